What follows belongs to an exercise in optimizing a design on an open flow for a short achievable clock period and few clock cycles; a production flow would make more cautious choices.
Where RTL was checked, it was by simulation tests only, not by an equivalence proof against the original.
Runs are listed by start time; runs that overlapped did not see each other's results, and the first one shown may already differ from the original design.
Not every run is shown, and edits may drop behaviour that the tests do not exercise.
No functional check of the RTL was part of runs 2, 4, 5, 7, 8, 10, 11 and 15.

==> flow/design.v <==
module mux
       #(parameter integer P_WIDTH = 'd2,
         parameter integer P_DEPTH = 'd1)
       (input wire [P_WIDTH - 1 : 0][P_DEPTH - 1 : 0] I_INPUT,
        input wire [$clog2(P_WIDTH) - 1 : 0] I_SELECT,
        output wire [P_DEPTH - 1 : 0] O_OUTPUT);
assign O_OUTPUT = I_INPUT[I_SELECT];
endmodule
module register #(parameter integer P_WIDTH = 16)
       (input wire I_CLK,
        input wire I_ENABLE,
        input wire I_NRESET,
        input wire [P_WIDTH - 1 : 0] I_DATA,
        output reg [P_WIDTH - 1 : 0] O_DATA);
always @(posedge I_CLK or negedge I_NRESET) begin
    if (!I_NRESET)
        O_DATA <= 0;
    else begin
        if (I_ENABLE)
            O_DATA <= I_DATA;
        else
            O_DATA <= O_DATA;
    end
end
endmodule
module decoder4_16
       (input wire [3:0] I_DATA,
        output reg [15:0] O_DATA);
always @(*) begin
    case (I_DATA)
        4'd0:
            O_DATA = 16'h0001;
        4'd1:
            O_DATA = 16'h0002;
        4'd2:
            O_DATA = 16'h0004;
        4'd3:
            O_DATA = 16'h0008;
        4'd4:
            O_DATA = 16'h0010;
        4'd5:
            O_DATA = 16'h0020;
        4'd6:
            O_DATA = 16'h0040;
        4'd7:
            O_DATA = 16'h0080;
        4'd8:
            O_DATA = 16'h0100;
        4'd9:
            O_DATA = 16'h0200;
        4'd10:
            O_DATA = 16'h0400;
        4'd11:
            O_DATA = 16'h0800;
        4'd12:
            O_DATA = 16'h1000;
        4'd13:
            O_DATA = 16'h2000;
        4'd14:
            O_DATA = 16'h4000;
        4'd15:
            O_DATA = 16'h8000;
        default:
            O_DATA = 16'h0;
    endcase
end
endmodule
module regfile
       #(parameter integer P_REG_WIDTH = 16,
         parameter integer P_FILE_WIDTH = 16)
       (input wire I_CLK,
        input wire I_NRESET,
        input wire [P_REG_WIDTH - 1 : 0] I_REG_BUS,
        input wire [P_FILE_WIDTH - 1 : 0] I_REG_ENABLE,
        output wire [P_FILE_WIDTH - 1 : 0][P_REG_WIDTH - 1 : 0] O_REG_DATA);
genvar reg_idx;
generate
    for (reg_idx = 0; reg_idx < P_FILE_WIDTH; reg_idx++) begin: g_registers
        register #(.P_WIDTH(P_REG_WIDTH))
                 i_register
                 (.I_CLK(I_CLK),
                  .I_ENABLE(I_REG_ENABLE[reg_idx]),
                  .I_NRESET(I_NRESET),
                  .I_DATA(I_REG_BUS),
                  .O_DATA(O_REG_DATA[reg_idx]));
    end
endgenerate
endmodule
module alu #(parameter integer P_WIDTH = 16)
       (input wire [3:0] I_OPCODE,
        input wire [P_WIDTH - 1 : 0] I_A,
        input wire [P_WIDTH - 1 : 0] I_B,
        output reg [P_WIDTH - 1 : 0] O_C,
        output reg [4:0] O_STATUS);
localparam [3:0]
           ADD  = 4'd0,   
           ADDC = 4'd1,   
           MUL  = 4'd2,   
           SUB  = 4'd3,   
           NOT  = 4'd4,   
           AND  = 4'd5,   
           OR   = 4'd6,   
           XOR  = 4'd7,   
           LSH  = 4'd8,   
           RSH  = 4'd9,   
           ALSH = 4'd10,  
           ARSH = 4'd11;  
localparam integer
           STATUS_INDEX_CARRY    = 0,  
           STATUS_INDEX_LOW      = 1,  
           STATUS_INDEX_FLAG     = 2,  
           STATUS_INDEX_ZERO     = 3,  
           STATUS_INDEX_NEGATIVE = 4;  
always @(*) begin
    case (I_OPCODE)
        ADD,
        ADDC: begin
            {O_STATUS[STATUS_INDEX_CARRY], O_C} = I_OPCODE == ADD ? I_B + I_A : I_B + I_A + 1'b1;
            if (I_B > I_A)
                O_STATUS[STATUS_INDEX_LOW] = 1'b1;
            else
                O_STATUS[STATUS_INDEX_LOW] = 1'b0;
            O_STATUS[STATUS_INDEX_FLAG] = (I_A[P_WIDTH - 1] == I_B[P_WIDTH - 1]) &
                                          (I_A[P_WIDTH - 1] != O_C[P_WIDTH - 1]);
            O_STATUS[STATUS_INDEX_ZERO] = O_C == 0;
            O_STATUS[STATUS_INDEX_NEGATIVE] =
                    (I_A[P_WIDTH - 1] != I_B[P_WIDTH - 1] & O_C[P_WIDTH - 1] == 1'b1) |
                    (I_A[P_WIDTH - 1] == 1'b1 & I_B[P_WIDTH - 1] == 1'b1);
        end
        MUL: begin
            O_C = $signed(I_A) * $signed(I_B);
            O_STATUS = 0;
        end
        SUB: begin
            O_C = I_B - I_A;
            if (I_B > I_A) begin
                O_STATUS[STATUS_INDEX_CARRY] = 1'b1;
                O_STATUS[STATUS_INDEX_LOW]   = 1'b1;
            end
            else begin
                O_STATUS[STATUS_INDEX_CARRY] = 1'b0;
                O_STATUS[STATUS_INDEX_LOW]   = 1'b0;
            end
            O_STATUS[STATUS_INDEX_FLAG] = (I_A[P_WIDTH - 1] != I_B[P_WIDTH - 1]) &
                                          (I_A[P_WIDTH - 1] == O_C[P_WIDTH - 1]);
            O_STATUS[STATUS_INDEX_ZERO] = O_C == 0;
            if ($signed(I_B) > $signed(I_A))
                O_STATUS[STATUS_INDEX_NEGATIVE] = 1'b1;
            else
                O_STATUS[STATUS_INDEX_NEGATIVE] = 1'b0;
        end
        NOT: begin
            O_C = ~I_A;
            O_STATUS[STATUS_INDEX_CARRY]    = 1'b0;
            O_STATUS[STATUS_INDEX_LOW]      = 1'b0;
            O_STATUS[STATUS_INDEX_FLAG]     = 1'b0;
            O_STATUS[STATUS_INDEX_ZERO]     = O_C == 0;
            O_STATUS[STATUS_INDEX_NEGATIVE] = 1'b0;
        end
        AND: begin
            O_C = I_A & I_B;
            O_STATUS[STATUS_INDEX_CARRY]    = 1'b0;
            O_STATUS[STATUS_INDEX_LOW]      = 1'b0;
            O_STATUS[STATUS_INDEX_FLAG]     = 1'b0;
            O_STATUS[STATUS_INDEX_ZERO]     = O_C == 0;
            O_STATUS[STATUS_INDEX_NEGATIVE] = 1'b0;
        end
        OR: begin
            O_C = I_A | I_B;
            O_STATUS[STATUS_INDEX_CARRY]    = 1'b0;
            O_STATUS[STATUS_INDEX_LOW]      = 1'b0;
            O_STATUS[STATUS_INDEX_FLAG]     = 1'b0;
            O_STATUS[STATUS_INDEX_ZERO]     = O_C == 0;
            O_STATUS[STATUS_INDEX_NEGATIVE] = 1'b0;
        end
        XOR: begin
            O_C = I_A ^ I_B;
            O_STATUS[STATUS_INDEX_CARRY]    = 1'b0;
            O_STATUS[STATUS_INDEX_LOW]      = 1'b0;
            O_STATUS[STATUS_INDEX_FLAG]     = 1'b0;
            O_STATUS[STATUS_INDEX_ZERO]     = O_C == 0;
            O_STATUS[STATUS_INDEX_NEGATIVE] = 1'b0;
        end
        LSH: begin
            O_C = I_B << I_A[3:0];
            O_STATUS[STATUS_INDEX_CARRY]    = 1'b0;
            O_STATUS[STATUS_INDEX_LOW]      = 1'b0;
            O_STATUS[STATUS_INDEX_FLAG]     = 1'b0;
            O_STATUS[STATUS_INDEX_ZERO]     = O_C == 0;
            O_STATUS[STATUS_INDEX_NEGATIVE] = 1'b0;
        end
        RSH: begin
            O_C = I_B >> I_A[3:0];
            O_STATUS[STATUS_INDEX_CARRY]    = 1'b0;
            O_STATUS[STATUS_INDEX_LOW]      = 1'b0;
            O_STATUS[STATUS_INDEX_FLAG]     = 1'b0;
            O_STATUS[STATUS_INDEX_ZERO]     = O_C == 0;
            O_STATUS[STATUS_INDEX_NEGATIVE] = 1'b0;
        end
        ALSH: begin
            O_C = I_B <<< I_A[3:0];
            O_STATUS[STATUS_INDEX_CARRY]    = 1'b0;
            O_STATUS[STATUS_INDEX_LOW]      = 1'b0;
            O_STATUS[STATUS_INDEX_FLAG]     = 1'b0;
            O_STATUS[STATUS_INDEX_ZERO]     = O_C == 0;
            O_STATUS[STATUS_INDEX_NEGATIVE] = 1'b0;
        end
        ARSH: begin
            O_C = I_B >>> I_A[3:0];
            O_STATUS[STATUS_INDEX_CARRY]    = 1'b0;
            O_STATUS[STATUS_INDEX_LOW]      = 1'b0;
            O_STATUS[STATUS_INDEX_FLAG]     = 1'b0;
            O_STATUS[STATUS_INDEX_ZERO]     = O_C == 0;
            O_STATUS[STATUS_INDEX_NEGATIVE] = 1'b0;
        end
        default: begin
            O_C      = 0;
            O_STATUS = 0;
        end
    endcase
end
endmodule
module datapath
       (input wire I_CLK,
        input wire I_ENABLE,
        input wire I_NRESET,
        input wire [15:0] I_REG_WRITE_ENABLE,
        input wire [3:0] I_REG_A_SELECT,
        input wire [3:0] I_REG_B_SELECT,
        input wire [15:0] I_IMMEDIATE,
        input wire I_IMMEDIATE_SELECT,
        input wire [3:0] I_OPCODE,
        input wire [15:0] I_REGFILE_DATA,
        input wire I_REGFILE_DATA_SELECT,
        output wire [15:0] O_A,
        output wire [15:0] O_B,
        output wire [15:0] O_RESULT_BUS,
        output reg [4:0] O_STATUS_FLAGS);
wire [15:0][15:0] regfile_data;  
wire [15:0] regfile_a;           
wire [15:0] regfile_b;           
wire [15:0] alu_input_a;         
wire [15:0] alu_input_b;         
wire [15:0] alu_output;          
assign O_A = regfile_a;
assign O_B = regfile_b;
assign alu_input_b = regfile_b;  
mux #(.P_WIDTH(16),
      .P_DEPTH(16))
    i_mux_regfile_reg_a_select
    (.I_INPUT(regfile_data),
     .I_SELECT(I_REG_A_SELECT),
     .O_OUTPUT(regfile_a));
mux #(.P_WIDTH(16),
      .P_DEPTH(16))
    i_mux_regfile_reg_b_select
    (.I_INPUT(regfile_data),
     .I_SELECT(I_REG_B_SELECT),
     .O_OUTPUT(regfile_b));
mux #(.P_WIDTH(2),
      .P_DEPTH(16))
    i_mux_immediate_select
    (.I_INPUT({I_IMMEDIATE, regfile_a}),
     .I_SELECT(I_IMMEDIATE_SELECT),
     .O_OUTPUT(alu_input_a));
regfile i_regfile
        (.I_CLK(I_CLK),
         .I_NRESET(I_NRESET),
         .I_REG_BUS(O_RESULT_BUS),
         .I_REG_ENABLE(I_REG_WRITE_ENABLE & {16{I_ENABLE}}),
         .O_REG_DATA(regfile_data));
mux #(.P_WIDTH(2),
      .P_DEPTH(16))
    i_mux_regfile_data_select
    (.I_INPUT({I_REGFILE_DATA, alu_output}),
     .I_SELECT(I_REGFILE_DATA_SELECT),
     .O_OUTPUT(O_RESULT_BUS));
alu #(.P_WIDTH(16))
    i_alu
    (.I_OPCODE(I_OPCODE),
     .I_A(alu_input_a),
     .I_B(alu_input_b),
     .O_C(alu_output),
     .O_STATUS(O_STATUS_FLAGS));
endmodule
module pc #(parameter integer P_ADDRESS_WIDTH = 16)
       (input wire I_CLK,
        input wire I_ENABLE,
        input wire I_NRESET,
        input wire [P_ADDRESS_WIDTH - 1 : 0] I_ADDRESS,
        input wire I_ADDRESS_SELECT,
        input wire I_ADDRESS_SELECT_DISPLACE,
        output reg [P_ADDRESS_WIDTH - 1 : 0] O_ADDRESS);
always @(posedge I_CLK or negedge I_NRESET) begin
    if (!I_NRESET)
        O_ADDRESS <= {P_ADDRESS_WIDTH{1'b0}};
    else if (I_ENABLE)
        if (I_ADDRESS_SELECT)
            if (I_ADDRESS_SELECT_DISPLACE)
                O_ADDRESS <= O_ADDRESS + $signed(I_ADDRESS);
            else
                O_ADDRESS <= I_ADDRESS;
        else
            O_ADDRESS <= O_ADDRESS + 1'b1;
    else
        O_ADDRESS <= O_ADDRESS;
end
endmodule
module cr16
       (input wire I_CLK,
        input wire I_ENABLE,
        input wire I_NRESET,
        input wire [15:0] I_MEM_DATA,
        input wire [15:0] I_EXT_MEM_DATA,
        output reg [15:0] O_MEM_DATA,
        output reg [15:0] O_MEM_ADDRESS,
        output reg O_MEM_WRITE_ENABLE,
        output reg [15:0] O_EXT_MEM_DATA,
        output reg [15:0] O_EXT_MEM_ADDRESS,
        output reg O_EXT_MEM_WRITE_ENABLE,
        output wire [15:0] O_RESULT_BUS,
        output wire [4:0] O_STATUS_FLAGS,
        output wire [15:0] O_PC);
localparam P_STATE_BIT_WIDTH = 5;
localparam [P_STATE_BIT_WIDTH - 1 : 0]
           S_FETCH                 = 0,
           S_DECODE                = 1,
           S_EXECUTE_ALU           = 2,
           S_EXECUTE_MOV           = 3,
           S_EXECUTE_J_COND        = 4,
           S_EXECUTE_CALL          = 5,
           S_EXECUTE_CALLD         = 6,
           S_EXECUTE_RET           = 7,
           S_EXECUTE_RET_SET_PC    = 8,
           S_EXECUTE_SSF           = 9,
           S_EXECUTE_PUSH          = 10,
           S_EXECUTE_POP           = 11,
           S_EXECUTE_POP_REGFILE   = 12,
           S_EXECUTE_LOAD          = 13,
           S_EXECUTE_LOAD_REGFILE  = 14,
           S_EXECUTE_STORE         = 15,
           S_DISABLE_PC_FETCH_WAIT = 16,
           S_FETCH_WAIT            = 17;
localparam [7:0]
           ADD    = 8'b0000_0000,
           ADDC   = 8'b0000_0001,
           MUL    = 8'b0000_0010,
           SUB    = 8'b0000_0011,
           CMP    = 8'b0000_0100,
           NOT    = 8'b0000_0101,
           AND    = 8'b0000_0110,
           OR     = 8'b0000_0111,
           XOR    = 8'b0000_1000,
           LSH    = 8'b0000_1001,
           LSHI   = 8'b0000_1010,
           RSH    = 8'b0000_1011,
           RSHI   = 8'b0000_1100,
           ALSH   = 8'b0000_1101,
           ALSHI  = 8'b0000_1110,
           ARSH   = 8'b0000_1111,
           ARSHI  = 8'b1111_0000,
           MOV    = 8'b1111_0001,
           J_COND = 8'b1111_0010,
           CALL   = 8'b1111_0011,
           RET    = 8'b1111_0100,
           LPC    = 8'b1111_0101,
           LSF    = 8'b1111_0110,
           SSF    = 8'b1111_0111,
           PUSH   = 8'b1111_1000,
           POP    = 8'b1111_1001,
           LOAD   = 8'b1111_1010,
           STORE  = 8'b1111_1011,
           LOADX  = 8'b1111_1100,
           STOREX = 8'b1111_1101;
localparam [3:0]
           ADDI   = 4'b0001,
           ADDCI  = 4'b0010,
           MULI   = 4'b0011,
           SUBI   = 4'b0100,
           CMPI   = 4'b0101,
           NOTI   = 4'b0110,
           ANDI   = 4'b0111,
           ORI    = 4'b1000,
           XORI   = 4'b1001,
           MOVIL  = 4'b1010,
           MOVIU  = 4'b1011,
           B_COND = 4'b1100,
           CALLD  = 4'b1101;
localparam [3:0]
           ALU_ADD   = 4'd0,
           ALU_ADDC  = 4'd1,
           ALU_MUL   = 4'd2,
           ALU_SUB   = 4'd3,
           ALU_NOT   = 4'd4,
           ALU_AND   = 4'd5,
           ALU_OR    = 4'd6,
           ALU_XOR   = 4'd7,
           ALU_LSH   = 4'd8,
           ALU_RSH   = 4'd9,
           ALU_ALSH  = 4'd10,
           ALU_ARSH  = 4'd11,
           ALU_CLEAR = 4'd12;  
localparam integer
           ALU_STATUS_INDEX_CARRY    = 0,  
           ALU_STATUS_INDEX_LOW      = 1,  
           ALU_STATUS_INDEX_FLAG     = 2,  
           ALU_STATUS_INDEX_ZERO     = 3,  
           ALU_STATUS_INDEX_NEGATIVE = 4;  
localparam [3:0]
           COND_EQ = 4'b0000,  
           COND_NE = 4'b0001,  
           COND_CS = 4'b0010,  
           COND_CC = 4'b0011,  
           COND_FS = 4'b0100,  
           COND_FC = 4'b0101,  
           COND_LT = 4'b0110,  
           COND_LE = 4'b0111,  
           COND_LO = 4'b1000,  
           COND_LS = 4'b1001,  
           COND_GT = 4'b1010,  
           COND_GE = 4'b1011,  
           COND_HI = 4'b1100,  
           COND_HS = 4'b1101,  
           COND_UC = 4'b1110;  
localparam [3:0] RSP = 4'd15;
localparam [15:0] REGFILE_WRITE_ENABLE_RSP = {1'b1, 15'b0};
reg pc_enable;
reg [15:0] pc_i_address;
reg pc_address_select;
reg pc_address_select_displace;
wire [15:0] pc_o_address;
assign O_PC = pc_o_address;
reg [15:0] reg_write_enable;
reg [3:0] reg_a_select, reg_b_select;
reg [15:0] immediate;
reg immediate_select;
reg [3:0] alu_opcode;
reg [15:0] regfile_data;
reg regfile_data_select;
wire [15:0] a, b;  
wire [15:0] result_bus;
wire [4:0] alu_status_flags;
assign O_RESULT_BUS = result_bus;
wire [15:0] regfile_instr_dest_reg;
reg [P_STATE_BIT_WIDTH - 1 : 0] state;
reg [15:0] instruction;
wire [3:0] instr_opcode         = instruction[15:12];
wire [3:0] instr_opcode_ext     = instruction[7:4];
wire [7:0] instr_opcode_and_ext = {instr_opcode, instr_opcode_ext};
wire [3:0] instr_rdest          = instruction[11:8];
wire [3:0] instr_rsrc           = instruction[3:0];
wire [3:0] instr_immhi          = instruction[7:4];
wire [3:0] instr_immlo          = instruction[3:0];
wire [7:0] instr_immhi_immlo    = {instr_immhi, instr_immlo};
wire instr_has_opcode_ext = instr_opcode == 4'b0000 || instr_opcode == 4'b1111;
wire instr_has_imm = !instr_has_opcode_ext ||
                     instr_opcode_and_ext == LSHI || instr_opcode_and_ext == RSHI ||
                     instr_opcode_and_ext == ALSHI || instr_opcode_and_ext == ARSHI;
reg [15:0] instr_alu_immediate;
reg instr_alu_immediate_select;
reg [3:0] instr_alu_opcode;
wire [15:0] instr_mov_imm_lower = {a[15:8], instr_immhi_immlo};
wire [15:0] instr_mov_imm_upper = {instr_immhi_immlo, a[7:0]};
wire [3:0] instr_load_raddr  = instr_rsrc;
wire [3:0] instr_store_raddr = instr_rdest;
wire [3:0] instr_store_rsrc  = instr_rsrc;
wire [15:0] instr_load_i_mem_data_port = instr_opcode_and_ext == LOADX
                                         ? I_EXT_MEM_DATA : I_MEM_DATA;
wire [3:0] instr_cond_condition      = instr_rdest;
wire [3:0] instr_jcond_rtarget       = instr_rsrc;
wire [15:0] instr_bcond_displacement = {{8{instr_immhi_immlo[7]}}, instr_immhi_immlo};
reg instr_cond_true;
wire [3:0] instr_call_rtarget = instr_rsrc;
wire [15:0] instr_calld_displacement = {{4{instruction[11]}}, instruction[11:0]};
reg [4:0] status_flags;
assign O_STATUS_FLAGS = status_flags;
pc #(.P_ADDRESS_WIDTH(16))
   i_pc
   (.I_CLK(I_CLK),
    .I_ENABLE(pc_enable),
    .I_NRESET(I_NRESET),
    .I_ADDRESS(pc_i_address),
    .I_ADDRESS_SELECT(pc_address_select),
    .I_ADDRESS_SELECT_DISPLACE(pc_address_select_displace),
    .O_ADDRESS(pc_o_address));
datapath i_datapath
         (.I_CLK(I_CLK),
          .I_ENABLE(I_ENABLE),
          .I_NRESET(I_NRESET),
          .I_REG_WRITE_ENABLE(reg_write_enable),
          .I_REG_A_SELECT(reg_a_select),
          .I_REG_B_SELECT(reg_b_select),
          .I_IMMEDIATE(immediate),
          .I_IMMEDIATE_SELECT(immediate_select),
          .I_OPCODE(alu_opcode),
          .I_REGFILE_DATA(regfile_data),
          .I_REGFILE_DATA_SELECT(regfile_data_select),
          .O_A(a),
          .O_B(b),
          .O_RESULT_BUS(result_bus),
          .O_STATUS_FLAGS(alu_status_flags));
decoder4_16 i_decoder_regfile_instr_dest_reg
            (.I_DATA(instr_rdest),
             .O_DATA(regfile_instr_dest_reg));
always @(posedge I_CLK or negedge I_NRESET) begin
    if (!I_NRESET) begin
        state        <= S_FETCH;
        instruction  <= 16'b0;
        status_flags <= 5'b0;
        pc_enable                  <= 1'b0;
        pc_i_address               <= 16'b0;
        pc_address_select          <= 1'b0;
        pc_address_select_displace <= 1'b0;
        reg_write_enable    <= 16'b0;
        reg_a_select        <= 4'b0;
        reg_b_select        <= 4'b0;
        immediate           <= 16'b0;
        immediate_select    <= 1'b0;
        alu_opcode          <= 4'b0;
        regfile_data        <= 16'b0;
        regfile_data_select <= 1'b0;
    end
    else if (I_ENABLE)
        case (state)
            S_FETCH: begin
                state        <= S_DECODE;
                instruction  <= I_MEM_DATA;
                pc_enable                  <= 1'b1;
                pc_address_select          <= 1'b0;
                pc_address_select_displace <= 1'b0;
                reg_write_enable    <= 16'b0;
                immediate_select    <= 1'b0;
                regfile_data_select <= 1'b0;
            end
            S_DECODE: begin
                if (instr_has_opcode_ext) begin
                    pc_enable <= 1'b0;
                    case (instr_opcode_and_ext)
                        ADD,
                        ADDC,
                        MUL,
                        SUB,
                        CMP,
                        NOT,
                        AND,
                        OR,
                        XOR,
                        LSH,
                        LSHI,
                        RSH,
                        RSHI,
                        ALSH,
                        ALSHI,
                        ARSH,
                        ARSHI: begin
                            state <= S_EXECUTE_ALU;
                            reg_a_select     <= instr_rsrc;
                            reg_b_select     <= instr_rdest;
                            immediate        <= instr_alu_immediate;
                            immediate_select <= instr_alu_immediate_select;
                            alu_opcode       <= instr_alu_opcode;
                        end
                        MOV: begin
                            state        <= S_EXECUTE_MOV;
                            reg_a_select <= instr_rsrc;
                        end
                        J_COND: begin
                            if (instr_cond_true) begin
                                state        <= S_EXECUTE_J_COND;
                                reg_a_select <= instr_jcond_rtarget;
                            end
                            else
                                state <= S_FETCH_WAIT;
                        end
                        CALL: begin
                            state <= S_EXECUTE_CALL;
                            reg_write_enable <= REGFILE_WRITE_ENABLE_RSP;
                            reg_a_select     <= instr_call_rtarget;
                            reg_b_select     <= RSP;
                            immediate        <= 16'd1;
                            immediate_select <= 1'b1;
                            alu_opcode       <= ALU_SUB;
                        end
                        RET: begin
                            state <= S_EXECUTE_RET;
                            reg_write_enable <= REGFILE_WRITE_ENABLE_RSP;
                            reg_b_select     <= RSP;
                            immediate        <= 16'd1;
                            immediate_select <= 1'b1;
                            alu_opcode       <= ALU_ADD;
                        end
                        LPC: begin
                            state <= S_FETCH_WAIT;
                            reg_write_enable    <= regfile_instr_dest_reg;
                            regfile_data        <= pc_o_address;
                            regfile_data_select <= 1'b1;
                        end
                        LSF: begin
                            state <= S_FETCH_WAIT;
                            reg_write_enable    <= regfile_instr_dest_reg;
                            regfile_data        <= {11'b0, status_flags};
                            regfile_data_select <= 1'b1;
                        end
                        SSF: begin
                            state        <= S_EXECUTE_SSF;
                            reg_a_select <= instr_rsrc;
                        end
                        PUSH: begin
                            state <= S_EXECUTE_PUSH;
                            reg_write_enable <= REGFILE_WRITE_ENABLE_RSP;
                            reg_a_select     <= instr_call_rtarget;
                            reg_b_select     <= RSP;
                            immediate        <= 16'd1;
                            immediate_select <= 1'b1;
                            alu_opcode       <= ALU_SUB;
                        end
                        POP: begin
                            state <= S_EXECUTE_POP;
                            reg_write_enable <= REGFILE_WRITE_ENABLE_RSP;
                            reg_b_select     <= RSP;
                            immediate        <= 16'd1;
                            immediate_select <= 1'b1;
                            alu_opcode       <= ALU_ADD;
                        end
                        LOAD,
                        LOADX: begin
                            state        <= S_EXECUTE_LOAD;
                            reg_a_select <= instr_load_raddr;
                        end
                        STORE,
                        STOREX: begin
                            state <= S_EXECUTE_STORE;
                            reg_a_select <= instr_store_rsrc;
                            reg_b_select <= instr_store_raddr;
                        end
                        default:
                            state <= S_FETCH_WAIT;
                    endcase
                end
                else begin
                    case (instr_opcode)
                        ADDI,
                        ADDCI,
                        MULI,
                        SUBI,
                        CMPI,
                        NOTI,
                        ANDI,
                        ORI,
                        XORI: begin
                            state <= S_EXECUTE_ALU;
                            pc_enable <= 1'b0;
                            reg_a_select     <= instr_rsrc;
                            reg_b_select     <= instr_rdest;
                            immediate        <= instr_alu_immediate;
                            immediate_select <= instr_alu_immediate_select;
                            alu_opcode       <= instr_alu_opcode;
                        end
                        MOVIL,
                        MOVIU: begin
                            state        <= S_EXECUTE_MOV;
                            pc_enable    <= 1'b0;
                            reg_a_select <= instr_rdest;
                        end
                        B_COND: begin
                            if (instr_cond_true) begin
                                state <= S_DISABLE_PC_FETCH_WAIT;
                                pc_enable                  <= 1'b1;
                                pc_i_address               <= instr_bcond_displacement;
                                pc_address_select          <= 1'b1;
                                pc_address_select_displace <= 1'b1;
                            end
                            else begin
                                state     <= S_FETCH_WAIT;
                                pc_enable <= 1'b0;
                            end
                        end
                        CALLD: begin
                            state <= S_EXECUTE_CALLD;
                            pc_enable                  <= 1'b1;
                            pc_i_address               <= instr_calld_displacement;
                            pc_address_select          <= 1'b1;
                            pc_address_select_displace <= 1'b1;
                            reg_write_enable <= REGFILE_WRITE_ENABLE_RSP;
                            reg_b_select     <= RSP;
                            immediate        <= 16'd1;
                            immediate_select <= 1'b1;
                            alu_opcode       <= ALU_SUB;
                        end
                        default: begin
                            state     <= S_FETCH_WAIT;
                            pc_enable <= 1'b0;
                        end
                    endcase
                end
            end
            S_EXECUTE_ALU: begin
                state <= S_FETCH;
                status_flags <= alu_status_flags;
                if (instr_opcode_and_ext != CMP && instr_opcode != CMPI)
                    reg_write_enable <= regfile_instr_dest_reg;
            end
            S_EXECUTE_MOV: begin
                state <= S_FETCH;
                reg_write_enable <= regfile_instr_dest_reg;
                if (instr_opcode_and_ext == MOV)
                    regfile_data <= a;
                else if (instr_opcode == MOVIL)
                    regfile_data <= instr_mov_imm_lower;
                else if (instr_opcode == MOVIU)
                    regfile_data <= instr_mov_imm_upper;
                regfile_data_select <= 1'b1;
            end
            S_EXECUTE_J_COND: begin
                state <= S_DISABLE_PC_FETCH_WAIT;
                pc_enable         <= 1'b1;
                pc_i_address      <= a;
                pc_address_select <= 1'b1;
            end
            S_EXECUTE_CALL: begin
                state <= S_DISABLE_PC_FETCH_WAIT;
                pc_enable         <= 1'b1;
                pc_i_address      <= a;
                pc_address_select <= 1'b1;
                reg_write_enable <= 16'b0;
            end
            S_EXECUTE_CALLD: begin
                state            <= S_FETCH_WAIT;
                pc_enable        <= 1'b0;
                reg_write_enable <= 16'b0;
            end
            S_EXECUTE_RET: begin
                state            <= S_EXECUTE_RET_SET_PC;
                reg_write_enable <= 16'b0;
            end
            S_EXECUTE_RET_SET_PC: begin
                state <= S_DISABLE_PC_FETCH_WAIT;
                pc_enable         <= 1'b1;
                pc_i_address      <= I_MEM_DATA;
                pc_address_select <= 1'b1;
            end
            S_EXECUTE_SSF: begin
                state        <= S_FETCH;
                status_flags <= a[4:0];
            end
            S_EXECUTE_PUSH: begin
                state            <= S_FETCH_WAIT;
                reg_write_enable <= 16'b0;
            end
            S_EXECUTE_POP: begin
                state            <= S_EXECUTE_POP_REGFILE;
                reg_write_enable <= 16'b0;
            end
            S_EXECUTE_POP_REGFILE: begin
                state <= S_FETCH;
                reg_write_enable    <= regfile_instr_dest_reg;
                regfile_data        <= I_MEM_DATA;
                regfile_data_select <= 1'b1;
            end
            S_EXECUTE_LOAD: begin
                state <= S_EXECUTE_LOAD_REGFILE;
            end
            S_EXECUTE_LOAD_REGFILE: begin
                state <= S_FETCH;
                reg_write_enable    <= regfile_instr_dest_reg;
                regfile_data        <= instr_load_i_mem_data_port;
                regfile_data_select <= 1'b1;
            end
            S_EXECUTE_STORE: begin
                state <= S_FETCH_WAIT;
            end
            S_DISABLE_PC_FETCH_WAIT: begin
                state     <= S_FETCH_WAIT;
                pc_enable <= 1'b0;
            end
            S_FETCH_WAIT: begin
                state <= S_FETCH;
            end
            default: begin
                state <= S_FETCH;
            end
        endcase
end
always @(instr_opcode, instr_opcode_and_ext, instr_has_opcode_ext, instr_has_imm,
         instr_immhi_immlo, instr_immlo) begin
    if (instr_has_imm)
        if (instr_has_opcode_ext)
            case (instr_opcode_and_ext)
                LSHI,
                RSHI,
                ALSHI,
                ARSHI: begin
                    instr_alu_immediate        = {12'b0, instr_immlo};
                    instr_alu_immediate_select = 1'b1;
                end
                default: begin
                    instr_alu_immediate        = 16'b0;
                    instr_alu_immediate_select = 1'b0;
                end
            endcase
        else
            case (instr_opcode)
                ADDI,
                ADDCI,
                MULI,
                SUBI,
                CMPI: begin
                    instr_alu_immediate        = {{8{instr_immhi_immlo[7]}}, instr_immhi_immlo};
                    instr_alu_immediate_select = 1'b1;
                end
                NOTI,
                ANDI,
                ORI,
                XORI: begin
                    instr_alu_immediate        = {8'b0, instr_immhi_immlo};
                    instr_alu_immediate_select = 1'b1;
                end
                default: begin
                    instr_alu_immediate        = 16'b0;
                    instr_alu_immediate_select = 1'b0;
                end
            endcase
    else begin
        instr_alu_immediate        = 16'b0;
        instr_alu_immediate_select = 1'b0;
    end
end
always @(instr_opcode, instr_opcode_and_ext, instr_has_opcode_ext) begin
    if (instr_has_opcode_ext)
        case (instr_opcode_and_ext)
            ADD:
                instr_alu_opcode = ALU_ADD;
            ADDC:
                instr_alu_opcode = ALU_ADDC;
            MUL:
                instr_alu_opcode = ALU_MUL;
            SUB:
                instr_alu_opcode = ALU_SUB;
            CMP:
                instr_alu_opcode = ALU_SUB;
            NOT:
                instr_alu_opcode = ALU_NOT;
            AND:
                instr_alu_opcode = ALU_AND;
            OR:
                instr_alu_opcode = ALU_OR;
            XOR:
                instr_alu_opcode = ALU_XOR;
            LSH,
            LSHI:
                instr_alu_opcode = ALU_LSH;
            RSH,
            RSHI:
                instr_alu_opcode = ALU_RSH;
            ALSH,
            ALSHI:
                instr_alu_opcode = ALU_ALSH;
            ARSH,
            ARSHI:
                instr_alu_opcode = ALU_ARSH;
            default:
                instr_alu_opcode = ALU_CLEAR;
        endcase
    else
        case (instr_opcode)
            ADDI:
                instr_alu_opcode = ALU_ADD;
            ADDCI:
                instr_alu_opcode = ALU_ADDC;
            MULI:
                instr_alu_opcode = ALU_MUL;
            SUBI:
                instr_alu_opcode = ALU_SUB;
            CMPI:
                instr_alu_opcode = ALU_SUB;
            NOTI:
                instr_alu_opcode = ALU_NOT;
            ANDI:
                instr_alu_opcode = ALU_AND;
            ORI:
                instr_alu_opcode = ALU_OR;
            XORI:
                instr_alu_opcode = ALU_XOR;
            default:
                instr_alu_opcode = ALU_CLEAR;
        endcase
end
always @(instr_cond_condition, status_flags) begin
    case (instr_cond_condition)
        COND_EQ:
            instr_cond_true = status_flags[ALU_STATUS_INDEX_ZERO];
        COND_NE:
            instr_cond_true = ~status_flags[ALU_STATUS_INDEX_ZERO];
        COND_CS:
            instr_cond_true = status_flags[ALU_STATUS_INDEX_CARRY];
        COND_CC:
            instr_cond_true = ~status_flags[ALU_STATUS_INDEX_CARRY];
        COND_FS:
            instr_cond_true = status_flags[ALU_STATUS_INDEX_FLAG];
        COND_FC:
            instr_cond_true = ~status_flags[ALU_STATUS_INDEX_FLAG];
        COND_LT:
            instr_cond_true = ~status_flags[ALU_STATUS_INDEX_NEGATIVE] &
                              ~status_flags[ALU_STATUS_INDEX_ZERO];
        COND_LE:
            instr_cond_true = ~status_flags[ALU_STATUS_INDEX_NEGATIVE];
        COND_LO:
            instr_cond_true = ~status_flags[ALU_STATUS_INDEX_LOW] &
                              ~status_flags[ALU_STATUS_INDEX_ZERO];
        COND_LS:
            instr_cond_true = ~status_flags[ALU_STATUS_INDEX_LOW];
        COND_GT:
            instr_cond_true = status_flags[ALU_STATUS_INDEX_NEGATIVE];
        COND_GE:
            instr_cond_true = status_flags[ALU_STATUS_INDEX_NEGATIVE] |
                              status_flags[ALU_STATUS_INDEX_ZERO];
        COND_HI:
            instr_cond_true = status_flags[ALU_STATUS_INDEX_LOW];
        COND_HS:
            instr_cond_true = status_flags[ALU_STATUS_INDEX_LOW] |
                              status_flags[ALU_STATUS_INDEX_ZERO];
        COND_UC:
            instr_cond_true = 1'b1;
        default:
            instr_cond_true = 1'b0;
    endcase
end
always @(I_NRESET, state, instr_has_opcode_ext, instr_opcode_and_ext, pc_o_address, a, b,
         result_bus) begin
    if (!I_NRESET) begin
        O_MEM_DATA             = 16'b0;
        O_MEM_ADDRESS          = 16'b0;
        O_MEM_WRITE_ENABLE     = 1'b0;
        O_EXT_MEM_DATA         = 16'b0;
        O_EXT_MEM_ADDRESS      = 16'b0;
        O_EXT_MEM_WRITE_ENABLE = 1'b0;
    end
    else
        case (state)
            S_EXECUTE_CALL,
            S_EXECUTE_CALLD: begin
                O_MEM_DATA             = pc_o_address;
                O_MEM_ADDRESS          = b;
                O_MEM_WRITE_ENABLE     = 1'b1;
                O_EXT_MEM_DATA         = 16'b0;
                O_EXT_MEM_ADDRESS      = 16'b0;
                O_EXT_MEM_WRITE_ENABLE = 1'b0;
            end
            S_EXECUTE_PUSH: begin
                O_MEM_DATA             = a;
                O_MEM_ADDRESS          = b;
                O_MEM_WRITE_ENABLE     = 1'b1;
                O_EXT_MEM_DATA         = 16'b0;
                O_EXT_MEM_ADDRESS      = 16'b0;
                O_EXT_MEM_WRITE_ENABLE = 1'b0;
            end
            S_EXECUTE_RET,
            S_EXECUTE_POP: begin
                O_MEM_DATA             = 16'b0;
                O_MEM_ADDRESS          = result_bus;
                O_MEM_WRITE_ENABLE     = 1'b0;
                O_EXT_MEM_DATA         = 16'b0;
                O_EXT_MEM_ADDRESS      = 16'b0;
                O_EXT_MEM_WRITE_ENABLE = 1'b0;
            end
            S_EXECUTE_LOAD: begin
                if (instr_opcode_and_ext == LOAD) begin
                    O_MEM_DATA             = 16'b0;
                    O_MEM_ADDRESS          = a;
                    O_MEM_WRITE_ENABLE     = 1'b0;
                    O_EXT_MEM_DATA         = 16'b0;
                    O_EXT_MEM_ADDRESS      = 16'b0;
                    O_EXT_MEM_WRITE_ENABLE = 1'b0;
                end
                else begin
                    O_MEM_DATA             = 16'b0;
                    O_MEM_ADDRESS          = pc_o_address;
                    O_MEM_WRITE_ENABLE     = 1'b0;
                    O_EXT_MEM_DATA         = 16'b0;
                    O_EXT_MEM_ADDRESS      = a;
                    O_EXT_MEM_WRITE_ENABLE = 1'b0;
                end
            end
            S_EXECUTE_STORE: begin
                if (instr_opcode_and_ext == STORE) begin
                    O_MEM_DATA             = a;
                    O_MEM_ADDRESS          = b;
                    O_MEM_WRITE_ENABLE     = 1'b1;
                    O_EXT_MEM_DATA         = 16'b0;
                    O_EXT_MEM_ADDRESS      = 16'b0;
                    O_EXT_MEM_WRITE_ENABLE = 1'b0;
                end
                else begin
                    O_MEM_DATA             = 16'b0;
                    O_MEM_ADDRESS          = 16'b0;
                    O_MEM_WRITE_ENABLE     = 1'b0;
                    O_EXT_MEM_DATA         = a;
                    O_EXT_MEM_ADDRESS      = b;
                    O_EXT_MEM_WRITE_ENABLE = 1'b1;
                end
            end
            default: begin
                O_MEM_DATA             = 16'b0;
                O_MEM_ADDRESS          = pc_o_address;
                O_MEM_WRITE_ENABLE     = 1'b0;
                O_EXT_MEM_DATA         = 16'b0;
                O_EXT_MEM_ADDRESS      = 16'b0;
                O_EXT_MEM_WRITE_ENABLE = 1'b0;
            end
        endcase
end
endmodule
module cr16_core
       (input wire I_CLK,
        input wire I_NRESET,
        input wire [15:0] I_MEM_DATA,
        input wire [15:0] I_EXT_MEM_DATA,
        output wire [15:0] O_MEM_DATA,
        output wire [15:0] O_MEM_ADDRESS,
        output wire O_MEM_WRITE_ENABLE,
        output wire [15:0] O_EXT_MEM_DATA,
        output wire [15:0] O_EXT_MEM_ADDRESS,
        output wire O_EXT_MEM_WRITE_ENABLE);
cr16 i_cr16
     (.I_CLK(I_CLK),
      .I_ENABLE(1'b1),
      .I_NRESET(I_NRESET),
      .I_MEM_DATA(I_MEM_DATA),
      .I_EXT_MEM_DATA(I_EXT_MEM_DATA),
      .O_MEM_DATA(O_MEM_DATA),
      .O_MEM_ADDRESS(O_MEM_ADDRESS),
      .O_MEM_WRITE_ENABLE(O_MEM_WRITE_ENABLE),
      .O_EXT_MEM_DATA(O_EXT_MEM_DATA),
      .O_EXT_MEM_ADDRESS(O_EXT_MEM_ADDRESS),
      .O_EXT_MEM_WRITE_ENABLE(O_EXT_MEM_WRITE_ENABLE),
      .O_RESULT_BUS(),
      .O_STATUS_FLAGS(),
      .O_PC());
endmodule
==> flow/run.sh <==
#!/bin/bash
# synth_recipe.tcl (not shown) runs the flow's synth.tcl, then flattens the netlist and writes it again
# the make line also repeats each setting of config.mk as NAME=value (left out here)
make -C /OpenROAD-flow-scripts/flow DESIGN_CONFIG=/design/flow/config.mk WORK_HOME=/design/flow/orfs CLKGATE_MAP_FILE= SYNTH_SCRIPT=/design/flow/synth_recipe.tcl finish
==> flow/config.mk <==
export PLATFORM = sky130hd
export DESIGN_NAME = cr16_core
export DESIGN_NICKNAME = cr16_core
export VERILOG_FILES = /design/flow/design.v
export SDC_FILE = /design/flow/constraint.sdc
export NUM_CORES = 4
export LEC_CHECK = 0
export CAP_MARGIN = 20
export CORE_MARGIN = 2
export CORE_UTILIZATION = 40
export SLEW_MARGIN = 20
==> flow/constraint.sdc <==
create_clock -name core_clock -period 15.0 [get_ports {I_CLK}]
set_input_delay 3.0000 -clock core_clock [delete_from_list [all_inputs] [get_ports {I_CLK}]]
set_output_delay 3.0000 -clock core_clock [all_outputs]
set_load 0.01 [all_outputs]
==> results by group, run 1 <==
Outcome
  • Status: timing/DRC/antenna clean

Timing
  • Setup TNS: 0 ns
  • Period utilisation layout: 0.876
  • Fmax: 0.0761 GHz
  • RSZ-0062 raised after global routing: no
  • Measured slew at the worst slew-check pin: 1.12 ns
  • Slew margin rel.: 0.252
  • Fin crit period: 13.14 ns
  • Final setup viols: 0
  • Final Hold Vio Count: 0
  • Final setup skew: 0.0228 ns
  • Final slew viol count: 0

Clock tree
  • # Post-CTS Setup Buffers: 0
  • CTS root buf: clkbuf_16
  • Clock transition at path regs: 0.07 ns
  • Total CTS buffers: 41
  • H-Tree Level Count: 2
  • CTS tree: built
  • Clock tree buffer depth: 3
  • Hold_buf cts: 0
  • Clk sinks: 372
  • Post-CTS Resized: 0
  • Clock latency (worst-skew pair): 0.59 ns

Die
  • Row cnt: 102
  • Core ar.: 0.0773 mm^2
  • # IOs: 100
  • Chip Width: 283 um
  • Height of the die: 283 um
  • Die ar.: 0.0803 mm^2
  • Initial Util: 0.404

Critical path
  • Crit path DAT: 10.14 ns
  • Critical path peak fanout: 34
  • Worst setup SP type: flip-flop
  • CP bufs+invs: 8
  • Worst Path Required: 12.00 ns
  • Setup CP Type: flip-flop to primary output
  • CP Capture Type: primary output
  • CP most frequent cell: inv_1
  • Delay-heaviest family, CP: adder cells
  • CP peak stage delay: 0.86 ns
  • Slowest CP cell: dfrtp_4

GRT
  • Vias in the first global route: 27,200
  • Initial antenna violation count: 0
  • Largest net degree at the start of global routing: 160
  • Total grt overflow: 0
  • Global-route wire length before repair: 179,000 um
  • GRT Overall Usage: 0.293

Logic synthesis
  • Yosys reg bits: 372
  • Sequential share of the synthesized area: 0.298
  • Synth Area per Inst: 9.05 um^2
  • Syn nets: 3,697
  • Synth warnings: 5
  • Post-Syn Instances: 3,450
  • Primary FF master, synth: dfrtp_1
  • Area of the mapped netlist: 0.0312 mm^2
  • Post-synth ARST share: 1.00
  • Synth unique cells: 105
  • Post-synth EDFFs: 0

Route
  • Final WL: 120,000 um
  • Routed len/inst: 26.7 um
  • Detail Route Antenna Nets: 0
  • Routed vias: 28,000
  • First-pass detailed-route iteration total: 7
  • Violation count after the first detailed-route iteration: 3,373
  • # DRC: 0
  • Vias per cell: 6.25

Layout
  • Filler cell count: 7,616
  • Fin nets: 3,663
  • Layout cells sized above 1: 0.130
  • Layout Area Growth over Synthesis: 10.3%

Placed design
  • HPWL after detailed placement: 84,900 um
  • Placer Congestion: 1.05
  • # port buffers: 99

Hold path
  • Worst hold path type: flip-flop to flip-flop

Job
  • Max-cap violations: 0
## cells in the final DEF, fill, tap and decap left out, types with 11 or more instances in the layout
master           count
o211ai_1            21
nand2b_1            19
nand4_1             16
inv_1              217
dfrtp_1            367
o22ai_1             20
o31ai_1             11
a221oi_1            24
nor3_1              42
a21oi_1            377
a211oi_1            25
clkbuf_16           42
buf_4               90
mux4_2             125
xnor2_1             58
a21o_1              18
mux4_1              16
nor2_1             508
o221ai_1            23
mux2i_1            137
and3_1              29
or2_2               13
mux2_2              91
fa_1                82
ha_1               131
a222oi_1            14
nand3_1             36
nand2_1            265
nor2b_1             15
nor4_1              18
clkdlybuf4s50_1     98
o21ai_0            160
a22oi_1             39
xor2_1              20
a31oi_1             30
## cells by family after synthesis
logic type,Yosys count,synth area share
adders and majority gates,213,0.105
DFF,372,0.298
xor gates and xnor gates,84,0.0258
and+or+nand+nor,1016,0.141
muxes,372,0.182
AOI/OAI and AO/OA,899,0.182
buffers and inverters,494,0.0668
## registers in the layout, indices dropped and copies added (netlist names), 5 cells and up
name	count
i_cr16.i_datapath.i_regfile.g_registers.i_register.O_DATA	256
i_cr16.i_pc.O_ADDRESS	16
i_cr16.instruction	16
i_cr16.pc_i_address	16
i_cr16.reg_write_enable	16
i_cr16.regfile_data	16
i_cr16.immediate	9
i_cr16.state	5
i_cr16.status_flags	5
## final cells by class
cell class / instances / area [um^2] / share of cell area
multi-input combinational: 2584 / 19900 / 0.577
clock inverter: 14 / 221 / 0.00643
inverter: 227 / 857 / 0.0249
antenna: 1 / 2.50 / 0.0000727
clock buffer: 56 / 1170 / 0.0341
tap: 1040 / 1300 / 0.0378
sequential: 372 / 9320 / 0.271
timing repair buffer: 190 / 1690 / 0.0491
## synth_stat cells, drive strengths merged, types with 8 or more instances
| cell type | count | share of area |
|---|---|---|
| nand4 | 16 | 0.0032 |
| o21a | 11 | 0.0027 |
| nor4 | 19 | 0.0038 |
| nor2 | 510 | 0.062 |
| a21o | 18 | 0.0043 |
| o21ai | 167 | 0.027 |
| ha | 131 | 0.052 |
| a222oi | 14 | 0.0045 |
| nand2 | 267 | 0.032 |
| nand3 | 36 | 0.0058 |
| or2 | 13 | 0.0026 |
| buf | 92 | 0.018 |
| mux2i | 139 | 0.045 |
| a31o | 8 | 0.0022 |
| o31ai | 11 | 0.0026 |
| inv | 222 | 0.027 |
| fa | 82 | 0.053 |
| a21oi | 379 | 0.061 |
| o22ai | 20 | 0.0040 |
| a31oi | 40 | 0.010 |
| mux2 | 92 | 0.033 |
| a221oi | 25 | 0.0072 |
| nor3 | 44 | 0.0070 |
| xor2 | 21 | 0.0061 |
| o211ai | 22 | 0.0054 |
| xnor2 | 59 | 0.017 |
| mux4 | 141 | 0.10 |
| dfrtp | 372 | 0.30 |
| a22oi | 39 | 0.0094 |
| a211oi | 25 | 0.0060 |
| nor2b | 15 | 0.0030 |
| a21boi | 12 | 0.0034 |
| clkbuf | 175 | 0.021 |
| o221ai | 23 | 0.0064 |
| and3 | 29 | 0.0058 |
| o21bai | 8 | 0.0019 |
| nand2b | 20 | 0.0040 |
## final timing paths
path | start | to | slack, ns | cells past startpoint
min | i_cr16.immediate[3] | i_cr16.immediate[3] | 0.47 | 2
max in group asynchronous | I_NRESET | async pin | 10.23 | 3
min in group asynchronous | I_NRESET | i_cr16.pc_i_address[8] | 2.47 | 1
min reg2reg | i_cr16.immediate[3] | i_cr16.immediate[3] | 0.47 | 2
max | i_cr16.reg_b_select[0] | O_MEM_ADDRESS[15] | 1.86 | 29
max reg2reg | i_cr16.reg_b_select[0] | flip-flop | 5.33 | 24
## metal layers
layer	vias to the layer above	wire length, um	track usage
li1	12300	-	-
met1	13900	49700	0.403
met2	1524	52300	0.442
met3	319	11900	0.0697
met4	0	5950	0.125
met5	-	0	0
## worst register-to-register path: cells and delay by family (launching register included)
family / cells / cell delay (ns)
mux: 3 / 1.12
xor+xnor: 7 / 1.56
flops: 1 / 0.86
compound gates: 3 / 1.06
simple gates: 3 / 0.61
fa+ha+maj: 6 / 2.94
buf+inv: 2 / 1.38
## through the flow
step	utilization	std cells	setup WS (ns)	hold WS (ns)	cell area (um^2)
finish	0.445	4484	1.86	0.474	34400
global route	0.445	4483	1.42	0.499	34400
CTS	0.445	4483	1.87	0.476	34400
detailed placement	0.427	4413	2.51	0.462	33000
global placement	0.427	4413	2.64	0.456	33000
floorplan	-	3450	4.62	0.441	31200
Testbench counts, summed over its fixed seeds: cycles 799,184.
Power of run 1 is not shown: default switching activity piles up to over one toggle a cycle in this logic, so the estimate is an artifact.
==> run 2, diff against run 1 <==
==> flow/design.v (replaced) <==
module cr16_core
       (input wire I_CLK,
        input wire I_NRESET,
        input wire [15:0] I_MEM_DATA,
        input wire [15:0] I_EXT_MEM_DATA,
        output wire [15:0] O_MEM_DATA,
        output wire [15:0] O_MEM_ADDRESS,
        output wire O_MEM_WRITE_ENABLE,
        output wire [15:0] O_EXT_MEM_DATA,
        output wire [15:0] O_EXT_MEM_ADDRESS,
        output wire O_EXT_MEM_WRITE_ENABLE);
reg [15:0][15:0] rf;      
reg [4:0] flags;          
reg [15:0] maddr, mwd;
reg mwe;
reg [15:0] xaddr, xwd;
reg xwe;
assign O_MEM_ADDRESS          = maddr;
assign O_MEM_DATA             = mwd;
assign O_MEM_WRITE_ENABLE     = mwe;
assign O_EXT_MEM_ADDRESS      = xaddr;
assign O_EXT_MEM_DATA         = xwd;
assign O_EXT_MEM_WRITE_ENABLE = xwe;
reg rq_f;                 
reg ar_f;                 
reg [15:0] ar_pc;
reg [15:0] lastf;         
reg pend_v;               
reg [15:0] pend_tgt;
reg ret_q, ret_a;         
reg lq_v, lq_x, la_v, la_x;
reg [3:0] lq_rd, la_rd;
reg [2:0] qv;
reg [2:0][15:0] qi, qpc;
reg mul_ph;
reg [15:0] ma, mb;
wire [15:0] ir   = qi[0];
wire [15:0] irpc = qpc[0];
wire iv          = qv[0];
wire [3:0] op  = ir[15:12];
wire [3:0] ex  = ir[7:4];
wire [3:0] rdf = ir[11:8];
wire [3:0] rsf = ir[3:0];
wire [15:0] ra = rf[rsf];
wire [15:0] rb = rf[rdf];
wire [15:0] sp = rf[15];
wire op0 = op == 4'h0;
wire opf = op == 4'hF;
wire d_aluim  = op >= 4'h1 && op <= 4'h9;
wire d_arshi  = opf && ex == 4'h0;
wire d_alu    = op0 || d_aluim || d_arshi;
wire d_mul    = (op0 && ex == 4'h2) || op == 4'h3;
wire d_cmp    = (op0 && ex == 4'h4) || op == 4'h5;
wire d_mov    = opf && ex == 4'h1;
wire d_jc     = opf && ex == 4'h2;
wire d_call   = opf && ex == 4'h3;
wire d_ret    = opf && ex == 4'h4;
wire d_lpc    = opf && ex == 4'h5;
wire d_lsf    = opf && ex == 4'h6;
wire d_ssf    = opf && ex == 4'h7;
wire d_push   = opf && ex == 4'h8;
wire d_pop    = opf && ex == 4'h9;
wire d_load   = opf && ex == 4'hA;
wire d_store  = opf && ex == 4'hB;
wire d_loadx  = opf && ex == 4'hC;
wire d_storex = opf && ex == 4'hD;
wire d_movil  = op == 4'hA;
wire d_moviu  = op == 4'hB;
wire d_bc     = op == 4'hC;
wire d_calld  = op == 4'hD;
wire imm_shift = op0 && (ex == 4'hA || ex == 4'hC || ex == 4'hE);
wire u_rs = (op0 && !imm_shift) || d_mov || d_jc || d_call || d_ssf || d_push ||
            d_load || d_loadx || d_store || d_storex;
wire u_rd = d_alu || d_movil || d_moviu || d_store || d_storex || d_mov || d_lpc || d_lsf ||
            d_pop || d_load || d_loadx;
wire u_sp = d_push || d_pop || d_call || d_calld || d_ret;
function automatic hz(input v, input [3:0] r, input urs, input urd, input usp,
                      input [3:0] rs_, input [3:0] rd_);
    hz = v && ((urs && rs_ == r) || (urd && rd_ == r) || (usp && r == 4'd15));
endfunction
wire stall_ld = hz(lq_v, lq_rd, u_rs, u_rd, u_sp, rsf, rdf) ||
                hz(la_v, la_rd, u_rs, u_rd, u_sp, rsf, rdf);
wire stall    = stall_ld || (d_mul && !mul_ph);
wire e_go     = iv && !stall;
reg ctrue;
always @(*) begin
    case (rdf)
        4'h0: ctrue = flags[3];
        4'h1: ctrue = !flags[3];
        4'h2: ctrue = flags[0];
        4'h3: ctrue = !flags[0];
        4'h4: ctrue = flags[2];
        4'h5: ctrue = !flags[2];
        4'h6: ctrue = !flags[4] && !flags[3];
        4'h7: ctrue = !flags[4];
        4'h8: ctrue = !flags[1] && !flags[3];
        4'h9: ctrue = !flags[1];
        4'hA: ctrue = flags[4];
        4'hB: ctrue = flags[4] || flags[3];
        4'hC: ctrue = flags[1];
        4'hD: ctrue = flags[1] || flags[3];
        4'hE: ctrue = 1'b1;
        default: ctrue = 1'b0;
    endcase
end
reg [15:0] aa;
always @(*) begin
    if (op0)
        aa = imm_shift ? {12'b0, ir[3:0]} : ra;
    else if (opf)
        aa = {12'b0, ir[3:0]};
    else if (op <= 4'h5)
        aa = {{8{ir[7]}}, ir[7:0]};
    else
        aa = {8'b0, ir[7:0]};
end
wire [15:0] bb = rb;
wire k_add  = (op0 && (ex == 4'h0 || ex == 4'h1)) || op == 4'h1 || op == 4'h2;
wire k_addc = (op0 && ex == 4'h1) || op == 4'h2;
wire k_sub  = (op0 && (ex == 4'h3 || ex == 4'h4)) || op == 4'h4 || op == 4'h5;
wire k_not  = (op0 && ex == 4'h5) || op == 4'h6;
wire k_and  = (op0 && ex == 4'h6) || op == 4'h7;
wire k_or   = (op0 && ex == 4'h7) || op == 4'h8;
wire k_xor  = (op0 && ex == 4'h8) || op == 4'h9;
wire k_lsh  = op0 && (ex == 4'h9 || ex == 4'hA || ex == 4'hD || ex == 4'hE);
wire k_rsh  = (op0 && (ex == 4'hB || ex == 4'hC || ex == 4'hF)) || d_arshi;
wire [15:0] a_x = k_sub ? ~aa : aa;
wire [16:0] sum = {1'b0, bb} + {1'b0, a_x} + {16'b0, k_sub || k_addc};
wire b_gt_a  = bb > aa;
wire b_gt_as = $signed(bb) > $signed(aa);
reg [15:0] alu_r;
always @(*) begin
    alu_r = 16'b0;
    if (k_add || k_sub) alu_r = sum[15:0];
    if (k_not) alu_r = ~aa;
    if (k_and) alu_r = aa & bb;
    if (k_or)  alu_r = aa | bb;
    if (k_xor) alu_r = aa ^ bb;
    if (k_lsh) alu_r = bb << aa[3:0];
    if (k_rsh) alu_r = bb >> aa[3:0];
end
reg [4:0] alu_f;
always @(*) begin
    alu_f = 5'b0;
    alu_f[3] = alu_r == 16'b0;
    if (k_add) begin
        alu_f[0] = sum[16];
        alu_f[1] = b_gt_a;
        alu_f[2] = (aa[15] == bb[15]) && (aa[15] != sum[15]);
        alu_f[4] = (aa[15] != bb[15] && sum[15]) || (aa[15] && bb[15]);
    end
    if (k_sub) begin
        alu_f[0] = b_gt_a;
        alu_f[1] = b_gt_a;
        alu_f[2] = (aa[15] != bb[15]) && (aa[15] == sum[15]);
        alu_f[4] = b_gt_as;
    end
    if (d_mul) alu_f = 5'b0;
end
wire [15:0] mul_r = ma * mb;
reg e_we;
reg [3:0] e_wr;
reg [15:0] e_wd;
always @(*) begin
    e_we = 1'b0;
    e_wr = rdf;
    e_wd = alu_r;
    if (d_mul)
        e_wd = mul_r;
    else if (d_mov)
        e_wd = ra;
    else if (d_movil)
        e_wd = {rb[15:8], ir[7:0]};
    else if (d_moviu)
        e_wd = {ir[7:0], rb[7:0]};
    else if (d_lpc)
        e_wd = irpc;
    else if (d_lsf)
        e_wd = {11'b0, flags};
    if ((d_alu && !d_cmp) || d_mov || d_movil || d_moviu || d_lpc || d_lsf)
        e_we = e_go;
    if (d_push || d_call || d_calld) begin
        e_we = e_go;
        e_wr = 4'd15;
        e_wd = sp - 16'd1;
    end
    if (d_pop || d_ret) begin
        e_we = e_go;
        e_wr = 4'd15;
        e_wd = sp + 16'd1;
    end
end
wire [15:0] pc1 = irpc + 16'd1;
wire [15:0] br_tgt = pc1 + {{8{ir[7]}}, ir[7:0]};
wire [15:0] cd_tgt = pc1 + {{4{ir[11]}}, ir[11:0]};
wire t_br   = e_go && ((d_bc || d_jc) && ctrue);
wire [15:0] t_tgt = d_bc ? br_tgt : ra;
wire t_call = e_go && (d_call || d_calld);
wire t_ret  = e_go && d_ret;
wire kill   = t_br || t_call || t_ret;
wire e_mw = e_go && (d_push || d_call || d_calld || d_store);
wire e_mr = e_go && (d_pop || d_ret || d_load);
reg [15:0] e_ma, e_md;
always @(*) begin
    e_ma = sp;
    e_md = ra;
    if (d_call || d_calld) e_md = pc1;
    if (d_pop || d_ret) e_ma = sp + 16'd1;
    if (d_load) e_ma = ra;
    if (d_store) e_ma = rb;
end
wire [2:0] sv = e_go ? {1'b0, qv[2:1]} : qv;
wire [2:0][15:0] si = e_go ? {qi[2], qi[2:1]} : qi;
wire [2:0][15:0] sp_ = e_go ? {qpc[2], qpc[2:1]} : qpc;
wire [1:0] scnt = {1'b0, sv[0]} + {1'b0, sv[1]} + {1'b0, sv[2]};
wire enq = ar_f && !kill;
wire [2:0] sv_prev = {sv[1:0], 1'b1};
wire [1:0] qcnt_n = kill ? 2'd0 : scnt + {1'b0, enq};
wire ar_f_n = rq_f && !kill;
wire room = ({1'b0, qcnt_n} + {2'b0, ar_f_n}) <= 3'd2;
integer i;
always @(posedge I_CLK or negedge I_NRESET) begin
    if (!I_NRESET) begin
        rf     <= '0;
        flags  <= 5'b0;
        maddr  <= 16'b0;
        mwd    <= 16'b0;
        mwe    <= 1'b0;
        xaddr  <= 16'b0;
        xwd    <= 16'b0;
        xwe    <= 1'b0;
        rq_f   <= 1'b0;
        ar_f   <= 1'b1;
        ar_pc  <= 16'b0;
        lastf  <= 16'b0;
        pend_v <= 1'b0;
        pend_tgt <= 16'b0;
        ret_q  <= 1'b0;
        ret_a  <= 1'b0;
        lq_v   <= 1'b0;
        lq_x   <= 1'b0;
        lq_rd  <= 4'b0;
        la_v   <= 1'b0;
        la_x   <= 1'b0;
        la_rd  <= 4'b0;
        qv     <= 3'b0;
        qi     <= '0;
        qpc    <= '0;
        mul_ph <= 1'b0;
        ma     <= 16'b0;
        mb     <= 16'b0;
    end
    else begin
        for (i = 0; i < 16; i = i + 1) begin
            if (e_we && e_wr == i)
                rf[i] <= e_wd;
            else if (la_v && la_rd == i)
                rf[i] <= la_x ? I_EXT_MEM_DATA : I_MEM_DATA;
        end
        if (e_go && d_alu) flags <= alu_f;
        if (e_go && d_ssf) flags <= ra[4:0];
        if (iv && d_mul && !stall_ld) begin
            mul_ph <= !mul_ph;
            ma <= aa;
            mb <= bb;
        end
        lq_v  <= e_go && (d_pop || d_load || d_loadx);
        lq_x  <= d_loadx;
        lq_rd <= rdf;
        la_v  <= lq_v;
        la_x  <= lq_x;
        la_rd <= lq_rd;
        ret_q <= t_ret;
        ret_a <= ret_q;
        xwe <= e_go && d_storex;
        if (e_go && (d_loadx || d_storex)) begin
            xaddr <= d_storex ? rb : ra;
            xwd   <= ra;
        end
        ar_f  <= ar_f_n;
        ar_pc <= maddr;
        if (t_call) begin
            pend_v   <= 1'b1;
            pend_tgt <= d_calld ? cd_tgt : ra;
        end
        mwe  <= e_mw;
        rq_f <= 1'b0;
        if (e_mw || e_mr) begin
            maddr <= e_ma;
            mwd   <= e_md;
        end
        else if (t_br) begin
            maddr <= t_tgt;
            lastf <= t_tgt;
            rq_f  <= 1'b1;
        end
        else if (pend_v) begin
            pend_v <= 1'b0;
            maddr  <= pend_tgt;
            lastf  <= pend_tgt;
            rq_f   <= 1'b1;
        end
        else if (ret_a) begin
            maddr <= I_MEM_DATA;
            lastf <= I_MEM_DATA;
            rq_f  <= 1'b1;
        end
        else if (!ret_q && room) begin
            maddr <= lastf + 16'd1;
            lastf <= lastf + 16'd1;
            rq_f  <= 1'b1;
        end
        for (i = 0; i < 3; i = i + 1) begin
            if (kill)
                qv[i] <= 1'b0;
            else if (sv[i]) begin
                qv[i]  <= 1'b1;
                qi[i]  <= si[i];
                qpc[i] <= sp_[i];
            end
            else if (enq && sv_prev[i]) begin
                qv[i]  <= 1'b1;
                qi[i]  <= I_MEM_DATA;
                qpc[i] <= ar_pc;
            end
            else
                qv[i] <= 1'b0;
        end
    end
end
endmodule
==> results by group, run 2 <==
Outcome
  • Status: timing/DRC/antenna clean

Critical path
  • CP peak stage delay: 1.07 ns (+0.21 ns)
  • CP Capture Type: flip-flop
  • Setup CP Type: flip-flop to flip-flop
  • Cell depth of the worst flop-to-flop path: 24 (unchanged)
  • Slowest CP cell: o31ai_4
  • CP Depth: 24 (-17%)
  • Crit. Startpoint: qi[13]
  • CP bufs+invs: 5 (-3)
  • Setup crit end: maddr[15]
  • Crit Reg-Reg Startpoint: qi[13]
  • Delay-heaviest family, CP: simple AND/OR/NAND/NOR gates
  • Critical path, cell by cell: nand4_1, o31ai_4, a21oi_1, buf_4, nor3_1, o21ai_0, nand3_1, o21ai_2, buf_4, inv_1, fa_1, ha_1, nor2b_1, ha_1, ha_1, a21oi_1, nor2_1, nor4_2, buf_4, or2_2, inv_2, nand3_1, nor3b_1, a311o_1
  • Worst Path Required: 15.57 ns (+3.57 ns)
  • Setup slack, reg-to-reg: 7.03 ns (+1.70 ns)
  • RR Endpoint: maddr[15]
  • Crit path DAT: 8.54 ns (-1.60 ns)
  • Critical path peak fanout: 24 (-29%)
  • Worst setup SP type: flip-flop

GRT
  • Largest net degree at the start of global routing: 148 (-7.5%)
  • Vias in the first global route: 34,300 (+26%)
  • Initial antenna violation count: 10 (+10)
  • Global-route wire length before repair: 245,000 um (+36%)
  • GRT Overall Usage: 0.333 (+0.0395)
  • Total grt overflow: 0 (unchanged)

Layout
  • Layout cells sized above 1: 0.118 (-0.0111)
  • Top reg by flops: rf
  • Max reg flops: 256 (unchanged)
  • Most common cell after layout, fill and taps aside: nand2_1
  • Register area: 0.0131 mm^2 (+41%)
  • Layout Area Growth over Synthesis: 11.5%
  • Fin nets: 4,512 (+23%)
  • Multi-input gate area: 0.0242 mm^2 (+22%)
  • Top flop regs: rf (256), qi (48), qpc (48)
  • Most frequent cells in the layout: nand2_1 (622), dfrtp_1 (517), o21ai_0 (389)
  • Filler cell count: 9,426 (+24%)
  • Final Util: 0.450 (+0.00502)

Clock tree
  • CTS root buf: clkbuf_16
  • H-Tree Level Count: 2 (unchanged)
  • # Post-CTS Setup Buffers: 0 (unchanged)
  • Post-CTS Resized: 0 (unchanged)
  • Clock latency (worst-skew pair): 0.70 ns (+0.11 ns)
  • Clock tree buffer depth: 3 (unchanged)
  • Hold_buf cts: 0 (unchanged)
  • Clock transition at path regs: 0.07 ns (about the same)
  • Clk sinks: 524 (+41%)
  • CTS tree: built
  • Total CTS buffers: 58 (+41%)

Route
  • Violation count after the first detailed-route iteration: 5,129 (+52%)
  • First-pass detailed-route iteration total: 7 (unchanged)
  • # DRC: 0 (unchanged)
  • Final WL: 168,000 um (+40%)
  • Detail Route Antenna Nets: 0 (unchanged)
  • Vias per cell: 6.55 (+4.8%)
  • Routed len/inst: 30.1 um (+13%)
  • Routed vias: 36,500 (+30%)

Logic synthesis
  • Area of the mapped netlist: 0.0390 mm^2 (+25%)
  • Synth Area per Inst: 9.13 um^2 (+0.83%)
  • Post-synth EDFFs: 0 (unchanged)
  • Count leader, synth: nand2_1
  • Synth Area in Compound Gates: 0.212 (+0.0300)
  • Syn nets: 4,538 (+23%)
  • Sequential share of the synthesized area: 0.336 (+0.0378)
  • Simple-gate share of the synthesized area: 0.150 (+0.00884)
  • Commonest cells post-synth: nand2_1 (624), dfrtp_1 (523), o21ai_0 (389)
  • Top cell type's share of synthesized area: 0.335 (+0.0372)
  • Main combinational cell family by area after synthesis: compound AO/OA/AOI/OAI gates
  • Yosys reg bits: 524 (+41%)
  • Primary FF master, synth: dfrtp_1
  • Top post-synthesis cells by area: dfrtp_1 (34%), mux4_2 (7.8%), nand2_1 (6.0%)
  • Post-Syn Instances: 4,277 (+24%)
  • Post-synthesis xor/xnor area fraction: 0.0336 (+0.00785)
  • Post-synth ARST share: 1.00 (unchanged)
  • Synth warnings: 1 (-4)
  • Synth area leader: dfrtp_1
  • Synth unique cells: 96 (-8.6%)
  • Synth Area in Adders: 0.0889 (-0.0161)
  • Post-synthesis mux area share: 0.128 (-0.0534)

Die
  • Core ar.: 0.0967 mm^2 (+25%)
  • # IOs: 100 (unchanged)
  • Height of the die: 316 um (+12%)
  • Chip Width: 316 um (+12%)
  • Die ar.: 0.100 mm^2 (+25%)
  • Initial Util: 0.404 (about the same)
  • Row cnt: 114 (+12%)

Placed design
  • HPWL after detailed placement: 118,000 um (+40%)
  • # port buffers: 99 (unchanged)
  • Placer Congestion: 1.04 (-1.7%)

Job
  • Max-cap violations: 0 (unchanged)

Timing
  • Final setup viols: 0 (unchanged)
  • Period utilisation layout: 0.531 (-0.345)
  • Fmax: 0.125 GHz (+65%)
  • Measured slew at the worst slew-check pin: 1.24 ns (+0.115 ns)
  • Setup TNS: 0 ns (unchanged)
  • RSZ-0062 raised after global routing: no
  • Final Hold Vio Count: 0 (unchanged)
  • Fin crit period: 7.97 ns (-5.17 ns)
  • Slew margin rel.: 0.172 (-0.0799)
  • Final setup skew: 0.0555 ns (+0.0327 ns)
  • Final slew viol count: 0 (unchanged)

Hold path
  • Worst hold path type: flip-flop to flip-flop
==> run 2: cell types whose count changed in the layout (fill, tap and decap cells not counted), sizes merged, moves of 45 or more <==
cell / delta
nand2: +358
o21ai: +233
nor2: -198
a21oi: -186
dfrtp: +151
o211ai: +134
and2: +68
a221o: +65
nand3: +55
inv: -45
==> run 2: layout make-up <==
type / count / share of cell area
Timing Repair Buffer: 229 / 0.0462
Sequential cell: 524 / 0.301
Tap cell: 1276 / 0.0367
Multi-Input combinational cell: 3261 / 0.555
Clock inverter: 18 / 0.00488
Antenna cell: 3 / 0.000172
Inverter: 177 / 0.0153
Clock buffer: 89 / 0.0404
==> run 2: logic make-up after synthesis <==
kind of cell	Yosys count
simple gates	1327
compound gates	1237
flops	524
buf+inv	492
mux	320
fa+ha+maj	227
xor+xnor	150
==> run 2: worst register-to-register path: stages, from the launching register on <==
cell and delay (ns):
dfrtp_1 0.83, nand4_1 0.78, o31ai_4 1.07, a21oi_1 0.08, buf_4 0.25, nor3_1 0.19, o21ai_0 0.18, nand3_1 0.16
o21ai_2 0.06, buf_4 0.24, inv_1 0.75, fa_1 0.56, ha_1 0.29, nor2b_1 0.13, ha_1 0.23, ha_1 0.27
a21oi_1 0.14, nor2_1 0.07, nor4_2 0.12, buf_4 0.33, or2_2 0.42, inv_2 0.20, nand3_1 0.11, nor3b_1 0.06
a311o_1 0.33
==> run 2: metal layers <==
metal | up-vias | global-route usage | routed length, um | part of all wire
li1 | 15600 | - | - | -
met1 | 18100 | 0.462 | 68200 | 0.41
met5 | - | 0 | 100 | 0.00060
met4 | 16 | 0.154 | 9270 | 0.055
met3 | 523 | 0.0969 | 20300 | 0.12
met2 | 2319 | 0.477 | 70200 | 0.42
==> run 2: worst min-delay path by stage <==
stage                     startpoint   end  slack (ns)  cells past startpoint
final                           lq_x  la_x        0.35                      0
after floorplan                 lq_x  la_x        0.33                      0
after global placement          lq_x  la_x        0.33                      0
after detailed placement        lq_x  la_x        0.34                      0
after global routing            lq_x  la_x        0.36                      0
after CTS                       lq_x  la_x        0.35                      0
==> run 2: per-stage QoR <==
| stage | hold WS [ns] | cells | cell area (um^2) | worst slack [ns] |
|---|---|---|---|---|
| 5_1_grt | 0.355 | 5574 | 43500 | 6.44 |
| 4_1_cts | 0.348 | 5573 | 43500 | 7.21 |
| 2_1_floorplan | 0.331 | 4277 | 39000 | 8.85 |
| 6_report | 0.346 | 5577 | 43600 | 7.03 |
| 3_5_place_dp | 0.337 | 5466 | 41500 | 7.17 |
| 3_3_place_gp | 0.334 | 5464 | 41500 | 7.20 |
Power of run 2 is left out for the same reason.
==> run 3, diff against run 2 <==
==> flow/design.v (replaced) <==
module cr16_core
       (input wire I_CLK,
        input wire I_NRESET,
        input wire [15:0] I_MEM_DATA,
        input wire [15:0] I_EXT_MEM_DATA,
        output wire [15:0] O_MEM_DATA,
        output wire [15:0] O_MEM_ADDRESS,
        output wire O_MEM_WRITE_ENABLE,
        output wire [15:0] O_EXT_MEM_DATA,
        output wire [15:0] O_EXT_MEM_ADDRESS,
        output wire O_EXT_MEM_WRITE_ENABLE);
reg [15:0][15:0] rf;      
reg [4:0] flags;          
reg [15:0] maddr, mwd;
reg mwe;
reg [15:0] xaddr, xwd;
reg xwe;
assign O_MEM_ADDRESS          = maddr;
assign O_MEM_DATA             = mwd;
assign O_MEM_WRITE_ENABLE     = mwe;
assign O_EXT_MEM_ADDRESS      = xaddr;
assign O_EXT_MEM_DATA         = xwd;
assign O_EXT_MEM_WRITE_ENABLE = xwe;
reg rq_f;                 
reg ar_f;                 
reg [15:0] ar_pc;
reg [15:0] lastf;         
reg pend_v;               
reg [15:0] pend_tgt;
reg ret_q, ret_a;         
reg lq_v, lq_x, la_v, la_x;
reg [3:0] lq_rd, la_rd;
wire [15:0] ldata = la_x ? I_EXT_MEM_DATA : I_MEM_DATA;
reg [3:0] qv;
reg [3:0][15:0] qi, qpc;
reg e_v;
reg [15:0] opa, opx, opb, e_sd, e_tgt;
reg [3:0] sh;
reg [3:0] e_rd, e_ldrd, e_cc;
reg e_add, e_addc, e_sub, e_not, e_and, e_or, e_xor, e_lsh, e_rsh;
reg e_alu, e_mul, e_ssf, e_wrd;
reg e_push, e_call, e_store, e_pop, e_ret, e_load, e_loadx, e_storex, e_bc, e_jc;
reg mul_ph;
reg [15:0] ma, mb, mp0, mp1, mp2, mp3;
reg wb_v;
reg [3:0] wb_rd;
reg [15:0] wb_d;
wire e_stall = e_v && e_mul && !mul_ph;
wire e_go    = e_v && !e_stall;
reg ctrue;
always @(*) begin
    case (e_cc)
        4'h0: ctrue = flags[3];
        4'h1: ctrue = !flags[3];
        4'h2: ctrue = flags[0];
        4'h3: ctrue = !flags[0];
        4'h4: ctrue = flags[2];
        4'h5: ctrue = !flags[2];
        4'h6: ctrue = !flags[4] && !flags[3];
        4'h7: ctrue = !flags[4];
        4'h8: ctrue = !flags[1] && !flags[3];
        4'h9: ctrue = !flags[1];
        4'hA: ctrue = flags[4];
        4'hB: ctrue = flags[4] || flags[3];
        4'hC: ctrue = flags[1];
        4'hD: ctrue = flags[1] || flags[3];
        4'hE: ctrue = 1'b1;
        default: ctrue = 1'b0;
    endcase
end
wire cin = e_sub || e_addc;
wire [16:0] sum = {1'b0, opb} + {1'b0, opx} + {16'b0, cin};
wire z_sum = ((opb ^ opx) ^ {opb[14:0] | opx[14:0], cin}) == 16'b0;
wire b_gt_a  = opb > opa;
wire b_gt_as = $signed(opb) > $signed(opa);
reg [15:0] alu_r;
always @(*) begin
    alu_r = 16'b0;
    if (e_add || e_sub) alu_r = sum[15:0];
    if (e_not) alu_r = ~opa;
    if (e_and) alu_r = opa & opb;
    if (e_or)  alu_r = opa | opb;
    if (e_xor) alu_r = opa ^ opb;
    if (e_lsh) alu_r = opb << sh;
    if (e_rsh) alu_r = opb >> sh;
end
reg [4:0] alu_f;
always @(*) begin
    alu_f = 5'b0;
    alu_f[3] = (e_add || e_sub) ? z_sum : alu_r == 16'b0;
    if (e_add) begin
        alu_f[0] = sum[16];
        alu_f[1] = b_gt_a;
        alu_f[2] = (opa[15] == opb[15]) && (opa[15] != sum[15]);
        alu_f[4] = (opa[15] != opb[15] && sum[15]) || (opa[15] && opb[15]);
    end
    if (e_sub) begin
        alu_f[0] = b_gt_a;
        alu_f[1] = b_gt_a;
        alu_f[2] = (opa[15] != opb[15]) && (opa[15] == sum[15]);
        alu_f[4] = b_gt_as;
    end
    if (e_mul) alu_f = 5'b0;
end
wire [4:0] flags_n = (e_go && e_alu) ? alu_f : (e_go && e_ssf) ? opa[4:0] : flags;
wire [15:0] mul_r = mp0 + mp1 + mp2 + mp3;
wire e_we = e_go && e_wrd;
wire [3:0] e_wr = e_rd;
wire [15:0] e_wd = e_mul ? mul_r : alu_r;
wire t_br   = e_go && (e_bc || e_jc) && ctrue;
wire t_call = e_go && e_call;
wire t_ret  = e_go && e_ret;
wire kill   = t_br || t_call || t_ret;
wire e_mw = e_go && (e_push || e_call || e_store);
wire e_mr = e_go && (e_pop || e_ret || e_load);
wire [15:0] e_ma = (e_pop || e_ret) ? sum[15:0] : opb;
wire [15:0] ir   = qi[0];
wire [15:0] irpc = qpc[0];
wire [3:0] op  = ir[15:12];
wire [3:0] ex  = ir[7:4];
wire [3:0] rdf = ir[11:8];
wire [3:0] rsf = ir[3:0];
wire op0 = op == 4'h0;
wire opf = op == 4'hF;
wire d_aluim  = op >= 4'h1 && op <= 4'h9;
wire d_arshi  = opf && ex == 4'h0;
wire d_alu    = op0 || d_aluim || d_arshi;
wire d_mul    = (op0 && ex == 4'h2) || op == 4'h3;
wire d_cmp    = (op0 && ex == 4'h4) || op == 4'h5;
wire d_mov    = opf && ex == 4'h1;
wire d_jc     = opf && ex == 4'h2;
wire d_call   = opf && ex == 4'h3;
wire d_ret    = opf && ex == 4'h4;
wire d_lpc    = opf && ex == 4'h5;
wire d_lsf    = opf && ex == 4'h6;
wire d_ssf    = opf && ex == 4'h7;
wire d_push   = opf && ex == 4'h8;
wire d_pop    = opf && ex == 4'h9;
wire d_load   = opf && ex == 4'hA;
wire d_store  = opf && ex == 4'hB;
wire d_loadx  = opf && ex == 4'hC;
wire d_storex = opf && ex == 4'hD;
wire d_movil  = op == 4'hA;
wire d_moviu  = op == 4'hB;
wire d_bc     = op == 4'hC;
wire d_calld  = op == 4'hD;
wire d_lsh    = op0 && (ex == 4'h9 || ex == 4'hA || ex == 4'hD || ex == 4'hE);
wire d_rsh    = (op0 && (ex == 4'hB || ex == 4'hC || ex == 4'hF)) || d_arshi;
wire imm_shift = (op0 && (ex == 4'hA || ex == 4'hC || ex == 4'hE)) || d_arshi;
wire a_reg = (op0 && !imm_shift) || d_mov || d_ssf;    
wire u_rs = a_reg || d_jc || d_call || d_push || d_load || d_loadx || d_store || d_storex;
wire u_rd = d_alu || d_movil || d_moviu || d_store || d_storex || d_mov || d_lpc || d_lsf ||
            d_pop || d_load || d_loadx;
wire u_sp = d_push || d_pop || d_call || d_calld || d_ret;
wire d_pass = d_mov || d_movil || d_moviu || d_lpc || d_lsf;
wire b_rs   = d_load || d_loadx;                       
wire [3:0] bsel = u_sp ? 4'd15 : b_rs ? rsf : rdf;
wire [15:0] ra_w = (wb_v && wb_rd == rsf) ? wb_d : rf[rsf];
wire [15:0] rb_w = (wb_v && wb_rd == bsel) ? wb_d : rf[bsel];
wire fa = e_we && e_wr == rsf;               
wire fb = e_we && e_wr == bsel;              
wire la_a = la_v && la_rd == rsf && !fa;     
wire la_b = la_v && la_rd == bsel && !fb;    
wire e_isld = e_v && (e_pop || e_load || e_loadx);
function automatic hz(input v, input [3:0] r, input urs, input urd, input usp,
                      input [3:0] rs_, input [3:0] rd_);
    hz = v && ((urs && rs_ == r) || (urd && rd_ == r) || (usp && r == 4'd15));
endfunction
wire r_stall = hz(e_isld, e_ldrd, u_rs, u_rd, u_sp, rsf, rdf) ||
               hz(lq_v, lq_rd, u_rs, u_rd, u_sp, rsf, rdf) ||
               (d_mul && (fa || fb || la_a || la_b)) ||
               (d_lsf && e_v && (e_alu || e_ssf));
wire issue = qv[0] && !r_stall && !e_stall && !kill;
reg [15:0] opa_e;
always @(*) begin
    if (d_movil)
        opa_e = {rb_w[15:8], ir[7:0]};
    else if (d_moviu)
        opa_e = {ir[7:0], rb_w[7:0]};
    else if (d_lpc)
        opa_e = irpc;
    else if (u_sp)
        opa_e = 16'd1;
    else if (imm_shift)
        opa_e = {12'b0, ir[3:0]};
    else if (d_aluim && op <= 4'h5)
        opa_e = {{8{ir[7]}}, ir[7:0]};
    else if (d_aluim)
        opa_e = {8'b0, ir[7:0]};
    else if (d_lsf)
        opa_e = 16'b0;
    else
        opa_e = ra_w;
end
wire a_hi_f = (a_reg && fa) || (d_movil && fb);
wire a_lo_f = (a_reg && fa) || (d_moviu && fb);
wire a_hi_l = (a_reg && la_a) || (d_movil && la_b);
wire a_lo_l = (a_reg && la_a) || (d_moviu && la_b);
wire [15:0] opa_d;
assign opa_d[15:8] = a_hi_f ? e_wd[15:8] : a_hi_l ? ldata[15:8] : opa_e[15:8];
assign opa_d[7:0]  = a_lo_f ? e_wd[7:0] : a_lo_l ? ldata[7:0] :
                     d_lsf ? {3'b0, flags} : opa_e[7:0];
wire [15:0] opb_d = d_pass ? 16'b0 : fb ? e_wd : la_b ? ldata : rb_w;
wire [15:0] r_pc1 = irpc + 16'd1;
wire sd_call = d_call || d_calld;
wire [15:0] sd_d = sd_call ? r_pc1 : fa ? e_wd : la_a ? ldata : ra_w;
wire [15:0] r_disp = d_bc ? {{8{ir[7]}}, ir[7:0]} : {{4{ir[11]}}, ir[11:0]};
wire t_imm = d_bc || d_calld;
wire r_sub = (op0 && (ex == 4'h3 || ex == 4'h4)) || op == 4'h4 || op == 4'h5 ||
             d_push || d_call || d_calld;
wire [15:0] tgt_d = t_imm ? r_pc1 + r_disp : fa ? e_wd : la_a ? ldata : ra_w;
wire [3:0] sv = issue ? {1'b0, qv[3:1]} : qv;
wire [3:0][15:0] si = issue ? {qi[3], qi[3:1]} : qi;
wire [3:0][15:0] sp_ = issue ? {qpc[3], qpc[3:1]} : qpc;
wire enq = ar_f && !kill;
wire [3:0] sv_prev = {sv[2:0], 1'b1};
wire ar_f_n = rq_f && !kill;
wire room = !qv[3] && !(qv[2] && (ar_f || rq_f)) && !(qv[1] && ar_f && rq_f);
integer i;
always @(posedge I_CLK or negedge I_NRESET) begin
    if (!I_NRESET) begin
        rf       <= '0;
        flags    <= 5'b0;
        maddr    <= 16'b0;
        mwd      <= 16'b0;
        mwe      <= 1'b0;
        xaddr    <= 16'b0;
        xwd      <= 16'b0;
        xwe      <= 1'b0;
        rq_f     <= 1'b0;
        ar_f     <= 1'b1;
        ar_pc    <= 16'b0;
        lastf    <= 16'b0;
        pend_v   <= 1'b0;
        pend_tgt <= 16'b0;
        ret_q    <= 1'b0;
        ret_a    <= 1'b0;
        lq_v     <= 1'b0;
        lq_x     <= 1'b0;
        lq_rd    <= 4'b0;
        la_v     <= 1'b0;
        la_x     <= 1'b0;
        la_rd    <= 4'b0;
        qv       <= 4'b0;
        qi       <= '0;
        qpc      <= '0;
        e_v      <= 1'b0;
        opa      <= 16'b0;
        opx      <= 16'b0;
        opb      <= 16'b0;
        e_sd     <= 16'b0;
        e_tgt    <= 16'b0;
        sh       <= 4'b0;
        e_rd     <= 4'b0;
        e_ldrd   <= 4'b0;
        e_cc     <= 4'b0;
        {e_add, e_addc, e_sub, e_not, e_and, e_or, e_xor, e_lsh, e_rsh} <= 9'b0;
        {e_alu, e_mul, e_ssf, e_wrd} <= 4'b0;
        {e_push, e_call, e_store, e_pop, e_ret, e_load, e_loadx, e_storex, e_bc, e_jc} <= 10'b0;
        mul_ph   <= 1'b0;
        ma       <= 16'b0;
        mb       <= 16'b0;
        mp0      <= 16'b0;
        mp1      <= 16'b0;
        mp2      <= 16'b0;
        mp3      <= 16'b0;
        wb_v     <= 1'b0;
        wb_rd    <= 4'b0;
        wb_d     <= 16'b0;
    end
    else begin
        for (i = 0; i < 16; i = i + 1) begin
            if (wb_v && wb_rd == i)
                rf[i] <= wb_d;
            else if (la_v && la_rd == i)
                rf[i] <= ldata;
        end
        wb_v  <= e_we;
        wb_rd <= e_wr;
        wb_d  <= e_wd;
        flags <= flags_n;
        if (e_v && e_mul) begin
            mul_ph <= !mul_ph;
            mp0 <= ma * mb[3:0];
            mp1 <= (ma * mb[7:4]) << 4;
            mp2 <= (ma * mb[11:8]) << 8;
            mp3 <= (ma * mb[15:12]) << 12;
        end
        lq_v  <= e_go && (e_pop || e_load || e_loadx);
        lq_x  <= e_loadx;
        lq_rd <= e_ldrd;
        la_v  <= lq_v;
        la_x  <= lq_x;
        la_rd <= lq_rd;
        ret_q <= t_ret;
        ret_a <= ret_q;
        xwe <= e_go && e_storex;
        if (e_go && (e_loadx || e_storex)) begin
            xaddr <= opb;
            xwd   <= e_sd;
        end
        ar_f  <= ar_f_n;
        ar_pc <= maddr;
        if (t_call) begin
            pend_v   <= 1'b1;
            pend_tgt <= e_tgt;
        end
        mwe  <= e_mw;
        rq_f <= 1'b0;
        if (e_mw || e_mr) begin
            maddr <= e_ma;
            mwd   <= e_sd;
        end
        else if (t_br) begin
            maddr <= e_tgt;
            lastf <= e_tgt;
            rq_f  <= 1'b1;
        end
        else if (pend_v) begin
            pend_v <= 1'b0;
            maddr  <= pend_tgt;
            lastf  <= pend_tgt;
            rq_f   <= 1'b1;
        end
        else if (ret_a) begin
            maddr <= I_MEM_DATA;
            lastf <= I_MEM_DATA;
            rq_f  <= 1'b1;
        end
        else if (!ret_q && room) begin
            maddr <= lastf + 16'd1;
            lastf <= lastf + 16'd1;
            rq_f  <= 1'b1;
        end
        for (i = 0; i < 4; i = i + 1) begin
            if (kill)
                qv[i] <= 1'b0;
            else if (sv[i]) begin
                qv[i]  <= 1'b1;
                qi[i]  <= si[i];
                qpc[i] <= sp_[i];
            end
            else if (enq && sv_prev[i]) begin
                qv[i]  <= 1'b1;
                qi[i]  <= I_MEM_DATA;
                qpc[i] <= ar_pc;
            end
            else
                qv[i] <= 1'b0;
        end
        if (issue && d_mul) begin
            ma <= opa_e;
            mb <= rb_w;
        end
        if (issue && (d_lsh || d_rsh))
            sh <= opa_d[3:0];
        if (kill)
            e_v <= 1'b0;
        else if (!e_stall) begin
            e_v <= issue;
            if (issue) begin
                opa    <= opa_d;
                opx    <= r_sub ? ~opa_d : opa_d;
                opb    <= opb_d;
                e_sd   <= sd_d;
                e_tgt  <= tgt_d;
                e_rd   <= u_sp ? 4'd15 : rdf;
                e_ldrd <= rdf;
                e_cc   <= rdf;
                e_add  <= (op0 && (ex == 4'h0 || ex == 4'h1)) || op == 4'h1 || op == 4'h2 ||
                          d_pop || d_ret;
                e_addc <= (op0 && ex == 4'h1) || op == 4'h2;
                e_sub  <= r_sub;
                e_not  <= (op0 && ex == 4'h5) || op == 4'h6;
                e_and  <= (op0 && ex == 4'h6) || op == 4'h7;
                e_or   <= (op0 && ex == 4'h7) || op == 4'h8 || d_pass;
                e_xor  <= (op0 && ex == 4'h8) || op == 4'h9;
                e_lsh  <= d_lsh;
                e_rsh  <= d_rsh;
                e_alu  <= d_alu;
                e_mul  <= d_mul;
                e_ssf  <= d_ssf;
                e_wrd  <= (d_alu && !d_cmp) || d_pass || u_sp;
                e_push   <= d_push;
                e_call   <= d_call || d_calld;
                e_store  <= d_store;
                e_pop    <= d_pop;
                e_ret    <= d_ret;
                e_load   <= d_load;
                e_loadx  <= d_loadx;
                e_storex <= d_storex;
                e_bc     <= d_bc;
                e_jc     <= d_jc;
            end
        end
    end
end
endmodule
==> results by group, run 3 <==
Timing
  • Final Hold Vio Count: 0 (unchanged)
  • Final slew viol count: 0 (unchanged)
  • Final setup skew: 0.0542 ns (-0.00130 ns)
  • Period utilisation layout: 0.442 (-0.0890)
  • Setup TNS: 0 ns (unchanged)
  • Fin crit period: 6.64 ns (-1.34 ns)
  • RSZ-0062 raised after global routing: no
  • Final setup viols: 0 (unchanged)
  • Fmax: 0.151 GHz (+20%)
  • Measured slew at the worst slew-check pin: 1.12 ns (-0.119 ns)
  • Slew margin rel.: 0.246 (+0.0744)

GRT
  • Vias in the first global route: 41,400 (+21%)
  • GRT Overall Usage: 0.300 (-0.0332)
  • Total grt overflow: 0 (unchanged)
  • Global-route wire length before repair: 283,000 um (+15%)
  • Initial antenna violation count: 13 (+3)
  • Largest net degree at the start of global routing: 145 (-2.0%)

Logic synthesis
  • Synth area leader: dfrtp_1
  • Post-synth ARST share: 1.00 (unchanged)
  • Top cell type's share of synthesized area: 0.375 (+0.0398)
  • Post-synth EDFFs: 0 (unchanged)
  • Post-Syn Instances: 5,546 (+30%)
  • Synth unique cells: 97 (+1.0%)
  • Top post-synthesis cells by area: dfrtp_1 (37%), nand2_1 (7.8%), o21ai_0 (7.6%)
  • Area of the mapped netlist: 0.0489 mm^2 (+25%)
  • Count leader, synth: nand2_1
  • Sequential share of the synthesized area: 0.376 (+0.0397)
  • Syn nets: 5,800 (+28%)
  • Commonest cells post-synth: nand2_1 (1,022), o21ai_0 (738), dfrtp_1 (733)
  • Synth warnings: 1 (unchanged)
  • Synth Area per Inst: 8.82 um^2 (-3.4%)
  • Yosys reg bits: 734 (+40%)
  • Primary FF master, synth: dfrtp_1

Placed design
  • # port buffers: 99 (unchanged)
  • Placement Cell Area: 0.0515 mm^2 (+24%)
  • Placer Congestion: 0.995 (-3.9%)
  • Dpl cells: 6,952 (+27%)
  • HPWL after detailed placement: 133,000 um (+12%)

Route
  • Detail Route Antenna Nets: 0 (unchanged)
  • Final WL: 190,000 um (+13%)
  • First-pass detailed-route iteration total: 7 (unchanged)
  • Routed vias: 43,600 (+19%)
  • Violation count after the first detailed-route iteration: 5,022 (-2.1%)
  • Vias per cell: 6.14 (-6.3%)
  • # DRC: 0 (unchanged)
  • Routed len/inst: 26.8 um (-11%)

Critical path
  • CP Capture Type: flip-flop
  • Slowest CP cell: o211ai_1
  • Critical path peak fanout: 25 (+4.2%)
  • Worst Path Required: 15.54 ns (-0.03 ns)
  • Crit Reg-Reg Startpoint: qi[13]
  • RR Endpoint: opx[7]
  • CP peak stage delay: 0.97 ns (-0.10 ns)
  • CP bufs+invs: 0 (-5)
  • Crit path DAT: 7.17 ns (-1.37 ns)
  • CP most frequent cell: o221ai_1
  • Setup CP Type: flip-flop to flip-flop
  • Worst setup SP type: flip-flop
  • CP Depth: 10 (-58%)
  • Cell depth of the worst flop-to-flop path: 10 (-58%)
  • Critical path, cell by cell: nand4_2, nor3_4, mux2i_1, nand2_1, o211ai_1, and2_1, o31ai_1, o2bb2ai_1, o221ai_1, o221ai_1
  • Setup slack, reg-to-reg: 8.36 ns (+1.34 ns)
  • Delay-heaviest family, CP: simple AND/OR/NAND/NOR gates

Die
  • Core ar.: 0.122 mm^2 (+26%)
  • Die ar.: 0.125 mm^2 (+25%)
  • Height of the die: 354 um (+12%)
  • Initial Util: 0.402 (-0.00134)
  • # IOs: 100 (unchanged)
  • Chip Width: 354 um (+12%)
  • Row cnt: 128 (+12%)

Layout
  • Filler cell count: 11,700 (+24%)
  • Multi-input gate area: 0.0284 mm^2 (+18%)
  • Layout Cells excl Fill: 7,109 (+27%)
  • Design Area, Final: 0.0544 mm^2 (+25%)
  • Layout Area Growth over Synthesis: 11.2%
  • Layout cells sized above 1: 0.134 (+0.0159)
  • Top reg by flops: rf
  • Fin nets: 5,668 (+26%)
  • Final Util: 0.448 (-0.00279)
  • Top flop regs: rf (256), qi (64), qpc (64)
  • Register area: 0.0184 mm^2 (+40%)
  • Most frequent cells in the layout: nand2_1 (1,020), o21ai_0 (736), dfrtp_1 (727)
  • Max reg flops: 256 (unchanged)
  • Most common cell after layout, fill and taps aside: nand2_1

Clock tree
  • Post-CTS Resized: 0 (unchanged)
  • # Post-CTS Setup Buffers: 0 (unchanged)
  • Clock latency (worst-skew pair): 0.72 ns (+0.02 ns)
  • Hold_buf cts: 0 (unchanged)
  • Clock transition at path regs: 0.06 ns (about the same)
  • CTS root buf: clkbuf_16
  • CTS tree: built
  • Clock tree buffer depth: 3 (unchanged)
  • Total CTS buffers: 84 (+45%)
  • H-Tree Level Count: 3 (+1)
  • Clk sinks: 734 (+40%)

Outcome
  • Status: timing/DRC/antenna clean

Hold path
  • Hold_sp: lq_x
  • Worst hold path type: flip-flop to flip-flop
  • Hold Path Sink: la_x
  • Worst hold stages: 0 (unchanged)

Job
  • Max-cap violations: 0 (unchanged)
[run 3: changes by cell type after synthesis, moves of 28 or more]
cell      change
o21ai_0     +349
a31oi_1      +28
o211ai_1    -107
mux2_2      +176
a21oi_1      +88
o221ai_1     -30
mux4_2       -31
clkbuf_1    +117
a221o_1      -60
nor2_1       +34
dfrtp_1     +210
nand2_1     +398
a22oi_1      -36
[run 3: metrics by stage]
stage	setup slack (ns)	hold slack (ns)
floorplan	10.78	0.331
finish	8.36	0.358
detailed placement	8.46	0.336
global placement	8.71	0.334
global route	7.99	0.379
CTS	8.47	0.362
[run 3: cell type report]
cell class / instances / share of cell area
diodes: 3 / 0.000138
clock buffers: 124 / 0.0464
clock inverters: 29 / 0.00674
inverters: 174 / 0.0120
multi-input cells: 4187 / 0.522
flip-flops and latches: 734 / 0.338
well taps: 1625 / 0.0374
repair buffers: 233 / 0.0373
[run 3: worst reg2reg max path: cells and delay by family, from the launching register on]
family,cells,cell delay [ns]
compound gates,5,2.28
simple gates,4,2.77
mux,1,0.58
flops,1,0.84
[run 3: how the worst max path moves through the flow]
stage          startpoint  endpoint  slack (ns)
2_1_floorplan       e_sub   opx[14]       10.78
3_3_place_gp       qi[13]    qi[32]        8.71
3_5_place_dp       qi[13]    opx[7]        8.46
4_1_cts            qi[13]    opx[7]        8.47
5_1_grt            qi[13]    opx[7]        7.99
6_report           qi[13]    opx[7]        8.36
[run 3: kinds of logic (layout without fill, tap and decap cells)]
logic type | after synthesis | after routing | share of synthesized area
AND/OR/NAND/NOR | 1777 | 1777 | 0.156
adder cells (fa/ha/maj) | 220 | 220 | 0.0662
AO/OA/AOI/OAI | 1580 | 1580 | 0.196
other | 0 | 3 | 0
buffers and inverters | 625 | 560 | 0.0504
flip-flops | 734 | 734 | 0.376
multiplexers | 453 | 453 | 0.126
XOR/XNOR | 157 | 157 | 0.0289
[run 3: layer usage]
metal  up-vias  global-route usage  part of all wire
met3       485              0.0599             0.095
li1      19300                   -                 -
met1     21500               0.420              0.42
met4         6               0.137             0.051
met2      2317               0.446              0.43
met5         -                   0           0.00024
Testbench counts for the RTL of run 3, summed over its fixed seeds: cycles 363,852.
Power of run 3 is not shown: the default activity estimate is doubtful for this run.
==> run 4, diff against run 3 <==
--- a/flow/design.v
+++ b/flow/design.v
@@ -25,15 +25,47 @@
 reg ar_f;                 
 reg [15:0] ar_pc;
-reg [15:0] lastf;         
+reg [15:0] fpc;           
+reg [15:0] nextf;         
+reg ar_pt;                
+reg [15:0] ar_ptgt;
+reg [31:0] btb_v;
+reg [31:0][10:0] btb_tag;
+reg [31:0][15:0] btb_tgt;
+reg [31:0] fidx;          
+reg bt_v;
+reg [10:0] bt_tag;
+reg [15:0] bt_tgt;
+integer j;
+always @(*) begin
+    bt_v   = 1'b0;
+    bt_tag = 11'b0;
+    bt_tgt = 16'b0;
+    for (j = 0; j < 32; j = j + 1) begin
+        bt_v   = bt_v | (fidx[j] & btb_v[j]);
+        bt_tag = bt_tag | ({11{fidx[j]}} & btb_tag[j]);
+        bt_tgt = bt_tgt | ({16{fidx[j]}} & btb_tgt[j]);
+    end
+end
+wire bt_hit = bt_v && bt_tag == fpc[15:5];
+wire [15:0] succ = rq_f ? (bt_hit ? bt_tgt : fpc + 16'd1) : nextf;
 reg pend_v;               
 reg [15:0] pend_tgt;
 reg ret_q, ret_a;         
-reg lq_v, lq_x, la_v, la_x;
+reg lq_v, lq_x, la_v, la_x, lq_c, la_c;
 reg [3:0] lq_rd, la_rd;
-wire [15:0] ldata = la_x ? I_EXT_MEM_DATA : I_MEM_DATA;
-reg [3:0] qv;
-reg [3:0][15:0] qi, qpc;
+reg [15:0] lq_cd, la_cd;
+wire [15:0] ldata = la_c ? la_cd : la_x ? I_EXT_MEM_DATA : I_MEM_DATA;
+reg [15:0] wc_v;
+reg [15:0] sp1;           
+reg sp1_ok;
+reg [15:0][15:0] wc_a, wc_d;
+reg [3:0][15:0] qi, qpc, qptgt;
+reg [3:0] qpt;
+reg [3:0] qh, qt;
+reg [2:0] qn;
 reg e_v;
-reg [15:0] opa, opx, opb, e_sd, e_tgt;
+reg [15:0] opa, opx, opb, e_sd, e_tgt, e_pc, e_pc1, e_ptgt;
+reg e_pt, e_chit;
+reg [15:0] e_cdata;
 reg [3:0] sh;
 reg [3:0] e_rd, e_ldrd, e_cc;
@@ -108,13 +140,32 @@
 wire [3:0] e_wr = e_rd;
 wire [15:0] e_wd = e_mul ? mul_r : alu_r;
-wire t_br   = e_go && (e_bc || e_jc) && ctrue;
+wire e_retm = e_ret && !e_chit;             
+wire e_ctl  = e_bc || e_jc || e_call || e_ret;
+wire taken  = ((e_bc || e_jc) && ctrue) || e_call || e_ret;
+wire tgt_ok = e_tgt == e_ptgt;
+wire mispr  = e_go && !e_retm && (taken ? !(e_pt && tgt_ok) : e_pt);
+wire [15:0] fix_tgt = taken ? e_tgt : e_pc1;
 wire t_call = e_go && e_call;
-wire t_ret  = e_go && e_ret;
-wire kill   = t_br || t_call || t_ret;
+wire t_ret  = e_go && e_retm;
+wire kill   = mispr || t_ret;
 wire e_mw = e_go && (e_push || e_call || e_store);
-wire e_mr = e_go && (e_pop || e_ret || e_load);
+wire e_mr = e_go && (((e_pop || e_load) && !e_chit) || e_retm);
 wire [15:0] e_ma = (e_pop || e_ret) ? sum[15:0] : opb;
-wire [15:0] ir   = qi[0];
-wire [15:0] irpc = qpc[0];
+reg [15:0] ir, irpc, irptgt;
+reg irpt;
+integer k;
+always @(*) begin
+    ir = 16'b0;
+    irpc = 16'b0;
+    irptgt = 16'b0;
+    irpt = 1'b0;
+    for (k = 0; k < 4; k = k + 1) begin
+        ir     = ir | ({16{qh[k]}} & qi[k]);
+        irpc   = irpc | ({16{qh[k]}} & qpc[k]);
+        irptgt = irptgt | ({16{qh[k]}} & qptgt[k]);
+        irpt   = irpt | (qh[k] & qpt[k]);
+    end
+end
+wire iv = qn != 3'd0;
 wire [3:0] op  = ir[15:12];
 wire [3:0] ex  = ir[7:4];
@@ -154,4 +205,6 @@
 wire u_sp = d_push || d_pop || d_call || d_calld || d_ret;
 wire d_pass = d_mov || d_movil || d_moviu || d_lpc || d_lsf;
+wire r_sub = (op0 && (ex == 4'h3 || ex == 4'h4)) || op == 4'h4 || op == 4'h5 ||
+             d_push || d_call || d_calld;
 wire b_rs   = d_load || d_loadx;                       
 wire [3:0] bsel = u_sp ? 4'd15 : b_rs ? rsf : rdf;
@@ -170,6 +223,15 @@
                hz(lq_v, lq_rd, u_rs, u_rd, u_sp, rsf, rdf) ||
                (d_mul && (fa || fb || la_a || la_b)) ||
-               (d_lsf && e_v && (e_alu || e_ssf));
-wire issue = qv[0] && !r_stall && !e_stall && !kill;
+               (d_lsf && e_v && (e_alu || e_ssf)) ||
+               (d_ret && (fb || la_b || (wb_v && wb_rd == 4'd15)));
+wire issue = iv && !r_stall && !e_stall && !kill;
+wire lk_sp = d_pop || d_ret;
+wire sp_cur = !fb && !la_b && !(wb_v && wb_rd == 4'd15) && sp1_ok;    
+wire [15:0] lk_a = lk_sp ? sp1 : ra_w;
+wire lk_fwd = lk_sp ? !sp_cur : (fa || la_a);
+wire e_wr_hit = e_mw && opb == lk_a;
+wire c_hit = wc_v[lk_a[3:0]] && wc_a[lk_a[3:0]] == lk_a;
+wire r_hit = (lk_sp || d_load) && !lk_fwd && (e_wr_hit || c_hit);
+wire [15:0] r_cd = e_wr_hit ? e_sd : wc_d[lk_a[3:0]];
 reg [15:0] opa_e;
 always @(*) begin
@@ -197,24 +259,24 @@
 wire a_hi_l = (a_reg && la_a) || (d_movil && la_b);
 wire a_lo_l = (a_reg && la_a) || (d_moviu && la_b);
-wire [15:0] opa_d;
-assign opa_d[15:8] = a_hi_f ? e_wd[15:8] : a_hi_l ? ldata[15:8] : opa_e[15:8];
-assign opa_d[7:0]  = a_lo_f ? e_wd[7:0] : a_lo_l ? ldata[7:0] :
-                     d_lsf ? {3'b0, flags} : opa_e[7:0];
-wire [15:0] opb_d = d_pass ? 16'b0 : fb ? e_wd : la_b ? ldata : rb_w;
+wire [15:0] opa_d, opa_n, opx_d;
+assign opa_n[15:8] = a_hi_l ? ldata[15:8] : opa_e[15:8];
+assign opa_n[7:0]  = a_lo_l ? ldata[7:0] : d_lsf ? {3'b0, flags} : opa_e[7:0];
+assign opa_d[15:8] = a_hi_f ? e_wd[15:8] : opa_n[15:8];
+assign opa_d[7:0]  = a_lo_f ? e_wd[7:0] : opa_n[7:0];
+wire [15:0] subm = {16{r_sub}};
+assign opx_d[15:8] = a_hi_f ? e_wd[15:8] ^ subm[15:8] : opa_n[15:8] ^ subm[15:8];
+assign opx_d[7:0]  = a_lo_f ? e_wd[7:0] ^ subm[7:0] : opa_n[7:0] ^ subm[7:0];
+wire [15:0] opb_d = (fb && !d_pass) ? e_wd : d_pass ? 16'b0 : la_b ? ldata : rb_w;
 wire [15:0] r_pc1 = irpc + 16'd1;
 wire sd_call = d_call || d_calld;
-wire [15:0] sd_d = sd_call ? r_pc1 : fa ? e_wd : la_a ? ldata : ra_w;
+wire [15:0] sd_d = (fa && !sd_call) ? e_wd : sd_call ? r_pc1 : la_a ? ldata : ra_w;
 wire [15:0] r_disp = d_bc ? {{8{ir[7]}}, ir[7:0]} : {{4{ir[11]}}, ir[11:0]};
 wire t_imm = d_bc || d_calld;
-wire r_sub = (op0 && (ex == 4'h3 || ex == 4'h4)) || op == 4'h4 || op == 4'h5 ||
-             d_push || d_call || d_calld;
-wire [15:0] tgt_d = t_imm ? r_pc1 + r_disp : fa ? e_wd : la_a ? ldata : ra_w;
-wire [3:0] sv = issue ? {1'b0, qv[3:1]} : qv;
-wire [3:0][15:0] si = issue ? {qi[3], qi[3:1]} : qi;
-wire [3:0][15:0] sp_ = issue ? {qpc[3], qpc[3:1]} : qpc;
+wire [15:0] r_tgt = r_pc1 + r_disp;
+wire [15:0] tgt_d = (fa && !t_imm && !d_ret) ? e_wd : t_imm ? r_tgt : d_ret ? r_cd :
+                   la_a ? ldata : ra_w;
 wire enq = ar_f && !kill;
-wire [3:0] sv_prev = {sv[2:0], 1'b1};
 wire ar_f_n = rq_f && !kill;
-wire room = !qv[3] && !(qv[2] && (ar_f || rq_f)) && !(qv[1] && ar_f && rq_f);
+wire room = qn[2] ? 1'b0 : (qn == 3'd3) ? !(ar_f || rq_f) : (qn == 3'd2) ? !(ar_f && rq_f) : 1'b1;
 integer i;
 always @(posedge I_CLK or negedge I_NRESET) begin
@@ -231,5 +293,29 @@
         ar_f     <= 1'b1;
         ar_pc    <= 16'b0;
-        lastf    <= 16'b0;
+        fpc      <= 16'b0;
+        fidx     <= 32'b1;
+        nextf    <= 16'd1;
+        ar_pt    <= 1'b0;
+        ar_ptgt  <= 16'b0;
+        btb_v    <= 32'b0;
+        btb_tag  <= '0;
+        btb_tgt  <= '0;
+        qpt      <= 4'b0;
+        qptgt    <= '0;
+        e_pc     <= 16'b0;
+        e_pc1    <= 16'b0;
+        e_ptgt   <= 16'b0;
+        e_pt     <= 1'b0;
+        e_chit   <= 1'b0;
+        e_cdata  <= 16'b0;
+        lq_c     <= 1'b0;
+        la_c     <= 1'b0;
+        lq_cd    <= 16'b0;
+        la_cd    <= 16'b0;
+        wc_v     <= 16'b0;
+        sp1      <= 16'd1;
+        sp1_ok   <= 1'b1;
+        wc_a     <= '0;
+        wc_d     <= '0;
         pend_v   <= 1'b0;
         pend_tgt <= 16'b0;
@@ -242,5 +328,7 @@
         la_x     <= 1'b0;
         la_rd    <= 4'b0;
-        qv       <= 4'b0;
+        qh       <= 4'b1;
+        qt       <= 4'b1;
+        qn       <= 3'b0;
         qi       <= '0;
         qpc      <= '0;
@@ -276,4 +364,10 @@
                 rf[i] <= ldata;
         end
+        if (wb_v && wb_rd == 4'd15) begin
+            sp1    <= wb_d + 16'd1;
+            sp1_ok <= 1'b1;
+        end
+        else if (la_v && la_rd == 4'd15)
+            sp1_ok <= 1'b0;
         wb_v  <= e_we;
         wb_rd <= e_wr;
@@ -288,4 +382,13 @@
         end
         lq_v  <= e_go && (e_pop || e_load || e_loadx);
+        lq_c  <= e_chit && !e_loadx;
+        lq_cd <= e_cdata;
+        la_c  <= lq_c;
+        la_cd <= lq_cd;
+        if (e_mw) begin
+            wc_v[opb[3:0]] <= 1'b1;
+            wc_a[opb[3:0]] <= opb;
+            wc_d[opb[3:0]] <= e_sd;
+        end
         lq_x  <= e_loadx;
         lq_rd <= e_ldrd;
@@ -300,19 +403,23 @@
             xwd   <= e_sd;
         end
-        ar_f  <= ar_f_n;
-        ar_pc <= maddr;
-        if (t_call) begin
+        ar_f    <= ar_f_n;
+        ar_pc   <= fpc;
+        ar_pt   <= bt_hit;
+        ar_ptgt <= bt_tgt;
+        if (t_call && mispr) begin
             pend_v   <= 1'b1;
             pend_tgt <= e_tgt;
         end
-        mwe  <= e_mw;
-        rq_f <= 1'b0;
+        mwe   <= e_mw;
+        rq_f  <= 1'b0;
+        nextf <= succ;
         if (e_mw || e_mr) begin
             maddr <= e_ma;
             mwd   <= e_sd;
         end
-        else if (t_br) begin
-            maddr <= e_tgt;
-            lastf <= e_tgt;
+        else if (mispr) begin
+            maddr <= fix_tgt;
+            fpc   <= fix_tgt;
+            fidx   <= 32'b1 << fix_tgt[4:0];
             rq_f  <= 1'b1;
         end
@@ -320,38 +427,52 @@
             pend_v <= 1'b0;
             maddr  <= pend_tgt;
-            lastf  <= pend_tgt;
+            fpc    <= pend_tgt;
+            fidx    <= 32'b1 << pend_tgt[4:0];
             rq_f   <= 1'b1;
         end
         else if (ret_a) begin
             maddr <= I_MEM_DATA;
-            lastf <= I_MEM_DATA;
+            fpc   <= I_MEM_DATA;
+            fidx   <= 32'b1 << I_MEM_DATA[4:0];
             rq_f  <= 1'b1;
         end
         else if (!ret_q && room) begin
-            maddr <= lastf + 16'd1;
-            lastf <= lastf + 16'd1;
+            maddr <= succ;
+            fpc   <= succ;
+            fidx   <= 32'b1 << succ[4:0];
             rq_f  <= 1'b1;
         end
-        for (i = 0; i < 4; i = i + 1) begin
-            if (kill)
-                qv[i] <= 1'b0;
-            else if (sv[i]) begin
-                qv[i]  <= 1'b1;
-                qi[i]  <= si[i];
-                qpc[i] <= sp_[i];
+        if (e_go && e_ctl) begin
+            if (taken) begin
+                btb_v[e_pc[4:0]]   <= 1'b1;
+                btb_tag[e_pc[4:0]] <= e_pc[15:5];
+                btb_tgt[e_pc[4:0]] <= e_tgt;
             end
-            else if (enq && sv_prev[i]) begin
-                qv[i]  <= 1'b1;
-                qi[i]  <= I_MEM_DATA;
-                qpc[i] <= ar_pc;
+            else if (e_pt)
+                btb_v[e_pc[4:0]] <= 1'b0;
+        end
+        for (i = 0; i < 4; i = i + 1) begin
+            if (enq && qt[i]) begin
+                qi[i]    <= I_MEM_DATA;
+                qpc[i]   <= ar_pc;
+                qpt[i]   <= ar_pt;
+                qptgt[i] <= ar_ptgt;
             end
-            else
-                qv[i] <= 1'b0;
         end
-        if (issue && d_mul) begin
+        if (kill) begin
+            qh <= 4'b1;
+            qt <= 4'b1;
+            qn <= 3'b0;
+        end
+        else begin
+            if (enq) qt <= {qt[2:0], qt[3]};
+            if (issue) qh <= {qh[2:0], qh[3]};
+            qn <= issue ? (enq ? qn : qn - 3'd1) : (enq ? qn + 3'd1 : qn);
+        end
+        if (!e_stall && d_mul) begin
             ma <= opa_e;
             mb <= rb_w;
         end
-        if (issue && (d_lsh || d_rsh))
+        if (!e_stall && (d_lsh || d_rsh))
             sh <= opa_d[3:0];
         if (kill)
@@ -359,10 +480,16 @@
         else if (!e_stall) begin
             e_v <= issue;
-            if (issue) begin
+            begin
                 opa    <= opa_d;
-                opx    <= r_sub ? ~opa_d : opa_d;
+                opx    <= opx_d;
                 opb    <= opb_d;
                 e_sd   <= sd_d;
                 e_tgt  <= tgt_d;
+                e_pc   <= irpc;
+                e_pc1  <= r_pc1;
+                e_pt   <= irpt;
+                e_ptgt <= irptgt;
+                e_chit <= r_hit;
+                e_cdata <= r_cd;
                 e_rd   <= u_sp ? 4'd15 : rdf;
                 e_ldrd <= rdf;
--- a/flow/config.mk
+++ b/flow/config.mk
@@ -6,6 +6,6 @@
 export NUM_CORES = 4
 export LEC_CHECK = 0
-export CAP_MARGIN = 20
+export CAP_MARGIN = 80
 export CORE_MARGIN = 2
 export CORE_UTILIZATION = 40
-export SLEW_MARGIN = 20
+export SLEW_MARGIN = 80
==> results by group, run 4 <==
Outcome
  • Status: timing/DRC/antenna clean

Logic synthesis
  • Primary FF master, synth: dfrtp_1
  • Yosys reg bits: 2,415 (+230%)
  • Top cell type's share of synthesized area: 0.495 (+0.120)
  • Count leader, synth: dfrtp_1
  • Commonest cells post-synth: dfrtp_1 (2,408), nand2_1 (1,989), mux2_2 (1,073)
  • Post-synth EDFFs: 0 (unchanged)
  • Synth Area per Inst: 10.2 um^2 (+16%)
  • Synth warnings: 1 (unchanged)
  • Synth unique cells: 104 (+7.2%)
  • Synth area leader: dfrtp_1
  • Top post-synthesis cells by area: dfrtp_1 (50%), mux2_2 (9.9%), nand2_1 (6.1%)
  • Syn nets: 12,200 (+110%)
  • Post-Syn Instances: 11,900 (+110%)
  • Area of the mapped netlist: 0.122 mm^2 (+150%)
  • Sequential share of the synthesized area: 0.497 (+0.121)
  • Post-synth ARST share: 1.00 (unchanged)

Critical path
  • Critical path peak fanout: 23 (-8.0%)
  • Setup CP Type: flip-flop to flip-flop
  • Crit Reg-Reg Startpoint: qh[0]
  • Setup slack, reg-to-reg: 7.98 ns (-0.38 ns)
  • Slowest CP cell: dfstp_4
  • Crit. Startpoint: qh[0]
  • CP peak stage delay: 0.80 ns (-0.17 ns)
  • CP bufs+invs: 14 (+14)
  • Cell depth of the worst flop-to-flop path: 28 (+18)
  • CP Capture Type: flip-flop
  • Worst Path Required: 15.83 ns (+0.29 ns)
  • Delay-heaviest family, CP: buffers and inverters
  • Crit path DAT: 7.85 ns (+0.68 ns)
  • CP most frequent cell: buf_8
  • Worst setup SP type: flip-flop
  • RR Endpoint: e_chit

Timing
  • Final setup skew: 0.0738 ns (+0.0196 ns)
  • Final setup viols: 0 (unchanged)
  • Setup TNS: 0 ns (unchanged)
  • Worst setup margin: 7.98 ns (-0.380 ns)
  • Period utilisation layout: 0.468 (+0.0253)
  • Final slew viol count: 0 (unchanged)
  • Measured slew at the worst slew-check pin: 0.345 ns (-0.773 ns)
  • Fin crit period: 7.02 ns (+0.380 ns)
  • Fmax: 0.143 GHz (-5.4%)
  • Final Hold Vio Count: 0 (unchanged)
  • RSZ-0062 raised after global routing: no
  • Slew margin rel.: 0.770 (+0.524)

Placed design
  • Placer Congestion: 1.01 (+1.8%)
  • # port buffers: 99 (unchanged)
  • Dpl cells: 16,000 (+130%)
  • Placement Cell Area: 0.142 mm^2 (+180%)
  • HPWL after detailed placement: 361,000 um (+170%)
  • Setup WS pre-CTS: 8.64 ns (+0.181 ns)

GRT
  • Initial antenna violation count: 36 (+23)
  • Total grt overflow: 0 (unchanged)
  • Largest net degree at the start of global routing: 43 (-70%)
  • Vias in the first global route: 104,000 (+150%)
  • GRT Overall Usage: 0.324 (+0.0248)
  • Global-route wire length before repair: 739,000 um (+160%)

Die
  • Chip Width: 555 um (+57%)
  • Die ar.: 0.309 mm^2 (+150%)
  • Core ar.: 0.303 mm^2 (+150%)
  • Initial Util: 0.402 (-0.000710)
  • Height of the die: 555 um (+57%)
  • # IOs: 100 (unchanged)
  • Row cnt: 202 (+58%)

Clock tree
  • Clock transition at path regs: 0.06 ns (about the same)
  • H-Tree Level Count: 5 (+2)
  • CTS tree: built
  • Hold_buf cts: 0 (unchanged)
  • CTS root buf: clkbuf_16
  • # Post-CTS Setup Buffers: 0 (unchanged)
  • Clock tree buffer depth: 4 (+1)
  • Total CTS buffers: 278 (+230%)
  • Clock latency (worst-skew pair): 0.93 ns (+0.21 ns)
  • Clk sinks: 2,415 (+230%)
  • Post-CTS Resized: 0 (unchanged)

Layout
  • Fin nets: 12,600 (+120%)
  • Max reg flops: 512 (+100%)
  • Most common cell after layout, fill and taps aside: dfrtp_1
  • Layout Cells excl Fill: 16,600 (+130%)
  • Most frequent cells in the layout: dfrtp_1 (2,289), nand2_1 (1,878), mux2_2 (1,070)
  • Layout Area Growth over Synthesis: 26.1%
  • Design Area, Final: 0.153 mm^2 (+180%)
  • Top reg by flops: btb_tgt
  • Layout cells sized above 1: 0.287 (+0.153)
  • Top flop regs: btb_tgt (512), btb_tag (352)
  • Filler cell count: 26,200 (+120%)

Route
  • Detail Route Antenna Nets: 0 (unchanged)
  • Routed len/inst: 30.8 um (+15%)
  • Routed vias: 105,000 (+140%)
  • Final WL: 511,000 um (+170%)
  • First-pass detailed-route iteration total: 6 (-1)
  • Violation count after the first detailed-route iteration: 13,900 (+180%)
  • # DRC: 0 (unchanged)
  • Vias per cell: 6.35 (+3.5%)

Hold path
  • Worst hold stages: 0 (unchanged)
  • Hold Path Sink: la_cd[10]
  • Worst hold path type: flip-flop to flip-flop
  • Hold_sp: lq_cd[10]

Job
  • Max-cap violations: 0 (unchanged)
run 4: cell types whose count changed after synthesis, sizes merged, moves of 232 or more:
cell    before   now
a22o        11   288
mux2i      100   354
mux2       249  1077
dfrtp      733  2408
nand2     1023  1994
a22oi       17   392
nand3       85   431
clkbuf     371   731
nor2       347   579
run 4: cells by family (layout without fill, tap and decap cells):
family / after synthesis / count (layout) / synth area share
flops: 2415 / 2415 / 0.497
buf+inv: 1196 / 1890 / 0.0405
other cells: 0 / 13 / 0
mux: 1456 / 1456 / 0.134
compound gates: 2787 / 2787 / 0.157
xor+xnor: 265 / 265 / 0.0191
fa+ha+maj: 232 / 232 / 0.0279
simple gates: 3544 / 3544 / 0.125
run 4: area by class of cell:
class | instances | area (um^2) | share of cell area
timing repair buffer | 1207 | 14700 | 0.0955
antenna | 13 | 32.5 | 0.000212
sequential | 2415 | 60800 | 0.396
multi-input combinational | 8284 | 62800 | 0.409
clock inverter | 100 | 1270 | 0.00826
clock buffer | 399 | 8140 | 0.0531
tap | 3978 | 4980 | 0.0325
inverter | 184 | 756 | 0.00493
run 4: routing by layer:
layer  GRT usage  share of wire  vias to the layer above
met3      0.0876           0.11                     1612
li1            -              -                    43600
met1       0.438           0.40                    53600
met5           0        0.00033                        -
met4       0.184          0.067                       28
met2       0.469           0.42                     6558
run 4: worst register-to-register path: cells and delay by family, from the launching register on:
kind | cells | cell delay [ns]
DFF | 1 | 0.80
AOI/OAI and AO/OA | 6 | 1.35
muxes | 1 | 0.37
and+or+nand+nor | 7 | 0.99
buffers and inverters | 14 | 3.40
run 4: worst max-delay path by stage:
stage,end,slack (ns),cells after the start
floorplan,e_tgt[13],10.34,23
global route,e_chit,7.82,28
finish,e_chit,7.98,28
detailed placement,e_chit,8.64,27
global placement,e_chit,7.96,19
CTS,e_chit,8.55,27
run 4: through the flow:
stage / hold slack, ns / utilization
after CTS: 0.344 / 0.500
after detailed placement: 0.336 / 0.469
final: 0.343 / 0.507
after global routing: 0.355 / 0.506
after floorplan: 0.331 / -
after global placement: 0.334 / 0.418
Power of run 4 is not shown: the default activity estimate is doubtful for this run.
==> run 5, diff against run 4 <==
--- a/flow/config.mk
+++ b/flow/config.mk
@@ -6,6 +6,6 @@
 export NUM_CORES = 4
 export LEC_CHECK = 0
-export CAP_MARGIN = 80
+export CAP_MARGIN = 90
 export CORE_MARGIN = 2
-export CORE_UTILIZATION = 40
-export SLEW_MARGIN = 80
+export CORE_UTILIZATION = 55
+export SLEW_MARGIN = 90
==> results by group, run 5 <==
Logic synthesis
  • Post-synthesis xor/xnor area fraction: 0.0191 (unchanged)
  • Post-synthesis mux area share: 0.134 (unchanged)
  • Area of the mapped netlist: 0.122 mm^2 (unchanged)
  • Primary FF master, synth: dfrtp_1
  • Commonest cells post-synth: dfrtp_1 (2,408), nand2_1 (1,989), mux2_2 (1,073)
  • Post-synth EDFFs: 0 (unchanged)
  • Yosys reg bits: 2,415 (unchanged)
  • Syn nets: 12,200 (unchanged)
  • Sequential share of the synthesized area: 0.497 (unchanged)
  • Top post-synthesis cells by area: dfrtp_1 (50%), mux2_2 (9.9%), nand2_1 (6.1%)
  • Count leader, synth: dfrtp_1
  • Simple-gate share of the synthesized area: 0.125 (unchanged)
  • Top cell type's share of synthesized area: 0.495 (unchanged)
  • Synth Area per Inst: 10.2 um^2 (unchanged)
  • Synth area leader: dfrtp_1
  • Synth warnings: 1 (unchanged)
  • Synth Area in Adders: 0.0279 (unchanged)
  • Main combinational cell family by area after synthesis: compound AO/OA/AOI/OAI gates
  • Synth Area in Compound Gates: 0.157 (unchanged)
  • Post-synth ARST share: 1.00 (unchanged)
  • Synth unique cells: 104 (unchanged)
  • Post-Syn Instances: 11,900 (unchanged)

Outcome
  • Err: [ERROR DPL-0033] detailed placement checks failed during check placement.
  • Status: did not finish
  • Last stage reached: clock tree synthesis

Die
  • # IOs: 100 (unchanged)
  • Height of the die: 474 um (-15%)
  • Row cnt: 172 (-15%)
  • Chip Width: 474 um (-15%)
  • Initial Util: 0.554 (+0.152)

Clock tree
  • # Post-CTS Setup Buffers: 39 (+39)
  • Total CTS buffers: 280 (+0.72%)
  • Clock tree buffer depth: 4 (unchanged)
  • Hold_buf cts: 0 (unchanged)
  • CTS root buf: clkbuf_16
  • Clk sinks: 2,415 (unchanged)
  • Post-CTS Resized: 185 (+185)
  • H-Tree Level Count: 5 (unchanged)

Placed design
  • Setup WS pre-CTS: -10.36 ns (-19.00 ns)
  • Placer Congestion: 1.03 (+1.7%)
  • Dpl cells: 19,400 (+21%)
  • # port buffers: 99 (unchanged)
  • HPWL after detailed placement: 566,000 um (+57%)
-- run 5: cell counts after synthesis --
No cell type changed its count.
-- run 5: worst max path at each step --
stage,from,endpoint,slack (ns),cells past startpoint
after detailed placement,qh[1],e_tgt[9],-10.36,68
after floorplan,qh[0],e_tgt[13],10.34,23
after global placement,qh[2],e_tgt[15],8.24,17
-- run 5: cell families after synthesis --
kind of cell / count (synthesis)
AOI/OAI and AO/OA: 2787
xor gates and xnor gates: 265
adders and majority gates: 232
buffers and inverters: 1196
DFF: 2415
muxes: 1456
and+or+nand+nor: 3544
-- run 5: through the flow --
stage          hold WS, ns  cell area, um^2  TNS (ns)
3_5_place_dp         0.340           207000   -543.61
3_3_place_gp         0.333           125000         0
2_1_floorplan        0.331           122000         0
==> run 6, diff against run 5 <==
==> flow/design.v: back to that of run 3 <==
--- a/flow/config.mk
+++ b/flow/config.mk
@@ -6,6 +6,6 @@
 export NUM_CORES = 4
 export LEC_CHECK = 0
-export CAP_MARGIN = 90
+export CAP_MARGIN = 80
 export CORE_MARGIN = 2
-export CORE_UTILIZATION = 55
-export SLEW_MARGIN = 90
+export CORE_UTILIZATION = 40
+export SLEW_MARGIN = 80
==> results by group, run 6 <==
Route
  • Routed len/inst: 26.5 um
  • Violation count after the first detailed-route iteration: 5,260
  • Detail Route Antenna Nets: 0
  • Routed vias: 45,300
  • Vias per cell: 6.12
  • Final WL: 196,000 um
  • # DRC: 0
  • First-pass detailed-route iteration total: 7

Critical path
  • CP Capture Type: flip-flop
  • Worst setup SP type: flip-flop
  • Crit path DAT: 6.04 ns
  • Slowest CP cell: o41ai_4
  • Critical path peak fanout: 31
  • Worst Path Required: 15.59 ns
  • Critical path, cell by cell: buf_8, nand4_4, buf_4, nor3_4, buf_2, buf_2, mux2i_4, buf_2, xnor2_1, a32o_1, and2_4, o41ai_4, buf_1, buf_1, buf_2, nand2_8, buf_12, a21boi_4, buf_8, buf_12, mux2_2, mux2_2
  • CP most frequent cell: buf_2
  • CP peak stage delay: 0.38 ns
  • Setup CP Type: flip-flop to flip-flop

Logic synthesis
  • Synth area leader: dfrtp_1
  • Post-synthesis mux area share: 0.126 (-0.00733)
  • Synth Area in Compound Gates: 0.196 (+0.0399)
  • Post-synthesis xor/xnor area fraction: 0.0289 (+0.00980)
  • Top post-synthesis cells by area: dfrtp_1 (37%), nand2_1 (7.8%), o21ai_0 (7.6%)
  • Synth Area in Adders: 0.0662 (+0.0383)
  • Count leader, synth: nand2_1
  • Synth warnings: 1 (unchanged)
  • Synth unique cells: 97 (-6.7%)
  • Commonest cells post-synth: nand2_1 (1,022), o21ai_0 (738), dfrtp_1 (733)
  • Simple-gate share of the synthesized area: 0.156 (+0.0308)
  • Sequential share of the synthesized area: 0.376 (-0.121)
  • Synth Area per Inst: 8.82 um^2 (-14%)
  • Primary FF master, synth: dfrtp_1
  • Post-synth ARST share: 1.00 (unchanged)
  • Yosys reg bits: 734 (-70%)
  • Syn nets: 5,800 (-52%)
  • Post-synth EDFFs: 0 (unchanged)
  • Area of the mapped netlist: 0.0489 mm^2 (-60%)
  • Main combinational cell family by area after synthesis: compound AO/OA/AOI/OAI gates
  • Post-Syn Instances: 5,546 (-53%)
  • Top cell type's share of synthesized area: 0.375 (-0.120)

Layout
  • N_diodes: 0
  • Most common cell after layout, fill and taps aside: nand2_1
  • Filler cell count: 10,900
  • Top flop regs: rf (256), qi (64), qpc (64)
  • Fin nets: 5,958
  • Most frequent cells in the layout: nand2_1 (1,006), o21ai_0 (663), dfrtp_1 (624)
  • Top reg by flops: rf
  • Layout Area Growth over Synthesis: 26.4%
  • Max reg flops: 256
  • Layout cells sized above 1: 0.258

Die
  • Row cnt: 128 (-26%)
  • # IOs: 100 (unchanged)
  • Chip Width: 354 um (-25%)
  • Core ar.: 0.122 mm^2
  • Height of the die: 354 um (-25%)
  • Die ar.: 0.125 mm^2
  • Initial Util: 0.402 (-0.151)

Placed design
  • HPWL after detailed placement: 144,000 um (-75%)
  • Placer Congestion: 0.995 (-3.4%)
  • # port buffers: 99 (unchanged)

Timing
  • Slew margin rel.: 0.747
  • Final Hold Vio Count: 0
  • Fin crit period: 5.45 ns
  • Setup TNS: 0 ns
  • RSZ-0062 raised after global routing: no
  • Measured slew at the worst slew-check pin: 0.379 ns
  • Final setup viols: 0
  • Fmax: 0.183 GHz
  • Final slew viol count: 0
  • Period utilisation layout: 0.364
  • Final setup skew: 0.0276 ns

Clock tree
  • Clock latency (worst-skew pair): 0.71 ns
  • # Post-CTS Setup Buffers: 0 (-100%)
  • Clock tree buffer depth: 3 (-1)
  • Total CTS buffers: 87 (-69%)
  • Post-CTS Resized: 0 (-100%)
  • H-Tree Level Count: 3 (-2)
  • Hold_buf cts: 0 (unchanged)
  • CTS tree: built
  • Clock transition at path regs: 0.06 ns
  • CTS root buf: clkbuf_16
  • Clk sinks: 734 (-70%)

GRT
  • Vias in the first global route: 43,700
  • GRT Overall Usage: 0.308
  • Largest net degree at the start of global routing: 49
  • GR met1 Demand/Resource: 0.423
  • Initial antenna violation count: 18
  • Global-route wire length before repair: 292,000 um
  • GR Util met3: 0.0641
  • Gr busiest metal: met2
  • GRT met2 Usage: 0.461
  • Total grt overflow: 0

Job
  • Max-cap violations: 0

Outcome
  • Status: timing/DRC/antenna clean

Hold path
  • Worst hold path type: flip-flop to flip-flop
## run 6: cell count changes after synthesis, moves of 82 or more
cell      previous run  this run
nand3_1            431        85
mux2_2            1073       236
nand2_1           1989      1022
a22oi_1            386        17
clkbuf_1           727       371
nor2_1             571       345
a22o_1             288        11
mux2i_1            353       100
a311oi_1            95        13
dfrtp_1           2408       733
a32o_1             145         4
a21oi_1            471       280
buf_2              120        31
## run 6: cell type report
type                            instances  area (um^2)  area share
Sequential cell                       734        18600       0.302
Clock inverter                         38          539     0.00872
Timing Repair Buffer                  520         5660      0.0916
Inverter                              174          666      0.0108
Clock buffer                          123         2560      0.0414
Multi-Input combinational cell       4187        31700       0.513
Tap cell                             1625         2030      0.0329
## run 6: cell families after synthesis
kind of cell,after synthesis
xor gates and xnor gates,157
AOI/OAI and AO/OA,1580
muxes,453
and+or+nand+nor,1777
buffers and inverters,625
DFF,734
adders and majority gates,220
## run 6: worst paths after layout
| check | from | end | slack (ns) | cells past startpoint |
|---|---|---|---|---|
| setup / recovery | qi[12] | qi[16] | 9.55 | 22 |
| hold / removal | lq_x | la_x | 0.35 | 0 |
| setup reg to reg | qi[12] | qi[16] | 9.55 | 22 |
| hold reg to reg | lq_x | la_x | 0.35 | 0 |
| max in group asynchronous | I_NRESET | rf[85] | 10.69 | 12 |
| min in group asynchronous | I_NRESET | xwd[3] | 2.19 | 2 |
## run 6: worst max-delay path, delay by kind of cell, from the launching register on
family | cells | cell delay [ns]
buffers and inverters | 11 | 2.30
multiplexers | 3 | 0.89
AO/OA/AOI/OAI | 3 | 0.82
AND/OR/NAND/NOR | 4 | 0.81
flip-flops | 1 | 0.35
XOR/XNOR | 1 | 0.08
## run 6: routing by layer
| metal | vias up | share of wire |
|---|---|---|
| met1 | 22500 | 0.42 |
| met5 | - | 0.00034 |
| met2 | 2324 | 0.44 |
| met4 | 10 | 0.057 |
| met3 | 565 | 0.090 |
| li1 | 19900 | - |
## run 6: through the flow
step | worst slack [ns] | hold slack, ns | instance area, um^2 | utilization | instances
6_report | 9.55 | 0.347 | 61800 | 0.508 | 7401
5_1_grt | 9.36 | 0.366 | 61800 | 0.508 | 7401
4_1_cts | 9.41 | 0.349 | 60700 | 0.499 | 7361
3_5_place_dp | 9.42 | 0.336 | 57600 | 0.474 | 7200
3_3_place_gp | 8.71 | 0.334 | 51500 | 0.423 | 6952
2_1_floorplan | 10.78 | 0.331 | 48900 | - | 5546
Testbench counts for the RTL of run 6, summed over its fixed seeds: cycles 363,852.
Power of run 6 is not shown: the default activity estimate is doubtful for this run.
==> run 7, diff against run 6 <==
--- a/flow/design.v
+++ b/flow/design.v
@@ -10,4 +10,25 @@
         output wire [15:0] O_EXT_MEM_ADDRESS,
         output wire O_EXT_MEM_WRITE_ENABLE);
+function automatic [16:0] add16(input [15:0] a, input [15:0] b, input cin);
+    reg [15:0] g, p, gn, pn, c;
+    integer d, n;
+    begin
+        g = a & b;
+        p = a ^ b;
+        g[0] = g[0] | (p[0] & cin);
+        for (d = 1; d < 16; d = d * 2) begin
+            gn = g;
+            pn = p;
+            for (n = d; n < 16; n = n + 1) begin
+                gn[n] = g[n] | (p[n] & g[n - d]);
+                pn[n] = p[n] & p[n - d];
+            end
+            g = gn;
+            p = pn;
+        end
+        c = {g[14:0], cin};
+        add16 = {g[15], (a ^ b) ^ c};
+    end
+endfunction
 reg [15:0][15:0] rf;      
 reg [4:0] flags;          
@@ -24,16 +45,55 @@
 reg rq_f;                 
 reg ar_f;                 
-reg [15:0] ar_pc;
-reg [15:0] lastf;         
+reg [15:0] ar_pc, ar_pc1;    
+reg [15:0] fpc;           
+reg [15:0] nextf;         
+reg ar_pt;                
+reg [15:0] ar_ptgt;
+reg [31:0] btb_v;
+reg [31:0][10:0] btb_tag;
+reg [31:0][15:0] btb_tgt;
+reg [31:0] btb_r;         
+reg [3:0][15:0] ras;
+reg [31:0] fidx;          
+reg bt_v, bt_r;
+reg [10:0] bt_tag;
+reg [15:0] bt_tgt0;
+integer j;
+always @(*) begin
+    bt_v   = 1'b0;
+    bt_r   = 1'b0;
+    bt_tag = 11'b0;
+    bt_tgt0 = 16'b0;
+    for (j = 0; j < 32; j = j + 1) begin
+        bt_v   = bt_v | (fidx[j] & btb_v[j]);
+        bt_tag = bt_tag | ({11{fidx[j]}} & btb_tag[j]);
+        bt_r   = bt_r | (fidx[j] & btb_r[j]);
+        bt_tgt0 = bt_tgt0 | ({16{fidx[j]}} & btb_tgt[j]);
+    end
+end
+wire bt_hit = bt_v && bt_tag == fpc[15:5];
+wire [15:0] bt_tgt = bt_r ? ras[0] : bt_tgt0;
+wire [15:0] succ = rq_f ? (bt_hit ? bt_tgt : fpc + 16'd1) : nextf;
 reg pend_v;               
 reg [15:0] pend_tgt;
 reg ret_q, ret_a;         
-reg lq_v, lq_x, la_v, la_x;
+reg lq_v, lq_x, la_v, la_x, lq_c, la_c;
 reg [3:0] lq_rd, la_rd;
-wire [15:0] ldata = la_x ? I_EXT_MEM_DATA : I_MEM_DATA;
-reg [3:0] qv;
-reg [3:0][15:0] qi, qpc;
+reg [15:0] lq_cd, la_cd;
+wire [15:0] ldata = la_c ? la_cd : la_x ? I_EXT_MEM_DATA : I_MEM_DATA;
+reg [15:0] wc_v;
+reg [15:0] sp1;           
+reg sp1_ok;
+reg [15:0][15:0] wc_a, wc_d;
+reg [2:0][15:0] qi, qpc, qpc1, qptgt;
+reg [2:0] qpt;
+reg [2:0] qh, qt;
+reg [1:0] qn;
+reg ir_v, irpt;
+reg [15:0] ir, irpc, r_pc1, irptgt;
 reg e_v;
-reg [15:0] opa, opx, opb, e_sd, e_tgt;
+reg [15:0] opa, opx, opb, e_sd, e_tgt, e_pc, e_pc1, e_ptgt;
+reg e_pt, e_chit, e_topa;
+reg [15:0] e_cdata;
 reg [3:0] sh;
 reg [3:0] e_rd, e_ldrd, e_cc;
@@ -70,5 +130,5 @@
 end
 wire cin = e_sub || e_addc;
-wire [16:0] sum = {1'b0, opb} + {1'b0, opx} + {16'b0, cin};
+wire [16:0] sum = add16(opb, opx, cin);
 wire z_sum = ((opb ^ opx) ^ {opb[14:0] | opx[14:0], cin}) == 16'b0;
 wire b_gt_a  = opb > opa;
@@ -108,13 +168,36 @@
 wire [3:0] e_wr = e_rd;
 wire [15:0] e_wd = e_mul ? mul_r : alu_r;
-wire t_br   = e_go && (e_bc || e_jc) && ctrue;
+wire e_retm = e_ret && !e_chit;             
+wire e_ctl  = e_bc || e_jc || e_call || e_ret;
+wire taken  = ((e_bc || e_jc) && ctrue) || e_call || e_ret;
+wire [15:0] e_rt = e_topa ? opa : e_tgt;     
+wire tgt_ok = e_rt == e_ptgt;
+wire mispr  = e_go && !e_retm && (taken ? !(e_pt && tgt_ok) : e_pt);
+wire [15:0] fix_tgt = taken ? e_rt : e_pc1;
+wire [15:0] e_wdat = e_call ? e_sd : opa;
 wire t_call = e_go && e_call;
-wire t_ret  = e_go && e_ret;
-wire kill   = t_br || t_call || t_ret;
+wire t_ret  = e_go && e_retm;
+wire kill   = mispr || t_ret;
 wire e_mw = e_go && (e_push || e_call || e_store);
-wire e_mr = e_go && (e_pop || e_ret || e_load);
+wire e_mr = e_go && (((e_pop || e_load) && !e_chit) || e_retm);
 wire [15:0] e_ma = (e_pop || e_ret) ? sum[15:0] : opb;
-wire [15:0] ir   = qi[0];
-wire [15:0] irpc = qpc[0];
+wire iv = ir_v;
+reg [15:0] qh_i, qh_pc, qh_pc1, qh_ptgt;
+reg qh_pt;
+integer k;
+always @(*) begin
+    qh_i = 16'b0;
+    qh_pc = 16'b0;
+    qh_pc1 = 16'b0;
+    qh_ptgt = 16'b0;
+    qh_pt = 1'b0;
+    for (k = 0; k < 3; k = k + 1) begin
+        qh_i    = qh_i | ({16{qh[k]}} & qi[k]);
+        qh_pc   = qh_pc | ({16{qh[k]}} & qpc[k]);
+        qh_pc1  = qh_pc1 | ({16{qh[k]}} & qpc1[k]);
+        qh_ptgt = qh_ptgt | ({16{qh[k]}} & qptgt[k]);
+        qh_pt   = qh_pt | (qh[k] & qpt[k]);
+    end
+end
 wire [3:0] op  = ir[15:12];
 wire [3:0] ex  = ir[7:4];
@@ -148,5 +231,6 @@
 wire d_rsh    = (op0 && (ex == 4'hB || ex == 4'hC || ex == 4'hF)) || d_arshi;
 wire imm_shift = (op0 && (ex == 4'hA || ex == 4'hC || ex == 4'hE)) || d_arshi;
-wire a_reg = (op0 && !imm_shift) || d_mov || d_ssf;    
+wire a_reg = (op0 && !imm_shift) || d_mov || d_ssf ||   
+             d_jc || d_call || d_push || d_store || d_storex;
 wire u_rs = a_reg || d_jc || d_call || d_push || d_load || d_loadx || d_store || d_storex;
 wire u_rd = d_alu || d_movil || d_moviu || d_store || d_storex || d_mov || d_lpc || d_lsf ||
@@ -154,4 +238,6 @@
 wire u_sp = d_push || d_pop || d_call || d_calld || d_ret;
 wire d_pass = d_mov || d_movil || d_moviu || d_lpc || d_lsf;
+wire r_sub = (op0 && (ex == 4'h3 || ex == 4'h4)) || op == 4'h4 || op == 4'h5 ||
+             d_push || d_call || d_calld;
 wire b_rs   = d_load || d_loadx;                       
 wire [3:0] bsel = u_sp ? 4'd15 : b_rs ? rsf : rdf;
@@ -170,6 +256,15 @@
                hz(lq_v, lq_rd, u_rs, u_rd, u_sp, rsf, rdf) ||
                (d_mul && (fa || fb || la_a || la_b)) ||
-               (d_lsf && e_v && (e_alu || e_ssf));
-wire issue = qv[0] && !r_stall && !e_stall && !kill;
+               (d_lsf && e_v && (e_alu || e_ssf)) ||
+               (d_ret && (fb || la_b || (wb_v && wb_rd == 4'd15)));
+wire issue = iv && !r_stall && !e_stall && !kill;
+wire lk_sp = d_pop || d_ret;
+wire sp_cur = !fb && !la_b && !(wb_v && wb_rd == 4'd15) && sp1_ok;    
+wire [15:0] lk_a = lk_sp ? sp1 : ra_w;
+wire lk_fwd = lk_sp ? !sp_cur : (fa || la_a);
+wire e_wr_hit = e_mw && opb == lk_a;
+wire c_hit = wc_v[lk_a[3:0]] && wc_a[lk_a[3:0]] == lk_a;
+wire r_hit = (lk_sp || d_load) && !lk_fwd && (e_wr_hit || c_hit);
+wire [15:0] r_cd = e_wr_hit ? e_wdat : wc_d[lk_a[3:0]];
 reg [15:0] opa_e;
 always @(*) begin
@@ -180,6 +275,4 @@
     else if (d_lpc)
         opa_e = irpc;
-    else if (u_sp)
-        opa_e = 16'd1;
     else if (imm_shift)
         opa_e = {12'b0, ir[3:0]};
@@ -197,24 +290,30 @@
 wire a_hi_l = (a_reg && la_a) || (d_movil && la_b);
 wire a_lo_l = (a_reg && la_a) || (d_moviu && la_b);
-wire [15:0] opa_d;
-assign opa_d[15:8] = a_hi_f ? e_wd[15:8] : a_hi_l ? ldata[15:8] : opa_e[15:8];
-assign opa_d[7:0]  = a_lo_f ? e_wd[7:0] : a_lo_l ? ldata[7:0] :
-                     d_lsf ? {3'b0, flags} : opa_e[7:0];
-wire [15:0] opb_d = d_pass ? 16'b0 : fb ? e_wd : la_b ? ldata : rb_w;
-wire [15:0] r_pc1 = irpc + 16'd1;
+wire [15:0] opa_d, opa_n, opx_d;
+assign opa_n[15:8] = a_hi_l ? ldata[15:8] : opa_e[15:8];
+assign opa_n[7:0]  = a_lo_l ? ldata[7:0] : d_lsf ? {3'b0, flags} : opa_e[7:0];
+assign opa_d[15:8] = a_hi_f ? e_wd[15:8] : opa_n[15:8];
+assign opa_d[7:0]  = a_lo_f ? e_wd[7:0] : opa_n[7:0];
+wire [15:0] subm = {16{r_sub}};
+wire [15:0] opx_sp = r_sub ? 16'hFFFE : 16'h0001;
+assign opx_d[15:8] = (a_hi_f && !u_sp) ? e_wd[15:8] ^ subm[15:8] :
+                     u_sp ? opx_sp[15:8] : opa_n[15:8] ^ subm[15:8];
+assign opx_d[7:0]  = (a_lo_f && !u_sp) ? e_wd[7:0] ^ subm[7:0] :
+                     u_sp ? opx_sp[7:0] : opa_n[7:0] ^ subm[7:0];
+wire [15:0] opb_d = (fb && !d_pass) ? e_wd : d_pass ? 16'b0 : la_b ? ldata : rb_w;
 wire sd_call = d_call || d_calld;
-wire [15:0] sd_d = sd_call ? r_pc1 : fa ? e_wd : la_a ? ldata : ra_w;
+wire [15:0] sd_d = r_pc1;
 wire [15:0] r_disp = d_bc ? {{8{ir[7]}}, ir[7:0]} : {{4{ir[11]}}, ir[11:0]};
 wire t_imm = d_bc || d_calld;
-wire r_sub = (op0 && (ex == 4'h3 || ex == 4'h4)) || op == 4'h4 || op == 4'h5 ||
-             d_push || d_call || d_calld;
-wire [15:0] tgt_d = t_imm ? r_pc1 + r_disp : fa ? e_wd : la_a ? ldata : ra_w;
-wire [3:0] sv = issue ? {1'b0, qv[3:1]} : qv;
-wire [3:0][15:0] si = issue ? {qi[3], qi[3:1]} : qi;
-wire [3:0][15:0] sp_ = issue ? {qpc[3], qpc[3:1]} : qpc;
+wire [16:0] r_tgt17 = add16(r_pc1, r_disp, 1'b0);
+wire [15:0] r_tgt = r_tgt17[15:0];
+wire [15:0] tgt_d = d_ret ? r_cd : r_tgt;
 wire enq = ar_f && !kill;
-wire [3:0] sv_prev = {sv[2:0], 1'b1};
 wire ar_f_n = rq_f && !kill;
-wire room = !qv[3] && !(qv[2] && (ar_f || rq_f)) && !(qv[1] && ar_f && rq_f);
+wire [2:0] held = {1'b0, qn} + {2'b0, ir_v};
+wire room = (held <= 3'd1) || (held == 3'd2 && !(ar_f && rq_f)) || (held == 3'd3 && !(ar_f || rq_f));
+wire ir_take = issue || !ir_v;          
+wire q_deq = ir_take && qn != 2'd0;    
+wire q_enq = enq && !(ir_take && qn == 2'd0);
 integer i;
 always @(posedge I_CLK or negedge I_NRESET) begin
@@ -231,5 +330,39 @@
         ar_f     <= 1'b1;
         ar_pc    <= 16'b0;
-        lastf    <= 16'b0;
+        ar_pc1   <= 16'd1;
+        fpc      <= 16'b0;
+        fidx     <= 32'b1;
+        nextf    <= 16'd1;
+        ar_pt    <= 1'b0;
+        ar_ptgt  <= 16'b0;
+        btb_v    <= 32'b0;
+        btb_tag  <= '0;
+        btb_tgt  <= '0;
+        btb_r    <= 32'b0;
+        ras      <= '0;
+        qpt      <= 3'b0;
+        ir_v     <= 1'b0;
+        irpt     <= 1'b0;
+        ir       <= 16'b0;
+        irpc     <= 16'b0;
+        r_pc1    <= 16'b0;
+        irptgt   <= 16'b0;
+        qptgt    <= '0;
+        e_pc     <= 16'b0;
+        e_pc1    <= 16'b0;
+        e_ptgt   <= 16'b0;
+        e_pt     <= 1'b0;
+        e_chit   <= 1'b0;
+        e_topa   <= 1'b0;
+        e_cdata  <= 16'b0;
+        lq_c     <= 1'b0;
+        la_c     <= 1'b0;
+        lq_cd    <= 16'b0;
+        la_cd    <= 16'b0;
+        wc_v     <= 16'b0;
+        sp1      <= 16'd1;
+        sp1_ok   <= 1'b1;
+        wc_a     <= '0;
+        wc_d     <= '0;
         pend_v   <= 1'b0;
         pend_tgt <= 16'b0;
@@ -242,7 +375,10 @@
         la_x     <= 1'b0;
         la_rd    <= 4'b0;
-        qv       <= 4'b0;
+        qh       <= 3'b1;
+        qt       <= 3'b1;
+        qn       <= 2'b0;
         qi       <= '0;
         qpc      <= '0;
+        qpc1     <= '0;
         e_v      <= 1'b0;
         opa      <= 16'b0;
@@ -276,4 +412,10 @@
                 rf[i] <= ldata;
         end
+        if (wb_v && wb_rd == 4'd15) begin
+            sp1    <= wb_d + 16'd1;
+            sp1_ok <= 1'b1;
+        end
+        else if (la_v && la_rd == 4'd15)
+            sp1_ok <= 1'b0;
         wb_v  <= e_we;
         wb_rd <= e_wr;
@@ -288,4 +430,13 @@
         end
         lq_v  <= e_go && (e_pop || e_load || e_loadx);
+        lq_c  <= e_chit && !e_loadx;
+        lq_cd <= e_cdata;
+        la_c  <= lq_c;
+        la_cd <= lq_cd;
+        if (e_mw) begin
+            wc_v[opb[3:0]] <= 1'b1;
+            wc_a[opb[3:0]] <= opb;
+            wc_d[opb[3:0]] <= e_wdat;
+        end
         lq_x  <= e_loadx;
         lq_rd <= e_ldrd;
@@ -298,21 +449,26 @@
         if (e_go && (e_loadx || e_storex)) begin
             xaddr <= opb;
-            xwd   <= e_sd;
+            xwd   <= opa;
         end
-        ar_f  <= ar_f_n;
-        ar_pc <= maddr;
-        if (t_call) begin
+        ar_f    <= ar_f_n;
+        ar_pc   <= fpc;
+        ar_pc1  <= fpc + 16'd1;
+        ar_pt   <= bt_hit;
+        ar_ptgt <= bt_tgt;
+        if (t_call && mispr) begin
             pend_v   <= 1'b1;
-            pend_tgt <= e_tgt;
+            pend_tgt <= e_rt;
         end
-        mwe  <= e_mw;
-        rq_f <= 1'b0;
+        mwe   <= e_mw;
+        rq_f  <= 1'b0;
+        nextf <= succ;
         if (e_mw || e_mr) begin
             maddr <= e_ma;
-            mwd   <= e_sd;
+            mwd   <= e_wdat;
         end
-        else if (t_br) begin
-            maddr <= e_tgt;
-            lastf <= e_tgt;
+        else if (mispr) begin
+            maddr <= fix_tgt;
+            fpc   <= fix_tgt;
+            fidx   <= 32'b1 << fix_tgt[4:0];
             rq_f  <= 1'b1;
         end
@@ -320,38 +476,76 @@
             pend_v <= 1'b0;
             maddr  <= pend_tgt;
-            lastf  <= pend_tgt;
+            fpc    <= pend_tgt;
+            fidx    <= 32'b1 << pend_tgt[4:0];
             rq_f   <= 1'b1;
         end
         else if (ret_a) begin
             maddr <= I_MEM_DATA;
-            lastf <= I_MEM_DATA;
+            fpc   <= I_MEM_DATA;
+            fidx   <= 32'b1 << I_MEM_DATA[4:0];
             rq_f  <= 1'b1;
         end
         else if (!ret_q && room) begin
-            maddr <= lastf + 16'd1;
-            lastf <= lastf + 16'd1;
+            maddr <= succ;
+            fpc   <= succ;
+            fidx   <= 32'b1 << succ[4:0];
             rq_f  <= 1'b1;
         end
-        for (i = 0; i < 4; i = i + 1) begin
-            if (kill)
-                qv[i] <= 1'b0;
-            else if (sv[i]) begin
-                qv[i]  <= 1'b1;
-                qi[i]  <= si[i];
-                qpc[i] <= sp_[i];
+        if (e_go && e_call)
+            ras <= {ras[2:0], e_pc1};
+        else if (e_go && e_ret)
+            ras <= {ras[3], ras[3:1]};
+        if (e_go && e_ctl) begin
+            if (taken) begin
+                btb_v[e_pc[4:0]]   <= 1'b1;
+                btb_tag[e_pc[4:0]] <= e_pc[15:5];
+                btb_tgt[e_pc[4:0]] <= e_rt;
+                btb_r[e_pc[4:0]]   <= e_ret;
+            end
+            else if (e_pt)
+                btb_v[e_pc[4:0]] <= 1'b0;
+        end
+        for (i = 0; i < 3; i = i + 1) begin
+            if (q_enq && qt[i]) begin
+                qi[i]    <= I_MEM_DATA;
+                qpc[i]   <= ar_pc;
+                qpc1[i]  <= ar_pc1;
+                qpt[i]   <= ar_pt;
+                qptgt[i] <= ar_ptgt;
             end
-            else if (enq && sv_prev[i]) begin
-                qv[i]  <= 1'b1;
-                qi[i]  <= I_MEM_DATA;
-                qpc[i] <= ar_pc;
+        end
+        if (kill) begin
+            qh <= 3'b1;
+            qt <= 3'b1;
+            qn <= 2'b0;
+            ir_v <= 1'b0;
+        end
+        else begin
+            if (q_enq) qt <= {qt[1:0], qt[2]};
+            if (q_deq) qh <= {qh[1:0], qh[2]};
+            qn <= q_deq ? (q_enq ? qn : qn - 2'd1) : (q_enq ? qn + 2'd1 : qn);
+            if (ir_take) begin
+                ir_v <= qn != 2'd0 || enq;
+                if (qn != 2'd0) begin
+                    ir     <= qh_i;
+                    irpc   <= qh_pc;
+                    r_pc1  <= qh_pc1;
+                    irptgt <= qh_ptgt;
+                    irpt   <= qh_pt;
+                end
+                else begin
+                    ir     <= I_MEM_DATA;
+                    irpc   <= ar_pc;
+                    r_pc1  <= ar_pc1;
+                    irptgt <= ar_ptgt;
+                    irpt   <= ar_pt;
+                end
             end
-            else
-                qv[i] <= 1'b0;
         end
-        if (issue && d_mul) begin
+        if (!e_stall && d_mul) begin
             ma <= opa_e;
             mb <= rb_w;
         end
-        if (issue && (d_lsh || d_rsh))
+        if (!e_stall && (d_lsh || d_rsh))
             sh <= opa_d[3:0];
         if (kill)
@@ -359,10 +553,17 @@
         else if (!e_stall) begin
             e_v <= issue;
-            if (issue) begin
+            begin
                 opa    <= opa_d;
-                opx    <= r_sub ? ~opa_d : opa_d;
+                opx    <= opx_d;
                 opb    <= opb_d;
                 e_sd   <= sd_d;
                 e_tgt  <= tgt_d;
+                e_topa <= d_jc || d_call;
+                e_pc   <= irpc;
+                e_pc1  <= r_pc1;
+                e_pt   <= irpt;
+                e_ptgt <= irptgt;
+                e_chit <= r_hit;
+                e_cdata <= r_cd;
                 e_rd   <= u_sp ? 4'd15 : rdf;
                 e_ldrd <= rdf;
==> flow/flow/run.sh (new file) <==
#!/bin/bash
# Layout flow: the standard flow, with the delay cells (clkdlybuf4s*, dlygate4sd*,
# dlymetal6s*) kept out of the layout steps so that buffering and resizing use ordinary buffers.
# The synthesis is the standard one, unchanged. Each step's full output goes to its own log here.
set -euo pipefail
DU="sky130_fd_sc_hd__probe_p_8 sky130_fd_sc_hd__probec_p_8 sky130_fd_sc_hd__lpflow_bleeder_1 sky130_fd_sc_hd__lpflow_clkbufkapwr_1 sky130_fd_sc_hd__lpflow_clkbufkapwr_16 sky130_fd_sc_hd__lpflow_clkbufkapwr_2 sky130_fd_sc_hd__lpflow_clkbufkapwr_4 sky130_fd_sc_hd__lpflow_clkbufkapwr_8 sky130_fd_sc_hd__lpflow_clkinvkapwr_1 sky130_fd_sc_hd__lpflow_clkinvkapwr_16 sky130_fd_sc_hd__lpflow_clkinvkapwr_2 sky130_fd_sc_hd__lpflow_clkinvkapwr_4 sky130_fd_sc_hd__lpflow_clkinvkapwr_8 sky130_fd_sc_hd__lpflow_decapkapwr_12 sky130_fd_sc_hd__lpflow_decapkapwr_3 sky130_fd_sc_hd__lpflow_decapkapwr_4 sky130_fd_sc_hd__lpflow_decapkapwr_6 sky130_fd_sc_hd__lpflow_decapkapwr_8 sky130_fd_sc_hd__lpflow_inputiso0n_1 sky130_fd_sc_hd__lpflow_inputiso0p_1 sky130_fd_sc_hd__lpflow_inputiso1n_1 sky130_fd_sc_hd__lpflow_inputiso1p_1 sky130_fd_sc_hd__lpflow_inputisolatch_1 sky130_fd_sc_hd__lpflow_isobufsrc_1 sky130_fd_sc_hd__lpflow_isobufsrc_16 sky130_fd_sc_hd__lpflow_isobufsrc_2 sky130_fd_sc_hd__lpflow_isobufsrc_4 sky130_fd_sc_hd__lpflow_isobufsrc_8 sky130_fd_sc_hd__lpflow_isobufsrckapwr_16 sky130_fd_sc_hd__lpflow_lsbuf_lh_hl_isowell_tap_1 sky130_fd_sc_hd__lpflow_lsbuf_lh_hl_isowell_tap_2 sky130_fd_sc_hd__lpflow_lsbuf_lh_hl_isowell_tap_4 sky130_fd_sc_hd__lpflow_lsbuf_lh_isowell_4 sky130_fd_sc_hd__lpflow_lsbuf_lh_isowell_tap_1 sky130_fd_sc_hd__lpflow_lsbuf_lh_isowell_tap_2 sky130_fd_sc_hd__lpflow_lsbuf_lh_isowell_tap_4  sky130_fd_sc_hd__clkdlybuf4s15_1 sky130_fd_sc_hd__clkdlybuf4s15_2 sky130_fd_sc_hd__clkdlybuf4s18_1 sky130_fd_sc_hd__clkdlybuf4s18_2 sky130_fd_sc_hd__clkdlybuf4s25_1 sky130_fd_sc_hd__clkdlybuf4s25_2 sky130_fd_sc_hd__clkdlybuf4s50_1 sky130_fd_sc_hd__clkdlybuf4s50_2 sky130_fd_sc_hd__dlygate4sd1_1 sky130_fd_sc_hd__dlygate4sd2_1 sky130_fd_sc_hd__dlygate4sd3_1 sky130_fd_sc_hd__dlymetal6s2s_1 sky130_fd_sc_hd__dlymetal6s4s_1 sky130_fd_sc_hd__dlymetal6s6s_1"
bash standard.sh synth > run_synth.log 2>&1
bash standard.sh "DONT_USE_CELLS=$DU" finish > run_layout.log 2>&1
==> flow/standard.sh (new file) <==
#!/bin/bash
# synth_recipe.tcl (not shown) runs the flow's synth.tcl, then flattens the netlist and writes it again
# the make line also repeats each setting of config.mk as NAME=value (left out here)
make -C /OpenROAD-flow-scripts/flow DESIGN_CONFIG=/design/flow/config.mk WORK_HOME=/design/flow/orfs CLKGATE_MAP_FILE= SYNTH_SCRIPT=/design/flow/synth_recipe.tcl "${@:-finish}"
removed: flow/run.sh
==> results by group, run 7 <==
Outcome
  • Status: timing/DRC/antenna clean

Clock tree
  • Clock transition at path regs: 0.06 ns (about the same)
  • Clk sinks: 2,574 (+250%)
  • CTS tree: built
  • Clock tree buffer depth: 4 (+1)
  • H-Tree Level Count: 5 (+2)
  • Post-CTS Resized: 0 (unchanged)
  • # Post-CTS Setup Buffers: 0 (unchanged)
  • Total CTS buffers: 290 (+230%)
  • CTS root buf: clkbuf_16
  • Hold_buf cts: 0 (unchanged)
  • Clock latency (worst-skew pair): 0.92 ns (+0.21 ns)

Timing
  • RSZ-0062 raised after global routing: no
  • Measured slew at the worst slew-check pin: 0.367 ns (-0.0120 ns)
  • Final setup viols: 0 (unchanged)
  • Final Hold Vio Count: 0 (unchanged)
  • Period utilisation layout: 0.384 (+0.0204)
  • Slew margin rel.: 0.749 (+0.00177)
  • Hold_ws: 0.347 ns (+0.0000190 ns)
  • Final slew viol count: 0 (unchanged)
  • Setup TNS: 0 ns (unchanged)
  • Fin crit period: 5.76 ns (+0.306 ns)
  • Worst setup margin: 9.24 ns (-0.306 ns)
  • Final setup skew: 0.0967 ns (+0.0691 ns)
  • Fmax: 0.174 GHz (-5.3%)

Layout
  • Top flop regs: btb_tgt (512), btb_tag (352)
  • Layout Cells excl Fill: 18,300 (+150%)
  • Layout Area Growth over Synthesis: 27.2%
  • Most common cell after layout, fill and taps aside: dfrtp_1
  • Fin nets: 14,200 (+140%)
  • Max reg flops: 512 (+100%)
  • Most frequent cells in the layout: dfrtp_1 (2,356), nand2_1 (1,790), o21ai_0 (1,151)
  • Top reg by flops: btb_tgt
  • Layout cells sized above 1: 0.269 (+0.0106)

Die
  • Core ar.: 0.318 mm^2 (+160%)
  • Row cnt: 207 (+62%)
  • # IOs: 100 (unchanged)
  • Height of the die: 569 um (+61%)
  • Die ar.: 0.324 mm^2 (+160%)
  • Chip Width: 569 um (+61%)
  • Initial Util: 0.402 (-0.000452)

Logic synthesis
  • Synth area leader: dfrtp_1
  • Synth Area per Inst: 9.80 um^2 (+11%)
  • Post-synth ARST share: 1.00 (unchanged)
  • Post-Syn Instances: 13,000 (+140%)
  • Yosys reg bits: 2,574 (+250%)
  • Count leader, synth: dfrtp_1
  • Synth warnings: 1 (unchanged)
  • Primary FF master, synth: dfrtp_1
  • Top cell type's share of synthesized area: 0.503 (+0.128)
  • Post-synth EDFFs: 0 (unchanged)
  • Syn nets: 13,300 (+130%)
  • Sequential share of the synthesized area: 0.504 (+0.129)
  • Area of the mapped netlist: 0.128 mm^2 (+160%)
  • Commonest cells post-synth: dfrtp_1 (2,566), nand2_1 (1,896), o21ai_0 (1,226)
  • Top post-synthesis cells by area: dfrtp_1 (50%), nand2_1 (5.6%), o21ai_0 (4.8%)
  • Synth unique cells: 98 (+1.0%)

Critical path
  • Worst Path Required: 15.80 ns (+0.21 ns)
  • Crit path DAT: 6.56 ns (+0.52 ns)
  • CP Capture Type: flip-flop
  • Critical path peak fanout: 25 (-19%)
  • Setup CP Type: flip-flop to flip-flop
  • Worst setup SP type: flip-flop

GRT
  • Initial antenna violation count: 24 (+6)
  • GRT Overall Usage: 0.315 (+0.00647)
  • Global-route wire length before repair: 759,000 um (+160%)
  • Largest net degree at the start of global routing: 48 (-2.0%)
  • Total grt overflow: 0 (unchanged)
  • Vias in the first global route: 108,000 (+150%)

Route
  • # DRC: 0 (unchanged)
  • Final WL: 520,000 um (+160%)
  • Routed vias: 111,000 (+150%)
  • First-pass detailed-route iteration total: 9 (+2)
  • Violation count after the first detailed-route iteration: 13,300 (+150%)
  • Routed len/inst: 28.3 um (+6.9%)
  • Detail Route Antenna Nets: 0 (unchanged)
  • Vias per cell: 6.07 (-0.71%)

Placed design
  • Dpl cells: 17,700 (+150%)
  • HPWL after detailed placement: 387,000 um (+170%)
  • # port buffers: 99 (unchanged)
  • Setup WS pre-CTS: 8.85 ns (-0.571 ns)
  • Placer Congestion: 1.01 (+1.6%)

Job
  • Max-cap violations: 0 (unchanged)

Hold path
  • Worst hold path type: flip-flop to flip-flop
[run 7: cell count changes in the layout (fill, tap and decap cells not counted), moves of 366 or more]
cell,change
dfrtp_1,+1732
nand2_1,+784
a21oi_1,+650
nor2_1,+640
o21ai_0,+488
mux2i_1,+450
a22oi_1,+394
buf_2,+366
[run 7: final timing paths]
path,slack (ns),end,cells after the start,startpoint
min in group asynchronous,2.04,btb_tgt[378],2,I_NRESET
max in group asynchronous,9.79,wc_a[183],16,I_NRESET
setup reg to reg,9.24,e_tgt[15],27,ir[7]
hold reg to reg,0.35,la_cd[12],0,lq_cd[12]
hold / removal,0.35,la_cd[12],0,lq_cd[12]
setup / recovery,9.24,e_tgt[15],27,ir[7]
[run 7: cells by family (layout without fill, tap and decap cells)]
family,count (synthesis),count (layout),synth area share
adders and majority gates,234,234,0.0267
other,0,25,0
xor gates and xnor gates,227,227,0.0156
AOI/OAI and AO/OA,3608,3608,0.174
and+or+nand+nor,3861,3861,0.129
buffers and inverters,1325,2427,0.0408
muxes,1212,1212,0.109
DFF,2574,2574,0.504
[run 7: layout make-up]
| class | instances | area, um^2 |
|---|---|---|
| flip-flops and latches | 2574 | 65000 |
| clock inverters | 90 | 1170 |
| diodes | 25 | 62.6 |
| repair buffers | 1678 | 15400 |
| well taps | 4180 | 5230 |
| multi-input cells | 9142 | 66100 |
| inverters | 235 | 956 |
| clock buffers | 424 | 8630 |
| fillers | 27800 | 155000 |
[run 7: critical path: stages, from the launching register on]
cell and delay [ns]:
dfrtp_4 0.53, buf_8 0.18, or3b_4 0.42, a211oi_4 0.29, buf_2 0.21, buf_2 0.17
a21oi_4 0.06, buf_2 0.17, buf_2 0.17, buf_2 0.16, a21oi_4 0.19, buf_2 0.22
buf_4 0.18, buf_2 0.18, buf_2 0.20, buf_8 0.14, buf_12 0.18, buf_12 0.20
buf_12 0.20, buf_8 0.21, buf_12 0.19, nand2_1 0.06, and3_1 0.16, a311oi_1 0.24
a211o_1 0.15, a21boi_1 0.09, or3_1 0.35, o211ai_1 0.10
[run 7: metal layers]
layer / part of all wire / track usage / vias to the layer above
met2: 0.44 / 0.478 / 6027
met5: 0.00024 / 0 / -
met4: 0.077 / 0.205 / 20
met3: 0.095 / 0.0669 / 1710
met1: 0.39 / 0.407 / 55700
li1: - / - / 48100
[run 7: per-stage QoR]
stage           util  area (um^2)
4_1_cts        0.506       161000
6_report       0.511       163000
3_3_place_gp   0.414       132000
2_1_floorplan      -       128000
5_1_grt        0.511       162000
3_5_place_dp   0.475       151000
Power of run 7 is not shown: the default activity estimate is doubtful for this run.
==> run 8, diff against run 7 <==
==> flow/run.sh (new file) <==
#!/bin/bash
# synth_recipe.tcl (not shown) runs the flow's synth.tcl, then flattens the netlist and writes it again
# the make line also repeats each setting of config.mk as NAME=value (left out here)
make -C /OpenROAD-flow-scripts/flow DESIGN_CONFIG=/design/flow/config.mk WORK_HOME=/design/flow/orfs CLKGATE_MAP_FILE= SYNTH_SCRIPT=/design/flow/synth_recipe.tcl finish
removed: flow/flow/run.sh
removed: flow/standard.sh
==> results by group, run 8 <==
Outcome
  • Status: timing/DRC/antenna clean

Clock tree
  • Clk sinks: 2,574 (unchanged)
  • Hold_buf cts: 0 (unchanged)
  • CTS tree: built
  • Clock tree buffer depth: 4 (unchanged)
  • Clock transition at path regs: 0.06 ns (about the same)
  • H-Tree Level Count: 5 (unchanged)
  • Total CTS buffers: 286 (-1.4%)
  • # Post-CTS Setup Buffers: 0 (unchanged)
  • Post-CTS Resized: 0 (unchanged)
  • Clock latency (worst-skew pair): 0.92 ns (about the same)
  • CTS root buf: clkbuf_16

Critical path
  • Setup CP Type: flip-flop to flip-flop
  • Slowest CP cell: clkdlybuf4s50_1
  • CP Capture Type: flip-flop
  • Critical path, cell by cell: buf_8, buf_16, or3b_4, a211oi_4, buf_1, buf_6, o41ai_2, clkdlybuf4s25_1, clkdlybuf4s50_1, buf_1, a21oi_4, buf_8, nor2_1, a32oi_1, clkdlybuf4s50_1, and4b_1, nor4_2, clkdlybuf4s50_1, a2111oi_4, clkdlybuf4s50_1, clkdlybuf4s50_1, o2111ai_1, o21ai_1
  • Worst Path Required: 15.79 ns (about the same)
  • Crit. Startpoint: ir[7]
  • CP peak stage delay: 0.56 ns (+0.03 ns)
  • Crit Reg-Reg Startpoint: ir[7]
  • Critical path peak fanout: 24 (-4.0%)
  • Crit path DAT: 7.60 ns (+1.04 ns)
  • Delay-heaviest family, CP: buffers and inverters
  • Worst setup SP type: flip-flop
  • CP most frequent cell: clkdlybuf4s50_1
  • CP bufs+invs: 12 (-4)

GRT
  • GRT Overall Usage: 0.306 (-0.00865)
  • Vias in the first global route: 105,000 (-2.9%)
  • Initial antenna violation count: 13 (-46%)
  • Largest net degree at the start of global routing: 41 (-15%)
  • Global-route wire length before repair: 737,000 um (-2.8%)
  • Total grt overflow: 0 (unchanged)

Layout
  • Register area: 0.0648 mm^2 (-0.28%)
  • Top reg by flops: btb_tgt
  • Layout Area Growth over Synthesis: 26.3%
  • Final Util: 0.508 (-0.00375)
  • Most frequent cells in the layout: dfrtp_1 (2,386), nand2_1 (1,803), o21ai_0 (1,154)
  • Filler cell count: 27,900 (+0.17%)
  • Design Area, Final: 0.161 mm^2 (-0.73%)
  • Fin nets: 13,700 (-3.2%)
  • Multi-input gate area: 0.0651 mm^2 (-1.5%)
  • Most common cell after layout, fill and taps aside: dfrtp_1
  • Top flop regs: btb_tgt (512), btb_tag (352)
  • Max reg flops: 512 (unchanged)
  • Layout cells sized above 1: 0.232 (-0.0367)

Placed design
  • # port buffers: 99 (unchanged)
  • Placement Cell Area: 0.149 mm^2 (-1.1%)
  • Placer Congestion: 0.970 (-4.0%)
  • HPWL after detailed placement: 357,000 um (-7.9%)

Timing
  • Setup TNS: 0 ns (unchanged)
  • Fmax: 0.147 GHz (-15%)
  • Fin crit period: 6.80 ns (+1.04 ns)
  • Final Hold Vio Count: 0 (unchanged)
  • Slew margin rel.: 0.784 (+0.0354)
  • Period utilisation layout: 0.454 (+0.0695)
  • Measured slew at the worst slew-check pin: 0.317 ns (-0.0493 ns)
  • RSZ-0062 raised after global routing: no
  • Final setup viols: 0 (unchanged)
  • Final setup skew: 0.0808 ns (-0.0159 ns)
  • Hold_ws: 0.349 ns (+0.00231 ns)
  • Final slew viol count: 0 (unchanged)

Logic synthesis
  • Synth Area per Inst: 9.80 um^2 (unchanged)
  • Top cell type's share of synthesized area: 0.503 (unchanged)
  • Primary FF master, synth: dfrtp_1
  • Post-Syn Instances: 13,000 (unchanged)
  • Area of the mapped netlist: 0.128 mm^2 (unchanged)
  • Post-synth ARST share: 1.00 (unchanged)
  • Commonest cells post-synth: dfrtp_1 (2,566), nand2_1 (1,896), o21ai_0 (1,226)
  • Synth unique cells: 98 (unchanged)
  • Synth area leader: dfrtp_1
  • Top post-synthesis cells by area: dfrtp_1 (50%), nand2_1 (5.6%), o21ai_0 (4.8%)
  • Count leader, synth: dfrtp_1
  • Yosys reg bits: 2,574 (unchanged)
  • Sequential share of the synthesized area: 0.504 (unchanged)
  • Synth warnings: 1 (unchanged)
  • Post-synth EDFFs: 0 (unchanged)
  • Syn nets: 13,300 (unchanged)

Route
  • Violation count after the first detailed-route iteration: 13,100 (-1.7%)
  • Routed len/inst: 28.3 um (about the same)
  • # DRC: 0 (unchanged)
  • Final WL: 506,000 um (-2.7%)
  • Vias per cell: 6.09 (+0.18%)
  • Detail Route Antenna Nets: 0 (unchanged)
  • Routed vias: 109,000 (-2.4%)
  • First-pass detailed-route iteration total: 8 (-1)

Job
  • Max-cap violations: 0 (unchanged)

Die
  • Die ar.: 0.324 mm^2 (unchanged)
  • Core ar.: 0.318 mm^2 (unchanged)
  • Row cnt: 207 (unchanged)
  • Initial Util: 0.402 (unchanged)
  • Height of the die: 569 um (unchanged)
  • # IOs: 100 (unchanged)
  • Chip Width: 569 um (unchanged)

Hold path
  • Hold_sp: lq_cd[7]
  • Worst hold path type: flip-flop to flip-flop
run 8: worst paths after layout:
path                       depth (start not counted)          end  slack (ns)
max                                               23       e_chit        8.20
min                                                0     la_cd[7]        0.35
max reg2reg                                       23       e_chit        8.20
min reg2reg                                        0     la_cd[7]        0.35
max in group asynchronous                         15    wc_a[143]        9.59
min in group asynchronous                          1  btb_tgt[77]        1.93
run 8: cell type report:
type	instances	share of cell area
Tap cell	4180	0.0324
Clock inverter	98	0.00900
Clock buffer	405	0.0519
Antenna cell	9	0.000140
Sequential cell	2574	0.402
Multi-Input combinational cell	9142	0.403
Inverter	235	0.00575
Timing Repair Buffer	1229	0.0958
run 8: stage by stage:
stage	setup WS, ns	std cells
3_5_place_dp	8.66	17300
4_1_cts	8.67	17800
6_report	8.20	17900
2_1_floorplan	10.67	13000
5_1_grt	7.95	17900
3_3_place_gp	8.53	16600
run 8: routing by layer:
| layer | global-route usage | wire length, um | up-vias |
|---|---|---|---|
| li1 | - | - | 47100 |
| met1 | 0.401 | 198000 | 54400 |
| met4 | 0.184 | 35400 | 4 |
| met3 | 0.0592 | 45500 | 1528 |
| met2 | 0.470 | 227000 | 5722 |
| met5 | 0 | 34 | - |
run 8: kinds of logic after synthesis:
| family | synth area share |
|---|---|
| AOI/OAI and AO/OA | 0.174 |
| xor gates and xnor gates | 0.0156 |
| adders and majority gates | 0.0267 |
| buffers and inverters | 0.0408 |
| DFF | 0.504 |
| muxes | 0.109 |
| and+or+nand+nor | 0.129 |
Power of run 8 is not shown: the default activity estimate is doubtful for this run.
==> run 9, diff against run 8 <==
--- a/flow/design.v
+++ b/flow/design.v
@@ -53,5 +53,9 @@
 reg [31:0][10:0] btb_tag;
 reg [31:0][15:0] btb_tgt;
-reg [31:0] btb_r;         
+reg [31:0] btb_r;
+reg bu_set, bu_clr, bu_r;
+reg [4:0] bu_idx;
+reg [10:0] bu_tag;
+reg [15:0] bu_tgt;         
 reg [3:0][15:0] ras;
 reg [31:0] fidx;          
@@ -82,8 +86,8 @@
 reg [15:0] lq_cd, la_cd;
 wire [15:0] ldata = la_c ? la_cd : la_x ? I_EXT_MEM_DATA : I_MEM_DATA;
-reg [15:0] wc_v;
+reg [7:0] wc_v;
 reg [15:0] sp1;           
 reg sp1_ok;
-reg [15:0][15:0] wc_a, wc_d;
+reg [7:0][15:0] wc_a, wc_d;
 reg [2:0][15:0] qi, qpc, qpc1, qptgt;
 reg [2:0] qpt;
@@ -94,5 +98,5 @@
 reg e_v;
 reg [15:0] opa, opx, opb, e_sd, e_tgt, e_pc, e_pc1, e_ptgt;
-reg e_pt, e_chit, e_topa;
+reg e_pt, e_chit, e_topa, e_lsf;
 reg [15:0] e_cdata;
 reg [3:0] sh;
@@ -140,5 +144,5 @@
     if (e_not) alu_r = ~opa;
     if (e_and) alu_r = opa & opb;
-    if (e_or)  alu_r = opa | opb;
+    if (e_or)  alu_r = opa | opb | {11'b0, e_lsf ? flags : 5'b0};    
     if (e_xor) alu_r = opa ^ opb;
     if (e_lsh) alu_r = opb << sh;
@@ -256,7 +260,9 @@
                hz(lq_v, lq_rd, u_rs, u_rd, u_sp, rsf, rdf) ||
                (d_mul && (fa || fb || la_a || la_b)) ||
-               (d_lsf && e_v && (e_alu || e_ssf)) ||
                (d_ret && (fb || la_b || (wb_v && wb_rd == 4'd15)));
 wire issue = iv && !r_stall && !e_stall && !kill;
+wire r_pbr = d_ret || d_calld || (d_bc && rdf != 4'hF && (ir[7] || rdf == 4'hE));
+wire rdr = iv && !irpt && r_pbr && !kill;
+wire [15:0] ras_eff = (e_go && e_call) ? e_pc1 : (e_go && e_ret) ? ras[1] : ras[0];
 wire lk_sp = d_pop || d_ret;
 wire sp_cur = !fb && !la_b && !(wb_v && wb_rd == 4'd15) && sp1_ok;    
@@ -264,7 +270,7 @@
 wire lk_fwd = lk_sp ? !sp_cur : (fa || la_a);
 wire e_wr_hit = e_mw && opb == lk_a;
-wire c_hit = wc_v[lk_a[3:0]] && wc_a[lk_a[3:0]] == lk_a;
+wire c_hit = wc_v[lk_a[2:0]] && wc_a[lk_a[2:0]] == lk_a;
 wire r_hit = (lk_sp || d_load) && !lk_fwd && (e_wr_hit || c_hit);
-wire [15:0] r_cd = e_wr_hit ? e_wdat : wc_d[lk_a[3:0]];
+wire [15:0] r_cd = e_wr_hit ? e_wdat : wc_d[lk_a[2:0]];
 reg [15:0] opa_e;
 always @(*) begin
@@ -292,5 +298,5 @@
 wire [15:0] opa_d, opa_n, opx_d;
 assign opa_n[15:8] = a_hi_l ? ldata[15:8] : opa_e[15:8];
-assign opa_n[7:0]  = a_lo_l ? ldata[7:0] : d_lsf ? {3'b0, flags} : opa_e[7:0];
+assign opa_n[7:0]  = a_lo_l ? ldata[7:0] : opa_e[7:0];
 assign opa_d[15:8] = a_hi_f ? e_wd[15:8] : opa_n[15:8];
 assign opa_d[7:0]  = a_lo_f ? e_wd[7:0] : opa_n[7:0];
@@ -308,7 +314,10 @@
 wire [16:0] r_tgt17 = add16(r_pc1, r_disp, 1'b0);
 wire [15:0] r_tgt = r_tgt17[15:0];
+wire [15:0] r_ptgt = d_ret ? ras_eff : r_tgt;
 wire [15:0] tgt_d = d_ret ? r_cd : r_tgt;
-wire enq = ar_f && !kill;
-wire ar_f_n = rq_f && !kill;
+wire a_pt = ar_pt;
+wire [15:0] a_ptgt = ar_ptgt;
+wire enq = ar_f && !kill && !rdr;
+wire ar_f_n = rq_f && !kill && !rdr;
 wire [2:0] held = {1'b0, qn} + {2'b0, ir_v};
 wire room = (held <= 3'd1) || (held == 3'd2 && !(ar_f && rq_f)) || (held == 3'd3 && !(ar_f || rq_f));
@@ -340,4 +349,10 @@
         btb_tgt  <= '0;
         btb_r    <= 32'b0;
+        bu_set   <= 1'b0;
+        bu_clr   <= 1'b0;
+        bu_r     <= 1'b0;
+        bu_idx   <= 5'b0;
+        bu_tag   <= 11'b0;
+        bu_tgt   <= 16'b0;
         ras      <= '0;
         qpt      <= 3'b0;
@@ -355,4 +370,5 @@
         e_chit   <= 1'b0;
         e_topa   <= 1'b0;
+        e_lsf    <= 1'b0;
         e_cdata  <= 16'b0;
         lq_c     <= 1'b0;
@@ -360,5 +376,5 @@
         lq_cd    <= 16'b0;
         la_cd    <= 16'b0;
-        wc_v     <= 16'b0;
+        wc_v     <= 8'b0;
         sp1      <= 16'd1;
         sp1_ok   <= 1'b1;
@@ -435,7 +451,7 @@
         la_cd <= lq_cd;
         if (e_mw) begin
-            wc_v[opb[3:0]] <= 1'b1;
-            wc_a[opb[3:0]] <= opb;
-            wc_d[opb[3:0]] <= e_wdat;
+            wc_v[opb[2:0]] <= 1'b1;
+            wc_a[opb[2:0]] <= opb;
+            wc_d[opb[2:0]] <= e_wdat;
         end
         lq_x  <= e_loadx;
@@ -462,5 +478,5 @@
         mwe   <= e_mw;
         rq_f  <= 1'b0;
-        nextf <= succ;
+        nextf <= rdr ? r_ptgt : succ;
         if (e_mw || e_mr) begin
             maddr <= e_ma;
@@ -473,4 +489,10 @@
             rq_f  <= 1'b1;
         end
+        else if (rdr) begin
+            maddr <= r_ptgt;
+            fpc   <= r_ptgt;
+            fidx  <= 32'b1 << r_ptgt[4:0];
+            rq_f  <= 1'b1;
+        end
         else if (pend_v) begin
             pend_v <= 1'b0;
@@ -496,21 +518,25 @@
         else if (e_go && e_ret)
             ras <= {ras[3], ras[3:1]};
-        if (e_go && e_ctl) begin
-            if (taken) begin
-                btb_v[e_pc[4:0]]   <= 1'b1;
-                btb_tag[e_pc[4:0]] <= e_pc[15:5];
-                btb_tgt[e_pc[4:0]] <= e_rt;
-                btb_r[e_pc[4:0]]   <= e_ret;
-            end
-            else if (e_pt)
-                btb_v[e_pc[4:0]] <= 1'b0;
+        bu_set <= e_go && e_ctl && taken;
+        bu_clr <= e_go && e_ctl && !taken && e_pt;
+        bu_idx <= e_pc[4:0];
+        bu_tag <= e_pc[15:5];
+        bu_tgt <= e_rt;
+        bu_r   <= e_ret;
+        if (bu_set) begin
+            btb_v[bu_idx]   <= 1'b1;
+            btb_tag[bu_idx] <= bu_tag;
+            btb_tgt[bu_idx] <= bu_tgt;
+            btb_r[bu_idx]   <= bu_r;
         end
+        else if (bu_clr)
+            btb_v[bu_idx] <= 1'b0;
         for (i = 0; i < 3; i = i + 1) begin
-            if (q_enq && qt[i]) begin
+            if (enq && qt[i]) begin    
                 qi[i]    <= I_MEM_DATA;
                 qpc[i]   <= ar_pc;
                 qpc1[i]  <= ar_pc1;
-                qpt[i]   <= ar_pt;
-                qptgt[i] <= ar_ptgt;
+                qpt[i]   <= a_pt;
+                qptgt[i] <= a_ptgt;
             end
         end
@@ -521,4 +547,15 @@
             ir_v <= 1'b0;
         end
+        else if (rdr) begin
+            qh <= 3'b1;
+            qt <= 3'b1;
+            qn <= 2'b0;
+            if (issue)
+                ir_v <= 1'b0;
+            else begin
+                irpt   <= 1'b1;
+                irptgt <= r_ptgt;
+            end
+        end
         else begin
             if (q_enq) qt <= {qt[1:0], qt[2]};
@@ -538,6 +575,6 @@
                     irpc   <= ar_pc;
                     r_pc1  <= ar_pc1;
-                    irptgt <= ar_ptgt;
-                    irpt   <= ar_pt;
+                    irptgt <= a_ptgt;
+                    irpt   <= a_pt;
                 end
             end
@@ -560,8 +597,9 @@
                 e_tgt  <= tgt_d;
                 e_topa <= d_jc || d_call;
+                e_lsf  <= d_lsf;
                 e_pc   <= irpc;
                 e_pc1  <= r_pc1;
-                e_pt   <= irpt;
-                e_ptgt <= irptgt;
+                e_pt   <= irpt || rdr;
+                e_ptgt <= rdr ? r_ptgt : irptgt;
                 e_chit <= r_hit;
                 e_cdata <= r_cd;
==> flow/flow/run.sh (new file) <==
#!/bin/bash
# Layout flow: the standard flow, with the delay cells (clkdlybuf4s*, dlygate4sd*,
# dlymetal6s*) kept out of the layout steps so that buffering and resizing use ordinary buffers.
# The synthesis is the standard one, unchanged. Each step's full output goes to its own log here.
set -euo pipefail
DU="sky130_fd_sc_hd__probe_p_8 sky130_fd_sc_hd__probec_p_8 sky130_fd_sc_hd__lpflow_bleeder_1 sky130_fd_sc_hd__lpflow_clkbufkapwr_1 sky130_fd_sc_hd__lpflow_clkbufkapwr_16 sky130_fd_sc_hd__lpflow_clkbufkapwr_2 sky130_fd_sc_hd__lpflow_clkbufkapwr_4 sky130_fd_sc_hd__lpflow_clkbufkapwr_8 sky130_fd_sc_hd__lpflow_clkinvkapwr_1 sky130_fd_sc_hd__lpflow_clkinvkapwr_16 sky130_fd_sc_hd__lpflow_clkinvkapwr_2 sky130_fd_sc_hd__lpflow_clkinvkapwr_4 sky130_fd_sc_hd__lpflow_clkinvkapwr_8 sky130_fd_sc_hd__lpflow_decapkapwr_12 sky130_fd_sc_hd__lpflow_decapkapwr_3 sky130_fd_sc_hd__lpflow_decapkapwr_4 sky130_fd_sc_hd__lpflow_decapkapwr_6 sky130_fd_sc_hd__lpflow_decapkapwr_8 sky130_fd_sc_hd__lpflow_inputiso0n_1 sky130_fd_sc_hd__lpflow_inputiso0p_1 sky130_fd_sc_hd__lpflow_inputiso1n_1 sky130_fd_sc_hd__lpflow_inputiso1p_1 sky130_fd_sc_hd__lpflow_inputisolatch_1 sky130_fd_sc_hd__lpflow_isobufsrc_1 sky130_fd_sc_hd__lpflow_isobufsrc_16 sky130_fd_sc_hd__lpflow_isobufsrc_2 sky130_fd_sc_hd__lpflow_isobufsrc_4 sky130_fd_sc_hd__lpflow_isobufsrc_8 sky130_fd_sc_hd__lpflow_isobufsrckapwr_16 sky130_fd_sc_hd__lpflow_lsbuf_lh_hl_isowell_tap_1 sky130_fd_sc_hd__lpflow_lsbuf_lh_hl_isowell_tap_2 sky130_fd_sc_hd__lpflow_lsbuf_lh_hl_isowell_tap_4 sky130_fd_sc_hd__lpflow_lsbuf_lh_isowell_4 sky130_fd_sc_hd__lpflow_lsbuf_lh_isowell_tap_1 sky130_fd_sc_hd__lpflow_lsbuf_lh_isowell_tap_2 sky130_fd_sc_hd__lpflow_lsbuf_lh_isowell_tap_4  sky130_fd_sc_hd__clkdlybuf4s15_1 sky130_fd_sc_hd__clkdlybuf4s15_2 sky130_fd_sc_hd__clkdlybuf4s18_1 sky130_fd_sc_hd__clkdlybuf4s18_2 sky130_fd_sc_hd__clkdlybuf4s25_1 sky130_fd_sc_hd__clkdlybuf4s25_2 sky130_fd_sc_hd__clkdlybuf4s50_1 sky130_fd_sc_hd__clkdlybuf4s50_2 sky130_fd_sc_hd__dlygate4sd1_1 sky130_fd_sc_hd__dlygate4sd2_1 sky130_fd_sc_hd__dlygate4sd3_1 sky130_fd_sc_hd__dlymetal6s2s_1 sky130_fd_sc_hd__dlymetal6s4s_1 sky130_fd_sc_hd__dlymetal6s6s_1"
bash standard.sh synth > run_synth.log 2>&1
bash standard.sh "DONT_USE_CELLS=$DU" finish > run_layout.log 2>&1
==> flow/standard.sh (new file) <==
#!/bin/bash
# synth_recipe.tcl (not shown) runs the flow's synth.tcl, then flattens the netlist and writes it again
# the make line also repeats each setting of config.mk as NAME=value (left out here)
make -C /OpenROAD-flow-scripts/flow DESIGN_CONFIG=/design/flow/config.mk WORK_HOME=/design/flow/orfs CLKGATE_MAP_FILE= SYNTH_SCRIPT=/design/flow/synth_recipe.tcl "${@:-finish}"
removed: flow/run.sh
==> results by group, run 9 <==
GRT
  • Initial antenna violation count: 29 (+16)
  • Total grt overflow: 0 (unchanged)
  • Vias in the first global route: 104,000 (-0.72%)
  • Largest net degree at the start of global routing: 43 (+4.9%)
  • Global-route wire length before repair: 768,000 um (+4.2%)
  • GRT Overall Usage: 0.351 (+0.0450)

Layout
  • Most frequent cells in the layout: dfrtp_1 (2,089), nand2_1 (1,431), mux2_2 (1,004)
  • Top flop regs: btb_tgt (512), btb_tag (352), rf (256)
  • Layout cells sized above 1: 0.338 (+0.105)
  • Most common cell after layout, fill and taps aside: dfrtp_1
  • Layout Area Growth over Synthesis: 27.7%
  • Layout Cells excl Fill: 16,600 (-7.0%)
  • Register area: 0.0594 mm^2 (-8.3%)
  • Top reg by flops: btb_tgt
  • Max reg flops: 512 (unchanged)
  • Fin nets: 12,700 (-7.4%)
  • Multi-input gate area: 0.0631 mm^2 (-3.0%)
  • Filler cell count: 25,800 (-7.5%)

Die
  • Die ar.: 0.301 mm^2 (-6.9%)
  • Chip Width: 549 um (-3.5%)
  • # IOs: 100 (unchanged)
  • Core ar.: 0.296 mm^2 (-6.8%)
  • Row cnt: 200 (-3.4%)
  • Height of the die: 549 um (-3.5%)
  • Initial Util: 0.401 (-0.000991)

Outcome
  • Status: timing/DRC/antenna clean

Logic synthesis
  • Sequential share of the synthesized area: 0.494 (-0.0101)
  • Area of the mapped netlist: 0.119 mm^2 (-7.0%)
  • Primary FF master, synth: dfrtp_1
  • Yosys reg bits: 2,346 (-8.9%)
  • Post-synth EDFFs: 0 (unchanged)
  • Count leader, synth: dfrtp_1
  • Top cell type's share of synthesized area: 0.492 (-0.0102)
  • Synth warnings: 1 (unchanged)
  • Top post-synthesis cells by area: dfrtp_1 (49%), mux2_2 (9.5%), nand2_1 (4.9%)
  • Post-synth ARST share: 1.00 (unchanged)
  • Syn nets: 11,800 (-11%)
  • Synth Area per Inst: 10.3 um^2 (+5.1%)
  • Post-Syn Instances: 11,500 (-11%)
  • Commonest cells post-synth: dfrtp_1 (2,338), nand2_1 (1,549), mux2_2 (1,004)
  • Synth unique cells: 107 (+9.2%)
  • Synth area leader: dfrtp_1

Timing
  • Slew margin rel.: 0.758 (-0.0257)
  • Final setup viols: 0 (unchanged)
  • Period utilisation layout: 0.390 (-0.0638)
  • Fmax: 0.171 GHz (+16%)
  • Setup TNS: 0 ns (unchanged)
  • Final setup skew: 0.0730 ns (-0.00783 ns)
  • RSZ-0062 raised after global routing: no
  • Hold_ws: 0.302 ns (-0.0466 ns)
  • Fin crit period: 5.85 ns (-0.956 ns)
  • Final Hold Vio Count: 0 (unchanged)
  • Final slew viol count: 0 (unchanged)
  • Measured slew at the worst slew-check pin: 0.363 ns (+0.0453 ns)

Critical path
  • CP bufs+invs: 10 (-2)
  • Delay-heaviest family, CP: buffers and inverters
  • Critical path peak fanout: 16 (-33%)
  • Slowest CP cell: mux4_2
  • Worst Path Required: 15.79 ns (about the same)
  • Worst setup SP type: flip-flop
  • CP Capture Type: flip-flop
  • CP peak stage delay: 0.62 ns (+0.06 ns)
  • CP most frequent cell: buf_2
  • Setup CP Type: flip-flop to flip-flop
  • Critical path, cell by cell: buf_8, buf_12, buf_12, mux4_2, mux4_2, o2111a_2, a211o_4, xnor2_1, nand2_1, or4_1, a211oi_4, buf_2, buf_2, buf_2, buf_2, buf_2, buf_4, buf_4, a311oi_2, a211o_1, a31oi_1
  • Crit path DAT: 6.64 ns (-0.96 ns)

Clock tree
  • CTS tree: built
  • Clk sinks: 2,346 (-8.9%)
  • # Post-CTS Setup Buffers: 0 (unchanged)
  • Hold_buf cts: 0 (unchanged)
  • Total CTS buffers: 272 (-4.9%)
  • Clock tree buffer depth: 4 (unchanged)
  • H-Tree Level Count: 5 (unchanged)
  • Clock latency (worst-skew pair): 0.94 ns (+0.02 ns)
  • CTS root buf: clkbuf_16
  • Clock transition at path regs: 0.06 ns (about the same)
  • Post-CTS Resized: 0 (unchanged)

Route
  • Violation count after the first detailed-route iteration: 12,800 (-2.7%)
  • Routed len/inst: 32.4 um (+14%)
  • First-pass detailed-route iteration total: 8 (unchanged)
  • # DRC: 0 (unchanged)
  • Vias per cell: 6.30 (+3.6%)
  • Detail Route Antenna Nets: 0 (unchanged)
  • Routed vias: 105,000 (-3.7%)
  • Final WL: 538,000 um (+6.4%)

Placed design
  • HPWL after detailed placement: 409,000 um (+15%)
  • # port buffers: 99 (unchanged)
  • Dpl cells: 16,100 (-7.0%)
  • Placer Congestion: 1.05 (+8.4%)

Job
  • Max-cap violations: 0 (unchanged)

Hold path
  • Worst hold path type: flip-flop to flip-flop
[run 9: cell count changes after synthesis, sizes merged, moves of 228 or more]
cell and change:
mux2 +488, a21oi -429, nor2 -429, nand2 -347
o21ai -249, dfrtp -228
[run 9: kinds of logic after synthesis]
group,share of synthesized area
muxes,0.146
AOI/OAI and AO/OA,0.161
and+or+nand+nor,0.117
adders and majority gates,0.0287
buffers and inverters,0.0376
DFF,0.494
xor gates and xnor gates,0.0153
[run 9: metal layers]
metal	vias to the layer above	wire [um]	GRT usage	share of wire
met3	1904	52200	0.0875	0.097
met4	22	50200	0.270	0.093
li1	43400	-	-	-
met5	-	132	0	0.00025
met1	53100	198000	0.428	0.37
met2	6258	237000	0.536	0.44
[run 9: final cells by class]
| cell class | instances | share of cell area |
|---|---|---|
| Sequential cell | 2346 | 0.392 |
| Clock inverter | 91 | 0.00653 |
| Tap cell | 3939 | 0.0325 |
| Clock buffer | 400 | 0.0526 |
| Antenna cell | 15 | 0.000247 |
| Multi-Input combinational cell | 8040 | 0.416 |
| Inverter | 201 | 0.00563 |
| Timing Repair Buffer | 1588 | 0.0947 |
[run 9: final timing paths]
kind                            from     endpoint  slack, ns  cells after the start
max                            ir[0]     e_tgt[7]       9.15                     21
min                        lq_cd[12]    la_cd[12]       0.30                      0
max in group asynchronous   I_NRESET     wc_a[15]      10.50                     12
min in group asynchronous   I_NRESET  btb_tgt[92]       1.91                      1
max reg2reg                    ir[0]     e_tgt[7]       9.15                     21
min reg2reg                lq_cd[12]    la_cd[12]       0.30                      0
[run 9: metrics by stage]
stage | instance area [um^2] | utilization | setup slack, ns
4_1_cts | 150000 | 0.507 | 9.19
6_report | 152000 | 0.512 | 9.15
2_1_floorplan | 119000 | - | 10.76
3_3_place_gp | 123000 | 0.414 | 8.34
5_1_grt | 152000 | 0.512 | 8.99
3_5_place_dp | 141000 | 0.476 | 9.24
[run 9: worst register-to-register path, delay by kind of cell (launching register included)]
kind	cells	cell delay (ns)
xor gates and xnor gates	1	0.16
DFF	1	0.52
AOI/OAI and AO/OA	6	1.55
buffers and inverters	10	1.83
and+or+nand+nor	2	0.55
muxes	2	1.14
Testbench counts for the RTL of run 9, summed over its fixed seeds: cycles 300,718.
Power of run 9 is not shown: the default activity estimate is doubtful for this run.
==> run 10, diff against run 9 <==
--- a/flow/design.v
+++ b/flow/design.v
@@ -31,4 +31,39 @@
     end
 endfunction
+function automatic [15:0] inc16(input [15:0] a);
+    reg [15:0] c;
+    integer d, n;
+    begin
+        c = a;                                   
+        for (d = 1; d < 16; d = d * 2)
+            for (n = 15; n >= d; n = n - 1)
+                c[n] = c[n] & c[n - d];
+        inc16 = a ^ {c[14:0], 1'b1};
+    end
+endfunction
+function automatic [31:0] csa(input [15:0] a, input [15:0] b, input [15:0] c);
+    reg [15:0] sm, cy;
+    begin
+        sm = a ^ b ^ c;
+        cy = (a & b) | (a & c) | (b & c);
+        csa = {cy[14:0], 1'b0, sm};
+    end
+endfunction
+function automatic [15:0] add4(input [15:0] a, input [15:0] b, input [15:0] c, input [15:0] d);
+    reg [31:0] x, y;
+    reg [16:0] r;
+    begin
+        x = csa(a, b, c);
+        y = csa(x[15:0], x[31:16], d);
+        r = add16(y[15:0], y[31:16], 1'b0);
+        add4 = r[15:0];
+    end
+endfunction
+function automatic [15:0] mul4(input [15:0] a, input [3:0] b);
+    begin
+        mul4 = add4(b[0] ? a : 16'b0, b[1] ? a << 1 : 16'b0, b[2] ? a << 2 : 16'b0,
+                    b[3] ? a << 3 : 16'b0);
+    end
+endfunction
 reg [15:0][15:0] rf;      
 reg [4:0] flags;          
@@ -78,5 +113,6 @@
 wire bt_hit = bt_v && bt_tag == fpc[15:5];
 wire [15:0] bt_tgt = bt_r ? ras[0] : bt_tgt0;
-wire [15:0] succ = rq_f ? (bt_hit ? bt_tgt : fpc + 16'd1) : nextf;
+wire [15:0] fpc_inc = inc16(fpc);
+wire [15:0] succ = rq_f ? (bt_hit ? bt_tgt : fpc_inc) : nextf;
 reg pend_v;               
 reg [15:0] pend_tgt;
@@ -90,8 +126,8 @@
 reg sp1_ok;
 reg [7:0][15:0] wc_a, wc_d;
-reg [2:0][15:0] qi, qpc, qpc1, qptgt;
-reg [2:0] qpt;
-reg [2:0] qh, qt;
-reg [1:0] qn;
+reg [3:0][15:0] qi, qpc, qpc1, qptgt;
+reg [3:0] qpt;
+reg [3:0] qh, qt;
+reg [2:0] qn;
 reg ir_v, irpt;
 reg [15:0] ir, irpc, r_pc1, irptgt;
@@ -105,10 +141,11 @@
 reg e_alu, e_mul, e_ssf, e_wrd;
 reg e_push, e_call, e_store, e_pop, e_ret, e_load, e_loadx, e_storex, e_bc, e_jc;
-reg mul_ph;
+reg m_v;                  
+reg [3:0] m_rd;
 reg [15:0] ma, mb, mp0, mp1, mp2, mp3;
 reg wb_v;
 reg [3:0] wb_rd;
 reg [15:0] wb_d;
-wire e_stall = e_v && e_mul && !mul_ph;
+wire e_stall = 1'b0;
 wire e_go    = e_v && !e_stall;
 reg ctrue;
@@ -136,21 +173,23 @@
 wire [16:0] sum = add16(opb, opx, cin);
 wire z_sum = ((opb ^ opx) ^ {opb[14:0] | opx[14:0], cin}) == 16'b0;
-wire b_gt_a  = opb > opa;
-wire b_gt_as = $signed(opb) > $signed(opa);
-reg [15:0] alu_r;
+wire [16:0] cmp_u = add16(opb, ~opa, 1'b0);
+wire [16:0] cmp_s = add16({~opb[15], opb[14:0]}, {opa[15], ~opa[14:0]}, 1'b0);
+wire b_gt_a  = cmp_u[16];
+wire b_gt_as = cmp_s[16];
+reg [15:0] alu_r, alu_o;
 always @(*) begin
-    alu_r = 16'b0;
-    if (e_add || e_sub) alu_r = sum[15:0];
-    if (e_not) alu_r = ~opa;
-    if (e_and) alu_r = opa & opb;
-    if (e_or)  alu_r = opa | opb | {11'b0, e_lsf ? flags : 5'b0};    
-    if (e_xor) alu_r = opa ^ opb;
-    if (e_lsh) alu_r = opb << sh;
-    if (e_rsh) alu_r = opb >> sh;
+    alu_o = 16'b0;
+    if (e_not) alu_o = ~opa;
+    if (e_and) alu_o = opa & opb;
+    if (e_or)  alu_o = opa | opb | {11'b0, e_lsf ? flags : 5'b0};    
+    if (e_xor) alu_o = opa ^ opb;
+    if (e_lsh) alu_o = opb << sh;
+    if (e_rsh) alu_o = opb >> sh;
+    alu_r = (e_add || e_sub) ? sum[15:0] : alu_o;
 end
 reg [4:0] alu_f;
 always @(*) begin
     alu_f = 5'b0;
-    alu_f[3] = (e_add || e_sub) ? z_sum : alu_r == 16'b0;
+    alu_f[3] = (e_add || e_sub) ? z_sum : alu_o == 16'b0;
     if (e_add) begin
         alu_f[0] = sum[16];
@@ -168,8 +207,8 @@
 end
 wire [4:0] flags_n = (e_go && e_alu) ? alu_f : (e_go && e_ssf) ? opa[4:0] : flags;
-wire [15:0] mul_r = mp0 + mp1 + mp2 + mp3;
+wire [15:0] mul_r = add4(mp0, mp1, mp2, mp3);
 wire e_we = e_go && e_wrd;
 wire [3:0] e_wr = e_rd;
-wire [15:0] e_wd = e_mul ? mul_r : alu_r;
+wire [15:0] e_wd = alu_r;
 wire e_retm = e_ret && !e_chit;             
 wire e_ctl  = e_bc || e_jc || e_call || e_ret;
@@ -196,5 +235,5 @@
     qh_ptgt = 16'b0;
     qh_pt = 1'b0;
-    for (k = 0; k < 3; k = k + 1) begin
+    for (k = 0; k < 4; k = k + 1) begin
         qh_i    = qh_i | ({16{qh[k]}} & qi[k]);
         qh_pc   = qh_pc | ({16{qh[k]}} & qpc[k]);
@@ -246,11 +285,11 @@
 wire b_rs   = d_load || d_loadx;                       
 wire [3:0] bsel = u_sp ? 4'd15 : b_rs ? rsf : rdf;
-wire [15:0] ra_w = (wb_v && wb_rd == rsf) ? wb_d : rf[rsf];
-wire [15:0] rb_w = (wb_v && wb_rd == bsel) ? wb_d : rf[bsel];
+wire [15:0] ra_w = (wb_v && wb_rd == rsf) ? wb_d : (m_v && m_rd == rsf) ? mul_r : rf[rsf];
+wire [15:0] rb_w = (wb_v && wb_rd == bsel) ? wb_d : (m_v && m_rd == bsel) ? mul_r : rf[bsel];
 wire fa = e_we && e_wr == rsf;               
 wire fb = e_we && e_wr == bsel;              
 wire la_a = la_v && la_rd == rsf && !fa;     
 wire la_b = la_v && la_rd == bsel && !fb;    
-wire e_isld = e_v && (e_pop || e_load || e_loadx);
+wire e_isld = e_v && (e_pop || e_load || e_loadx || e_mul);
 function automatic hz(input v, input [3:0] r, input urs, input urd, input usp,
                       input [3:0] rs_, input [3:0] rd_);
@@ -266,10 +305,10 @@
 wire [15:0] ras_eff = (e_go && e_call) ? e_pc1 : (e_go && e_ret) ? ras[1] : ras[0];
 wire lk_sp = d_pop || d_ret;
-wire sp_cur = !fb && !la_b && !(wb_v && wb_rd == 4'd15) && sp1_ok;    
-wire [15:0] lk_a = lk_sp ? sp1 : ra_w;
-wire lk_fwd = lk_sp ? !sp_cur : (fa || la_a);
+wire sp_cur = !fb && !la_b && !(wb_v && wb_rd == 4'd15) && !(m_v && m_rd == 4'd15) && sp1_ok;    
+wire [15:0] lk_a = sp1;
+wire lk_fwd = !sp_cur;
 wire e_wr_hit = e_mw && opb == lk_a;
 wire c_hit = wc_v[lk_a[2:0]] && wc_a[lk_a[2:0]] == lk_a;
-wire r_hit = (lk_sp || d_load) && !lk_fwd && (e_wr_hit || c_hit);
+wire r_hit = lk_sp && !lk_fwd && (e_wr_hit || c_hit);
 wire [15:0] r_cd = e_wr_hit ? e_wdat : wc_d[lk_a[2:0]];
 reg [15:0] opa_e;
@@ -312,6 +351,15 @@
 wire [15:0] r_disp = d_bc ? {{8{ir[7]}}, ir[7:0]} : {{4{ir[11]}}, ir[11:0]};
 wire t_imm = d_bc || d_calld;
-wire [16:0] r_tgt17 = add16(r_pc1, r_disp, 1'b0);
-wire [15:0] r_tgt = r_tgt17[15:0];
+wire [16:0] t8_s = add16({8'b0, r_pc1[7:0]}, {8'b0, ir[7:0]}, 1'b0);
+wire [8:0] t8_lo = t8_s[8:0];
+wire [7:0] p1_hi = r_pc1[15:8];
+wire [7:0] p1_hi_inc = p1_hi + 8'd1;
+wire [7:0] p1_hi_dec = p1_hi - 8'd1;
+wire [7:0] t8_hi = (ir[7] == t8_lo[8]) ? p1_hi : t8_lo[8] ? p1_hi_inc : p1_hi_dec;
+wire [16:0] t12_s = add16({4'b0, r_pc1[11:0]}, {4'b0, ir[11:0]}, 1'b0);
+wire [12:0] t12_lo = t12_s[12:0];
+wire [3:0] p1_h4 = r_pc1[15:12];
+wire [3:0] t12_hi = (ir[11] == t12_lo[12]) ? p1_h4 : t12_lo[12] ? p1_h4 + 4'd1 : p1_h4 - 4'd1;
+wire [15:0] r_tgt = d_bc ? {t8_hi, t8_lo[7:0]} : {t12_hi, t12_lo[11:0]};
 wire [15:0] r_ptgt = d_ret ? ras_eff : r_tgt;
 wire [15:0] tgt_d = d_ret ? r_cd : r_tgt;
@@ -320,9 +368,9 @@
 wire enq = ar_f && !kill && !rdr;
 wire ar_f_n = rq_f && !kill && !rdr;
-wire [2:0] held = {1'b0, qn} + {2'b0, ir_v};
-wire room = (held <= 3'd1) || (held == 3'd2 && !(ar_f && rq_f)) || (held == 3'd3 && !(ar_f || rq_f));
+wire [3:0] held = {1'b0, qn} + {3'b0, ir_v};
+wire room = ({2'b0, ar_f} + {2'b0, rq_f} + {1'b0, held}) <= 4'd4;
 wire ir_take = issue || !ir_v;          
-wire q_deq = ir_take && qn != 2'd0;    
-wire q_enq = enq && !(ir_take && qn == 2'd0);
+wire q_deq = ir_take && qn != 3'd0;    
+wire q_enq = enq && !(ir_take && qn == 3'd0);
 integer i;
 always @(posedge I_CLK or negedge I_NRESET) begin
@@ -356,5 +404,5 @@
         bu_tgt   <= 16'b0;
         ras      <= '0;
-        qpt      <= 3'b0;
+        qpt      <= 4'b0;
         ir_v     <= 1'b0;
         irpt     <= 1'b0;
@@ -391,7 +439,7 @@
         la_x     <= 1'b0;
         la_rd    <= 4'b0;
-        qh       <= 3'b1;
-        qt       <= 3'b1;
-        qn       <= 2'b0;
+        qh       <= 4'b1;
+        qt       <= 4'b1;
+        qn       <= 3'b0;
         qi       <= '0;
         qpc      <= '0;
@@ -410,5 +458,6 @@
         {e_alu, e_mul, e_ssf, e_wrd} <= 4'b0;
         {e_push, e_call, e_store, e_pop, e_ret, e_load, e_loadx, e_storex, e_bc, e_jc} <= 10'b0;
-        mul_ph   <= 1'b0;
+        m_v      <= 1'b0;
+        m_rd     <= 4'b0;
         ma       <= 16'b0;
         mb       <= 16'b0;
@@ -425,12 +474,14 @@
             if (wb_v && wb_rd == i)
                 rf[i] <= wb_d;
+            else if (m_v && m_rd == i)
+                rf[i] <= mul_r;
             else if (la_v && la_rd == i)
                 rf[i] <= ldata;
         end
         if (wb_v && wb_rd == 4'd15) begin
-            sp1    <= wb_d + 16'd1;
+            sp1    <= inc16(wb_d);
             sp1_ok <= 1'b1;
         end
-        else if (la_v && la_rd == 4'd15)
+        else if ((la_v && la_rd == 4'd15) || (m_v && m_rd == 4'd15))
             sp1_ok <= 1'b0;
         wb_v  <= e_we;
@@ -438,10 +489,11 @@
         wb_d  <= e_wd;
         flags <= flags_n;
-        if (e_v && e_mul) begin
-            mul_ph <= !mul_ph;
-            mp0 <= ma * mb[3:0];
-            mp1 <= (ma * mb[7:4]) << 4;
-            mp2 <= (ma * mb[11:8]) << 8;
-            mp3 <= (ma * mb[15:12]) << 12;
+        m_v  <= e_go && e_mul;
+        m_rd <= e_rd;
+        if (e_go && e_mul) begin
+            mp0 <= mul4(ma, mb[3:0]);
+            mp1 <= mul4(ma << 4, mb[7:4]);
+            mp2 <= mul4(ma << 8, mb[11:8]);
+            mp3 <= mul4(ma << 12, mb[15:12]);
         end
         lq_v  <= e_go && (e_pop || e_load || e_loadx);
@@ -469,5 +521,5 @@
         ar_f    <= ar_f_n;
         ar_pc   <= fpc;
-        ar_pc1  <= fpc + 16'd1;
+        ar_pc1  <= fpc_inc;
         ar_pt   <= bt_hit;
         ar_ptgt <= bt_tgt;
@@ -532,5 +584,5 @@
         else if (bu_clr)
             btb_v[bu_idx] <= 1'b0;
-        for (i = 0; i < 3; i = i + 1) begin
+        for (i = 0; i < 4; i = i + 1) begin
             if (enq && qt[i]) begin    
                 qi[i]    <= I_MEM_DATA;
@@ -542,13 +594,13 @@
         end
         if (kill) begin
-            qh <= 3'b1;
-            qt <= 3'b1;
-            qn <= 2'b0;
+            qh <= 4'b1;
+            qt <= 4'b1;
+            qn <= 3'b0;
             ir_v <= 1'b0;
         end
         else if (rdr) begin
-            qh <= 3'b1;
-            qt <= 3'b1;
-            qn <= 2'b0;
+            qh <= 4'b1;
+            qt <= 4'b1;
+            qn <= 3'b0;
             if (issue)
                 ir_v <= 1'b0;
@@ -559,10 +611,10 @@
         end
         else begin
-            if (q_enq) qt <= {qt[1:0], qt[2]};
-            if (q_deq) qh <= {qh[1:0], qh[2]};
-            qn <= q_deq ? (q_enq ? qn : qn - 2'd1) : (q_enq ? qn + 2'd1 : qn);
+            if (q_enq) qt <= {qt[2:0], qt[3]};
+            if (q_deq) qh <= {qh[2:0], qh[3]};
+            qn <= q_deq ? (q_enq ? qn : qn - 3'd1) : (q_enq ? qn + 3'd1 : qn);
             if (ir_take) begin
-                ir_v <= qn != 2'd0 || enq;
-                if (qn != 2'd0) begin
+                ir_v <= qn != 3'd0 || enq;
+                if (qn != 3'd0) begin
                     ir     <= qh_i;
                     irpc   <= qh_pc;
@@ -620,5 +672,5 @@
                 e_mul  <= d_mul;
                 e_ssf  <= d_ssf;
-                e_wrd  <= (d_alu && !d_cmp) || d_pass || u_sp;
+                e_wrd  <= (d_alu && !d_cmp && !d_mul) || d_pass || u_sp;
                 e_push   <= d_push;
                 e_call   <= d_call || d_calld;
--- a/flow/config.mk
+++ b/flow/config.mk
@@ -9,3 +9,3 @@
 export CORE_MARGIN = 2
 export CORE_UTILIZATION = 40
-export SLEW_MARGIN = 80
+export SLEW_MARGIN = 40
==> results by group, run 10 <==
Outcome
  • Status: timing/DRC/antenna clean

Route
  • Routed len/inst: 30.9 um (-4.7%)
  • Violation count after the first detailed-route iteration: 15,100 (+18%)
  • Detail Route Antenna Nets: 0 (unchanged)
  • Routed vias: 110,000 (+4.8%)
  • Vias per cell: 6.32 (+0.33%)
  • # DRC: 0 (unchanged)
  • Final WL: 536,000 um (-0.44%)
  • First-pass detailed-route iteration total: 11 (+3)

Die
  • Height of the die: 555 um (+1.1%)
  • Core ar.: 0.303 mm^2 (+2.1%)
  • # IOs: 100 (unchanged)
  • Chip Width: 555 um (+1.1%)
  • Die ar.: 0.308 mm^2 (+2.3%)
  • Row cnt: 202 (+1.0%)
  • Initial Util: 0.402 (+0.000772)

Layout
  • Fin nets: 13,400 (+5.5%)
  • Top flop regs: btb_tgt (512), btb_tag (352), rf (256)
  • Top reg by flops: btb_tgt
  • Most common cell after layout, fill and taps aside: dfrtp_1
  • Max reg flops: 512 (unchanged)
  • Layout Area Growth over Synthesis: 25.3%
  • Layout cells sized above 1: 0.304 (-0.0336)
  • Most frequent cells in the layout: dfrtp_1 (2,357), nand2_1 (1,200), mux2_2 (1,057)

Clock tree
  • CTS root buf: clkbuf_16
  • H-Tree Level Count: 5 (unchanged)
  • # Post-CTS Setup Buffers: 0 (unchanged)
  • Post-CTS Resized: 0 (unchanged)
  • Clk sinks: 2,414 (+2.9%)
  • Clock latency (worst-skew pair): 0.94 ns (about the same)
  • Total CTS buffers: 276 (+1.5%)
  • CTS tree: built
  • Clock tree buffer depth: 4 (unchanged)
  • Clock transition at path regs: 0.06 ns (about the same)
  • Hold_buf cts: 0 (unchanged)

Logic synthesis
  • Commonest cells post-synth: dfrtp_1 (2,406), nand2_1 (1,229), mux2_2 (1,057)
  • Synth unique cells: 118 (+10%)
  • Post-synth ARST share: 1.00 (unchanged)
  • Sequential share of the synthesized area: 0.497 (+0.00286)
  • Post-synth EDFFs: 0 (unchanged)
  • Top cell type's share of synthesized area: 0.495 (+0.00290)
  • Synth warnings: 1 (unchanged)
  • Area of the mapped netlist: 0.122 mm^2 (+2.3%)
  • Post-Syn Instances: 11,200 (-2.6%)
  • Synth area leader: dfrtp_1
  • Top post-synthesis cells by area: dfrtp_1 (50%), mux2_2 (9.8%), nand2_1 (3.8%)
  • Primary FF master, synth: dfrtp_1
  • Count leader, synth: dfrtp_1
  • Synth Area per Inst: 10.8 um^2 (+5.0%)
  • Syn nets: 11,500 (-2.5%)
  • Yosys reg bits: 2,414 (+2.9%)

Critical path
  • Critical path peak fanout: 10 (-6)
  • Worst setup SP type: flip-flop
  • RR Endpoint: qn[2]
  • Setup crit end: qn[2]
  • Setup slack, reg-to-reg: 9.31 ns (+0.15 ns)
  • Crit path DAT: 6.48 ns (-0.16 ns)
  • Crit. Startpoint: ir[14]
  • Cell depth of the worst flop-to-flop path: 26 (+24%)
  • Crit Reg-Reg Startpoint: ir[14]
  • Setup CP Type: flip-flop to flip-flop
  • CP Capture Type: flip-flop
  • Worst Path Required: 15.78 ns (about the same)

GRT
  • Vias in the first global route: 109,000 (+5.0%)
  • Global-route wire length before repair: 774,000 um (+0.72%)
  • Largest net degree at the start of global routing: 151 (+250%)
  • GRT Overall Usage: 0.340 (-0.0115)
  • Initial antenna violation count: 24 (-17%)
  • Total grt overflow: 0 (unchanged)

Hold path
  • Worst hold path type: flip-flop to flip-flop

Timing
  • Final setup viols: 0 (unchanged)
  • Final setup skew: 0.0727 ns (-0.000240 ns)
  • Setup TNS: 0 ns (unchanged)
  • Period utilisation layout: 0.380 (-0.0102)
  • Slew margin rel.: 0.604 (-0.154)
  • Fin crit period: 5.69 ns (-0.153 ns)
  • Hold_ws: 0.332 ns (+0.0297 ns)
  • Final slew viol count: 0 (unchanged)
  • Fmax: 0.176 GHz (+2.7%)
  • RSZ-0062 raised after global routing: no
  • Final Hold Vio Count: 0 (unchanged)
  • Measured slew at the worst slew-check pin: 0.594 ns (+0.231 ns)

Placed design
  • # port buffers: 99 (unchanged)
  • HPWL after detailed placement: 419,000 um (+2.4%)
  • Placer Congestion: 1.02 (-2.8%)

Job
  • Max-cap violations: 0 (unchanged)
## run 10: cell count changes in the layout (fill, tap and decap cells not counted), moves of 135 or more
cell     change
buf_2      +553
nand2_1    -231
dfrtp_4    -148
buf_4      +135
dfrtp_1    +268
buf_1      +247
a22o_1     +148
## run 10: kinds of logic after synthesis
family                   after synthesis  synth area share
AO/OA/AOI/OAI                       3196             0.180
buffers and inverters               1086            0.0357
AND/OR/NAND/NOR                     2698             0.101
multiplexers                        1391             0.141
flip-flops                          2414             0.497
adder cells (fa/ha/maj)              239            0.0292
XOR/XNOR                             222            0.0161
## run 10: layout make-up
| cell class | count | area (um^2) |
|---|---|---|
| inverter | 170 | 638 |
| fill | 26800 | 150000 |
| tap | 3978 | 4980 |
| antenna | 12 | 30.0 |
| timing repair buffer | 2539 | 18900 |
| clock buffer | 407 | 8210 |
| multi-input combinational | 7746 | 57800 |
| sequential | 2414 | 60500 |
| clock inverter | 90 | 1180 |
## run 10: layer usage
| layer | GRT usage | part of all wire | routed length, um |
|---|---|---|---|
| met2 | 0.527 | 0.45 | 239000 |
| met1 | 0.426 | 0.37 | 199000 |
| met4 | 0.220 | 0.080 | 42800 |
| met3 | 0.0784 | 0.10 | 55100 |
| met5 | 0 | 0.00024 | 127 |
## run 10: stage by stage
| stage | util | std cells | worst slack (ns) | cell area (um^2) |
|---|---|---|---|---|
| CTS | 0.502 | 17300 | 9.48 | 152000 |
| global route | 0.503 | 17300 | 9.05 | 152000 |
| finish | 0.503 | 17400 | 9.31 | 152000 |
| floorplan | - | 11200 | 10.58 | 122000 |
| detailed placement | 0.471 | 16800 | 9.20 | 142000 |
| global placement | 0.414 | 14700 | 8.57 | 125000 |
## run 10: worst min path at each step
stage | from | end | slack, ns | cells after the start
final | lq_cd[5] | la_cd[5] | 0.33 | 0
after global routing | lq_cd[5] | la_cd[5] | 0.35 | 0
after CTS | lq_cd[5] | la_cd[5] | 0.33 | 0
after detailed placement | lq_cd[7] | la_cd[7] | 0.34 | 0
after global placement | lq_cd[15] | la_cd[15] | 0.33 | 0
after floorplan | lq_c | la_c | 0.33 | 0
## run 10: worst max-delay path, stage by stage (launching register included)
cell and delay, ns:
dfrtp_1 0.46, buf_4 0.21, nand4_2 0.10, buf_4 0.19, buf_1 0.29, buf_2 0.25, buf_2 0.21, nor4_1 0.10
buf_1 0.12, a21oi_2 0.17, buf_2 0.20, buf_2 0.19, nand2_2 0.16, o211ai_2 0.34, buf_2 0.26, a21oi_1 0.14
o221ai_2 0.32, buf_2 0.25, o21ai_4 0.07, buf_4 0.19, nand2_1 0.16, inv_1 0.07, fa_1 0.37, or3_1 0.37
mux2i_1 0.17, xnor2_1 0.16, nor2_1 0.06
Power of run 10 is not shown: the default activity estimate is doubtful for this run.
==> run 11, diff against run 10 <==
--- a/flow/config.mk
+++ b/flow/config.mk
@@ -9,3 +9,3 @@
 export CORE_MARGIN = 2
 export CORE_UTILIZATION = 40
-export SLEW_MARGIN = 40
+export SLEW_MARGIN = 60
==> results by group, run 11 <==
Outcome
  • Status: timing/DRC/antenna clean

Layout
  • Top flop regs: btb_tgt (512), btb_tag (352), rf (256)
  • Final Util: 0.499 (-0.00376)
  • Top reg by flops: btb_tgt
  • Register area: 0.0606 mm^2 (+0.22%)
  • Layout Area Growth over Synthesis: 24.3%
  • Most frequent cells in the layout: dfrtp_1 (2,298), nand2_1 (1,160), mux2_2 (1,057)
  • Most common cell after layout, fill and taps aside: dfrtp_1
  • Fin nets: 12,800 (-4.4%)
  • Max reg flops: 512 (unchanged)
  • Layout cells sized above 1: 0.304 (about the same)
  • Filler cell count: 26,800 (-0.12%)
  • Multi-input gate area: 0.0589 mm^2 (+1.9%)

Critical path
  • Critical path, cell by cell: buf_4, and4_1, buf_2, buf_1, buf_2, a31oi_1, buf_1, or3_1, a211oi_2, o221a_2, a21oi_1, o221ai_2, buf_2, o21ai_4, buf_4, nand2_1, inv_1, fa_1, or3_1, mux2i_1, xnor2_1, nor2_1
  • CP most frequent cell: buf_2
  • Worst Path Required: 15.80 ns (+0.02 ns)
  • Delay-heaviest family, CP: buffers and inverters
  • Cell depth of the worst flop-to-flop path: 22 (-15%)
  • CP bufs+invs: 8 (-4)
  • CP Depth: 22 (-15%)
  • Critical path peak fanout: 10 (unchanged)
  • Crit path DAT: 6.35 ns (-0.13 ns)
  • CP peak stage delay: 0.44 ns (-0.02 ns)
  • CP Capture Type: flip-flop
  • Setup CP Type: flip-flop to flip-flop
  • Slowest CP cell: dfrtp_1
  • Worst setup SP type: flip-flop

Clock tree
  • Clk sinks: 2,414 (unchanged)
  • # Post-CTS Setup Buffers: 0 (unchanged)
  • Post-CTS Resized: 0 (unchanged)
  • Clock tree buffer depth: 4 (unchanged)
  • Clock latency (worst-skew pair): 0.96 ns (+0.02 ns)
  • Total CTS buffers: 276 (unchanged)
  • CTS root buf: clkbuf_16
  • Clock transition at path regs: 0.06 ns (about the same)
  • CTS tree: built
  • H-Tree Level Count: 5 (unchanged)
  • Hold_buf cts: 0 (unchanged)

Route
  • Detail Route Antenna Nets: 0 (unchanged)
  • Vias per cell: 6.39 (+1.1%)
  • # DRC: 0 (unchanged)
  • First-pass detailed-route iteration total: 15 (+4)
  • Final WL: 532,000 um (-0.76%)
  • Routed len/inst: 31.7 um (+2.7%)
  • Violation count after the first detailed-route iteration: 14,300 (-5.4%)
  • Routed vias: 107,000 (-2.3%)

Hold path
  • Worst hold stages: 0 (unchanged)
  • Worst hold path type: flip-flop to flip-flop

Timing
  • Setup TNS: 0 ns (unchanged)
  • Fmax: 0.180 GHz (+2.6%)
  • RSZ-0062 raised after global routing: no
  • Hold_ws: 0.346 ns (+0.0140 ns)
  • Measured slew at the worst slew-check pin: 0.590 ns (-0.00412 ns)
  • Period utilisation layout: 0.370 (-0.00956)
  • Final setup viols: 0 (unchanged)
  • Final slew viol count: 0 (unchanged)
  • Final Hold Vio Count: 0 (unchanged)
  • Slew margin rel.: 0.607 (+0.00274)
  • Worst setup margin: 9.45 ns (+0.143 ns)
  • Final setup skew: 0.0662 ns (-0.00652 ns)
  • Fin crit period: 5.55 ns (-0.143 ns)

GRT
  • GRT met2 Usage: 0.517 (-0.0103)
  • Vias in the first global route: 106,000 (-2.8%)
  • GR met1 Demand/Resource: 0.429 (+0.00297)
  • Largest net degree at the start of global routing: 81 (-46%)
  • Total grt overflow: 0 (unchanged)
  • Gr busiest metal: met2
  • Global-route wire length before repair: 766,000 um (-0.96%)
  • GRT Overall Usage: 0.338 (-0.00168)
  • Initial antenna violation count: 31 (+29%)
  • GR Util met3: 0.0746 (-0.00381)

Placed design
  • Setup WS pre-CTS: 9.05 ns (-0.148 ns)
  • HPWL after detailed placement: 406,000 um (-3.2%)
  • Placer Congestion: 1.02 (unchanged)
  • # port buffers: 99 (unchanged)

Logic synthesis
  • Top cell type's share of synthesized area: 0.495 (unchanged)
  • Commonest cells post-synth: dfrtp_1 (2,406), nand2_1 (1,229), mux2_2 (1,057)
  • Sequential share of the synthesized area: 0.497 (unchanged)
  • Post-Syn Instances: 11,200 (unchanged)
  • Primary FF master, synth: dfrtp_1
  • Area of the mapped netlist: 0.122 mm^2 (unchanged)
  • Syn nets: 11,500 (unchanged)
  • Synth area leader: dfrtp_1
  • Yosys reg bits: 2,414 (unchanged)
  • Post-synth ARST share: 1.00 (unchanged)
  • Synth Area per Inst: 10.8 um^2 (unchanged)
  • Post-synth EDFFs: 0 (unchanged)
  • Synth unique cells: 118 (unchanged)
  • Synth warnings: 1 (unchanged)
  • Count leader, synth: dfrtp_1
  • Top post-synthesis cells by area: dfrtp_1 (50%), mux2_2 (9.8%), nand2_1 (3.8%)

Die
  • Height of the die: 555 um (unchanged)
  • Initial Util: 0.402 (unchanged)
  • Die ar.: 0.308 mm^2 (unchanged)
  • # IOs: 100 (unchanged)
  • Chip Width: 555 um (unchanged)
  • Core ar.: 0.303 mm^2 (unchanged)
  • Row cnt: 202 (unchanged)

Job
  • Max-cap violations: 0 (unchanged)
## run 11: cell counts after synthesis
Identical to the previous run, type by type.
## run 11: cell type report
type / count / area share
Multi-Input combinational cell: 7746 / 0.390
Timing Repair Buffer: 1953 / 0.109
Antenna cell: 12 / 0.000199
Sequential cell: 2414 / 0.401
Clock buffer: 393 / 0.0536
Inverter: 170 / 0.00423
Tap cell: 3978 / 0.0329
Clock inverter: 106 / 0.00927
## run 11: cell families after synthesis
group                    count (synthesis)  share of synthesized area
AO/OA/AOI/OAI                         3196                      0.180
AND/OR/NAND/NOR                       2698                      0.101
flip-flops                            2414                      0.497
multiplexers                          1391                      0.141
buffers and inverters                 1086                     0.0357
adder cells (fa/ha/maj)                239                     0.0292
XOR/XNOR                               222                     0.0161
## run 11: stage by stage
step | instances | cell area (um^2)
final | 16800 | 151000
after global routing | 16800 | 151000
after CTS | 16700 | 150000
after detailed placement | 16200 | 141000
after global placement | 14700 | 125000
after floorplan | 11200 | 122000
## run 11: path summary, 6_finish.rpt
check | start | end | slack, ns
hold / removal | lq_cd[5] | la_cd[5] | 0.35
hold reg to reg | lq_cd[5] | la_cd[5] | 0.35
setup / recovery | ir[12] | qn[2] | 9.45
max in group asynchronous | I_NRESET | rf[84] | 10.05
min in group asynchronous | I_NRESET | btb_tag[182] | 2.02
setup reg to reg | ir[12] | qn[2] | 9.45
## run 11: layer usage
layer	vias up	share of wire
li1	44100	-
met1	54400	0.37
met2	6863	0.44
met3	1805	0.10
met4	10	0.082
met5	-	0.00012
Power of run 11 is not shown: the default activity estimate is doubtful for this run.
==> run 12, diff against run 11 <==
==> flow/design.v: back to that of run 9 <==
==> results by group, run 12 <==
Outcome
  • Status: timing/DRC/antenna clean

Critical path
  • Slowest CP cell: mux4_2
  • Critical path, cell by cell: buf_12, buf_12, buf_12, mux4_2, mux4_2, a21boi_1, buf_2, o31a_4, buf_12, xnor2_1, nand2_1, or4_1, a211oi_4, buf_2, buf_2, buf_2, buf_8, mux2_2, o211ai_1, o21a_1
  • Crit path DAT: 6.51 ns (+0.16 ns)
  • Delay-heaviest family, CP: buffers and inverters
  • CP bufs+invs: 9 (+1)
  • Worst setup SP type: flip-flop
  • CP Capture Type: flip-flop
  • Worst Path Required: 15.83 ns (+0.03 ns)
  • CP peak stage delay: 0.61 ns (+0.17 ns)
  • Setup slack, reg-to-reg: 9.32 ns (-0.13 ns)
  • Critical path peak fanout: 15 (+5)
  • Setup CP Type: flip-flop to flip-flop

Clock tree
  • Clock transition at path regs: 0.06 ns (about the same)
  • Clk sinks: 2,346 (-2.8%)
  • Clock latency (worst-skew pair): 0.95 ns (about the same)
  • # Post-CTS Setup Buffers: 0 (unchanged)
  • Total CTS buffers: 271 (-1.8%)
  • CTS root buf: clkbuf_16
  • CTS tree: built
  • Clock tree buffer depth: 4 (unchanged)
  • Hold_buf cts: 0 (unchanged)
  • Post-CTS Resized: 0 (unchanged)
  • H-Tree Level Count: 5 (unchanged)

Logic synthesis
  • Yosys reg bits: 2,346 (-2.8%)
  • Post-synth EDFFs: 0 (unchanged)
  • Synth unique cells: 107 (-9.3%)
  • Post-synth ARST share: 1.00 (unchanged)
  • Area of the mapped netlist: 0.119 mm^2 (-2.3%)
  • Count leader, synth: dfrtp_1
  • Commonest cells post-synth: dfrtp_1 (2,338), nand2_1 (1,549), mux2_2 (1,004)
  • Post-Syn Instances: 11,500 (+2.6%)
  • Synth area leader: dfrtp_1
  • Synth warnings: 1 (unchanged)
  • Top cell type's share of synthesized area: 0.492 (-0.00290)
  • Synth Area per Inst: 10.3 um^2 (-4.8%)
  • Top post-synthesis cells by area: dfrtp_1 (49%), mux2_2 (9.5%), nand2_1 (4.9%)
  • Primary FF master, synth: dfrtp_1
  • Sequential share of the synthesized area: 0.494 (-0.00286)
  • Syn nets: 11,800 (+2.5%)

GRT
  • GR Util met3: 0.0798 (+0.00519)
  • GRT met2 Usage: 0.540 (+0.0234)
  • GR met1 Demand/Resource: 0.427 (-0.00133)
  • Initial antenna violation count: 42 (+35%)
  • Global-route wire length before repair: 765,000 um (-0.14%)
  • Total grt overflow: 0 (unchanged)
  • Vias in the first global route: 105,000 (-1.8%)
  • Largest net degree at the start of global routing: 83 (+2.5%)
  • Gr busiest metal: met2
  • GRT Overall Usage: 0.348 (+0.0102)

Timing
  • Final setup skew: 0.0905 ns (+0.0243 ns)
  • Fmax: 0.176 GHz (-2.3%)
  • Measured slew at the worst slew-check pin: 0.575 ns (-0.0145 ns)
  • Final Hold Vio Count: 0 (unchanged)
  • RSZ-0062 raised after global routing: no
  • Final setup viols: 0 (unchanged)
  • Final slew viol count: 0 (unchanged)
  • Setup TNS: 0 ns (unchanged)
  • Fin crit period: 5.68 ns (+0.133 ns)
  • Period utilisation layout: 0.379 (+0.00887)
  • Slew margin rel.: 0.617 (+0.00964)

Layout
  • Fin nets: 13,100 (+1.9%)
  • Max reg flops: 512 (unchanged)
  • Top flop regs: btb_tgt (512), btb_tag (352), rf (256)
  • Top reg by flops: btb_tgt
  • Layout Area Growth over Synthesis: 24.7%
  • Layout cells sized above 1: 0.288 (-0.0162)
  • Most common cell after layout, fill and taps aside: dfrtp_1
  • Most frequent cells in the layout: dfrtp_1 (2,238), nand2_1 (1,492), mux2_2 (1,004)

Route
  • Vias per cell: 6.24 (-2.3%)
  • Detail Route Antenna Nets: 0 (unchanged)
  • Final WL: 533,000 um (+0.29%)
  • First-pass detailed-route iteration total: 7 (-8)
  • Routed vias: 106,000 (-1.2%)
  • Violation count after the first detailed-route iteration: 14,100 (-0.99%)
  • Routed len/inst: 31.4 um (-0.84%)
  • # DRC: 0 (unchanged)

Hold path
  • Worst hold path type: flip-flop to flip-flop

Die
  • Chip Width: 549 um (-1.1%)
  • # IOs: 100 (unchanged)
  • Die ar.: 0.301 mm^2 (-2.2%)
  • Initial Util: 0.401 (-0.000772)
  • Row cnt: 200 (-0.99%)
  • Height of the die: 549 um (-1.1%)
  • Core ar.: 0.296 mm^2 (-2.1%)

Placed design
  • HPWL after detailed placement: 409,000 um (+0.89%)
  • # port buffers: 99 (unchanged)
  • Placer Congestion: 1.05 (+2.9%)

Job
  • Max-cap violations: 0 (unchanged)
[run 12: cell count changes in the layout (fill, tap and decap cells not counted), moves of 52 or more]
| cell | previous run | this run |
|---|---|---|
| a22oi_1 | 531 | 451 |
| mux2_2 | 1057 | 1004 |
| mux2i_1 | 159 | 339 |
| nor2_1 | 543 | 595 |
| a221oi_1 | 160 | 70 |
| o21ai_0 | 795 | 956 |
| mux4_2 | 153 | 96 |
| a22o_1 | 225 | 77 |
| o21a_1 | 106 | 18 |
| buf_8 | 165 | 222 |
| nand3_1 | 151 | 227 |
| a222oi_1 | 150 | 65 |
| dfrtp_1 | 2298 | 2238 |
| nand2_1 | 1160 | 1492 |
[run 12: kinds of logic after synthesis]
logic type | after synthesis | synth area share
DFF | 2346 | 0.494
and+or+nand+nor | 3150 | 0.117
buffers and inverters | 1156 | 0.0376
xor gates and xnor gates | 208 | 0.0153
adders and majority gates | 234 | 0.0287
AOI/OAI and AO/OA | 2972 | 0.161
muxes | 1476 | 0.146
[run 12: final cells by class]
class                           count  area, um^2
Timing Repair Buffer             1952       16700
Sequential cell                  2346       58900
Antenna cell                       10        25.0
Clock inverter                     96        1280
Clock buffer                      379        7840
Fill cell                       26600      148000
Inverter                          201         758
Multi-Input combinational cell   8040       57700
Tap cell                         3939        4930
[run 12: per-stage QoR]
step	utilization	hold WS (ns)	setup WS, ns	instances	instance area [um^2]
6_report	0.500	0.323	9.32	17000	148000
3_3_place_gp	0.414	0.333	8.34	15000	123000
5_1_grt	0.500	0.326	9.13	17000	148000
4_1_cts	0.498	0.317	9.34	16900	148000
2_1_floorplan	-	0.331	10.76	11500	119000
3_5_place_dp	0.467	0.335	9.32	16400	138000
[run 12: layer usage]
metal / share of wire / vias up
li1: - / 44100
met1: 0.37 / 53600
met2: 0.45 / 6400
met3: 0.097 / 1842
met4: 0.087 / 30
met5: 0.00037 / -
[run 12: path summary, 6_finish.rpt]
kind | start | endpoint | cells past startpoint
hold reg to reg | lq_cd[14] | la_cd[14] | 0
min in group asynchronous | I_NRESET | btb_tgt[92] | 1
hold / removal | lq_cd[14] | la_cd[14] | 0
setup reg to reg | ir[0] | e_tgt[11] | 20
setup / recovery | ir[0] | e_tgt[11] | 20
max in group asynchronous | I_NRESET | bu_tag[1] | 9
Testbench counts for the RTL of run 12, summed over its fixed seeds: cycles 300,718.
Power of run 12 is not shown: the default activity estimate is doubtful for this run.
==> run 13, diff against run 12 <==
--- a/flow/design.v
+++ b/flow/design.v
@@ -31,4 +31,68 @@
     end
 endfunction
+function automatic [15:0] inc16(input [15:0] a);
+    reg [15:0] c;
+    integer d, n;
+    begin
+        c = a;                                   
+        for (d = 1; d < 16; d = d * 2)
+            for (n = 15; n >= d; n = n - 1)
+                c[n] = c[n] & c[n - d];
+        inc16 = a ^ {c[14:0], 1'b1};
+    end
+endfunction
+function automatic [31:0] csa(input [15:0] a, input [15:0] b, input [15:0] c);
+    reg [15:0] sm, cy;
+    begin
+        sm = a ^ b ^ c;
+        cy = (a & b) | (a & c) | (b & c);
+        csa = {cy[14:0], 1'b0, sm};
+    end
+endfunction
+function automatic [63:0] mulcs16(input [15:0] a, input [15:0] b);
+    reg [15:0][15:0] r;
+    reg [31:0] t0, t1, t2, t3, t4, t5, t6, t7, t8, t9, t10, t11;
+    begin
+        r[0] = b[0] ? a << 0 : 16'b0;
+        r[1] = b[1] ? a << 1 : 16'b0;
+        r[2] = b[2] ? a << 2 : 16'b0;
+        r[3] = b[3] ? a << 3 : 16'b0;
+        r[4] = b[4] ? a << 4 : 16'b0;
+        r[5] = b[5] ? a << 5 : 16'b0;
+        r[6] = b[6] ? a << 6 : 16'b0;
+        r[7] = b[7] ? a << 7 : 16'b0;
+        r[8] = b[8] ? a << 8 : 16'b0;
+        r[9] = b[9] ? a << 9 : 16'b0;
+        r[10] = b[10] ? a << 10 : 16'b0;
+        r[11] = b[11] ? a << 11 : 16'b0;
+        r[12] = b[12] ? a << 12 : 16'b0;
+        r[13] = b[13] ? a << 13 : 16'b0;
+        r[14] = b[14] ? a << 14 : 16'b0;
+        r[15] = b[15] ? a << 15 : 16'b0;
+        t0 = csa(r[0], r[1], r[2]);
+        t1 = csa(r[3], r[4], r[5]);
+        t2 = csa(r[6], r[7], r[8]);
+        t3 = csa(r[9], r[10], r[11]);
+        t4 = csa(r[12], r[13], r[14]);
+        t5 = csa(t0[15:0], t0[31:16], t1[15:0]);
+        t6 = csa(t1[31:16], t2[15:0], t2[31:16]);
+        t7 = csa(t3[15:0], t3[31:16], t4[15:0]);
+        t8 = csa(t5[15:0], t5[31:16], t6[15:0]);
+        t9 = csa(t6[31:16], t7[15:0], t7[31:16]);
+        t10 = csa(t8[15:0], t8[31:16], t9[15:0]);
+        t11 = csa(t9[31:16], t4[31:16], r[15]);
+        mulcs16 = {t11[31:16], t11[15:0], t10[31:16], t10[15:0]};
+    end
+endfunction
+function automatic [15:0] add4(input [15:0] a, input [15:0] b, input [15:0] c, input [15:0] d);
+    reg [31:0] x, y;
+    reg [16:0] r;
+    begin
+        x = csa(a, b, c);
+        y = csa(x[15:0], x[31:16], d);
+        r = add16(y[15:0], y[31:16], 1'b0);
+        add4 = r[15:0];
+    end
+endfunction
 reg [15:0][15:0] rf;      
 reg [4:0] flags;          
@@ -78,5 +142,6 @@
 wire bt_hit = bt_v && bt_tag == fpc[15:5];
 wire [15:0] bt_tgt = bt_r ? ras[0] : bt_tgt0;
-wire [15:0] succ = rq_f ? (bt_hit ? bt_tgt : fpc + 16'd1) : nextf;
+wire [15:0] fpc_inc = inc16(fpc);
+wire [15:0] succ = rq_f ? (bt_hit ? bt_tgt : fpc_inc) : nextf;
 reg pend_v;               
 reg [15:0] pend_tgt;
@@ -90,8 +155,8 @@
 reg sp1_ok;
 reg [7:0][15:0] wc_a, wc_d;
-reg [2:0][15:0] qi, qpc, qpc1, qptgt;
-reg [2:0] qpt;
-reg [2:0] qh, qt;
-reg [1:0] qn;
+reg [3:0][15:0] qi, qpc, qpc1, qptgt;
+reg [3:0] qpt;
+reg [3:0] qh, qt;
+reg [2:0] qn;
 reg ir_v, irpt;
 reg [15:0] ir, irpc, r_pc1, irptgt;
@@ -105,10 +170,11 @@
 reg e_alu, e_mul, e_ssf, e_wrd;
 reg e_push, e_call, e_store, e_pop, e_ret, e_load, e_loadx, e_storex, e_bc, e_jc;
-reg mul_ph;
-reg [15:0] ma, mb, mp0, mp1, mp2, mp3;
+reg m_v;                  
+reg [3:0] m_rd;
+reg [15:0] ma, mb, mp0, mp1, mp2, mp3;    
 reg wb_v;
 reg [3:0] wb_rd;
 reg [15:0] wb_d;
-wire e_stall = e_v && e_mul && !mul_ph;
+wire e_stall = 1'b0;
 wire e_go    = e_v && !e_stall;
 reg ctrue;
@@ -136,21 +202,23 @@
 wire [16:0] sum = add16(opb, opx, cin);
 wire z_sum = ((opb ^ opx) ^ {opb[14:0] | opx[14:0], cin}) == 16'b0;
-wire b_gt_a  = opb > opa;
-wire b_gt_as = $signed(opb) > $signed(opa);
-reg [15:0] alu_r;
+wire [16:0] cmp_u = add16(opb, ~opa, 1'b0);
+wire [16:0] cmp_s = add16({~opb[15], opb[14:0]}, {opa[15], ~opa[14:0]}, 1'b0);
+wire b_gt_a  = cmp_u[16];
+wire b_gt_as = cmp_s[16];
+reg [15:0] alu_r, alu_o;
 always @(*) begin
-    alu_r = 16'b0;
-    if (e_add || e_sub) alu_r = sum[15:0];
-    if (e_not) alu_r = ~opa;
-    if (e_and) alu_r = opa & opb;
-    if (e_or)  alu_r = opa | opb | {11'b0, e_lsf ? flags : 5'b0};    
-    if (e_xor) alu_r = opa ^ opb;
-    if (e_lsh) alu_r = opb << sh;
-    if (e_rsh) alu_r = opb >> sh;
+    alu_o = 16'b0;
+    if (e_not) alu_o = ~opa;
+    if (e_and) alu_o = opa & opb;
+    if (e_or)  alu_o = opa | opb | {11'b0, e_lsf ? flags : 5'b0};    
+    if (e_xor) alu_o = opa ^ opb;
+    if (e_lsh) alu_o = opb << sh;
+    if (e_rsh) alu_o = opb >> sh;
+    alu_r = (e_add || e_sub) ? sum[15:0] : alu_o;
 end
 reg [4:0] alu_f;
 always @(*) begin
     alu_f = 5'b0;
-    alu_f[3] = (e_add || e_sub) ? z_sum : alu_r == 16'b0;
+    alu_f[3] = (e_add || e_sub) ? z_sum : alu_o == 16'b0;
     if (e_add) begin
         alu_f[0] = sum[16];
@@ -168,8 +236,8 @@
 end
 wire [4:0] flags_n = (e_go && e_alu) ? alu_f : (e_go && e_ssf) ? opa[4:0] : flags;
-wire [15:0] mul_r = mp0 + mp1 + mp2 + mp3;
+wire [15:0] mul_r = add4(mp0, mp1, mp2, mp3);
 wire e_we = e_go && e_wrd;
 wire [3:0] e_wr = e_rd;
-wire [15:0] e_wd = e_mul ? mul_r : alu_r;
+wire [15:0] e_wd = alu_r;
 wire e_retm = e_ret && !e_chit;             
 wire e_ctl  = e_bc || e_jc || e_call || e_ret;
@@ -196,5 +264,5 @@
     qh_ptgt = 16'b0;
     qh_pt = 1'b0;
-    for (k = 0; k < 3; k = k + 1) begin
+    for (k = 0; k < 4; k = k + 1) begin
         qh_i    = qh_i | ({16{qh[k]}} & qi[k]);
         qh_pc   = qh_pc | ({16{qh[k]}} & qpc[k]);
@@ -246,11 +314,11 @@
 wire b_rs   = d_load || d_loadx;                       
 wire [3:0] bsel = u_sp ? 4'd15 : b_rs ? rsf : rdf;
-wire [15:0] ra_w = (wb_v && wb_rd == rsf) ? wb_d : rf[rsf];
-wire [15:0] rb_w = (wb_v && wb_rd == bsel) ? wb_d : rf[bsel];
+wire [15:0] ra_w = (wb_v && wb_rd == rsf) ? wb_d : (m_v && m_rd == rsf) ? mul_r : rf[rsf];
+wire [15:0] rb_w = (wb_v && wb_rd == bsel) ? wb_d : (m_v && m_rd == bsel) ? mul_r : rf[bsel];
 wire fa = e_we && e_wr == rsf;               
 wire fb = e_we && e_wr == bsel;              
 wire la_a = la_v && la_rd == rsf && !fa;     
 wire la_b = la_v && la_rd == bsel && !fb;    
-wire e_isld = e_v && (e_pop || e_load || e_loadx);
+wire e_isld = e_v && (e_pop || e_load || e_loadx || e_mul);
 function automatic hz(input v, input [3:0] r, input urs, input urd, input usp,
                       input [3:0] rs_, input [3:0] rd_);
@@ -266,10 +334,10 @@
 wire [15:0] ras_eff = (e_go && e_call) ? e_pc1 : (e_go && e_ret) ? ras[1] : ras[0];
 wire lk_sp = d_pop || d_ret;
-wire sp_cur = !fb && !la_b && !(wb_v && wb_rd == 4'd15) && sp1_ok;    
-wire [15:0] lk_a = lk_sp ? sp1 : ra_w;
-wire lk_fwd = lk_sp ? !sp_cur : (fa || la_a);
+wire sp_cur = !fb && !la_b && !(wb_v && wb_rd == 4'd15) && !(m_v && m_rd == 4'd15) && sp1_ok;    
+wire [15:0] lk_a = sp1;
+wire lk_fwd = !sp_cur;
 wire e_wr_hit = e_mw && opb == lk_a;
 wire c_hit = wc_v[lk_a[2:0]] && wc_a[lk_a[2:0]] == lk_a;
-wire r_hit = (lk_sp || d_load) && !lk_fwd && (e_wr_hit || c_hit);
+wire r_hit = lk_sp && !lk_fwd && (e_wr_hit || c_hit);
 wire [15:0] r_cd = e_wr_hit ? e_wdat : wc_d[lk_a[2:0]];
 reg [15:0] opa_e;
@@ -312,6 +380,19 @@
 wire [15:0] r_disp = d_bc ? {{8{ir[7]}}, ir[7:0]} : {{4{ir[11]}}, ir[11:0]};
 wire t_imm = d_bc || d_calld;
-wire [16:0] r_tgt17 = add16(r_pc1, r_disp, 1'b0);
-wire [15:0] r_tgt = r_tgt17[15:0];
+wire [16:0] t8_s = add16({8'b0, r_pc1[7:0]}, {8'b0, ir[7:0]}, 1'b0);
+wire [8:0] t8_lo = t8_s[8:0];
+wire [7:0] p1_hi = r_pc1[15:8];
+wire [15:0] p1_hi_i16 = inc16({8'b0, p1_hi});
+wire [15:0] p1_hi_d16 = ~inc16({8'hFF, ~p1_hi});    
+wire [7:0] p1_hi_inc = p1_hi_i16[7:0];
+wire [7:0] p1_hi_dec = p1_hi_d16[7:0];
+wire [7:0] t8_hi = (ir[7] == t8_lo[8]) ? p1_hi : t8_lo[8] ? p1_hi_inc : p1_hi_dec;
+wire [16:0] t12_s = add16({4'b0, r_pc1[11:0]}, {4'b0, ir[11:0]}, 1'b0);
+wire [12:0] t12_lo = t12_s[12:0];
+wire [3:0] p1_h4 = r_pc1[15:12];
+wire [15:0] p1_h4_i16 = inc16({12'b0, p1_h4});
+wire [15:0] p1_h4_d16 = ~inc16({12'hFFF, ~p1_h4});
+wire [3:0] t12_hi = (ir[11] == t12_lo[12]) ? p1_h4 : t12_lo[12] ? p1_h4_i16[3:0] : p1_h4_d16[3:0];
+wire [15:0] r_tgt = d_bc ? {t8_hi, t8_lo[7:0]} : {t12_hi, t12_lo[11:0]};
 wire [15:0] r_ptgt = d_ret ? ras_eff : r_tgt;
 wire [15:0] tgt_d = d_ret ? r_cd : r_tgt;
@@ -320,9 +401,12 @@
 wire enq = ar_f && !kill && !rdr;
 wire ar_f_n = rq_f && !kill && !rdr;
-wire [2:0] held = {1'b0, qn} + {2'b0, ir_v};
-wire room = (held <= 3'd1) || (held == 3'd2 && !(ar_f && rq_f)) || (held == 3'd3 && !(ar_f || rq_f));
+wire [3:0] held = {1'b0, qn} + {3'b0, ir_v};
+wire room = ({2'b0, ar_f} + {2'b0, rq_f} + {1'b0, held}) <= 4'd4;
 wire ir_take = issue || !ir_v;          
-wire q_deq = ir_take && qn != 2'd0;    
-wire q_enq = enq && !(ir_take && qn == 2'd0);
+wire [2:0] qn_p1 = {qn[1] & qn[0], qn[1] ^ qn[0], ~qn[0]};           
+wire [2:0] qn_m1 = {1'b0, qn[2] | (qn[1] & qn[0]), ~qn[0]};           
+wire ir_ld = (iv && !r_stall && !e_stall) || !ir_v;
+wire q_deq = ir_take && qn != 3'd0;    
+wire q_enq = enq && !(ir_take && qn == 3'd0);
 integer i;
 always @(posedge I_CLK or negedge I_NRESET) begin
@@ -356,5 +440,5 @@
         bu_tgt   <= 16'b0;
         ras      <= '0;
-        qpt      <= 3'b0;
+        qpt      <= 4'b0;
         ir_v     <= 1'b0;
         irpt     <= 1'b0;
@@ -391,7 +475,7 @@
         la_x     <= 1'b0;
         la_rd    <= 4'b0;
-        qh       <= 3'b1;
-        qt       <= 3'b1;
-        qn       <= 2'b0;
+        qh       <= 4'b1;
+        qt       <= 4'b1;
+        qn       <= 3'b0;
         qi       <= '0;
         qpc      <= '0;
@@ -410,5 +494,6 @@
         {e_alu, e_mul, e_ssf, e_wrd} <= 4'b0;
         {e_push, e_call, e_store, e_pop, e_ret, e_load, e_loadx, e_storex, e_bc, e_jc} <= 10'b0;
-        mul_ph   <= 1'b0;
+        m_v      <= 1'b0;
+        m_rd     <= 4'b0;
         ma       <= 16'b0;
         mb       <= 16'b0;
@@ -425,12 +510,14 @@
             if (wb_v && wb_rd == i)
                 rf[i] <= wb_d;
+            else if (m_v && m_rd == i)
+                rf[i] <= mul_r;
             else if (la_v && la_rd == i)
                 rf[i] <= ldata;
         end
         if (wb_v && wb_rd == 4'd15) begin
-            sp1    <= wb_d + 16'd1;
+            sp1    <= inc16(wb_d);
             sp1_ok <= 1'b1;
         end
-        else if (la_v && la_rd == 4'd15)
+        else if ((la_v && la_rd == 4'd15) || (m_v && m_rd == 4'd15))
             sp1_ok <= 1'b0;
         wb_v  <= e_we;
@@ -438,10 +525,8 @@
         wb_d  <= e_wd;
         flags <= flags_n;
-        if (e_v && e_mul) begin
-            mul_ph <= !mul_ph;
-            mp0 <= ma * mb[3:0];
-            mp1 <= (ma * mb[7:4]) << 4;
-            mp2 <= (ma * mb[11:8]) << 8;
-            mp3 <= (ma * mb[15:12]) << 12;
+        m_v  <= e_go && e_mul;
+        m_rd <= e_rd;
+        if (e_go && e_mul) begin
+            {mp3, mp2, mp1, mp0} <= mulcs16(ma, mb);
         end
         lq_v  <= e_go && (e_pop || e_load || e_loadx);
@@ -469,5 +554,5 @@
         ar_f    <= ar_f_n;
         ar_pc   <= fpc;
-        ar_pc1  <= fpc + 16'd1;
+        ar_pc1  <= fpc_inc;
         ar_pt   <= bt_hit;
         ar_ptgt <= bt_tgt;
@@ -532,5 +617,5 @@
         else if (bu_clr)
             btb_v[bu_idx] <= 1'b0;
-        for (i = 0; i < 3; i = i + 1) begin
+        for (i = 0; i < 4; i = i + 1) begin
             if (enq && qt[i]) begin    
                 qi[i]    <= I_MEM_DATA;
@@ -542,13 +627,13 @@
         end
         if (kill) begin
-            qh <= 3'b1;
-            qt <= 3'b1;
-            qn <= 2'b0;
+            qh <= 4'b1;
+            qt <= 4'b1;
+            qn <= 3'b0;
             ir_v <= 1'b0;
         end
         else if (rdr) begin
-            qh <= 3'b1;
-            qt <= 3'b1;
-            qn <= 2'b0;
+            qh <= 4'b1;
+            qt <= 4'b1;
+            qn <= 3'b0;
             if (issue)
                 ir_v <= 1'b0;
@@ -559,20 +644,14 @@
         end
         else begin
-            if (q_enq) qt <= {qt[1:0], qt[2]};
-            if (q_deq) qh <= {qh[1:0], qh[2]};
-            qn <= q_deq ? (q_enq ? qn : qn - 2'd1) : (q_enq ? qn + 2'd1 : qn);
+            if (q_enq) qt <= {qt[2:0], qt[3]};
+            if (q_deq) qh <= {qh[2:0], qh[3]};
+            qn <= (q_deq == q_enq) ? qn : q_enq ? qn_p1 : qn_m1;
             if (ir_take) begin
-                ir_v <= qn != 2'd0 || enq;
-                if (qn != 2'd0) begin
-                    ir     <= qh_i;
-                    irpc   <= qh_pc;
-                    r_pc1  <= qh_pc1;
+                ir_v <= qn != 3'd0 || enq;
+                if (qn != 3'd0) begin
                     irptgt <= qh_ptgt;
                     irpt   <= qh_pt;
                 end
                 else begin
-                    ir     <= I_MEM_DATA;
-                    irpc   <= ar_pc;
-                    r_pc1  <= ar_pc1;
                     irptgt <= a_ptgt;
                     irpt   <= a_pt;
@@ -580,4 +659,9 @@
             end
         end
+        if (ir_ld) begin
+            ir    <= (qn != 3'd0) ? qh_i : I_MEM_DATA;
+            irpc  <= (qn != 3'd0) ? qh_pc : ar_pc;
+            r_pc1 <= (qn != 3'd0) ? qh_pc1 : ar_pc1;
+        end
         if (!e_stall && d_mul) begin
             ma <= opa_e;
@@ -620,5 +704,5 @@
                 e_mul  <= d_mul;
                 e_ssf  <= d_ssf;
-                e_wrd  <= (d_alu && !d_cmp) || d_pass || u_sp;
+                e_wrd  <= (d_alu && !d_cmp && !d_mul) || d_pass || u_sp;
                 e_push   <= d_push;
                 e_call   <= d_call || d_calld;
==> results by group, run 13 <==
Route
  • Routed vias: 107,000 (+1.3%)
  • Detail Route Antenna Nets: 0 (unchanged)
  • # DRC: 0 (unchanged)
  • Vias per cell: 6.41 (+2.6%)
  • First-pass detailed-route iteration total: 10 (+3)
  • Final WL: 529,000 um (-0.74%)
  • Violation count after the first detailed-route iteration: 14,100 (-0.42%)
  • Routed len/inst: 31.6 um (+0.59%)

Logic synthesis
  • Top cell type's share of synthesized area: 0.496 (+0.00374)
  • Yosys reg bits: 2,408 (+2.6%)
  • Main combinational cell family by area after synthesis: compound AO/OA/AOI/OAI gates
  • Synth area leader: dfrtp_1
  • Synth Area in Compound Gates: 0.177 (+0.0154)
  • Top post-synthesis cells by area: dfrtp_1 (50%), mux2_2 (10%), a22oi_1 (3.7%)
  • Primary FF master, synth: dfrtp_1
  • Post-synthesis mux area share: 0.143 (-0.00285)
  • Commonest cells post-synth: dfrtp_1 (2,400), mux2_2 (1,087), nand2_1 (1,047)
  • Post-synth EDFFs: 0 (unchanged)
  • Synth unique cells: 110 (+2.8%)
  • Area of the mapped netlist: 0.121 mm^2 (+1.9%)
  • Post-synthesis xor/xnor area fraction: 0.0160 (+0.000668)
  • Post-synth ARST share: 1.00 (unchanged)
  • Synth Area in Adders: 0.0305 (+0.00181)
  • Simple-gate share of the synthesized area: 0.0997 (-0.0172)
  • Post-Syn Instances: 11,200 (-3.0%)
  • Count leader, synth: dfrtp_1
  • Synth warnings: 1 (unchanged)
  • Synth Area per Inst: 10.8 um^2 (+5.0%)
  • Syn nets: 11,500 (-2.9%)
  • Sequential share of the synthesized area: 0.498 (+0.00371)

Outcome
  • Status: timing/DRC/antenna clean

Clock tree
  • H-Tree Level Count: 5 (unchanged)
  • Post-CTS Resized: 0 (unchanged)
  • Hold_buf cts: 0 (unchanged)
  • CTS root buf: clkbuf_16
  • Clock tree buffer depth: 4 (unchanged)
  • CTS tree: built
  • Clock transition at path regs: 0.06 ns (about the same)
  • Total CTS buffers: 275 (+1.5%)
  • Clk sinks: 2,408 (+2.6%)
  • # Post-CTS Setup Buffers: 0 (unchanged)
  • Clock latency (worst-skew pair): 0.92 ns (-0.03 ns)

Layout
  • Layout cells sized above 1: 0.303 (+0.0152)
  • Multi-input gate area: 0.0583 mm^2 (+1.0%)
  • Top flop regs: btb_tgt (512), btb_tag (352), rf (256)
  • Max reg flops: 512 (unchanged)
  • Layout Area Growth over Synthesis: 24.3%
  • Top reg by flops: btb_tgt
  • Most frequent cells in the layout: dfrtp_1 (2,300), mux2_2 (1,085), nand2_1 (990)
  • Filler cell count: 26,300 (-0.97%)
  • Register area: 0.0605 mm^2 (+2.6%)
  • Fin nets: 12,800 (-1.8%)
  • Most common cell after layout, fill and taps aside: dfrtp_1

Critical path
  • Worst setup SP type: flip-flop
  • Crit path DAT: 6.29 ns (-0.22 ns)
  • Worst Path Required: 15.79 ns (-0.04 ns)
  • Cell depth of the worst flop-to-flop path: 22 (+10%)
  • Slowest CP cell: dfrtp_1
  • Setup slack, reg-to-reg: 9.49 ns (+0.18 ns)
  • CP Capture Type: flip-flop
  • Setup crit end: opx[0]
  • Critical path, cell by cell: buf_4, and4_2, buf_6, a21bo_2, nand2_1, buf_6, buf_12, nand2_2, buf_4, o31ai_1, o211ai_1, buf_2, buf_2, buf_8, o311a_1, a2bb2oi_1, buf_1, nand3b_1, o2111ai_1, buf_2, or4_1, o211ai_1
  • Critical path peak fanout: 27 (+12)
  • CP peak stage delay: 0.50 ns (-0.11 ns)
  • CP most frequent cell: buf_2
  • Setup CP Type: flip-flop to flip-flop
  • Crit Reg-Reg Startpoint: ir[13]
  • RR Endpoint: opx[0]
  • Crit. Startpoint: ir[13]

Timing
  • Fin crit period: 5.51 ns (-0.177 ns)
  • Worst setup margin: 9.49 ns (+0.177 ns)
  • RSZ-0062 raised after global routing: no
  • Slew margin rel.: 0.626 (+0.00973)
  • Final slew viol count: 0 (unchanged)
  • Final setup skew: 0.0726 ns (-0.0179 ns)
  • Measured slew at the worst slew-check pin: 0.561 ns (-0.0146 ns)
  • Period utilisation layout: 0.367 (-0.0118)
  • Fmax: 0.182 GHz (+3.2%)
  • Final Hold Vio Count: 0 (unchanged)
  • Final setup viols: 0 (unchanged)
  • Setup TNS: 0 ns (unchanged)

Die
  • Row cnt: 201 (+0.50%)
  • Core ar.: 0.301 mm^2 (+1.4%)
  • Height of the die: 554 um (+0.93%)
  • Initial Util: 0.403 (+0.00176)
  • # IOs: 100 (unchanged)
  • Die ar.: 0.307 mm^2 (+1.9%)
  • Chip Width: 554 um (+0.93%)

GRT
  • GRT Overall Usage: 0.336 (-0.0118)
  • Total grt overflow: 0 (unchanged)
  • Initial antenna violation count: 22 (-48%)
  • Global-route wire length before repair: 761,000 um (-0.53%)
  • Largest net degree at the start of global routing: 81 (-2.4%)
  • Vias in the first global route: 106,000 (+1.1%)

Hold path
  • Hold_sp: lq_cd[13]
  • Worst hold path type: flip-flop to flip-flop
  • Worst hold stages: 0 (unchanged)

Placed design
  • Placer Congestion: 1.00 (-4.5%)
  • Setup WS pre-CTS: 9.55 ns (+0.231 ns)
  • HPWL after detailed placement: 404,000 um (-1.2%)
  • # port buffers: 99 (unchanged)

Job
  • Max-cap violations: 0 (unchanged)
-- run 13: cell types whose count changed in the layout (fill, tap and decap cells not counted), sizes merged, moves of 55 or more --
cell,change
mux2i,-217
nand2,-501
a21oi,-55
a22oi,+146
nor2,+137
mux4,+61
a31oi,-67
o21ai,-215
a22o,+297
mux2,+73
a221oi,+126
buf,+66
dfrtp,+62
-- run 13: logic make-up (layout without fill, tap and decap cells) --
logic type	after synthesis	count (layout)
AO/OA/AOI/OAI	3115	3115
multiplexers	1393	1393
adder cells (fa/ha/maj)	242	242
XOR/XNOR	216	216
buffers and inverters	1128	2704
flip-flops	2408	2408
other	0	10
AND/OR/NAND/NOR	2694	2694
-- run 13: routing by layer --
layer  track usage  wire length (um)  vias up
met5             0               213        -
met3        0.0821             56300     1895
li1              -                 -    43800
met1         0.438            203000    54400
met4         0.200             38900       28
met2         0.508            231000     7111
-- run 13: cell type report --
type,instances,area share
antenna,10,0.000166
sequential,2408,0.402
clock buffer,385,0.0524
inverter,201,0.00505
clock inverter,97,0.00818
tap,3958,0.0329
multi-input combinational,7660,0.387
timing repair buffer,2021,0.112
-- run 13: worst min path at each step --
stage / endpoint / slack, ns
3_3_place_gp: la_cd[6] / 0.33
4_1_cts: la_cd[3] / 0.35
5_1_grt: la_cd[3] / 0.36
3_5_place_dp: la_cd[3] / 0.33
6_report: la_cd[13] / 0.34
2_1_floorplan: la_c / 0.33
-- run 13: through the flow --
step	cell area [um^2]	util	hold slack (ns)	cells
3_5_place_dp	141000	0.468	0.335	16200
6_report	150000	0.501	0.345	16700
4_1_cts	150000	0.498	0.348	16700
5_1_grt	150000	0.501	0.355	16700
2_1_floorplan	121000	-	0.331	11200
3_3_place_gp	125000	0.416	0.333	14700
-- run 13: critical path: cells and delay by family, from the launching register on --
family / cells / cell delay (ns)
buf+inv: 10 / 1.94
compound gates: 7 / 1.74
simple gates: 5 / 1.22
flops: 1 / 0.50
Testbench counts for the RTL of run 13, summed over its fixed seeds: cycles 300,005.
Power of run 13 is not shown: the default activity estimate is doubtful for this run.
==> run 14, diff against run 13 <==
--- a/flow/config.mk
+++ b/flow/config.mk
@@ -6,5 +6,5 @@
 export NUM_CORES = 4
 export LEC_CHECK = 0
-export CAP_MARGIN = 80
+export CAP_MARGIN = 60
 export CORE_MARGIN = 2
 export CORE_UTILIZATION = 40
==> results by group, run 14 <==
Outcome
  • Status: timing/DRC/antenna clean

Critical path
  • Worst setup SP type: flip-flop
  • Crit. Startpoint: fidx[28]
  • Crit Reg-Reg Startpoint: fidx[28]
  • Setup CP Type: flip-flop to flip-flop
  • Crit path DAT: 6.65 ns (+0.36 ns)
  • CP Capture Type: flip-flop
  • Critical path peak fanout: 17 (-37%)
  • Worst Path Required: 15.80 ns (about the same)

Logic synthesis
  • Post-synthesis xor/xnor area fraction: 0.0160 (unchanged)
  • Post-synthesis mux area share: 0.143 (unchanged)
  • Synth Area in Compound Gates: 0.177 (unchanged)
  • Post-synth EDFFs: 0 (unchanged)
  • Count leader, synth: dfrtp_1
  • Yosys reg bits: 2,408 (unchanged)
  • Post-synth ARST share: 1.00 (unchanged)
  • Top cell type's share of synthesized area: 0.496 (unchanged)
  • Synth warnings: 1 (unchanged)
  • Synth Area per Inst: 10.8 um^2 (unchanged)
  • Syn nets: 11,500 (unchanged)
  • Synth Area in Adders: 0.0305 (unchanged)
  • Primary FF master, synth: dfrtp_1
  • Area of the mapped netlist: 0.121 mm^2 (unchanged)
  • Main combinational cell family by area after synthesis: compound AO/OA/AOI/OAI gates
  • Synth area leader: dfrtp_1
  • Commonest cells post-synth: dfrtp_1 (2,400), mux2_2 (1,087), nand2_1 (1,047)
  • Top post-synthesis cells by area: dfrtp_1 (50%), mux2_2 (10%), a22oi_1 (3.7%)
  • Simple-gate share of the synthesized area: 0.0997 (unchanged)
  • Post-Syn Instances: 11,200 (unchanged)
  • Synth unique cells: 110 (unchanged)
  • Sequential share of the synthesized area: 0.498 (unchanged)

Layout
  • Fin nets: 11,400 (-11%)
  • Top flop regs: btb_tgt (512), btb_tag (352), rf (256)
  • Multi-input gate area: 0.0585 mm^2 (+0.41%)
  • Layout Area Growth over Synthesis: 14.6%
  • Most common cell after layout, fill and taps aside: dfrtp_1
  • Layout cells sized above 1: 0.233 (-0.0693)
  • Filler cell count: 27,300 (+3.6%)
  • Max reg flops: 512 (unchanged)
  • Top reg by flops: btb_tgt
  • Register area: 0.0605 mm^2 (about the same)
  • Most frequent cells in the layout: dfrtp_1 (2,287), mux2_2 (1,085), nand2_1 (989)

Clock tree
  • CTS root buf: clkbuf_16
  • Hold_buf cts: 0 (unchanged)
  • # Post-CTS Setup Buffers: 0 (unchanged)
  • Total CTS buffers: 274 (-0.36%)
  • Clk sinks: 2,408 (unchanged)
  • Post-CTS Resized: 0 (unchanged)
  • Clock tree buffer depth: 4 (unchanged)
  • Clock transition at path regs: 0.06 ns (about the same)
  • Clock latency (worst-skew pair): 0.93 ns (about the same)
  • H-Tree Level Count: 5 (unchanged)
  • CTS tree: built

Placed design
  • # port buffers: 99 (unchanged)
  • Setup WS pre-CTS: 9.22 ns (-0.332 ns)
  • HPWL after detailed placement: 362,000 um (-10%)
  • Placer Congestion: 1.00 (unchanged)

Hold path
  • Hold_sp: e_pc[0]
  • Worst hold path type: flip-flop to flip-flop

Die
  • Die ar.: 0.307 mm^2 (unchanged)
  • Row cnt: 201 (unchanged)
  • Initial Util: 0.403 (unchanged)
  • Core ar.: 0.301 mm^2 (unchanged)
  • Height of the die: 554 um (unchanged)
  • Chip Width: 554 um (unchanged)
  • # IOs: 100 (unchanged)

Timing
  • RSZ-0062 raised after global routing: no
  • Fmax: 0.171 GHz (-5.9%)
  • Slew margin rel.: 0.530 (-0.0960)
  • Period utilisation layout: 0.390 (+0.0229)
  • Final setup skew: 0.0934 ns (+0.0208 ns)
  • Worst setup margin: 9.15 ns (-0.343 ns)
  • Measured slew at the worst slew-check pin: 0.705 ns (+0.144 ns)
  • Final setup viols: 0 (unchanged)
  • Final slew viol count: 0 (unchanged)
  • Fin crit period: 5.85 ns (+0.343 ns)
  • Final Hold Vio Count: 0 (unchanged)
  • Setup TNS: 0 ns (unchanged)

GRT
  • GRT Overall Usage: 0.330 (-0.00674)
  • GR Util met3: 0.0855 (+0.00344)
  • Largest net degree at the start of global routing: 81 (unchanged)
  • Global-route wire length before repair: 738,000 um (-3.1%)
  • Vias in the first global route: 99,000 (-6.3%)
  • Total grt overflow: 0 (unchanged)
  • Gr busiest metal: met2
  • GR met1 Demand/Resource: 0.434 (-0.00469)
  • GRT met2 Usage: 0.493 (-0.0144)
  • Initial antenna violation count: 21 (-4.5%)

Route
  • Detail Route Antenna Nets: 0 (unchanged)
  • Violation count after the first detailed-route iteration: 13,000 (-7.6%)
  • Vias per cell: 6.56 (+2.4%)
  • Routed vias: 101,000 (-6.2%)
  • Final WL: 519,000 um (-2.0%)
  • # DRC: 0 (unchanged)
  • First-pass detailed-route iteration total: 14 (+4)
  • Routed len/inst: 33.8 um (+6.9%)

Job
  • Max-cap violations: 0 (unchanged)
-- run 14: cell counts after synthesis --
Identical to the previous run, type by type.
-- run 14: final cells by class --
cell class / count / area share
clock buffers: 383 / 0.0559
repair buffers: 600 / 0.0342
inverters: 201 / 0.00549
diodes: 12 / 0.000216
flip-flops and latches: 2408 / 0.436
multi-input cells: 7660 / 0.422
well taps: 3958 / 0.0357
clock inverters: 112 / 0.0108
-- run 14: stage by stage --
step	cells	instance area, um^2	util	hold WS (ns)
2_1_floorplan	11200	121000	-	0.331
3_3_place_gp	14700	125000	0.416	0.333
3_5_place_dp	14800	129000	0.428	0.337
4_1_cts	15300	138000	0.459	0.343
5_1_grt	15300	139000	0.462	0.342
6_report	15300	139000	0.462	0.340
-- run 14: cell families after synthesis --
kind of cell,after synthesis
buf+inv,1128
flops,2408
simple gates,2694
fa+ha+maj,242
mux,1393
xor+xnor,216
compound gates,3115
-- run 14: critical path: stages, from the launching register on --
cell and delay [ns]:
dfrtp_4 0.67, buf_2 0.41, a22oi_1 0.26, nand4_1 0.16, nor4_2 0.30, buf_1 0.43, xor2_1 0.19, nand4_1 0.40
nand3b_1 0.47, buf_2 0.36, mux2i_1 0.20, o21a_1 0.16, a2bb2oi_1 0.43, nor2b_1 0.57, nand2_1 0.37, o21ai_0 0.31
-- run 14: final timing paths --
| kind | to | slack (ns) | depth (start not counted) |
|---|---|---|---|
| max reg2reg | fidx[20] | 9.15 | 15 |
| min | bu_idx[0] | 0.34 | 0 |
| min reg2reg | bu_idx[0] | 0.34 | 0 |
| max | fidx[20] | 9.15 | 15 |
| max in group asynchronous | rf[84] | 10.71 | 7 |
| min in group asynchronous | mp1[7] | 1.99 | 1 |
-- run 14: metal layers --
layer / part of all wire / vias to the layer above
met1: 0.39 / 51800
met3: 0.11 / 1591
met2: 0.43 / 6321
met4: 0.069 / 14
met5: 0.00023 / -
li1: - / 41000
Power of run 14 is not shown: the default activity estimate is doubtful for this run.
==> run 15, diff against run 14 <==
--- a/flow/design.v
+++ b/flow/design.v
@@ -95,4 +95,66 @@
     end
 endfunction
+function automatic [45:0] predec(input [15:0] w);
+    reg [3:0] op, ex, rdf, rsf;
+    reg op0, opf, d_aluim, d_arshi, d_alu, d_mul, d_cmp, d_mov, d_jc, d_call, d_ret, d_lpc, d_lsf,
+        d_ssf, d_push, d_pop, d_load, d_store, d_loadx, d_storex, d_movil, d_moviu, d_bc, d_calld,
+        d_lsh, d_rsh, imm_shift, a_reg, u_rs, u_rd, u_sp, d_pass, r_sub, b_rs, imm_sx, x_add,
+        x_addc, x_not, x_and, x_or, x_xor, r_pbr, x_wrd;
+    reg [3:0] bsel;
+    begin
+        op  = w[15:12];
+        ex  = w[7:4];
+        rdf = w[11:8];
+        rsf = w[3:0];
+        op0 = op == 4'h0;
+        opf = op == 4'hF;
+        d_aluim  = op >= 4'h1 && op <= 4'h9;
+        d_arshi  = opf && ex == 4'h0;
+        d_alu    = op0 || d_aluim || d_arshi;
+        d_mul    = (op0 && ex == 4'h2) || op == 4'h3;
+        d_cmp    = (op0 && ex == 4'h4) || op == 4'h5;
+        d_mov    = opf && ex == 4'h1;
+        d_jc     = opf && ex == 4'h2;
+        d_call   = opf && ex == 4'h3;
+        d_ret    = opf && ex == 4'h4;
+        d_lpc    = opf && ex == 4'h5;
+        d_lsf    = opf && ex == 4'h6;
+        d_ssf    = opf && ex == 4'h7;
+        d_push   = opf && ex == 4'h8;
+        d_pop    = opf && ex == 4'h9;
+        d_load   = opf && ex == 4'hA;
+        d_store  = opf && ex == 4'hB;
+        d_loadx  = opf && ex == 4'hC;
+        d_storex = opf && ex == 4'hD;
+        d_movil  = op == 4'hA;
+        d_moviu  = op == 4'hB;
+        d_bc     = op == 4'hC;
+        d_calld  = op == 4'hD;
+        d_lsh    = op0 && (ex == 4'h9 || ex == 4'hA || ex == 4'hD || ex == 4'hE);
+        d_rsh    = (op0 && (ex == 4'hB || ex == 4'hC || ex == 4'hF)) || d_arshi;
+        imm_shift = (op0 && (ex == 4'hA || ex == 4'hC || ex == 4'hE)) || d_arshi;
+        a_reg = (op0 && !imm_shift) || d_mov || d_ssf ||      
+                d_jc || d_call || d_push || d_store || d_storex;
+        u_rs = a_reg || d_jc || d_call || d_push || d_load || d_loadx || d_store || d_storex;
+        u_rd = d_alu || d_movil || d_moviu || d_store || d_storex || d_mov || d_lpc || d_lsf ||
+               d_pop || d_load || d_loadx;
+        u_sp = d_push || d_pop || d_call || d_calld || d_ret;
+        d_pass = d_mov || d_movil || d_moviu || d_lpc || d_lsf;
+        r_sub = (op0 && (ex == 4'h3 || ex == 4'h4)) || op == 4'h4 || op == 4'h5 ||
+                d_push || d_call || d_calld;
+        b_rs = d_load || d_loadx;                             
+        imm_sx = d_aluim && op <= 4'h5;                       
+        x_add  = (op0 && (ex == 4'h0 || ex == 4'h1)) || op == 4'h1 || op == 4'h2 || d_pop || d_ret;
+        x_addc = (op0 && ex == 4'h1) || op == 4'h2;
+        x_not  = (op0 && ex == 4'h5) || op == 4'h6;
+        x_and  = (op0 && ex == 4'h6) || op == 4'h7;
+        x_or   = (op0 && ex == 4'h7) || op == 4'h8 || d_pass;
+        x_xor  = (op0 && ex == 4'h8) || op == 4'h9;
+        r_pbr  = d_ret || d_calld || (d_bc && rdf != 4'hF && (w[7] || rdf == 4'hE));
+        x_wrd  = (d_alu && !d_cmp && !d_mul) || d_pass || u_sp;
+        bsel = u_sp ? 4'd15 : b_rs ? rsf : rdf;
+        predec = {bsel, op0, d_aluim, d_arshi, d_alu, d_mul, d_cmp, d_mov, d_jc, d_call, d_ret, d_lpc, d_lsf, d_ssf, d_push, d_pop, d_load, d_store, d_loadx, d_storex, d_movil, d_moviu, d_bc, d_calld, d_lsh, d_rsh, imm_shift, a_reg, u_rs, u_rd, u_sp, d_pass, r_sub, b_rs, imm_sx, x_add, x_addc, x_not, x_and, x_or, x_xor, r_pbr, x_wrd};
+    end
+endfunction
 reg [15:0][15:0] rf;      
 reg [4:0] flags;          
@@ -161,4 +223,5 @@
 reg ir_v, irpt;
 reg [15:0] ir, irpc, r_pc1, irptgt;
+reg [45:0] ird;           
 reg e_v;
 reg [15:0] opa, opx, opb, e_sd, e_tgt, e_pc, e_pc1, e_ptgt;
@@ -272,46 +335,9 @@
     end
 end
-wire [3:0] op  = ir[15:12];
-wire [3:0] ex  = ir[7:4];
 wire [3:0] rdf = ir[11:8];
 wire [3:0] rsf = ir[3:0];
-wire op0 = op == 4'h0;
-wire opf = op == 4'hF;
-wire d_aluim  = op >= 4'h1 && op <= 4'h9;
-wire d_arshi  = opf && ex == 4'h0;
-wire d_alu    = op0 || d_aluim || d_arshi;
-wire d_mul    = (op0 && ex == 4'h2) || op == 4'h3;
-wire d_cmp    = (op0 && ex == 4'h4) || op == 4'h5;
-wire d_mov    = opf && ex == 4'h1;
-wire d_jc     = opf && ex == 4'h2;
-wire d_call   = opf && ex == 4'h3;
-wire d_ret    = opf && ex == 4'h4;
-wire d_lpc    = opf && ex == 4'h5;
-wire d_lsf    = opf && ex == 4'h6;
-wire d_ssf    = opf && ex == 4'h7;
-wire d_push   = opf && ex == 4'h8;
-wire d_pop    = opf && ex == 4'h9;
-wire d_load   = opf && ex == 4'hA;
-wire d_store  = opf && ex == 4'hB;
-wire d_loadx  = opf && ex == 4'hC;
-wire d_storex = opf && ex == 4'hD;
-wire d_movil  = op == 4'hA;
-wire d_moviu  = op == 4'hB;
-wire d_bc     = op == 4'hC;
-wire d_calld  = op == 4'hD;
-wire d_lsh    = op0 && (ex == 4'h9 || ex == 4'hA || ex == 4'hD || ex == 4'hE);
-wire d_rsh    = (op0 && (ex == 4'hB || ex == 4'hC || ex == 4'hF)) || d_arshi;
-wire imm_shift = (op0 && (ex == 4'hA || ex == 4'hC || ex == 4'hE)) || d_arshi;
-wire a_reg = (op0 && !imm_shift) || d_mov || d_ssf ||   
-             d_jc || d_call || d_push || d_store || d_storex;
-wire u_rs = a_reg || d_jc || d_call || d_push || d_load || d_loadx || d_store || d_storex;
-wire u_rd = d_alu || d_movil || d_moviu || d_store || d_storex || d_mov || d_lpc || d_lsf ||
-            d_pop || d_load || d_loadx;
-wire u_sp = d_push || d_pop || d_call || d_calld || d_ret;
-wire d_pass = d_mov || d_movil || d_moviu || d_lpc || d_lsf;
-wire r_sub = (op0 && (ex == 4'h3 || ex == 4'h4)) || op == 4'h4 || op == 4'h5 ||
-             d_push || d_call || d_calld;
-wire b_rs   = d_load || d_loadx;                       
-wire [3:0] bsel = u_sp ? 4'd15 : b_rs ? rsf : rdf;
+wire op0, d_aluim, d_arshi, d_alu, d_mul, d_cmp, d_mov, d_jc, d_call, d_ret, d_lpc, d_lsf, d_ssf, d_push, d_pop, d_load, d_store, d_loadx, d_storex, d_movil, d_moviu, d_bc, d_calld, d_lsh, d_rsh, imm_shift, a_reg, u_rs, u_rd, u_sp, d_pass, r_sub, b_rs, imm_sx, x_add, x_addc, x_not, x_and, x_or, x_xor, r_pbr, x_wrd;
+wire [3:0] bsel;
+assign {bsel, op0, d_aluim, d_arshi, d_alu, d_mul, d_cmp, d_mov, d_jc, d_call, d_ret, d_lpc, d_lsf, d_ssf, d_push, d_pop, d_load, d_store, d_loadx, d_storex, d_movil, d_moviu, d_bc, d_calld, d_lsh, d_rsh, imm_shift, a_reg, u_rs, u_rd, u_sp, d_pass, r_sub, b_rs, imm_sx, x_add, x_addc, x_not, x_and, x_or, x_xor, r_pbr, x_wrd} = ird;
 wire [15:0] ra_w = (wb_v && wb_rd == rsf) ? wb_d : (m_v && m_rd == rsf) ? mul_r : rf[rsf];
 wire [15:0] rb_w = (wb_v && wb_rd == bsel) ? wb_d : (m_v && m_rd == bsel) ? mul_r : rf[bsel];
@@ -330,5 +356,4 @@
                (d_ret && (fb || la_b || (wb_v && wb_rd == 4'd15)));
 wire issue = iv && !r_stall && !e_stall && !kill;
-wire r_pbr = d_ret || d_calld || (d_bc && rdf != 4'hF && (ir[7] || rdf == 4'hE));
 wire rdr = iv && !irpt && r_pbr && !kill;
 wire [15:0] ras_eff = (e_go && e_call) ? e_pc1 : (e_go && e_ret) ? ras[1] : ras[0];
@@ -351,5 +376,5 @@
     else if (imm_shift)
         opa_e = {12'b0, ir[3:0]};
-    else if (d_aluim && op <= 4'h5)
+    else if (imm_sx)
         opa_e = {{8{ir[7]}}, ir[7:0]};
     else if (d_aluim)
@@ -444,4 +469,5 @@
         irpt     <= 1'b0;
         ir       <= 16'b0;
+        ird      <= predec(16'b0);
         irpc     <= 16'b0;
         r_pc1    <= 16'b0;
@@ -661,4 +687,5 @@
         if (ir_ld) begin
             ir    <= (qn != 3'd0) ? qh_i : I_MEM_DATA;
+            ird   <= (qn != 3'd0) ? predec(qh_i) : predec(I_MEM_DATA);
             irpc  <= (qn != 3'd0) ? qh_pc : ar_pc;
             r_pc1 <= (qn != 3'd0) ? qh_pc1 : ar_pc1;
@@ -691,12 +718,11 @@
                 e_ldrd <= rdf;
                 e_cc   <= rdf;
-                e_add  <= (op0 && (ex == 4'h0 || ex == 4'h1)) || op == 4'h1 || op == 4'h2 ||
-                          d_pop || d_ret;
-                e_addc <= (op0 && ex == 4'h1) || op == 4'h2;
+                e_add  <= x_add;
+                e_addc <= x_addc;
                 e_sub  <= r_sub;
-                e_not  <= (op0 && ex == 4'h5) || op == 4'h6;
-                e_and  <= (op0 && ex == 4'h6) || op == 4'h7;
-                e_or   <= (op0 && ex == 4'h7) || op == 4'h8 || d_pass;
-                e_xor  <= (op0 && ex == 4'h8) || op == 4'h9;
+                e_not  <= x_not;
+                e_and  <= x_and;
+                e_or   <= x_or;
+                e_xor  <= x_xor;
                 e_lsh  <= d_lsh;
                 e_rsh  <= d_rsh;
@@ -704,5 +730,5 @@
                 e_mul  <= d_mul;
                 e_ssf  <= d_ssf;
-                e_wrd  <= (d_alu && !d_cmp && !d_mul) || d_pass || u_sp;
+                e_wrd  <= x_wrd;
                 e_push   <= d_push;
                 e_call   <= d_call || d_calld;
--- a/flow/config.mk
+++ b/flow/config.mk
@@ -6,5 +6,5 @@
 export NUM_CORES = 4
 export LEC_CHECK = 0
-export CAP_MARGIN = 60
+export CAP_MARGIN = 80
 export CORE_MARGIN = 2
 export CORE_UTILIZATION = 40
==> results by group, run 15 <==
Critical path
  • Setup slack, reg-to-reg: 10.13 ns (+0.98 ns)
  • Slowest CP cell: dfrtp_2
  • Setup CP Type: flip-flop to flip-flop
  • Worst Path Required: 15.88 ns (+0.08 ns)
  • CP Capture Type: flip-flop
  • CP peak stage delay: 0.52 ns (-0.15 ns)
  • CP most frequent cell: buf_2
  • Critical path, cell by cell: buf_4, buf_16, buf_12, a22oi_1, nand4_1, nor4_2, buf_2, buf_2, buf_2, xnor2_1, or4_4, nor4_1, buf_1, o311ai_1, buf_1, a221oi_4, buf_4, buf_4, nand3_1, o21ai_1, buf_2
  • Crit path DAT: 5.75 ns (-0.90 ns)
  • Critical path peak fanout: 12 (-5)
  • Worst setup SP type: flip-flop

Clock tree
  • Total CTS buffers: 279 (+1.8%)
  • Post-CTS Resized: 0 (unchanged)
  • Clock tree buffer depth: 4 (unchanged)
  • Clk sinks: 2,445 (+1.5%)
  • CTS root buf: clkbuf_16
  • Clock transition at path regs: 0.06 ns (about the same)
  • Hold_buf cts: 0 (unchanged)
  • CTS tree: built
  • H-Tree Level Count: 5 (unchanged)
  • # Post-CTS Setup Buffers: 0 (unchanged)
  • Clock latency (worst-skew pair): 0.96 ns (+0.03 ns)

Route
  • Violation count after the first detailed-route iteration: 16,900 (+30%)
  • Vias per cell: 6.48 (-1.3%)
  • Final WL: 541,000 um (+4.4%)
  • Routed len/inst: 31.2 um (-7.8%)
  • # DRC: 0 (unchanged)
  • Routed vias: 113,000 (+12%)
  • Detail Route Antenna Nets: 0 (unchanged)
  • First-pass detailed-route iteration total: 13 (-1)

Logic synthesis
  • Primary FF master, synth: dfrtp_1
  • Top cell type's share of synthesized area: 0.497 (+0.00127)
  • Synth warnings: 1 (unchanged)
  • Count leader, synth: dfrtp_1
  • Post-synth ARST share: 1.00 (unchanged)
  • Sequential share of the synthesized area: 0.500 (+0.00254)
  • Synth Area per Inst: 10.4 um^2 (-4.0%)
  • Top post-synthesis cells by area: dfrtp_1 (50%), mux2_2 (5.8%), nand2_1 (5.2%)
  • Commonest cells post-synth: dfrtp_1 (2,431), nand2_1 (1,685), o21ai_0 (1,055)
  • Synth area leader: dfrtp_1
  • Area of the mapped netlist: 0.122 mm^2 (+1.0%)
  • Yosys reg bits: 2,445 (+1.5%)
  • Post-Syn Instances: 11,800 (+5.2%)
  • Syn nets: 12,100 (+5.1%)
  • Post-synth EDFFs: 0 (unchanged)
  • Synth unique cells: 108 (-1.8%)

Placed design
  • HPWL after detailed placement: 401,000 um (+11%)
  • # port buffers: 99 (unchanged)
  • Placer Congestion: 1.03 (+2.1%)
  • Setup WS pre-CTS: 9.51 ns (+0.291 ns)

Layout
  • Top reg by flops: btb_tgt
  • Final Util: 0.499 (+0.0373)
  • Fin nets: 13,300 (+16%)
  • Max reg flops: 512 (unchanged)
  • Most frequent cells in the layout: dfrtp_1 (2,318), nand2_1 (1,633), o21ai_0 (1,036)
  • Most common cell after layout, fill and taps aside: dfrtp_1
  • Layout Area Growth over Synthesis: 24.5%
  • Top flop regs: btb_tgt (512), btb_tag (352), rf (256)
  • Layout cells sized above 1: 0.265 (+0.0317)
  • Filler cell count: 26,800 (-2.0%)

Hold path
  • Worst hold path type: flip-flop to flip-flop

Job
  • Max-cap violations: 0 (unchanged)

Die
  • Height of the die: 557 um (+0.51%)
  • Row cnt: 203 (+1.0%)
  • Initial Util: 0.401 (-0.00186)
  • Die ar.: 0.310 mm^2 (+1.0%)
  • Core ar.: 0.305 mm^2 (+1.5%)
  • # IOs: 100 (unchanged)
  • Chip Width: 557 um (+0.51%)

Timing
  • Measured slew at the worst slew-check pin: 0.544 ns (-0.160 ns)
  • Fmax: 0.205 GHz (+20%)
  • Final setup viols: 0 (unchanged)
  • Fin crit period: 4.87 ns (-0.977 ns)
  • RSZ-0062 raised after global routing: no
  • Setup TNS: 0 ns (unchanged)
  • Slew margin rel.: 0.637 (+0.107)
  • Final slew viol count: 0 (unchanged)
  • Worst setup margin: 10.13 ns (+0.977 ns)
  • Period utilisation layout: 0.325 (-0.0652)
  • Final setup skew: 0.113 ns (+0.0199 ns)
  • Final Hold Vio Count: 0 (unchanged)

GRT
  • Vias in the first global route: 111,000 (+12%)
  • Global-route wire length before repair: 783,000 um (+6.1%)
  • GRT Overall Usage: 0.342 (+0.0124)
  • Total grt overflow: 0 (unchanged)
  • Largest net degree at the start of global routing: 75 (-7.4%)
  • Initial antenna violation count: 32 (+52%)

Outcome
  • Status: timing/DRC/antenna clean
-- run 15: cell count changes in the layout (fill, tap and decap cells not counted), moves of 108 or more --
cell / change
nand2_1: +644
mux2_2: -455
buf_2: +451
o21ai_0: +333
buf_4: +318
buf_8: +181
a22o_1: -175
buf_12: +146
buf_6: +146
a221oi_1: -113
buf_1: +108
-- run 15: kinds of logic (layout without fill, tap and decap cells) --
family / Yosys count / in the layout / synth area share
flip-flops: 2445 / 2445 / 0.500
AND/OR/NAND/NOR: 3292 / 3292 / 0.117
multiplexers: 1033 / 1033 / 0.115
other: 0 / 12 / 0
adder cells (fa/ha/maj): 242 / 242 / 0.0302
AO/OA/AOI/OAI: 3340 / 3340 / 0.183
XOR/XNOR: 216 / 216 / 0.0156
buffers and inverters: 1214 / 2683 / 0.0387
-- run 15: final cells by class --
type	count	area, um^2	area share
flip-flops and latches	2445	61400	0.403
multi-input cells	8123	58300	0.383
repair buffers	1968	17100	0.112
clock buffers	417	8230	0.0540
well taps	4100	5130	0.0337
clock inverters	88	1300	0.00856
inverters	210	791	0.00520
diodes	12	30.0	0.000197
-- run 15: worst max-delay path: cells and delay by family (launching register included) --
kind            cells  cell delay (ns)
xor+xnor            1             0.08
flops               1             0.52
compound gates      4             0.79
simple gates        5             1.41
buf+inv            11             1.96
-- run 15: metrics by stage --
step | hold WS [ns] | area (um^2) | std cells
floorplan | 0.331 | 122000 | 11800
detailed placement | 0.335 | 142000 | 16800
global route | 0.322 | 152000 | 17400
finish | 0.307 | 152000 | 17400
CTS | 0.312 | 151000 | 17300
global placement | 0.331 | 126000 | 15300
-- run 15: metal layers --
metal / track usage / wire [um] / vias to the layer above
met5: 0 / 345 / -
met4: 0.249 / 49200 / 30
met3: 0.103 / 65700 / 2566
met2: 0.508 / 233000 / 8309
met1: 0.422 / 193000 / 56300
li1: - / - / 45300
-- run 15: worst paths after layout --
check / endpoint / cells past startpoint / from
min: lq_cd[3] / 0 / e_cdata[3]
max in group asynchronous: sp1[0] / 8 / I_NRESET
min in group asynchronous: btb_tgt[446] / 1 / I_NRESET
min reg2reg: lq_cd[3] / 0 / e_cdata[3]
max: fidx[17] / 21 / fidx[19]
max reg2reg: fidx[17] / 21 / fidx[19]
Power of run 15 is not shown: the default activity estimate is doubtful for this run.
==> run 16, diff against run 15 <==
--- a/flow/design.v
+++ b/flow/design.v
@@ -644,5 +644,5 @@
             btb_v[bu_idx] <= 1'b0;
         for (i = 0; i < 4; i = i + 1) begin
-            if (enq && qt[i]) begin    
+            if (ar_f && qt[i]) begin    
                 qi[i]    <= I_MEM_DATA;
                 qpc[i]   <= ar_pc;
==> results by group, run 16 <==
Critical path
  • Crit path DAT: 6.07 ns (+0.32 ns)
  • Worst setup SP type: input pin
  • Setup slack, reg-to-reg: 10.04 ns (-0.09 ns)
  • Slowest CP cell: buf_12
  • CP Capture Type: async pin
  • CP peak stage delay: 0.39 ns (-0.13 ns)
  • Critical path, cell by cell: clkbuf_8, buf_12, buf_8, buf_12, buf_12, buf_8, buf_16, buf_12, buf_12, buf_12
  • Cell depth of the worst flop-to-flop path: 20 (-4.8%)
  • Crit Reg-Reg Startpoint: fidx[29]
  • Critical path peak fanout: 76 (+64)
  • CP most frequent cell: buf_12
  • CP bufs+invs: 10 (-1)
  • Worst Path Required: 16.00 ns (+0.12 ns)
  • RR Endpoint: fidx[31]
  • Setup CP Type: input pin to async pin
  • Delay-heaviest family, CP: buffers and inverters

Layout
  • Layout Cells excl Fill: 17,300 (-0.64%)
  • Layout Area Growth over Synthesis: 24.1%
  • Most frequent cells in the layout: dfrtp_1 (2,334), nand2_1 (1,549), o21ai_0 (966)
  • Top reg by flops: btb_tgt
  • Layout cells sized above 1: 0.263 (-0.00178)
  • Max reg flops: 512 (unchanged)
  • Top flop regs: btb_tgt (512), btb_tag (352), rf (256)
  • Fin nets: 13,300 (+0.14%)
  • Most common cell after layout, fill and taps aside: dfrtp_1

Logic synthesis
  • Top post-synthesis cells by area: dfrtp_1 (50%), mux2_2 (5.7%), nand2_1 (4.9%)
  • Top cell type's share of synthesized area: 0.499 (+0.00169)
  • Sequential share of the synthesized area: 0.502 (+0.00170)
  • Area of the mapped netlist: 0.122 mm^2 (-0.34%)
  • Main combinational cell family by area after synthesis: compound AO/OA/AOI/OAI gates
  • Yosys reg bits: 2,445 (unchanged)
  • Synth Area per Inst: 10.4 um^2 (+0.28%)
  • Post-synthesis mux area share: 0.115 (about the same)
  • Post-synth EDFFs: 0 (unchanged)
  • Post-synthesis xor/xnor area fraction: 0.0149 (-0.000666)
  • Post-Syn Instances: 11,700 (-0.62%)
  • Commonest cells post-synth: dfrtp_1 (2,431), nand2_1 (1,604), o21ai_0 (987)
  • Post-synth ARST share: 1.00 (unchanged)
  • Simple-gate share of the synthesized area: 0.116 (-0.00175)
  • Synth warnings: 1 (unchanged)
  • Synth unique cells: 100 (-7.4%)
  • Count leader, synth: dfrtp_1
  • Primary FF master, synth: dfrtp_1
  • Synth Area in Compound Gates: 0.184 (+0.00100)
  • Syn nets: 12,000 (-0.61%)
  • Synth Area in Adders: 0.0303 (+0.000103)
  • Synth area leader: dfrtp_1

Outcome
  • Status: timing/DRC/antenna clean

Clock tree
  • # Post-CTS Setup Buffers: 0 (unchanged)
  • Total CTS buffers: 275 (-1.4%)
  • Hold_buf cts: 0 (unchanged)
  • Post-CTS Resized: 0 (unchanged)
  • Clock transition at path regs: 0.06 ns (about the same)
  • CTS root buf: clkbuf_16
  • H-Tree Level Count: 5 (unchanged)
  • Clk sinks: 2,445 (unchanged)
  • Clock latency (worst-skew pair): 0.94 ns (-0.02 ns)
  • CTS tree: built
  • Clock tree buffer depth: 4 (unchanged)

Timing
  • Final setup skew: 0.109 ns (-0.00417 ns)
  • Final setup viols: 0 (unchanged)
  • Setup TNS: 0 ns (unchanged)
  • RSZ-0062 raised after global routing: no
  • Hold_ws: 0.329 ns (+0.0226 ns)
  • Final slew viol count: 0 (unchanged)
  • Fmax: 0.197 GHz (-3.8%)
  • Slew margin rel.: 0.580 (-0.0571)
  • Final Hold Vio Count: 0 (unchanged)
  • Period utilisation layout: 0.338 (+0.0129)
  • Measured slew at the worst slew-check pin: 0.630 ns (+0.0856 ns)
  • Fin crit period: 5.07 ns (+0.194 ns)

Die
  • Initial Util: 0.402 (+0.00129)
  • Height of the die: 556 um (-0.17%)
  • # IOs: 100 (unchanged)
  • Die ar.: 0.309 mm^2 (-0.34%)
  • Chip Width: 556 um (-0.17%)
  • Core ar.: 0.303 mm^2 (-0.66%)
  • Row cnt: 202 (-0.49%)

Placed design
  • HPWL after detailed placement: 417,000 um (+4.2%)
  • # port buffers: 99 (unchanged)
  • Placer Congestion: 0.997 (-2.8%)
  • Dpl cells: 16,700 (-0.56%)

Route
  • Violation count after the first detailed-route iteration: 18,800 (+11%)
  • Routed vias: 113,000 (+0.40%)
  • Vias per cell: 6.55 (+1.0%)
  • First-pass detailed-route iteration total: 13 (unchanged)
  • # DRC: 0 (unchanged)
  • Final WL: 552,000 um (+2.0%)
  • Routed len/inst: 32.0 um (+2.6%)
  • Detail Route Antenna Nets: 0 (unchanged)

Hold path
  • Hold Path Sink: la_cd[3]
  • Worst hold path type: flip-flop to flip-flop
  • Worst hold stages: 0 (unchanged)
  • Hold_sp: lq_cd[3]

Job
  • Max-cap violations: 0 (unchanged)

GRT
  • GRT Overall Usage: 0.349 (+0.00748)
  • Global-route wire length before repair: 794,000 um (+1.5%)
  • Vias in the first global route: 111,000 (-0.0018%)
  • Total grt overflow: 0 (unchanged)
  • Initial antenna violation count: 33 (+3.1%)
  • Largest net degree at the start of global routing: 87 (+16%)
## run 16: logic make-up (layout without fill, tap and decap cells)
| group | Yosys count | after routing |
|---|---|---|
| adders and majority gates | 242 | 242 |
| buffers and inverters | 1207 | 2751 |
| and+or+nand+nor | 3241 | 3241 |
| other | 0 | 21 |
| xor gates and xnor gates | 206 | 206 |
| AOI/OAI and AO/OA | 3338 | 3338 |
| DFF | 2445 | 2445 |
| muxes | 1030 | 1030 |
## run 16: cell type report
cell class	instances	area [um^2]
sequential	2445	61400
fill	26900	152000
clock buffer	406	8050
tap	3978	4980
antenna	21	52.6
clock inverter	78	931
multi-input combinational	8057	57900
timing repair buffer	2047	17100
inverter	220	828
## run 16: stage by stage
step                utilization  cell area, um^2  setup WS (ns)
detailed placement        0.467           141000           9.03
global placement          0.415           126000           8.60
floorplan                     -           122000          10.16
finish                    0.499           151000           9.93
global route              0.499           151000           9.59
CTS                       0.497           150000           9.93
## run 16: worst max path at each step
stage | startpoint | endpoint | slack (ns) | cells after the start
floorplan | I_MEM_DATA[14] | ird[14] | 10.16 | 10
global route | I_NRESET | wc_a[73] | 9.59 | 10
detailed placement | I_NRESET | wc_a[43] | 9.03 | 9
global placement | I_NRESET | sp1[1] | 8.60 | 4
finish | I_NRESET | wc_a[73] | 9.93 | 10
CTS | I_NRESET | wc_a[72] | 9.93 | 9
## run 16: metal layers
layer | up-vias | track usage | routed length [um]
li1 | 45400 | - | -
met2 | 8879 | 0.493 | 225000
met5 | - | 0.00250 | 195
met3 | 2146 | 0.129 | 79600
met1 | 56600 | 0.466 | 210000
met4 | 22 | 0.183 | 36700
Testbench counts for the RTL of run 16, summed over its fixed seeds: cycles 300,005.
Power of run 16 is not shown: the default activity estimate is doubtful for this run.

==> separate check: timing with driven ports <==
No port has a modelled driver above. Below, the same layouts with a new extraction and two added sets of constraints.
Step 1: set_driving_cell puts a clkbuf_16 on I_CLK and a buf_2 on each other input, an assumption about the parent block.
Step 2 adds t to the input delays and takes it off the output delays; t is the mean of the earliest and latest rising clock arrival at the registers after step 1. Input paths then give back, and output paths get back, about the clock's delay inside the block.
a / b / c = ideal / step 1 / step 2; a / b = the first two.
| run | shift t [ns] | setup WS [ns] | cell pins on the clock port's net |
|---|---|---|---|
| run 1 | 0.640 | 1.861 / 1.794 / 2.434 | 1 |
| run 2 | 0.746 | 7.029 / 7.029 / 7.029 | 1 |
| run 3 | 0.774 | 8.364 / 8.364 / 8.364 | 1 |
| run 4 | 1.003 | 7.985 / 7.985 / 7.985 | 1 |
| run 6 | 0.770 | 9.546 / 9.546 / 9.546 | 1 |
| run 7 | 1.002 | 9.240 / 9.240 / 8.861 | 1 |
| run 8 | 0.972 | 8.196 / 8.196 / 8.196 | 1 |
| run 9 | 1.008 | 9.153 / 9.153 / 9.153 | 1 |
| run 10 | 1.025 | 9.306 / 9.306 / 9.222 | 1 |
| run 11 | 1.022 | 9.449 / 9.449 / 9.097 | 1 |
| run 12 | 1.004 | 9.316 / 9.316 / 9.316 | 1 |
| run 13 | 0.997 | 9.494 / 9.494 / 9.387 | 1 |
| run 14 | 1.002 | 9.151 / 9.151 / 9.151 | 1 |
| run 15 | 1.020 | 10.128 / 10.128 / 9.443 | 1 |
| run 16 | 0.989 | 9.934 / 9.903 / 8.914 | 1 |
After both steps setup and hold are still met in every run listed. The setup slack of run 16, which loses most, moves by -0.031 ns with the drivers and by -1.020 ns with both steps. The worst setup slack also covers recovery checks on asynchronous resets.
